This is an optimization exercise on Yosys and OpenROAD, whose aim is small area, a short achievable clock period and few clock cycles per item, not a production implementation. Where RTL was checked, it was by simulation tests only, not by an equivalence proof against the original. The runs stand in the order in which they began. Some may have run side by side, so a run need not build on the results above it, and the first need not be the original design. Some runs may be left out. An edit can pass the tests and still lose a function that they never use. For runs 2 to 5, 9 to 12 and 21, only the layout was checked, not whether the RTL still works.

==> flow/design.v <==
`timescale 1ns/1ps
module pyjamask96(
    input clk,
    input reset_n,
    input load,
    input start,
    input [7:0] byte_in,
    input [7:0] byte_key_in,
    output reg valid,
    output reg [7:0] byte_out 
    );
    localparam [3:0]  
        IDLE =              4'd0,
        LOAD_STATES =       4'd1,
        PYJAMASK_RND =      4'd2,
        ADD_RND_KEY =       4'd3,
        SUB_BYTES =         4'd4,
        MIX_ROWS =          4'd5,
        FINAL_RND =         4'd6,
        OUT =               4'd7,
        DONE =              4'd8;
    reg [0:95] state;
    reg [0:127] key_state;
    reg [2:0] curr_state, next_state;
    reg load_key_and_state;
    reg load_key;
    reg add_rnd_key;
    reg sub_byte;
    reg mix_row;
    reg ks_mix_col;
    reg ks_mix_and_rot;
    reg ks_add_const;
    reg rst;  
    reg out;  
    reg [3:0] round_count;
    reg [4:0] byte_count;
    always @(posedge clk or negedge reset_n) begin
        if(!reset_n) curr_state <= IDLE;
        else curr_state <= next_state;       
    end
    always@(*) begin
        case(curr_state)
            IDLE: begin
                if(load) begin
                    load_key_and_state = 1;
                    load_key           = 0;
                    add_rnd_key        = 0;
                    sub_byte           = 0;
                    mix_row            = 0;
                    ks_mix_col         = 0;
                    ks_mix_and_rot     = 0;
                    ks_add_const       = 0;
                    rst                = 0;
                    out                = 0;  
                    next_state         = LOAD_STATES;
                end
                else begin
                    load_key_and_state = 0;
                    load_key           = 0;
                    add_rnd_key        = 0;
                    sub_byte           = 0;
                    mix_row            = 0;
                    ks_mix_col         = 0;
                    ks_mix_and_rot     = 0;
                    ks_add_const       = 0;
                    rst                = 0;
                    out                = 0;                
                    next_state         = IDLE;
                end
            end
            LOAD_STATES: begin
                if(start) begin
                    load_key_and_state = 0;
                    load_key           = 0;
                    add_rnd_key        = 0;
                    sub_byte           = 0;
                    mix_row            = 0;
                    ks_mix_col         = 0;
                    ks_mix_and_rot     = 0;
                    ks_add_const       = 0;
                    rst                = 0;
                    out                = 0; 
                    next_state         = PYJAMASK_RND;
                end
                else begin
                    load_key_and_state = (byte_count <= 5'hb) ? 1 : 0;
                    load_key           = (byte_count >= 5'hb & byte_count <= 5'hf) ? 1 : 0;
                    add_rnd_key        = 0;
                    sub_byte           = 0;
                    mix_row            = 0;
                    ks_mix_col         = 0;
                    ks_mix_and_rot     = 0;
                    ks_add_const       = 0;
                    rst                = 0;
                    out                = 0;                   
                    next_state         = LOAD_STATES;
                end
            end
            PYJAMASK_RND: begin
                if(round_count == 14) begin
                    load_key_and_state     = 0;
                    load_key               = 0;
                    add_rnd_key            = 1;
                    sub_byte               = 0;
                    mix_row                = 0;
                    ks_mix_col             = 0;
                    ks_mix_and_rot         = 0;
                    ks_add_const           = 0;
                    rst                    = 1;
                    out                    = 0;               
                    next_state             = FINAL_RND;
                end
                else begin
                    load_key_and_state     = 0;
                    load_key               = 0;
                    add_rnd_key            = 1;
                    sub_byte               = 0;
                    mix_row                = 0;
                    ks_mix_col             = 1;
                    ks_mix_and_rot         = 0;
                    ks_add_const           = 0;
                    rst                    = 0;
                    out                    = 0;               
                    next_state             = ADD_RND_KEY;
                end
            end
            ADD_RND_KEY: begin
                load_key_and_state     = 0;
                load_key               = 0;
                add_rnd_key            = 0;
                sub_byte               = 1;
                mix_row                = 0;
                ks_mix_col             = 0;
                ks_mix_and_rot         = 1;
                ks_add_const           = 0;
                rst                    = 0;
                out                    = 0;                 
                next_state             = SUB_BYTES;
            end
            SUB_BYTES: begin
                load_key_and_state     = 0;
                load_key               = 0;
                add_rnd_key            = 0;
                sub_byte               = 0;
                mix_row                = 1;
                ks_mix_col             = 0;
                ks_mix_and_rot         = 0;
                ks_add_const           = 1;
                rst                    = 0;
                out                    = 0;   
                next_state             = MIX_ROWS;
            end
            MIX_ROWS: begin
                load_key_and_state     = 0;
                load_key               = 0;
                add_rnd_key            = 0;
                sub_byte               = 0;
                mix_row                = 0;
                ks_mix_col             = 0;
                ks_mix_and_rot         = 0;
                ks_add_const           = 0;
                rst                    = 0;
                out                    = 0;                 
                next_state             = PYJAMASK_RND;
            end
            FINAL_RND: begin
                load_key_and_state     = 0;
                load_key               = 0;
                add_rnd_key            = 0;
                sub_byte               = 0;
                mix_row                = 0;
                ks_mix_col             = 0;
                ks_mix_and_rot         = 0;
                ks_add_const           = 0;
                rst                    = 0;
                out                    = 1;   
                next_state             = OUT;
            end
            OUT: begin
                if(byte_count == 4'd12) begin
                    load_key_and_state     = 0;
                    load_key               = 0;
                    add_rnd_key            = 0;
                    sub_byte               = 0;
                    mix_row                = 0;
                    ks_mix_col             = 0;
                    ks_mix_and_rot         = 0;
                    ks_add_const           = 0;
                    rst                    = 1;
                    out                    = 0; 
                    next_state             = DONE;
                end
                else begin
                    load_key_and_state     = 0;
                    load_key               = 0;
                    add_rnd_key            = 0;
                    sub_byte               = 0;
                    mix_row                = 0;
                    ks_mix_col             = 0;
                    ks_mix_and_rot         = 0;
                    ks_add_const           = 0;
                    rst                    = 0;
                    out                    = 1;     
                    next_state             = OUT;
                end
            end
            DONE: begin
                load_key_and_state     = 0;
                load_key               = 0;
                add_rnd_key            = 0;
                sub_byte               = 0;
                mix_row                = 0;
                ks_mix_col             = 0;
                ks_mix_and_rot         = 0;
                ks_add_const           = 0;
                rst                    = 0;
                out                    = 0; 
                next_state             = IDLE;
            end
        endcase
    end
    always@(posedge clk) begin
        if(!reset_n) begin
            state <= 96'b0;
            round_count <= 4'b0;
        end
        if(rst) begin
            round_count <= 4'b0;
        end
        if(add_rnd_key) begin
            state <= state ^ key_state[0:95];
        end
        else if(load_key_and_state) begin
            state <= (state << 8) | byte_in;
        end
        else if(sub_byte) begin
            state <= sub_bytes_96(state);
        end
        else if(mix_row) begin
            state[0:31] <= mat_mult(32'ha3861085, state[0:31]);
            state[32:63] <= mat_mult(32'h63417021, state[32:63]);
            state[64:95] <= mat_mult(32'h692cf280, state[64:95]);
            round_count <= round_count + 1;
        end
    end
    always@(posedge clk) begin
        if(!reset_n) begin
            byte_count <= 5'b0;
            valid <= 0;
        end
        if(rst) begin
            byte_count <= 5'b0;
            valid <= 0;
        end
        else if(load_key) begin
            byte_count <= byte_count + 1;
        end
        else if(load_key_and_state) begin
            byte_count <= byte_count + 1;
        end
        else if(out) begin
            valid <= 1;
            byte_out <= state >> (8*byte_count);
            byte_count <= byte_count + 1;
        end
    end
    function [0:95] sub_bytes_96 (input [0:95] state);
        reg [0:31] s0, s1, s2;
        begin
            s0 = state[0:31];
            s1 = state[32:63];
            s2 = state[64:95];
            s0 = s0 ^ s1;
            s1 = s1 ^ s2;
            s2 = s2 ^ (s0 & s1);
            s0 = s0 ^ (s1 & s2);
            s1 = s1 ^ (s0 & s2);
            s2 = s2 ^ s0;
            s0 = s0 ^ s1;
            s2 = ~s2;
            s0 = s0 ^ s1;
            s1 = s1 ^ s0;
            s0 = s0 ^ s1;
            sub_bytes_96 = {s0, s1, s2};
        end
    endfunction
    function [0:31] mat_mult (input [0:31] mat_col, input [0:31] vec);
        integer i;
        reg [0:31] mask, res, tmp_mat_col;
        begin
            mask = 32'b0;
            res = 32'b0;
            tmp_mat_col = mat_col;
            for(i=31; i>=0; i=i-1) begin
                mask = -((vec >> i) & 1);
                res = res ^ (mask & tmp_mat_col);
                tmp_mat_col = {tmp_mat_col[31], tmp_mat_col[0:30]};
            end
            mat_mult = res;
        end
    endfunction
    always@(posedge clk) begin
        if(!reset_n) begin
            key_state <= 128'b0;
        end
        else if(load_key_and_state) begin
            key_state <= (key_state << 8) | byte_key_in;
        end
        else if(load_key) begin
            key_state <= (key_state << 8) | byte_key_in;
        end
        else if(ks_mix_col) begin
            key_state <= ks_mix_columns(key_state);
        end
        else if(ks_mix_and_rot) begin
            key_state <= ks_mix_and_rotate_rows(key_state);
        end
        else if(ks_add_const) begin
            key_state <= ks_add_constant(key_state, round_count);
        end
    end
    function [0:127] ks_mix_columns (input [0:127] key_state);
        reg [0:127] temp;
        reg [0:31] k0, k1, k2, k3;
        begin
            k0 = key_state[0:31];
            k1 = key_state[32:63];
            k2 = key_state[64:95];
            k3 = key_state[96:127];
            temp = k0 ^ k1 ^ k2 ^ k3;
            k0 = k0 ^ temp;
            k1 = k1 ^ temp;
            k2 = k2 ^ temp;
            k3 = k3 ^ temp;
            ks_mix_columns = {k0, k1, k2, k3};
        end
    endfunction
    function [0:127] ks_mix_and_rotate_rows(input [0:127] key_state);
        reg [0:31] k0, k1, k2, k3;
        begin
            k0 = key_state[0:31];
            k1 = key_state[32:63];
            k2 = key_state[64:95];
            k3 = key_state[96:127];
            k0 = mat_mult(32'hb881b9ca, k0);
            k1 = (k1 >> 8) | (k1 << (32 - 8));
            k2 = (k2 >> 15) | (k2 << (32 - 15));
            k3 = (k3 >> 18) | (k3 << (32 - 18));
            ks_mix_and_rotate_rows = {k0 ,k1, k2, k3};
        end
    endfunction
    function [0:127] ks_add_constant( input [0:127] key_state, input[3:0] ctr);
        reg [0:31] k0, k1, k2, k3;
        begin
            k0 = key_state[0:31];
            k1 = key_state[32:63];
            k2 = key_state[64:95];
            k3 = key_state[96:127];
            k0 = k0 ^ 32'h00000080 ^ ctr;
            k1 = k1 ^ 32'h00006a00;
            k2 = k2 ^ 32'h003f0000;
            k3 = k3 ^ 32'h24000000;
            ks_add_constant = {k0, k1, k2, k3};
        end
    endfunction
endmodule
==> flow/run.sh <==
#!/bin/bash
# synth_recipe.tcl (not shown) runs the flow's synth.tcl, then flattens the netlist and writes it again
# the make line also repeats each setting of config.mk as NAME=value (left out here)
make -C /OpenROAD-flow-scripts/flow DESIGN_CONFIG=/design/flow/config.mk WORK_HOME=/design/flow/orfs CLKGATE_MAP_FILE= SYNTH_SCRIPT=/design/flow/synth_recipe.tcl finish
==> flow/config.mk <==
export PLATFORM = sky130hd
export DESIGN_NAME = pyjamask96
export DESIGN_NICKNAME = pyjamask96
export VERILOG_FILES = /design/flow/design.v
export SDC_FILE = /design/flow/constraint.sdc
export NUM_CORES = 4
export LEC_CHECK = 0
export CAP_MARGIN = 20
export CORE_MARGIN = 2
export CORE_UTILIZATION = 40
export PLACE_DENSITY = 0.6
export SLEW_MARGIN = 20
==> flow/constraint.sdc <==
create_clock -name core_clock -period 8.0 [get_ports {clk}]
set_input_delay 1.6000 -clock core_clock [delete_from_list [all_inputs] [get_ports {clk}]]
set_output_delay 1.6000 -clock core_clock [all_outputs]
set_load 0.01 [all_outputs]
==> key figures, run 1 <==
Global route
  • Initial antenna violation count: 1
  • Vias in the first global route: 21134
  • Total gr overflow: 0
  • Largest net degree at the start of global routing: 83
  • First-pass GRT wire length: around 150 mm
  • GRT Total Usage: a little under a third

Timing
  • Clock Skews: between 0.02 and 0.025 ns
  • Final worst slack: about 3.2 ns
  • Max Clk Rate: 209 MHz
  • Slew Viols, Final: 0
  • Final setup violation count: 0
  • Setup TNS: 0 ns
  • Unrepaired setup endpoints after global routing: no
  • Final Hold Fails: 0
  • Worst slew pin tran: about 1.2 ns
  • Fin crit period: roughly 4.8 ns
  • Tcrit/Tclk final: 59.9%
  • Slew headroom: 19.9%
  • Final Hold Slack: ~0.47 ns

Yosys
  • Synth warn: 1
  • Synth Area in Simple Gates: 8.43%
  • Syn_area_per_cell: between 8 and 9 µm²
  • Register area share after synthesis: between 20% and 30%
  • Top cells by area, synth: xnor2_1, xor2_1, edfxtp_1, dfxtp_1, xnor3_1
  • Synthesized flop and latch total: between 200 and 250
  • Async SR Flop Fraction: 1.22%
  • Mapped Area: approximately 0.026 mm²
  • Largest family of logic cells by synthesized area: XOR/XNOR gates
  • Compound-gate portion of the synthesized area: 17.4%
  • Synth Instances: between 2000 and 3000
  • Post-synthesis mux area share: between 2 and 3%
  • Cell variety after synth: 68
  • Syn_nets: between 2000 and 3000
  • EDFF count, synth: ~100
  • XOR/XNOR share of the synthesized area: 41.7%
  • Synthesized-area fraction occupied by adder cells: less than 1%
  • Area leader, netlist: xnor2_1
  • Share of the synthesized area in the top cell type: approximately a quarter
  • Dominant synthesized flop cell: dfxtp_1

Finish
  • Area Overhead vs Synth: 4.97%
  • Commonest non-fill, non-tap cell in the layout: xnor2_1
  • Share of cells above drive strength 1: under 10%
  • Area taken by flip-flops and latches: about 0.0060 mm²
  • Nets@finish: around 2700
  • Area of the multi-input gates: ~0.018 mm²
  • Commonest non-fill, non-tap cells in the layout: xnor2_1, xor2_1, nor2_1
  • Fillers: 6329

Route
  • Routed via count: 22199
  • Antenna violation net count after detailed routing: 0
  • DR vias/cell: between 6 and 7
  • DR pass1 iterations: 6
  • First DRT Iteration DRCs: 3188
  • DRC viols: 0
  • DRT Wirelength: between 100 and 150 mm
  • Routed len/inst: 29.6 µm

Placed design
  • DP HPWL: between 70 and 80 mm
  • Dpl ws: between 2 and 3 ns
  • # port buffers: 28
  • Gpl congestion: 1.02

Run
  • MaxCap Viol Count: 0

Clock network
  • CTS resizes: 0
  • CTS tree: done
  • Post-cts hold buffer count: 0
  • H-Tree Depth: 2
  • Clock root buffer: clkbuf_16
  • CTS Sinks: ~250
  • Max clock buf depth: 3
  • TritonCTS buffer count: 34
  • Post-CTS Setup Inserts: 0
  • Worst skew pair latency: 0.57 ns
  • Reg clk slew, reported paths: roughly 0.06 ns

Die
  • Height of the chip: 257 µm
  • Core area: between 0.06 and 0.07 mm²
  • Die width: between 200 and 300 µm
  • Die Footprint: between 0.06 and 0.07 mm²
  • # rows: between 90 and 100
  • Initial Util: 40.4%
  • # IOs: 29

Worst hold path
  • Worst hold path class: reg2reg
  • Worst Hold Depth: 1

Outcome
  • Status: timing/DRC/antenna clean

Worst setup path
  • Kind of critical path: in2reg
  • Crit. End Element: flop
  • Worst r2r path cells: 4
  • CP startpoint kind: input port
  • Worst EP arrival: between 5 and 6 ns
  • Critical Path Fanout Max: 53
  • Critical Path RT: a little over 8 ns
## final cells by class
class	instances	area share, %
antenna	1	0.00934
clock buffer	45	3.49
clock inverter	15	0.598
inverter	13	0.187
multi-input combinational	2303	67.3
sequential	245	22.3
tap	846	3.95
timing repair buffer	70	2.22
## cell families (layout without fill, tap and decap cells)
group,count (synthesis),in the layout
AOI/OAI and AO/OA,644,644
and+or+nand+nor,497,497
xor gates and xnor gates,1123,1123
buffers and inverters,372,143
muxes,34,34
other,0,1
adders and majority gates,5,5
DFF,245,245
## synth_stat cells, types with 33 or more instances
library cell / count
nand3_1: 36
xnor2_1: 698
edfxtp_1: 104
nand2_1: 159
nor2_1: 208
xnor3_1: 44
a22oi_1: 42
a31oi_1: 34
xor2_1: 364
a221o_1: 36
o21ai_0: 106
a21oi_1: 140
a211oi_1: 103
clkbuf_1: 220
dfxtp_1: 138
o221ai_1: 43
buf_2: 92
a221oi_1: 33
a2bb2oi_1: 39
## metal layers
metal	GRT usage [%]	wire length, µm	up-vias
li1	-	-	9476
met1	42.8	42800	10934
met2	45.5	44700	1517
met3	6.25	11400	272
met4	15.3	5860	0
met5	0	0	-
## per-stage QoR
stage / cell area [µm²] / util (%) / cells
after global placement: 25700 / 40.7 / 3477
final: 26800 / 42.5 / 3538
after global routing: 26800 / 42.5 / 3537
after floorplan: 25500 / - / 2920
after detailed placement: 25700 / 40.7 / 3477
after CTS: 26800 / 42.4 / 3537
## registers in the layout (all words and copies together), names as in the netlist
name / count
key_state: 128
state: 96
byte_out: 8
byte_count: 5
round_count: 4
curr_state: 3
valid: 1
## critical path: stages
cell and delay, ns:
clkdlybuf4s50_1 0.45, buf_4 0.43, clkinv_2 0.79, or4_4 1.15
buf_4 0.49
## path summary, 6_finish.rpt
check	startpoint	endpoint	slack, ns
max	reset_n	state[0]	3.21
min	valid	valid	0.47
max reg2reg	curr_state[0]	state[0]	4.09
min reg2reg	valid	valid	0.47
max in group asynchronous	reset_n	curr_state[0]	6.12
min in group asynchronous	reset_n	curr_state[2]	1.50
Testbench counts, summed over its fixed seeds: cycles 16,704, blocks 192.
Power of run 1 is not shown: default switching activity piles up to over one toggle a cycle in this logic, so the estimate is an artifact.
==> run 2, diff against run 1 <==
==> flow/design.v (replaced) <==
`timescale 1ns/1ps
module pyjamask96(
    input clk,
    input reset_n,
    input load,
    input start,
    input [7:0] byte_in,
    input [7:0] byte_key_in,
    output reg valid,
    output reg [7:0] byte_out
    );
    localparam [2:0] IDLE = 3'd0, LOAD = 3'd1, RUN = 3'd2, WAIT = 3'd3, OUT = 3'd4;
    reg [2:0]   phase;
    reg [3:0]   cnt;
    reg         started;
    reg [95:0]  state;
    reg [127:0] key;
    wire [31:0] s0 = state[95:64], s1 = state[63:32], s2 = state[31:0];
    wire [31:0] k0 = key[127:96], k1 = key[95:64], k2 = key[63:32], k3 = key[31:0];
    wire [31:0] x0 = s0 ^ k0, x1 = s1 ^ k1, x2 = s2 ^ k2;
    wire [31:0] a0 = x0 ^ x1;
    wire [31:0] a1 = x1 ^ x2;
    wire [31:0] a2 = x2 ^ (a0 & a1);
    wire [31:0] b0 = a0 ^ (a1 & a2);
    wire [31:0] b1 = a1 ^ (b0 & a2);
    wire [31:0] b2 = a2 ^ b0;
    wire [31:0] sb1 = b0 ^ b1;
    wire [31:0] sb0 = b1;
    wire [31:0] sb2 = ~b2;
    wire [31:0] mr0, mr1, mr2;
    wire [31:0] ka = k0 ^ k1, kb = k2 ^ k3;
    wire [31:0] kx0 = k1 ^ kb;
    wire [31:0] kmk;
    wire [31:0] kx1 = k0 ^ kb, kx2 = k3 ^ ka, kx3 = k2 ^ ka;
    wire [31:0] nk0 = kmk ^ {24'h0, 4'h8, cnt};
    wire [31:0] nk1 = {kx1[7:0],  kx1[31:8]}  ^ 32'h00006a00;
    wire [31:0] nk2 = {kx2[14:0], kx2[31:15]} ^ 32'h003f0000;
    wire [31:0] nk3 = {kx3[17:0], kx3[31:18]} ^ 32'h24000000;
    wire [31:0] m0_f1;
    assign m0_f1[0] = sb0[0] ^ sb0[5];
    assign m0_f1[1] = sb0[1] ^ sb0[6];
    assign m0_f1[2] = sb0[2] ^ sb0[7];
    assign m0_f1[3] = sb0[3] ^ sb0[8];
    assign m0_f1[4] = sb0[4] ^ sb0[9];
    assign m0_f1[5] = sb0[5] ^ sb0[10];
    assign m0_f1[6] = sb0[6] ^ sb0[11];
    assign m0_f1[7] = sb0[7] ^ sb0[12];
    assign m0_f1[8] = sb0[8] ^ sb0[13];
    assign m0_f1[9] = sb0[9] ^ sb0[14];
    assign m0_f1[10] = sb0[10] ^ sb0[15];
    assign m0_f1[11] = sb0[11] ^ sb0[16];
    assign m0_f1[12] = sb0[12] ^ sb0[17];
    assign m0_f1[13] = sb0[13] ^ sb0[18];
    assign m0_f1[14] = sb0[14] ^ sb0[19];
    assign m0_f1[15] = sb0[15] ^ sb0[20];
    assign m0_f1[16] = sb0[16] ^ sb0[21];
    assign m0_f1[17] = sb0[17] ^ sb0[22];
    assign m0_f1[18] = sb0[18] ^ sb0[23];
    assign m0_f1[19] = sb0[19] ^ sb0[24];
    assign m0_f1[20] = sb0[20] ^ sb0[25];
    assign m0_f1[21] = sb0[21] ^ sb0[26];
    assign m0_f1[22] = sb0[22] ^ sb0[27];
    assign m0_f1[23] = sb0[23] ^ sb0[28];
    assign m0_f1[24] = sb0[24] ^ sb0[29];
    assign m0_f1[25] = sb0[25] ^ sb0[30];
    assign m0_f1[26] = sb0[26] ^ sb0[31];
    assign m0_f1[27] = sb0[27] ^ sb0[0];
    assign m0_f1[28] = sb0[28] ^ sb0[1];
    assign m0_f1[29] = sb0[29] ^ sb0[2];
    assign m0_f1[30] = sb0[30] ^ sb0[3];
    assign m0_f1[31] = sb0[31] ^ sb0[4];
    wire [31:0] m0_f2;
    assign m0_f2[0] = sb0[0] ^ m0_f1[2];
    assign m0_f2[1] = sb0[1] ^ m0_f1[3];
    assign m0_f2[2] = sb0[2] ^ m0_f1[4];
    assign m0_f2[3] = sb0[3] ^ m0_f1[5];
    assign m0_f2[4] = sb0[4] ^ m0_f1[6];
    assign m0_f2[5] = sb0[5] ^ m0_f1[7];
    assign m0_f2[6] = sb0[6] ^ m0_f1[8];
    assign m0_f2[7] = sb0[7] ^ m0_f1[9];
    assign m0_f2[8] = sb0[8] ^ m0_f1[10];
    assign m0_f2[9] = sb0[9] ^ m0_f1[11];
    assign m0_f2[10] = sb0[10] ^ m0_f1[12];
    assign m0_f2[11] = sb0[11] ^ m0_f1[13];
    assign m0_f2[12] = sb0[12] ^ m0_f1[14];
    assign m0_f2[13] = sb0[13] ^ m0_f1[15];
    assign m0_f2[14] = sb0[14] ^ m0_f1[16];
    assign m0_f2[15] = sb0[15] ^ m0_f1[17];
    assign m0_f2[16] = sb0[16] ^ m0_f1[18];
    assign m0_f2[17] = sb0[17] ^ m0_f1[19];
    assign m0_f2[18] = sb0[18] ^ m0_f1[20];
    assign m0_f2[19] = sb0[19] ^ m0_f1[21];
    assign m0_f2[20] = sb0[20] ^ m0_f1[22];
    assign m0_f2[21] = sb0[21] ^ m0_f1[23];
    assign m0_f2[22] = sb0[22] ^ m0_f1[24];
    assign m0_f2[23] = sb0[23] ^ m0_f1[25];
    assign m0_f2[24] = sb0[24] ^ m0_f1[26];
    assign m0_f2[25] = sb0[25] ^ m0_f1[27];
    assign m0_f2[26] = sb0[26] ^ m0_f1[28];
    assign m0_f2[27] = sb0[27] ^ m0_f1[29];
    assign m0_f2[28] = sb0[28] ^ m0_f1[30];
    assign m0_f2[29] = sb0[29] ^ m0_f1[31];
    assign m0_f2[30] = sb0[30] ^ m0_f1[0];
    assign m0_f2[31] = sb0[31] ^ m0_f1[1];
    assign mr0[0] = sb0[31] ^ m0_f1[14] ^ m0_f1[24] ^ m0_f2[0] ^ m0_f2[6];
    assign mr0[1] = sb0[0] ^ m0_f1[15] ^ m0_f1[25] ^ m0_f2[1] ^ m0_f2[7];
    assign mr0[2] = sb0[1] ^ m0_f1[16] ^ m0_f1[26] ^ m0_f2[2] ^ m0_f2[8];
    assign mr0[3] = sb0[2] ^ m0_f1[17] ^ m0_f1[27] ^ m0_f2[3] ^ m0_f2[9];
    assign mr0[4] = sb0[3] ^ m0_f1[18] ^ m0_f1[28] ^ m0_f2[4] ^ m0_f2[10];
    assign mr0[5] = sb0[4] ^ m0_f1[19] ^ m0_f1[29] ^ m0_f2[5] ^ m0_f2[11];
    assign mr0[6] = sb0[5] ^ m0_f1[20] ^ m0_f1[30] ^ m0_f2[6] ^ m0_f2[12];
    assign mr0[7] = sb0[6] ^ m0_f1[21] ^ m0_f1[31] ^ m0_f2[7] ^ m0_f2[13];
    assign mr0[8] = sb0[7] ^ m0_f1[22] ^ m0_f1[0] ^ m0_f2[8] ^ m0_f2[14];
    assign mr0[9] = sb0[8] ^ m0_f1[23] ^ m0_f1[1] ^ m0_f2[9] ^ m0_f2[15];
    assign mr0[10] = sb0[9] ^ m0_f1[24] ^ m0_f1[2] ^ m0_f2[10] ^ m0_f2[16];
    assign mr0[11] = sb0[10] ^ m0_f1[25] ^ m0_f1[3] ^ m0_f2[11] ^ m0_f2[17];
    assign mr0[12] = sb0[11] ^ m0_f1[26] ^ m0_f1[4] ^ m0_f2[12] ^ m0_f2[18];
    assign mr0[13] = sb0[12] ^ m0_f1[27] ^ m0_f1[5] ^ m0_f2[13] ^ m0_f2[19];
    assign mr0[14] = sb0[13] ^ m0_f1[28] ^ m0_f1[6] ^ m0_f2[14] ^ m0_f2[20];
    assign mr0[15] = sb0[14] ^ m0_f1[29] ^ m0_f1[7] ^ m0_f2[15] ^ m0_f2[21];
    assign mr0[16] = sb0[15] ^ m0_f1[30] ^ m0_f1[8] ^ m0_f2[16] ^ m0_f2[22];
    assign mr0[17] = sb0[16] ^ m0_f1[31] ^ m0_f1[9] ^ m0_f2[17] ^ m0_f2[23];
    assign mr0[18] = sb0[17] ^ m0_f1[0] ^ m0_f1[10] ^ m0_f2[18] ^ m0_f2[24];
    assign mr0[19] = sb0[18] ^ m0_f1[1] ^ m0_f1[11] ^ m0_f2[19] ^ m0_f2[25];
    assign mr0[20] = sb0[19] ^ m0_f1[2] ^ m0_f1[12] ^ m0_f2[20] ^ m0_f2[26];
    assign mr0[21] = sb0[20] ^ m0_f1[3] ^ m0_f1[13] ^ m0_f2[21] ^ m0_f2[27];
    assign mr0[22] = sb0[21] ^ m0_f1[4] ^ m0_f1[14] ^ m0_f2[22] ^ m0_f2[28];
    assign mr0[23] = sb0[22] ^ m0_f1[5] ^ m0_f1[15] ^ m0_f2[23] ^ m0_f2[29];
    assign mr0[24] = sb0[23] ^ m0_f1[6] ^ m0_f1[16] ^ m0_f2[24] ^ m0_f2[30];
    assign mr0[25] = sb0[24] ^ m0_f1[7] ^ m0_f1[17] ^ m0_f2[25] ^ m0_f2[31];
    assign mr0[26] = sb0[25] ^ m0_f1[8] ^ m0_f1[18] ^ m0_f2[26] ^ m0_f2[0];
    assign mr0[27] = sb0[26] ^ m0_f1[9] ^ m0_f1[19] ^ m0_f2[27] ^ m0_f2[1];
    assign mr0[28] = sb0[27] ^ m0_f1[10] ^ m0_f1[20] ^ m0_f2[28] ^ m0_f2[2];
    assign mr0[29] = sb0[28] ^ m0_f1[11] ^ m0_f1[21] ^ m0_f2[29] ^ m0_f2[3];
    assign mr0[30] = sb0[29] ^ m0_f1[12] ^ m0_f1[22] ^ m0_f2[30] ^ m0_f2[4];
    assign mr0[31] = sb0[30] ^ m0_f1[13] ^ m0_f1[23] ^ m0_f2[31] ^ m0_f2[5];
    wire [31:0] m1_f1;
    assign m1_f1[0] = sb1[0] ^ sb1[8];
    assign m1_f1[1] = sb1[1] ^ sb1[9];
    assign m1_f1[2] = sb1[2] ^ sb1[10];
    assign m1_f1[3] = sb1[3] ^ sb1[11];
    assign m1_f1[4] = sb1[4] ^ sb1[12];
    assign m1_f1[5] = sb1[5] ^ sb1[13];
    assign m1_f1[6] = sb1[6] ^ sb1[14];
    assign m1_f1[7] = sb1[7] ^ sb1[15];
    assign m1_f1[8] = sb1[8] ^ sb1[16];
    assign m1_f1[9] = sb1[9] ^ sb1[17];
    assign m1_f1[10] = sb1[10] ^ sb1[18];
    assign m1_f1[11] = sb1[11] ^ sb1[19];
    assign m1_f1[12] = sb1[12] ^ sb1[20];
    assign m1_f1[13] = sb1[13] ^ sb1[21];
    assign m1_f1[14] = sb1[14] ^ sb1[22];
    assign m1_f1[15] = sb1[15] ^ sb1[23];
    assign m1_f1[16] = sb1[16] ^ sb1[24];
    assign m1_f1[17] = sb1[17] ^ sb1[25];
    assign m1_f1[18] = sb1[18] ^ sb1[26];
    assign m1_f1[19] = sb1[19] ^ sb1[27];
    assign m1_f1[20] = sb1[20] ^ sb1[28];
    assign m1_f1[21] = sb1[21] ^ sb1[29];
    assign m1_f1[22] = sb1[22] ^ sb1[30];
    assign m1_f1[23] = sb1[23] ^ sb1[31];
    assign m1_f1[24] = sb1[24] ^ sb1[0];
    assign m1_f1[25] = sb1[25] ^ sb1[1];
    assign m1_f1[26] = sb1[26] ^ sb1[2];
    assign m1_f1[27] = sb1[27] ^ sb1[3];
    assign m1_f1[28] = sb1[28] ^ sb1[4];
    assign m1_f1[29] = sb1[29] ^ sb1[5];
    assign m1_f1[30] = sb1[30] ^ sb1[6];
    assign m1_f1[31] = sb1[31] ^ sb1[7];
    wire [31:0] m1_f2;
    assign m1_f2[0] = sb1[0] ^ sb1[15];
    assign m1_f2[1] = sb1[1] ^ sb1[16];
    assign m1_f2[2] = sb1[2] ^ sb1[17];
    assign m1_f2[3] = sb1[3] ^ sb1[18];
    assign m1_f2[4] = sb1[4] ^ sb1[19];
    assign m1_f2[5] = sb1[5] ^ sb1[20];
    assign m1_f2[6] = sb1[6] ^ sb1[21];
    assign m1_f2[7] = sb1[7] ^ sb1[22];
    assign m1_f2[8] = sb1[8] ^ sb1[23];
    assign m1_f2[9] = sb1[9] ^ sb1[24];
    assign m1_f2[10] = sb1[10] ^ sb1[25];
    assign m1_f2[11] = sb1[11] ^ sb1[26];
    assign m1_f2[12] = sb1[12] ^ sb1[27];
    assign m1_f2[13] = sb1[13] ^ sb1[28];
    assign m1_f2[14] = sb1[14] ^ sb1[29];
    assign m1_f2[15] = sb1[15] ^ sb1[30];
    assign m1_f2[16] = sb1[16] ^ sb1[31];
    assign m1_f2[17] = sb1[17] ^ sb1[0];
    assign m1_f2[18] = sb1[18] ^ sb1[1];
    assign m1_f2[19] = sb1[19] ^ sb1[2];
    assign m1_f2[20] = sb1[20] ^ sb1[3];
    assign m1_f2[21] = sb1[21] ^ sb1[4];
    assign m1_f2[22] = sb1[22] ^ sb1[5];
    assign m1_f2[23] = sb1[23] ^ sb1[6];
    assign m1_f2[24] = sb1[24] ^ sb1[7];
    assign m1_f2[25] = sb1[25] ^ sb1[8];
    assign m1_f2[26] = sb1[26] ^ sb1[9];
    assign m1_f2[27] = sb1[27] ^ sb1[10];
    assign m1_f2[28] = sb1[28] ^ sb1[11];
    assign m1_f2[29] = sb1[29] ^ sb1[12];
    assign m1_f2[30] = sb1[30] ^ sb1[13];
    assign m1_f2[31] = sb1[31] ^ sb1[14];
    assign mr1[0] = sb1[6] ^ sb1[19] ^ sb1[31] ^ m1_f1[1] ^ m1_f1[7] ^ m1_f1[18] ^ m1_f2[2];
    assign mr1[1] = sb1[7] ^ sb1[20] ^ sb1[0] ^ m1_f1[2] ^ m1_f1[8] ^ m1_f1[19] ^ m1_f2[3];
    assign mr1[2] = sb1[8] ^ sb1[21] ^ sb1[1] ^ m1_f1[3] ^ m1_f1[9] ^ m1_f1[20] ^ m1_f2[4];
    assign mr1[3] = sb1[9] ^ sb1[22] ^ sb1[2] ^ m1_f1[4] ^ m1_f1[10] ^ m1_f1[21] ^ m1_f2[5];
    assign mr1[4] = sb1[10] ^ sb1[23] ^ sb1[3] ^ m1_f1[5] ^ m1_f1[11] ^ m1_f1[22] ^ m1_f2[6];
    assign mr1[5] = sb1[11] ^ sb1[24] ^ sb1[4] ^ m1_f1[6] ^ m1_f1[12] ^ m1_f1[23] ^ m1_f2[7];
    assign mr1[6] = sb1[12] ^ sb1[25] ^ sb1[5] ^ m1_f1[7] ^ m1_f1[13] ^ m1_f1[24] ^ m1_f2[8];
    assign mr1[7] = sb1[13] ^ sb1[26] ^ sb1[6] ^ m1_f1[8] ^ m1_f1[14] ^ m1_f1[25] ^ m1_f2[9];
    assign mr1[8] = sb1[14] ^ sb1[27] ^ sb1[7] ^ m1_f1[9] ^ m1_f1[15] ^ m1_f1[26] ^ m1_f2[10];
    assign mr1[9] = sb1[15] ^ sb1[28] ^ sb1[8] ^ m1_f1[10] ^ m1_f1[16] ^ m1_f1[27] ^ m1_f2[11];
    assign mr1[10] = sb1[16] ^ sb1[29] ^ sb1[9] ^ m1_f1[11] ^ m1_f1[17] ^ m1_f1[28] ^ m1_f2[12];
    assign mr1[11] = sb1[17] ^ sb1[30] ^ sb1[10] ^ m1_f1[12] ^ m1_f1[18] ^ m1_f1[29] ^ m1_f2[13];
    assign mr1[12] = sb1[18] ^ sb1[31] ^ sb1[11] ^ m1_f1[13] ^ m1_f1[19] ^ m1_f1[30] ^ m1_f2[14];
    assign mr1[13] = sb1[19] ^ sb1[0] ^ sb1[12] ^ m1_f1[14] ^ m1_f1[20] ^ m1_f1[31] ^ m1_f2[15];
    assign mr1[14] = sb1[20] ^ sb1[1] ^ sb1[13] ^ m1_f1[15] ^ m1_f1[21] ^ m1_f1[0] ^ m1_f2[16];
    assign mr1[15] = sb1[21] ^ sb1[2] ^ sb1[14] ^ m1_f1[16] ^ m1_f1[22] ^ m1_f1[1] ^ m1_f2[17];
    assign mr1[16] = sb1[22] ^ sb1[3] ^ sb1[15] ^ m1_f1[17] ^ m1_f1[23] ^ m1_f1[2] ^ m1_f2[18];
    assign mr1[17] = sb1[23] ^ sb1[4] ^ sb1[16] ^ m1_f1[18] ^ m1_f1[24] ^ m1_f1[3] ^ m1_f2[19];
    assign mr1[18] = sb1[24] ^ sb1[5] ^ sb1[17] ^ m1_f1[19] ^ m1_f1[25] ^ m1_f1[4] ^ m1_f2[20];
    assign mr1[19] = sb1[25] ^ sb1[6] ^ sb1[18] ^ m1_f1[20] ^ m1_f1[26] ^ m1_f1[5] ^ m1_f2[21];
    assign mr1[20] = sb1[26] ^ sb1[7] ^ sb1[19] ^ m1_f1[21] ^ m1_f1[27] ^ m1_f1[6] ^ m1_f2[22];
    assign mr1[21] = sb1[27] ^ sb1[8] ^ sb1[20] ^ m1_f1[22] ^ m1_f1[28] ^ m1_f1[7] ^ m1_f2[23];
    assign mr1[22] = sb1[28] ^ sb1[9] ^ sb1[21] ^ m1_f1[23] ^ m1_f1[29] ^ m1_f1[8] ^ m1_f2[24];
    assign mr1[23] = sb1[29] ^ sb1[10] ^ sb1[22] ^ m1_f1[24] ^ m1_f1[30] ^ m1_f1[9] ^ m1_f2[25];
    assign mr1[24] = sb1[30] ^ sb1[11] ^ sb1[23] ^ m1_f1[25] ^ m1_f1[31] ^ m1_f1[10] ^ m1_f2[26];
    assign mr1[25] = sb1[31] ^ sb1[12] ^ sb1[24] ^ m1_f1[26] ^ m1_f1[0] ^ m1_f1[11] ^ m1_f2[27];
    assign mr1[26] = sb1[0] ^ sb1[13] ^ sb1[25] ^ m1_f1[27] ^ m1_f1[1] ^ m1_f1[12] ^ m1_f2[28];
    assign mr1[27] = sb1[1] ^ sb1[14] ^ sb1[26] ^ m1_f1[28] ^ m1_f1[2] ^ m1_f1[13] ^ m1_f2[29];
    assign mr1[28] = sb1[2] ^ sb1[15] ^ sb1[27] ^ m1_f1[29] ^ m1_f1[3] ^ m1_f1[14] ^ m1_f2[30];
    assign mr1[29] = sb1[3] ^ sb1[16] ^ sb1[28] ^ m1_f1[30] ^ m1_f1[4] ^ m1_f1[15] ^ m1_f2[31];
    assign mr1[30] = sb1[4] ^ sb1[17] ^ sb1[29] ^ m1_f1[31] ^ m1_f1[5] ^ m1_f1[16] ^ m1_f2[0];
    assign mr1[31] = sb1[5] ^ sb1[18] ^ sb1[30] ^ m1_f1[0] ^ m1_f1[6] ^ m1_f1[17] ^ m1_f2[1];
    wire [31:0] m2_f1;
    assign m2_f1[0] = sb2[0] ^ sb2[6];
    assign m2_f1[1] = sb2[1] ^ sb2[7];
    assign m2_f1[2] = sb2[2] ^ sb2[8];
    assign m2_f1[3] = sb2[3] ^ sb2[9];
    assign m2_f1[4] = sb2[4] ^ sb2[10];
    assign m2_f1[5] = sb2[5] ^ sb2[11];
    assign m2_f1[6] = sb2[6] ^ sb2[12];
    assign m2_f1[7] = sb2[7] ^ sb2[13];
    assign m2_f1[8] = sb2[8] ^ sb2[14];
    assign m2_f1[9] = sb2[9] ^ sb2[15];
    assign m2_f1[10] = sb2[10] ^ sb2[16];
    assign m2_f1[11] = sb2[11] ^ sb2[17];
    assign m2_f1[12] = sb2[12] ^ sb2[18];
    assign m2_f1[13] = sb2[13] ^ sb2[19];
    assign m2_f1[14] = sb2[14] ^ sb2[20];
    assign m2_f1[15] = sb2[15] ^ sb2[21];
    assign m2_f1[16] = sb2[16] ^ sb2[22];
    assign m2_f1[17] = sb2[17] ^ sb2[23];
    assign m2_f1[18] = sb2[18] ^ sb2[24];
    assign m2_f1[19] = sb2[19] ^ sb2[25];
    assign m2_f1[20] = sb2[20] ^ sb2[26];
    assign m2_f1[21] = sb2[21] ^ sb2[27];
    assign m2_f1[22] = sb2[22] ^ sb2[28];
    assign m2_f1[23] = sb2[23] ^ sb2[29];
    assign m2_f1[24] = sb2[24] ^ sb2[30];
    assign m2_f1[25] = sb2[25] ^ sb2[31];
    assign m2_f1[26] = sb2[26] ^ sb2[0];
    assign m2_f1[27] = sb2[27] ^ sb2[1];
    assign m2_f1[28] = sb2[28] ^ sb2[2];
    assign m2_f1[29] = sb2[29] ^ sb2[3];
    assign m2_f1[30] = sb2[30] ^ sb2[4];
    assign m2_f1[31] = sb2[31] ^ sb2[5];
    wire [31:0] m2_f2;
    assign m2_f2[0] = sb2[0] ^ m2_f1[31];
    assign m2_f2[1] = sb2[1] ^ m2_f1[0];
    assign m2_f2[2] = sb2[2] ^ m2_f1[1];
    assign m2_f2[3] = sb2[3] ^ m2_f1[2];
    assign m2_f2[4] = sb2[4] ^ m2_f1[3];
    assign m2_f2[5] = sb2[5] ^ m2_f1[4];
    assign m2_f2[6] = sb2[6] ^ m2_f1[5];
    assign m2_f2[7] = sb2[7] ^ m2_f1[6];
    assign m2_f2[8] = sb2[8] ^ m2_f1[7];
    assign m2_f2[9] = sb2[9] ^ m2_f1[8];
    assign m2_f2[10] = sb2[10] ^ m2_f1[9];
    assign m2_f2[11] = sb2[11] ^ m2_f1[10];
    assign m2_f2[12] = sb2[12] ^ m2_f1[11];
    assign m2_f2[13] = sb2[13] ^ m2_f1[12];
    assign m2_f2[14] = sb2[14] ^ m2_f1[13];
    assign m2_f2[15] = sb2[15] ^ m2_f1[14];
    assign m2_f2[16] = sb2[16] ^ m2_f1[15];
    assign m2_f2[17] = sb2[17] ^ m2_f1[16];
    assign m2_f2[18] = sb2[18] ^ m2_f1[17];
    assign m2_f2[19] = sb2[19] ^ m2_f1[18];
    assign m2_f2[20] = sb2[20] ^ m2_f1[19];
    assign m2_f2[21] = sb2[21] ^ m2_f1[20];
    assign m2_f2[22] = sb2[22] ^ m2_f1[21];
    assign m2_f2[23] = sb2[23] ^ m2_f1[22];
    assign m2_f2[24] = sb2[24] ^ m2_f1[23];
    assign m2_f2[25] = sb2[25] ^ m2_f1[24];
    assign m2_f2[26] = sb2[26] ^ m2_f1[25];
    assign m2_f2[27] = sb2[27] ^ m2_f1[26];
    assign m2_f2[28] = sb2[28] ^ m2_f1[27];
    assign m2_f2[29] = sb2[29] ^ m2_f1[28];
    assign m2_f2[30] = sb2[30] ^ m2_f1[29];
    assign m2_f2[31] = sb2[31] ^ m2_f1[30];
    assign mr2[0] = sb2[24] ^ m2_f1[4] ^ m2_f1[12] ^ m2_f1[13] ^ m2_f2[2] ^ m2_f2[17];
    assign mr2[1] = sb2[25] ^ m2_f1[5] ^ m2_f1[13] ^ m2_f1[14] ^ m2_f2[3] ^ m2_f2[18];
    assign mr2[2] = sb2[26] ^ m2_f1[6] ^ m2_f1[14] ^ m2_f1[15] ^ m2_f2[4] ^ m2_f2[19];
    assign mr2[3] = sb2[27] ^ m2_f1[7] ^ m2_f1[15] ^ m2_f1[16] ^ m2_f2[5] ^ m2_f2[20];
    assign mr2[4] = sb2[28] ^ m2_f1[8] ^ m2_f1[16] ^ m2_f1[17] ^ m2_f2[6] ^ m2_f2[21];
    assign mr2[5] = sb2[29] ^ m2_f1[9] ^ m2_f1[17] ^ m2_f1[18] ^ m2_f2[7] ^ m2_f2[22];
    assign mr2[6] = sb2[30] ^ m2_f1[10] ^ m2_f1[18] ^ m2_f1[19] ^ m2_f2[8] ^ m2_f2[23];
    assign mr2[7] = sb2[31] ^ m2_f1[11] ^ m2_f1[19] ^ m2_f1[20] ^ m2_f2[9] ^ m2_f2[24];
    assign mr2[8] = sb2[0] ^ m2_f1[12] ^ m2_f1[20] ^ m2_f1[21] ^ m2_f2[10] ^ m2_f2[25];
    assign mr2[9] = sb2[1] ^ m2_f1[13] ^ m2_f1[21] ^ m2_f1[22] ^ m2_f2[11] ^ m2_f2[26];
    assign mr2[10] = sb2[2] ^ m2_f1[14] ^ m2_f1[22] ^ m2_f1[23] ^ m2_f2[12] ^ m2_f2[27];
    assign mr2[11] = sb2[3] ^ m2_f1[15] ^ m2_f1[23] ^ m2_f1[24] ^ m2_f2[13] ^ m2_f2[28];
    assign mr2[12] = sb2[4] ^ m2_f1[16] ^ m2_f1[24] ^ m2_f1[25] ^ m2_f2[14] ^ m2_f2[29];
    assign mr2[13] = sb2[5] ^ m2_f1[17] ^ m2_f1[25] ^ m2_f1[26] ^ m2_f2[15] ^ m2_f2[30];
    assign mr2[14] = sb2[6] ^ m2_f1[18] ^ m2_f1[26] ^ m2_f1[27] ^ m2_f2[16] ^ m2_f2[31];
    assign mr2[15] = sb2[7] ^ m2_f1[19] ^ m2_f1[27] ^ m2_f1[28] ^ m2_f2[17] ^ m2_f2[0];
    assign mr2[16] = sb2[8] ^ m2_f1[20] ^ m2_f1[28] ^ m2_f1[29] ^ m2_f2[18] ^ m2_f2[1];
    assign mr2[17] = sb2[9] ^ m2_f1[21] ^ m2_f1[29] ^ m2_f1[30] ^ m2_f2[19] ^ m2_f2[2];
    assign mr2[18] = sb2[10] ^ m2_f1[22] ^ m2_f1[30] ^ m2_f1[31] ^ m2_f2[20] ^ m2_f2[3];
    assign mr2[19] = sb2[11] ^ m2_f1[23] ^ m2_f1[31] ^ m2_f1[0] ^ m2_f2[21] ^ m2_f2[4];
    assign mr2[20] = sb2[12] ^ m2_f1[24] ^ m2_f1[0] ^ m2_f1[1] ^ m2_f2[22] ^ m2_f2[5];
    assign mr2[21] = sb2[13] ^ m2_f1[25] ^ m2_f1[1] ^ m2_f1[2] ^ m2_f2[23] ^ m2_f2[6];
    assign mr2[22] = sb2[14] ^ m2_f1[26] ^ m2_f1[2] ^ m2_f1[3] ^ m2_f2[24] ^ m2_f2[7];
    assign mr2[23] = sb2[15] ^ m2_f1[27] ^ m2_f1[3] ^ m2_f1[4] ^ m2_f2[25] ^ m2_f2[8];
    assign mr2[24] = sb2[16] ^ m2_f1[28] ^ m2_f1[4] ^ m2_f1[5] ^ m2_f2[26] ^ m2_f2[9];
    assign mr2[25] = sb2[17] ^ m2_f1[29] ^ m2_f1[5] ^ m2_f1[6] ^ m2_f2[27] ^ m2_f2[10];
    assign mr2[26] = sb2[18] ^ m2_f1[30] ^ m2_f1[6] ^ m2_f1[7] ^ m2_f2[28] ^ m2_f2[11];
    assign mr2[27] = sb2[19] ^ m2_f1[31] ^ m2_f1[7] ^ m2_f1[8] ^ m2_f2[29] ^ m2_f2[12];
    assign mr2[28] = sb2[20] ^ m2_f1[0] ^ m2_f1[8] ^ m2_f1[9] ^ m2_f2[30] ^ m2_f2[13];
    assign mr2[29] = sb2[21] ^ m2_f1[1] ^ m2_f1[9] ^ m2_f1[10] ^ m2_f2[31] ^ m2_f2[14];
    assign mr2[30] = sb2[22] ^ m2_f1[2] ^ m2_f1[10] ^ m2_f1[11] ^ m2_f2[0] ^ m2_f2[15];
    assign mr2[31] = sb2[23] ^ m2_f1[3] ^ m2_f1[11] ^ m2_f1[12] ^ m2_f2[1] ^ m2_f2[16];
    wire [31:0] mk_f1;
    assign mk_f1[0] = kx0[0] ^ kx0[4];
    assign mk_f1[1] = kx0[1] ^ kx0[5];
    assign mk_f1[2] = kx0[2] ^ kx0[6];
    assign mk_f1[3] = kx0[3] ^ kx0[7];
    assign mk_f1[4] = kx0[4] ^ kx0[8];
    assign mk_f1[5] = kx0[5] ^ kx0[9];
    assign mk_f1[6] = kx0[6] ^ kx0[10];
    assign mk_f1[7] = kx0[7] ^ kx0[11];
    assign mk_f1[8] = kx0[8] ^ kx0[12];
    assign mk_f1[9] = kx0[9] ^ kx0[13];
    assign mk_f1[10] = kx0[10] ^ kx0[14];
    assign mk_f1[11] = kx0[11] ^ kx0[15];
    assign mk_f1[12] = kx0[12] ^ kx0[16];
    assign mk_f1[13] = kx0[13] ^ kx0[17];
    assign mk_f1[14] = kx0[14] ^ kx0[18];
    assign mk_f1[15] = kx0[15] ^ kx0[19];
    assign mk_f1[16] = kx0[16] ^ kx0[20];
    assign mk_f1[17] = kx0[17] ^ kx0[21];
    assign mk_f1[18] = kx0[18] ^ kx0[22];
    assign mk_f1[19] = kx0[19] ^ kx0[23];
    assign mk_f1[20] = kx0[20] ^ kx0[24];
    assign mk_f1[21] = kx0[21] ^ kx0[25];
    assign mk_f1[22] = kx0[22] ^ kx0[26];
    assign mk_f1[23] = kx0[23] ^ kx0[27];
    assign mk_f1[24] = kx0[24] ^ kx0[28];
    assign mk_f1[25] = kx0[25] ^ kx0[29];
    assign mk_f1[26] = kx0[26] ^ kx0[30];
    assign mk_f1[27] = kx0[27] ^ kx0[31];
    assign mk_f1[28] = kx0[28] ^ kx0[0];
    assign mk_f1[29] = kx0[29] ^ kx0[1];
    assign mk_f1[30] = kx0[30] ^ kx0[2];
    assign mk_f1[31] = kx0[31] ^ kx0[3];
    wire [31:0] mk_f2;
    assign mk_f2[0] = kx0[0] ^ kx0[15];
    assign mk_f2[1] = kx0[1] ^ kx0[16];
    assign mk_f2[2] = kx0[2] ^ kx0[17];
    assign mk_f2[3] = kx0[3] ^ kx0[18];
    assign mk_f2[4] = kx0[4] ^ kx0[19];
    assign mk_f2[5] = kx0[5] ^ kx0[20];
    assign mk_f2[6] = kx0[6] ^ kx0[21];
    assign mk_f2[7] = kx0[7] ^ kx0[22];
    assign mk_f2[8] = kx0[8] ^ kx0[23];
    assign mk_f2[9] = kx0[9] ^ kx0[24];
    assign mk_f2[10] = kx0[10] ^ kx0[25];
    assign mk_f2[11] = kx0[11] ^ kx0[26];
    assign mk_f2[12] = kx0[12] ^ kx0[27];
    assign mk_f2[13] = kx0[13] ^ kx0[28];
    assign mk_f2[14] = kx0[14] ^ kx0[29];
    assign mk_f2[15] = kx0[15] ^ kx0[30];
    assign mk_f2[16] = kx0[16] ^ kx0[31];
    assign mk_f2[17] = kx0[17] ^ kx0[0];
    assign mk_f2[18] = kx0[18] ^ kx0[1];
    assign mk_f2[19] = kx0[19] ^ kx0[2];
    assign mk_f2[20] = kx0[20] ^ kx0[3];
    assign mk_f2[21] = kx0[21] ^ kx0[4];
    assign mk_f2[22] = kx0[22] ^ kx0[5];
    assign mk_f2[23] = kx0[23] ^ kx0[6];
    assign mk_f2[24] = kx0[24] ^ kx0[7];
    assign mk_f2[25] = kx0[25] ^ kx0[8];
    assign mk_f2[26] = kx0[26] ^ kx0[9];
    assign mk_f2[27] = kx0[27] ^ kx0[10];
    assign mk_f2[28] = kx0[28] ^ kx0[11];
    assign mk_f2[29] = kx0[29] ^ kx0[12];
    assign mk_f2[30] = kx0[30] ^ kx0[13];
    assign mk_f2[31] = kx0[31] ^ kx0[14];
    wire [31:0] mk_f3;
    assign mk_f3[0] = mk_f1[0] ^ mk_f1[15];
    assign mk_f3[1] = mk_f1[1] ^ mk_f1[16];
    assign mk_f3[2] = mk_f1[2] ^ mk_f1[17];
    assign mk_f3[3] = mk_f1[3] ^ mk_f1[18];
    assign mk_f3[4] = mk_f1[4] ^ mk_f1[19];
    assign mk_f3[5] = mk_f1[5] ^ mk_f1[20];
    assign mk_f3[6] = mk_f1[6] ^ mk_f1[21];
    assign mk_f3[7] = mk_f1[7] ^ mk_f1[22];
    assign mk_f3[8] = mk_f1[8] ^ mk_f1[23];
    assign mk_f3[9] = mk_f1[9] ^ mk_f1[24];
    assign mk_f3[10] = mk_f1[10] ^ mk_f1[25];
    assign mk_f3[11] = mk_f1[11] ^ mk_f1[26];
    assign mk_f3[12] = mk_f1[12] ^ mk_f1[27];
    assign mk_f3[13] = mk_f1[13] ^ mk_f1[28];
    assign mk_f3[14] = mk_f1[14] ^ mk_f1[29];
    assign mk_f3[15] = mk_f1[15] ^ mk_f1[30];
    assign mk_f3[16] = mk_f1[16] ^ mk_f1[31];
    assign mk_f3[17] = mk_f1[17] ^ mk_f1[0];
    assign mk_f3[18] = mk_f1[18] ^ mk_f1[1];
    assign mk_f3[19] = mk_f1[19] ^ mk_f1[2];
    assign mk_f3[20] = mk_f1[20] ^ mk_f1[3];
    assign mk_f3[21] = mk_f1[21] ^ mk_f1[4];
    assign mk_f3[22] = mk_f1[22] ^ mk_f1[5];
    assign mk_f3[23] = mk_f1[23] ^ mk_f1[6];
    assign mk_f3[24] = mk_f1[24] ^ mk_f1[7];
    assign mk_f3[25] = mk_f1[25] ^ mk_f1[8];
    assign mk_f3[26] = mk_f1[26] ^ mk_f1[9];
    assign mk_f3[27] = mk_f1[27] ^ mk_f1[10];
    assign mk_f3[28] = mk_f1[28] ^ mk_f1[11];
    assign mk_f3[29] = mk_f1[29] ^ mk_f1[12];
    assign mk_f3[30] = mk_f1[30] ^ mk_f1[13];
    assign mk_f3[31] = mk_f1[31] ^ mk_f1[14];
    assign kmk[0] = kx0[25] ^ mk_f1[16] ^ mk_f1[24] ^ mk_f1[30] ^ mk_f2[3] ^ mk_f2[8] ^ mk_f3[0];
    assign kmk[1] = kx0[26] ^ mk_f1[17] ^ mk_f1[25] ^ mk_f1[31] ^ mk_f2[4] ^ mk_f2[9] ^ mk_f3[1];
    assign kmk[2] = kx0[27] ^ mk_f1[18] ^ mk_f1[26] ^ mk_f1[0] ^ mk_f2[5] ^ mk_f2[10] ^ mk_f3[2];
    assign kmk[3] = kx0[28] ^ mk_f1[19] ^ mk_f1[27] ^ mk_f1[1] ^ mk_f2[6] ^ mk_f2[11] ^ mk_f3[3];
    assign kmk[4] = kx0[29] ^ mk_f1[20] ^ mk_f1[28] ^ mk_f1[2] ^ mk_f2[7] ^ mk_f2[12] ^ mk_f3[4];
    assign kmk[5] = kx0[30] ^ mk_f1[21] ^ mk_f1[29] ^ mk_f1[3] ^ mk_f2[8] ^ mk_f2[13] ^ mk_f3[5];
    assign kmk[6] = kx0[31] ^ mk_f1[22] ^ mk_f1[30] ^ mk_f1[4] ^ mk_f2[9] ^ mk_f2[14] ^ mk_f3[6];
    assign kmk[7] = kx0[0] ^ mk_f1[23] ^ mk_f1[31] ^ mk_f1[5] ^ mk_f2[10] ^ mk_f2[15] ^ mk_f3[7];
    assign kmk[8] = kx0[1] ^ mk_f1[24] ^ mk_f1[0] ^ mk_f1[6] ^ mk_f2[11] ^ mk_f2[16] ^ mk_f3[8];
    assign kmk[9] = kx0[2] ^ mk_f1[25] ^ mk_f1[1] ^ mk_f1[7] ^ mk_f2[12] ^ mk_f2[17] ^ mk_f3[9];
    assign kmk[10] = kx0[3] ^ mk_f1[26] ^ mk_f1[2] ^ mk_f1[8] ^ mk_f2[13] ^ mk_f2[18] ^ mk_f3[10];
    assign kmk[11] = kx0[4] ^ mk_f1[27] ^ mk_f1[3] ^ mk_f1[9] ^ mk_f2[14] ^ mk_f2[19] ^ mk_f3[11];
    assign kmk[12] = kx0[5] ^ mk_f1[28] ^ mk_f1[4] ^ mk_f1[10] ^ mk_f2[15] ^ mk_f2[20] ^ mk_f3[12];
    assign kmk[13] = kx0[6] ^ mk_f1[29] ^ mk_f1[5] ^ mk_f1[11] ^ mk_f2[16] ^ mk_f2[21] ^ mk_f3[13];
    assign kmk[14] = kx0[7] ^ mk_f1[30] ^ mk_f1[6] ^ mk_f1[12] ^ mk_f2[17] ^ mk_f2[22] ^ mk_f3[14];
    assign kmk[15] = kx0[8] ^ mk_f1[31] ^ mk_f1[7] ^ mk_f1[13] ^ mk_f2[18] ^ mk_f2[23] ^ mk_f3[15];
    assign kmk[16] = kx0[9] ^ mk_f1[0] ^ mk_f1[8] ^ mk_f1[14] ^ mk_f2[19] ^ mk_f2[24] ^ mk_f3[16];
    assign kmk[17] = kx0[10] ^ mk_f1[1] ^ mk_f1[9] ^ mk_f1[15] ^ mk_f2[20] ^ mk_f2[25] ^ mk_f3[17];
    assign kmk[18] = kx0[11] ^ mk_f1[2] ^ mk_f1[10] ^ mk_f1[16] ^ mk_f2[21] ^ mk_f2[26] ^ mk_f3[18];
    assign kmk[19] = kx0[12] ^ mk_f1[3] ^ mk_f1[11] ^ mk_f1[17] ^ mk_f2[22] ^ mk_f2[27] ^ mk_f3[19];
    assign kmk[20] = kx0[13] ^ mk_f1[4] ^ mk_f1[12] ^ mk_f1[18] ^ mk_f2[23] ^ mk_f2[28] ^ mk_f3[20];
    assign kmk[21] = kx0[14] ^ mk_f1[5] ^ mk_f1[13] ^ mk_f1[19] ^ mk_f2[24] ^ mk_f2[29] ^ mk_f3[21];
    assign kmk[22] = kx0[15] ^ mk_f1[6] ^ mk_f1[14] ^ mk_f1[20] ^ mk_f2[25] ^ mk_f2[30] ^ mk_f3[22];
    assign kmk[23] = kx0[16] ^ mk_f1[7] ^ mk_f1[15] ^ mk_f1[21] ^ mk_f2[26] ^ mk_f2[31] ^ mk_f3[23];
    assign kmk[24] = kx0[17] ^ mk_f1[8] ^ mk_f1[16] ^ mk_f1[22] ^ mk_f2[27] ^ mk_f2[0] ^ mk_f3[24];
    assign kmk[25] = kx0[18] ^ mk_f1[9] ^ mk_f1[17] ^ mk_f1[23] ^ mk_f2[28] ^ mk_f2[1] ^ mk_f3[25];
    assign kmk[26] = kx0[19] ^ mk_f1[10] ^ mk_f1[18] ^ mk_f1[24] ^ mk_f2[29] ^ mk_f2[2] ^ mk_f3[26];
    assign kmk[27] = kx0[20] ^ mk_f1[11] ^ mk_f1[19] ^ mk_f1[25] ^ mk_f2[30] ^ mk_f2[3] ^ mk_f3[27];
    assign kmk[28] = kx0[21] ^ mk_f1[12] ^ mk_f1[20] ^ mk_f1[26] ^ mk_f2[31] ^ mk_f2[4] ^ mk_f3[28];
    assign kmk[29] = kx0[22] ^ mk_f1[13] ^ mk_f1[21] ^ mk_f1[27] ^ mk_f2[0] ^ mk_f2[5] ^ mk_f3[29];
    assign kmk[30] = kx0[23] ^ mk_f1[14] ^ mk_f1[22] ^ mk_f1[28] ^ mk_f2[1] ^ mk_f2[6] ^ mk_f3[30];
    assign kmk[31] = kx0[24] ^ mk_f1[15] ^ mk_f1[23] ^ mk_f1[29] ^ mk_f2[2] ^ mk_f2[7] ^ mk_f3[31];
    wire last_load  = (phase == LOAD) & (cnt == 4'd15);
    wire last_round = (phase == RUN) & (cnt == 4'd13);
    wire last_out   = (phase == OUT) & (cnt == 4'd11);
    always @(posedge clk or negedge reset_n) begin
        if (!reset_n) begin
            phase   <= IDLE;
            cnt     <= 4'd0;
            started <= 1'b0;
            valid   <= 1'b0;
        end else begin
            case (phase)
                IDLE: begin
                    cnt <= 4'd1;
                    if (load) phase <= LOAD;
                end
                LOAD: begin
                    cnt <= cnt + 4'd1;
                    started <= 1'b0;
                    if (cnt == 4'd15) phase <= RUN;
                end
                RUN: begin
                    cnt <= cnt + 4'd1;
                    if (start) started <= 1'b1;
                    if (cnt == 4'd13) begin
                        cnt <= 4'd0;
                        if (start | started) begin
                            phase <= OUT;
                            valid <= 1'b1;
                        end else begin
                            phase <= WAIT;
                        end
                    end
                end
                WAIT: begin
                    cnt <= 4'd0;
                    if (start) begin
                        phase <= OUT;
                        valid <= 1'b1;
                    end
                end
                default: begin  
                    cnt <= cnt + 4'd1;
                    if (cnt == 4'd11) begin
                        phase <= IDLE;
                        valid <= 1'b0;
                    end
                end
            endcase
        end
    end
    wire shift_in  = (phase == IDLE & load) | (phase == LOAD);
    wire state_in  = shift_in & ((phase == IDLE) | (cnt < 4'd12));
    always @(posedge clk) begin
        if (state_in)
            state <= {state[87:0], byte_in};
        else if (phase == RUN)
            state <= {mr0, mr1, mr2};
        else if (phase == OUT)
            state <= {8'h00, state[95:8]};
    end
    always @(posedge clk) begin
        if (shift_in)
            key <= {key[119:0], byte_key_in};
        else if (phase == RUN)
            key <= {nk0, nk1, nk2, nk3};
        else if (phase == OUT)
            key[127:32] <= {8'h00, key[127:40]};
    end
    always @(*) byte_out = state[7:0] ^ key[39:32];
endmodule
==> run 2 against run 1 <==
Utilization up 0.87 points. Critical endpoint is now state[65]. Sequential share of layout area grew 4.2 points. Synthesized area down 3.6%. First-iteration DRC count decreased by 40%. Cell count fell by 14%. Global-route usage shrank 5.6 points. Via count is 23% lower. Critical path type unchanged. Highest routed layer is now met5. Critical path depth increased by 1.
==> key figures, run 2 <==
Global route
  • GRT Total Usage: 25.3% (-5.6 points)
  • First-pass GRT wire length: 117 mm (-23%)
  • Total gr overflow: 0 (unchanged)
  • Vias in the first global route: 16687 (-21%)
  • Initial antenna violation count: 1 (unchanged)
  • Largest net degree at the start of global routing: 238 (+190%)

Timing
  • Slew Viols, Final: 0 (unchanged)
  • Final setup violation count: 0 (unchanged)
  • Clock Skews: 0.0171 ns (-0.00475 ns)
  • Unrepaired setup endpoints after global routing: no
  • Final Hold Fails: 0 (unchanged)
  • Setup TNS: 0 ns (unchanged)
  • Worst slew pin tran: 1.17 ns (-0.0324 ns)
  • Tcrit/Tclk final: 52.7% (-7.2 points)
  • Fin crit period: 4.21 ns (-0.574 ns)
  • Slew headroom: 21.6% (+1.7 points)
  • Max Clk Rate: 237 MHz (+14%)

Die
  • Die width: 252 µm (-1.8%)
  • Initial Util: 40.6% (+0.13 points)
  • Die Footprint: 0.0635 mm² (-3.6%)
  • # rows: 90 (-2.2%)
  • Height of the chip: 252 µm (-1.8%)
  • # IOs: 29 (unchanged)
  • Core area: 0.0606 mm² (-4.0%)

Yosys
  • Share of the synthesized area in the top cell type: 27.4% (+3.4 points)
  • Syn_area_per_cell: 10.6 µm² (+21%)
  • Most frequent cells after synthesis: xnor2_1, edfxtp_1, nor2_1, xor2_1, nand2_1
  • Compound-gate portion of the synthesized area: 8.10% (-9.3 points)
  • Largest family of logic cells by synthesized area: XOR/XNOR gates
  • Cell variety after synth: 56 (-18%)
  • Synth Area in Simple Gates: 9.40% (+0.97 points)
  • Syn_nets: 2348 (-20%)
  • Synthesized-area fraction occupied by adder cells: 0.102% (-0.14 points)
  • Synth Instances: 2326 (-20%)
  • Dominant synthesized flop cell: edfxtp_1
  • Synth warn: 1 (unchanged)
  • Mapped Area: 0.0246 mm² (-3.6%)
  • Register area share after synthesis: 28.3% (+4.9 points)
  • EDFF count, synth: 224 (+120%)
  • Synthesized flop and latch total: 233 (-4.9%)
  • Async SR Flop Fraction: 3.86% (+2.6 points)
  • Area leader, netlist: edfxtp_1
  • Most frequent cell after synthesis: xnor2_1
  • Post-synthesis mux area share: 0% (-2.5 points)
  • XOR/XNOR share of the synthesized area: 50.9% (+9.2 points)
  • Top cells by area, synth: edfxtp_1, xnor2_1, xnor3_1, xor2_1, xnor2_2

Worst setup path
  • Critical Path RT: 8.20 ns (-0.03 ns)
  • Worst EP arrival: 4.41 ns (-0.61 ns)
  • Critical Path Fanout Max: 87 (+64%)
  • R2R Setup Slk: 4.18 ns (+0.09 ns)
  • CP startpoint kind: input port
  • Crit. End Element: flop
  • Kind of critical path: in2reg

Clock network
  • Reg clk slew, reported paths: 0.06 ns (about the same)
  • Post-CTS Setup Inserts: 0 (unchanged)
  • Max clock buf depth: 3 (unchanged)
  • Post-cts hold buffer count: 0 (unchanged)
  • Clock root buffer: clkbuf_16
  • CTS Sinks: 233 (-4.9%)
  • TritonCTS buffer count: 28 (-18%)
  • Worst skew pair latency: 0.56 ns (about the same)
  • CTS tree: done
  • H-Tree Depth: 1 (-1)
  • CTS resizes: 0 (unchanged)

Worst hold path
  • Worst hold path class: reg2reg

Finish
  • Nets@finish: 2260 (-16%)
  • Commonest non-fill, non-tap cell in the layout: xnor2_1
  • Largest reg by FF count: key
  • Commonest non-fill, non-tap cells in the layout: xnor2_1, edfxtp_1, nor2_1
  • Share of cells above drive strength 1: 7.26% (+1.8 points)
  • Largest registers: key (128), state (96), cnt (4)
  • Max FFs per register: 128 (unchanged)
  • Area Overhead vs Synth: 6.76%

Outcome
  • Status: timing/DRC/antenna clean

Route
  • Antenna violation net count after detailed routing: 0 (unchanged)
  • First DRT Iteration DRCs: 1920 (-40%)
  • DRT Wirelength: 80.8 mm (-23%)
  • DR pass1 iterations: 7 (+1)
  • Routed len/inst: 26.6 µm (-10%)
  • DRC viols: 0 (unchanged)
  • Routed via count: 17142 (-23%)
  • DR vias/cell: 5.63 (-10%)

Placed design
  • # port buffers: 28 (unchanged)
  • Gpl congestion: 0.993 (-2.5%)
  • DP HPWL: 63.7 mm (-12%)

Run
  • MaxCap Viol Count: 0 (unchanged)
[run 2: cell count changes after synthesis, moves of 50 or more]
cell      change
edfxtp_1    +120
xnor2_2      +50
xnor2_1      -95
clkbuf_1    -128
and3_1       +70
xnor3_1     +121
dfxtp_1     -138
a211oi_1     -99
xor2_1      -183
[run 2: cell families (layout without fill, tap and decap cells)]
kind of cell / after synthesis / count (layout)
and+or+nand+nor: 520 / 520
xor gates and xnor gates: 1050 / 1050
buffers and inverters: 176 / 110
adders and majority gates: 2 / 2
DFF: 233 / 233
other: 0 / 1
AOI/OAI and AO/OA: 345 / 345
[run 2: per-layer routing]
metal / vias to the layer above / GRT usage (%) / routed length (µm)
met5: - / 0 / 8
met4: 2 / 9.03 / 3070
met3: 134 / 2.21 / 6060
met2: 771 / 40.7 / 37200
met1: 8567 / 35.7 / 34500
li1: 7668 / - / -
[run 2: worst paths after layout]
path / depth (start not counted) / end / startpoint
max in group asynchronous: 1 / cnt[0] / reset_n
min in group asynchronous: 1 / valid / reset_n
setup reg to reg: 7 / state[33] / key[99]
hold reg to reg: 2 / valid / valid
setup / recovery: 6 / state[65] / load
hold / removal: 2 / valid / valid
[run 2: through the flow]
stage	utilization, %	cell area [µm²]	setup slack, ns	cells	hold WS, ns
global route	43.3	26200	3.63	3042	0.586
detailed placement	41.8	25300	3.21	2990	0.507
global placement	41.8	25300	3.23	2990	0.497
CTS	43.3	26200	3.80	3042	0.520
floorplan	-	24600	1.88	2326	0.535
finish	43.3	26200	3.79	3043	0.506
[run 2: final cells by class]
type	count	area [µm²]
Fill cell	5764	34300
Multi-Input combinational cell	1917	16900
Sequential cell	233	6950
Tap cell	782	978
Clock buffer	38	759
Timing Repair Buffer	49	450
Clock inverter	14	169
Inverter	9	33.8
Antenna cell	1	2.50
[run 2: worst max-delay path, cell delays in order]
cell and delay, ns:
clkdlybuf4s50_1 0.57, o21a_4 0.58, nand2_2 0.07, buf_4 0.37, o21ai_4 0.48, buf_4 0.65
Power of run 2 is left out for the same reason.
==> run 3, diff against run 2 <==
==> flow/design.v (replaced) <==
`timescale 1ns/1ps
module pyjamask96(
    input clk,
    input reset_n,
    input load,
    input start,
    input [7:0] byte_in,
    input [7:0] byte_key_in,
    output reg valid,
    output reg [7:0] byte_out
    );
    localparam [2:0] IDLE = 3'd0, LOAD = 3'd1, RUN = 3'd2, WAIT = 3'd3, OUT = 3'd4;
    reg [2:0]   phase;
    reg [3:0]   cnt;
    reg         started;
    reg [95:0]  state;
    reg [127:0] key;
    wire [31:0] s0 = state[95:64], s1 = state[63:32], s2 = state[31:0];
    wire [31:0] k0 = key[127:96], k1 = key[95:64], k2 = key[63:32], k3 = key[31:0];
    wire [31:0] x0 = s0, x1 = s1, x2 = s2;
    wire [31:0] a0 = x0 ^ x1;
    wire [31:0] a1 = x1 ^ x2;
    wire [31:0] a2 = x2 ^ (a0 & a1);
    wire [31:0] b0 = a0 ^ (a1 & a2);
    wire [31:0] b1 = a1 ^ (b0 & a2);
    wire [31:0] b2 = a2 ^ b0;
    wire [31:0] sb1 = b0 ^ b1;
    wire [31:0] sb0 = b1;
    wire [31:0] sb2 = ~b2;
    wire [31:0] mr0, mr1, mr2;
    wire [31:0] ka = k0 ^ k1, kb = k2 ^ k3;
    wire [31:0] kx0 = k1 ^ kb;
    wire [31:0] kmk;
    wire [31:0] kx1 = k0 ^ kb, kx2 = k3 ^ ka, kx3 = k2 ^ ka;
    wire [31:0] nk0 = kmk ^ {24'h0, 4'h8, cnt};
    wire [31:0] nk1 = {kx1[7:0],  kx1[31:8]}  ^ 32'h00006a00;
    wire [31:0] nk2 = {kx2[14:0], kx2[31:15]} ^ 32'h003f0000;
    wire [31:0] nk3 = {kx3[17:0], kx3[31:18]} ^ 32'h24000000;
    wire [31:0] m0_f1;
    assign m0_f1[0] = sb0[0] ^ sb0[5];
    assign m0_f1[1] = sb0[1] ^ sb0[6];
    assign m0_f1[2] = sb0[2] ^ sb0[7];
    assign m0_f1[3] = sb0[3] ^ sb0[8];
    assign m0_f1[4] = sb0[4] ^ sb0[9];
    assign m0_f1[5] = sb0[5] ^ sb0[10];
    assign m0_f1[6] = sb0[6] ^ sb0[11];
    assign m0_f1[7] = sb0[7] ^ sb0[12];
    assign m0_f1[8] = sb0[8] ^ sb0[13];
    assign m0_f1[9] = sb0[9] ^ sb0[14];
    assign m0_f1[10] = sb0[10] ^ sb0[15];
    assign m0_f1[11] = sb0[11] ^ sb0[16];
    assign m0_f1[12] = sb0[12] ^ sb0[17];
    assign m0_f1[13] = sb0[13] ^ sb0[18];
    assign m0_f1[14] = sb0[14] ^ sb0[19];
    assign m0_f1[15] = sb0[15] ^ sb0[20];
    assign m0_f1[16] = sb0[16] ^ sb0[21];
    assign m0_f1[17] = sb0[17] ^ sb0[22];
    assign m0_f1[18] = sb0[18] ^ sb0[23];
    assign m0_f1[19] = sb0[19] ^ sb0[24];
    assign m0_f1[20] = sb0[20] ^ sb0[25];
    assign m0_f1[21] = sb0[21] ^ sb0[26];
    assign m0_f1[22] = sb0[22] ^ sb0[27];
    assign m0_f1[23] = sb0[23] ^ sb0[28];
    assign m0_f1[24] = sb0[24] ^ sb0[29];
    assign m0_f1[25] = sb0[25] ^ sb0[30];
    assign m0_f1[26] = sb0[26] ^ sb0[31];
    assign m0_f1[27] = sb0[27] ^ sb0[0];
    assign m0_f1[28] = sb0[28] ^ sb0[1];
    assign m0_f1[29] = sb0[29] ^ sb0[2];
    assign m0_f1[30] = sb0[30] ^ sb0[3];
    assign m0_f1[31] = sb0[31] ^ sb0[4];
    wire [31:0] m0_f2;
    assign m0_f2[0] = sb0[0] ^ m0_f1[2];
    assign m0_f2[1] = sb0[1] ^ m0_f1[3];
    assign m0_f2[2] = sb0[2] ^ m0_f1[4];
    assign m0_f2[3] = sb0[3] ^ m0_f1[5];
    assign m0_f2[4] = sb0[4] ^ m0_f1[6];
    assign m0_f2[5] = sb0[5] ^ m0_f1[7];
    assign m0_f2[6] = sb0[6] ^ m0_f1[8];
    assign m0_f2[7] = sb0[7] ^ m0_f1[9];
    assign m0_f2[8] = sb0[8] ^ m0_f1[10];
    assign m0_f2[9] = sb0[9] ^ m0_f1[11];
    assign m0_f2[10] = sb0[10] ^ m0_f1[12];
    assign m0_f2[11] = sb0[11] ^ m0_f1[13];
    assign m0_f2[12] = sb0[12] ^ m0_f1[14];
    assign m0_f2[13] = sb0[13] ^ m0_f1[15];
    assign m0_f2[14] = sb0[14] ^ m0_f1[16];
    assign m0_f2[15] = sb0[15] ^ m0_f1[17];
    assign m0_f2[16] = sb0[16] ^ m0_f1[18];
    assign m0_f2[17] = sb0[17] ^ m0_f1[19];
    assign m0_f2[18] = sb0[18] ^ m0_f1[20];
    assign m0_f2[19] = sb0[19] ^ m0_f1[21];
    assign m0_f2[20] = sb0[20] ^ m0_f1[22];
    assign m0_f2[21] = sb0[21] ^ m0_f1[23];
    assign m0_f2[22] = sb0[22] ^ m0_f1[24];
    assign m0_f2[23] = sb0[23] ^ m0_f1[25];
    assign m0_f2[24] = sb0[24] ^ m0_f1[26];
    assign m0_f2[25] = sb0[25] ^ m0_f1[27];
    assign m0_f2[26] = sb0[26] ^ m0_f1[28];
    assign m0_f2[27] = sb0[27] ^ m0_f1[29];
    assign m0_f2[28] = sb0[28] ^ m0_f1[30];
    assign m0_f2[29] = sb0[29] ^ m0_f1[31];
    assign m0_f2[30] = sb0[30] ^ m0_f1[0];
    assign m0_f2[31] = sb0[31] ^ m0_f1[1];
    assign mr0[0] = m0_f1[24] ^ m0_f1[14] ^ sb0[31] ^ m0_f2[0] ^ m0_f2[6];
    assign mr0[1] = m0_f1[25] ^ m0_f1[15] ^ sb0[0] ^ m0_f2[1] ^ m0_f2[7];
    assign mr0[2] = m0_f1[26] ^ m0_f1[16] ^ sb0[1] ^ m0_f2[2] ^ m0_f2[8];
    assign mr0[3] = m0_f1[27] ^ m0_f1[17] ^ sb0[2] ^ m0_f2[3] ^ m0_f2[9];
    assign mr0[4] = m0_f1[28] ^ m0_f1[18] ^ sb0[3] ^ m0_f2[4] ^ m0_f2[10];
    assign mr0[5] = m0_f1[29] ^ m0_f1[19] ^ sb0[4] ^ m0_f2[5] ^ m0_f2[11];
    assign mr0[6] = m0_f1[30] ^ m0_f1[20] ^ sb0[5] ^ m0_f2[6] ^ m0_f2[12];
    assign mr0[7] = m0_f1[31] ^ m0_f1[21] ^ sb0[6] ^ m0_f2[7] ^ m0_f2[13];
    assign mr0[8] = m0_f1[0] ^ m0_f1[22] ^ sb0[7] ^ m0_f2[8] ^ m0_f2[14];
    assign mr0[9] = m0_f1[1] ^ m0_f1[23] ^ sb0[8] ^ m0_f2[9] ^ m0_f2[15];
    assign mr0[10] = m0_f1[2] ^ m0_f1[24] ^ sb0[9] ^ m0_f2[10] ^ m0_f2[16];
    assign mr0[11] = m0_f1[3] ^ m0_f1[25] ^ sb0[10] ^ m0_f2[11] ^ m0_f2[17];
    assign mr0[12] = m0_f1[4] ^ m0_f1[26] ^ sb0[11] ^ m0_f2[12] ^ m0_f2[18];
    assign mr0[13] = m0_f1[5] ^ m0_f1[27] ^ sb0[12] ^ m0_f2[13] ^ m0_f2[19];
    assign mr0[14] = m0_f1[6] ^ m0_f1[28] ^ sb0[13] ^ m0_f2[14] ^ m0_f2[20];
    assign mr0[15] = m0_f1[7] ^ m0_f1[29] ^ sb0[14] ^ m0_f2[15] ^ m0_f2[21];
    assign mr0[16] = m0_f1[8] ^ m0_f1[30] ^ sb0[15] ^ m0_f2[16] ^ m0_f2[22];
    assign mr0[17] = m0_f1[9] ^ m0_f1[31] ^ sb0[16] ^ m0_f2[17] ^ m0_f2[23];
    assign mr0[18] = m0_f1[10] ^ m0_f1[0] ^ sb0[17] ^ m0_f2[18] ^ m0_f2[24];
    assign mr0[19] = m0_f1[11] ^ m0_f1[1] ^ sb0[18] ^ m0_f2[19] ^ m0_f2[25];
    assign mr0[20] = m0_f1[12] ^ m0_f1[2] ^ sb0[19] ^ m0_f2[20] ^ m0_f2[26];
    assign mr0[21] = m0_f1[13] ^ m0_f1[3] ^ sb0[20] ^ m0_f2[21] ^ m0_f2[27];
    assign mr0[22] = m0_f1[14] ^ m0_f1[4] ^ sb0[21] ^ m0_f2[22] ^ m0_f2[28];
    assign mr0[23] = m0_f1[15] ^ m0_f1[5] ^ sb0[22] ^ m0_f2[23] ^ m0_f2[29];
    assign mr0[24] = m0_f1[16] ^ m0_f1[6] ^ sb0[23] ^ m0_f2[24] ^ m0_f2[30];
    assign mr0[25] = m0_f1[17] ^ m0_f1[7] ^ sb0[24] ^ m0_f2[25] ^ m0_f2[31];
    assign mr0[26] = m0_f1[18] ^ m0_f1[8] ^ sb0[25] ^ m0_f2[26] ^ m0_f2[0];
    assign mr0[27] = m0_f1[19] ^ m0_f1[9] ^ sb0[26] ^ m0_f2[27] ^ m0_f2[1];
    assign mr0[28] = m0_f1[20] ^ m0_f1[10] ^ sb0[27] ^ m0_f2[28] ^ m0_f2[2];
    assign mr0[29] = m0_f1[21] ^ m0_f1[11] ^ sb0[28] ^ m0_f2[29] ^ m0_f2[3];
    assign mr0[30] = m0_f1[22] ^ m0_f1[12] ^ sb0[29] ^ m0_f2[30] ^ m0_f2[4];
    assign mr0[31] = m0_f1[23] ^ m0_f1[13] ^ sb0[30] ^ m0_f2[31] ^ m0_f2[5];
    wire [31:0] m1_f1;
    assign m1_f1[0] = sb1[0] ^ sb1[13];
    assign m1_f1[1] = sb1[1] ^ sb1[14];
    assign m1_f1[2] = sb1[2] ^ sb1[15];
    assign m1_f1[3] = sb1[3] ^ sb1[16];
    assign m1_f1[4] = sb1[4] ^ sb1[17];
    assign m1_f1[5] = sb1[5] ^ sb1[18];
    assign m1_f1[6] = sb1[6] ^ sb1[19];
    assign m1_f1[7] = sb1[7] ^ sb1[20];
    assign m1_f1[8] = sb1[8] ^ sb1[21];
    assign m1_f1[9] = sb1[9] ^ sb1[22];
    assign m1_f1[10] = sb1[10] ^ sb1[23];
    assign m1_f1[11] = sb1[11] ^ sb1[24];
    assign m1_f1[12] = sb1[12] ^ sb1[25];
    assign m1_f1[13] = sb1[13] ^ sb1[26];
    assign m1_f1[14] = sb1[14] ^ sb1[27];
    assign m1_f1[15] = sb1[15] ^ sb1[28];
    assign m1_f1[16] = sb1[16] ^ sb1[29];
    assign m1_f1[17] = sb1[17] ^ sb1[30];
    assign m1_f1[18] = sb1[18] ^ sb1[31];
    assign m1_f1[19] = sb1[19] ^ sb1[0];
    assign m1_f1[20] = sb1[20] ^ sb1[1];
    assign m1_f1[21] = sb1[21] ^ sb1[2];
    assign m1_f1[22] = sb1[22] ^ sb1[3];
    assign m1_f1[23] = sb1[23] ^ sb1[4];
    assign m1_f1[24] = sb1[24] ^ sb1[5];
    assign m1_f1[25] = sb1[25] ^ sb1[6];
    assign m1_f1[26] = sb1[26] ^ sb1[7];
    assign m1_f1[27] = sb1[27] ^ sb1[8];
    assign m1_f1[28] = sb1[28] ^ sb1[9];
    assign m1_f1[29] = sb1[29] ^ sb1[10];
    assign m1_f1[30] = sb1[30] ^ sb1[11];
    assign m1_f1[31] = sb1[31] ^ sb1[12];
    wire [31:0] m1_f2;
    assign m1_f2[0] = sb1[0] ^ m1_f1[17];
    assign m1_f2[1] = sb1[1] ^ m1_f1[18];
    assign m1_f2[2] = sb1[2] ^ m1_f1[19];
    assign m1_f2[3] = sb1[3] ^ m1_f1[20];
    assign m1_f2[4] = sb1[4] ^ m1_f1[21];
    assign m1_f2[5] = sb1[5] ^ m1_f1[22];
    assign m1_f2[6] = sb1[6] ^ m1_f1[23];
    assign m1_f2[7] = sb1[7] ^ m1_f1[24];
    assign m1_f2[8] = sb1[8] ^ m1_f1[25];
    assign m1_f2[9] = sb1[9] ^ m1_f1[26];
    assign m1_f2[10] = sb1[10] ^ m1_f1[27];
    assign m1_f2[11] = sb1[11] ^ m1_f1[28];
    assign m1_f2[12] = sb1[12] ^ m1_f1[29];
    assign m1_f2[13] = sb1[13] ^ m1_f1[30];
    assign m1_f2[14] = sb1[14] ^ m1_f1[31];
    assign m1_f2[15] = sb1[15] ^ m1_f1[0];
    assign m1_f2[16] = sb1[16] ^ m1_f1[1];
    assign m1_f2[17] = sb1[17] ^ m1_f1[2];
    assign m1_f2[18] = sb1[18] ^ m1_f1[3];
    assign m1_f2[19] = sb1[19] ^ m1_f1[4];
    assign m1_f2[20] = sb1[20] ^ m1_f1[5];
    assign m1_f2[21] = sb1[21] ^ m1_f1[6];
    assign m1_f2[22] = sb1[22] ^ m1_f1[7];
    assign m1_f2[23] = sb1[23] ^ m1_f1[8];
    assign m1_f2[24] = sb1[24] ^ m1_f1[9];
    assign m1_f2[25] = sb1[25] ^ m1_f1[10];
    assign m1_f2[26] = sb1[26] ^ m1_f1[11];
    assign m1_f2[27] = sb1[27] ^ m1_f1[12];
    assign m1_f2[28] = sb1[28] ^ m1_f1[13];
    assign m1_f2[29] = sb1[29] ^ m1_f1[14];
    assign m1_f2[30] = sb1[30] ^ m1_f1[15];
    assign m1_f2[31] = sb1[31] ^ m1_f1[16];
    wire [31:0] m1_f3;
    assign m1_f3[0] = m1_f2[0] ^ m1_f2[8];
    assign m1_f3[1] = m1_f2[1] ^ m1_f2[9];
    assign m1_f3[2] = m1_f2[2] ^ m1_f2[10];
    assign m1_f3[3] = m1_f2[3] ^ m1_f2[11];
    assign m1_f3[4] = m1_f2[4] ^ m1_f2[12];
    assign m1_f3[5] = m1_f2[5] ^ m1_f2[13];
    assign m1_f3[6] = m1_f2[6] ^ m1_f2[14];
    assign m1_f3[7] = m1_f2[7] ^ m1_f2[15];
    assign m1_f3[8] = m1_f2[8] ^ m1_f2[16];
    assign m1_f3[9] = m1_f2[9] ^ m1_f2[17];
    assign m1_f3[10] = m1_f2[10] ^ m1_f2[18];
    assign m1_f3[11] = m1_f2[11] ^ m1_f2[19];
    assign m1_f3[12] = m1_f2[12] ^ m1_f2[20];
    assign m1_f3[13] = m1_f2[13] ^ m1_f2[21];
    assign m1_f3[14] = m1_f2[14] ^ m1_f2[22];
    assign m1_f3[15] = m1_f2[15] ^ m1_f2[23];
    assign m1_f3[16] = m1_f2[16] ^ m1_f2[24];
    assign m1_f3[17] = m1_f2[17] ^ m1_f2[25];
    assign m1_f3[18] = m1_f2[18] ^ m1_f2[26];
    assign m1_f3[19] = m1_f2[19] ^ m1_f2[27];
    assign m1_f3[20] = m1_f2[20] ^ m1_f2[28];
    assign m1_f3[21] = m1_f2[21] ^ m1_f2[29];
    assign m1_f3[22] = m1_f2[22] ^ m1_f2[30];
    assign m1_f3[23] = m1_f2[23] ^ m1_f2[31];
    assign m1_f3[24] = m1_f2[24] ^ m1_f2[0];
    assign m1_f3[25] = m1_f2[25] ^ m1_f2[1];
    assign m1_f3[26] = m1_f2[26] ^ m1_f2[2];
    assign m1_f3[27] = m1_f2[27] ^ m1_f2[3];
    assign m1_f3[28] = m1_f2[28] ^ m1_f2[4];
    assign m1_f3[29] = m1_f2[29] ^ m1_f2[5];
    assign m1_f3[30] = m1_f2[30] ^ m1_f2[6];
    assign m1_f3[31] = m1_f2[31] ^ m1_f2[7];
    assign mr1[0] = m1_f1[6] ^ m1_f2[1] ^ m1_f3[9];
    assign mr1[1] = m1_f1[7] ^ m1_f2[2] ^ m1_f3[10];
    assign mr1[2] = m1_f1[8] ^ m1_f2[3] ^ m1_f3[11];
    assign mr1[3] = m1_f1[9] ^ m1_f2[4] ^ m1_f3[12];
    assign mr1[4] = m1_f1[10] ^ m1_f2[5] ^ m1_f3[13];
    assign mr1[5] = m1_f1[11] ^ m1_f2[6] ^ m1_f3[14];
    assign mr1[6] = m1_f1[12] ^ m1_f2[7] ^ m1_f3[15];
    assign mr1[7] = m1_f1[13] ^ m1_f2[8] ^ m1_f3[16];
    assign mr1[8] = m1_f1[14] ^ m1_f2[9] ^ m1_f3[17];
    assign mr1[9] = m1_f1[15] ^ m1_f2[10] ^ m1_f3[18];
    assign mr1[10] = m1_f1[16] ^ m1_f2[11] ^ m1_f3[19];
    assign mr1[11] = m1_f1[17] ^ m1_f2[12] ^ m1_f3[20];
    assign mr1[12] = m1_f1[18] ^ m1_f2[13] ^ m1_f3[21];
    assign mr1[13] = m1_f1[19] ^ m1_f2[14] ^ m1_f3[22];
    assign mr1[14] = m1_f1[20] ^ m1_f2[15] ^ m1_f3[23];
    assign mr1[15] = m1_f1[21] ^ m1_f2[16] ^ m1_f3[24];
    assign mr1[16] = m1_f1[22] ^ m1_f2[17] ^ m1_f3[25];
    assign mr1[17] = m1_f1[23] ^ m1_f2[18] ^ m1_f3[26];
    assign mr1[18] = m1_f1[24] ^ m1_f2[19] ^ m1_f3[27];
    assign mr1[19] = m1_f1[25] ^ m1_f2[20] ^ m1_f3[28];
    assign mr1[20] = m1_f1[26] ^ m1_f2[21] ^ m1_f3[29];
    assign mr1[21] = m1_f1[27] ^ m1_f2[22] ^ m1_f3[30];
    assign mr1[22] = m1_f1[28] ^ m1_f2[23] ^ m1_f3[31];
    assign mr1[23] = m1_f1[29] ^ m1_f2[24] ^ m1_f3[0];
    assign mr1[24] = m1_f1[30] ^ m1_f2[25] ^ m1_f3[1];
    assign mr1[25] = m1_f1[31] ^ m1_f2[26] ^ m1_f3[2];
    assign mr1[26] = m1_f1[0] ^ m1_f2[27] ^ m1_f3[3];
    assign mr1[27] = m1_f1[1] ^ m1_f2[28] ^ m1_f3[4];
    assign mr1[28] = m1_f1[2] ^ m1_f2[29] ^ m1_f3[5];
    assign mr1[29] = m1_f1[3] ^ m1_f2[30] ^ m1_f3[6];
    assign mr1[30] = m1_f1[4] ^ m1_f2[31] ^ m1_f3[7];
    assign mr1[31] = m1_f1[5] ^ m1_f2[0] ^ m1_f3[8];
    wire [31:0] m2_f1;
    assign m2_f1[0] = sb2[0] ^ sb2[6];
    assign m2_f1[1] = sb2[1] ^ sb2[7];
    assign m2_f1[2] = sb2[2] ^ sb2[8];
    assign m2_f1[3] = sb2[3] ^ sb2[9];
    assign m2_f1[4] = sb2[4] ^ sb2[10];
    assign m2_f1[5] = sb2[5] ^ sb2[11];
    assign m2_f1[6] = sb2[6] ^ sb2[12];
    assign m2_f1[7] = sb2[7] ^ sb2[13];
    assign m2_f1[8] = sb2[8] ^ sb2[14];
    assign m2_f1[9] = sb2[9] ^ sb2[15];
    assign m2_f1[10] = sb2[10] ^ sb2[16];
    assign m2_f1[11] = sb2[11] ^ sb2[17];
    assign m2_f1[12] = sb2[12] ^ sb2[18];
    assign m2_f1[13] = sb2[13] ^ sb2[19];
    assign m2_f1[14] = sb2[14] ^ sb2[20];
    assign m2_f1[15] = sb2[15] ^ sb2[21];
    assign m2_f1[16] = sb2[16] ^ sb2[22];
    assign m2_f1[17] = sb2[17] ^ sb2[23];
    assign m2_f1[18] = sb2[18] ^ sb2[24];
    assign m2_f1[19] = sb2[19] ^ sb2[25];
    assign m2_f1[20] = sb2[20] ^ sb2[26];
    assign m2_f1[21] = sb2[21] ^ sb2[27];
    assign m2_f1[22] = sb2[22] ^ sb2[28];
    assign m2_f1[23] = sb2[23] ^ sb2[29];
    assign m2_f1[24] = sb2[24] ^ sb2[30];
    assign m2_f1[25] = sb2[25] ^ sb2[31];
    assign m2_f1[26] = sb2[26] ^ sb2[0];
    assign m2_f1[27] = sb2[27] ^ sb2[1];
    assign m2_f1[28] = sb2[28] ^ sb2[2];
    assign m2_f1[29] = sb2[29] ^ sb2[3];
    assign m2_f1[30] = sb2[30] ^ sb2[4];
    assign m2_f1[31] = sb2[31] ^ sb2[5];
    wire [31:0] m2_f2;
    assign m2_f2[0] = m2_f1[0] ^ m2_f1[3];
    assign m2_f2[1] = m2_f1[1] ^ m2_f1[4];
    assign m2_f2[2] = m2_f1[2] ^ m2_f1[5];
    assign m2_f2[3] = m2_f1[3] ^ m2_f1[6];
    assign m2_f2[4] = m2_f1[4] ^ m2_f1[7];
    assign m2_f2[5] = m2_f1[5] ^ m2_f1[8];
    assign m2_f2[6] = m2_f1[6] ^ m2_f1[9];
    assign m2_f2[7] = m2_f1[7] ^ m2_f1[10];
    assign m2_f2[8] = m2_f1[8] ^ m2_f1[11];
    assign m2_f2[9] = m2_f1[9] ^ m2_f1[12];
    assign m2_f2[10] = m2_f1[10] ^ m2_f1[13];
    assign m2_f2[11] = m2_f1[11] ^ m2_f1[14];
    assign m2_f2[12] = m2_f1[12] ^ m2_f1[15];
    assign m2_f2[13] = m2_f1[13] ^ m2_f1[16];
    assign m2_f2[14] = m2_f1[14] ^ m2_f1[17];
    assign m2_f2[15] = m2_f1[15] ^ m2_f1[18];
    assign m2_f2[16] = m2_f1[16] ^ m2_f1[19];
    assign m2_f2[17] = m2_f1[17] ^ m2_f1[20];
    assign m2_f2[18] = m2_f1[18] ^ m2_f1[21];
    assign m2_f2[19] = m2_f1[19] ^ m2_f1[22];
    assign m2_f2[20] = m2_f1[20] ^ m2_f1[23];
    assign m2_f2[21] = m2_f1[21] ^ m2_f1[24];
    assign m2_f2[22] = m2_f1[22] ^ m2_f1[25];
    assign m2_f2[23] = m2_f1[23] ^ m2_f1[26];
    assign m2_f2[24] = m2_f1[24] ^ m2_f1[27];
    assign m2_f2[25] = m2_f1[25] ^ m2_f1[28];
    assign m2_f2[26] = m2_f1[26] ^ m2_f1[29];
    assign m2_f2[27] = m2_f1[27] ^ m2_f1[30];
    assign m2_f2[28] = m2_f1[28] ^ m2_f1[31];
    assign m2_f2[29] = m2_f1[29] ^ m2_f1[0];
    assign m2_f2[30] = m2_f1[30] ^ m2_f1[1];
    assign m2_f2[31] = m2_f1[31] ^ m2_f1[2];
    assign mr2[0] = sb2[2] ^ sb2[24] ^ sb2[17] ^ m2_f1[12] ^ m2_f2[13] ^ m2_f2[1];
    assign mr2[1] = sb2[3] ^ sb2[25] ^ sb2[18] ^ m2_f1[13] ^ m2_f2[14] ^ m2_f2[2];
    assign mr2[2] = sb2[4] ^ sb2[26] ^ sb2[19] ^ m2_f1[14] ^ m2_f2[15] ^ m2_f2[3];
    assign mr2[3] = sb2[5] ^ sb2[27] ^ sb2[20] ^ m2_f1[15] ^ m2_f2[16] ^ m2_f2[4];
    assign mr2[4] = sb2[6] ^ sb2[28] ^ sb2[21] ^ m2_f1[16] ^ m2_f2[17] ^ m2_f2[5];
    assign mr2[5] = sb2[7] ^ sb2[29] ^ sb2[22] ^ m2_f1[17] ^ m2_f2[18] ^ m2_f2[6];
    assign mr2[6] = sb2[8] ^ sb2[30] ^ sb2[23] ^ m2_f1[18] ^ m2_f2[19] ^ m2_f2[7];
    assign mr2[7] = sb2[9] ^ sb2[31] ^ sb2[24] ^ m2_f1[19] ^ m2_f2[20] ^ m2_f2[8];
    assign mr2[8] = sb2[10] ^ sb2[0] ^ sb2[25] ^ m2_f1[20] ^ m2_f2[21] ^ m2_f2[9];
    assign mr2[9] = sb2[11] ^ sb2[1] ^ sb2[26] ^ m2_f1[21] ^ m2_f2[22] ^ m2_f2[10];
    assign mr2[10] = sb2[12] ^ sb2[2] ^ sb2[27] ^ m2_f1[22] ^ m2_f2[23] ^ m2_f2[11];
    assign mr2[11] = sb2[13] ^ sb2[3] ^ sb2[28] ^ m2_f1[23] ^ m2_f2[24] ^ m2_f2[12];
    assign mr2[12] = sb2[14] ^ sb2[4] ^ sb2[29] ^ m2_f1[24] ^ m2_f2[25] ^ m2_f2[13];
    assign mr2[13] = sb2[15] ^ sb2[5] ^ sb2[30] ^ m2_f1[25] ^ m2_f2[26] ^ m2_f2[14];
    assign mr2[14] = sb2[16] ^ sb2[6] ^ sb2[31] ^ m2_f1[26] ^ m2_f2[27] ^ m2_f2[15];
    assign mr2[15] = sb2[17] ^ sb2[7] ^ sb2[0] ^ m2_f1[27] ^ m2_f2[28] ^ m2_f2[16];
    assign mr2[16] = sb2[18] ^ sb2[8] ^ sb2[1] ^ m2_f1[28] ^ m2_f2[29] ^ m2_f2[17];
    assign mr2[17] = sb2[19] ^ sb2[9] ^ sb2[2] ^ m2_f1[29] ^ m2_f2[30] ^ m2_f2[18];
    assign mr2[18] = sb2[20] ^ sb2[10] ^ sb2[3] ^ m2_f1[30] ^ m2_f2[31] ^ m2_f2[19];
    assign mr2[19] = sb2[21] ^ sb2[11] ^ sb2[4] ^ m2_f1[31] ^ m2_f2[0] ^ m2_f2[20];
    assign mr2[20] = sb2[22] ^ sb2[12] ^ sb2[5] ^ m2_f1[0] ^ m2_f2[1] ^ m2_f2[21];
    assign mr2[21] = sb2[23] ^ sb2[13] ^ sb2[6] ^ m2_f1[1] ^ m2_f2[2] ^ m2_f2[22];
    assign mr2[22] = sb2[24] ^ sb2[14] ^ sb2[7] ^ m2_f1[2] ^ m2_f2[3] ^ m2_f2[23];
    assign mr2[23] = sb2[25] ^ sb2[15] ^ sb2[8] ^ m2_f1[3] ^ m2_f2[4] ^ m2_f2[24];
    assign mr2[24] = sb2[26] ^ sb2[16] ^ sb2[9] ^ m2_f1[4] ^ m2_f2[5] ^ m2_f2[25];
    assign mr2[25] = sb2[27] ^ sb2[17] ^ sb2[10] ^ m2_f1[5] ^ m2_f2[6] ^ m2_f2[26];
    assign mr2[26] = sb2[28] ^ sb2[18] ^ sb2[11] ^ m2_f1[6] ^ m2_f2[7] ^ m2_f2[27];
    assign mr2[27] = sb2[29] ^ sb2[19] ^ sb2[12] ^ m2_f1[7] ^ m2_f2[8] ^ m2_f2[28];
    assign mr2[28] = sb2[30] ^ sb2[20] ^ sb2[13] ^ m2_f1[8] ^ m2_f2[9] ^ m2_f2[29];
    assign mr2[29] = sb2[31] ^ sb2[21] ^ sb2[14] ^ m2_f1[9] ^ m2_f2[10] ^ m2_f2[30];
    assign mr2[30] = sb2[0] ^ sb2[22] ^ sb2[15] ^ m2_f1[10] ^ m2_f2[11] ^ m2_f2[31];
    assign mr2[31] = sb2[1] ^ sb2[23] ^ sb2[16] ^ m2_f1[11] ^ m2_f2[12] ^ m2_f2[0];
    wire [31:0] mk_f1;
    assign mk_f1[0] = kx0[0] ^ kx0[2];
    assign mk_f1[1] = kx0[1] ^ kx0[3];
    assign mk_f1[2] = kx0[2] ^ kx0[4];
    assign mk_f1[3] = kx0[3] ^ kx0[5];
    assign mk_f1[4] = kx0[4] ^ kx0[6];
    assign mk_f1[5] = kx0[5] ^ kx0[7];
    assign mk_f1[6] = kx0[6] ^ kx0[8];
    assign mk_f1[7] = kx0[7] ^ kx0[9];
    assign mk_f1[8] = kx0[8] ^ kx0[10];
    assign mk_f1[9] = kx0[9] ^ kx0[11];
    assign mk_f1[10] = kx0[10] ^ kx0[12];
    assign mk_f1[11] = kx0[11] ^ kx0[13];
    assign mk_f1[12] = kx0[12] ^ kx0[14];
    assign mk_f1[13] = kx0[13] ^ kx0[15];
    assign mk_f1[14] = kx0[14] ^ kx0[16];
    assign mk_f1[15] = kx0[15] ^ kx0[17];
    assign mk_f1[16] = kx0[16] ^ kx0[18];
    assign mk_f1[17] = kx0[17] ^ kx0[19];
    assign mk_f1[18] = kx0[18] ^ kx0[20];
    assign mk_f1[19] = kx0[19] ^ kx0[21];
    assign mk_f1[20] = kx0[20] ^ kx0[22];
    assign mk_f1[21] = kx0[21] ^ kx0[23];
    assign mk_f1[22] = kx0[22] ^ kx0[24];
    assign mk_f1[23] = kx0[23] ^ kx0[25];
    assign mk_f1[24] = kx0[24] ^ kx0[26];
    assign mk_f1[25] = kx0[25] ^ kx0[27];
    assign mk_f1[26] = kx0[26] ^ kx0[28];
    assign mk_f1[27] = kx0[27] ^ kx0[29];
    assign mk_f1[28] = kx0[28] ^ kx0[30];
    assign mk_f1[29] = kx0[29] ^ kx0[31];
    assign mk_f1[30] = kx0[30] ^ kx0[0];
    assign mk_f1[31] = kx0[31] ^ kx0[1];
    wire [31:0] mk_f2;
    assign mk_f2[0] = kx0[0] ^ kx0[5];
    assign mk_f2[1] = kx0[1] ^ kx0[6];
    assign mk_f2[2] = kx0[2] ^ kx0[7];
    assign mk_f2[3] = kx0[3] ^ kx0[8];
    assign mk_f2[4] = kx0[4] ^ kx0[9];
    assign mk_f2[5] = kx0[5] ^ kx0[10];
    assign mk_f2[6] = kx0[6] ^ kx0[11];
    assign mk_f2[7] = kx0[7] ^ kx0[12];
    assign mk_f2[8] = kx0[8] ^ kx0[13];
    assign mk_f2[9] = kx0[9] ^ kx0[14];
    assign mk_f2[10] = kx0[10] ^ kx0[15];
    assign mk_f2[11] = kx0[11] ^ kx0[16];
    assign mk_f2[12] = kx0[12] ^ kx0[17];
    assign mk_f2[13] = kx0[13] ^ kx0[18];
    assign mk_f2[14] = kx0[14] ^ kx0[19];
    assign mk_f2[15] = kx0[15] ^ kx0[20];
    assign mk_f2[16] = kx0[16] ^ kx0[21];
    assign mk_f2[17] = kx0[17] ^ kx0[22];
    assign mk_f2[18] = kx0[18] ^ kx0[23];
    assign mk_f2[19] = kx0[19] ^ kx0[24];
    assign mk_f2[20] = kx0[20] ^ kx0[25];
    assign mk_f2[21] = kx0[21] ^ kx0[26];
    assign mk_f2[22] = kx0[22] ^ kx0[27];
    assign mk_f2[23] = kx0[23] ^ kx0[28];
    assign mk_f2[24] = kx0[24] ^ kx0[29];
    assign mk_f2[25] = kx0[25] ^ kx0[30];
    assign mk_f2[26] = kx0[26] ^ kx0[31];
    assign mk_f2[27] = kx0[27] ^ kx0[0];
    assign mk_f2[28] = kx0[28] ^ kx0[1];
    assign mk_f2[29] = kx0[29] ^ kx0[2];
    assign mk_f2[30] = kx0[30] ^ kx0[3];
    assign mk_f2[31] = kx0[31] ^ kx0[4];
    wire [31:0] mk_f3;
    assign mk_f3[0] = mk_f1[0] ^ mk_f2[19];
    assign mk_f3[1] = mk_f1[1] ^ mk_f2[20];
    assign mk_f3[2] = mk_f1[2] ^ mk_f2[21];
    assign mk_f3[3] = mk_f1[3] ^ mk_f2[22];
    assign mk_f3[4] = mk_f1[4] ^ mk_f2[23];
    assign mk_f3[5] = mk_f1[5] ^ mk_f2[24];
    assign mk_f3[6] = mk_f1[6] ^ mk_f2[25];
    assign mk_f3[7] = mk_f1[7] ^ mk_f2[26];
    assign mk_f3[8] = mk_f1[8] ^ mk_f2[27];
    assign mk_f3[9] = mk_f1[9] ^ mk_f2[28];
    assign mk_f3[10] = mk_f1[10] ^ mk_f2[29];
    assign mk_f3[11] = mk_f1[11] ^ mk_f2[30];
    assign mk_f3[12] = mk_f1[12] ^ mk_f2[31];
    assign mk_f3[13] = mk_f1[13] ^ mk_f2[0];
    assign mk_f3[14] = mk_f1[14] ^ mk_f2[1];
    assign mk_f3[15] = mk_f1[15] ^ mk_f2[2];
    assign mk_f3[16] = mk_f1[16] ^ mk_f2[3];
    assign mk_f3[17] = mk_f1[17] ^ mk_f2[4];
    assign mk_f3[18] = mk_f1[18] ^ mk_f2[5];
    assign mk_f3[19] = mk_f1[19] ^ mk_f2[6];
    assign mk_f3[20] = mk_f1[20] ^ mk_f2[7];
    assign mk_f3[21] = mk_f1[21] ^ mk_f2[8];
    assign mk_f3[22] = mk_f1[22] ^ mk_f2[9];
    assign mk_f3[23] = mk_f1[23] ^ mk_f2[10];
    assign mk_f3[24] = mk_f1[24] ^ mk_f2[11];
    assign mk_f3[25] = mk_f1[25] ^ mk_f2[12];
    assign mk_f3[26] = mk_f1[26] ^ mk_f2[13];
    assign mk_f3[27] = mk_f1[27] ^ mk_f2[14];
    assign mk_f3[28] = mk_f1[28] ^ mk_f2[15];
    assign mk_f3[29] = mk_f1[29] ^ mk_f2[16];
    assign mk_f3[30] = mk_f1[30] ^ mk_f2[17];
    assign mk_f3[31] = mk_f1[31] ^ mk_f2[18];
    assign kmk[0] = mk_f1[23] ^ kx0[4] ^ mk_f3[16] ^ mk_f3[28] ^ mk_f3[0];
    assign kmk[1] = mk_f1[24] ^ kx0[5] ^ mk_f3[17] ^ mk_f3[29] ^ mk_f3[1];
    assign kmk[2] = mk_f1[25] ^ kx0[6] ^ mk_f3[18] ^ mk_f3[30] ^ mk_f3[2];
    assign kmk[3] = mk_f1[26] ^ kx0[7] ^ mk_f3[19] ^ mk_f3[31] ^ mk_f3[3];
    assign kmk[4] = mk_f1[27] ^ kx0[8] ^ mk_f3[20] ^ mk_f3[0] ^ mk_f3[4];
    assign kmk[5] = mk_f1[28] ^ kx0[9] ^ mk_f3[21] ^ mk_f3[1] ^ mk_f3[5];
    assign kmk[6] = mk_f1[29] ^ kx0[10] ^ mk_f3[22] ^ mk_f3[2] ^ mk_f3[6];
    assign kmk[7] = mk_f1[30] ^ kx0[11] ^ mk_f3[23] ^ mk_f3[3] ^ mk_f3[7];
    assign kmk[8] = mk_f1[31] ^ kx0[12] ^ mk_f3[24] ^ mk_f3[4] ^ mk_f3[8];
    assign kmk[9] = mk_f1[0] ^ kx0[13] ^ mk_f3[25] ^ mk_f3[5] ^ mk_f3[9];
    assign kmk[10] = mk_f1[1] ^ kx0[14] ^ mk_f3[26] ^ mk_f3[6] ^ mk_f3[10];
    assign kmk[11] = mk_f1[2] ^ kx0[15] ^ mk_f3[27] ^ mk_f3[7] ^ mk_f3[11];
    assign kmk[12] = mk_f1[3] ^ kx0[16] ^ mk_f3[28] ^ mk_f3[8] ^ mk_f3[12];
    assign kmk[13] = mk_f1[4] ^ kx0[17] ^ mk_f3[29] ^ mk_f3[9] ^ mk_f3[13];
    assign kmk[14] = mk_f1[5] ^ kx0[18] ^ mk_f3[30] ^ mk_f3[10] ^ mk_f3[14];
    assign kmk[15] = mk_f1[6] ^ kx0[19] ^ mk_f3[31] ^ mk_f3[11] ^ mk_f3[15];
    assign kmk[16] = mk_f1[7] ^ kx0[20] ^ mk_f3[0] ^ mk_f3[12] ^ mk_f3[16];
    assign kmk[17] = mk_f1[8] ^ kx0[21] ^ mk_f3[1] ^ mk_f3[13] ^ mk_f3[17];
    assign kmk[18] = mk_f1[9] ^ kx0[22] ^ mk_f3[2] ^ mk_f3[14] ^ mk_f3[18];
    assign kmk[19] = mk_f1[10] ^ kx0[23] ^ mk_f3[3] ^ mk_f3[15] ^ mk_f3[19];
    assign kmk[20] = mk_f1[11] ^ kx0[24] ^ mk_f3[4] ^ mk_f3[16] ^ mk_f3[20];
    assign kmk[21] = mk_f1[12] ^ kx0[25] ^ mk_f3[5] ^ mk_f3[17] ^ mk_f3[21];
    assign kmk[22] = mk_f1[13] ^ kx0[26] ^ mk_f3[6] ^ mk_f3[18] ^ mk_f3[22];
    assign kmk[23] = mk_f1[14] ^ kx0[27] ^ mk_f3[7] ^ mk_f3[19] ^ mk_f3[23];
    assign kmk[24] = mk_f1[15] ^ kx0[28] ^ mk_f3[8] ^ mk_f3[20] ^ mk_f3[24];
    assign kmk[25] = mk_f1[16] ^ kx0[29] ^ mk_f3[9] ^ mk_f3[21] ^ mk_f3[25];
    assign kmk[26] = mk_f1[17] ^ kx0[30] ^ mk_f3[10] ^ mk_f3[22] ^ mk_f3[26];
    assign kmk[27] = mk_f1[18] ^ kx0[31] ^ mk_f3[11] ^ mk_f3[23] ^ mk_f3[27];
    assign kmk[28] = mk_f1[19] ^ kx0[0] ^ mk_f3[12] ^ mk_f3[24] ^ mk_f3[28];
    assign kmk[29] = mk_f1[20] ^ kx0[1] ^ mk_f3[13] ^ mk_f3[25] ^ mk_f3[29];
    assign kmk[30] = mk_f1[21] ^ kx0[2] ^ mk_f3[14] ^ mk_f3[26] ^ mk_f3[30];
    assign kmk[31] = mk_f1[22] ^ kx0[3] ^ mk_f3[15] ^ mk_f3[27] ^ mk_f3[31];
    wire last_load  = (phase == LOAD) & (cnt == 4'd15);
    wire last_round = (phase == RUN) & (cnt == 4'd13);
    wire last_out   = (phase == OUT) & (cnt == 4'd11);
    always @(posedge clk or negedge reset_n) begin
        if (!reset_n) begin
            phase   <= IDLE;
            cnt     <= 4'd0;
            started <= 1'b0;
            valid   <= 1'b0;
        end else begin
            case (phase)
                IDLE: begin
                    cnt <= 4'd1;
                    if (load) phase <= LOAD;
                end
                LOAD: begin
                    cnt <= cnt + 4'd1;
                    started <= 1'b0;
                    if (cnt == 4'd15) phase <= RUN;
                end
                RUN: begin
                    cnt <= cnt + 4'd1;
                    if (start) started <= 1'b1;
                    if (cnt == 4'd13) begin
                        cnt <= 4'd0;
                        if (start | started) begin
                            phase <= OUT;
                            valid <= 1'b1;
                        end else begin
                            phase <= WAIT;
                        end
                    end
                end
                WAIT: begin
                    cnt <= 4'd0;
                    if (start) begin
                        phase <= OUT;
                        valid <= 1'b1;
                    end
                end
                default: begin  
                    cnt <= cnt + 4'd1;
                    if (cnt == 4'd11) begin
                        phase <= IDLE;
                        valid <= 1'b0;
                    end
                end
            endcase
        end
    end
    wire shift_in  = (phase == IDLE) | (phase == LOAD);
    wire state_in  = (phase == IDLE) | ((phase == LOAD) & (cnt < 4'd12));
    always @(posedge clk) begin
        if (state_in)
            state <= {state[87:0], byte_in ^ byte_key_in};    
        else if (phase == RUN)
            state <= {mr0 ^ nk0, mr1 ^ nk1, mr2 ^ nk2};        
        else if (phase == OUT)
            state <= {8'h00, state[95:8]};
    end
    always @(posedge clk) begin
        if (shift_in)
            key <= {key[119:0], byte_key_in};
        else
            key <= {nk0, nk1, nk2, nk3};
    end
    always @(*) byte_out = state[7:0];
endmodule
==> run 3 against run 2 <==
Still clean on timing, DRC and antenna. Wire length fell by 1.7%. Utilization rose by 1.2 points. Design area fell by 13%. Die area fell by 15%. Non-clock buffer count fell by 7. Register-to-register slack improved by 0.18 ns. Clock skew rose by 0.018 ns. Global-route usage rose by 4.3 points. Synthesized area fell by 16%. Critical path type is now reg2reg. Largest cell class unchanged.
==> key figures, run 3 <==
Outcome
  • Status: timing/DRC/antenna clean

Clock network
  • CTS Sinks: 233 (unchanged)
  • Post-CTS Setup Inserts: 0 (unchanged)
  • Reg clk slew, reported paths: 0.06 ns (about the same)
  • Post-cts hold buffer count: 0 (unchanged)
  • Max clock buf depth: 3 (unchanged)
  • CTS tree: done
  • H-Tree Depth: 1 (unchanged)
  • CTS resizes: 0 (unchanged)
  • Worst skew pair latency: 0.61 ns (+0.05 ns)
  • Clock root buffer: clkbuf_16
  • TritonCTS buffer count: 30 (+7.1%)

Finish
  • Max FFs per register: 128 (unchanged)
  • Share of cells above drive strength 1: 6.47% (-0.79 points)
  • Area Overhead vs Synth: 10.1%
  • Largest registers: key (128), state (96), cnt (4)
  • Commonest non-fill, non-tap cell in the layout: xnor2_1
  • Nets@finish: 2193 (-3.0%)
  • Largest reg by FF count: key
  • Commonest non-fill, non-tap cells in the layout: xnor2_1, xor2_1, nand2_1
  • Fillers: 4986 (-13%)
  • Util after Layout: 44.5% (+1.2 points)

Die
  • Initial Util: 40.4% (-0.17 points)
  • Height of the chip: 232 µm (-8.0%)
  • # rows: 83 (-7.8%)
  • Core area: 0.0513 mm² (-15%)
  • Die Footprint: 0.0537 mm² (-15%)
  • # IOs: 29 (unchanged)
  • Die width: 232 µm (-8.0%)

Route
  • Routed via count: 15327 (-11%)
  • Antenna violation net count after detailed routing: 0 (unchanged)
  • First DRT Iteration DRCs: 1866 (-2.8%)
  • DR pass1 iterations: 5 (-2)
  • Routed len/inst: 27.6 µm (+4.0%)
  • DRC viols: 0 (unchanged)
  • DR vias/cell: 5.33 (-5.4%)
  • DRT Wirelength: 79.5 mm (-1.7%)

Timing
  • Slew Viols, Final: 0 (unchanged)
  • Clock Skews: 0.0348 ns (+0.0178 ns)
  • Unrepaired setup endpoints after global routing: no
  • Final setup violation count: 0 (unchanged)
  • Setup TNS: 0 ns (unchanged)
  • Tcrit/Tclk final: 45.5% (-7.1 points)
  • Final Hold Slack: 0.470 ns (-0.0360 ns)
  • Slew headroom: 19.5% (-2.1 points)
  • Max Clk Rate: 274 MHz (+16%)
  • Final Hold Fails: 0 (unchanged)
  • Fin crit period: 3.64 ns (-0.571 ns)
  • Worst slew pin tran: 1.20 ns (+0.0313 ns)

Placed design
  • DP HPWL: 64.6 mm (+1.3%)
  • # port buffers: 28 (unchanged)
  • Gpl congestion: 1.04 (+4.6%)

Global route
  • GRT Total Usage: 29.6% (+4.3 points)
  • Vias in the first global route: 15121 (-9.4%)
  • First-pass GRT wire length: 112 mm (-3.8%)
  • Initial antenna violation count: 0 (-1)
  • Total gr overflow: 0 (unchanged)
  • Largest net degree at the start of global routing: 127 (-47%)

Worst setup path
  • Critical Path Fanout Max: 5 (-94%)
  • Critical Path RT: 8.30 ns (+0.10 ns)
  • Crit. End Element: flop
  • Buffers & Inverters on Critical Path: 0 (-3)
  • Kind of critical path: reg2reg
  • CP startpoint kind: flop
  • CP top delay family: XOR/XNOR gates
  • Crit-path max cell delay: 0.88 ns (+0.23 ns)
  • Worst EP arrival: 3.94 ns (-0.47 ns)
  • CP max-delay cell: xnor2_1
  • Worst path most repeated cell: xnor2_1
  • Crit path cell chain: nor2b_1 -> xnor2_1 -> xnor2_1 -> xnor2_1 -> xnor3_1 -> mux2i_1 -> o21ai_0

Yosys
  • Synthesized flop and latch total: 233 (unchanged)
  • Top cells by area, synth: xnor2_1, edfxtp_1, dfxtp_1, xor2_1, nand2_1
  • Mapped Area: 0.0207 mm² (-16%)
  • Register area share after synthesis: 27.4% (-0.92 points)
  • Dominant synthesized flop cell: dfxtp_1
  • Synth Instances: 2171 (-6.7%)
  • Syn_area_per_cell: 9.55 µm² (-9.7%)
  • Synth warn: 1 (unchanged)
  • Syn_nets: 2193 (-6.6%)
  • Cell variety after synth: 40 (-29%)
  • Area leader, netlist: xnor2_1
  • EDFF count, synth: 96 (-57%)
  • Most frequent cells after synthesis: xnor2_1, xor2_1, nand2_1, o21ai_0, nor2_1
  • Async SR Flop Fraction: 3.86% (unchanged)
  • Most frequent cell after synthesis: xnor2_1
  • Share of the synthesized area in the top cell type: 32.7% (+5.3 points)

Run
  • MaxCap Viol Count: 0 (unchanged)

Worst hold path
  • Worst hold path class: reg2reg
[run 3: worst paths after layout]
kind,from,slack [ns],end,depth (start not counted)
setup / recovery,state[60],4.36,state[24],7
hold / removal,key[113],0.47,key[121],2
setup reg to reg,state[60],4.36,state[24],7
hold reg to reg,key[113],0.47,key[121],2
max in group asynchronous,reset_n,6.41,cnt[3],1
min in group asynchronous,reset_n,1.30,phase[1],1
[run 3: cell type report]
cell class              instances  area (µm²)  share of cell area (%)
flip-flops and latches        233        5670                    24.8
clock inverters                15         236                    1.04
clock buffers                  41         893                    3.91
multi-input cells            1860       14800                    64.7
inverters                       4        15.0                  0.0658
diodes                          1        2.50                  0.0110
repair buffers                 42         389                    1.70
well taps                     680         851                    3.73
[run 3: cell families (layout without fill, tap and decap cells)]
logic type,count (synthesis),in the layout,synth area share [%]
compound gates,265,265,7.00
other cells,0,1,0
flops,233,233,27.4
fa+ha+maj,2,2,0.121
xor+xnor,1148,1148,54.6
buf+inv,78,102,1.56
mux,25,25,1.21
simple gates,420,420,8.14
[run 3: metal layers]
metal | up-vias | global-route usage (%) | share of wire [%]
li1 | 6998 | - | -
met1 | 7475 | 40.2 | 42
met2 | 704 | 46.2 | 44
met3 | 150 | 3.65 | 7.7
met4 | 0 | 15.1 | 5.7
met5 | - | 0 | 0
[run 3: per-stage QoR]
step | setup WS, ns | instances | area, µm²
floorplan | 4.18 | 2171 | 20700
global placement | 4.30 | 2819 | 21700
detailed placement | 4.43 | 2819 | 21700
CTS | 4.40 | 2875 | 22800
global route | 4.24 | 2875 | 22800
finish | 4.36 | 2876 | 22800
[run 3: worst reg2reg max path: cells and delay by family, from the launching register on]
kind                      cells  cell delay [ns]
AOI/OAI and AO/OA             1             0.08
and+or+nand+nor               1             0.19
xor gates and xnor gates      4             2.48
DFF                           1             0.48
muxes                         1             0.13
Power of run 3 is left out for the same reason.
==> run 4, diff against run 3 <==
--- a/flow/config.mk
+++ b/flow/config.mk
@@ -11,2 +11,3 @@
 export PLACE_DENSITY = 0.6
+export SETUP_SLACK_MARGIN = 5
 export SLEW_MARGIN = 20
==> run 4 against run 3 <==
Via count is 1.9% higher. Largest cell class unchanged. Critical path type unchanged. First-iteration DRC count down 8.4%. Critical endpoint is now state[66]. Worst setup slack better by 0.56 ns.
==> key figures, run 4 <==
Timing
  • Final Hold Fails: 0 (unchanged)
  • Tcrit/Tclk final: 38.6% (-7.0 points)
  • Worst slew pin tran: 1.15 ns (-0.0508 ns)
  • Slew Viols, Final: 0 (unchanged)
  • Clock Skews: 0.0252 ns (-0.00960 ns)
  • Unrepaired setup endpoints after global routing: yes
  • Final setup violation count: 0 (unchanged)
  • Slew headroom: 22.9% (+3.4 points)
  • Fin crit period: 3.09 ns (-0.557 ns)
  • Max Clk Rate: 324 MHz (+18%)
  • Setup TNS: 0 ns (unchanged)

Clock network
  • Clock root buffer: clkbuf_16
  • Post-cts hold buffer count: 0 (unchanged)
  • CTS Sinks: 233 (unchanged)
  • Max clock buf depth: 3 (unchanged)
  • CTS tree: done
  • Worst skew pair latency: 0.60 ns (about the same)
  • Reg clk slew, reported paths: 0.06 ns (about the same)
  • H-Tree Depth: 1 (unchanged)
  • TritonCTS buffer count: 29 (-3.3%)

Worst hold path
  • Worst hold path class: reg2reg
  • Worst Hold Launch: key[102]

Placed design
  • Gpl congestion: 1.04 (-0.15%)
  • Cell Area, Placed: 0.0217 mm² (+0.14%)
  • DP HPWL: 64.3 mm (-0.44%)
  • # port buffers: 28 (unchanged)

Die
  • Die width: 232 µm (unchanged)
  • # IOs: 29 (unchanged)
  • Height of the chip: 232 µm (unchanged)
  • Die Footprint: 0.0537 mm² (unchanged)
  • Initial Util: 40.4% (unchanged)
  • # rows: 83 (unchanged)
  • Core area: 0.0513 mm² (unchanged)

Route
  • Routed len/inst: 27.9 µm (+0.94%)
  • Routed via count: 15613 (+1.9%)
  • Met1 wire length: 33.6 mm (-0.34%)
  • Met3 routed WL: 7.41 mm (+21%)
  • DRT Wirelength: 81.4 mm (+2.4%)
  • DR top layer: met4
  • DR vias/cell: 5.35 (+0.43%)
  • DR pass1 iterations: 5 (unchanged)
  • Antenna violation net count after detailed routing: 0 (unchanged)
  • Metal2 WL: 35.8 mm (+1.7%)
  • DRC viols: 0 (unchanged)
  • First DRT Iteration DRCs: 1709 (-8.4%)

Global route
  • Total gr overflow: 0 (unchanged)
  • First-pass GRT wire length: 114 mm (+1.8%)
  • Vias in the first global route: 15306 (+1.2%)
  • GRT Total Usage: 30.1% (+0.50 points)
  • Initial antenna violation count: 0 (unchanged)
  • Largest net degree at the start of global routing: 102 (-20%)

Yosys
  • Share of the synthesized area in the top cell type: 32.7% (unchanged)
  • Syn_nets: 2193 (unchanged)
  • EDFF count, synth: 96 (unchanged)
  • Top cells by area, synth: xnor2_1, edfxtp_1, dfxtp_1, xor2_1, nand2_1
  • Synth warn: 1 (unchanged)
  • Most frequent cell after synthesis: xnor2_1
  • Most frequent cells after synthesis: xnor2_1, xor2_1, nand2_1, o21ai_0, nor2_1
  • Async SR Flop Fraction: 3.86% (unchanged)
  • Mapped Area: 0.0207 mm² (unchanged)
  • Area leader, netlist: xnor2_1
  • Cell variety after synth: 40 (unchanged)
  • Dominant synthesized flop cell: dfxtp_1
  • Synth Instances: 2171 (unchanged)
  • Synthesized flop and latch total: 233 (unchanged)
  • Syn_area_per_cell: 9.55 µm² (unchanged)
  • Register area share after synthesis: 27.4% (unchanged)

Worst setup path
  • Crit. End Element: flop
  • Crit path launch: key[22]
  • Critical Path RT: 8.30 ns (about the same)
  • Worst EP arrival: 3.38 ns (-0.56 ns)
  • CP max-delay cell: xnor3_1
  • Crit-path max cell delay: 0.77 ns (-0.11 ns)
  • Critical Path Fanout Max: 4 (-1)
  • CP startpoint kind: flop
  • Worst path most repeated cell: xnor2_1
  • R2r startpoint: key[22]
  • Crit path cell chain: xnor3_1 -> xor2_2 -> xnor2_1 -> xor2_1 -> xnor2_1 -> xnor2_1 -> xnor2_1 -> o21ai_1
  • Kind of critical path: reg2reg

Finish
  • Commonest non-fill, non-tap cell in the layout: xnor2_1
  • Area of the multi-input gates: 0.0161 mm² (+9.2%)
  • Largest registers: key (128), state (96), cnt (4)
  • Area Overhead vs Synth: 17.5%
  • Max FFs per register: 128 (unchanged)
  • Area taken by flip-flops and latches: 0.00567 mm² (about the same)
  • Design area: 0.0244 mm² (+6.7%)
  • Share of cells above drive strength 1: 14.4% (+8.0 points)
  • Largest reg by FF count: key
  • Fillers: 4822 (-3.3%)
  • Nets@finish: 2236 (+2.0%)
  • Commonest non-fill, non-tap cells in the layout: xnor2_1, nand2_1, xor2_1

Outcome
  • Status: timing/DRC/antenna clean

Run
  • MaxCap Viol Count: 0 (unchanged)
==> run 4: changes by cell type in the layout (fill, tap and decap cells not counted), moves of 10 or more <==
cell | previous run | this run
buf_4 | 13 | 52
xnor2_1 | 773 | 692
xnor2_2 | 26 | 88
xnor2_4 | 0 | 19
xor2_1 | 270 | 218
xor2_2 | 9 | 51
xor2_4 | 3 | 13
==> run 4: final cells by class <==
type,instances,area share [%]
well taps,680,3.49
repair buffers,84,2.92
inverters,4,0.0616
flip-flops and latches,233,23.3
clock buffers,43,3.70
multi-input cells,1862,66.2
clock inverters,10,0.313
diodes,1,0.0103
==> run 4: logic make-up (layout without fill, tap and decap cells) <==
| logic type | Yosys count | in the layout | synth area share (%) |
|---|---|---|---|
| AND/OR/NAND/NOR | 420 | 422 | 8.14 |
| XOR/XNOR | 1148 | 1148 | 54.6 |
| AO/OA/AOI/OAI | 265 | 265 | 7.00 |
| buffers and inverters | 78 | 141 | 1.56 |
| adder cells (fa/ha/maj) | 2 | 2 | 0.121 |
| multiplexers | 25 | 25 | 1.21 |
| flip-flops | 233 | 233 | 27.4 |
| other | 0 | 1 | 0 |
==> run 4: routing by layer <==
| metal | GRT usage (%) | vias to the layer above |
|---|---|---|
| li1 | - | 7071 |
| met3 | 4.77 | 166 |
| met5 | 0 | - |
| met4 | 14.6 | 0 |
| met2 | 46.5 | 775 |
| met1 | 40.9 | 7601 |
==> run 4: critical path, delay by kind of cell, from the launching register on <==
family                    cells  cell delay (ns)
AOI/OAI and AO/OA             1             0.07
xor gates and xnor gates      7             2.36
DFF                           1             0.34
==> run 4: metrics by stage <==
step / util [%] / cells / setup WS (ns) / hold slack, ns
finish: 47.5 / 2917 / 4.91 / 0.487
global route: 47.5 / 2916 / 4.90 / 0.505
CTS: 46.1 / 2892 / 4.88 / 0.483
detailed placement: 42.3 / 2823 / 4.42 / 0.475
global placement: 42.3 / 2823 / 4.39 / 0.472
floorplan: - / 2171 / 5.07 / 0.449
==> run 4: worst paths after layout <==
check                      cells after the start  slack, ns         to
max                                            8       4.91  state[66]
min                                            2       0.49   key[110]
max reg2reg                                    8       4.91  state[66]
min reg2reg                                    2       0.49   key[110]
max in group asynchronous                      1       6.38     cnt[2]
min in group asynchronous                      1       1.31   phase[1]
==> run 4: repair_timing <==
action | in CTS | in global routing
pin swaps | 8 | 19
gates cloned | 1 | 1
setup buffers | 15 | 23
gates resized for setup | 121 | 69
endpoints found under the setup margin | 145 | 112
Power of run 4 is left out for the same reason.
==> run 5, diff against run 4 <==
--- a/flow/config.mk
+++ b/flow/config.mk
@@ -7,2 +7,3 @@
 export LEC_CHECK = 0
+export ABC_AREA = 1
 export CAP_MARGIN = 20
==> run 5 against run 4 <==
Still clean. First-iteration DRC count up 130%. Non-clock buffer count up 65. Clock skew up 0.010 ns. Clock-buffer cell count up 1. Register-to-register slack better by 0.02 ns. Flip-flop and latch count unchanged. Global-route usage up 5.8 points. Critical path depth up 8. Via count up 120%. Sequential share of layout area down 6.0 points.
==> key figures, run 5 <==
Worst setup path
  • CP top delay family: simple AND/OR/NAND/NOR gates
  • Worst EP arrival: 3.44 ns (+0.06 ns)
  • Kind of critical path: reg2reg
  • Critical Path Fanout Max: 7 (+3)
  • Critical Path RT: 8.36 ns (+0.06 ns)
  • Buffers & Inverters on Critical Path: 2 (+2)
  • Worst path most repeated cell: nand2_1
  • CP max-delay cell: edfxtp_1
  • Crit-path max cell delay: 0.66 ns (-0.11 ns)
  • CP startpoint kind: flop
  • Crit path cell chain: buf_4 -> nand3_1 -> o21ai_2 -> nand2_1 -> nand2_1 -> nand2_1 -> nand2_1 -> nand2_1 -> nand2_1 -> nand2_1 -> nand2_1 -> inv_1 -> nand3_1 -> nand3_1 -> nand2_1 -> nand2_1
  • Crit. End Element: flop

Finish
  • Largest registers: key (128), state (96), cnt (4)
  • Area taken by flip-flops and latches: 0.00568 mm² (+0.15%)
  • Max FFs per register: 128 (unchanged)
  • Commonest non-fill, non-tap cell in the layout: nand2_1
  • N_diodes: 0 (-1)
  • Area of the multi-input gates: 0.0214 mm² (+32%)
  • Largest reg by FF count: key
  • Commonest non-fill, non-tap cells in the layout: nand2_1, inv_1, nand3_1
  • Nets@finish: 5400 (+140%)
  • Area Overhead vs Synth: 14.3%
  • Fillers: 7751 (+61%)
  • Share of cells above drive strength 1: 8.63% (-5.8 points)

Yosys
  • Most frequent cell after synthesis: nand2_1
  • Mapped Area: 0.0287 mm² (+39%)
  • Cell variety after synth: 45 (+13%)
  • EDFF count, synth: 96 (unchanged)
  • Most frequent cells after synthesis: nand2_1, inv_1, nand3_1, xor2_1, o21ai_0
  • Area leader, netlist: nand2_1
  • Synth Instances: 5289 (+140%)
  • Syn_nets: 5311 (+140%)
  • Share of the synthesized area in the top cell type: 39.5% (+6.8 points)
  • Top cells by area, synth: nand2_1, edfxtp_1, dfxtp_1, nand3_1, xor2_1
  • Dominant synthesized flop cell: dfxtp_1
  • Async SR Flop Fraction: 3.86% (unchanged)
  • Synthesized flop and latch total: 233 (unchanged)
  • Register area share after synthesis: 19.7% (-7.6 points)
  • Syn_area_per_cell: 5.43 µm² (-43%)
  • Synth warn: 1 (unchanged)

Route
  • DRT Wirelength: 137 mm (+68%)
  • Antenna violation net count after detailed routing: 0 (unchanged)
  • DRC viols: 0 (unchanged)
  • Routed via count: 33789 (+120%)
  • First DRT Iteration DRCs: 3896 (+130%)
  • DR pass1 iterations: 9 (+4)
  • Routed len/inst: 21.6 µm (-23%)
  • DR vias/cell: 5.32 (-0.62%)

Timing
  • Worst slew pin tran: 1.09 ns (-0.0549 ns)
  • Final Hold Fails: 0 (unchanged)
  • Slew headroom: 26.9% (+4.0 points)
  • Max Clk Rate: 326 MHz (+0.52%)
  • Final setup violation count: 0 (unchanged)
  • Tcrit/Tclk final: 38.4% (-0.20 points)
  • Unrepaired setup endpoints after global routing: yes
  • Slew Viols, Final: 0 (unchanged)
  • Clock Skews: 0.0355 ns (+0.0103 ns)
  • Fin crit period: 3.07 ns (-0.0160 ns)
  • Setup TNS: 0 ns (unchanged)

Die
  • # IOs: 29 (unchanged)
  • # rows: 98 (+18%)
  • Die Footprint: 0.0740 mm² (+38%)
  • Height of the chip: 272 µm (+17%)
  • Initial Util: 40.3% (-0.089 points)
  • Core area: 0.0712 mm² (+39%)
  • Die width: 272 µm (+17%)

Global route
  • GRT Total Usage: 35.9% (+5.8 points)
  • Total gr overflow: 0 (unchanged)
  • First-pass GRT wire length: 195 mm (+71%)
  • M2 GR Usage: 55.1% (+8.5 points)
  • GR Util met1: 46.7% (+5.8 points)
  • Vias in the first global route: 29583 (+93%)
  • Largest net degree at the start of global routing: 218 (+110%)
  • Initial antenna violation count: 2 (+2)
  • Global route hottest layer: met2
  • GR Layer Usage met3: 5.06% (+0.29 points)

Outcome
  • Status: timing/DRC/antenna clean

Clock network
  • Max clock buf depth: 3 (unchanged)
  • Clock root buffer: clkbuf_16
  • H-Tree Depth: 1 (unchanged)
  • Worst skew pair latency: 0.61 ns (about the same)
  • TritonCTS buffer count: 31 (+6.9%)
  • Reg clk slew, reported paths: 0.07 ns (about the same)
  • CTS Sinks: 233 (unchanged)
  • CTS tree: done

Run
  • MaxCap Viol Count: 0 (unchanged)

Placed design
  • Gpl congestion: 1.05 (+0.89%)
  • # port buffers: 28 (unchanged)
  • DP HPWL: 112 mm (+74%)

Worst hold path
  • Worst hold path class: reg2reg
==> run 5: metrics by stage <==
stage | area (µm²) | worst slack [ns] | std cells | hold WS [ns] | util (%)
3_3_place_gp | 29900 | 4.53 | 6185 | 0.512 | 42.0
4_1_cts | 31300 | 4.98 | 6261 | 0.524 | 43.9
6_report | 32800 | 4.93 | 6352 | 0.517 | 46.1
3_5_place_dp | 29900 | 4.45 | 6185 | 0.520 | 42.0
2_1_floorplan | 28700 | 5.38 | 5289 | 0.472 | -
5_1_grt | 32800 | 4.88 | 6352 | 0.553 | 46.1
==> run 5: layout make-up <==
class | count | share of cell area, %
multi-input combinational | 4399 | 65.1
sequential | 233 | 17.3
inverter | 564 | 6.49
timing repair buffer | 149 | 4.48
tap | 950 | 3.62
clock buffer | 44 | 2.82
clock inverter | 13 | 0.232
==> run 5: worst min-delay path, delay by kind of cell (launching register included) <==
| family | cells | cell delay, ns |
|---|---|---|
| DFF | 1 | 0.35 |
| AOI/OAI and AO/OA | 1 | 0.07 |
| and+or+nand+nor | 1 | 0.08 |
==> run 5: layer usage <==
| metal | up-vias | part of all wire, % |
|---|---|---|
| met1 | 15365 | 40 |
| met3 | 366 | 9.5 |
| met5 | - | 0.022 |
| met4 | 4 | 8.3 |
| met2 | 1587 | 42 |
| li1 | 16467 | - |
==> run 5: logic make-up after synthesis <==
family | share of synthesized area, %
xor+xnor | 13.4
flops | 19.7
simple gates | 50.7
compound gates | 7.30
buf+inv | 8.79
fa+ha+maj | 0.0871
==> run 5: worst paths after layout <==
kind	start	end	slack, ns	cells after the start
worst min-delay path	key[109]	key[117]	0.52	2
worst max-delay path	state[24]	state[75]	4.93	16
worst max register to register	state[24]	state[75]	4.93	16
max in group asynchronous	reset_n	phase[0]	6.39	1
min in group asynchronous	reset_n	started	1.31	1
worst min register to register	key[109]	key[117]	0.52	2
==> run 5: repair_timing <==
| action | CTS | global route |
|---|---|---|
| cloned | 0 | 0 |
| pin swaps | 5 | 27 |
| buffers inserted | 19 | 91 |
| gates resized for setup | 56 | 159 |
| hold buffers | 0 | 0 |
| endpoints found under the setup margin | 132 | 133 |
Power of run 5 is left out for the same reason.
==> run 6, diff against run 5 <==
==> flow/design.v (replaced) <==
`timescale 1ns/1ps
module pyjamask96(
    input clk,
    input reset_n,
    input load,
    input start,
    input [7:0] byte_in,
    input [7:0] byte_key_in,
    output reg valid,
    output reg [7:0] byte_out
    );
    reg         ph_ld, ph_run, ph_rot;
    reg         loading;
    reg         started;
    reg [3:0]   cnt;
    reg [95:0]  state;
    reg [127:0] key;     
    wire [31:0] x1 = state[95:64], x2 = state[63:32], x0 = state[31:0];
    wire [31:0] k0 = key[127:96], k1 = key[95:64], k2 = key[63:32], k3 = key[31:0];
    wire [31:0] sb0 = x1 ^ (x0 & x2);
    wire [31:0] sb1 = x2 ^ (x0 | x1);
    wire [31:0] sb2 = ~(x0 ^ (x1 & ~x2));
    wire [31:0] mr0, mr1, mr2;
    wire [31:0] ka = k0 ^ k1, kb = k2 ^ k3;
    wire [31:0] kx0 = k1 ^ kb;
    wire [31:0] kmk;
    wire [31:0] kx1 = k0 ^ kb, kx2 = k3 ^ ka, kx3 = k2 ^ ka;
    wire [31:0] nk0 = kmk ^ {24'h0, 4'h8, cnt};
    wire [31:0] nk1 = {kx1[7:0],  kx1[31:8]}  ^ 32'h00006a00;
    wire [31:0] nk2 = {kx2[14:0], kx2[31:15]} ^ 32'h003f0000;
    wire [31:0] nk3 = {kx3[17:0], kx3[31:18]} ^ 32'h24000000;
    wire [31:0] m0_f1;
    assign m0_f1[0] = sb0[0] ^ sb0[5];
    assign m0_f1[1] = sb0[1] ^ sb0[6];
    assign m0_f1[2] = sb0[2] ^ sb0[7];
    assign m0_f1[3] = sb0[3] ^ sb0[8];
    assign m0_f1[4] = sb0[4] ^ sb0[9];
    assign m0_f1[5] = sb0[5] ^ sb0[10];
    assign m0_f1[6] = sb0[6] ^ sb0[11];
    assign m0_f1[7] = sb0[7] ^ sb0[12];
    assign m0_f1[8] = sb0[8] ^ sb0[13];
    assign m0_f1[9] = sb0[9] ^ sb0[14];
    assign m0_f1[10] = sb0[10] ^ sb0[15];
    assign m0_f1[11] = sb0[11] ^ sb0[16];
    assign m0_f1[12] = sb0[12] ^ sb0[17];
    assign m0_f1[13] = sb0[13] ^ sb0[18];
    assign m0_f1[14] = sb0[14] ^ sb0[19];
    assign m0_f1[15] = sb0[15] ^ sb0[20];
    assign m0_f1[16] = sb0[16] ^ sb0[21];
    assign m0_f1[17] = sb0[17] ^ sb0[22];
    assign m0_f1[18] = sb0[18] ^ sb0[23];
    assign m0_f1[19] = sb0[19] ^ sb0[24];
    assign m0_f1[20] = sb0[20] ^ sb0[25];
    assign m0_f1[21] = sb0[21] ^ sb0[26];
    assign m0_f1[22] = sb0[22] ^ sb0[27];
    assign m0_f1[23] = sb0[23] ^ sb0[28];
    assign m0_f1[24] = sb0[24] ^ sb0[29];
    assign m0_f1[25] = sb0[25] ^ sb0[30];
    assign m0_f1[26] = sb0[26] ^ sb0[31];
    assign m0_f1[27] = sb0[27] ^ sb0[0];
    assign m0_f1[28] = sb0[28] ^ sb0[1];
    assign m0_f1[29] = sb0[29] ^ sb0[2];
    assign m0_f1[30] = sb0[30] ^ sb0[3];
    assign m0_f1[31] = sb0[31] ^ sb0[4];
    wire [31:0] m0_f2;
    assign m0_f2[0] = sb0[0] ^ m0_f1[8];
    assign m0_f2[1] = sb0[1] ^ m0_f1[9];
    assign m0_f2[2] = sb0[2] ^ m0_f1[10];
    assign m0_f2[3] = sb0[3] ^ m0_f1[11];
    assign m0_f2[4] = sb0[4] ^ m0_f1[12];
    assign m0_f2[5] = sb0[5] ^ m0_f1[13];
    assign m0_f2[6] = sb0[6] ^ m0_f1[14];
    assign m0_f2[7] = sb0[7] ^ m0_f1[15];
    assign m0_f2[8] = sb0[8] ^ m0_f1[16];
    assign m0_f2[9] = sb0[9] ^ m0_f1[17];
    assign m0_f2[10] = sb0[10] ^ m0_f1[18];
    assign m0_f2[11] = sb0[11] ^ m0_f1[19];
    assign m0_f2[12] = sb0[12] ^ m0_f1[20];
    assign m0_f2[13] = sb0[13] ^ m0_f1[21];
    assign m0_f2[14] = sb0[14] ^ m0_f1[22];
    assign m0_f2[15] = sb0[15] ^ m0_f1[23];
    assign m0_f2[16] = sb0[16] ^ m0_f1[24];
    assign m0_f2[17] = sb0[17] ^ m0_f1[25];
    assign m0_f2[18] = sb0[18] ^ m0_f1[26];
    assign m0_f2[19] = sb0[19] ^ m0_f1[27];
    assign m0_f2[20] = sb0[20] ^ m0_f1[28];
    assign m0_f2[21] = sb0[21] ^ m0_f1[29];
    assign m0_f2[22] = sb0[22] ^ m0_f1[30];
    assign m0_f2[23] = sb0[23] ^ m0_f1[31];
    assign m0_f2[24] = sb0[24] ^ m0_f1[0];
    assign m0_f2[25] = sb0[25] ^ m0_f1[1];
    assign m0_f2[26] = sb0[26] ^ m0_f1[2];
    assign m0_f2[27] = sb0[27] ^ m0_f1[3];
    assign m0_f2[28] = sb0[28] ^ m0_f1[4];
    assign m0_f2[29] = sb0[29] ^ m0_f1[5];
    assign m0_f2[30] = sb0[30] ^ m0_f1[6];
    assign m0_f2[31] = sb0[31] ^ m0_f1[7];
    assign mr0[0] = m0_f1[2] ^ m0_f1[24] ^ sb0[31] ^ m0_f2[0] ^ m0_f2[6];
    assign mr0[1] = m0_f1[3] ^ m0_f1[25] ^ sb0[0] ^ m0_f2[1] ^ m0_f2[7];
    assign mr0[2] = m0_f1[4] ^ m0_f1[26] ^ sb0[1] ^ m0_f2[2] ^ m0_f2[8];
    assign mr0[3] = m0_f1[5] ^ m0_f1[27] ^ sb0[2] ^ m0_f2[3] ^ m0_f2[9];
    assign mr0[4] = m0_f1[6] ^ m0_f1[28] ^ sb0[3] ^ m0_f2[4] ^ m0_f2[10];
    assign mr0[5] = m0_f1[7] ^ m0_f1[29] ^ sb0[4] ^ m0_f2[5] ^ m0_f2[11];
    assign mr0[6] = m0_f1[8] ^ m0_f1[30] ^ sb0[5] ^ m0_f2[6] ^ m0_f2[12];
    assign mr0[7] = m0_f1[9] ^ m0_f1[31] ^ sb0[6] ^ m0_f2[7] ^ m0_f2[13];
    assign mr0[8] = m0_f1[10] ^ m0_f1[0] ^ sb0[7] ^ m0_f2[8] ^ m0_f2[14];
    assign mr0[9] = m0_f1[11] ^ m0_f1[1] ^ sb0[8] ^ m0_f2[9] ^ m0_f2[15];
    assign mr0[10] = m0_f1[12] ^ m0_f1[2] ^ sb0[9] ^ m0_f2[10] ^ m0_f2[16];
    assign mr0[11] = m0_f1[13] ^ m0_f1[3] ^ sb0[10] ^ m0_f2[11] ^ m0_f2[17];
    assign mr0[12] = m0_f1[14] ^ m0_f1[4] ^ sb0[11] ^ m0_f2[12] ^ m0_f2[18];
    assign mr0[13] = m0_f1[15] ^ m0_f1[5] ^ sb0[12] ^ m0_f2[13] ^ m0_f2[19];
    assign mr0[14] = m0_f1[16] ^ m0_f1[6] ^ sb0[13] ^ m0_f2[14] ^ m0_f2[20];
    assign mr0[15] = m0_f1[17] ^ m0_f1[7] ^ sb0[14] ^ m0_f2[15] ^ m0_f2[21];
    assign mr0[16] = m0_f1[18] ^ m0_f1[8] ^ sb0[15] ^ m0_f2[16] ^ m0_f2[22];
    assign mr0[17] = m0_f1[19] ^ m0_f1[9] ^ sb0[16] ^ m0_f2[17] ^ m0_f2[23];
    assign mr0[18] = m0_f1[20] ^ m0_f1[10] ^ sb0[17] ^ m0_f2[18] ^ m0_f2[24];
    assign mr0[19] = m0_f1[21] ^ m0_f1[11] ^ sb0[18] ^ m0_f2[19] ^ m0_f2[25];
    assign mr0[20] = m0_f1[22] ^ m0_f1[12] ^ sb0[19] ^ m0_f2[20] ^ m0_f2[26];
    assign mr0[21] = m0_f1[23] ^ m0_f1[13] ^ sb0[20] ^ m0_f2[21] ^ m0_f2[27];
    assign mr0[22] = m0_f1[24] ^ m0_f1[14] ^ sb0[21] ^ m0_f2[22] ^ m0_f2[28];
    assign mr0[23] = m0_f1[25] ^ m0_f1[15] ^ sb0[22] ^ m0_f2[23] ^ m0_f2[29];
    assign mr0[24] = m0_f1[26] ^ m0_f1[16] ^ sb0[23] ^ m0_f2[24] ^ m0_f2[30];
    assign mr0[25] = m0_f1[27] ^ m0_f1[17] ^ sb0[24] ^ m0_f2[25] ^ m0_f2[31];
    assign mr0[26] = m0_f1[28] ^ m0_f1[18] ^ sb0[25] ^ m0_f2[26] ^ m0_f2[0];
    assign mr0[27] = m0_f1[29] ^ m0_f1[19] ^ sb0[26] ^ m0_f2[27] ^ m0_f2[1];
    assign mr0[28] = m0_f1[30] ^ m0_f1[20] ^ sb0[27] ^ m0_f2[28] ^ m0_f2[2];
    assign mr0[29] = m0_f1[31] ^ m0_f1[21] ^ sb0[28] ^ m0_f2[29] ^ m0_f2[3];
    assign mr0[30] = m0_f1[0] ^ m0_f1[22] ^ sb0[29] ^ m0_f2[30] ^ m0_f2[4];
    assign mr0[31] = m0_f1[1] ^ m0_f1[23] ^ sb0[30] ^ m0_f2[31] ^ m0_f2[5];
    wire [31:0] m1_f1;
    assign m1_f1[0] = sb1[0] ^ sb1[13];
    assign m1_f1[1] = sb1[1] ^ sb1[14];
    assign m1_f1[2] = sb1[2] ^ sb1[15];
    assign m1_f1[3] = sb1[3] ^ sb1[16];
    assign m1_f1[4] = sb1[4] ^ sb1[17];
    assign m1_f1[5] = sb1[5] ^ sb1[18];
    assign m1_f1[6] = sb1[6] ^ sb1[19];
    assign m1_f1[7] = sb1[7] ^ sb1[20];
    assign m1_f1[8] = sb1[8] ^ sb1[21];
    assign m1_f1[9] = sb1[9] ^ sb1[22];
    assign m1_f1[10] = sb1[10] ^ sb1[23];
    assign m1_f1[11] = sb1[11] ^ sb1[24];
    assign m1_f1[12] = sb1[12] ^ sb1[25];
    assign m1_f1[13] = sb1[13] ^ sb1[26];
    assign m1_f1[14] = sb1[14] ^ sb1[27];
    assign m1_f1[15] = sb1[15] ^ sb1[28];
    assign m1_f1[16] = sb1[16] ^ sb1[29];
    assign m1_f1[17] = sb1[17] ^ sb1[30];
    assign m1_f1[18] = sb1[18] ^ sb1[31];
    assign m1_f1[19] = sb1[19] ^ sb1[0];
    assign m1_f1[20] = sb1[20] ^ sb1[1];
    assign m1_f1[21] = sb1[21] ^ sb1[2];
    assign m1_f1[22] = sb1[22] ^ sb1[3];
    assign m1_f1[23] = sb1[23] ^ sb1[4];
    assign m1_f1[24] = sb1[24] ^ sb1[5];
    assign m1_f1[25] = sb1[25] ^ sb1[6];
    assign m1_f1[26] = sb1[26] ^ sb1[7];
    assign m1_f1[27] = sb1[27] ^ sb1[8];
    assign m1_f1[28] = sb1[28] ^ sb1[9];
    assign m1_f1[29] = sb1[29] ^ sb1[10];
    assign m1_f1[30] = sb1[30] ^ sb1[11];
    assign m1_f1[31] = sb1[31] ^ sb1[12];
    wire [31:0] m1_f2;
    assign m1_f2[0] = sb1[0] ^ m1_f1[17];
    assign m1_f2[1] = sb1[1] ^ m1_f1[18];
    assign m1_f2[2] = sb1[2] ^ m1_f1[19];
    assign m1_f2[3] = sb1[3] ^ m1_f1[20];
    assign m1_f2[4] = sb1[4] ^ m1_f1[21];
    assign m1_f2[5] = sb1[5] ^ m1_f1[22];
    assign m1_f2[6] = sb1[6] ^ m1_f1[23];
    assign m1_f2[7] = sb1[7] ^ m1_f1[24];
    assign m1_f2[8] = sb1[8] ^ m1_f1[25];
    assign m1_f2[9] = sb1[9] ^ m1_f1[26];
    assign m1_f2[10] = sb1[10] ^ m1_f1[27];
    assign m1_f2[11] = sb1[11] ^ m1_f1[28];
    assign m1_f2[12] = sb1[12] ^ m1_f1[29];
    assign m1_f2[13] = sb1[13] ^ m1_f1[30];
    assign m1_f2[14] = sb1[14] ^ m1_f1[31];
    assign m1_f2[15] = sb1[15] ^ m1_f1[0];
    assign m1_f2[16] = sb1[16] ^ m1_f1[1];
    assign m1_f2[17] = sb1[17] ^ m1_f1[2];
    assign m1_f2[18] = sb1[18] ^ m1_f1[3];
    assign m1_f2[19] = sb1[19] ^ m1_f1[4];
    assign m1_f2[20] = sb1[20] ^ m1_f1[5];
    assign m1_f2[21] = sb1[21] ^ m1_f1[6];
    assign m1_f2[22] = sb1[22] ^ m1_f1[7];
    assign m1_f2[23] = sb1[23] ^ m1_f1[8];
    assign m1_f2[24] = sb1[24] ^ m1_f1[9];
    assign m1_f2[25] = sb1[25] ^ m1_f1[10];
    assign m1_f2[26] = sb1[26] ^ m1_f1[11];
    assign m1_f2[27] = sb1[27] ^ m1_f1[12];
    assign m1_f2[28] = sb1[28] ^ m1_f1[13];
    assign m1_f2[29] = sb1[29] ^ m1_f1[14];
    assign m1_f2[30] = sb1[30] ^ m1_f1[15];
    assign m1_f2[31] = sb1[31] ^ m1_f1[16];
    wire [31:0] m1_f3;
    assign m1_f3[0] = m1_f2[0] ^ m1_f2[8];
    assign m1_f3[1] = m1_f2[1] ^ m1_f2[9];
    assign m1_f3[2] = m1_f2[2] ^ m1_f2[10];
    assign m1_f3[3] = m1_f2[3] ^ m1_f2[11];
    assign m1_f3[4] = m1_f2[4] ^ m1_f2[12];
    assign m1_f3[5] = m1_f2[5] ^ m1_f2[13];
    assign m1_f3[6] = m1_f2[6] ^ m1_f2[14];
    assign m1_f3[7] = m1_f2[7] ^ m1_f2[15];
    assign m1_f3[8] = m1_f2[8] ^ m1_f2[16];
    assign m1_f3[9] = m1_f2[9] ^ m1_f2[17];
    assign m1_f3[10] = m1_f2[10] ^ m1_f2[18];
    assign m1_f3[11] = m1_f2[11] ^ m1_f2[19];
    assign m1_f3[12] = m1_f2[12] ^ m1_f2[20];
    assign m1_f3[13] = m1_f2[13] ^ m1_f2[21];
    assign m1_f3[14] = m1_f2[14] ^ m1_f2[22];
    assign m1_f3[15] = m1_f2[15] ^ m1_f2[23];
    assign m1_f3[16] = m1_f2[16] ^ m1_f2[24];
    assign m1_f3[17] = m1_f2[17] ^ m1_f2[25];
    assign m1_f3[18] = m1_f2[18] ^ m1_f2[26];
    assign m1_f3[19] = m1_f2[19] ^ m1_f2[27];
    assign m1_f3[20] = m1_f2[20] ^ m1_f2[28];
    assign m1_f3[21] = m1_f2[21] ^ m1_f2[29];
    assign m1_f3[22] = m1_f2[22] ^ m1_f2[30];
    assign m1_f3[23] = m1_f2[23] ^ m1_f2[31];
    assign m1_f3[24] = m1_f2[24] ^ m1_f2[0];
    assign m1_f3[25] = m1_f2[25] ^ m1_f2[1];
    assign m1_f3[26] = m1_f2[26] ^ m1_f2[2];
    assign m1_f3[27] = m1_f2[27] ^ m1_f2[3];
    assign m1_f3[28] = m1_f2[28] ^ m1_f2[4];
    assign m1_f3[29] = m1_f2[29] ^ m1_f2[5];
    assign m1_f3[30] = m1_f2[30] ^ m1_f2[6];
    assign m1_f3[31] = m1_f2[31] ^ m1_f2[7];
    assign mr1[0] = m1_f1[6] ^ m1_f2[1] ^ m1_f3[9];
    assign mr1[1] = m1_f1[7] ^ m1_f2[2] ^ m1_f3[10];
    assign mr1[2] = m1_f1[8] ^ m1_f2[3] ^ m1_f3[11];
    assign mr1[3] = m1_f1[9] ^ m1_f2[4] ^ m1_f3[12];
    assign mr1[4] = m1_f1[10] ^ m1_f2[5] ^ m1_f3[13];
    assign mr1[5] = m1_f1[11] ^ m1_f2[6] ^ m1_f3[14];
    assign mr1[6] = m1_f1[12] ^ m1_f2[7] ^ m1_f3[15];
    assign mr1[7] = m1_f1[13] ^ m1_f2[8] ^ m1_f3[16];
    assign mr1[8] = m1_f1[14] ^ m1_f2[9] ^ m1_f3[17];
    assign mr1[9] = m1_f1[15] ^ m1_f2[10] ^ m1_f3[18];
    assign mr1[10] = m1_f1[16] ^ m1_f2[11] ^ m1_f3[19];
    assign mr1[11] = m1_f1[17] ^ m1_f2[12] ^ m1_f3[20];
    assign mr1[12] = m1_f1[18] ^ m1_f2[13] ^ m1_f3[21];
    assign mr1[13] = m1_f1[19] ^ m1_f2[14] ^ m1_f3[22];
    assign mr1[14] = m1_f1[20] ^ m1_f2[15] ^ m1_f3[23];
    assign mr1[15] = m1_f1[21] ^ m1_f2[16] ^ m1_f3[24];
    assign mr1[16] = m1_f1[22] ^ m1_f2[17] ^ m1_f3[25];
    assign mr1[17] = m1_f1[23] ^ m1_f2[18] ^ m1_f3[26];
    assign mr1[18] = m1_f1[24] ^ m1_f2[19] ^ m1_f3[27];
    assign mr1[19] = m1_f1[25] ^ m1_f2[20] ^ m1_f3[28];
    assign mr1[20] = m1_f1[26] ^ m1_f2[21] ^ m1_f3[29];
    assign mr1[21] = m1_f1[27] ^ m1_f2[22] ^ m1_f3[30];
    assign mr1[22] = m1_f1[28] ^ m1_f2[23] ^ m1_f3[31];
    assign mr1[23] = m1_f1[29] ^ m1_f2[24] ^ m1_f3[0];
    assign mr1[24] = m1_f1[30] ^ m1_f2[25] ^ m1_f3[1];
    assign mr1[25] = m1_f1[31] ^ m1_f2[26] ^ m1_f3[2];
    assign mr1[26] = m1_f1[0] ^ m1_f2[27] ^ m1_f3[3];
    assign mr1[27] = m1_f1[1] ^ m1_f2[28] ^ m1_f3[4];
    assign mr1[28] = m1_f1[2] ^ m1_f2[29] ^ m1_f3[5];
    assign mr1[29] = m1_f1[3] ^ m1_f2[30] ^ m1_f3[6];
    assign mr1[30] = m1_f1[4] ^ m1_f2[31] ^ m1_f3[7];
    assign mr1[31] = m1_f1[5] ^ m1_f2[0] ^ m1_f3[8];
    wire [31:0] m2_f1;
    assign m2_f1[0] = sb2[0] ^ sb2[2];
    assign m2_f1[1] = sb2[1] ^ sb2[3];
    assign m2_f1[2] = sb2[2] ^ sb2[4];
    assign m2_f1[3] = sb2[3] ^ sb2[5];
    assign m2_f1[4] = sb2[4] ^ sb2[6];
    assign m2_f1[5] = sb2[5] ^ sb2[7];
    assign m2_f1[6] = sb2[6] ^ sb2[8];
    assign m2_f1[7] = sb2[7] ^ sb2[9];
    assign m2_f1[8] = sb2[8] ^ sb2[10];
    assign m2_f1[9] = sb2[9] ^ sb2[11];
    assign m2_f1[10] = sb2[10] ^ sb2[12];
    assign m2_f1[11] = sb2[11] ^ sb2[13];
    assign m2_f1[12] = sb2[12] ^ sb2[14];
    assign m2_f1[13] = sb2[13] ^ sb2[15];
    assign m2_f1[14] = sb2[14] ^ sb2[16];
    assign m2_f1[15] = sb2[15] ^ sb2[17];
    assign m2_f1[16] = sb2[16] ^ sb2[18];
    assign m2_f1[17] = sb2[17] ^ sb2[19];
    assign m2_f1[18] = sb2[18] ^ sb2[20];
    assign m2_f1[19] = sb2[19] ^ sb2[21];
    assign m2_f1[20] = sb2[20] ^ sb2[22];
    assign m2_f1[21] = sb2[21] ^ sb2[23];
    assign m2_f1[22] = sb2[22] ^ sb2[24];
    assign m2_f1[23] = sb2[23] ^ sb2[25];
    assign m2_f1[24] = sb2[24] ^ sb2[26];
    assign m2_f1[25] = sb2[25] ^ sb2[27];
    assign m2_f1[26] = sb2[26] ^ sb2[28];
    assign m2_f1[27] = sb2[27] ^ sb2[29];
    assign m2_f1[28] = sb2[28] ^ sb2[30];
    assign m2_f1[29] = sb2[29] ^ sb2[31];
    assign m2_f1[30] = sb2[30] ^ sb2[0];
    assign m2_f1[31] = sb2[31] ^ sb2[1];
    wire [31:0] m2_f2;
    assign m2_f2[0] = sb2[0] ^ m2_f1[9];
    assign m2_f2[1] = sb2[1] ^ m2_f1[10];
    assign m2_f2[2] = sb2[2] ^ m2_f1[11];
    assign m2_f2[3] = sb2[3] ^ m2_f1[12];
    assign m2_f2[4] = sb2[4] ^ m2_f1[13];
    assign m2_f2[5] = sb2[5] ^ m2_f1[14];
    assign m2_f2[6] = sb2[6] ^ m2_f1[15];
    assign m2_f2[7] = sb2[7] ^ m2_f1[16];
    assign m2_f2[8] = sb2[8] ^ m2_f1[17];
    assign m2_f2[9] = sb2[9] ^ m2_f1[18];
    assign m2_f2[10] = sb2[10] ^ m2_f1[19];
    assign m2_f2[11] = sb2[11] ^ m2_f1[20];
    assign m2_f2[12] = sb2[12] ^ m2_f1[21];
    assign m2_f2[13] = sb2[13] ^ m2_f1[22];
    assign m2_f2[14] = sb2[14] ^ m2_f1[23];
    assign m2_f2[15] = sb2[15] ^ m2_f1[24];
    assign m2_f2[16] = sb2[16] ^ m2_f1[25];
    assign m2_f2[17] = sb2[17] ^ m2_f1[26];
    assign m2_f2[18] = sb2[18] ^ m2_f1[27];
    assign m2_f2[19] = sb2[19] ^ m2_f1[28];
    assign m2_f2[20] = sb2[20] ^ m2_f1[29];
    assign m2_f2[21] = sb2[21] ^ m2_f1[30];
    assign m2_f2[22] = sb2[22] ^ m2_f1[31];
    assign m2_f2[23] = sb2[23] ^ m2_f1[0];
    assign m2_f2[24] = sb2[24] ^ m2_f1[1];
    assign m2_f2[25] = sb2[25] ^ m2_f1[2];
    assign m2_f2[26] = sb2[26] ^ m2_f1[3];
    assign m2_f2[27] = sb2[27] ^ m2_f1[4];
    assign m2_f2[28] = sb2[28] ^ m2_f1[5];
    assign m2_f2[29] = sb2[29] ^ m2_f1[6];
    assign m2_f2[30] = sb2[30] ^ m2_f1[7];
    assign m2_f2[31] = sb2[31] ^ m2_f1[8];
    wire [31:0] m2_f3;
    assign m2_f3[0] = m2_f2[0] ^ m2_f2[6];
    assign m2_f3[1] = m2_f2[1] ^ m2_f2[7];
    assign m2_f3[2] = m2_f2[2] ^ m2_f2[8];
    assign m2_f3[3] = m2_f2[3] ^ m2_f2[9];
    assign m2_f3[4] = m2_f2[4] ^ m2_f2[10];
    assign m2_f3[5] = m2_f2[5] ^ m2_f2[11];
    assign m2_f3[6] = m2_f2[6] ^ m2_f2[12];
    assign m2_f3[7] = m2_f2[7] ^ m2_f2[13];
    assign m2_f3[8] = m2_f2[8] ^ m2_f2[14];
    assign m2_f3[9] = m2_f2[9] ^ m2_f2[15];
    assign m2_f3[10] = m2_f2[10] ^ m2_f2[16];
    assign m2_f3[11] = m2_f2[11] ^ m2_f2[17];
    assign m2_f3[12] = m2_f2[12] ^ m2_f2[18];
    assign m2_f3[13] = m2_f2[13] ^ m2_f2[19];
    assign m2_f3[14] = m2_f2[14] ^ m2_f2[20];
    assign m2_f3[15] = m2_f2[15] ^ m2_f2[21];
    assign m2_f3[16] = m2_f2[16] ^ m2_f2[22];
    assign m2_f3[17] = m2_f2[17] ^ m2_f2[23];
    assign m2_f3[18] = m2_f2[18] ^ m2_f2[24];
    assign m2_f3[19] = m2_f2[19] ^ m2_f2[25];
    assign m2_f3[20] = m2_f2[20] ^ m2_f2[26];
    assign m2_f3[21] = m2_f2[21] ^ m2_f2[27];
    assign m2_f3[22] = m2_f2[22] ^ m2_f2[28];
    assign m2_f3[23] = m2_f2[23] ^ m2_f2[29];
    assign m2_f3[24] = m2_f2[24] ^ m2_f2[30];
    assign m2_f3[25] = m2_f2[25] ^ m2_f2[31];
    assign m2_f3[26] = m2_f2[26] ^ m2_f2[0];
    assign m2_f3[27] = m2_f2[27] ^ m2_f2[1];
    assign m2_f3[28] = m2_f2[28] ^ m2_f2[2];
    assign m2_f3[29] = m2_f2[29] ^ m2_f2[3];
    assign m2_f3[30] = m2_f2[30] ^ m2_f2[4];
    assign m2_f3[31] = m2_f2[31] ^ m2_f2[5];
    assign mr2[0] = m2_f1[17] ^ m2_f1[2] ^ m2_f2[1] ^ m2_f3[7];
    assign mr2[1] = m2_f1[18] ^ m2_f1[3] ^ m2_f2[2] ^ m2_f3[8];
    assign mr2[2] = m2_f1[19] ^ m2_f1[4] ^ m2_f2[3] ^ m2_f3[9];
    assign mr2[3] = m2_f1[20] ^ m2_f1[5] ^ m2_f2[4] ^ m2_f3[10];
    assign mr2[4] = m2_f1[21] ^ m2_f1[6] ^ m2_f2[5] ^ m2_f3[11];
    assign mr2[5] = m2_f1[22] ^ m2_f1[7] ^ m2_f2[6] ^ m2_f3[12];
    assign mr2[6] = m2_f1[23] ^ m2_f1[8] ^ m2_f2[7] ^ m2_f3[13];
    assign mr2[7] = m2_f1[24] ^ m2_f1[9] ^ m2_f2[8] ^ m2_f3[14];
    assign mr2[8] = m2_f1[25] ^ m2_f1[10] ^ m2_f2[9] ^ m2_f3[15];
    assign mr2[9] = m2_f1[26] ^ m2_f1[11] ^ m2_f2[10] ^ m2_f3[16];
    assign mr2[10] = m2_f1[27] ^ m2_f1[12] ^ m2_f2[11] ^ m2_f3[17];
    assign mr2[11] = m2_f1[28] ^ m2_f1[13] ^ m2_f2[12] ^ m2_f3[18];
    assign mr2[12] = m2_f1[29] ^ m2_f1[14] ^ m2_f2[13] ^ m2_f3[19];
    assign mr2[13] = m2_f1[30] ^ m2_f1[15] ^ m2_f2[14] ^ m2_f3[20];
    assign mr2[14] = m2_f1[31] ^ m2_f1[16] ^ m2_f2[15] ^ m2_f3[21];
    assign mr2[15] = m2_f1[0] ^ m2_f1[17] ^ m2_f2[16] ^ m2_f3[22];
    assign mr2[16] = m2_f1[1] ^ m2_f1[18] ^ m2_f2[17] ^ m2_f3[23];
    assign mr2[17] = m2_f1[2] ^ m2_f1[19] ^ m2_f2[18] ^ m2_f3[24];
    assign mr2[18] = m2_f1[3] ^ m2_f1[20] ^ m2_f2[19] ^ m2_f3[25];
    assign mr2[19] = m2_f1[4] ^ m2_f1[21] ^ m2_f2[20] ^ m2_f3[26];
    assign mr2[20] = m2_f1[5] ^ m2_f1[22] ^ m2_f2[21] ^ m2_f3[27];
    assign mr2[21] = m2_f1[6] ^ m2_f1[23] ^ m2_f2[22] ^ m2_f3[28];
    assign mr2[22] = m2_f1[7] ^ m2_f1[24] ^ m2_f2[23] ^ m2_f3[29];
    assign mr2[23] = m2_f1[8] ^ m2_f1[25] ^ m2_f2[24] ^ m2_f3[30];
    assign mr2[24] = m2_f1[9] ^ m2_f1[26] ^ m2_f2[25] ^ m2_f3[31];
    assign mr2[25] = m2_f1[10] ^ m2_f1[27] ^ m2_f2[26] ^ m2_f3[0];
    assign mr2[26] = m2_f1[11] ^ m2_f1[28] ^ m2_f2[27] ^ m2_f3[1];
    assign mr2[27] = m2_f1[12] ^ m2_f1[29] ^ m2_f2[28] ^ m2_f3[2];
    assign mr2[28] = m2_f1[13] ^ m2_f1[30] ^ m2_f2[29] ^ m2_f3[3];
    assign mr2[29] = m2_f1[14] ^ m2_f1[31] ^ m2_f2[30] ^ m2_f3[4];
    assign mr2[30] = m2_f1[15] ^ m2_f1[0] ^ m2_f2[31] ^ m2_f3[5];
    assign mr2[31] = m2_f1[16] ^ m2_f1[1] ^ m2_f2[0] ^ m2_f3[6];
    wire [31:0] mk_f1;
    assign mk_f1[0] = kx0[0] ^ kx0[2];
    assign mk_f1[1] = kx0[1] ^ kx0[3];
    assign mk_f1[2] = kx0[2] ^ kx0[4];
    assign mk_f1[3] = kx0[3] ^ kx0[5];
    assign mk_f1[4] = kx0[4] ^ kx0[6];
    assign mk_f1[5] = kx0[5] ^ kx0[7];
    assign mk_f1[6] = kx0[6] ^ kx0[8];
    assign mk_f1[7] = kx0[7] ^ kx0[9];
    assign mk_f1[8] = kx0[8] ^ kx0[10];
    assign mk_f1[9] = kx0[9] ^ kx0[11];
    assign mk_f1[10] = kx0[10] ^ kx0[12];
    assign mk_f1[11] = kx0[11] ^ kx0[13];
    assign mk_f1[12] = kx0[12] ^ kx0[14];
    assign mk_f1[13] = kx0[13] ^ kx0[15];
    assign mk_f1[14] = kx0[14] ^ kx0[16];
    assign mk_f1[15] = kx0[15] ^ kx0[17];
    assign mk_f1[16] = kx0[16] ^ kx0[18];
    assign mk_f1[17] = kx0[17] ^ kx0[19];
    assign mk_f1[18] = kx0[18] ^ kx0[20];
    assign mk_f1[19] = kx0[19] ^ kx0[21];
    assign mk_f1[20] = kx0[20] ^ kx0[22];
    assign mk_f1[21] = kx0[21] ^ kx0[23];
    assign mk_f1[22] = kx0[22] ^ kx0[24];
    assign mk_f1[23] = kx0[23] ^ kx0[25];
    assign mk_f1[24] = kx0[24] ^ kx0[26];
    assign mk_f1[25] = kx0[25] ^ kx0[27];
    assign mk_f1[26] = kx0[26] ^ kx0[28];
    assign mk_f1[27] = kx0[27] ^ kx0[29];
    assign mk_f1[28] = kx0[28] ^ kx0[30];
    assign mk_f1[29] = kx0[29] ^ kx0[31];
    assign mk_f1[30] = kx0[30] ^ kx0[0];
    assign mk_f1[31] = kx0[31] ^ kx0[1];
    wire [31:0] mk_f2;
    assign mk_f2[0] = kx0[0] ^ kx0[11];
    assign mk_f2[1] = kx0[1] ^ kx0[12];
    assign mk_f2[2] = kx0[2] ^ kx0[13];
    assign mk_f2[3] = kx0[3] ^ kx0[14];
    assign mk_f2[4] = kx0[4] ^ kx0[15];
    assign mk_f2[5] = kx0[5] ^ kx0[16];
    assign mk_f2[6] = kx0[6] ^ kx0[17];
    assign mk_f2[7] = kx0[7] ^ kx0[18];
    assign mk_f2[8] = kx0[8] ^ kx0[19];
    assign mk_f2[9] = kx0[9] ^ kx0[20];
    assign mk_f2[10] = kx0[10] ^ kx0[21];
    assign mk_f2[11] = kx0[11] ^ kx0[22];
    assign mk_f2[12] = kx0[12] ^ kx0[23];
    assign mk_f2[13] = kx0[13] ^ kx0[24];
    assign mk_f2[14] = kx0[14] ^ kx0[25];
    assign mk_f2[15] = kx0[15] ^ kx0[26];
    assign mk_f2[16] = kx0[16] ^ kx0[27];
    assign mk_f2[17] = kx0[17] ^ kx0[28];
    assign mk_f2[18] = kx0[18] ^ kx0[29];
    assign mk_f2[19] = kx0[19] ^ kx0[30];
    assign mk_f2[20] = kx0[20] ^ kx0[31];
    assign mk_f2[21] = kx0[21] ^ kx0[0];
    assign mk_f2[22] = kx0[22] ^ kx0[1];
    assign mk_f2[23] = kx0[23] ^ kx0[2];
    assign mk_f2[24] = kx0[24] ^ kx0[3];
    assign mk_f2[25] = kx0[25] ^ kx0[4];
    assign mk_f2[26] = kx0[26] ^ kx0[5];
    assign mk_f2[27] = kx0[27] ^ kx0[6];
    assign mk_f2[28] = kx0[28] ^ kx0[7];
    assign mk_f2[29] = kx0[29] ^ kx0[8];
    assign mk_f2[30] = kx0[30] ^ kx0[9];
    assign mk_f2[31] = kx0[31] ^ kx0[10];
    wire [31:0] mk_f3;
    assign mk_f3[0] = mk_f1[0] ^ mk_f2[8];
    assign mk_f3[1] = mk_f1[1] ^ mk_f2[9];
    assign mk_f3[2] = mk_f1[2] ^ mk_f2[10];
    assign mk_f3[3] = mk_f1[3] ^ mk_f2[11];
    assign mk_f3[4] = mk_f1[4] ^ mk_f2[12];
    assign mk_f3[5] = mk_f1[5] ^ mk_f2[13];
    assign mk_f3[6] = mk_f1[6] ^ mk_f2[14];
    assign mk_f3[7] = mk_f1[7] ^ mk_f2[15];
    assign mk_f3[8] = mk_f1[8] ^ mk_f2[16];
    assign mk_f3[9] = mk_f1[9] ^ mk_f2[17];
    assign mk_f3[10] = mk_f1[10] ^ mk_f2[18];
    assign mk_f3[11] = mk_f1[11] ^ mk_f2[19];
    assign mk_f3[12] = mk_f1[12] ^ mk_f2[20];
    assign mk_f3[13] = mk_f1[13] ^ mk_f2[21];
    assign mk_f3[14] = mk_f1[14] ^ mk_f2[22];
    assign mk_f3[15] = mk_f1[15] ^ mk_f2[23];
    assign mk_f3[16] = mk_f1[16] ^ mk_f2[24];
    assign mk_f3[17] = mk_f1[17] ^ mk_f2[25];
    assign mk_f3[18] = mk_f1[18] ^ mk_f2[26];
    assign mk_f3[19] = mk_f1[19] ^ mk_f2[27];
    assign mk_f3[20] = mk_f1[20] ^ mk_f2[28];
    assign mk_f3[21] = mk_f1[21] ^ mk_f2[29];
    assign mk_f3[22] = mk_f1[22] ^ mk_f2[30];
    assign mk_f3[23] = mk_f1[23] ^ mk_f2[31];
    assign mk_f3[24] = mk_f1[24] ^ mk_f2[0];
    assign mk_f3[25] = mk_f1[25] ^ mk_f2[1];
    assign mk_f3[26] = mk_f1[26] ^ mk_f2[2];
    assign mk_f3[27] = mk_f1[27] ^ mk_f2[3];
    assign mk_f3[28] = mk_f1[28] ^ mk_f2[4];
    assign mk_f3[29] = mk_f1[29] ^ mk_f2[5];
    assign mk_f3[30] = mk_f1[30] ^ mk_f2[6];
    assign mk_f3[31] = mk_f1[31] ^ mk_f2[7];
    assign kmk[0] = kx0[20] ^ mk_f1[23] ^ mk_f3[0] ^ mk_f3[16] ^ mk_f3[28];
    assign kmk[1] = kx0[21] ^ mk_f1[24] ^ mk_f3[1] ^ mk_f3[17] ^ mk_f3[29];
    assign kmk[2] = kx0[22] ^ mk_f1[25] ^ mk_f3[2] ^ mk_f3[18] ^ mk_f3[30];
    assign kmk[3] = kx0[23] ^ mk_f1[26] ^ mk_f3[3] ^ mk_f3[19] ^ mk_f3[31];
    assign kmk[4] = kx0[24] ^ mk_f1[27] ^ mk_f3[4] ^ mk_f3[20] ^ mk_f3[0];
    assign kmk[5] = kx0[25] ^ mk_f1[28] ^ mk_f3[5] ^ mk_f3[21] ^ mk_f3[1];
    assign kmk[6] = kx0[26] ^ mk_f1[29] ^ mk_f3[6] ^ mk_f3[22] ^ mk_f3[2];
    assign kmk[7] = kx0[27] ^ mk_f1[30] ^ mk_f3[7] ^ mk_f3[23] ^ mk_f3[3];
    assign kmk[8] = kx0[28] ^ mk_f1[31] ^ mk_f3[8] ^ mk_f3[24] ^ mk_f3[4];
    assign kmk[9] = kx0[29] ^ mk_f1[0] ^ mk_f3[9] ^ mk_f3[25] ^ mk_f3[5];
    assign kmk[10] = kx0[30] ^ mk_f1[1] ^ mk_f3[10] ^ mk_f3[26] ^ mk_f3[6];
    assign kmk[11] = kx0[31] ^ mk_f1[2] ^ mk_f3[11] ^ mk_f3[27] ^ mk_f3[7];
    assign kmk[12] = kx0[0] ^ mk_f1[3] ^ mk_f3[12] ^ mk_f3[28] ^ mk_f3[8];
    assign kmk[13] = kx0[1] ^ mk_f1[4] ^ mk_f3[13] ^ mk_f3[29] ^ mk_f3[9];
    assign kmk[14] = kx0[2] ^ mk_f1[5] ^ mk_f3[14] ^ mk_f3[30] ^ mk_f3[10];
    assign kmk[15] = kx0[3] ^ mk_f1[6] ^ mk_f3[15] ^ mk_f3[31] ^ mk_f3[11];
    assign kmk[16] = kx0[4] ^ mk_f1[7] ^ mk_f3[16] ^ mk_f3[0] ^ mk_f3[12];
    assign kmk[17] = kx0[5] ^ mk_f1[8] ^ mk_f3[17] ^ mk_f3[1] ^ mk_f3[13];
    assign kmk[18] = kx0[6] ^ mk_f1[9] ^ mk_f3[18] ^ mk_f3[2] ^ mk_f3[14];
    assign kmk[19] = kx0[7] ^ mk_f1[10] ^ mk_f3[19] ^ mk_f3[3] ^ mk_f3[15];
    assign kmk[20] = kx0[8] ^ mk_f1[11] ^ mk_f3[20] ^ mk_f3[4] ^ mk_f3[16];
    assign kmk[21] = kx0[9] ^ mk_f1[12] ^ mk_f3[21] ^ mk_f3[5] ^ mk_f3[17];
    assign kmk[22] = kx0[10] ^ mk_f1[13] ^ mk_f3[22] ^ mk_f3[6] ^ mk_f3[18];
    assign kmk[23] = kx0[11] ^ mk_f1[14] ^ mk_f3[23] ^ mk_f3[7] ^ mk_f3[19];
    assign kmk[24] = kx0[12] ^ mk_f1[15] ^ mk_f3[24] ^ mk_f3[8] ^ mk_f3[20];
    assign kmk[25] = kx0[13] ^ mk_f1[16] ^ mk_f3[25] ^ mk_f3[9] ^ mk_f3[21];
    assign kmk[26] = kx0[14] ^ mk_f1[17] ^ mk_f3[26] ^ mk_f3[10] ^ mk_f3[22];
    assign kmk[27] = kx0[15] ^ mk_f1[18] ^ mk_f3[27] ^ mk_f3[11] ^ mk_f3[23];
    assign kmk[28] = kx0[16] ^ mk_f1[19] ^ mk_f3[28] ^ mk_f3[12] ^ mk_f3[24];
    assign kmk[29] = kx0[17] ^ mk_f1[20] ^ mk_f3[29] ^ mk_f3[13] ^ mk_f3[25];
    assign kmk[30] = kx0[18] ^ mk_f1[21] ^ mk_f3[30] ^ mk_f3[14] ^ mk_f3[26];
    assign kmk[31] = kx0[19] ^ mk_f1[22] ^ mk_f3[31] ^ mk_f3[15] ^ mk_f3[27];
    always @(posedge clk or negedge reset_n) begin
        if (!reset_n) begin
            ph_ld   <= 1'b1;
            ph_run  <= 1'b0;
            ph_rot  <= 1'b0;
            loading <= 1'b0;
            started <= 1'b0;
            valid   <= 1'b0;
            cnt     <= 4'd0;
        end else begin
            if (ph_ld) begin
                if (!loading) begin
                    started <= 1'b0;
                    if (load) begin
                        loading <= 1'b1;
                        cnt     <= 4'd1;
                    end
                end else begin
                    cnt <= cnt + 4'd1;
                    if (cnt == 4'd15) begin
                        loading <= 1'b0;
                        ph_ld   <= 1'b0;
                        ph_run  <= 1'b1;
                    end
                end
            end
            if (ph_run) begin
                cnt <= cnt + 4'd1;
                if (start) started <= 1'b1;
                if (cnt == 4'd13) begin
                    cnt    <= 4'd0;
                    ph_run <= 1'b0;
                    ph_rot <= 1'b1;
                    if (start | started) valid <= 1'b1;
                end
            end
            if (ph_rot) begin
                cnt <= (cnt == 4'd11) ? 4'd0 : cnt + 4'd1;
                if (start) started <= 1'b1;
                if (cnt == 4'd11) begin
                    if (valid) begin
                        valid  <= 1'b0;
                        ph_rot <= 1'b0;
                        ph_ld  <= 1'b1;
                    end else if (start | started) begin
                        valid  <= 1'b1;
                    end
                end
            end
        end
    end
    wire [7:0] low_in = (loading & cnt[3] & cnt[2]) ? state[95:88] : (byte_in ^ byte_key_in);
    always @(posedge clk) begin
        if (ph_ld)
            state <= {state[87:0], low_in};
        else if (ph_run)
            state <= {mr1 ^ nk1, mr2 ^ nk2, mr0 ^ nk0};
        else
            state <= {state[7:0], state[95:8]};
    end
    always @(posedge clk) begin
        if (ph_ld)
            key <= {key[119:0], byte_key_in};
        else
            key <= {nk0, nk1, nk2, nk3};
    end
    always @(*) byte_out = state[39:32];
endmodule
--- a/flow/config.mk
+++ b/flow/config.mk
@@ -7,3 +7,2 @@
 export LEC_CHECK = 0
-export ABC_AREA = 1
 export CAP_MARGIN = 20
==> run 6 against run 5 <==
Global-route usage shrank 6.7 points. Worst hold slack worse by 0.030 ns. Die area is 27% lower. Synthesized area fell by 28%. Worst setup slack better by 0.0030 ns.
==> key figures, run 6 <==
Outcome
  • Status: timing/DRC/antenna clean

Placed design
  • DP Cell Count: 2656 (-57%)
  • Gpl congestion: 1.01 (-3.2%)
  • DP HPWL: 63.8 mm (-43%)
  • # port buffers: 28 (unchanged)
  • Dpl ws: 4.56 ns (+0.100 ns)
  • Cell Area, Placed: 0.0218 mm² (-27%)

Global route
  • Initial antenna violation count: 1 (-1)
  • Global route hottest layer: met2
  • GRT Total Usage: 29.2% (-6.7 points)
  • GR Layer Usage met3: 3.45% (-1.6 points)
  • Largest net degree at the start of global routing: 102 (-53%)
  • First-pass GRT wire length: 110 mm (-43%)
  • GR Util met1: 41.5% (-5.3 points)
  • Vias in the first global route: 14509 (-51%)
  • Total gr overflow: 0 (unchanged)
  • M2 GR Usage: 43.6% (-11 points)

Yosys
  • Area leader, netlist: xnor3_1
  • Top cells by area, synth: xnor3_1, xnor2_1, dfxtp_1, xor2_1, nand2_1
  • Most frequent cells after synthesis: xnor2_1, nand2_1, dfxtp_1, xnor3_1, xor2_1
  • Async SR Flop Fraction: 4.27% (+0.41 points)
  • Cell variety after synth: 42 (-6.7%)
  • EDFF count, synth: 0 (-100%)
  • Syn_area_per_cell: 10.4 µm² (+92%)
  • Register area share after synthesis: 22.8% (+3.0 points)
  • Most frequent cell after synthesis: xnor2_1
  • Syn_nets: 2022 (-62%)
  • Mapped Area: 0.0208 mm² (-28%)
  • Share of the synthesized area in the top cell type: 23.8% (-16 points)
  • Synth warn: 1 (unchanged)
  • Synthesized flop and latch total: 234 (+0.43%)
  • Synth Instances: 2000 (-62%)
  • Dominant synthesized flop cell: dfxtp_1

Worst setup path
  • Critical Path Fanout Max: 5 (-2)
  • CP startpoint kind: flop
  • Crit. End Element: flop
  • Kind of critical path: reg2reg
  • Critical Path RT: 8.41 ns (+0.05 ns)
  • Worst EP arrival: 3.48 ns (+0.04 ns)

Finish
  • Share of cells above drive strength 1: 12.0% (+3.3 points)
  • Commonest non-fill, non-tap cell in the layout: xnor2_1
  • Largest reg by FF count: key
  • Area Overhead vs Synth: 14.2%
  • Max FFs per register: 128 (unchanged)
  • Design area: 0.0238 mm² (-28%)
  • Nets@finish: 2043 (-62%)
  • Finished Layout Cells: 2722 (-57%)
  • Commonest non-fill, non-tap cells in the layout: xnor2_1, nand2_1, dfxtp_1
  • Largest registers: key (128), state (96), cnt (4)

Route
  • DR pass1 iterations: 7 (-2)
  • Routed via count: 15055 (-55%)
  • Antenna violation net count after detailed routing: 0 (unchanged)
  • Routed len/inst: 29.0 µm (+35%)
  • DRC viols: 0 (unchanged)
  • DR vias/cell: 5.53 (+4.0%)
  • First DRT Iteration DRCs: 1710 (-56%)
  • DRT Wirelength: 79.1 mm (-42%)

Timing
  • Clock Skews: 0.0213 ns (-0.0142 ns)
  • Setup TNS: 0 ns (unchanged)
  • Worst slew pin tran: 1.29 ns (+0.194 ns)
  • Max Clk Rate: 326 MHz (about the same)
  • Slew Viols, Final: 0 (unchanged)
  • Final worst slack: 4.93 ns (+0.00302 ns)
  • Tcrit/Tclk final: 38.3% (about the same)
  • Unrepaired setup endpoints after global routing: yes
  • Slew headroom: 14.1% (-13 points)
  • Final setup violation count: 0 (unchanged)
  • Final Hold Fails: 0 (unchanged)
  • Fin crit period: 3.07 ns (-0.00302 ns)

Clock network
  • CTS Sinks: 234 (+0.43%)
  • H-Tree Depth: 1 (unchanged)
  • Clock root buffer: clkbuf_16
  • Worst skew pair latency: 0.59 ns (-0.02 ns)
  • TritonCTS buffer count: 27 (-13%)
  • Max clock buf depth: 3 (unchanged)
  • Reg clk slew, reported paths: 0.06 ns (about the same)
  • CTS tree: done

Die
  • Height of the chip: 232 µm (-15%)
  • Initial Util: 40.5% (+0.16 points)
  • Die Footprint: 0.0539 mm² (-27%)
  • # rows: 83 (-15%)
  • Core area: 0.0514 mm² (-28%)
  • # IOs: 29 (unchanged)
  • Die width: 232 µm (-15%)

Run
  • MaxCap Viol Count: 0 (unchanged)

Worst hold path
  • Worst hold path class: reg2reg
[run 6: changes by cell type in the layout (fill, tap and decap cells not counted), sizes merged, moves of 53 or more]
| cell | delta |
|---|---|
| dfxtp | +96 |
| edfxtp | -96 |
| buf | -83 |
| o21ai | -105 |
| inv | -553 |
| nand3 | -461 |
| xnor3 | +225 |
| nand2 | -2822 |
| xnor2 | +389 |
| xor2 | -53 |
[run 6: final timing paths]
check	cells past startpoint	end	start	slack (ns)
min in group asynchronous	1	ph_rot	reset_n	1.33
max in group asynchronous	1	ph_run	reset_n	6.31
worst max register to register	7	state[28]	key[12]	4.93
worst min register to register	2	key[85]	key[77]	0.49
worst min-delay path	2	key[85]	key[77]	0.49
worst max-delay path	7	state[28]	key[12]	4.93
[run 6: per-stage QoR]
stage | util, % | hold WS, ns
2_1_floorplan | - | 0.458
3_3_place_gp | 42.4 | 0.478
3_5_place_dp | 42.4 | 0.479
4_1_cts | 44.9 | 0.485
5_1_grt | 46.2 | 0.519
6_report | 46.2 | 0.486
[run 6: critical path, cell delays in order, from the launching register on]
cell and delay (ns):
dfxtp_1 0.40, xnor3_1 0.63, xor2_1 0.50, xnor2_1 0.24
xnor2_1 0.22, xnor2_1 0.64, xnor2_1 0.18, o21ai_0 0.09
[run 6: logic make-up (layout without fill, tap and decap cells)]
kind of cell             Yosys count  after routing  share of synthesized area [%]
XOR/XNOR                         997            997                           58.4
multiplexers                      41             41                           2.04
AO/OA/AOI/OAI                    281            281                           7.83
AND/OR/NAND/NOR                  360            360                           7.13
buffers and inverters             85            126                           1.68
adder cells (fa/ha/maj)            2              2                          0.120
flip-flops                       234            234                           22.8
other                              0              1                              0
[run 6: area by class of cell]
cell class / count / area [µm²]
antenna: 1 / 2.50
clock buffer: 42 / 802
clock inverter: 7 / 55.1
fill: 4840 / 27600
inverter: 9 / 33.8
multi-input combinational: 1681 / 16600
sequential: 234 / 4760
tap: 680 / 851
timing repair buffer: 68 / 607
[run 6: metal layers]
layer  wire, µm  up-vias  share of wire [%]
met5          0        -                  0
met4       4760        0                6.0
met3       7140      145                9.0
met2      33800      781                 43
met1      33300     7484                 42
li1           -     6645                  -
[run 6: repair_timing]
item | in CTS | in global routing
gates resized for setup | 75 | 81
pin swaps | 6 | 9
endpoints found under the setup margin | 67 | 59
setup buffers | 6 | 10
hold buffers | 0 | 0
Testbench counts for the RTL of run 6, summed over its fixed seeds: cycles 8,064, blocks 192.
Power of run 6 is not shown: the default activity estimate is doubtful for this run.
==> run 7, diff against run 6 <==
==> flow/flow/run.sh (new file) <==
#!/bin/bash
set -euo pipefail
bash standard.sh SETUP_SLACK_MARGIN=5.4 finish > orfs_make.log 2>&1
==> flow/standard.sh (new file) <==
#!/bin/bash
# synth_recipe.tcl (not shown) runs the flow's synth.tcl, then flattens the netlist and writes it again
# the make line also repeats each setting of config.mk as NAME=value (left out here)
make -C /OpenROAD-flow-scripts/flow DESIGN_CONFIG=/design/flow/config.mk WORK_HOME=/design/flow/orfs CLKGATE_MAP_FILE= SYNTH_SCRIPT=/design/flow/synth_recipe.tcl "${@:-finish}"
removed: flow/run.sh
==> run 7 against run 6 <==
Die area stayed put. Critical endpoint is now state[13]. Critical path type unchanged. Global-route usage grew 1.6 points. Fmax grew 9.4%. Highest routed layer unchanged. Wire length up 11%. Worst hold slack worse by 0.023 ns. Worst setup slack gained 0.26 ns. Clock-buffer cell count unchanged. Still clean. Non-clock buffer count increased by 222. First-iteration DRC count increased by 12%. Via count rose by 11%.
==> key figures, run 7 <==
Timing
  • Worst slew pin tran: 1.10 ns (-0.187 ns)
  • Max Clk Rate: 357 MHz (+9.4%)
  • Unrepaired setup endpoints after global routing: yes
  • Final setup violation count: 0 (unchanged)
  • Slew Viols, Final: 0 (unchanged)
  • Fin crit period: 2.80 ns (-0.263 ns)
  • Slew headroom: 26.5% (+12 points)
  • Setup TNS: 0 ns (unchanged)
  • Final Hold Fails: 0 (unchanged)
  • Tcrit/Tclk final: 35.1% (-3.3 points)
  • Clock Skews: 0.0252 ns (+0.00388 ns)

Clock network
  • Max clock buf depth: 3 (unchanged)
  • Worst skew pair latency: 0.59 ns (about the same)
  • Post-cts hold buffer count: 0 (unchanged)
  • CTS Sinks: 234 (unchanged)
  • Reg clk slew, reported paths: 0.06 ns (about the same)
  • H-Tree Depth: 1 (unchanged)
  • TritonCTS buffer count: 27 (unchanged)
  • CTS tree: done
  • Clock root buffer: clkbuf_16

Finish
  • Commonest non-fill, non-tap cell in the layout: xnor2_1
  • Largest reg by FF count: key
  • Max FFs per register: 128 (unchanged)
  • Largest registers: key (128), state (96), cnt (4)
  • Nets@finish: 2266 (+11%)
  • Commonest non-fill, non-tap cells in the layout: xnor2_1, buf_4, nand2_1
  • Area Overhead vs Synth: 36.2%
  • Share of cells above drive strength 1: 36.8% (+25 points)

Yosys
  • Synth warn: 1 (unchanged)
  • Most frequent cell after synthesis: xnor2_1
  • Top cells by area, synth: xnor3_1, xnor2_1, dfxtp_1, xor2_1, nand2_1
  • Syn_area_per_cell: 10.4 µm² (unchanged)
  • Most frequent cells after synthesis: xnor2_1, nand2_1, dfxtp_1, xnor3_1, xor2_1
  • Dominant synthesized flop cell: dfxtp_1
  • Area leader, netlist: xnor3_1
  • Synthesized flop and latch total: 234 (unchanged)
  • Synth Instances: 2000 (unchanged)
  • Async SR Flop Fraction: 4.27% (unchanged)
  • Syn_nets: 2022 (unchanged)
  • EDFF count, synth: 0 (unchanged)
  • Mapped Area: 0.0208 mm² (unchanged)
  • Register area share after synthesis: 22.8% (unchanged)
  • Cell variety after synth: 42 (unchanged)
  • Share of the synthesized area in the top cell type: 23.8% (unchanged)

Worst setup path
  • Worst path most repeated cell: xnor2_4
  • Crit-path max cell delay: 0.58 ns (-0.06 ns)
  • CP top delay family: XOR/XNOR gates
  • CP startpoint kind: flop
  • CP max-delay cell: xnor3_2
  • Kind of critical path: reg2reg
  • Crit path cell chain: xnor3_2 -> xnor2_4 -> xnor3_2 -> xnor2_4 -> xnor2_4 -> xnor2_1 -> a31o_2
  • Critical Path RT: 8.47 ns (+0.06 ns)
  • Crit. End Element: flop
  • Critical Path Fanout Max: 4 (-1)
  • Worst EP arrival: 3.27 ns (-0.21 ns)
  • Buffers & Inverters on Critical Path: 0 (unchanged)

Run
  • MaxCap Viol Count: 0 (unchanged)

Worst hold path
  • Worst hold path class: reg2reg

Global route
  • First-pass GRT wire length: 117 mm (+5.5%)
  • GRT Total Usage: 30.8% (+1.6 points)
  • Largest net degree at the start of global routing: 102 (unchanged)
  • Initial antenna violation count: 1 (unchanged)
  • Total gr overflow: 0 (unchanged)
  • Vias in the first global route: 15452 (+6.5%)

Route
  • DRT Wirelength: 87.6 mm (+11%)
  • Antenna violation net count after detailed routing: 0 (unchanged)
  • DR vias/cell: 5.69 (+2.8%)
  • Routed len/inst: 29.8 µm (+2.5%)
  • DR pass1 iterations: 6 (-1)
  • Routed via count: 16752 (+11%)
  • First DRT Iteration DRCs: 1923 (+12%)
  • DRC viols: 0 (unchanged)

Outcome
  • Status: timing/DRC/antenna clean

Die
  • Core area: 0.0514 mm² (unchanged)
  • Initial Util: 40.5% (unchanged)
  • # IOs: 29 (unchanged)
  • Die Footprint: 0.0539 mm² (unchanged)
  • Die width: 232 µm (unchanged)
  • Height of the chip: 232 µm (unchanged)
  • # rows: 83 (unchanged)

Placed design
  • DP HPWL: 63.8 mm (unchanged)
  • Gpl congestion: 1.01 (unchanged)
  • # port buffers: 28 (unchanged)
-- run 7: worst paths after layout --
| path | start | end | slack [ns] | depth (start not counted) |
|---|---|---|---|---|
| min | key[77] | key[85] | 0.46 | 2 |
| max | key[0] | state[13] | 5.20 | 7 |
| min in group asynchronous | reset_n | ph_rot | 1.33 | 1 |
| max in group asynchronous | reset_n | ph_run | 6.30 | 1 |
| min reg2reg | key[77] | key[85] | 0.46 | 2 |
| max reg2reg | key[0] | state[13] | 5.20 | 7 |
-- run 7: worst register-to-register path, stage by stage, from the launching register on --
cell and delay (ns):
dfxtp_4 0.40, xnor3_2 0.58, xnor2_4 0.28, xnor3_2 0.53, xnor2_4 0.34, xnor2_4 0.20, xnor2_1 0.11, a31o_2 0.24
-- run 7: per-layer routing --
layer,share of wire (%),GRT usage [%]
met2,43,45.7
met5,0,0
met4,7.8,18.3
met3,11,4.43
met1,39,42.7
-- run 7: area by class of cell --
class / instances / area (µm²)
diodes: 1 / 2.50
clock inverters: 7 / 55.1
repair inverters: 1 / 5.00
inverters: 9 / 37.5
clock buffers: 42 / 802
well taps: 680 / 851
repair buffers: 290 / 2460
multi-input cells: 1681 / 19100
flip-flops and latches: 234 / 5010
fillers: 4266 / 23100
-- run 7: what timing repair did --
action,CTS,global route
cloned,0,1
setup buffers,113,125
pin swaps,111,143
endpoints found under the setup margin,137,113
resized for setup,426,289
-- run 7: through the flow --
stage	hold WS [ns]	instance area (µm²)	setup WS [ns]	instances	util [%]
after floorplan	0.458	20800	5.41	2000	-
after global placement	0.478	21800	4.54	2656	42.4
after detailed placement	0.479	21800	4.56	2656	42.4
after CTS	0.485	26000	5.14	2818	50.5
after global routing	0.495	28300	5.16	2944	55.1
final	0.464	28300	5.20	2945	55.1
-- run 7: cells by family after synthesis --
group / synth area share [%]
and+or+nand+nor: 7.13
muxes: 2.04
DFF: 22.8
adders and majority gates: 0.120
AOI/OAI and AO/OA: 7.83
xor gates and xnor gates: 58.4
buffers and inverters: 1.68
Power of run 7 is not shown: the default activity estimate is doubtful for this run.
==> run 8, diff against run 7 <==
==> flow/flow/run.sh (replaced) <==
#!/bin/bash
set -euo pipefail
bash standard.sh SETUP_SLACK_MARGIN=5.7 finish > orfs_make.log 2>&1
==> run 8 against run 7 <==
Die area stayed put. Sequential share of layout area is 2.7 points lower. Utilization is 12 points higher. Register-to-register slack worse by 0.05 ns.
==> key figures, run 8 <==
Placed design
  • Gpl congestion: 1.01 (-0.40%)
  • # port buffers: 28 (unchanged)
  • Dpl ws: 4.74 ns (+0.186 ns)
  • DP HPWL: 63.1 mm (-1.1%)
  • Cell Area, Placed: 0.0221 mm² (+1.2%)

Die
  • Height of the chip: 232 µm (unchanged)
  • # rows: 83 (unchanged)
  • Initial Util: 40.5% (unchanged)
  • # IOs: 29 (unchanged)
  • Core area: 0.0514 mm² (unchanged)
  • Die Footprint: 0.0539 mm² (unchanged)
  • Die width: 232 µm (unchanged)

Clock network
  • CTS tree: done
  • TritonCTS buffer count: 29 (+7.4%)
  • CTS Sinks: 234 (unchanged)
  • Worst skew pair latency: 0.61 ns (+0.02 ns)
  • H-Tree Depth: 1 (unchanged)
  • Clock root buffer: clkbuf_16
  • Max clock buf depth: 3 (unchanged)
  • Reg clk slew, reported paths: 0.07 ns (about the same)

Finish
  • Commonest non-fill, non-tap cell in the layout: buf_4
  • Max FFs per register: 128 (unchanged)
  • Nets@finish: 2538 (+12%)
  • Share of cells above drive strength 1: 55.8% (+19 points)
  • Area of the multi-input gates: 0.0219 mm² (+14%)
  • Fillers: 3139 (-26%)
  • Area Overhead vs Synth: 66.2%
  • Largest reg by FF count: key
  • Commonest non-fill, non-tap cells in the layout: buf_4, xnor2_1, nand2_1
  • Area taken by flip-flops and latches: 0.00518 mm² (+3.4%)
  • Largest registers: key (128), state (96), cnt (4)
  • Design area: 0.0346 mm² (+22%)

Timing
  • Setup TNS: 0 ns (unchanged)
  • Final Hold Fails: 0 (unchanged)
  • Final worst slack: 4.97 ns (-0.225 ns)
  • Final setup violation count: 0 (unchanged)
  • Worst slew pin tran: 1.13 ns (+0.0300 ns)
  • Max Clk Rate: 330 MHz (-7.4%)
  • Slew headroom: 24.6% (-1.9 points)
  • Clock Skews: 0.0248 ns (-0.000379 ns)
  • Final Hold Slack: 0.473 ns (+0.00977 ns)
  • Unrepaired setup endpoints after global routing: yes
  • Fin crit period: 3.03 ns (+0.225 ns)
  • Slew Viols, Final: 0 (unchanged)
  • Tcrit/Tclk final: 37.9% (+2.8 points)

Worst setup path
  • Kind of critical path: in2reg
  • Worst EP arrival: 3.46 ns (+0.19 ns)
  • Critical Path Fanout Max: 2 (-2)
  • Crit. End Element: flop
  • Critical Path RT: 8.43 ns (-0.04 ns)
  • Crit path launch: byte_key_in[6]
  • CP startpoint kind: input port
  • R2r startpoint: key[76]

Worst hold path
  • Worst Hold Launch: key[76]
  • Worst hold path class: reg2reg

Global route
  • Largest net degree at the start of global routing: 117 (+15%)
  • First-pass GRT wire length: 134 mm (+15%)
  • Initial antenna violation count: 2 (+1)
  • GRT Total Usage: 35.2% (+4.4 points)
  • Vias in the first global route: 18022 (+17%)
  • Total gr overflow: 0 (unchanged)

Yosys
  • Async SR Flop Fraction: 4.27% (unchanged)
  • Dominant synthesized flop cell: dfxtp_1
  • EDFF count, synth: 0 (unchanged)
  • Mapped Area: 0.0208 mm² (unchanged)
  • Syn_area_per_cell: 10.4 µm² (unchanged)
  • Cell variety after synth: 42 (unchanged)
  • Register area share after synthesis: 22.8% (unchanged)
  • Synth Instances: 2000 (unchanged)
  • Synth warn: 1 (unchanged)
  • Most frequent cell after synthesis: xnor2_1
  • Top cells by area, synth: xnor3_1, xnor2_1, dfxtp_1, xor2_1, nand2_1
  • Share of the synthesized area in the top cell type: 23.8% (unchanged)
  • Synthesized flop and latch total: 234 (unchanged)
  • Area leader, netlist: xnor3_1
  • Most frequent cells after synthesis: xnor2_1, nand2_1, dfxtp_1, xnor3_1, xor2_1
  • Syn_nets: 2022 (unchanged)

Route
  • DRT Wirelength: 108 mm (+23%)
  • DR vias/cell: 6.01 (+5.7%)
  • First DRT Iteration DRCs: 2609 (+36%)
  • Routed len/inst: 33.4 µm (+12%)
  • DRC viols: 0 (unchanged)
  • Routed via count: 19363 (+16%)
  • Antenna violation net count after detailed routing: 0 (unchanged)
  • DR pass1 iterations: 8 (+2)

Outcome
  • Status: timing/DRC/antenna clean

Run
  • MaxCap Viol Count: 0 (unchanged)
## run 8: cell counts after synthesis
No cell type changed its count.
## run 8: what timing repair did
action                                  4_1_cts  5_1_grt
setup buffers                               359      164
hold buffers                                  0        0
endpoints found under the setup margin      139      141
resized for setup                           988      322
gates cloned                                  1        0
pin swaps                                   300      231
## run 8: layer usage
metal,GRT usage [%],wire [µm]
met4,26.0,11700
met3,7.78,14700
met1,44.5,36100
met5,0,25
met2,53.0,45200
## run 8: worst paths after layout
kind,end,slack (ns),cells past startpoint
setup / recovery,state[6],4.97,5
hold / removal,key[84],0.47,2
max in group asynchronous,ph_run,6.30,1
hold reg to reg,key[84],0.47,2
min in group asynchronous,ph_run,1.33,1
setup reg to reg,state[19],5.15,7
## run 8: layout make-up
cell class              count  area share (%)
clock buffers              39            2.44
inverters                   9          0.0977
clock inverters            15           0.546
well taps                 680            2.46
multi-input cells        1681            63.2
diodes                      1         0.00723
flip-flops and latches    234            15.0
repair buffers            561            16.3
## run 8: through the flow
step	utilization (%)	std cells
after floorplan	-	2000
after global placement	42.9	2641
after detailed placement	43.0	2641
after CTS	61.4	3055
after global routing	67.3	3219
final	67.3	3220
## run 8: cell families after synthesis
family          after synthesis  share of synthesized area [%]
compound gates              281                           7.83
xor+xnor                    997                           58.4
fa+ha+maj                     2                          0.120
buf+inv                      85                           1.68
flops                       234                           22.8
mux                          41                           2.04
simple gates                360                           7.13
## run 8: worst max-delay path: stages
cell,delay [ns]
clkdlybuf4s50_1,0.45
xnor2_1,0.73
o21ai_0,0.29
a22oi_1,0.24
o21ai_0,0.16
Power of run 8 is not shown: the default activity estimate is doubtful for this run.
==> run 9, diff against run 8 <==
--- a/flow/design.v
+++ b/flow/design.v
@@ -11,3 +11,3 @@
     );
-    reg         ph_ld, ph_run, ph_rot;
+    reg         ph_ld, ks1, ph_run, ph_rot;
     reg         loading;
@@ -17,8 +17,12 @@
     reg [127:0] key;     
-    wire [31:0] x1 = state[95:64], x2 = state[63:32], x0 = state[31:0];
+    wire [95:0] sl = {state[39:32], state[31:24], state[23:16], state[15:8], state[7:0], state[95:88], state[87:80], state[79:72], state[71:64], state[63:56], state[55:48], state[47:40]};    
+    wire [31:0] x0 = sl[95:64], x1 = sl[63:32], x2 = sl[31:0];
     wire [31:0] k0 = key[127:96], k1 = key[95:64], k2 = key[63:32], k3 = key[31:0];
-    wire [31:0] sb0 = x1 ^ (x0 & x2);
-    wire [31:0] sb1 = x2 ^ (x0 | x1);
-    wire [31:0] sb2 = ~(x0 ^ (x1 & ~x2));
+    wire g = ph_run;
+    wire [31:0] sb0 = ({32{g}} & x1) ^ ({32{g}} & x0 & x2);
+    wire [31:0] sb1 = ({32{g}} & x2) ^ ({32{g}} & (x0 | x1));
+    wire [31:0] sb2 = ({32{g}} & x0) ^ ({32{g}} & x1 & ~x2);
     wire [31:0] mr0, mr1, mr2;
+    wire [95:0] mr = {mr0, mr1, mr2};
+    wire [95:0] rk = {k0, k1, ~k2};
     wire [31:0] ka = k0 ^ k1, kb = k2 ^ k3;
@@ -525,2 +529,3 @@
             ph_ld   <= 1'b1;
+            ks1     <= 1'b0;
             ph_run  <= 1'b0;
@@ -544,3 +549,3 @@
                         ph_ld   <= 1'b0;
-                        ph_run  <= 1'b1;
+                        ks1     <= 1'b1;
                     end
@@ -548,2 +553,8 @@
             end
+            if (ks1) begin
+                cnt    <= 4'd1;
+                ks1    <= 1'b0;
+                ph_run <= 1'b1;
+                if (start) started <= 1'b1;
+            end
             if (ph_run) begin
@@ -551,3 +562,3 @@
                 if (start) started <= 1'b1;
-                if (cnt == 4'd13) begin
+                if (cnt == 4'd14) begin
                     cnt    <= 4'd0;
@@ -573,11 +584,9 @@
     end
-    wire [7:0] low_in = (loading & cnt[3] & cnt[2]) ? state[95:88] : (byte_in ^ byte_key_in);
-    always @(posedge clk) begin
-        if (ph_ld)
-            state <= {state[87:0], low_in};
-        else if (ph_run)
-            state <= {mr1 ^ nk1, mr2 ^ nk2, mr0 ^ nk0};
-        else
-            state <= {state[7:0], state[95:8]};
-    end
+    wire       rot_in = ks1 | (loading & cnt[3] & cnt[2]);
+    wire [7:0] low_in = rot_in ? state[95:88] : (byte_in ^ byte_key_in);
+    wire [95:0] b = ph_run ? {rk[55:48], rk[47:40], rk[39:32], rk[31:24], rk[23:16], rk[15:8], rk[7:0], rk[95:88], rk[87:80], rk[79:72], rk[71:64], rk[63:56]} :
+                    ph_rot ? {state[7:0], state[95:8]} :
+                             {state[87:0], low_in};
+    always @(posedge clk)
+        state <= {mr[55:48], mr[47:40], mr[39:32], mr[31:24], mr[23:16], mr[15:8], mr[7:0], mr[95:88], mr[87:80], mr[79:72], mr[71:64], mr[63:56]} ^ b;
     always @(posedge clk) begin
@@ -588,3 +597,3 @@
     end
-    always @(*) byte_out = state[39:32];
+    always @(*) byte_out = state[47:40];
 endmodule
==> flow/run.sh (new file) <==
#!/bin/bash
# synth_recipe.tcl (not shown) runs the flow's synth.tcl, then flattens the netlist and writes it again
# the make line also repeats each setting of config.mk as NAME=value (left out here)
make -C /OpenROAD-flow-scripts/flow DESIGN_CONFIG=/design/flow/config.mk WORK_HOME=/design/flow/orfs CLKGATE_MAP_FILE= SYNTH_SCRIPT=/design/flow/synth_recipe.tcl finish
removed: flow/flow/run.sh
removed: flow/standard.sh
==> run 9 against run 8 <==
Still clean. Design area is 35% lower. Sequential share of layout area is 6.3 points higher. Die area is 1.0% lower. Via count is 18% lower.
==> key figures, run 9 <==
Outcome
  • Status: timing/DRC/antenna clean

Timing
  • Slew headroom: 29.2% (+4.6 points)
  • Clock Skews: 0.0347 ns (+0.00995 ns)
  • Fin crit period: 2.97 ns (-0.0618 ns)
  • Setup TNS: 0 ns (unchanged)
  • Max Clk Rate: 337 MHz (+2.1%)
  • Tcrit/Tclk final: 37.1% (-0.77 points)
  • Worst slew pin tran: 1.06 ns (-0.0675 ns)
  • Final Hold Fails: 0 (unchanged)
  • Slew Viols, Final: 0 (unchanged)
  • Final setup violation count: 0 (unchanged)
  • Unrepaired setup endpoints after global routing: yes
  • Final worst slack: 5.03 ns (+0.0618 ns)

Placed design
  • Gpl congestion: 1.04 (+3.0%)
  • Cell Area, Placed: 0.0213 mm² (-3.7%)
  • DP HPWL: 61.7 mm (-2.3%)
  • Dpl ws: 4.39 ns (-0.348 ns)
  • # port buffers: 28 (unchanged)

Finish
  • Fillers: 5023 (+60%)
  • Commonest non-fill, non-tap cell in the layout: xnor2_1
  • Largest reg by FF count: key
  • Area of the multi-input gates: 0.0154 mm² (-29%)
  • Area Overhead vs Synth: 9.34%
  • Nets@finish: 2283 (-10%)
  • N_diodes: 0 (-1)
  • Area taken by flip-flops and latches: 0.00479 mm² (-7.4%)
  • Design area: 0.0225 mm² (-35%)
  • Share of cells above drive strength 1: 7.40% (-48 points)
  • Max FFs per register: 128 (unchanged)
  • Largest registers: key (128), state (96), cnt (4)
  • Commonest non-fill, non-tap cells in the layout: xnor2_1, xor2_1, nand2_1

Route
  • DR pass1 iterations: 5 (-3)
  • DRC viols: 0 (unchanged)
  • DRT Wirelength: 77.1 mm (-28%)
  • Antenna violation net count after detailed routing: 0 (unchanged)
  • DR vias/cell: 5.35 (-11%)
  • Routed len/inst: 26.0 µm (-22%)
  • First DRT Iteration DRCs: 1580 (-39%)
  • Routed via count: 15862 (-18%)

Global route
  • Largest net degree at the start of global routing: 137 (+17%)
  • GRT Total Usage: 28.5% (-6.7 points)
  • First-pass GRT wire length: 110 mm (-18%)
  • Total gr overflow: 0 (unchanged)
  • Vias in the first global route: 15313 (-15%)
  • Initial antenna violation count: 2 (unchanged)

Worst setup path
  • Crit. End Element: flop
  • Critical Path RT: 8.46 ns (+0.03 ns)
  • Worst EP arrival: 3.42 ns (-0.04 ns)
  • Kind of critical path: reg2reg
  • CP startpoint kind: flop
  • Critical Path Fanout Max: 47 (+45)

Yosys
  • Syn_area_per_cell: 8.93 µm² (-14%)
  • Share of the synthesized area in the top cell type: 32.8% (+8.9 points)
  • Syn_nets: 2327 (+15%)
  • EDFF count, synth: 0 (unchanged)
  • Dominant synthesized flop cell: dfxtp_1
  • Most frequent cell after synthesis: xnor2_1
  • Synthesized flop and latch total: 235 (+0.43%)
  • Area leader, netlist: xnor2_1
  • Synth warn: 1 (unchanged)
  • Top cells by area, synth: xnor2_1, dfxtp_1, xor2_1, nand2_1, xnor3_1
  • Cell variety after synth: 46 (+9.5%)
  • Async SR Flop Fraction: 4.68% (+0.41 points)
  • Most frequent cells after synthesis: xnor2_1, xor2_1, nand2_1, dfxtp_1, o21ai_0
  • Mapped Area: 0.0206 mm² (-1.1%)
  • Register area share after synthesis: 23.1% (+0.36 points)
  • Synth Instances: 2305 (+15%)

Die
  • # IOs: 29 (unchanged)
  • Core area: 0.0511 mm² (-0.61%)
  • Initial Util: 40.3% (-0.18 points)
  • Die Footprint: 0.0533 mm² (-1.0%)
  • # rows: 83 (unchanged)
  • Height of the chip: 231 µm (-0.52%)
  • Die width: 231 µm (-0.52%)

Worst hold path
  • Worst hold path class: reg2reg

Clock network
  • Post-cts hold buffer count: 0 (unchanged)
  • CTS Sinks: 235 (+0.43%)
  • H-Tree Depth: 1 (unchanged)
  • TritonCTS buffer count: 30 (+3.4%)
  • Worst skew pair latency: 0.62 ns (about the same)
  • Clock root buffer: clkbuf_16
  • Reg clk slew, reported paths: 0.06 ns (about the same)
  • CTS tree: done
  • Max clock buf depth: 3 (unchanged)

Run
  • MaxCap Viol Count: 0 (unchanged)
==> run 9: changes by cell type in the layout (fill, tap and decap cells not counted), sizes merged, moves of 26 or more <==
| cell | before | now |
|---|---|---|
| xnor3 | 225 | 62 |
| xnor2 | 549 | 785 |
| nand2 | 233 | 260 |
| a21oi | 26 | 72 |
| nor2b | 34 | 67 |
| a21o | 26 | 0 |
| xor2 | 209 | 294 |
| buf | 541 | 11 |
==> run 9: worst max-delay path, stage by stage, from the launching register on <==
cell and delay [ns]:
dfrtp_4 0.62, inv_2 0.07, buf_8 0.23, nor2_1 0.60, xnor2_1 0.30, xor2_1 0.47, xnor2_2 0.26, xnor2_1 0.20
==> run 9: cell type report <==
| class | instances | share of cell area, % |
|---|---|---|
| Clock buffer | 40 | 3.77 |
| Clock inverter | 15 | 0.611 |
| Inverter | 3 | 0.0500 |
| Multi-Input combinational cell | 1952 | 68.6 |
| Sequential cell | 235 | 21.3 |
| Tap cell | 680 | 3.78 |
| Timing Repair Buffer | 39 | 1.91 |
==> run 9: stage by stage <==
step / instances / util [%] / hold WS, ns
global placement: 2906 / 41.6 / 0.500
CTS: 2962 / 43.8 / 0.510
finish: 2964 / 44.1 / 0.511
detailed placement: 2906 / 41.6 / 0.501
global route: 2964 / 44.1 / 0.531
floorplan: 2305 / - / 0.468
==> run 9: cell families after synthesis <==
kind of cell,Yosys count,synth area share (%)
DFF,235,23.1
muxes,58,2.85
AOI/OAI and AO/OA,301,7.94
buffers and inverters,118,2.67
adders and majority gates,2,0.122
and+or+nand+nor,450,9.57
xor gates and xnor gates,1141,53.7
==> run 9: layer usage <==
| metal | global-route usage, % | part of all wire, % |
|---|---|---|
| met1 | 37.0 | 41 |
| met2 | 45.3 | 44 |
| met3 | 3.47 | 7.5 |
| met4 | 17.2 | 7.4 |
| met5 | 0 | 0.023 |
==> run 9: final timing paths <==
kind	from	endpoint	slack [ns]	cells after the start
worst max register to register	ph_run	state[50]	5.03	7
worst min-delay path	key[10]	key[18]	0.51	2
min in group asynchronous	reset_n	ph_rot	1.33	1
worst max-delay path	ph_run	state[50]	5.03	7
max in group asynchronous	reset_n	ph_run	6.28	1
worst min register to register	key[10]	key[18]	0.51	2
==> run 9: timing repair <==
item                       4_1_cts  5_1_grt
pin swaps                        0        0
setup endpoints to repair       99       46
gates resized for setup         42       15
buffers inserted                 1        2
cloned                           0        0
Power of run 9 is not shown: the default activity estimate is doubtful for this run.
==> run 10, diff against run 9 <==
==> flow/flow/run.sh (new file) <==
#!/bin/bash
set -euo pipefail
bash standard.sh SETUP_SLACK_MARGIN=5.4 finish > orfs_make.log 2>&1
==> flow/standard.sh (new file) <==
#!/bin/bash
# synth_recipe.tcl (not shown) runs the flow's synth.tcl, then flattens the netlist and writes it again
# the make line also repeats each setting of config.mk as NAME=value (left out here)
make -C /OpenROAD-flow-scripts/flow DESIGN_CONFIG=/design/flow/config.mk WORK_HOME=/design/flow/orfs CLKGATE_MAP_FILE= SYNTH_SCRIPT=/design/flow/synth_recipe.tcl "${@:-finish}"
removed: flow/run.sh
==> run 10 against run 9 <==
Still clean. Worst setup slack gained 0.26 ns. Utilization grew 2.6 points. Clock-buffer cell count grew 4. Critical path depth shrank 6. Synthesized cell count is the same. Register-to-register slack gained 0.32 ns. Cell count grew 1.2%. Synthesized area is the same. Wire length grew 4.0%. Clock skew is essentially flat. Critical path type is now reg2out. Critical endpoint is now valid.
==> key figures, run 10 <==
Run
  • MaxCap Viol Count: 0 (unchanged)

Finish
  • Commonest non-fill, non-tap cell in the layout: xnor2_1
  • Commonest non-fill, non-tap cells in the layout: xnor2_1, nand2_1, xor2_1
  • Largest reg by FF count: key
  • Area Overhead vs Synth: 15.8%
  • Max FFs per register: 128 (unchanged)
  • Share of cells above drive strength 1: 14.6% (+7.2 points)
  • Area taken by flip-flops and latches: 0.00484 mm² (+1.0%)
  • Area of the multi-input gates: 0.0162 mm² (+5.1%)
  • Nets@finish: 2315 (+1.4%)
  • Fillers: 4944 (-1.6%)
  • Largest registers: key (128), state (96), cnt (4)

Timing
  • Fin crit period: 2.71 ns (-0.257 ns)
  • Clock Skews: 0.0351 ns (+0.000384 ns)
  • Unrepaired setup endpoints after global routing: yes
  • Final setup violation count: 0 (unchanged)
  • Max Clk Rate: 369 MHz (+9.5%)
  • Slew Viols, Final: 0 (unchanged)
  • Tcrit/Tclk final: 33.9% (-3.2 points)
  • Setup TNS: 0 ns (unchanged)
  • Worst slew pin tran: 1.18 ns (+0.113 ns)
  • Final Hold Fails: 0 (unchanged)
  • Slew headroom: 21.3% (-7.9 points)

Yosys
  • Most frequent cells after synthesis: xnor2_1, xor2_1, nand2_1, dfxtp_1, o21ai_0
  • Synth Instances: 2305 (unchanged)
  • Syn_nets: 2327 (unchanged)
  • Synth warn: 1 (unchanged)
  • Synthesized flop and latch total: 235 (unchanged)
  • Top cells by area, synth: xnor2_1, dfxtp_1, xor2_1, nand2_1, xnor3_1
  • Register area share after synthesis: 23.1% (unchanged)
  • Area leader, netlist: xnor2_1
  • Most frequent cell after synthesis: xnor2_1
  • Dominant synthesized flop cell: dfxtp_1
  • Mapped Area: 0.0206 mm² (unchanged)
  • Syn_area_per_cell: 8.93 µm² (unchanged)
  • EDFF count, synth: 0 (unchanged)
  • Cell variety after synth: 46 (unchanged)
  • Async SR Flop Fraction: 4.68% (unchanged)
  • Share of the synthesized area in the top cell type: 32.8% (unchanged)

Global route
  • GR Util met1: 37.9% (+0.86 points)
  • Vias in the first global route: 15671 (+2.3%)
  • Largest net degree at the start of global routing: 131 (-4.4%)
  • M2 GR Usage: 47.7% (+2.3 points)
  • First-pass GRT wire length: 113 mm (+3.1%)
  • Global route hottest layer: met2
  • GR Layer Usage met3: 3.14% (-0.33 points)
  • GRT Total Usage: 29.5% (+0.99 points)
  • Total gr overflow: 0 (unchanged)
  • Initial antenna violation count: 2 (unchanged)

Route
  • First DRT Iteration DRCs: 1483 (-6.1%)
  • DR vias/cell: 5.36 (about the same)
  • DRT Wirelength: 80.2 mm (+4.0%)
  • Routed via count: 16063 (+1.3%)
  • Antenna violation net count after detailed routing: 0 (unchanged)
  • DRC viols: 0 (unchanged)
  • DR pass1 iterations: 8 (+3)
  • Routed len/inst: 26.8 µm (+2.8%)

Die
  • Height of the chip: 231 µm (unchanged)
  • Die width: 231 µm (unchanged)
  • Die Footprint: 0.0533 mm² (unchanged)
  • # IOs: 29 (unchanged)
  • Initial Util: 40.3% (unchanged)
  • # rows: 83 (unchanged)
  • Core area: 0.0511 mm² (unchanged)

Worst setup path
  • R2R Setup Slk: 5.35 ns (+0.32 ns)
  • CP top delay family: flip-flops
  • Buffers & Inverters on Critical Path: 1 (-1)
  • CP max-delay cell: dfrtp_1
  • CP startpoint kind: flop
  • Crit path cell chain: buf_2
  • Critical Path Fanout Max: 2 (-96%)
  • Worst EP arrival: 1.11 ns (-2.31 ns)
  • Cell depth of the worst setup path: 1 (-6)
  • Worst r2r path cells: 7 (unchanged)
  • Crit. End Element: output port
  • Critical Path RT: 6.40 ns (-2.06 ns)
  • R2r endpoint: state[25]
  • Kind of critical path: reg2out
  • Crit-path max cell delay: 0.37 ns (-0.25 ns)
  • R2r startpoint: state[22]

Clock network
  • Clock root buffer: clkbuf_16
  • CTS Sinks: 235 (unchanged)
  • CTS tree: done
  • TritonCTS buffer count: 31 (+3.3%)
  • Worst skew pair latency: 0.60 ns (-0.02 ns)
  • Reg clk slew, reported paths: 0.06 ns (about the same)
  • Post-cts hold buffer count: 0 (unchanged)
  • H-Tree Depth: 1 (unchanged)
  • Max clock buf depth: 3 (unchanged)

Placed design
  • DP HPWL: 62.2 mm (+0.85%)
  • Gpl congestion: 1.03 (-1.2%)
  • # port buffers: 28 (unchanged)

Outcome
  • Status: timing/DRC/antenna clean

Worst hold path
  • Worst Hold Path EP: started
  • Worst Hold Launch: started
  • Worst Hold Depth: 2 (unchanged)
  • Worst hold path class: reg2reg
run 10: changes by cell type in the layout (fill, tap and decap cells not counted), moves of 9 or more:
cell,before,now
nor2_1,76,67
xor2_1,281,249
xnor2_2,26,57
clkdlybuf4s50_1,19,8
dfxtp_1,216,182
xor2_2,13,38
nor2_4,1,11
buf_4,2,28
dfxtp_2,3,34
xnor2_1,758,721
run 10: cells by family after synthesis:
group	after synthesis	synth area share, %
buffers and inverters	118	2.67
muxes	58	2.85
AOI/OAI and AO/OA	301	7.94
xor gates and xnor gates	1141	53.7
and+or+nand+nor	450	9.57
adders and majority gates	2	0.122
DFF	235	23.1
run 10: routing by layer:
layer,vias up,part of all wire (%)
li1,7321,-
met5,-,0.016
met2,776,45
met1,7750,41
met3,214,6.7
met4,2,7.8
run 10: area by class of cell:
type                            instances  area share, %
Clock inverter                         14          0.766
Sequential cell                       235           20.3
Multi-Input combinational cell       1952           68.1
Clock buffer                           44           3.88
Tap cell                              680           3.57
Timing Repair Buffer                   70           3.35
Inverter                                3         0.0472
Antenna cell                            1         0.0105
run 10: worst min-delay path, delay by kind of cell, from the launching register on:
kind	cells	cell delay [ns]
simple gates	1	0.06
flops	1	0.34
compound gates	1	0.08
run 10: how the worst max path moves through the flow:
stage,from,endpoint
after global routing,valid,valid
after CTS,ph_rot,state[38]
after detailed placement,ph_run,state[38]
after global placement,ph_run,state[9]
after floorplan,byte_in[0],state[0]
final,valid,valid
run 10: repair_timing:
| action | CTS | global route |
|---|---|---|
| endpoints found under the setup margin | 176 | 100 |
| resized for setup | 177 | 90 |
| setup buffers | 21 | 11 |
| pin swaps | 25 | 19 |
| gates cloned | 1 | 1 |
| endpoints found under the hold margin | 0 | 0 |
run 10: stage by stage:
stage / std cells / instance area (µm²) / hold slack [ns] / setup WS, ns / utilization (%)
2_1_floorplan: 2305 / 20600 / 0.468 / 5.41 / -
3_3_place_gp: 2906 / 21300 / 0.497 / 4.21 / 41.6
3_5_place_dp: 2906 / 21300 / 0.499 / 4.27 / 41.6
4_1_cts: 2986 / 23200 / 0.512 / 5.27 / 45.4
5_1_grt: 2998 / 23800 / 0.529 / 5.27 / 46.7
6_report: 2999 / 23800 / 0.511 / 5.29 / 46.7
Power of run 10 is not shown: the default activity estimate is doubtful for this run.
==> run 11, diff against run 10 <==
--- a/flow/design.v
+++ b/flow/design.v
@@ -12,2 +12,4 @@
     reg         ph_ld, ks1, ph_run, ph_rot;
+    reg         sel_run, sel_rot, sel_ld;
+    reg [7:0]   in_x;
     reg         loading;
@@ -17,9 +19,8 @@
     reg [127:0] key;     
-    wire [95:0] sl = {state[39:32], state[31:24], state[23:16], state[15:8], state[7:0], state[95:88], state[87:80], state[79:72], state[71:64], state[63:56], state[55:48], state[47:40]};    
+    wire [95:0] sl = {state[31:24], state[23:16], state[15:8], state[7:0], state[95:88], state[87:80], state[79:72], state[71:64], state[63:56], state[55:48], state[47:40], state[39:32]};    
     wire [31:0] x0 = sl[95:64], x1 = sl[63:32], x2 = sl[31:0];
     wire [31:0] k0 = key[127:96], k1 = key[95:64], k2 = key[63:32], k3 = key[31:0];
-    wire g = ph_run;
-    wire [31:0] sb0 = ({32{g}} & x1) ^ ({32{g}} & x0 & x2);
-    wire [31:0] sb1 = ({32{g}} & x2) ^ ({32{g}} & (x0 | x1));
-    wire [31:0] sb2 = ({32{g}} & x0) ^ ({32{g}} & x1 & ~x2);
+    wire [31:0] sb0 = x1 ^ (x0 & x2);
+    wire [31:0] sb1 = x2 ^ (x0 | x1);
+    wire [31:0] sb2 = x0 ^ (x1 & ~x2);
     wire [31:0] mr0, mr1, mr2;
@@ -526,2 +527,11 @@
     assign kmk[31] = kx0[19] ^ mk_f1[22] ^ mk_f3[31] ^ mk_f3[15] ^ mk_f3[27];
+    wire last_load  = ph_ld & loading & (cnt == 4'd15);
+    wire last_round = ph_run & (cnt == 4'd14);
+    wire last_out   = ph_rot & valid & (cnt == 4'd11);
+    always @(posedge clk) begin
+        sel_ld  <= (ph_ld & ~last_load) | last_out;
+        sel_run <= ks1 | (ph_run & ~last_round);
+        sel_rot <= (ph_rot & ~last_out) | last_round;
+        in_x    <= byte_in ^ byte_key_in;
+    end
     always @(posedge clk or negedge reset_n) begin
@@ -584,11 +594,14 @@
     end
-    wire       rot_in = ks1 | (loading & cnt[3] & cnt[2]);
-    wire [7:0] low_in = rot_in ? state[95:88] : (byte_in ^ byte_key_in);
-    wire [95:0] b = ph_run ? {rk[55:48], rk[47:40], rk[39:32], rk[31:24], rk[23:16], rk[15:8], rk[7:0], rk[95:88], rk[87:80], rk[79:72], rk[71:64], rk[63:56]} :
-                    ph_rot ? {state[7:0], state[95:8]} :
-                             {state[87:0], low_in};
-    always @(posedge clk)
-        state <= {mr[55:48], mr[47:40], mr[39:32], mr[31:24], mr[23:16], mr[15:8], mr[7:0], mr[95:88], mr[87:80], mr[79:72], mr[71:64], mr[63:56]} ^ b;
+    wire       rot_in = ks1 | (loading & cnt[3] & cnt[2] & (cnt[1] | cnt[0]));
+    wire [7:0] low_in = rot_in ? state[95:88] : in_x;
+    always @(posedge clk) begin
+        if (sel_run)
+            state <= {mr[63:56], mr[55:48], mr[47:40], mr[39:32], mr[31:24], mr[23:16], mr[15:8], mr[7:0], mr[95:88], mr[87:80], mr[79:72], mr[71:64]} ^ {rk[63:56], rk[55:48], rk[47:40], rk[39:32], rk[31:24], rk[23:16], rk[15:8], rk[7:0], rk[95:88], rk[87:80], rk[79:72], rk[71:64]};
+        else if (sel_rot)
+            state <= {state[7:0], state[95:8]};
+        else
+            state <= {state[87:0], low_in};
+    end
     always @(posedge clk) begin
-        if (ph_ld)
+        if (sel_ld)
             key <= {key[119:0], byte_key_in};
@@ -597,3 +610,3 @@
     end
-    always @(*) byte_out = state[47:40];
+    always @(*) byte_out = state[39:32];
 endmodule
==> flow/flow/run.sh (replaced) <==
#!/bin/bash
set -euo pipefail
MARGIN=5.4
NOX3=1
PLATFORM_DONT_USE=$(sed -n '/^export DONT_USE_CELLS += \\/,/[^\\]$/p' "$FLOW_HOME/platforms/sky130hd/config.mk" | grep -o 'sky130_fd_sc_hd__[a-z0-9_]*' | tr '\n' ' ')
EXTRA=()
if [[ $NOX3 == 1 ]]; then
  EXTRA+=("DONT_USE_CELLS=$PLATFORM_DONT_USE sky130_fd_sc_hd__xor3_1 sky130_fd_sc_hd__xor3_2 sky130_fd_sc_hd__xor3_4 sky130_fd_sc_hd__xnor3_1 sky130_fd_sc_hd__xnor3_2 sky130_fd_sc_hd__xnor3_4")
fi
bash standard.sh "${EXTRA[@]}" SETUP_SLACK_MARGIN=$MARGIN finish > orfs_make.log 2>&1
==> run 11 against run 10 <==
Largest cell class unchanged. Sequential share of layout area grew 0.67 points. Die area shrank 3.8%. Clock skew shrank 0.013 ns. Worst hold slack gained 0.015 ns. Critical path depth is the same. Global-route usage shrank 1.0 points. Register-to-register slack gained 0.02 ns.
==> key figures, run 11 <==
Yosys
  • Most frequent cells after synthesis: xnor2_1, dfxtp_1, nand2_1, xor2_1, o21ai_0
  • Largest family of logic cells by synthesized area: XOR/XNOR gates
  • Synth Area in Simple Gates: 7.12% (-2.4 points)
  • Syn_area_per_cell: 9.17 µm² (+2.7%)
  • EDFF count, synth: 0 (unchanged)
  • Most frequent cell after synthesis: xnor2_1
  • Compound-gate portion of the synthesized area: 7.11% (-0.83 points)
  • Dominant synthesized flop cell: dfxtp_1
  • Cell variety after synth: 34 (-26%)
  • Share of the synthesized area in the top cell type: 41.9% (+9.1 points)
  • Syn_nets: 2181 (-6.3%)
  • Register area share after synthesis: 25.2% (+2.0 points)
  • Area leader, netlist: xnor2_1
  • Synthesized-area fraction occupied by adder cells: 0.190% (+0.068 points)
  • XOR/XNOR share of the synthesized area: 54.0% (+0.27 points)
  • Async SR Flop Fraction: 4.47% (-0.21 points)
  • Top cells by area, synth: xnor2_1, dfxtp_1, xor2_1, xnor2_2, nand2_1
  • Synthesized flop and latch total: 246 (+4.7%)
  • Post-synthesis mux area share: 4.70% (+1.9 points)
  • Synth warn: 1 (unchanged)
  • Synth Instances: 2158 (-6.4%)
  • Mapped Area: 0.0198 mm² (-3.9%)

Die
  • Core area: 0.0488 mm² (-4.4%)
  • Die width: 226 µm (-1.9%)
  • Initial Util: 40.5% (+0.22 points)
  • Die Footprint: 0.0513 mm² (-3.8%)
  • # IOs: 29 (unchanged)
  • # rows: 81 (-2.4%)
  • Height of the chip: 226 µm (-1.9%)

Finish
  • Fillers: 4622 (-6.5%)
  • Area Overhead vs Synth: 21.6%
  • Max FFs per register: 128 (unchanged)
  • Util after Layout: 49.3% (+2.6 points)
  • N_diodes: 0 (-1)
  • Commonest non-fill, non-tap cell in the layout: xnor2_1
  • Largest registers: key (128), state (96), in_x (8)
  • Largest reg by FF count: key
  • Commonest non-fill, non-tap cells in the layout: xnor2_1, dfxtp_1, nand2_1
  • Nets@finish: 2271 (-1.9%)
  • Share of cells above drive strength 1: 20.1% (+5.5 points)

Worst hold path
  • Worst Hold Path EP: ph_ld
  • Worst hold path class: reg2reg
  • Worst Hold Depth: 2 (unchanged)
  • Worst Hold Launch: ph_ld

Worst setup path
  • Worst EP arrival: 1.15 ns (+0.04 ns)
  • Kind of critical path: reg2out
  • CP max-delay cell: dfrtp_1
  • Worst r2r path cells: 9 (+2)
  • CP startpoint kind: flop
  • Critical Path RT: 6.40 ns (about the same)
  • R2r startpoint: state[90]
  • R2r endpoint: state[40]
  • Crit-path max cell delay: 0.40 ns (+0.03 ns)
  • Crit. End Element: output port
  • Crit path cell chain: buf_2
  • R2R Setup Slk: 5.37 ns (+0.02 ns)
  • CP top delay family: flip-flops
  • Buffers & Inverters on Critical Path: 1 (unchanged)
  • Critical Path Fanout Max: 2 (unchanged)

Placed design
  • DP HPWL: 58.9 mm (-5.3%)
  • # port buffers: 28 (unchanged)
  • Gpl congestion: 0.998 (-2.7%)

Route
  • DR pass1 iterations: 5 (-3)
  • DR vias/cell: 5.09 (-4.9%)
  • Antenna violation net count after detailed routing: 0 (unchanged)
  • DRC viols: 0 (unchanged)
  • Routed len/inst: 24.9 µm (-7.0%)
  • DRT Wirelength: 73.0 mm (-9.0%)
  • Routed via count: 14943 (-7.0%)
  • First DRT Iteration DRCs: 1147 (-23%)

Clock network
  • Clock root buffer: clkbuf_16
  • CTS tree: done
  • CTS Sinks: 246 (+4.7%)
  • Reg clk slew, reported paths: 0.06 ns (about the same)
  • H-Tree Depth: 1 (unchanged)
  • TritonCTS buffer count: 30 (-3.2%)
  • Post-cts hold buffer count: 0 (unchanged)
  • Max clock buf depth: 3 (unchanged)
  • Worst skew pair latency: 0.61 ns (about the same)

Timing
  • Setup TNS: 0 ns (unchanged)
  • Max Clk Rate: 363 MHz (-1.5%)
  • Fin crit period: 2.75 ns (+0.0420 ns)
  • Clock Skews: 0.0225 ns (-0.0126 ns)
  • Slew headroom: 34.2% (+13 points)
  • Unrepaired setup endpoints after global routing: yes
  • Tcrit/Tclk final: 34.4% (+0.53 points)
  • Final Hold Fails: 0 (unchanged)
  • Final setup violation count: 0 (unchanged)
  • Worst slew pin tran: 0.987 ns (-0.189 ns)
  • Slew Viols, Final: 0 (unchanged)

Global route
  • Largest net degree at the start of global routing: 103 (-21%)
  • Vias in the first global route: 14816 (-5.5%)
  • Total gr overflow: 0 (unchanged)
  • First-pass GRT wire length: 103 mm (-8.5%)
  • Initial antenna violation count: 1 (-1)
  • GRT Total Usage: 28.5% (-1.0 points)

Outcome
  • Status: timing/DRC/antenna clean

Run
  • MaxCap Viol Count: 0 (unchanged)
[run 11: layout make-up]
class	count	area (µm²)	share of cell area, %
Multi-Input combinational cell	1832	16100	66.7
Clock inverter	11	130	0.541
Clock buffer	44	863	3.59
Timing Repair Buffer	131	1100	4.57
Sequential cell	246	5050	21.0
Tap cell	664	831	3.45
Inverter	7	26.3	0.109
[run 11: per-layer routing]
metal | up-vias | GRT usage (%) | part of all wire [%] | wire, µm
met5 | - | 0 | 0 | 0
met4 | 0 | 11.9 | 5.0 | 3670
met3 | 163 | 3.63 | 5.8 | 4250
li1 | 7050 | - | - | -
met2 | 476 | 48.4 | 47 | 34600
met1 | 7254 | 36.4 | 42 | 30500
[run 11: worst max-delay path by stage]
stage | from | endpoint | slack, ns | cells after the start
floorplan | load | cnt[3] | 5.63 | 5
global placement | state[44] | state[57] | 4.43 | 8
finish | valid | valid | 5.25 | 1
detailed placement | state[44] | state[57] | 4.50 | 8
CTS | valid | valid | 5.20 | 1
global route | valid | valid | 5.20 | 1
[run 11: kinds of logic after synthesis]
family	Yosys count
xor+xnor	1160
flops	246
mux	89
compound gates	256
buf+inv	80
simple gates	324
fa+ha+maj	3
[run 11: through the flow]
| step | std cells | setup slack (ns) | instance area (µm²) | hold slack, ns |
|---|---|---|---|---|
| finish | 2935 | 5.25 | 24100 | 0.525 |
| global route | 2935 | 5.20 | 24100 | 0.547 |
| floorplan | 2158 | 5.63 | 19800 | 0.471 |
| detailed placement | 2795 | 4.50 | 20800 | 0.516 |
| global placement | 2795 | 4.43 | 20700 | 0.491 |
| CTS | 2884 | 5.20 | 22900 | 0.528 |
[run 11: repair_timing]
item / in CTS / in global routing
setup buffers: 34 / 51
pin swaps: 14 / 18
setup endpoints to repair: 117 / 102
gates resized for setup: 174 / 111
Power of run 11 is not shown: the default activity estimate is doubtful for this run.
==> run 12, diff against run 11 <==
--- a/flow/flow/run.sh
+++ b/flow/flow/run.sh
@@ -3,3 +3,3 @@
 MARGIN=5.4
-NOX3=1
+NOX3=0
 PLATFORM_DONT_USE=$(sed -n '/^export DONT_USE_CELLS += \\/,/[^\\]$/p' "$FLOW_HOME/platforms/sky130hd/config.mk" | grep -o 'sky130_fd_sc_hd__[a-z0-9_]*' | tr '\n' ' ')
==> run 12 against run 11 <==
Design area grew 7.1%. Utilization shrank 1.6 points. Via count grew 2.8%. Clock skew is essentially flat. Critical endpoint unchanged.
==> key figures, run 12 <==
Outcome
  • Status: timing/DRC/antenna clean

Timing
  • Worst slew pin tran: 0.955 ns (-0.0316 ns)
  • Final setup violation count: 0 (unchanged)
  • Slew Viols, Final: 0 (unchanged)
  • Clock Skews: 0.0227 ns (+0.000141 ns)
  • Slew headroom: 36.3% (+2.1 points)
  • Final Hold Fails: 0 (unchanged)
  • Fin crit period: 2.71 ns (-0.0458 ns)
  • Unrepaired setup endpoints after global routing: yes
  • Final worst slack: 5.29 ns (+0.0458 ns)
  • Setup TNS: 0 ns (unchanged)
  • Tcrit/Tclk final: 33.8% (-0.57 points)
  • Max Clk Rate: 369 MHz (+1.7%)

Placed design
  • DP HPWL: 63.7 mm (+8.2%)
  • Dpl ws: 4.91 ns (+0.405 ns)
  • Gpl congestion: 1.04 (+4.6%)
  • # port buffers: 28 (unchanged)

Yosys
  • Synthesized-area fraction occupied by adder cells: 0.171% (-0.018 points)
  • Synthesized flop and latch total: 246 (unchanged)
  • Register area share after synthesis: 22.7% (-2.4 points)
  • Compound-gate portion of the synthesized area: 8.34% (+1.2 points)
  • EDFF count, synth: 0 (unchanged)
  • Synth Area in Simple Gates: 7.29% (+0.17 points)
  • Most frequent cells after synthesis: xnor2_1, dfxtp_1, xnor3_1, xor2_1, nand2_1
  • Async SR Flop Fraction: 4.47% (unchanged)
  • Top cells by area, synth: xnor3_1, dfxtp_1, xnor2_1, xor2_1, xnor2_2
  • Cell variety after synth: 41 (+21%)
  • Syn_nets: 2078 (-4.7%)
  • Syn_area_per_cell: 10.7 µm² (+16%)
  • Synth Instances: 2055 (-4.8%)
  • XOR/XNOR share of the synthesized area: 57.5% (+3.5 points)
  • Area leader, netlist: xnor3_1
  • Largest family of logic cells by synthesized area: XOR/XNOR gates
  • Synth warn: 1 (unchanged)
  • Dominant synthesized flop cell: dfxtp_1
  • Share of the synthesized area in the top cell type: 21.6% (-20 points)
  • Most frequent cell after synthesis: xnor2_1
  • Mapped Area: 0.0219 mm² (+11%)
  • Post-synthesis mux area share: 1.39% (-3.3 points)

Die
  • Die width: 238 µm (+5.1%)
  • Initial Util: 40.5% (about the same)
  • # rows: 85 (+4.9%)
  • Die Footprint: 0.0566 mm² (+10%)
  • # IOs: 29 (unchanged)
  • Core area: 0.0540 mm² (+11%)
  • Height of the chip: 238 µm (+5.1%)

Global route
  • GRT Total Usage: 28.4% (-0.10 points)
  • Vias in the first global route: 14733 (-0.56%)
  • Initial antenna violation count: 0 (-1)
  • First-pass GRT wire length: 113 mm (+9.5%)
  • GR Layer Usage met3: 4.26% (+0.63 points)
  • M2 GR Usage: 44.8% (-3.6 points)
  • Largest net degree at the start of global routing: 132 (+28%)
  • GR Util met1: 38.9% (+2.5 points)
  • Total gr overflow: 0 (unchanged)
  • Global route hottest layer: met2

Worst setup path
  • Buffers & Inverters on Critical Path: 1 (unchanged)
  • Worst EP arrival: 1.11 ns (-0.04 ns)
  • Kind of critical path: reg2out
  • CP startpoint kind: flop
  • CP max-delay cell: dfrtp_1
  • Critical Path Fanout Max: 2 (unchanged)
  • CP top delay family: flip-flops
  • Crit. End Element: output port
  • Crit path cell chain: buf_2
  • Critical Path RT: 6.40 ns (about the same)
  • Crit-path max cell delay: 0.38 ns (-0.02 ns)

Route
  • DRC viols: 0 (unchanged)
  • First DRT Iteration DRCs: 1992 (+74%)
  • Antenna violation net count after detailed routing: 0 (unchanged)
  • DR pass1 iterations: 5 (unchanged)
  • Routed via count: 15359 (+2.8%)
  • DRT Wirelength: 81.6 mm (+12%)
  • Routed len/inst: 29.2 µm (+17%)
  • DR vias/cell: 5.50 (+8.0%)

Clock network
  • CTS Sinks: 246 (unchanged)
  • Worst skew pair latency: 0.59 ns (-0.02 ns)
  • CTS tree: done
  • Post-cts hold buffer count: 0 (unchanged)
  • H-Tree Depth: 1 (unchanged)
  • Clock root buffer: clkbuf_16
  • TritonCTS buffer count: 30 (unchanged)
  • Reg clk slew, reported paths: 0.06 ns (about the same)
  • Max clock buf depth: 3 (unchanged)

Finish
  • N_diodes: 0 (unchanged)
  • Max FFs per register: 128 (unchanged)
  • Nets@finish: 2095 (-7.7%)
  • Fillers: 4936 (+6.8%)
  • Area Overhead vs Synth: 17.7%
  • Share of cells above drive strength 1: 21.6% (+1.5 points)
  • Largest reg by FF count: key
  • Commonest non-fill, non-tap cells in the layout: xnor2_1, xnor3_1, nand2_1
  • Commonest non-fill, non-tap cell in the layout: xnor2_1
  • Largest registers: key (128), state (96), in_x (8)

Run
  • MaxCap Viol Count: 0 (unchanged)

Worst hold path
  • Worst hold path class: reg2reg
[run 12: cell types whose count changed after synthesis, moves of 37 or more]
cell / delta
a21oi_1: +37
xnor3_1: +210
xnor2_1: -480
clkbuf_1: +40
a211oi_1: +38
xor2_1: +48
[run 12: per-stage QoR]
step                      util, %  instances  cell area (µm²)  hold slack (ns)
after floorplan                 -       2055            21900            0.450
after global placement       41.8       2662            22600            0.486
after detailed placement     41.8       2662            22600            0.496
after CTS                    45.7       2746            24700            0.502
after global routing         47.7       2792            25800            0.530
final                        47.7       2792            25800            0.502
[run 12: kinds of logic (layout without fill, tap and decap cells)]
logic type / Yosys count / after routing
XOR/XNOR: 982 / 982
AND/OR/NAND/NOR: 345 / 345
AO/OA/AOI/OAI: 315 / 315
flip-flops: 246 / 246
buffers and inverters: 134 / 175
multiplexers: 30 / 30
adder cells (fa/ha/maj): 3 / 3
[run 12: timing repair]
action                                  4_1_cts  5_1_grt
buffers inserted                             28       46
endpoints found under the setup margin      118      106
pin swaps                                    24       32
gates resized for setup                     217      113
[run 12: routing by layer]
| metal | part of all wire, % | wire (µm) |
|---|---|---|
| met5 | 0 | 0 |
| met4 | 5.0 | 4080 |
| met3 | 8.2 | 6660 |
| met2 | 45 | 36700 |
| met1 | 42 | 34200 |
[run 12: final timing paths]
kind,startpoint,to,slack [ns],cells past startpoint
max reg2reg,state[26],state[72],5.36,7
min in group asynchronous,reset_n,cnt[3],1.35,1
max in group asynchronous,reset_n,ph_ld,6.29,1
min reg2reg,key[14],key[22],0.50,2
max,valid,valid,5.29,1
min,key[14],key[22],0.50,2
[run 12: final cells by class]
cell class	count	area [µm²]	area share [%]
Timing Repair Buffer	110	1010	3.91
Clock buffer	44	885	3.43
Inverter	9	33.8	0.131
Sequential cell	246	5120	19.9
Clock inverter	12	108	0.418
Tap cell	696	871	3.38
Multi-Input combinational cell	1675	17700	68.9
Power of run 12 is not shown: the default activity estimate is doubtful for this run.
==> run 13, diff against run 12 <==
--- a/flow/design.v
+++ b/flow/design.v
@@ -13,2 +13,3 @@
     reg         sel_run, sel_rot, sel_ld;
+    reg         vld;
     reg [7:0]   in_x;
@@ -22,5 +23,6 @@
     wire [31:0] k0 = key[127:96], k1 = key[95:64], k2 = key[63:32], k3 = key[31:0];
-    wire [31:0] sb0 = x1 ^ (x0 & x2);
-    wire [31:0] sb1 = x2 ^ (x0 | x1);
-    wire [31:0] sb2 = x0 ^ (x1 & ~x2);
+    wire g = sel_run;
+    wire [31:0] sb0 = ({32{g}} & x1) ^ ({32{g}} & x0 & x2);
+    wire [31:0] sb1 = ({32{g}} & x2) ^ ({32{g}} & (x0 | x1));
+    wire [31:0] sb2 = ({32{g}} & x0) ^ ({32{g}} & x1 & ~x2);
     wire [31:0] mr0, mr1, mr2;
@@ -529,3 +531,4 @@
     wire last_round = ph_run & (cnt == 4'd14);
-    wire last_out   = ph_rot & valid & (cnt == 4'd11);
+    wire last_out   = ph_rot & vld & (cnt == 4'd11);
+    wire out_go     = (last_round | (ph_rot & ~vld & (cnt == 4'd11))) & (start | started);
     always @(posedge clk) begin
@@ -534,2 +537,3 @@
         sel_rot <= (ph_rot & ~last_out) | last_round;
+        valid   <= (vld & ~last_out) | out_go;
         in_x    <= byte_in ^ byte_key_in;
@@ -544,3 +548,3 @@
             started <= 1'b0;
-            valid   <= 1'b0;
+            vld     <= 1'b0;
             cnt     <= 4'd0;
@@ -576,3 +580,3 @@
                     ph_rot <= 1'b1;
-                    if (start | started) valid <= 1'b1;
+                    if (start | started) vld <= 1'b1;
                 end
@@ -583,4 +587,4 @@
                 if (cnt == 4'd11) begin
-                    if (valid) begin
-                        valid  <= 1'b0;
+                    if (vld) begin
+                        vld    <= 1'b0;
                         ph_rot <= 1'b0;
@@ -588,3 +592,3 @@
                     end else if (start | started) begin
-                        valid  <= 1'b1;
+                        vld    <= 1'b1;
                     end
@@ -596,10 +600,7 @@
     wire [7:0] low_in = rot_in ? state[95:88] : in_x;
-    always @(posedge clk) begin
-        if (sel_run)
-            state <= {mr[63:56], mr[55:48], mr[47:40], mr[39:32], mr[31:24], mr[23:16], mr[15:8], mr[7:0], mr[95:88], mr[87:80], mr[79:72], mr[71:64]} ^ {rk[63:56], rk[55:48], rk[47:40], rk[39:32], rk[31:24], rk[23:16], rk[15:8], rk[7:0], rk[95:88], rk[87:80], rk[79:72], rk[71:64]};
-        else if (sel_rot)
-            state <= {state[7:0], state[95:8]};
-        else
-            state <= {state[87:0], low_in};
-    end
+    wire [95:0] b = sel_run ? {rk[63:56], rk[55:48], rk[47:40], rk[39:32], rk[31:24], rk[23:16], rk[15:8], rk[7:0], rk[95:88], rk[87:80], rk[79:72], rk[71:64]} :
+                    sel_rot ? {state[7:0], state[95:8]} :
+                             {state[87:0], low_in};
+    always @(posedge clk)
+        state <= {mr[63:56], mr[55:48], mr[47:40], mr[39:32], mr[31:24], mr[23:16], mr[15:8], mr[7:0], mr[95:88], mr[87:80], mr[79:72], mr[71:64]} ^ b;
     always @(posedge clk) begin
--- a/flow/flow/run.sh
+++ b/flow/flow/run.sh
@@ -3,3 +3,3 @@
 MARGIN=5.4
-NOX3=0
+NOX3=1
 PLATFORM_DONT_USE=$(sed -n '/^export DONT_USE_CELLS += \\/,/[^\\]$/p' "$FLOW_HOME/platforms/sky130hd/config.mk" | grep -o 'sky130_fd_sc_hd__[a-z0-9_]*' | tr '\n' ' ')
==> run 13 against run 12 <==
Still clean on timing, DRC and antenna. First-iteration DRC count down 27%. Non-clock buffer count down 32. Utilization down 0.84 points. Critical path type unchanged. Critical endpoint is now byte_out[5]. Largest cell class unchanged. Highest routed layer unchanged.
==> key figures, run 13 <==
Yosys
  • Mapped Area: 0.0206 mm² (-6.0%)
  • Share of the synthesized area in the top cell type: 37.3% (+16 points)
  • Synthesized flop and latch total: 247 (+0.41%)
  • Most frequent cells after synthesis: xnor2_1, dfxtp_1, nand2_1, xor2_1, o21ai_0
  • Synth warn: 1 (unchanged)
  • Dominant synthesized flop cell: dfxtp_1
  • EDFF count, synth: 0 (unchanged)
  • Register area share after synthesis: 24.3% (+1.6 points)
  • Most frequent cell after synthesis: xnor2_1
  • Cell variety after synth: 44 (+7.3%)
  • Top cells by area, synth: xnor2_1, dfxtp_1, xor2_1, xnor2_2, nand2_1
  • Area leader, netlist: xnor2_1
  • Synth Instances: 2286 (+11%)
  • Syn_area_per_cell: 9.00 µm² (-16%)
  • Async SR Flop Fraction: 4.45% (-0.018 points)
  • Syn_nets: 2309 (+11%)

Outcome
  • Status: timing/DRC/antenna clean

Timing
  • Tcrit/Tclk final: 33.5% (-0.30 points)
  • Worst slew pin tran: 1.01 ns (+0.0565 ns)
  • Final worst slack: 5.32 ns (+0.0239 ns)
  • Final setup violation count: 0 (unchanged)
  • Slew Viols, Final: 0 (unchanged)
  • Max Clk Rate: 373 MHz (+0.89%)
  • Final Hold Fails: 0 (unchanged)
  • Slew headroom: 32.5% (-3.8 points)
  • Unrepaired setup endpoints after global routing: yes
  • Clock Skews: 0.0189 ns (-0.00378 ns)
  • Setup TNS: 0 ns (unchanged)
  • Fin crit period: 2.68 ns (-0.0239 ns)

Clock network
  • Post-cts hold buffer count: 0 (unchanged)
  • Max clock buf depth: 3 (unchanged)
  • H-Tree Depth: 1 (unchanged)
  • CTS Sinks: 247 (+0.41%)
  • Clock root buffer: clkbuf_16
  • CTS tree: done
  • Reg clk slew, reported paths: 0.06 ns (about the same)
  • Worst skew pair latency: 0.62 ns (+0.03 ns)
  • TritonCTS buffer count: 31 (+3.3%)

Worst setup path
  • Kind of critical path: reg2out
  • Critical Path Fanout Max: 2 (unchanged)
  • Buffers & Inverters on Critical Path: 1 (unchanged)
  • R2R Setup Slk: 5.36 ns (about the same)
  • Crit-path max cell delay: 0.36 ns (-0.02 ns)
  • R2r endpoint: state[73]
  • Crit path to: byte_out[5]
  • Crit. End Element: output port
  • Critical Path RT: 6.40 ns (about the same)
  • Cell depth of the worst setup path: 1 (unchanged)
  • Crit path cell chain: buf_6
  • CP max-delay cell: dfxtp_4
  • R2r startpoint: state[27]
  • Worst EP arrival: 1.08 ns (-0.03 ns)
  • Worst r2r path cells: 8 (+1)
  • CP top delay family: flip-flops
  • CP startpoint kind: flop
  • Crit path launch: state[37]

Route
  • Antenna violation net count after detailed routing: 0 (unchanged)
  • First DRT Iteration DRCs: 1456 (-27%)
  • DRT Wirelength: 80.8 mm (-1.1%)
  • DRC viols: 0 (unchanged)
  • DR vias/cell: 5.26 (-4.3%)
  • Routed via count: 15852 (+3.2%)
  • Routed len/inst: 26.8 µm (-8.3%)
  • DR pass1 iterations: 6 (+1)

Finish
  • N_diodes: 0 (unchanged)
  • Max FFs per register: 128 (unchanged)
  • Commonest non-fill, non-tap cell in the layout: xnor2_1
  • Area of the multi-input gates: 0.0161 mm² (-9.2%)
  • Largest reg by FF count: key
  • Area Overhead vs Synth: 16.4%
  • Commonest non-fill, non-tap cells in the layout: xnor2_1, nand2_1, dfxtp_1
  • Largest registers: key (128), state (96), in_x (8)
  • Finished Layout Cells: 3012 (+7.9%)
  • Area taken by flip-flops and latches: 0.00506 mm² (-1.1%)
  • Fillers: 4951 (+0.30%)
  • Nets@finish: 2332 (+11%)
  • Share of cells above drive strength 1: 16.5% (-5.1 points)

Global route
  • First-pass GRT wire length: 115 mm (+1.9%)
  • Initial antenna violation count: 0 (unchanged)
  • GRT Total Usage: 30.0% (+1.7 points)
  • Vias in the first global route: 15764 (+7.0%)
  • Largest net degree at the start of global routing: 112 (-15%)
  • Total gr overflow: 0 (unchanged)

Die
  • Height of the chip: 231 µm (-3.0%)
  • Die Footprint: 0.0533 mm² (-5.9%)
  • # rows: 83 (-2.4%)
  • Core area: 0.0511 mm² (-5.4%)
  • Initial Util: 40.3% (-0.26 points)
  • # IOs: 29 (unchanged)
  • Die width: 231 µm (-3.0%)

Placed design
  • Dpl ws: 4.53 ns (-0.373 ns)
  • DP Cell Count: 2918 (+9.6%)
  • DP HPWL: 63.4 mm (-0.50%)
  • # port buffers: 28 (unchanged)
  • Gpl congestion: 1.03 (-1.2%)

Run
  • MaxCap Viol Count: 0 (unchanged)

Worst hold path
  • Worst hold path class: reg2reg
  • Worst Hold Depth: 2 (unchanged)
## run 13: cell types whose count changed after synthesis, moves of 19 or more
| cell | delta |
|---|---|
| a211oi_1 | -50 |
| clkbuf_1 | -43 |
| mux2_2 | +37 |
| mux2i_1 | +30 |
| nand2_1 | +56 |
| nor2_1 | +38 |
| nor2b_1 | -49 |
| xnor2_1 | +410 |
| xnor2_2 | +19 |
| xnor3_1 | -210 |
| xor3_1 | -21 |
## run 13: worst min-delay path by stage
stage,startpoint,to,slack (ns)
after floorplan,started,started,0.46
after global placement,started,started,0.49
after detailed placement,ph_ld,ph_ld,0.50
after CTS,key[23],key[31],0.51
after global routing,ph_ld,ph_ld,0.55
final,ph_ld,ph_ld,0.51
## run 13: logic make-up after synthesis
family	synth area share [%]
adder cells (fa/ha/maj)	0.182
AO/OA/AOI/OAI	6.96
XOR/XNOR	52.6
AND/OR/NAND/NOR	8.82
multiplexers	4.97
flip-flops	24.3
buffers and inverters	2.15
## run 13: metal layers
layer  GRT usage, %  share of wire, %  up-vias
met5              0                 0        -
met4           17.9               6.8        0
met3           3.67               6.4      189
met2           48.5                46      637
met1           38.4                41     7704
li1               -                 -     7322
## run 13: worst register-to-register path: cells and delay by family (launching register included)
kind,cells,cell delay [ns]
flip-flops,1,0.63
XOR/XNOR,6,1.62
AND/OR/NAND/NOR,2,0.31
## run 13: cell type report
type	count	area share, %
Clock buffer	43	3.72
Clock inverter	13	0.690
Inverter	14	0.220
Multi-Input combinational cell	1937	67.3
Sequential cell	247	21.1
Tap cell	680	3.55
Timing Repair Buffer	78	3.41
## run 13: timing repair
action | 4_1_cts | 5_1_grt
pin swaps | 3 | 11
resized for setup | 156 | 78
setup buffers | 17 | 19
cloned | 2 | 0
endpoints found under the setup margin | 122 | 108
## run 13: stage by stage
stage	util [%]	instance area (µm²)	hold slack, ns
floorplan	-	20600	0.464
global placement	41.9	21400	0.491
detailed placement	41.9	21400	0.504
CTS	45.6	23300	0.515
global route	46.9	23900	0.547
finish	46.9	23900	0.512
Testbench counts for the RTL of run 13, summed over its fixed seeds: cycles 8,256, blocks 192.
Power of run 13 is not shown: the default activity estimate is doubtful for this run.
==> run 14, diff against run 13 <==
--- a/flow/config.mk
+++ b/flow/config.mk
@@ -9,4 +9,6 @@
 export CORE_MARGIN = 2
-export CORE_UTILIZATION = 40
-export PLACE_DENSITY = 0.6
+export CORE_UTILIZATION = 60
+export CTS_CLUSTER_DIAMETER = 100
+export CTS_CLUSTER_SIZE = 30
+export PLACE_DENSITY = 0.75
 export SETUP_SLACK_MARGIN = 5
==> run 14 against run 13 <==
Cell count shrank 8.4%. Clock-buffer cell count fell by 28. Worst hold slack improved by 0.011 ns. Highest routed layer is now met5. Still clean on timing, DRC and antenna. Synthesized area did not move.
==> key figures, run 14 <==
Worst setup path
  • R2R Setup Slk: 5.32 ns (-0.04 ns)
  • Buffers & Inverters on Critical Path: 0 (-1)
  • Worst r2r path cells: 8 (unchanged)
  • R2r startpoint: state[58]
  • Worst path most repeated cell: xnor2_1
  • Crit-path max cell delay: 0.69 ns (+0.33 ns)
  • CP max-delay cell: dfxtp_1
  • Critical Path RT: 8.37 ns (+1.97 ns)
  • Crit. End Element: flop
  • Crit path cell chain: nor2b_1 -> xnor2_1 -> nor2_4 -> xnor2_2 -> xnor2_1 -> xnor2_1 -> xnor2_1 -> xnor2_1
  • Worst EP arrival: 3.05 ns (+1.97 ns)
  • CP startpoint kind: flop
  • CP top delay family: XOR/XNOR gates
  • Critical Path Fanout Max: 5 (+3)
  • Kind of critical path: reg2reg
  • R2r endpoint: state[40]

Die
  • Initial Util: 61.2% (+21 points)
  • # rows: 67 (-19%)
  • Die width: 189 µm (-18%)
  • # IOs: 29 (unchanged)
  • Core area: 0.0336 mm² (-34%)
  • Die Footprint: 0.0358 mm² (-33%)
  • Height of the chip: 189 µm (-18%)

Route
  • DRC viols: 0 (unchanged)
  • DR vias/cell: 6.01 (+14%)
  • Antenna violation net count after detailed routing: 0 (unchanged)
  • Routed via count: 16572 (+4.5%)
  • DRT Wirelength: 77.7 mm (-3.8%)
  • DR pass1 iterations: 6 (unchanged)
  • Routed len/inst: 28.2 µm (+5.0%)
  • First DRT Iteration DRCs: 2228 (+53%)

Clock network
  • Reg clk slew, reported paths: 0.11 ns (+0.05 ns)
  • Worst skew pair latency: 0.54 ns (-0.08 ns)
  • TritonCTS buffer count: 14 (-55%)
  • Post-cts hold buffer count: 0 (unchanged)
  • Clock root buffer: clkbuf_16
  • CTS Sinks: 247 (unchanged)
  • Max clock buf depth: 3 (unchanged)
  • H-Tree Depth: 1 (unchanged)
  • CTS tree: done

Timing
  • Slew headroom: 33.8% (+1.3 points)
  • Tcrit/Tclk final: 33.5% (about the same)
  • Clock Skews: 0.0202 ns (+0.00127 ns)
  • Worst slew pin tran: 0.986 ns (-0.0263 ns)
  • Final setup violation count: 0 (unchanged)
  • Setup TNS: 0 ns (unchanged)
  • Final Hold Slack: 0.523 ns (+0.0114 ns)
  • Slew Viols, Final: 0 (unchanged)
  • Max Clk Rate: 373 MHz (about the same)
  • Fin crit period: 2.68 ns (-0.00241 ns)
  • Unrepaired setup endpoints after global routing: yes
  • Final Hold Fails: 0 (unchanged)

Finish
  • Commonest non-fill, non-tap cell in the layout: xnor2_1
  • Largest reg by FF count: key
  • Max FFs per register: 128 (unchanged)
  • Largest registers: key (128), state (96), in_x (8)
  • Design area: 0.0233 mm² (-2.7%)
  • N_diodes: 0 (unchanged)
  • Fillers: 2716 (-45%)
  • Nets@finish: 2327 (-0.21%)
  • Commonest non-fill, non-tap cells in the layout: xnor2_1, nand2_1, dfxtp_1
  • Area Overhead vs Synth: 13.2%
  • Share of cells above drive strength 1: 16.1% (-0.37 points)
  • Finished Layout Cells: 2759 (-8.4%)

Placed design
  • # port buffers: 28 (unchanged)
  • Cell Area, Placed: 0.0211 mm² (-1.6%)
  • DP HPWL: 58.9 mm (-7.1%)
  • DP Cell Count: 2681 (-8.1%)
  • Gpl congestion: 1.08 (+4.6%)

Global route
  • Vias in the first global route: 15501 (-1.7%)
  • GRT Total Usage: 42.0% (+12 points)
  • First-pass GRT wire length: 108 mm (-6.5%)
  • Largest net degree at the start of global routing: 126 (+13%)
  • Total gr overflow: 0 (unchanged)
  • Initial antenna violation count: 1 (+1)

Yosys
  • Synth warn: 1 (unchanged)
  • Cell variety after synth: 44 (unchanged)
  • Synthesized flop and latch total: 247 (unchanged)
  • Most frequent cell after synthesis: xnor2_1
  • Mapped Area: 0.0206 mm² (unchanged)
  • Register area share after synthesis: 24.3% (unchanged)
  • Dominant synthesized flop cell: dfxtp_1
  • Syn_nets: 2309 (unchanged)
  • Syn_area_per_cell: 9.00 µm² (unchanged)
  • Top cells by area, synth: xnor2_1, dfxtp_1, xor2_1, xnor2_2, nand2_1
  • Synth Instances: 2286 (unchanged)
  • EDFF count, synth: 0 (unchanged)
  • Area leader, netlist: xnor2_1
  • Share of the synthesized area in the top cell type: 37.3% (unchanged)
  • Async SR Flop Fraction: 4.45% (unchanged)
  • Most frequent cells after synthesis: xnor2_1, dfxtp_1, nand2_1, xor2_1, o21ai_0

Run
  • MaxCap Viol Count: 0 (unchanged)

Worst hold path
  • Worst Hold Depth: 2 (unchanged)
  • Worst hold path class: reg2reg
  • Worst Hold Launch: started
  • Worst Hold Path EP: started

Outcome
  • Status: timing/DRC/antenna clean
-- run 14: cell counts after synthesis --
No cell type changed its count.
-- run 14: kinds of logic (layout without fill, tap and decap cells) --
logic type               Yosys count  count (layout)  share of synthesized area, %
buffers and inverters            102             127                          2.15
multiplexers                      97              97                          4.97
XOR/XNOR                        1158            1158                          52.6
adder cells (fa/ha/maj)            3               3                         0.182
AO/OA/AOI/OAI                    260             260                          6.96
flip-flops                       247             247                          24.3
AND/OR/NAND/NOR                  419             419                          8.82
-- run 14: worst min-delay path, cell delays in order, from the launching register on --
cell and delay [ns]:
dfrtp_1 0.35, o21ai_0 0.07, o21ai_0 0.07
-- run 14: metrics by stage --
| stage | utilization, % | setup slack [ns] |
|---|---|---|
| 2_1_floorplan | - | 5.63 |
| 3_5_place_dp | 62.7 | 4.31 |
| 4_1_cts | 66.4 | 5.33 |
| 3_3_place_gp | 62.7 | 4.29 |
| 6_report | 69.3 | 5.32 |
| 5_1_grt | 69.3 | 5.31 |
-- run 14: how the worst max path moves through the flow --
stage                   start        end  depth (start not counted)
detailed placement    sel_run  state[18]                          7
global placement      sel_run  state[18]                          7
finish              state[58]  state[40]                          8
CTS                 state[42]  state[18]                          8
floorplan                load     cnt[3]                          5
global route        state[13]  state[26]                          8
-- run 14: area by class of cell --
class | count | area (µm²) | share of cell area [%]
Multi-Input combinational cell | 1937 | 16200 | 69.4
Sequential cell | 247 | 5070 | 21.8
Clock inverter | 8 | 97.6 | 0.419
Timing Repair Buffer | 90 | 973 | 4.18
Tap cell | 448 | 561 | 2.41
Inverter | 14 | 52.6 | 0.226
Clock buffer | 15 | 375 | 1.61
-- run 14: layer usage --
layer | part of all wire, % | GRT usage [%] | routed length (µm)
met2 | 42 | 61.4 | 32700
met5 | 0.017 | 0 | 13
met3 | 12 | 8.82 | 9000
met4 | 6.0 | 20.6 | 4640
met1 | 40 | 58.5 | 31300
-- run 14: what timing repair did --
item                       in CTS  in global routing
pin swaps                       3                 13
gates cloned                    0                  2
resized for setup             138                114
setup buffers                  23                 30
hold endpoints to repair        0                  0
setup endpoints to repair     116                104
Power of run 14 is not shown: the default activity estimate is doubtful for this run.
==> run 15, diff against run 14 <==
--- a/flow/config.mk
+++ b/flow/config.mk
@@ -9,6 +9,6 @@
 export CORE_MARGIN = 2
-export CORE_UTILIZATION = 60
+export CORE_UTILIZATION = 40
 export CTS_CLUSTER_DIAMETER = 100
 export CTS_CLUSTER_SIZE = 30
-export PLACE_DENSITY = 0.75
+export PLACE_DENSITY = 0.6
 export SETUP_SLACK_MARGIN = 5
==> run 15 against run 14 <==
Sequential share of layout area fell by 0.16 points. Via count fell by 4.8%. Wire length rose by 3.6%. Fmax rose by 2.4%. Flip-flop and latch count did not move. Global-route usage fell by 12 points. Design area rose by 0.67%. Non-clock buffer count fell by 6. Worst hold slack got worse by 0.0045 ns. Clock-buffer cell count rose by 6. Clock skew rose by 0.016 ns. Utilization fell by 23 points.
==> key figures, run 15 <==
Timing
  • Fin crit period: 2.62 ns (-0.0617 ns)
  • Tcrit/Tclk final: 32.7% (-0.77 points)
  • Clock Skews: 0.0362 ns (+0.0161 ns)
  • Final setup violation count: 0 (unchanged)
  • Final Hold Slack: 0.519 ns (-0.00453 ns)
  • Max Clk Rate: 382 MHz (+2.4%)
  • Slew headroom: 32.9% (-0.92 points)
  • Slew Viols, Final: 0 (unchanged)
  • Final Hold Fails: 0 (unchanged)
  • Unrepaired setup endpoints after global routing: yes
  • Worst slew pin tran: 1.01 ns (+0.0209 ns)
  • Setup TNS: 0 ns (unchanged)

Clock network
  • H-Tree Depth: 1 (unchanged)
  • CTS tree: done
  • Clock root buffer: clkbuf_16
  • Reg clk slew, reported paths: 0.11 ns (about the same)
  • TritonCTS buffer count: 16 (+2)
  • CTS Sinks: 247 (unchanged)
  • Post-cts hold buffer count: 0 (unchanged)
  • Max clock buf depth: 3 (unchanged)
  • Worst skew pair latency: 0.54 ns (about the same)

Finish
  • Share of cells above drive strength 1: 16.3% (+0.14 points)
  • Util after Layout: 45.9% (-23 points)
  • Largest reg by FF count: key
  • Commonest non-fill, non-tap cell in the layout: xnor2_1
  • Nets@finish: 2323 (-0.17%)
  • Commonest non-fill, non-tap cells in the layout: xnor2_1, nand2_1, dfxtp_1
  • Max FFs per register: 128 (unchanged)
  • Largest registers: key (128), state (96), in_x (8)
  • Area Overhead vs Synth: 14.0%
  • Finished Layout Cells: 2990 (+8.4%)
  • N_diodes: 0 (unchanged)

Route
  • DRC viols: 0 (unchanged)
  • First DRT Iteration DRCs: 1311 (-41%)
  • Routed len/inst: 26.9 µm (-4.4%)
  • DRT Wirelength: 80.4 mm (+3.6%)
  • DR vias/cell: 5.28 (-12%)
  • Routed via count: 15781 (-4.8%)
  • DR pass1 iterations: 5 (-1)
  • Antenna violation net count after detailed routing: 0 (unchanged)

Placed design
  • Gpl congestion: 1.03 (-4.4%)
  • DP HPWL: 63.4 mm (+7.7%)
  • DP Cell Count: 2918 (+8.8%)
  • # port buffers: 28 (unchanged)

Yosys
  • Cell variety after synth: 44 (unchanged)
  • Synth Instances: 2286 (unchanged)
  • Synth Area in Simple Gates: 8.82% (unchanged)
  • Most frequent cells after synthesis: xnor2_1, dfxtp_1, nand2_1, xor2_1, o21ai_0
  • Compound-gate portion of the synthesized area: 6.96% (unchanged)
  • Area leader, netlist: xnor2_1
  • XOR/XNOR share of the synthesized area: 52.6% (unchanged)
  • EDFF count, synth: 0 (unchanged)
  • Syn_nets: 2309 (unchanged)
  • Async SR Flop Fraction: 4.45% (unchanged)
  • Mapped Area: 0.0206 mm² (unchanged)
  • Synth warn: 1 (unchanged)
  • Share of the synthesized area in the top cell type: 37.3% (unchanged)
  • Largest family of logic cells by synthesized area: XOR/XNOR gates
  • Synthesized-area fraction occupied by adder cells: 0.182% (unchanged)
  • Syn_area_per_cell: 9.00 µm² (unchanged)
  • Dominant synthesized flop cell: dfxtp_1
  • Top cells by area, synth: xnor2_1, dfxtp_1, xor2_1, xnor2_2, nand2_1
  • Synthesized flop and latch total: 247 (unchanged)
  • Post-synthesis mux area share: 4.97% (unchanged)
  • Register area share after synthesis: 24.3% (unchanged)
  • Most frequent cell after synthesis: xnor2_1

Worst setup path
  • Kind of critical path: reg2reg
  • CP max-delay cell: xnor2_2
  • CP startpoint kind: flop
  • Critical Path RT: 8.40 ns (+0.03 ns)
  • Critical Path Fanout Max: 6 (+1)
  • Crit. End Element: flop
  • Crit path cell chain: nor2_1 -> xnor2_2 -> xnor2_1 -> xor2_1 -> xnor2_1 -> a21oi_1 -> xor2_1
  • Worst EP arrival: 3.02 ns (-0.03 ns)
  • Crit-path max cell delay: 0.57 ns (-0.12 ns)

Die
  • # IOs: 29 (unchanged)
  • Die Footprint: 0.0533 mm² (+49%)
  • Die width: 231 µm (+22%)
  • Core area: 0.0511 mm² (+52%)
  • # rows: 83 (+24%)
  • Height of the chip: 231 µm (+22%)
  • Initial Util: 40.3% (-21 points)

Run
  • MaxCap Viol Count: 0 (unchanged)

Global route
  • First-pass GRT wire length: 114 mm (+6.1%)
  • Initial antenna violation count: 1 (unchanged)
  • GRT Total Usage: 29.8% (-12 points)
  • Largest net degree at the start of global routing: 112 (-11%)
  • Vias in the first global route: 15648 (+0.95%)
  • Total gr overflow: 0 (unchanged)

Worst hold path
  • Worst hold path class: reg2reg

Outcome
  • Status: timing/DRC/antenna clean
[run 15: metrics by stage]
step,worst slack (ns),instance area [µm²]
3_5_place_dp,4.53,21400
4_1_cts,5.23,22800
5_1_grt,5.29,23500
3_3_place_gp,4.48,21400
6_report,5.38,23500
2_1_floorplan,5.63,20600
[run 15: worst max-delay path: cells and delay by family (launching register included)]
kind                      cells  cell delay, ns
xor gates and xnor gates      5            1.69
DFF                           1            0.52
AOI/OAI and AO/OA             1            0.16
and+or+nand+nor               1            0.12
[run 15: final cells by class]
type                    instances  area, µm²
clock buffers                  21        460
clock inverters                 7       76.3
fillers                      5017      27600
inverters                      14       52.6
multi-input cells            1937      16100
flip-flops and latches        247       5070
well taps                     680        851
repair buffers                 84        848
[run 15: worst paths after layout]
check / cells past startpoint / start / slack [ns] / end
min in group asynchronous: 1 / reset_n / 1.39 / ph_run
max in group asynchronous: 1 / reset_n / 6.24 / ph_ld
worst min-delay path: 2 / ph_ld / 0.52 / ph_ld
worst min register to register: 2 / ph_ld / 0.52 / ph_ld
worst max-delay path: 7 / state[90] / 5.38 / state[71]
worst max register to register: 7 / state[90] / 5.38 / state[71]
[run 15: repair_timing]
item,CTS,global route
cloned,2,0
buffers inserted,15,27
endpoints found under the setup margin,123,102
gates resized for setup,157,82
pin swaps,2,9
[run 15: cells by family after synthesis]
logic type	count (synthesis)
multiplexers	97
AO/OA/AOI/OAI	260
adder cells (fa/ha/maj)	3
flip-flops	247
XOR/XNOR	1158
buffers and inverters	102
AND/OR/NAND/NOR	419
[run 15: metal layers]
metal	up-vias	track usage (%)	wire length, µm
li1	7290	-	-
met1	7644	38.3	33400
met2	646	49.1	36900
met3	199	3.11	4760
met4	2	16.1	5420
met5	-	0	14
Power of run 15 is not shown: the default activity estimate is doubtful for this run.
==> run 16, diff against run 15 <==
--- a/flow/flow/run.sh
+++ b/flow/flow/run.sh
@@ -9,2 +9,2 @@
 fi
-bash standard.sh "${EXTRA[@]}" SETUP_SLACK_MARGIN=$MARGIN finish > orfs_make.log 2>&1
+bash standard.sh "${EXTRA[@]}" SETUP_SLACK_MARGIN=$MARGIN MATCH_CELL_FOOTPRINT=0 finish > orfs_make.log 2>&1
==> run 16 against run 15 <==
Worst setup slack worse by 0.12 ns. Worst hold slack worse by 0.00054 ns. Highest routed layer unchanged. Wire length about the same. Critical path depth unchanged.
==> key figures, run 16 <==
Yosys
  • Largest family of logic cells by synthesized area: XOR/XNOR gates
  • Post-synthesis mux area share: 4.97% (unchanged)
  • Synth Instances: 2286 (unchanged)
  • Synthesized-area fraction occupied by adder cells: 0.182% (unchanged)
  • Top cells by area, synth: xnor2_1, dfxtp_1, xor2_1, xnor2_2, nand2_1
  • Most frequent cells after synthesis: xnor2_1, dfxtp_1, nand2_1, xor2_1, o21ai_0
  • Synth warn: 1 (unchanged)
  • Mapped Area: 0.0206 mm² (unchanged)
  • Syn_area_per_cell: 9.00 µm² (unchanged)
  • Compound-gate portion of the synthesized area: 6.96% (unchanged)
  • Area leader, netlist: xnor2_1
  • Syn_nets: 2309 (unchanged)
  • Register area share after synthesis: 24.3% (unchanged)
  • Async SR Flop Fraction: 4.45% (unchanged)
  • Dominant synthesized flop cell: dfxtp_1
  • XOR/XNOR share of the synthesized area: 52.6% (unchanged)
  • Cell variety after synth: 44 (unchanged)
  • Share of the synthesized area in the top cell type: 37.3% (unchanged)
  • Synthesized flop and latch total: 247 (unchanged)
  • Synth Area in Simple Gates: 8.82% (unchanged)
  • Most frequent cell after synthesis: xnor2_1
  • EDFF count, synth: 0 (unchanged)

Timing
  • Clock Skews: 0.0343 ns (-0.00192 ns)
  • Setup TNS: 0 ns (unchanged)
  • Max Clk Rate: 366 MHz (-4.2%)
  • Unrepaired setup endpoints after global routing: yes
  • Fin crit period: 2.74 ns (+0.116 ns)
  • Tcrit/Tclk final: 34.2% (+1.4 points)
  • Worst slew pin tran: 1.02 ns (+0.00972 ns)
  • Slew headroom: 32.2% (-0.65 points)
  • Final setup violation count: 0 (unchanged)
  • Slew Viols, Final: 0 (unchanged)
  • Final Hold Fails: 0 (unchanged)

Finish
  • N_diodes: 0 (unchanged)
  • Max FFs per register: 128 (unchanged)
  • Commonest non-fill, non-tap cells in the layout: xnor2_1, nand2_1, dfxtp_1
  • Nets@finish: 2328 (+0.22%)
  • Largest registers: key (128), state (96), in_x (8)
  • Largest reg by FF count: key
  • Commonest non-fill, non-tap cell in the layout: xnor2_1
  • Area Overhead vs Synth: 13.7%
  • Finished Layout Cells: 2995 (+0.17%)
  • Share of cells above drive strength 1: 16.0% (-0.25 points)
  • Fillers: 5028 (+0.22%)

Outcome
  • Status: timing/DRC/antenna clean

Worst setup path
  • Buffers & Inverters on Critical Path: 0 (unchanged)
  • CP top delay family: XOR/XNOR gates
  • Critical Path Fanout Max: 5 (-1)
  • R2r startpoint: state[20]
  • Crit path launch: state[20]
  • Kind of critical path: reg2reg
  • Crit. End Element: flop
  • CP max-delay cell: dfxtp_1
  • Crit-path max cell delay: 0.57 ns (about the same)
  • Crit path cell chain: nand2_1 -> xnor2_1 -> nand2_1 -> xor2_2 -> xor2_1 -> xor2_1 -> xnor2_1
  • CP startpoint kind: flop
  • Worst EP arrival: 3.13 ns (+0.11 ns)
  • Critical Path RT: 8.39 ns (about the same)

Global route
  • Initial antenna violation count: 1 (unchanged)
  • Total gr overflow: 0 (unchanged)
  • GRT Total Usage: 29.8% (about the same)
  • First-pass GRT wire length: 114 mm (about the same)
  • Vias in the first global route: 15697 (+0.31%)
  • Largest net degree at the start of global routing: 112 (unchanged)

Die
  • # rows: 83 (unchanged)
  • Die width: 231 µm (unchanged)
  • Die Footprint: 0.0533 mm² (unchanged)
  • Core area: 0.0511 mm² (unchanged)
  • Height of the chip: 231 µm (unchanged)
  • # IOs: 29 (unchanged)
  • Initial Util: 40.3% (unchanged)

Clock network
  • TritonCTS buffer count: 16 (unchanged)
  • CTS Sinks: 247 (unchanged)
  • Max clock buf depth: 3 (unchanged)
  • Worst skew pair latency: 0.54 ns (about the same)
  • Reg clk slew, reported paths: 0.10 ns (about the same)
  • CTS tree: done
  • Clock root buffer: clkbuf_16
  • H-Tree Depth: 1 (unchanged)

Placed design
  • Gpl congestion: 1.03 (unchanged)
  • DP HPWL: 63.4 mm (unchanged)
  • # port buffers: 28 (unchanged)
  • DP Cell Count: 2918 (unchanged)

Route
  • Routed via count: 15772 (-0.057%)
  • DRT Wirelength: 80.4 mm (about the same)
  • DRC viols: 0 (unchanged)
  • First DRT Iteration DRCs: 1430 (+9.1%)
  • Routed len/inst: 26.8 µm (-0.25%)
  • Antenna violation net count after detailed routing: 0 (unchanged)
  • DR vias/cell: 5.27 (-0.22%)
  • DR pass1 iterations: 5 (unchanged)

Run
  • MaxCap Viol Count: 0 (unchanged)

Worst hold path
  • Worst hold path class: reg2reg
  • Worst Hold Launch: ph_ld
==> run 16: cell count changes in the layout (fill, tap and decap cells not counted), sizes merged <==
cell / delta
bufbuf: -2
clkbuf: +4
buf: +3
==> run 16: tightest hold or removal path: stages, from the launching register on <==
cell and delay, ns:
dfstp_2 0.40, nand2_1 0.07, nand2_1 0.05
==> run 16: layer usage <==
layer	track usage [%]	wire, µm	vias up
met5	0	14	-
li1	-	-	7309
met3	3.33	4690	191
met4	17.2	5720	2
met1	38.2	33300	7659
met2	48.6	36700	611
==> run 16: kinds of logic (layout without fill, tap and decap cells) <==
| logic type | count (synthesis) | in the layout |
|---|---|---|
| buffers and inverters | 102 | 131 |
| AND/OR/NAND/NOR | 419 | 419 |
| AO/OA/AOI/OAI | 260 | 260 |
| adder cells (fa/ha/maj) | 3 | 3 |
| flip-flops | 247 | 247 |
| multiplexers | 97 | 97 |
| XOR/XNOR | 1158 | 1158 |
==> run 16: final timing paths <==
kind / slack (ns) / end / cells past startpoint
max: 5.26 / state[23] / 7
min reg2reg: 0.52 / ph_ld / 2
min in group asynchronous: 1.39 / ph_run / 1
max in group asynchronous: 6.24 / ph_ld / 1
min: 0.52 / ph_ld / 2
max reg2reg: 5.26 / state[23] / 7
==> run 16: metrics by stage <==
stage / setup slack [ns] / utilization (%) / hold slack [ns] / cell area, µm²
finish: 5.26 / 45.8 / 0.518 / 23400
global route: 5.31 / 45.8 / 0.555 / 23400
CTS: 5.33 / 44.6 / 0.522 / 22800
detailed placement: 4.53 / 41.9 / 0.504 / 21400
global placement: 4.48 / 41.9 / 0.491 / 21400
floorplan: 5.63 / - / 0.464 / 20600
==> run 16: final cells by class <==
class,instances,area [µm²],area share [%]
clock inverters,7,76.3,0.326
inverters,14,52.6,0.225
clock buffers,21,460,1.97
repair buffers,89,862,3.69
well taps,680,851,3.64
flip-flops and latches,247,5070,21.7
multi-input cells,1937,16000,68.5
==> run 16: what timing repair did <==
item,4_1_cts,5_1_grt
hold endpoints to repair,0,0
gates resized for setup,140,73
gates cloned,2,0
setup buffers,19,28
hold buffers,0,0
pin swaps,3,11
endpoints found under the setup margin,123,92
Power of run 16 is not shown: the default activity estimate is doubtful for this run.
==> run 17, diff against run 16 <==
--- a/flow/flow/run.sh
+++ b/flow/flow/run.sh
@@ -2,3 +2,3 @@
 set -euo pipefail
-MARGIN=5.4
+MARGIN=5.5
 NOX3=1
@@ -9,2 +9,2 @@
 fi
-bash standard.sh "${EXTRA[@]}" SETUP_SLACK_MARGIN=$MARGIN MATCH_CELL_FOOTPRINT=0 finish > orfs_make.log 2>&1
+bash standard.sh "${EXTRA[@]}" SETUP_SLACK_MARGIN=$MARGIN finish > orfs_make.log 2>&1
==> run 17 against run 16 <==
Via count increased by 0.82%. Wire length is 0.59% higher. Non-clock buffer count increased by 5. Flip-flop and latch count unchanged. Fmax increased by 5.3%. Worst setup slack gained 0.14 ns. Cell count is 0.17% higher. Critical endpoint is now byte_out[5]. Clock skew rose by 0.0017 ns. Utilization up 1.4 points. Global-route usage grew 0.26 points. Worst hold slack improved by 0.0014 ns.
==> key figures, run 17 <==
Clock network
  • TritonCTS buffer count: 16 (unchanged)
  • CTS tree: done
  • Worst skew pair latency: 0.54 ns (about the same)
  • H-Tree Depth: 1 (unchanged)
  • Clock root buffer: clkbuf_16
  • Max clock buf depth: 3 (unchanged)
  • CTS Sinks: 247 (unchanged)
  • Reg clk slew, reported paths: 0.10 ns (about the same)

Finish
  • Commonest non-fill, non-tap cell in the layout: xnor2_1
  • Commonest non-fill, non-tap cells in the layout: xnor2_1, nand2_1, dfxtp_1
  • Share of cells above drive strength 1: 19.9% (+3.8 points)
  • Area Overhead vs Synth: 17.1%
  • N_diodes: 0 (unchanged)
  • Max FFs per register: 128 (unchanged)
  • Area of the multi-input gates: 0.0166 mm² (+3.5%)
  • Largest registers: key (128), state (96), in_x (8)
  • Area taken by flip-flops and latches: 0.00510 mm² (+0.69%)
  • Largest reg by FF count: key
  • Fillers: 4949 (-1.6%)
  • Nets@finish: 2333 (+0.21%)

Yosys
  • Most frequent cells after synthesis: xnor2_1, dfxtp_1, nand2_1, xor2_1, o21ai_0
  • Area leader, netlist: xnor2_1
  • Synth Instances: 2286 (unchanged)
  • Register area share after synthesis: 24.3% (unchanged)
  • Dominant synthesized flop cell: dfxtp_1
  • Syn_area_per_cell: 9.00 µm² (unchanged)
  • Most frequent cell after synthesis: xnor2_1
  • Synth warn: 1 (unchanged)
  • Mapped Area: 0.0206 mm² (unchanged)
  • Cell variety after synth: 44 (unchanged)
  • Top cells by area, synth: xnor2_1, dfxtp_1, xor2_1, xnor2_2, nand2_1
  • Async SR Flop Fraction: 4.45% (unchanged)
  • Share of the synthesized area in the top cell type: 37.3% (unchanged)
  • Syn_nets: 2309 (unchanged)
  • EDFF count, synth: 0 (unchanged)
  • Synthesized flop and latch total: 247 (unchanged)

Worst setup path
  • CP max-delay cell: dfxtp_4
  • Crit. End Element: output port
  • Worst EP arrival: 1.00 ns (-2.13 ns)
  • CP startpoint kind: flop
  • Crit path cell chain: buf_6
  • CP top delay family: flip-flops
  • Buffers & Inverters on Critical Path: 1 (+1)
  • Critical Path Fanout Max: 2 (-3)
  • Critical Path RT: 6.40 ns (-1.99 ns)
  • Crit-path max cell delay: 0.37 ns (-0.20 ns)
  • Kind of critical path: reg2out

Timing
  • Final setup violation count: 0 (unchanged)
  • Final Hold Slack: 0.520 ns (+0.00138 ns)
  • Fin crit period: 2.60 ns (-0.137 ns)
  • Tcrit/Tclk final: 32.5% (-1.7 points)
  • Slew Viols, Final: 0 (unchanged)
  • Clock Skews: 0.0360 ns (+0.00165 ns)
  • Unrepaired setup endpoints after global routing: yes
  • Max Clk Rate: 385 MHz (+5.3%)
  • Worst slew pin tran: 1.03 ns (+0.0153 ns)
  • Slew headroom: 31.2% (-1.0 points)
  • Final Hold Fails: 0 (unchanged)
  • Setup TNS: 0 ns (unchanged)

Route
  • Routed len/inst: 27.0 µm (+0.43%)
  • DRC viols: 0 (unchanged)
  • DRT Wirelength: 80.9 mm (+0.59%)
  • First DRT Iteration DRCs: 1412 (-1.3%)
  • Routed via count: 15901 (+0.82%)
  • DR pass1 iterations: 7 (+2)
  • DR vias/cell: 5.30 (+0.65%)
  • Antenna violation net count after detailed routing: 0 (unchanged)

Die
  • Initial Util: 40.3% (unchanged)
  • # rows: 83 (unchanged)
  • # IOs: 29 (unchanged)
  • Die Footprint: 0.0533 mm² (unchanged)
  • Core area: 0.0511 mm² (unchanged)
  • Height of the chip: 231 µm (unchanged)
  • Die width: 231 µm (unchanged)

Placed design
  • DP HPWL: 63.4 mm (unchanged)
  • # port buffers: 28 (unchanged)
  • Gpl congestion: 1.03 (unchanged)

Worst hold path
  • Worst hold path class: reg2reg

Run
  • MaxCap Viol Count: 0 (unchanged)

Global route
  • Initial antenna violation count: 0 (-1)
  • Total gr overflow: 0 (unchanged)
  • GRT Total Usage: 30.1% (+0.26 points)
  • First-pass GRT wire length: 115 mm (+0.89%)
  • Largest net degree at the start of global routing: 112 (unchanged)
  • Vias in the first global route: 15742 (+0.29%)

Outcome
  • Status: timing/DRC/antenna clean
-- run 17: final cells by class --
cell class	instances	area share [%]
Clock inverter	7	0.317
Multi-Input combinational cell	1937	68.8
Timing Repair Buffer	94	4.09
Sequential cell	247	21.2
Clock buffer	21	1.91
Inverter	14	0.218
Tap cell	680	3.53
-- run 17: kinds of logic after synthesis --
kind of cell | count (synthesis) | share of synthesized area [%]
xor gates and xnor gates | 1158 | 52.6
and+or+nand+nor | 419 | 8.82
AOI/OAI and AO/OA | 260 | 6.96
DFF | 247 | 24.3
buffers and inverters | 102 | 2.15
muxes | 97 | 4.97
adders and majority gates | 3 | 0.182
-- run 17: per-layer routing --
metal / GRT usage (%) / vias up / part of all wire, %
met1: 38.5 / 7760 / 41
li1: - / 7304 / -
met3: 3.38 / 194 / 6.0
met5: 0 / - / 0
met2: 49.3 / 643 / 46
met4: 17.0 / 0 / 7.0
-- run 17: timing repair --
| action | CTS | global route |
|---|---|---|
| cloned | 2 | 0 |
| hold buffers | 0 | 0 |
| pin swaps | 7 | 10 |
| gates resized for setup | 218 | 119 |
| buffers inserted | 30 | 22 |
| endpoints found under the setup margin | 134 | 103 |
-- run 17: path summary, 6_finish.rpt --
kind | cells after the start | start | slack [ns] | end
worst max-delay path | 1 | state[37] | 5.40 | byte_out[5]
worst min-delay path | 2 | ph_ld | 0.52 | ph_ld
worst max register to register | 7 | state[25] | 5.49 | state[95]
worst min register to register | 2 | ph_ld | 0.52 | ph_ld
max in group asynchronous | 1 | reset_n | 6.24 | cnt[2]
min in group asynchronous | 1 | reset_n | 1.39 | ph_run
-- run 17: per-stage QoR --
step	cells	setup slack [ns]	cell area, µm²	utilization [%]
2_1_floorplan	2286	5.63	20600	-
6_report	3000	5.40	24100	47.2
5_1_grt	3000	5.38	24100	47.2
3_5_place_dp	2918	4.53	21400	41.9
4_1_cts	2978	5.36	23200	45.5
3_3_place_gp	2918	4.48	21400	41.9
Power of run 17 is not shown: the default activity estimate is doubtful for this run.
==> run 18, diff against run 17 <==
--- a/flow/flow/run.sh
+++ b/flow/flow/run.sh
@@ -2,3 +2,3 @@
 set -euo pipefail
-MARGIN=5.5
+MARGIN=5.6
 NOX3=1
==> run 18 against run 17 <==
Still clean. Worst hold slack worse by 0.00077 ns. Non-clock buffer count up 28. Clock-buffer cell count unchanged. Flip-flop and latch count unchanged. Critical path type unchanged.
==> key figures, run 18 <==
Outcome
  • Status: timing/DRC/antenna clean

Route
  • First DRT Iteration DRCs: 1453 (+2.9%)
  • DRT Wirelength: 81.8 mm (+1.1%)
  • Routed len/inst: 27.0 µm (+0.19%)
  • Routed via count: 16163 (+1.6%)
  • Antenna violation net count after detailed routing: 0 (unchanged)
  • DR vias/cell: 5.34 (+0.71%)
  • DR pass1 iterations: 5 (-2)
  • DRC viols: 0 (unchanged)

Placed design
  • Gpl congestion: 1.03 (unchanged)
  • # port buffers: 28 (unchanged)
  • DP HPWL: 63.4 mm (unchanged)

Finish
  • Largest reg by FF count: key
  • Nets@finish: 2361 (+1.2%)
  • Commonest non-fill, non-tap cell in the layout: xnor2_1
  • N_diodes: 0 (unchanged)
  • Fillers: 4837 (-2.3%)
  • Max FFs per register: 128 (unchanged)
  • Share of cells above drive strength 1: 24.4% (+4.6 points)
  • Largest registers: key (128), state (96), in_x (8)
  • Commonest non-fill, non-tap cells in the layout: xnor2_1, nand2_1, xnor2_2
  • Area Overhead vs Synth: 21.5%

Worst hold path
  • Worst Hold Depth: 2 (unchanged)
  • Worst Hold Path EP: ph_ld
  • Worst hold path class: reg2reg
  • Worst Hold Launch: ph_ld

Die
  • Die Footprint: 0.0533 mm² (unchanged)
  • # rows: 83 (unchanged)
  • Core area: 0.0511 mm² (unchanged)
  • Die width: 231 µm (unchanged)
  • Initial Util: 40.3% (unchanged)
  • Height of the chip: 231 µm (unchanged)
  • # IOs: 29 (unchanged)

Yosys
  • Top cells by area, synth: xnor2_1, dfxtp_1, xor2_1, xnor2_2, nand2_1
  • Mapped Area: 0.0206 mm² (unchanged)
  • Dominant synthesized flop cell: dfxtp_1
  • Syn_area_per_cell: 9.00 µm² (unchanged)
  • EDFF count, synth: 0 (unchanged)
  • Syn_nets: 2309 (unchanged)
  • Register area share after synthesis: 24.3% (unchanged)
  • Async SR Flop Fraction: 4.45% (unchanged)
  • Most frequent cell after synthesis: xnor2_1
  • Synthesized flop and latch total: 247 (unchanged)
  • Share of the synthesized area in the top cell type: 37.3% (unchanged)
  • Area leader, netlist: xnor2_1
  • Synth Instances: 2286 (unchanged)
  • Synth warn: 1 (unchanged)
  • Cell variety after synth: 44 (unchanged)
  • Most frequent cells after synthesis: xnor2_1, dfxtp_1, nand2_1, xor2_1, o21ai_0

Worst setup path
  • Worst r2r path cells: 9 (+2)
  • Kind of critical path: reg2out
  • Crit path cell chain: buf_6
  • R2R Setup Slk: 5.52 ns (+0.03 ns)
  • Cell depth of the worst setup path: 1 (unchanged)
  • CP max-delay cell: dfxtp_4
  • R2r endpoint: state[52]
  • Buffers & Inverters on Critical Path: 1 (unchanged)
  • Crit-path max cell delay: 0.37 ns (about the same)
  • Crit. End Element: output port
  • R2r startpoint: state[38]
  • CP startpoint kind: flop
  • Critical Path Fanout Max: 2 (unchanged)
  • CP top delay family: flip-flops
  • Worst EP arrival: 1.00 ns (about the same)
  • Critical Path RT: 6.40 ns (about the same)

Timing
  • Clock Skews: 0.0343 ns (-0.00173 ns)
  • Slew Viols, Final: 0 (unchanged)
  • Worst slew pin tran: 1.01 ns (-0.0255 ns)
  • Slew headroom: 32.9% (+1.7 points)
  • Unrepaired setup endpoints after global routing: yes
  • Final setup violation count: 0 (unchanged)
  • Setup TNS: 0 ns (unchanged)
  • Fin crit period: 2.60 ns (-0.00129 ns)
  • Tcrit/Tclk final: 32.5% (about the same)
  • Max Clk Rate: 385 MHz (about the same)
  • Final Hold Fails: 0 (unchanged)

Global route
  • First-pass GRT wire length: 116 mm (+0.53%)
  • Vias in the first global route: 15894 (+0.97%)
  • Largest net degree at the start of global routing: 112 (unchanged)
  • Total gr overflow: 0 (unchanged)
  • Initial antenna violation count: 0 (unchanged)
  • GRT Total Usage: 30.3% (+0.20 points)

Run
  • MaxCap Viol Count: 0 (unchanged)

Clock network
  • TritonCTS buffer count: 16 (unchanged)
  • Max clock buf depth: 3 (unchanged)
  • CTS tree: done
  • H-Tree Depth: 1 (unchanged)
  • Clock root buffer: clkbuf_16
  • CTS Sinks: 247 (unchanged)
  • Reg clk slew, reported paths: 0.10 ns (about the same)
  • Post-cts hold buffer count: 0 (unchanged)
  • Worst skew pair latency: 0.54 ns (about the same)
==> run 18: worst max path at each step <==
stage / end / slack, ns / start
detailed placement: state[18] / 4.53 / sel_run
global route: byte_out[5] / 5.38 / state[37]
floorplan: cnt[3] / 5.63 / load
global placement: state[18] / 4.48 / sel_run
CTS: byte_out[5] / 5.38 / state[37]
finish: byte_out[5] / 5.40 / state[37]
==> run 18: kinds of logic after synthesis <==
kind of cell | count (synthesis) | synth area share [%]
adder cells (fa/ha/maj) | 3 | 0.182
multiplexers | 97 | 4.97
AND/OR/NAND/NOR | 419 | 8.82
AO/OA/AOI/OAI | 260 | 6.96
XOR/XNOR | 1158 | 52.6
flip-flops | 247 | 24.3
buffers and inverters | 102 | 2.15
==> run 18: through the flow <==
stage / hold slack [ns] / setup WS (ns) / util (%) / cells / instance area (µm²)
floorplan: 0.464 / 5.63 / - / 2286 / 20600
global placement: 0.491 / 4.48 / 41.9 / 2918 / 21400
detailed placement: 0.504 / 4.53 / 41.9 / 2918 / 21400
CTS: 0.522 / 5.38 / 46.7 / 2991 / 23900
global route: 0.556 / 5.38 / 48.9 / 3028 / 25000
finish: 0.519 / 5.40 / 48.9 / 3028 / 25000
==> run 18: cell type report <==
class / instances / area (µm²) / area share (%)
Multi-Input combinational cell: 1937 / 17200 / 68.7
Sequential cell: 247 / 5130 / 20.5
Timing Repair Buffer: 122 / 1250 / 4.99
Tap cell: 680 / 851 / 3.40
Clock buffer: 21 / 460 / 1.84
Clock inverter: 7 / 76.3 / 0.305
Inverter: 14 / 52.6 / 0.210
==> run 18: routing by layer <==
layer | track usage [%] | wire, µm
met5 | 0 | 0
met4 | 17.5 | 5990
met3 | 3.26 | 5590
met2 | 49.5 | 37400
met1 | 38.8 | 32800
==> run 18: worst reg2reg max path, stage by stage, from the launching register on <==
cell	delay, ns
dfxtp_4	0.36
buf_4	0.19
nor2b_1	0.09
xnor2_1	0.38
nor2_4	0.12
xnor2_2	0.36
xnor2_1	0.23
xnor2_1	0.14
xnor2_1	0.33
xor2_1	0.20
==> run 18: what timing repair did <==
| action | 4_1_cts | 5_1_grt |
|---|---|---|
| buffers inserted | 43 | 36 |
| endpoints found under the setup margin | 137 | 102 |
| gates resized for setup | 315 | 130 |
| gates cloned | 2 | 1 |
| pin swaps | 19 | 24 |
| hold endpoints to repair | 0 | 0 |
Power of run 18 is not shown: the default activity estimate is doubtful for this run.
==> run 19, diff against run 18 <==
--- a/flow/flow/run.sh
+++ b/flow/flow/run.sh
@@ -2,3 +2,3 @@
 set -euo pipefail
-MARGIN=5.6
+MARGIN=5.4
 NOX3=1
--- a/flow/config.mk
+++ b/flow/config.mk
@@ -10,4 +10,4 @@
 export CORE_UTILIZATION = 40
-export CTS_CLUSTER_DIAMETER = 100
-export CTS_CLUSTER_SIZE = 30
+export CTS_CLUSTER_DIAMETER = 80
+export CTS_CLUSTER_SIZE = 25
 export PLACE_DENSITY = 0.6
==> run 19 against run 18 <==
Still clean on timing, DRC and antenna. Non-clock buffer count down 41. Worst hold slack lost 0.0016 ns. Register-to-register slack lost 0.18 ns. Clock skew decreased by 0.0017 ns. Design area shrank 5.1%. Die area is the same. Sequential share of layout area rose by 0.82 points. First-iteration DRC count is 3.0% lower. Critical path depth rose by 7.
==> key figures, run 19 <==
Clock network
  • TritonCTS buffer count: 23 (+7)
  • Clock root buffer: clkbuf_16
  • Max clock buf depth: 3 (unchanged)
  • Reg clk slew, reported paths: 0.10 ns (about the same)
  • H-Tree Depth: 1 (unchanged)
  • CTS Sinks: 247 (unchanged)
  • Worst skew pair latency: 0.57 ns (+0.03 ns)
  • CTS tree: done

Worst setup path
  • Critical Path RT: 8.49 ns (+2.09 ns)
  • Kind of critical path: reg2reg
  • Critical Path Fanout Max: 39 (+37)
  • Crit. End Element: flop
  • Worst EP arrival: 3.15 ns (+2.15 ns)
  • CP startpoint kind: flop

Yosys
  • Area leader, netlist: xnor2_1
  • Syn_nets: 2309 (unchanged)
  • Synthesized flop and latch total: 247 (unchanged)
  • Share of the synthesized area in the top cell type: 37.3% (unchanged)
  • Synth Instances: 2286 (unchanged)
  • Top cells by area, synth: xnor2_1, dfxtp_1, xor2_1, xnor2_2, nand2_1
  • Async SR Flop Fraction: 4.45% (unchanged)
  • Mapped Area: 0.0206 mm² (unchanged)
  • Most frequent cell after synthesis: xnor2_1
  • Register area share after synthesis: 24.3% (unchanged)
  • EDFF count, synth: 0 (unchanged)
  • Dominant synthesized flop cell: dfxtp_1
  • Cell variety after synth: 44 (unchanged)
  • Most frequent cells after synthesis: xnor2_1, dfxtp_1, nand2_1, xor2_1, o21ai_0
  • Synth warn: 1 (unchanged)
  • Syn_area_per_cell: 9.00 µm² (unchanged)

Finish
  • Share of cells above drive strength 1: 16.3% (-8.2 points)
  • Largest reg by FF count: key
  • Nets@finish: 2327 (-1.4%)
  • Largest registers: key (128), state (96), in_x (8)
  • Commonest non-fill, non-tap cells in the layout: xnor2_1, nand2_1, dfxtp_1
  • Fillers: 4989 (+3.1%)
  • N_diodes: 0 (unchanged)
  • Area of the multi-input gates: 0.0161 mm² (-6.5%)
  • Max FFs per register: 128 (unchanged)
  • Area taken by flip-flops and latches: 0.00506 mm² (-1.3%)
  • Commonest non-fill, non-tap cell in the layout: xnor2_1
  • Area Overhead vs Synth: 15.2%

Route
  • Routed len/inst: 26.8 µm (-0.89%)
  • DR vias/cell: 5.29 (-0.84%)
  • DRC viols: 0 (unchanged)
  • Routed via count: 15879 (-1.8%)
  • DRT Wirelength: 80.3 mm (-1.8%)
  • DR pass1 iterations: 7 (+2)
  • First DRT Iteration DRCs: 1410 (-3.0%)
  • Antenna violation net count after detailed routing: 0 (unchanged)

Global route
  • GRT Total Usage: 29.9% (-0.40 points)
  • Vias in the first global route: 15673 (-1.4%)
  • Initial antenna violation count: 2 (+2)
  • First-pass GRT wire length: 114 mm (-1.2%)
  • Total gr overflow: 0 (unchanged)
  • Largest net degree at the start of global routing: 112 (unchanged)

Placed design
  • DP HPWL: 63.4 mm (unchanged)
  • Gpl congestion: 1.03 (unchanged)
  • # port buffers: 28 (unchanged)

Timing
  • Clock Skews: 0.0325 ns (-0.00174 ns)
  • Setup TNS: 0 ns (unchanged)
  • Slew Viols, Final: 0 (unchanged)
  • Final setup violation count: 0 (unchanged)
  • Fin crit period: 2.66 ns (+0.0622 ns)
  • Tcrit/Tclk final: 33.2% (+0.78 points)
  • Worst slew pin tran: 1.01 ns (+0.00234 ns)
  • Slew headroom: 32.8% (-0.16 points)
  • Max Clk Rate: 376 MHz (-2.3%)
  • Unrepaired setup endpoints after global routing: yes
  • Final Hold Fails: 0 (unchanged)

Run
  • MaxCap Viol Count: 0 (unchanged)

Die
  • Initial Util: 40.3% (unchanged)
  • # rows: 83 (unchanged)
  • Core area: 0.0511 mm² (unchanged)
  • Die Footprint: 0.0533 mm² (unchanged)
  • # IOs: 29 (unchanged)
  • Die width: 231 µm (unchanged)
  • Height of the chip: 231 µm (unchanged)

Outcome
  • Status: timing/DRC/antenna clean

Worst hold path
  • Worst hold path class: reg2reg
## run 19: cell count changes in the layout (fill, tap and decap cells not counted), sizes merged
cell      delta
inv          +9
clkinv       +4
buf         -41
clkbuf       +2
clkinvlp     -2
## run 19: path summary, 6_finish.rpt
kind | startpoint | end | slack (ns) | cells past startpoint
worst max-delay path | sel_run | state[52] | 5.34 | 8
worst min-delay path | ph_ld | ph_ld | 0.52 | 2
worst max register to register | sel_run | state[52] | 5.34 | 8
worst min register to register | ph_ld | ph_ld | 0.52 | 2
max in group asynchronous | reset_n | ph_ld | 6.29 | 1
min in group asynchronous | reset_n | cnt[3] | 1.35 | 1
## run 19: cell families (layout without fill, tap and decap cells)
family                     after synthesis  in the layout  share of synthesized area [%]
xor gates and xnor gates              1158           1158                           52.6
and+or+nand+nor                        419            419                           8.82
AOI/OAI and AO/OA                      260            260                           6.96
DFF                                    247            247                           24.3
buffers and inverters                  102            136                           2.15
muxes                                   97             97                           4.97
adders and majority gates                3              3                          0.182
## run 19: layout make-up
| class | count | area share [%] |
|---|---|---|
| Tap cell | 680 | 3.59 |
| Timing Repair Buffer | 81 | 3.54 |
| Clock inverter | 18 | 1.12 |
| Multi-Input combinational cell | 1937 | 67.7 |
| Inverter | 14 | 0.222 |
| Clock buffer | 23 | 2.43 |
| Sequential cell | 247 | 21.4 |
## run 19: per-layer routing
layer  track usage [%]  part of all wire [%]
met3              3.03                   6.4
met1              38.5                    41
met4              17.9                   7.0
met2              48.3                    45
met5                 0                 0.020
## run 19: per-stage QoR
step	instances	worst slack (ns)	util (%)	hold slack, ns	area [µm²]
finish	3000	5.34	46.4	0.517	23700
global route	3000	5.27	46.4	0.554	23700
CTS	2976	5.25	45.1	0.521	23000
detailed placement	2918	4.53	41.9	0.504	21400
global placement	2918	4.48	41.9	0.491	21400
floorplan	2286	5.63	-	0.464	20600
## run 19: timing repair
item                                    CTS  global route
setup buffers                            15            24
cloned                                    2             0
pin swaps                                 2            11
resized for setup                       142            85
hold buffers                              0             0
endpoints found under the setup margin  119           111
## run 19: critical path, cell delays in order, from the launching register on
cell      delay [ns]
dfxtp_4         0.51
inv_2           0.05
clkbuf_8        0.31
nor2_1          0.48
xnor2_2         0.22
xnor2_1         0.34
xnor2_1         0.14
xnor2_1         0.30
xor2_1          0.19
Power of run 19 is not shown: the default activity estimate is doubtful for this run.
==> run 20, diff against run 19 <==
--- a/flow/flow/run.sh
+++ b/flow/flow/run.sh
@@ -9,2 +9,3 @@
 fi
+export POST_FLOORPLAN_TCL="$PWD/flow/upsize_ff.tcl"
 bash standard.sh "${EXTRA[@]}" SETUP_SLACK_MARGIN=$MARGIN finish > orfs_make.log 2>&1
==> flow/flow/upsize_ff.tcl (new file) <==
# Give every plain flip-flop the 2x drive strength: the state and key bits
# each drive five gates, and their clock-to-output delay starts every round path.
foreach inst [get_cells -filter "ref_name == sky130_fd_sc_hd__dfxtp_1"] {
  replace_cell $inst sky130_fd_sc_hd__dfxtp_2
}
--- a/flow/config.mk
+++ b/flow/config.mk
@@ -10,4 +10,4 @@
 export CORE_UTILIZATION = 40
-export CTS_CLUSTER_DIAMETER = 80
-export CTS_CLUSTER_SIZE = 25
+export CTS_CLUSTER_DIAMETER = 100
+export CTS_CLUSTER_SIZE = 30
 export PLACE_DENSITY = 0.6
==> run 20 against run 19 <==
Sequential share of layout area increased by 1.3 points. Flip-flop and latch count stayed put. Worst setup slack worse by 0.016 ns. Cell count decreased by 0.73%. Synthesized cell count unchanged. Clock skew is 0.021 ns higher. Design area down 0.77%. Non-clock buffer count down 9. Synthesized area is the same. Utilization is 0.36 points lower. Global-route usage fell by 0.46 points. Critical endpoint is now state[6].
==> key figures, run 20 <==
Finish
  • Design area: 0.0235 mm² (-0.77%)
  • Finished Layout Cells: 2978 (-0.73%)
  • Largest reg by FF count: key
  • Area Overhead vs Synth: 14.3%
  • Share of cells above drive strength 1: 23.7% (+7.4 points)
  • Max FFs per register: 128 (unchanged)
  • Largest registers: key (128), state (96), in_x (8)
  • Nets@finish: 2311 (-0.69%)
  • Commonest non-fill, non-tap cells in the layout: xnor2_1, dfxtp_2, nand2_1
  • Commonest non-fill, non-tap cell in the layout: xnor2_1
  • N_diodes: 0 (unchanged)

Die
  • Die width: 231 µm (unchanged)
  • Height of the chip: 231 µm (unchanged)
  • # rows: 83 (unchanged)
  • Initial Util: 40.3% (unchanged)
  • Die Footprint: 0.0533 mm² (unchanged)
  • # IOs: 29 (unchanged)
  • Core area: 0.0511 mm² (unchanged)

Yosys
  • Top cells by area, synth: xnor2_1, dfxtp_1, xor2_1, xnor2_2, nand2_1
  • Async SR Flop Fraction: 4.45% (unchanged)
  • Share of the synthesized area in the top cell type: 37.3% (unchanged)
  • Syn_nets: 2309 (unchanged)
  • Synth Instances: 2286 (unchanged)
  • Cell variety after synth: 44 (unchanged)
  • Area leader, netlist: xnor2_1
  • EDFF count, synth: 0 (unchanged)
  • Synth warn: 1 (unchanged)
  • Dominant synthesized flop cell: dfxtp_1
  • Mapped Area: 0.0206 mm² (unchanged)
  • Synthesized flop and latch total: 247 (unchanged)
  • Most frequent cells after synthesis: xnor2_1, dfxtp_1, nand2_1, xor2_1, o21ai_0
  • Register area share after synthesis: 24.3% (unchanged)
  • Syn_area_per_cell: 9.00 µm² (unchanged)
  • Most frequent cell after synthesis: xnor2_1

Run
  • MaxCap Viol Count: 0 (unchanged)

Clock network
  • Max clock buf depth: 3 (unchanged)
  • TritonCTS buffer count: 16 (-30%)
  • CTS Sinks: 247 (unchanged)
  • H-Tree Depth: 1 (unchanged)
  • Clock root buffer: clkbuf_16
  • Worst skew pair latency: 0.56 ns (about the same)
  • CTS tree: done
  • Reg clk slew, reported paths: 0.12 ns (+0.02 ns)
  • Post-cts hold buffer count: 0 (unchanged)

Route
  • Antenna violation net count after detailed routing: 0 (unchanged)
  • First DRT Iteration DRCs: 1491 (+5.7%)
  • Metal2 WL: 36.0 mm (-1.4%)
  • DR top layer: met5
  • Met3 routed WL: 5.02 mm (-2.5%)
  • DRT Wirelength: 79.0 mm (-1.6%)
  • DR pass1 iterations: 6 (-1)
  • Met1 wire length: 32.7 mm (-0.88%)
  • Routed via count: 15596 (-1.8%)
  • DR vias/cell: 5.24 (-1.1%)
  • Routed len/inst: 26.5 µm (-0.86%)
  • DRC viols: 0 (unchanged)

Timing
  • Unrepaired setup endpoints after global routing: yes
  • Worst slew pin tran: 1.05 ns (+0.0429 ns)
  • Final Hold Slack: 0.499 ns (-0.0185 ns)
  • Setup TNS: 0 ns (unchanged)
  • Tcrit/Tclk final: 33.4% (+0.20 points)
  • Final setup violation count: 0 (unchanged)
  • Final Hold Fails: 0 (unchanged)
  • Fin crit period: 2.68 ns (+0.0160 ns)
  • Slew Viols, Final: 0 (unchanged)
  • Clock Skews: 0.0536 ns (+0.0211 ns)
  • Slew headroom: 29.4% (-3.4 points)
  • Max Clk Rate: 374 MHz (-0.60%)

Placed design
  • Gpl congestion: 1.06 (+3.1%)
  • DP HPWL: 62.9 mm (-0.82%)
  • # port buffers: 28 (unchanged)
  • Cell Area, Placed: 0.0218 mm² (+1.5%)
  • DP Cell Count: 2922 (+0.14%)

Global route
  • GRT Total Usage: 29.4% (-0.46 points)
  • Initial antenna violation count: 1 (-1)
  • Total gr overflow: 0 (unchanged)
  • Largest net degree at the start of global routing: 81 (-28%)
  • Vias in the first global route: 15393 (-1.8%)
  • First-pass GRT wire length: 112 mm (-2.0%)

Worst hold path
  • Worst Hold Depth: 2 (unchanged)
  • Worst Hold Launch: key[24]
  • Worst Hold Path EP: key[32]
  • Worst hold path class: reg2reg

Worst setup path
  • Crit. End Element: flop
  • R2r startpoint: state[20]
  • Worst r2r path cells: 7 (-1)
  • Kind of critical path: reg2reg
  • R2R Setup Slk: 5.32 ns (-0.02 ns)
  • CP startpoint kind: flop
  • Critical Path Fanout Max: 5 (-87%)
  • R2r endpoint: state[6]
  • Critical Path RT: 8.42 ns (-0.07 ns)
  • Worst EP arrival: 3.09 ns (-0.06 ns)

Outcome
  • Status: timing/DRC/antenna clean
-- run 20: area by class of cell --
| class | instances | area, µm² |
|---|---|---|
| tap | 680 | 851 |
| timing repair buffer | 72 | 797 |
| multi-input combinational | 1937 | 15900 |
| clock inverter | 9 | 169 |
| inverter | 14 | 52.6 |
| clock buffer | 19 | 433 |
| fill | 5001 | 27600 |
| sequential | 247 | 5330 |
-- run 20: how the worst max path moves through the flow --
stage	cells past startpoint	startpoint	endpoint	slack (ns)
finish	7	state[20]	state[6]	5.32
global route	7	sel_run	state[6]	5.25
CTS	7	sel_run	state[64]	5.22
detailed placement	7	sel_run	state[64]	4.37
global placement	7	sel_run	state[64]	4.40
floorplan	5	load	cnt[3]	5.63
-- run 20: worst max-delay path: stages, from the launching register on --
cell     delay, ns
dfxtp_2       0.50
nand2_1       0.11
xnor2_1       0.31
nand2_1       0.37
xor2_2        0.30
xnor2_1       0.53
xnor2_2       0.25
xnor2_1       0.18
-- run 20: through the flow --
step / util [%] / setup WS, ns
6_report: 46.0 / 5.32
4_1_cts: 45.1 / 5.22
3_3_place_gp: 42.6 / 4.40
3_5_place_dp: 42.6 / 4.37
2_1_floorplan: - / 5.63
5_1_grt: 46.0 / 5.25
-- run 20: per-layer routing --
layer  track usage (%)  vias up
met5                 0        -
met4              17.5        2
met3              3.19      180
met2              47.5      613
met1              37.9     7530
li1                  -     7271
-- run 20: repair_timing --
| item | CTS | global route |
|---|---|---|
| buffers inserted | 13 | 13 |
| pin swaps | 1 | 6 |
| setup endpoints to repair | 119 | 102 |
| hold endpoints to repair | 0 | 0 |
| resized for setup | 130 | 61 |
| gates cloned | 2 | 0 |
-- run 20: kinds of logic (layout without fill, tap and decap cells) --
family,count (synthesis),after routing,share of synthesized area (%)
buffers and inverters,102,114,2.15
muxes,97,97,4.97
and+or+nand+nor,419,419,8.82
xor gates and xnor gates,1158,1158,52.6
AOI/OAI and AO/OA,260,260,6.96
DFF,247,247,24.3
adders and majority gates,3,3,0.182
Power of run 20 is not shown: the default activity estimate is doubtful for this run.
==> run 21, diff against run 20 <==
--- a/flow/design.v
+++ b/flow/design.v
@@ -14,3 +14,2 @@
     reg         vld;
-    reg [7:0]   in_x;
     reg         loading;
@@ -20,3 +19,3 @@
     reg [127:0] key;     
-    wire [95:0] sl = {state[31:24], state[23:16], state[15:8], state[7:0], state[95:88], state[87:80], state[79:72], state[71:64], state[63:56], state[55:48], state[47:40], state[39:32]};    
+    wire [95:0] sl = {state[39:32], state[31:24], state[23:16], state[15:8], state[7:0], state[95:88], state[87:80], state[79:72], state[71:64], state[63:56], state[55:48], state[47:40]};    
     wire [31:0] x0 = sl[95:64], x1 = sl[63:32], x2 = sl[31:0];
@@ -538,3 +537,2 @@
         valid   <= (vld & ~last_out) | out_go;
-        in_x    <= byte_in ^ byte_key_in;
     end
@@ -598,5 +596,5 @@
     end
-    wire       rot_in = ks1 | (loading & cnt[3] & cnt[2] & (cnt[1] | cnt[0]));
-    wire [7:0] low_in = rot_in ? state[95:88] : in_x;
-    wire [95:0] b = sel_run ? {rk[63:56], rk[55:48], rk[47:40], rk[39:32], rk[31:24], rk[23:16], rk[15:8], rk[7:0], rk[95:88], rk[87:80], rk[79:72], rk[71:64]} :
+    wire       rot_in = ks1 | (loading & cnt[3] & cnt[2]);
+    wire [7:0] low_in = rot_in ? state[95:88] : (byte_in ^ byte_key_in);
+    wire [95:0] b = sel_run ? {rk[55:48], rk[47:40], rk[39:32], rk[31:24], rk[23:16], rk[15:8], rk[7:0], rk[95:88], rk[87:80], rk[79:72], rk[71:64], rk[63:56]} :
                     sel_rot ? {state[7:0], state[95:8]} :
@@ -604,3 +602,3 @@
     always @(posedge clk)
-        state <= {mr[63:56], mr[55:48], mr[47:40], mr[39:32], mr[31:24], mr[23:16], mr[15:8], mr[7:0], mr[95:88], mr[87:80], mr[79:72], mr[71:64]} ^ b;
+        state <= {mr[55:48], mr[47:40], mr[39:32], mr[31:24], mr[23:16], mr[15:8], mr[7:0], mr[95:88], mr[87:80], mr[79:72], mr[71:64], mr[63:56]} ^ b;
     always @(posedge clk) begin
@@ -611,3 +609,3 @@
     end
-    always @(*) byte_out = state[39:32];
+    always @(*) byte_out = state[47:40];
 endmodule
--- a/flow/flow/run.sh
+++ b/flow/flow/run.sh
@@ -9,3 +9,2 @@
 fi
-export POST_FLOORPLAN_TCL="$PWD/flow/upsize_ff.tcl"
 bash standard.sh "${EXTRA[@]}" SETUP_SLACK_MARGIN=$MARGIN finish > orfs_make.log 2>&1
--- a/flow/config.mk
+++ b/flow/config.mk
@@ -12,3 +12,3 @@
 export CTS_CLUSTER_SIZE = 30
-export PLACE_DENSITY = 0.6
+export PLACE_DENSITY = 0.75
 export SETUP_SLACK_MARGIN = 5
removed: flow/flow/upsize_ff.tcl
==> run 21 against run 20 <==
Synthesized area down 0.50%. Register-to-register slack better by 0.05 ns. Fmax up 1.8%. Synthesized cell count up 0.13%. First-iteration DRC count up 22%. Wire length down 1.2%. Cell count about the same. Utilization up 0.28 points. Die area down 0.49%. Clock skew up 0.014 ns. Global-route usage down 0.69 points. Critical path depth down 6. Critical path type is now reg2out. Largest cell class unchanged.
==> key figures, run 21 <==
Global route
  • Vias in the first global route: 15598 (+1.3%)
  • Global route hottest layer: met2
  • Initial antenna violation count: 0 (-1)
  • First-pass GRT wire length: 111 mm (-1.1%)
  • GR Util met1: 39.1% (+1.2 points)
  • Total gr overflow: 0 (unchanged)
  • GR Layer Usage met3: 4.63% (+1.4 points)
  • Largest net degree at the start of global routing: 98 (+21%)
  • M2 GR Usage: 43.6% (-3.8 points)
  • GRT Total Usage: 28.7% (-0.69 points)

Die
  • Initial Util: 40.6% (+0.37 points)
  • Core area: 0.0504 mm² (-1.4%)
  • Height of the chip: 230 µm (-0.25%)
  • Die Footprint: 0.0530 mm² (-0.49%)
  • Die width: 230 µm (-0.25%)
  • # rows: 82 (-1.2%)
  • # IOs: 29 (unchanged)

Finish
  • N_diodes: 0 (unchanged)
  • Largest registers: key (128), state (96), cnt (4)
  • Area Overhead vs Synth: 14.0%
  • Commonest non-fill, non-tap cells in the layout: xnor2_1, nand2_1, dfxtp_1
  • Share of cells above drive strength 1: 15.8% (-7.9 points)
  • Max FFs per register: 128 (unchanged)
  • Fillers: 4801 (-4.0%)
  • Util after Layout: 46.3% (+0.28 points)
  • Commonest non-fill, non-tap cell in the layout: xnor2_1
  • Nets@finish: 2320 (+0.39%)
  • Largest reg by FF count: key

Yosys
  • Register area share after synthesis: 23.6% (-0.66 points)
  • Synthesized flop and latch total: 239 (-3.2%)
  • Area leader, netlist: xnor2_1
  • Syn_area_per_cell: 8.94 µm² (-0.64%)
  • Largest family of logic cells by synthesized area: XOR/XNOR gates
  • Top cells by area, synth: xnor2_1, dfxtp_1, xor2_1, xnor2_2, nand2_1
  • EDFF count, synth: 0 (unchanged)
  • Mapped Area: 0.0205 mm² (-0.50%)
  • Synth warn: 1 (unchanged)
  • XOR/XNOR share of the synthesized area: 52.5% (-0.069 points)
  • Share of the synthesized area in the top cell type: 38.6% (+1.3 points)
  • Most frequent cells after synthesis: xnor2_1, nand2_1, dfxtp_1, xor2_1, o21ai_0
  • Synthesized-area fraction occupied by adder cells: 0.122% (-0.060 points)
  • Cell variety after synth: 41 (-6.8%)
  • Post-synthesis mux area share: 4.97% (about the same)
  • Async SR Flop Fraction: 4.60% (+0.15 points)
  • Dominant synthesized flop cell: dfxtp_1
  • Synth Area in Simple Gates: 9.38% (+0.56 points)
  • Compound-gate portion of the synthesized area: 6.91% (-0.050 points)
  • Synth Instances: 2289 (+0.13%)
  • Most frequent cell after synthesis: xnor2_1
  • Syn_nets: 2311 (+0.087%)

Route
  • First DRT Iteration DRCs: 1819 (+22%)
  • DR pass1 iterations: 5 (-1)
  • DR vias/cell: 5.40 (+3.1%)
  • Routed len/inst: 26.2 µm (-1.2%)
  • Antenna violation net count after detailed routing: 0 (unchanged)
  • Routed via count: 16078 (+3.1%)
  • DRC viols: 0 (unchanged)
  • DRT Wirelength: 78.1 mm (-1.2%)

Clock network
  • Worst skew pair latency: 0.58 ns (+0.02 ns)
  • Reg clk slew, reported paths: 0.11 ns (about the same)
  • H-Tree Depth: 1 (unchanged)
  • CTS Sinks: 239 (-3.2%)
  • TritonCTS buffer count: 16 (unchanged)
  • Clock root buffer: clkbuf_16
  • Max clock buf depth: 3 (unchanged)
  • Post-cts hold buffer count: 0 (unchanged)
  • CTS tree: done

Worst setup path
  • Worst EP arrival: 1.03 ns (-2.06 ns)
  • CP startpoint kind: flop
  • CP max-delay cell: dfxtp_4
  • Buffers & Inverters on Critical Path: 1 (+1)
  • Crit path cell chain: buf_6
  • R2r startpoint: state[16]
  • Kind of critical path: reg2out
  • CP top delay family: flip-flops
  • Crit. End Element: output port
  • Crit path launch: state[44]
  • Critical Path RT: 6.40 ns (-2.02 ns)
  • Crit-path max cell delay: 0.38 ns (-0.15 ns)
  • Critical Path Fanout Max: 2 (-3)

Run
  • MaxCap Viol Count: 0 (unchanged)

Worst hold path
  • Worst Hold Launch: started
  • Worst hold path class: reg2reg

Timing
  • Setup TNS: 0 ns (unchanged)
  • Clock Skews: 0.0674 ns (+0.0137 ns)
  • Final Hold Slack: 0.522 ns (+0.0227 ns)
  • Final Hold Fails: 0 (unchanged)
  • Final setup violation count: 0 (unchanged)
  • Slew headroom: 47.2% (+18 points)
  • Worst slew pin tran: 0.786 ns (-0.265 ns)
  • Max Clk Rate: 380 MHz (+1.8%)
  • Tcrit/Tclk final: 32.9% (-0.58 points)
  • Unrepaired setup endpoints after global routing: yes
  • Fin crit period: 2.63 ns (-0.0466 ns)
  • Slew Viols, Final: 0 (unchanged)

Placed design
  • Gpl congestion: 1.04 (-2.6%)
  • # port buffers: 28 (unchanged)
  • DP HPWL: 60.6 mm (-3.7%)

Outcome
  • Status: timing/DRC/antenna clean
[run 21: cell types whose count changed in the layout (fill, tap and decap cells not counted), sizes merged, moves of 11 or more]
cell,before,now
a21oi,80,69
nor2b,59,34
and2,1,32
xor2,208,175
nand2,225,239
o21ai,134,147
nand2b,0,32
inv,20,7
buf,50,77
nor2,106,62
xnor2,950,976
[run 21: final timing paths]
check / slack, ns / cells past startpoint / endpoint
min in group asynchronous: 1.36 / 1 / ks1
min reg2reg: 0.52 / 2 / started
max reg2reg: 5.37 / 7 / state[8]
max: 5.37 / 1 / byte_out[4]
min: 0.52 / 2 / started
max in group asynchronous: 6.25 / 1 / cnt[1]
[run 21: timing repair]
| action | in CTS | in global routing |
|---|---|---|
| setup buffers | 26 | 35 |
| pin swaps | 9 | 19 |
| endpoints found under the setup margin | 136 | 104 |
| gates resized for setup | 136 | 93 |
| gates cloned | 1 | 1 |
| hold endpoints to repair | 0 | 0 |
[run 21: layout make-up]
type / instances / area, µm² / share of cell area [%]
clock buffer: 17 / 404 / 1.73
sequential: 239 / 4920 / 21.1
tap: 672 / 841 / 3.60
clock inverter: 10 / 136 / 0.584
inverter: 3 / 11.3 / 0.0483
timing repair buffer: 98 / 1040 / 4.44
multi-input combinational: 1940 / 16000 / 68.5
[run 21: routing by layer]
layer | wire (µm) | part of all wire (%) | vias to the layer above
li1 | - | - | 7287
met1 | 32500 | 42 | 7720
met2 | 33500 | 43 | 883
met3 | 7240 | 9.3 | 188
met4 | 4890 | 6.3 | 0
met5 | 0 | 0 | -
[run 21: logic make-up after synthesis]
logic type / Yosys count
XOR/XNOR: 1151
adder cells (fa/ha/maj): 2
AO/OA/AOI/OAI: 260
flip-flops: 239
buffers and inverters: 110
AND/OR/NAND/NOR: 430
multiplexers: 97
[run 21: per-stage QoR]
step	setup WS (ns)	cells	area, µm²
finish	5.37	2979	23300
CTS	5.22	2943	22500
global route	5.34	2979	23300
global placement	4.54	2889	21200
floorplan	5.50	2289	20500
detailed placement	4.65	2889	21200
Power of run 21 is not shown: the default activity estimate is doubtful for this run.
==> run 22, diff against run 21 <==
--- a/flow/design.v
+++ b/flow/design.v
@@ -14,2 +14,3 @@
     reg         vld;
+    reg [7:0]   in_x;
     reg         loading;
@@ -19,3 +20,3 @@
     reg [127:0] key;     
-    wire [95:0] sl = {state[39:32], state[31:24], state[23:16], state[15:8], state[7:0], state[95:88], state[87:80], state[79:72], state[71:64], state[63:56], state[55:48], state[47:40]};    
+    wire [95:0] sl = {state[31:24], state[23:16], state[15:8], state[7:0], state[95:88], state[87:80], state[79:72], state[71:64], state[63:56], state[55:48], state[47:40], state[39:32]};    
     wire [31:0] x0 = sl[95:64], x1 = sl[63:32], x2 = sl[31:0];
@@ -537,2 +538,3 @@
         valid   <= (vld & ~last_out) | out_go;
+        in_x    <= byte_in ^ byte_key_in;
     end
@@ -596,5 +598,5 @@
     end
-    wire       rot_in = ks1 | (loading & cnt[3] & cnt[2]);
-    wire [7:0] low_in = rot_in ? state[95:88] : (byte_in ^ byte_key_in);
-    wire [95:0] b = sel_run ? {rk[55:48], rk[47:40], rk[39:32], rk[31:24], rk[23:16], rk[15:8], rk[7:0], rk[95:88], rk[87:80], rk[79:72], rk[71:64], rk[63:56]} :
+    wire       rot_in = ks1 | (loading & cnt[3] & cnt[2] & (cnt[1] | cnt[0]));
+    wire [7:0] low_in = rot_in ? state[95:88] : in_x;
+    wire [95:0] b = sel_run ? {rk[63:56], rk[55:48], rk[47:40], rk[39:32], rk[31:24], rk[23:16], rk[15:8], rk[7:0], rk[95:88], rk[87:80], rk[79:72], rk[71:64]} :
                     sel_rot ? {state[7:0], state[95:8]} :
@@ -602,3 +604,3 @@
     always @(posedge clk)
-        state <= {mr[55:48], mr[47:40], mr[39:32], mr[31:24], mr[23:16], mr[15:8], mr[7:0], mr[95:88], mr[87:80], mr[79:72], mr[71:64], mr[63:56]} ^ b;
+        state <= {mr[63:56], mr[55:48], mr[47:40], mr[39:32], mr[31:24], mr[23:16], mr[15:8], mr[7:0], mr[95:88], mr[87:80], mr[79:72], mr[71:64]} ^ b;
     always @(posedge clk) begin
@@ -609,3 +611,3 @@
     end
-    always @(*) byte_out = state[47:40];
+    always @(*) byte_out = state[39:32];
 endmodule
--- a/flow/config.mk
+++ b/flow/config.mk
@@ -7,3 +7,3 @@
 export LEC_CHECK = 0
-export CAP_MARGIN = 20
+export CAP_MARGIN = 0
 export CORE_MARGIN = 2
@@ -14,2 +14,2 @@
 export SETUP_SLACK_MARGIN = 5
-export SLEW_MARGIN = 20
+export SLEW_MARGIN = 0
==> run 22 against run 21 <==
Global-route usage decreased by 0.29 points. Critical endpoint is now byte_out[5]. Largest cell class unchanged. Utilization decreased by 0.94 points. Critical path type unchanged. First-iteration DRC count decreased by 16%. Flip-flop and latch count is 8 higher. Fmax is 0.62% lower. Non-clock buffer count is 19 lower.
==> key figures, run 22 <==
Worst setup path
  • Worst EP arrival: 1.05 ns (+0.02 ns)
  • CP startpoint kind: flop
  • Crit-path max cell delay: 0.41 ns (+0.03 ns)
  • Buffers & Inverters on Critical Path: 1 (unchanged)
  • Kind of critical path: reg2out
  • Crit path cell chain: buf_6
  • CP top delay family: flip-flops
  • Crit. End Element: output port
  • R2r startpoint: state[57]
  • R2R Setup Slk: 5.40 ns (+0.03 ns)
  • R2r endpoint: state[45]
  • Critical Path Fanout Max: 2 (unchanged)
  • Worst r2r path cells: 7 (unchanged)
  • Critical Path RT: 6.40 ns (about the same)
  • CP max-delay cell: dfxtp_4

Worst hold path
  • Worst Hold Launch: ph_ld
  • Worst Hold Depth: 2 (unchanged)
  • Worst Hold Path EP: ph_ld
  • Worst hold path class: reg2reg

Yosys
  • Dominant synthesized flop cell: dfxtp_1
  • Synth Instances: 2286 (-0.13%)
  • Syn_nets: 2309 (-0.087%)
  • Cell variety after synth: 44 (+7.3%)
  • Async SR Flop Fraction: 4.45% (-0.15 points)
  • Most frequent cells after synthesis: xnor2_1, dfxtp_1, nand2_1, xor2_1, o21ai_0
  • Most frequent cell after synthesis: xnor2_1
  • Synth warn: 1 (unchanged)
  • Synthesized flop and latch total: 247 (+3.3%)
  • Mapped Area: 0.0206 mm² (+0.51%)
  • Area leader, netlist: xnor2_1
  • Register area share after synthesis: 24.3% (+0.66 points)
  • EDFF count, synth: 0 (unchanged)
  • Syn_area_per_cell: 9.00 µm² (+0.64%)
  • Share of the synthesized area in the top cell type: 37.3% (-1.3 points)
  • Top cells by area, synth: xnor2_1, dfxtp_1, xor2_1, xnor2_2, nand2_1

Clock network
  • CTS tree: done
  • Post-cts hold buffer count: 0 (unchanged)
  • H-Tree Depth: 1 (unchanged)
  • Worst skew pair latency: 0.54 ns (-0.04 ns)
  • TritonCTS buffer count: 14 (-2)
  • CTS Sinks: 247 (+3.3%)
  • Max clock buf depth: 3 (unchanged)
  • Reg clk slew, reported paths: 0.10 ns (about the same)
  • Clock root buffer: clkbuf_16

Finish
  • Largest reg by FF count: key
  • Fillers: 4939 (+2.9%)
  • Commonest non-fill, non-tap cells in the layout: xnor2_1, nand2_1, dfxtp_1
  • Largest registers: key (128), state (96), in_x (8)
  • Area Overhead vs Synth: 12.7%
  • Max FFs per register: 128 (unchanged)
  • Commonest non-fill, non-tap cell in the layout: xnor2_1
  • Share of cells above drive strength 1: 14.6% (-1.2 points)
  • Nets@finish: 2316 (-0.17%)

Global route
  • GRT Total Usage: 28.4% (-0.29 points)
  • Vias in the first global route: 15761 (+1.0%)
  • Largest net degree at the start of global routing: 98 (unchanged)
  • Total gr overflow: 0 (unchanged)
  • Initial antenna violation count: 1 (+1)
  • First-pass GRT wire length: 110 mm (-0.95%)

Timing
  • Setup TNS: 0 ns (unchanged)
  • Worst slew pin tran: 0.785 ns (-0.000831 ns)
  • Final setup violation count: 0 (unchanged)
  • Fin crit period: 2.65 ns (+0.0164 ns)
  • Tcrit/Tclk final: 33.1% (+0.21 points)
  • Max Clk Rate: 378 MHz (-0.62%)
  • Unrepaired setup endpoints after global routing: yes
  • Final Hold Fails: 0 (unchanged)
  • Slew headroom: 47.3% (+0.056 points)
  • Clock Skews: 0.0230 ns (-0.0444 ns)
  • Slew Viols, Final: 0 (unchanged)

Route
  • First DRT Iteration DRCs: 1523 (-16%)
  • Routed len/inst: 25.8 µm (-1.7%)
  • DRT Wirelength: 76.8 mm (-1.6%)
  • DR pass1 iterations: 5 (unchanged)
  • DRC viols: 0 (unchanged)
  • Routed via count: 16014 (-0.40%)
  • DR vias/cell: 5.37 (-0.46%)
  • Antenna violation net count after detailed routing: 0 (unchanged)

Placed design
  • DP HPWL: 60.7 mm (+0.14%)
  • # port buffers: 28 (unchanged)
  • Gpl congestion: 1.07 (+2.9%)

Outcome
  • Status: timing/DRC/antenna clean

Die
  • Initial Util: 40.3% (-0.37 points)
  • Core area: 0.0511 mm² (+1.4%)
  • Die width: 231 µm (+0.25%)
  • # IOs: 29 (unchanged)
  • # rows: 83 (+1.2%)
  • Height of the chip: 231 µm (+0.25%)
  • Die Footprint: 0.0533 mm² (+0.50%)

Run
  • MaxCap Viol Count: 0 (unchanged)
run 22: worst max path at each step:
stage	slack, ns	from	endpoint	cells after the start
2_1_floorplan	5.63	load	cnt[3]	5
3_3_place_gp	4.50	sel_run	state[64]	7
3_5_place_dp	4.48	sel_run	state[64]	7
4_1_cts	5.35	state[37]	byte_out[5]	1
5_1_grt	5.35	state[37]	byte_out[5]	1
6_report	5.35	state[37]	byte_out[5]	1
run 22: metrics by stage:
| stage | utilization [%] | std cells | hold WS, ns | area, µm² | setup slack (ns) |
|---|---|---|---|---|---|
| final | 45.4 | 2981 | 0.527 | 23200 | 5.35 |
| after global routing | 45.4 | 2980 | 0.544 | 23200 | 5.35 |
| after detailed placement | 41.8 | 2911 | 0.509 | 21400 | 4.48 |
| after CTS | 44.1 | 2954 | 0.524 | 22500 | 5.35 |
| after global placement | 41.8 | 2911 | 0.490 | 21400 | 4.50 |
| after floorplan | - | 2286 | 0.464 | 20600 | 5.63 |
run 22: logic make-up after synthesis:
group	synth area share [%]
XOR/XNOR	52.6
AND/OR/NAND/NOR	8.82
AO/OA/AOI/OAI	6.96
flip-flops	24.3
buffers and inverters	2.15
multiplexers	4.97
adder cells (fa/ha/maj)	0.182
run 22: final cells by class:
type / count / area [µm²] / area share (%)
Antenna cell: 1 / 2.50 / 0.0108
Clock buffer: 20 / 414 / 1.79
Clock inverter: 3 / 32.5 / 0.140
Inverter: 14 / 57.6 / 0.248
Multi-Input combinational cell: 1937 / 15900 / 68.7
Sequential cell: 247 / 5070 / 21.9
Tap cell: 680 / 851 / 3.67
Timing Repair Buffer: 79 / 822 / 3.55
run 22: metal layers:
| layer | wire, µm | global-route usage, % |
|---|---|---|
| met5 | 0 | 0 |
| met2 | 34000 | 44.9 |
| met4 | 5520 | 15.9 |
| met1 | 31000 | 37.2 |
| met3 | 6300 | 4.04 |
run 22: what timing repair did:
action                     4_1_cts  5_1_grt
setup buffers                   18       26
resized for setup              123       81
pin swaps                        4        8
setup endpoints to repair      127       89
cloned                           2        0
Testbench counts for the RTL of run 22, summed over its fixed seeds: cycles 8,256, blocks 192.
Power of run 22 is not shown: the default activity estimate is doubtful for this run.
==> run 23, diff against run 22 <==
--- a/flow/config.mk
+++ b/flow/config.mk
@@ -7,3 +7,3 @@
 export LEC_CHECK = 0
-export CAP_MARGIN = 0
+export CAP_MARGIN = 20
 export CORE_MARGIN = 2
@@ -12,4 +12,5 @@
 export CTS_CLUSTER_SIZE = 30
+export GPL_ROUTABILITY_DRIVEN = 0
 export PLACE_DENSITY = 0.75
 export SETUP_SLACK_MARGIN = 5
-export SLEW_MARGIN = 0
+export SLEW_MARGIN = 20
==> run 23 against run 22 <==
Flip-flop and latch count is the same. Utilization shrank 0.71 points. Synthesized area is the same. Global-route usage shrank 2.7 points. Cell count shrank 0.50%. Worst setup slack lost 0.0058 ns. Wire length shrank 7.5%. Clock skew grew 0.020 ns. Via count grew 3.4%. Critical path type is now reg2reg. Largest cell class unchanged.
==> key figures, run 23 <==
Outcome
  • Status: timing/DRC/antenna clean

Timing
  • Clock Skews: 0.0428 ns (+0.0199 ns)
  • Tcrit/Tclk final: 33.1% (+0.073 points)
  • Slew Viols, Final: 0 (unchanged)
  • Max Clk Rate: 377 MHz (-0.22%)
  • Fin crit period: 2.65 ns (+0.00583 ns)
  • Setup TNS: 0 ns (unchanged)
  • Final Hold Fails: 0 (unchanged)
  • Slew headroom: 30.8% (-16 points)
  • Worst slew pin tran: 1.04 ns (+0.253 ns)
  • Unrepaired setup endpoints after global routing: yes
  • Final setup violation count: 0 (unchanged)

Worst setup path
  • Critical Path Fanout Max: 6 (+4)
  • Kind of critical path: reg2reg
  • Worst r2r path cells: 8 (+1)
  • Worst EP arrival: 3.07 ns (+2.02 ns)
  • Critical Path RT: 8.42 ns (+2.02 ns)
  • Crit. End Element: flop
  • CP startpoint kind: flop

Yosys
  • Share of the synthesized area in the top cell type: 37.3% (unchanged)
  • Syn_nets: 2309 (unchanged)
  • Synthesized flop and latch total: 247 (unchanged)
  • Async SR Flop Fraction: 4.45% (unchanged)
  • Mapped Area: 0.0206 mm² (unchanged)
  • EDFF count, synth: 0 (unchanged)
  • Synth Instances: 2286 (unchanged)
  • Most frequent cell after synthesis: xnor2_1
  • Cell variety after synth: 44 (unchanged)
  • Top cells by area, synth: xnor2_1, dfxtp_1, xor2_1, xnor2_2, nand2_1
  • Syn_area_per_cell: 9.00 µm² (unchanged)
  • Area leader, netlist: xnor2_1
  • Register area share after synthesis: 24.3% (unchanged)
  • Most frequent cells after synthesis: xnor2_1, dfxtp_1, nand2_1, xor2_1, o21ai_0
  • Synth warn: 1 (unchanged)
  • Dominant synthesized flop cell: dfxtp_1

Die
  • Height of the chip: 231 µm (unchanged)
  • # IOs: 29 (unchanged)
  • Core area: 0.0511 mm² (unchanged)
  • Die Footprint: 0.0533 mm² (unchanged)
  • # rows: 83 (unchanged)
  • Die width: 231 µm (unchanged)
  • Initial Util: 40.3% (unchanged)

Global route
  • Total gr overflow: 0 (unchanged)
  • Vias in the first global route: 16036 (+1.7%)
  • Initial antenna violation count: 4 (+3)
  • First-pass GRT wire length: 102 mm (-7.0%)
  • Largest net degree at the start of global routing: 115 (+17%)
  • GRT Total Usage: 25.8% (-2.7 points)

Finish
  • Area Overhead vs Synth: 11.0%
  • Largest reg by FF count: key
  • Largest registers: key (128), state (96), in_x (8)
  • Commonest non-fill, non-tap cell in the layout: xnor2_1
  • Fillers: 4765 (-3.5%)
  • Nets@finish: 2303 (-0.56%)
  • Max FFs per register: 128 (unchanged)
  • Finished Layout Cells: 2966 (-0.50%)
  • Commonest non-fill, non-tap cells in the layout: xnor2_1, nand2_1, dfxtp_1
  • Area taken by flip-flops and latches: 0.00506 mm² (-0.27%)
  • Area of the multi-input gates: 0.0157 mm² (-1.2%)
  • Share of cells above drive strength 1: 12.7% (-1.9 points)

Clock network
  • Reg clk slew, reported paths: 0.11 ns (about the same)
  • CTS tree: done
  • TritonCTS buffer count: 13 (-1)
  • CTS Sinks: 247 (unchanged)
  • H-Tree Depth: 1 (unchanged)
  • Max clock buf depth: 3 (unchanged)
  • Clock root buffer: clkbuf_16
  • Worst skew pair latency: 0.53 ns (about the same)
  • Post-cts hold buffer count: 0 (unchanged)

Run
  • MaxCap Viol Count: 0 (unchanged)

Route
  • Routed len/inst: 23.9 µm (-7.1%)
  • Routed via count: 16562 (+3.4%)
  • DR pass1 iterations: 6 (+1)
  • DRC viols: 0 (unchanged)
  • First DRT Iteration DRCs: 2289 (+50%)
  • DRT Wirelength: 71.0 mm (-7.5%)
  • DR vias/cell: 5.58 (+3.9%)
  • Antenna violation net count after detailed routing: 0 (unchanged)

Placed design
  • DP Cell Count: 2910 (-0.034%)
  • DP HPWL: 54.6 mm (-10%)
  • # port buffers: 28 (unchanged)

Worst hold path
  • Worst Hold Depth: 2 (unchanged)
  • Worst hold path class: reg2reg
==> run 23: cell counts after synthesis <==
No cell type changed its count.
==> run 23: kinds of logic after synthesis <==
logic type                 Yosys count  synth area share, %
xor gates and xnor gates          1158                 52.6
AOI/OAI and AO/OA                  260                 6.96
buffers and inverters              102                 2.15
DFF                                247                 24.3
and+or+nand+nor                    419                 8.82
adders and majority gates            3                0.182
muxes                               97                 4.97
==> run 23: through the flow <==
| step | util, % | area, µm² | setup WS, ns | hold WS [ns] |
|---|---|---|---|---|
| 3_5_place_dp | 41.8 | 21400 | 4.64 | 0.506 |
| 4_1_cts | 43.6 | 22300 | 5.34 | 0.503 |
| 5_1_grt | 44.7 | 22800 | 5.26 | 0.545 |
| 2_1_floorplan | - | 20600 | 5.63 | 0.464 |
| 3_3_place_gp | 41.8 | 21400 | 4.75 | 0.489 |
| 6_report | 44.7 | 22800 | 5.35 | 0.495 |
==> run 23: metal layers <==
layer  global-route usage (%)  vias up  wire [µm]
met5                        0        -         29
met4                     15.8        4       5380
met3                     7.62      335       8840
met2                     38.7     1181      29900
met1                     32.4     7796      26800
li1                         -     7246          -
==> run 23: critical path, stage by stage, from the launching register on <==
cell     delay (ns)
dfxtp_2        0.51
nand2_1        0.19
xnor2_4        0.33
nand2_1        0.28
xor2_2         0.32
xor2_1         0.28
xor2_1         0.35
xnor2_1        0.13
xnor2_1        0.14
==> run 23: what timing repair did <==
item                                    CTS  global route
cloned                                    1             1
endpoints found under the setup margin  112           116
resized for setup                        96            65
pin swaps                                 3             4
buffers inserted                         19            14
==> run 23: area by class of cell <==
cell class / instances / share of cell area, %
Multi-Input combinational cell: 1937 / 69.0
Sequential cell: 247 / 22.1
Tap cell: 680 / 3.73
Timing Repair Buffer: 67 / 3.12
Clock buffer: 15 / 1.46
Clock inverter: 5 / 0.312
Inverter: 14 / 0.252
Antenna cell: 1 / 0.0110
==> run 23: final timing paths <==
| path | start | end | slack [ns] |
|---|---|---|---|
| max in group asynchronous | reset_n | ph_ld | 6.22 |
| hold reg to reg | key[115] | key[123] | 0.49 |
| setup reg to reg | state[15] | state[18] | 5.35 |
| min in group asynchronous | reset_n | cnt[3] | 1.42 |
| setup / recovery | state[15] | state[18] | 5.35 |
| hold / removal | key[115] | key[123] | 0.49 |
Power of run 23 is not shown: the default activity estimate is doubtful for this run.
==> run 24, diff against run 23 <==
--- a/flow/config.mk
+++ b/flow/config.mk
@@ -12,3 +12,2 @@
 export CTS_CLUSTER_SIZE = 30
-export GPL_ROUTABILITY_DRIVEN = 0
 export PLACE_DENSITY = 0.75
==> run 24 against run 23 <==
Still clean. Wire length up 8.1%. Utilization up 0.71 points. Worst hold slack better by 0.032 ns. Critical path depth down 7. Clock skew down 0.020 ns. Largest cell class unchanged. Highest routed layer is now met4.
==> key figures, run 24 <==
Yosys
  • Async SR Flop Fraction: 4.45% (unchanged)
  • Cell variety after synth: 44 (unchanged)
  • Syn_nets: 2309 (unchanged)
  • Share of the synthesized area in the top cell type: 37.3% (unchanged)
  • Top cells by area, synth: xnor2_1, dfxtp_1, xor2_1, xnor2_2, nand2_1
  • Synthesized flop and latch total: 247 (unchanged)
  • Mapped Area: 0.0206 mm² (unchanged)
  • Most frequent cells after synthesis: xnor2_1, dfxtp_1, nand2_1, xor2_1, o21ai_0
  • Synth warn: 1 (unchanged)
  • Area leader, netlist: xnor2_1
  • Most frequent cell after synthesis: xnor2_1
  • Syn_area_per_cell: 9.00 µm² (unchanged)
  • Dominant synthesized flop cell: dfxtp_1
  • Synth Instances: 2286 (unchanged)
  • Register area share after synthesis: 24.3% (unchanged)
  • EDFF count, synth: 0 (unchanged)

Die
  • Initial Util: 40.3% (unchanged)
  • Core area: 0.0511 mm² (unchanged)
  • Die Footprint: 0.0533 mm² (unchanged)
  • # IOs: 29 (unchanged)
  • Die width: 231 µm (unchanged)
  • # rows: 83 (unchanged)
  • Height of the chip: 231 µm (unchanged)

Clock network
  • Worst skew pair latency: 0.54 ns (about the same)
  • H-Tree Depth: 1 (unchanged)
  • CTS tree: done
  • Reg clk slew, reported paths: 0.10 ns (about the same)
  • Max clock buf depth: 3 (unchanged)
  • Post-cts hold buffer count: 0 (unchanged)
  • TritonCTS buffer count: 14 (+1)
  • CTS Sinks: 247 (unchanged)
  • Clock root buffer: clkbuf_16

Finish
  • Share of cells above drive strength 1: 14.6% (+1.9 points)
  • Area Overhead vs Synth: 12.7%
  • Commonest non-fill, non-tap cells in the layout: xnor2_1, nand2_1, dfxtp_1
  • Max FFs per register: 128 (unchanged)
  • Fillers: 4939 (+3.7%)
  • Commonest non-fill, non-tap cell in the layout: xnor2_1
  • Util after Layout: 45.4% (+0.71 points)
  • Nets@finish: 2316 (+0.56%)
  • Largest reg by FF count: key
  • Largest registers: key (128), state (96), in_x (8)

Run
  • MaxCap Viol Count: 0 (unchanged)

Timing
  • Slew Viols, Final: 0 (unchanged)
  • Worst slew pin tran: 0.785 ns (-0.253 ns)
  • Unrepaired setup endpoints after global routing: yes
  • Final setup violation count: 0 (unchanged)
  • Setup TNS: 0 ns (unchanged)
  • Final Hold Fails: 0 (unchanged)
  • Max Clk Rate: 378 MHz (+0.22%)
  • Final Hold Slack: 0.527 ns (+0.0324 ns)
  • Fin crit period: 2.65 ns (-0.00583 ns)
  • Tcrit/Tclk final: 33.1% (-0.073 points)
  • Clock Skews: 0.0230 ns (-0.0199 ns)
  • Slew headroom: 47.3% (+16 points)

Placed design
  • # port buffers: 28 (unchanged)
  • DP HPWL: 60.7 mm (+11%)
  • Gpl congestion: around 1.1

Global route
  • Vias in the first global route: 15761 (-1.7%)
  • GR Layer Usage met3: 4.04% (-3.6 points)
  • M2 GR Usage: 44.9% (+6.3 points)
  • Largest net degree at the start of global routing: 98 (-15%)
  • Total gr overflow: 0 (unchanged)
  • GR Util met1: 37.2% (+4.8 points)
  • Global route hottest layer: met2
  • First-pass GRT wire length: 110 mm (+7.6%)
  • GRT Total Usage: 28.4% (+2.7 points)
  • Initial antenna violation count: 1 (-3)

Worst setup path
  • Critical Path Fanout Max: 2 (-4)
  • Crit-path max cell delay: 0.41 ns (-0.10 ns)
  • Crit path cell chain: buf_6
  • CP max-delay cell: dfxtp_4
  • Buffers & Inverters on Critical Path: 1 (+1)
  • Worst EP arrival: 1.05 ns (-2.02 ns)
  • Crit. End Element: output port
  • CP top delay family: flip-flops
  • Kind of critical path: reg2out
  • Critical Path RT: 6.40 ns (-2.02 ns)
  • CP startpoint kind: flop

Route
  • DR vias/cell: 5.37 (-3.8%)
  • Antenna violation net count after detailed routing: 0 (unchanged)
  • DRT Wirelength: 76.8 mm (+8.1%)
  • First DRT Iteration DRCs: 1523 (-33%)
  • DR pass1 iterations: 5 (-1)
  • Routed len/inst: 25.8 µm (+7.6%)
  • DRC viols: 0 (unchanged)
  • Routed via count: 16014 (-3.3%)

Worst hold path
  • Worst hold path class: reg2reg

Outcome
  • Status: timing/DRC/antenna clean
[run 24: cell counts after synthesis]
No cell type changed its count.
[run 24: path summary, 6_finish.rpt]
kind | from | end | slack (ns) | cells past startpoint
worst max-delay path | state[37] | byte_out[5] | 5.35 | 1
worst max register to register | state[57] | state[45] | 5.40 | 7
max in group asynchronous | reset_n | ph_ld | 6.25 | 1
min in group asynchronous | reset_n | cnt[1] | 1.38 | 1
worst min register to register | ph_ld | ph_ld | 0.53 | 2
worst min-delay path | ph_ld | ph_ld | 0.53 | 2
[run 24: timing repair]
action,CTS,global route
buffers inserted,18,26
gates cloned,2,0
endpoints found under the setup margin,127,89
pin swaps,4,8
resized for setup,123,81
[run 24: metrics by stage]
stage                     instances  worst slack (ns)  cell area (µm²)
after CTS                      2954              5.35            22500
after floorplan                2286              5.63            20600
final                          2981              5.35            23200
after detailed placement       2911              4.48            21400
after global routing           2980              5.35            23200
after global placement         2911              4.50            21400
[run 24: cells by family (layout without fill, tap and decap cells)]
group	after synthesis	after routing	share of synthesized area (%)
adders and majority gates	3	3	0.182
and+or+nand+nor	419	419	8.82
AOI/OAI and AO/OA	260	260	6.96
xor gates and xnor gates	1158	1158	52.6
muxes	97	97	4.97
DFF	247	247	24.3
buffers and inverters	102	116	2.15
other	0	1	0
[run 24: worst register-to-register path: cells and delay by family (launching register included)]
kind | cells | cell delay (ns)
XOR/XNOR | 5 | 1.17
flip-flops | 1 | 0.68
AND/OR/NAND/NOR | 2 | 0.62
[run 24: final cells by class]
| type | instances | area [µm²] | area share (%) |
|---|---|---|---|
| multi-input combinational | 1937 | 15900 | 68.7 |
| sequential | 247 | 5070 | 21.9 |
| tap | 680 | 851 | 3.67 |
| timing repair buffer | 79 | 822 | 3.55 |
| clock buffer | 20 | 414 | 1.79 |
| inverter | 14 | 57.6 | 0.248 |
| clock inverter | 3 | 32.5 | 0.140 |
| antenna | 1 | 2.50 | 0.0108 |
[run 24: per-layer routing]
metal | share of wire, % | up-vias
met4 | 7.2 | 0
met1 | 40 | 7720
met2 | 44 | 800
met5 | 0 | -
li1 | - | 7260
met3 | 8.2 | 234
Power of run 24 is not shown: the default activity estimate is doubtful for this run.
==> run 25, diff against run 24 <==
--- a/flow/flow/run.sh
+++ b/flow/flow/run.sh
@@ -2,3 +2,3 @@
 set -euo pipefail
-MARGIN=5.4
+MARGIN=5.45
 NOX3=1
--- a/flow/config.mk
+++ b/flow/config.mk
@@ -12,2 +12,3 @@
 export CTS_CLUSTER_SIZE = 30
+export GPL_ROUTABILITY_DRIVEN = 0
 export PLACE_DENSITY = 0.75
==> run 25 against run 24 <==
Critical endpoint is now state[49]. Synthesized cell count is the same. First-iteration DRC count grew 55%. Still clean. Sequential share of layout area is essentially flat. Worst setup slack lost 0.065 ns. Wire length shrank 6.3%. Clock-buffer cell count shrank 5. Cell count shrank 0.13%. Clock skew grew 0.025 ns. Critical path type is now reg2reg. Flip-flop and latch count is the same.
==> key figures, run 25 <==
Outcome
  • Status: timing/DRC/antenna clean

Worst hold path
  • Worst hold path class: reg2reg
  • Worst Hold Launch: key[115]

Placed design
  • # port buffers: 28 (unchanged)
  • DP HPWL: 54.6 mm (-10%)

Route
  • Routed via count: 16654 (+4.0%)
  • First DRT Iteration DRCs: 2364 (+55%)
  • DR vias/cell: 5.59 (+4.1%)
  • Antenna violation net count after detailed routing: 0 (unchanged)
  • DRT Wirelength: 72.0 mm (-6.3%)
  • Routed len/inst: 24.2 µm (-6.1%)
  • DR pass1 iterations: 6 (+1)
  • DRC viols: 0 (unchanged)

Yosys
  • Syn_area_per_cell: 9.00 µm² (unchanged)
  • Mapped Area: 0.0206 mm² (unchanged)
  • Top cells by area, synth: xnor2_1, dfxtp_1, xor2_1, xnor2_2, nand2_1
  • Async SR Flop Fraction: 4.45% (unchanged)
  • EDFF count, synth: 0 (unchanged)
  • Synthesized flop and latch total: 247 (unchanged)
  • Cell variety after synth: 44 (unchanged)
  • Synth warn: 1 (unchanged)
  • Most frequent cells after synthesis: xnor2_1, dfxtp_1, nand2_1, xor2_1, o21ai_0
  • Area leader, netlist: xnor2_1
  • Most frequent cell after synthesis: xnor2_1
  • Register area share after synthesis: 24.3% (unchanged)
  • Syn_nets: 2309 (unchanged)
  • Synth Instances: 2286 (unchanged)
  • Share of the synthesized area in the top cell type: 37.3% (unchanged)
  • Dominant synthesized flop cell: dfxtp_1

Worst setup path
  • Buffers & Inverters on Critical Path: 0 (-1)
  • Crit. End Element: flop
  • Worst path most repeated cell: xnor2_1
  • Kind of critical path: reg2reg
  • CP top delay family: XOR/XNOR gates
  • Crit path launch: state[85]
  • R2r startpoint: state[85]
  • Critical Path RT: 8.44 ns (+2.04 ns)
  • Crit-path max cell delay: 0.52 ns (+0.11 ns)
  • CP max-delay cell: xnor2_1
  • R2R Setup Slk: 5.29 ns (-0.11 ns)
  • Worst EP arrival: 3.16 ns (+2.11 ns)
  • Crit path cell chain: nor2b_1 -> xnor2_1 -> nor2_1 -> xnor2_1 -> xnor2_1 -> xnor2_1 -> xnor2_1 -> xnor2_1
  • CP startpoint kind: flop
  • Critical Path Fanout Max: 6 (+4)

Clock network
  • Clock root buffer: clkbuf_16
  • Max clock buf depth: 3 (unchanged)
  • CTS Sinks: 247 (unchanged)
  • H-Tree Depth: 1 (unchanged)
  • Worst skew pair latency: 0.53 ns (about the same)
  • Reg clk slew, reported paths: 0.12 ns (+0.02 ns)
  • CTS tree: done
  • Post-cts hold buffer count: 0 (unchanged)
  • TritonCTS buffer count: 13 (-1)

Timing
  • Worst slew pin tran: 1.03 ns (+0.246 ns)
  • Clock Skews: 0.0482 ns (+0.0253 ns)
  • Max Clk Rate: 369 MHz (-2.4%)
  • Unrepaired setup endpoints after global routing: yes
  • Final setup violation count: 0 (unchanged)
  • Fin crit period: 2.71 ns (+0.0653 ns)
  • Slew headroom: 31.3% (-16 points)
  • Tcrit/Tclk final: 33.9% (+0.82 points)
  • Setup TNS: 0 ns (unchanged)
  • Final Hold Fails: 0 (unchanged)
  • Slew Viols, Final: 0 (unchanged)

Finish
  • Nets@finish: 2311 (-0.22%)
  • Commonest non-fill, non-tap cell in the layout: xnor2_1
  • Area of the multi-input gates: 0.0159 mm² (about the same)
  • Area taken by flip-flops and latches: 0.00506 mm² (-0.20%)
  • Max FFs per register: 128 (unchanged)
  • Area Overhead vs Synth: 12.5%
  • Share of cells above drive strength 1: 14.0% (-0.65 points)
  • Largest registers: key (128), state (96), in_x (8)
  • Fillers: 4704 (-4.8%)
  • Largest reg by FF count: key
  • Util after Layout: 45.3% (-0.083 points)
  • Commonest non-fill, non-tap cells in the layout: xnor2_1, nand2_1, dfxtp_1

Global route
  • Total gr overflow: 0 (unchanged)
  • Vias in the first global route: 16107 (+2.2%)
  • Initial antenna violation count: 5 (+4)
  • First-pass GRT wire length: 104 mm (-5.8%)
  • GRT Total Usage: 26.2% (-2.3 points)
  • Largest net degree at the start of global routing: 115 (+17%)

Die
  • Die width: 231 µm (unchanged)
  • Die Footprint: 0.0533 mm² (unchanged)
  • # rows: 83 (unchanged)
  • # IOs: 29 (unchanged)
  • Initial Util: 40.3% (unchanged)
  • Core area: 0.0511 mm² (unchanged)
  • Height of the chip: 231 µm (unchanged)

Run
  • MaxCap Viol Count: 0 (unchanged)
## run 25: cell counts after synthesis
Identical to the previous run, type by type.
## run 25: logic make-up (layout without fill, tap and decap cells)
logic type / count (synthesis) / after routing / synth area share (%)
xor+xnor: 1158 / 1158 / 52.6
fa+ha+maj: 3 / 3 / 0.182
buf+inv: 102 / 109 / 2.15
mux: 97 / 97 / 4.97
flops: 247 / 247 / 24.3
simple gates: 419 / 419 / 8.82
compound gates: 260 / 260 / 6.96
other cells: 0 / 4 / 0
## run 25: area by class of cell
| cell class | count | share of cell area [%] |
|---|---|---|
| antenna | 4 | 0.0432 |
| timing repair buffer | 75 | 3.52 |
| inverter | 14 | 0.249 |
| clock inverter | 5 | 0.308 |
| tap | 680 | 3.68 |
| clock buffer | 15 | 1.44 |
| sequential | 247 | 21.9 |
| multi-input combinational | 1937 | 68.9 |
## run 25: worst reg2reg max path, stage by stage (launching register included)
cell     delay [ns]
dfxtp_1        0.42
nor2b_1        0.19
xnor2_1        0.45
nor2_1         0.27
xnor2_1        0.53
xnor2_1        0.17
xnor2_1        0.16
xnor2_1        0.18
xnor2_1        0.27
## run 25: final timing paths
path | to | cells after the start
max in group asynchronous | ph_ld | 1
min | key[123] | 2
min in group asynchronous | vld | 1
max reg2reg | state[49] | 8
max | state[49] | 8
min reg2reg | key[123] | 2
## run 25: layer usage
| layer | GRT usage (%) | up-vias | wire (µm) |
|---|---|---|---|
| met5 | 0 | - | 29 |
| met4 | 16.5 | 4 | 5590 |
| met3 | 8.23 | 321 | 9280 |
| met2 | 38.9 | 1180 | 30200 |
| li1 | - | 7264 | - |
| met1 | 32.7 | 7885 | 26900 |
## run 25: stage by stage
stage	cell area, µm²	worst slack [ns]	hold WS [ns]	instances
finish	23100	5.29	0.490	2977
global route	23100	5.24	0.535	2973
CTS	22400	5.34	0.503	2953
detailed placement	21400	4.64	0.506	2910
global placement	21400	4.75	0.489	2910
floorplan	20600	5.63	0.464	2286
## run 25: timing repair
action                                  4_1_cts  5_1_grt
endpoints found under the setup margin      122      102
pin swaps                                     4        4
cloned                                        2        1
buffers inserted                             21       19
resized for setup                           106       88
Power of run 25 is not shown: the default activity estimate is doubtful for this run.
==> run 26, diff against run 25 <==
--- a/flow/flow/run.sh
+++ b/flow/flow/run.sh
@@ -2,3 +2,3 @@
 set -euo pipefail
-MARGIN=5.45
+MARGIN=5.4
 NOX3=1
--- a/flow/config.mk
+++ b/flow/config.mk
@@ -12,3 +12,2 @@
 export CTS_CLUSTER_SIZE = 30
-export GPL_ROUTABILITY_DRIVEN = 0
 export PLACE_DENSITY = 0.75
@@ -16 +15,2 @@
 export SLEW_MARGIN = 20
+export TNS_END_PERCENT = 5
==> run 26 against run 25 <==
First-iteration DRC count shrank 33%. Critical path depth is the same. Highest routed layer unchanged. Critical path type unchanged. Synthesized area is the same. Fmax shrank 2.4%. Sequential share of layout area grew 0.67 points. Design area shrank 3.2%. Die area is the same.
==> key figures, run 26 <==
Worst setup path
  • Critical Path RT: 8.41 ns (-0.03 ns)
  • Crit path cell chain: nor2_1 -> xnor2_2 -> xnor2_1 -> o21ai_0 -> nor3b_1 -> xnor2_1 -> xnor2_1 -> xnor2_1
  • Kind of critical path: reg2reg
  • Crit path launch: state[16]
  • CP max-delay cell: dfxtp_1
  • CP startpoint kind: flop
  • Critical Path Fanout Max: 5 (-1)
  • R2r startpoint: state[16]
  • Crit. End Element: flop
  • Crit-path max cell delay: 0.65 ns (+0.13 ns)
  • Worst path most repeated cell: xnor2_1
  • Worst EP arrival: 3.19 ns (+0.03 ns)

Route
  • Routed len/inst: 25.7 µm (+6.2%)
  • DRT Wirelength: 76.0 mm (+5.5%)
  • DR pass1 iterations: 5 (-1)
  • Antenna violation net count after detailed routing: 0 (unchanged)
  • Routed via count: 15764 (-5.3%)
  • First DRT Iteration DRCs: 1591 (-33%)
  • DRC viols: 0 (unchanged)
  • DR vias/cell: 5.33 (-4.8%)

Yosys
  • Syn_nets: 2309 (unchanged)
  • Mapped Area: 0.0206 mm² (unchanged)
  • Synth warn: 1 (unchanged)
  • Synthesized flop and latch total: 247 (unchanged)
  • Register area share after synthesis: 24.3% (unchanged)
  • Synth Instances: 2286 (unchanged)
  • Top cells by area, synth: xnor2_1, dfxtp_1, xor2_1, xnor2_2, nand2_1
  • Async SR Flop Fraction: 4.45% (unchanged)
  • Most frequent cells after synthesis: xnor2_1, dfxtp_1, nand2_1, xor2_1, o21ai_0
  • Syn_area_per_cell: 9.00 µm² (unchanged)
  • Cell variety after synth: 44 (unchanged)
  • Share of the synthesized area in the top cell type: 37.3% (unchanged)
  • Dominant synthesized flop cell: dfxtp_1
  • Area leader, netlist: xnor2_1
  • Most frequent cell after synthesis: xnor2_1
  • EDFF count, synth: 0 (unchanged)

Placed design
  • Dpl ws: 4.48 ns (-0.162 ns)
  • # port buffers: 28 (unchanged)
  • Gpl congestion: ~1.1
  • DP HPWL: 60.7 mm (+11%)

Clock network
  • TritonCTS buffer count: 14 (+1)
  • Worst skew pair latency: 0.54 ns (about the same)
  • Reg clk slew, reported paths: 0.12 ns (about the same)
  • Post-cts hold buffer count: 0 (unchanged)
  • H-Tree Depth: 1 (unchanged)
  • CTS tree: done
  • CTS Sinks: 247 (unchanged)
  • Clock root buffer: clkbuf_16
  • Max clock buf depth: 3 (unchanged)

Die
  • Die Footprint: 0.0533 mm² (unchanged)
  • Die width: 231 µm (unchanged)
  • Initial Util: 40.3% (unchanged)
  • Core area: 0.0511 mm² (unchanged)
  • # rows: 83 (unchanged)
  • # IOs: 29 (unchanged)
  • Height of the chip: 231 µm (unchanged)

Outcome
  • Status: timing/DRC/antenna clean

Finish
  • Max FFs per register: 128 (unchanged)
  • Largest registers: key (128), state (96), in_x (8)
  • Commonest non-fill, non-tap cell in the layout: xnor2_1
  • Area Overhead vs Synth: 8.90%
  • Fillers: 5039 (+7.1%)
  • Share of cells above drive strength 1: 10.4% (-3.6 points)
  • Commonest non-fill, non-tap cells in the layout: xnor2_1, nand2_1, dfxtp_1
  • Largest reg by FF count: key
  • Nets@finish: 2294 (-0.74%)

Timing
  • Unrepaired setup endpoints after global routing: yes
  • Setup TNS: 0 ns (unchanged)
  • Tcrit/Tclk final: 34.7% (+0.84 points)
  • Slew Viols, Final: 0 (unchanged)
  • Final Hold Fails: 0 (unchanged)
  • Clock Skews: 0.0230 ns (-0.0252 ns)
  • Slew headroom: 35.3% (+4.1 points)
  • Final setup violation count: 0 (unchanged)
  • Final worst slack: 5.22 ns (-0.0674 ns)
  • Worst slew pin tran: 0.963 ns (-0.0679 ns)
  • Max Clk Rate: 360 MHz (-2.4%)
  • Fin crit period: 2.78 ns (+0.0674 ns)

Global route
  • Total gr overflow: 0 (unchanged)
  • Vias in the first global route: 15562 (-3.4%)
  • Largest net degree at the start of global routing: 98 (-15%)
  • GRT Total Usage: 28.3% (+2.1 points)
  • First-pass GRT wire length: 109 mm (+5.4%)
  • Initial antenna violation count: 2 (-3)

Worst hold path
  • Worst Hold Launch: key[24]
  • Worst hold path class: reg2reg

Run
  • MaxCap Viol Count: 0 (unchanged)
==> run 26: metal layers <==
layer,GRT usage (%),part of all wire (%),vias up
met5,0,0.012,-
met1,36.9,41,7570
met2,44.9,45,757
met3,4.51,8.3,216
met4,14.9,6.5,2
li1,-,-,7219
==> run 26: worst max-delay path: cells and delay by family, from the launching register on <==
family | cells | cell delay (ns)
flops | 1 | 0.65
compound gates | 1 | 0.19
simple gates | 2 | 0.36
xor+xnor | 5 | 1.46
==> run 26: repair_timing <==
item                                    CTS  global route
setup buffers                            11            11
endpoints found under the setup margin  127           138
pin swaps                                 0             4
gates resized for setup                  83            13
cloned                                    2             0
==> run 26: logic make-up after synthesis <==
kind of cell	synth area share, %
XOR/XNOR	52.6
AND/OR/NAND/NOR	8.82
AO/OA/AOI/OAI	6.96
flip-flops	24.3
buffers and inverters	2.15
multiplexers	4.97
adder cells (fa/ha/maj)	0.182
==> run 26: path summary, 6_finish.rpt <==
check                       endpoint  slack [ns]  depth (start not counted)
setup / recovery           state[78]        5.22                          8
setup reg to reg           state[78]        5.22                          8
max in group asynchronous      ph_ld        6.25                          1
hold reg to reg              key[32]        0.51                          2
hold / removal               key[32]        0.51                          2
min in group asynchronous     cnt[1]        1.38                          1
==> run 26: final cells by class <==
type / count / area [µm²] / area share (%)
multi-input cells: 1937 / 15400 / 68.7
flip-flops and latches: 247 / 5050 / 22.5
well taps: 680 / 851 / 3.80
repair buffers: 57 / 616 / 2.75
clock buffers: 20 / 414 / 1.85
inverters: 14 / 57.6 / 0.257
clock inverters: 3 / 32.5 / 0.145
diodes: 1 / 2.50 / 0.0112
==> run 26: per-stage QoR <==
stage / instances / hold slack, ns / util [%] / area (µm²)
after CTS: 2947 / 0.524 / 43.5 / 22200
after detailed placement: 2911 / 0.509 / 41.8 / 21400
after floorplan: 2286 / 0.464 / - / 20600
after global placement: 2911 / 0.490 / 41.8 / 21400
final: 2959 / 0.506 / 43.9 / 22400
after global routing: 2958 / 0.544 / 43.8 / 22400
Power of run 26 is not shown: the default activity estimate is doubtful for this run.
==> run 27, diff against run 26 <==
--- a/flow/config.mk
+++ b/flow/config.mk
@@ -15,2 +15,2 @@
 export SLEW_MARGIN = 20
-export TNS_END_PERCENT = 5
+export TNS_END_PERCENT = 0
==> run 27 against run 26 <==
First-iteration DRC count increased by 7.4%. Sequential share of layout area about the same. Clock skew hardly changed. Wire length rose by 0.17%. Worst hold slack better by 0.0030 ns. Via count is 0.22% higher. Still clean on timing, DRC and antenna. Die area unchanged. Synthesized area unchanged. Critical path type unchanged.
==> key figures, run 27 <==
Clock network
  • CTS Sinks: 247 (unchanged)
  • H-Tree Depth: 1 (unchanged)
  • CTS tree: done
  • Reg clk slew, reported paths: 0.12 ns (about the same)
  • Worst skew pair latency: 0.53 ns (about the same)
  • Max clock buf depth: 3 (unchanged)
  • Clock root buffer: clkbuf_16
  • TritonCTS buffer count: 14 (unchanged)

Worst hold path
  • Worst hold path class: reg2reg

Placed design
  • Gpl congestion: 1.07 (unchanged)
  • # port buffers: 28 (unchanged)
  • Cell Area, Placed: 0.0214 mm² (unchanged)
  • DP HPWL: 60.7 mm (unchanged)

Finish
  • Largest reg by FF count: key
  • Area Overhead vs Synth: 9.05%
  • Area of the multi-input gates: 0.0155 mm² (+0.50%)
  • Max FFs per register: 128 (unchanged)
  • Commonest non-fill, non-tap cells in the layout: xnor2_1, nand2_1, dfxtp_1
  • Design area: 0.0224 mm² (+0.13%)
  • Share of cells above drive strength 1: 10.6% (+0.20 points)
  • Commonest non-fill, non-tap cell in the layout: xnor2_1
  • Fillers: 5038 (-0.020%)
  • Largest registers: key (128), state (96), in_x (8)
  • Nets@finish: 2289 (-0.22%)
  • Area taken by flip-flops and latches: 0.00505 mm² (unchanged)

Global route
  • First-pass GRT wire length: 109 mm (-0.26%)
  • Largest net degree at the start of global routing: 98 (unchanged)
  • GRT Total Usage: 28.2% (-0.096 points)
  • Total gr overflow: 0 (unchanged)
  • Initial antenna violation count: 1 (-1)
  • Vias in the first global route: 15468 (-0.60%)

Outcome
  • Status: timing/DRC/antenna clean

Die
  • Initial Util: 40.3% (unchanged)
  • Core area: 0.0511 mm² (unchanged)
  • Die width: 231 µm (unchanged)
  • # IOs: 29 (unchanged)
  • # rows: 83 (unchanged)
  • Height of the chip: 231 µm (unchanged)
  • Die Footprint: 0.0533 mm² (unchanged)

Yosys
  • Cell variety after synth: 44 (unchanged)
  • Register area share after synthesis: 24.3% (unchanged)
  • Syn_area_per_cell: 9.00 µm² (unchanged)
  • Most frequent cell after synthesis: xnor2_1
  • Synth warn: 1 (unchanged)
  • Area leader, netlist: xnor2_1
  • Mapped Area: 0.0206 mm² (unchanged)
  • Most frequent cells after synthesis: xnor2_1, dfxtp_1, nand2_1, xor2_1, o21ai_0
  • Dominant synthesized flop cell: dfxtp_1
  • Syn_nets: 2309 (unchanged)
  • Top cells by area, synth: xnor2_1, dfxtp_1, xor2_1, xnor2_2, nand2_1
  • Share of the synthesized area in the top cell type: 37.3% (unchanged)
  • Async SR Flop Fraction: 4.45% (unchanged)
  • Synth Instances: 2286 (unchanged)
  • Synthesized flop and latch total: 247 (unchanged)
  • EDFF count, synth: 0 (unchanged)

Worst setup path
  • Kind of critical path: reg2reg
  • Critical Path RT: 8.41 ns (about the same)
  • Crit. End Element: flop
  • CP startpoint kind: flop
  • Worst EP arrival: 3.19 ns (about the same)
  • Critical Path Fanout Max: 5 (unchanged)

Timing
  • Slew headroom: 33.6% (-1.8 points)
  • Slew Viols, Final: 0 (unchanged)
  • Unrepaired setup endpoints after global routing: yes
  • Final Hold Fails: 0 (unchanged)
  • Final setup violation count: 0 (unchanged)
  • Setup TNS: 0 ns (unchanged)
  • Max Clk Rate: 359 MHz (-0.23%)
  • Worst slew pin tran: 0.990 ns (+0.0266 ns)
  • Fin crit period: 2.78 ns (+0.00627 ns)
  • Tcrit/Tclk final: 34.8% (+0.078 points)
  • Clock Skews: 0.0229 ns (-0.000154 ns)

Run
  • MaxCap Viol Count: 0 (unchanged)

Route
  • DRC viols: 0 (unchanged)
  • Routed via count: 15798 (+0.22%)
  • Routed len/inst: 25.8 µm (+0.34%)
  • DR vias/cell: 5.35 (+0.39%)
  • DRT Wirelength: 76.1 mm (+0.17%)
  • DR pass1 iterations: 7 (+2)
  • First DRT Iteration DRCs: 1708 (+7.4%)
  • Antenna violation net count after detailed routing: 0 (unchanged)
run 27: cell counts after synthesis:
Identical to the previous run, type by type.
run 27: per-stage QoR:
stage / setup slack, ns / util (%) / hold WS [ns] / std cells
after floorplan: 5.63 / - / 0.464 / 2286
after detailed placement: 4.48 / 41.8 / 0.509 / 2911
after global routing: 5.21 / 43.9 / 0.544 / 2953
after global placement: 4.50 / 41.8 / 0.490 / 2911
final: 5.22 / 43.9 / 0.509 / 2954
after CTS: 5.29 / 43.5 / 0.524 / 2946
run 27: repair_timing:
item	4_1_cts	5_1_grt
cloned	1	1
setup buffers	11	6
setup endpoints to repair	127	142
hold buffers	0	0
pin swaps	0	2
gates resized for setup	81	25
run 27: cells by family (layout without fill, tap and decap cells):
kind of cell,Yosys count,in the layout,synth area share [%]
AND/OR/NAND/NOR,419,419,8.82
other,0,1,0
buffers and inverters,102,89,2.15
XOR/XNOR,1158,1158,52.6
multiplexers,97,97,4.97
adder cells (fa/ha/maj),3,3,0.182
AO/OA/AOI/OAI,260,260,6.96
flip-flops,247,247,24.3
run 27: worst max-delay path, stage by stage, from the launching register on:
cell	delay (ns)
dfxtp_1	0.67
nor2_1	0.16
xnor2_2	0.25
xnor2_1	0.55
o21ai_0	0.19
nor3b_1	0.19
xnor2_1	0.37
xnor2_1	0.15
xnor2_1	0.14
run 27: layer usage:
layer | routed length [µm] | vias up | track usage (%)
met5 | 0 | - | 0
met4 | 4750 | 0 | 14.2
met3 | 6170 | 213 | 3.75
met2 | 34200 | 809 | 45.2
met1 | 31000 | 7564 | 37.1
li1 | - | 7212 | -
run 27: worst paths after layout:
| kind | depth (start not counted) | to | slack (ns) | from |
|---|---|---|---|---|
| worst max-delay path | 8 | state[78] | 5.22 | state[16] |
| worst min-delay path | 2 | key[32] | 0.51 | key[24] |
| worst max register to register | 8 | state[78] | 5.22 | state[16] |
| worst min register to register | 2 | key[32] | 0.51 | key[24] |
| max in group asynchronous | 1 | ph_ld | 6.25 | reset_n |
| min in group asynchronous | 1 | cnt[0] | 1.38 | reset_n |
run 27: final cells by class:
cell class / instances / area share (%)
multi-input cells: 1937 / 68.9
flip-flops and latches: 247 / 22.5
well taps: 680 / 3.79
repair buffers: 52 / 2.53
clock buffers: 20 / 1.85
inverters: 14 / 0.257
clock inverters: 3 / 0.145
diodes: 1 / 0.0112
Power of run 27 is not shown: the default activity estimate is doubtful for this run.

afterwards: timing with drivers on the ports:
In the flow no input, the clock included, has a driving cell. The finished layouts below were timed again as built, in two steps.
Step 1 sets driving cells, clkbuf_16 on the clock port and buf_2 on the other inputs (assumed; they add their load-dependent delay and slew).
Step 2 times the ports against the registers' clock, not the clock port: input delays grow and output delays shrink by t, the midpoint of the rising clock arrivals with the driver on.
Slacks: ideal / step 1 / step 2; pairs: ideal / step 1.
run | t, ns | setup slack, ns | worst hold slack (ns) | worst setup path after step 2 | pins driven straight from the clock port
run 1 | 0.614 | 3.212 / 3.247 / 2.633 | 0.466 / 0.466 / 0.466 | input to register | 1
run 2 | 0.617 | 3.786 / 3.805 / 3.188 | 0.506 / 0.506 / 0.506 | input to register | 1
run 3 | 0.643 | 4.356 / 4.356 / 4.356 | 0.470 / 0.470 / 0.470 | register to register | 1
run 4 | 0.639 | 4.913 / 4.913 / 4.913 | 0.487 / 0.487 / 0.487 | register to register | 1
run 5 | 0.664 | 4.929 / 4.929 / 4.739 | 0.517 / 0.517 / 0.517 | input to register | 1
run 6 | 0.626 | 4.932 / 4.932 / 4.701 | 0.486 / 0.486 / 0.486 | input to register | 1
run 7 | 0.627 | 5.195 / 5.195 / 4.661 | 0.464 / 0.464 / 0.464 | input to register | 1
run 8 | 0.649 | 4.970 / 4.983 / 4.334 | 0.473 / 0.473 / 0.473 | input to register | 1
run 9 | 0.655 | 5.032 / 5.019 / 4.445 | 0.511 / 0.511 / 0.511 | input to register | 1
run 10 | 0.637 | 5.288 / 5.235 / 4.880 | 0.511 / 0.511 / 0.511 | input to register | 1
run 11 | 0.655 | 5.246 / 5.190 / 5.052 | 0.525 / 0.525 / 0.525 | input to register | 1
run 12 | 0.639 | 5.292 / 5.236 / 5.062 | 0.502 / 0.502 / 0.502 | input to register | 1
run 13 | 0.663 | 5.316 / 5.260 / 5.053 | 0.512 / 0.512 / 0.512 | input to register | 1
run 14 | 0.586 | 5.319 / 5.307 / 5.055 | 0.523 / 0.523 / 0.523 | input to register | 1
run 15 | 0.584 | 5.380 / 5.340 / 5.077 | 0.519 / 0.519 / 0.519 | input to register | 1
run 16 | 0.583 | 5.265 / 5.265 / 5.028 | 0.518 / 0.518 / 0.518 | input to register | 1
run 17 | 0.583 | 5.401 / 5.344 / 5.138 | 0.520 / 0.520 / 0.520 | input to register | 1
run 18 | 0.581 | 5.403 / 5.346 / 5.157 | 0.519 / 0.519 / 0.519 | input to register | 1
run 19 | 0.616 | 5.340 / 5.287 / 5.051 | 0.517 / 0.517 / 0.517 | input to register | 1
run 20 | 0.590 | 5.324 / 5.302 / 5.077 | 0.499 / 0.499 / 0.499 | input to register | 1
run 21 | 0.597 | 5.371 / 5.317 / 4.890 | 0.522 / 0.522 / 0.522 | input to register | 1
run 22 | 0.583 | 5.355 / 5.297 / 5.032 | 0.527 / 0.527 / 0.527 | input to register | 1
run 23 | 0.568 | 5.349 / 5.298 / 5.108 | 0.495 / 0.495 / 0.495 | input to register | 1
run 24 | 0.583 | 5.355 / 5.297 / 5.032 | 0.527 / 0.527 / 0.527 | input to register | 1
run 25 | 0.570 | 5.289 / 5.289 / 5.101 | 0.490 / 0.490 / 0.490 | input to register | 1
run 26 | 0.583 | 5.222 / 5.222 / 5.032 | 0.506 / 0.506 / 0.506 | input to register | 1
run 27 | 0.580 | 5.216 / 5.216 / 5.029 | 0.509 / 0.509 / 0.509 | input to register | 1
After both steps setup and hold are still met in every run listed. The setup slack of run 8, which loses most, moves by +0.013 ns with the drivers and by -0.636 ns with both steps.
